What follows belongs to an exercise in optimizing a design on an open flow for a short achievable clock period and few clock cycles; a production flow would make more cautious choices. Only simulation tests tie the RTL to the original design; equivalence was not proved. Order is by start time. A run may have started before the one above it ended, and the first run may already hold edits. The series may have gaps, and a smaller design here may also do less where the tests do not look. Power and IR drop assume default switching activity.

## design/flow/config.mk

```make
export PLATFORM = sky130hd
export DESIGN_NAME = riscv_pipeline
export DESIGN_NICKNAME = riscv_pipeline
export VERILOG_FILES = /design/flow/design.v
export SDC_FILE = /design/flow/constraint.sdc
export NUM_CORES = 4
export LEC_CHECK = 0
export CAP_MARGIN = 20
export CORE_MARGIN = 2
export CORE_UTILIZATION = 40
export SLEW_MARGIN = 20
```

## design/flow/constraint.sdc

```tcl
create_clock -name core_clock -period 10.0 [get_ports {clk}]
set_input_delay 2.0000 -clock core_clock [delete_from_list [all_inputs] [get_ports {clk}]]
set_output_delay 2.0000 -clock core_clock [all_outputs]
set_load 0.01 [all_outputs]
```

## design/flow/design.v

```verilog
module flopenrc 
#(parameter WIDTH = 8) (
	input logic clk,
  input logic rst_n,
  input logic en,
  input logic clear,
	input logic [WIDTH-1:0] d,
	output logic [WIDTH-1:0] q
);
always @(posedge clk) begin
  if(~rst_n) begin
    q <= 0;
  end else if(clear) begin
    q <= 0;
  end else if(en) begin
    q <= d;
  end
end
endmodule
module ram32x32 (
  input logic clk,
  input logic rst_n,
  input logic i_we,
  input logic [ 4:0] i_waddr,
  input logic [31:0] i_wdata,
  input logic [ 4:0] i_raddr1,
  input logic [ 4:0] i_raddr2,
  output logic [31:0] o_rdata1,
  output logic [31:0] o_rdata2
);
logic [31:0] data_ram_cell [0:31];
always_ff @(posedge clk) begin
  if (~rst_n) begin
    for (int i = 0; i < 32; i++) data_ram_cell[i] <= 32'b0;
  end else if (i_we) begin
    data_ram_cell[i_waddr] <= i_wdata;
  end
end
assign o_rdata1 = data_ram_cell[i_raddr1];
assign o_rdata2 = data_ram_cell[i_raddr2];
endmodule
module riscv_reg(
  input logic clk,
  input logic rst_n,
  input logic i_re1,
  input logic [4:0]  i_raddr1,
  input logic i_re2,
  input logic [4:0]  i_raddr2,
  input logic i_we,
  input logic [4:0] i_waddr,
  input logic [31:0] i_wdata,
  output logic [31:0] o_rdata1,
  output logic [31:0] o_rdata2
);
logic override1;
logic override2;
logic [31:0] or_rdata1;
logic [31:0] or_rdata2;
assign o_rdata1 = override1 ? 32'b0 : or_rdata1;
assign o_rdata2 = override2 ? 32'b0 : or_rdata2;
assign override1 = ~i_re1 || i_raddr1 == 5'b00000;
assign override2 = ~i_re2 || i_raddr2 == 5'b00000;
ram32x32 regfile(
  .clk(clk),
  .rst_n(rst_n),
  .i_we(i_we),
  .i_waddr(i_waddr),
  .i_wdata(i_wdata),
  .i_raddr1(i_raddr1),
  .i_raddr2(i_raddr2),
  .o_rdata1(or_rdata1),
  .o_rdata2(or_rdata2)
);
endmodule
module riscv_if(
  input logic clk,
  input logic rst_n,
  input logic i_ex_jmp,
  input logic i_id_jmp,
  input logic i_stall,
  input logic [31:0] i_boot_addr,
  input logic [31:0] i_ex_target,
  input logic [31:0] i_id_target, 
  output logic [31:0] o_pc,
  output logic [31:0] o_instr,
  output logic [31:0] o_imem_addr,
  input  logic [31:0] i_imem_data
);
logic [31:0] npc;
assign o_imem_addr = npc;
always_comb begin
  if (i_ex_jmp) begin
    npc = i_ex_target;
  end else if (i_id_jmp) begin
    npc = i_id_target;
  end else if (~i_stall) begin
    npc = o_pc;
  end else begin
    npc = o_pc + 4;
  end
end
always_ff @(posedge clk) begin
  if (~rst_n) begin
    o_instr <= 32'b0;
  end else if (~i_stall) begin
    o_instr <= o_instr;
  end else begin
    o_instr <= i_imem_data;
  end 
end
always_ff @(posedge clk) begin
  if (~rst_n) begin
    o_pc <= {i_boot_addr[31:2], 2'b00} - 4;
  end else begin
    o_pc <= npc;
  end
end
endmodule
module riscv_id(
  input logic [31:0] i_instr,
  output logic [6:0] o_opcode,
  output logic [6:0] o_funct7,
  output logic [2:0] o_funct3,
  output logic [31:0] o_imm_num,
  output logic o_src1_reg_en,
  output logic o_src2_reg_en,
  output logic [4:0] o_src1_reg_addr, 
  output logic [4:0] o_src2_reg_addr,
  output logic o_jal,
  output logic o_alures2reg,
  output logic o_memory2reg,
  output logic o_mem_write,
  output logic [4:0] o_dst_reg_addr
);
parameter OP_LUI    = 7'b0110111;
parameter OP_AUIPC  = 7'b0010111;
parameter OP_JAL    = 7'b1101111;
parameter OP_JALR   = 7'b1100111;
parameter OP_BRANCH = 7'b1100011;
parameter OP_LOAD   = 7'b0000011;
parameter OP_STORE  = 7'b0100011;
parameter OP_ALI    = 7'b0010011;  
parameter OP_ALR    = 7'b0110011;  
assign {o_funct7, o_src2_reg_addr, o_src1_reg_addr, o_funct3, o_dst_reg_addr, o_opcode} = i_instr;
localparam UKNOWN_TYPE = 3'd0, R_TYPE = 3'd1, I_TYPE = 3'd2, S_TYPE = 3'd3, B_TYPE = 3'd4, U_TYPE = 3'd5, J_TYPE = 3'd6;
logic [2:0] instr_type;
assign o_jal = (o_opcode == OP_JAL);
assign o_memory2reg = (o_opcode == OP_LOAD);
assign o_mem_write = (o_opcode == OP_STORE);
assign o_alures2reg = (o_opcode == OP_LUI || o_opcode == OP_AUIPC ||
                       o_opcode == OP_JAL || o_opcode == OP_JALR ||
                       o_opcode == OP_ALI || o_opcode == OP_ALR );
always_comb begin
  case(o_opcode)
    OP_LUI : instr_type = U_TYPE;
    OP_AUIPC : instr_type = U_TYPE;
    OP_JAL : instr_type = J_TYPE;
    OP_JALR : instr_type = I_TYPE;
    OP_BRANCH : instr_type = B_TYPE;
    OP_LOAD : instr_type = I_TYPE;
    OP_STORE : instr_type = S_TYPE;
    OP_ALI : instr_type = I_TYPE;
    OP_ALR : instr_type = R_TYPE;
    default : instr_type = UKNOWN_TYPE;
  endcase
end
always_comb begin
  case(instr_type)
    I_TYPE : o_imm_num = {{20{i_instr[31]}}, i_instr[31:20]};
    S_TYPE : o_imm_num = {{20{i_instr[31]}}, i_instr[31:25], i_instr[11:7]};
    B_TYPE : o_imm_num = {{20{i_instr[31]}}, i_instr[7], i_instr[30:25], i_instr[11:8], 1'b0};
    U_TYPE : o_imm_num = {i_instr[31:12], 12'h0};
    J_TYPE : o_imm_num = {{12{i_instr[31]}}, i_instr[19:12], i_instr[20], i_instr[30:21], 1'b0};
    default: o_imm_num = 0;
  endcase
end
always_comb begin
  case(instr_type)
    R_TYPE : {o_src2_reg_en, o_src1_reg_en} = 2'b11;
    I_TYPE : {o_src2_reg_en, o_src1_reg_en} = 2'b01;
    S_TYPE : {o_src2_reg_en, o_src1_reg_en} = 2'b11;
    B_TYPE : {o_src2_reg_en, o_src1_reg_en} = 2'b11;
    default: {o_src2_reg_en, o_src1_reg_en} = 2'b00;
  endcase
end
endmodule
module riscv_alu(
  input logic [6:0] i_opcode,
  input logic [6:0] i_funct7,
  input logic [2:0] i_funct3,
  input logic [31:0] i_num1,
  input logic [31:0] i_num2,
  input logic [31:0] i_imm_num,
  input logic [31:0] i_pc,
  output logic o_if_branch,
  output logic [31:0] o_num,
  output logic [31:0] o_pc
);
parameter OP_JALR   = 7'b1100111;
parameter OP_BRANCH = 7'b1100011;
parameter OP_BEQ    = 3'b000;
parameter OP_BNE    = 3'b001;
parameter OP_BLT    = 3'b100;
parameter OP_BGE    = 3'b101;
parameter OP_BLTU   = 3'b110;
parameter OP_BGEU   = 3'b111;
logic [ 4:0] shamt, shamt_rs;
logic [31:0] num1_plus_imm;
logic [31:0] pc_plus_imm;
logic signed [31:0] i_num1s, i_num2s, i_imm_nums;
assign shamt         = i_imm_num[4:0];
assign shamt_rs      = i_num2[4:0];
assign num1_plus_imm = i_num1 + i_imm_num;
assign pc_plus_imm   = i_pc + i_imm_num;
assign i_num1s       = i_num1;
assign i_num2s       = i_num2;
assign i_imm_nums    = i_imm_num;
always_comb begin : PC_handle
  case(i_opcode)
    OP_JALR: begin
      o_if_branch = 1'b1;
      o_pc        = {num1_plus_imm[31:1], 1'b0};
    end   
    OP_BRANCH: begin
      case(i_funct3)
        OP_BEQ:  o_if_branch = (i_num1  == i_num2 );
        OP_BNE:  o_if_branch = (i_num1  != i_num2 );
        OP_BLT:  o_if_branch = (i_num1s <  i_num2s);
        OP_BGE:  o_if_branch = (i_num1s >= i_num2s);
        OP_BLTU: o_if_branch = (i_num1  <  i_num2 );
        OP_BGEU: o_if_branch = (i_num1  >= i_num2 );
        default: o_if_branch = 1'b0;  
      endcase
      o_pc        = pc_plus_imm;
    end
    default: begin
      o_if_branch = 1'b0;  
      o_pc        = 32'b0;
    end
  endcase
end
always_comb begin : ONUM_handle
  casex({i_funct7,i_funct3,i_opcode})
    17'bxxxxxxx_xxx_0110111: o_num = i_imm_num;      
    17'bxxxxxxx_xxx_0010111: o_num = pc_plus_imm;    
    17'bxxxxxxx_xxx_110x111: o_num = i_pc + 4;       
    17'bxxxxxxx_000_0010011: o_num = num1_plus_imm;  
    17'bxxxxxxx_010_0010011: o_num = (i_num1s < i_imm_nums) ? 1 : 0;  
    17'bxxxxxxx_011_0010011: o_num = (i_num1 < i_imm_num) ? 1 : 0;  
    17'bxxxxxxx_100_0010011: o_num = i_num1 ^ i_imm_num;  
    17'bxxxxxxx_110_0010011: o_num = i_num1 | i_imm_num;  
    17'bxxxxxxx_111_0010011: o_num = i_num1 & i_imm_num;  
    17'b0000000_001_0010011: o_num = i_num1 << shamt;  
    17'b0000000_101_0010011: o_num = i_num1 >> shamt;  
    17'b0100000_101_0010011: o_num = i_num1s >>> shamt;  
    17'b0000000_000_0110011: o_num = i_num1 + i_num2;  
    17'b0100000_000_0110011: o_num = i_num1 - i_num2;  
    17'b0000000_001_0110011: o_num = i_num1 << shamt_rs;  
    17'b0000000_010_0110011: o_num = (i_num1s < i_num2s) ? 1 : 0;  
    17'b0000000_011_0110011: o_num = (i_num1 < i_num2) ? 1 : 0;  
    17'b0000000_100_0110011: o_num = i_num1 ^ i_num2;  
    17'b0000000_101_0110011: o_num = i_num1 >> shamt_rs;  
    17'b0100000_101_0110011: o_num = i_num1s >>> shamt_rs;  
    17'b0000000_110_0110011: o_num = i_num1 | i_num2;  
    17'b0000000_111_0110011: o_num = i_num1 & i_num2;  
    default:                 o_num = 0;  
  endcase
end
endmodule
module riscv_mem(
  input logic i_re,
  input logic i_we,
  input logic [2:0] i_funct3,
  input logic [31:0] i_addr,
  input logic [31:0] i_wdata,
  output logic [31:0] o_rdata,
  output logic [31:0] o_dmem_rd_addr,
  input  logic [31:0] i_dmem_rd_data,
  output logic o_dmem_wr_req,
  output logic [3:0] o_dmem_wr_be,
  output logic [31:0] o_dmem_wr_addr,
  output logic [31:0] o_dmem_wr_data
);
logic [31:0] addr_bus;
logic [1:0] addr_lsb;
logic [31:0] rdata;
logic [3:0] byte_enable;
logic [31:0] wdata;
assign addr_bus = {i_addr[31:2], 2'b00};
assign addr_lsb = i_addr[1:0];
assign o_dmem_rd_addr = i_re ? addr_bus : 32'b0;
assign rdata = i_dmem_rd_data;
assign o_dmem_wr_req = i_we;
assign o_dmem_wr_be = i_we ? byte_enable : 4'h0;
assign o_dmem_wr_addr = i_we ? addr_bus : 32'b0;
assign o_dmem_wr_data = i_we ? wdata : 32'b0;
always_comb begin
  casex(i_funct3)
    3'bx00: begin
      if (addr_lsb == 2'b00) begin 
        byte_enable = 4'b0001;
      end else if (addr_lsb == 2'b01) begin
        byte_enable = 4'b0010;
      end else if (addr_lsb == 2'b10) begin
        byte_enable = 4'b0100;
      end else begin
        byte_enable = 4'b1000;
      end
    end
    3'bx01: begin
      if (addr_lsb == 2'b00) begin 
        byte_enable = 4'b0011;
      end else if (addr_lsb == 2'b10) begin
        byte_enable = 4'b1100;
      end else begin
        byte_enable = 4'b0000;
      end
    end
    3'b010: begin
      if (addr_lsb == 2'b00) begin 
        byte_enable = 4'b1111;
      end else begin
        byte_enable = 4'b0000;
      end   
    end
    default: begin
      byte_enable = 4'b0000;
    end
  endcase
end
always_comb begin
  casex(i_funct3)
    3'bx00: begin
      if (addr_lsb == 2'b00) begin 
        wdata = {24'b0, i_wdata[7:0]};
      end else if (addr_lsb == 2'b01) begin
        wdata = {16'b0, i_wdata[7:0], 8'b0};
      end else if (addr_lsb == 2'b10) begin
        wdata = {8'b0, i_wdata[7:0], 16'b0};
      end else begin
        wdata = {i_wdata[7:0], 24'b0};
      end
    end
    3'bx01: begin
      if (addr_lsb == 2'b00) begin 
        wdata = {16'b0, i_wdata[15:0]};
      end else if (addr_lsb == 2'b10) begin
        wdata = {i_wdata[15:0], 16'b0};
      end else begin
        wdata = 32'b0;
      end
    end
    3'b010: begin
      if (addr_lsb == 2'b00) begin 
        wdata = i_wdata;
      end else begin
        wdata = 32'b0;
      end   
    end
    default: begin
      wdata = 32'b0;
    end
  endcase
end
always_comb begin
  if(i_re) begin
    case(i_funct3)
      3'b000: if (addr_lsb==2'b00) o_rdata = {{24{rdata[7]}}, rdata[7:0]};
              else if(addr_lsb==2'b01) o_rdata = {{24{rdata[15]}}, rdata[15:8]};
              else if(addr_lsb==2'b10) o_rdata = {{24{rdata[23]}}, rdata[23:16]};
              else o_rdata = {{24{rdata[31]}}, rdata[31:24]};
      3'b100: if (addr_lsb==2'b00) o_rdata = {24'b0, rdata[7:0]};
              else if(addr_lsb==2'b01) o_rdata = {24'b0, rdata[15: 8]};
              else if(addr_lsb==2'b10) o_rdata = {24'b0, rdata[23:16]};
              else o_rdata = {24'b0, rdata[31:24]};
      3'b001: if (addr_lsb==2'b00) o_rdata = {{16{rdata[15]}}, rdata[15:0]};
              else if(addr_lsb==2'b10) o_rdata = {{16{rdata[31]}}, rdata[31:16]};
              else o_rdata = 0;
      3'b101: if (addr_lsb==2'b00) o_rdata = {16'b0, rdata[15:0]};
              else if(addr_lsb==2'b10) o_rdata = {16'b0, rdata[31:16]};
              else o_rdata = 0;
      3'b010: if(addr_lsb==2'b00) o_rdata = rdata;
              else o_rdata = 0;
      default: o_rdata = 0;
    endcase
  end else begin
    o_rdata = 0;
  end
end
endmodule
module riscv_hazard(
  input logic clk,
  input logic rst_n,
  input logic i_src1_reg_en,
  input logic i_src2_reg_en,
  input logic [4:0] i_src1_reg_addr,
  input logic [4:0] i_src2_reg_addr,
  input logic i_dst_reg_enE,
  input logic i_dst_reg_enM,
  input logic i_dst_reg_enB,
  input logic [4:0] i_dst_reg_addrE,
  input logic [4:0] i_dst_reg_addrM,
  input logic [4:0] i_dst_reg_addrB,
  input logic i_jalD,  
  input logic i_ex_branchE,
  input logic i_bus_stallM,
  output logic o_stallFD,o_flushFD,
  output logic o_stallDE,o_flushDE,
  output logic o_stallEM,o_flushEM,
  output logic o_stallMB,o_flushMB,
  output logic o_stallF
);
logic [3:0] pipeline_stall;
logic [3:0] pipeline_flush;
logic stall_bus, stall_conflict;
assign {o_flushFD,o_flushDE,o_flushEM,o_flushMB} = pipeline_flush;
assign {o_stallFD,o_stallDE,o_stallEM,o_stallMB} = pipeline_stall;
assign o_stallF = stall_bus & stall_conflict;
always_comb begin
  if (~rst_n) begin
    pipeline_flush = 4'b0000;
    stall_conflict = 1'b1;
  end else if (i_ex_branchE) begin
    pipeline_flush = 4'b1100;
    stall_conflict = 1'b1;
  end else if (i_src1_reg_en && i_src1_reg_addr != 5'b00000) begin
    if (i_dst_reg_enE && i_dst_reg_addrE == i_src1_reg_addr) begin
      pipeline_flush = 4'b0100;
      stall_conflict = 1'b0;
    end else if (i_dst_reg_enM && i_dst_reg_addrM == i_src1_reg_addr) begin
      pipeline_flush = 4'b0100;
      stall_conflict = 1'b0;
    end else if (i_dst_reg_enB && i_dst_reg_addrB == i_src1_reg_addr) begin
      pipeline_flush = 4'b0100;
      stall_conflict = 1'b0;
    end else if (i_src2_reg_en && i_src2_reg_addr != 5'b00000) begin
      if (i_dst_reg_enE && i_dst_reg_addrE == i_src2_reg_addr) begin
        pipeline_flush = 4'b0100;
        stall_conflict = 1'b0;
      end else if (i_dst_reg_enM && i_dst_reg_addrM == i_src2_reg_addr) begin
        pipeline_flush = 4'b0100;
        stall_conflict = 1'b0;
      end else if (i_dst_reg_enB && i_dst_reg_addrB == i_src2_reg_addr) begin
        pipeline_flush = 4'b0100;
        stall_conflict = 1'b0;
      end else begin
        pipeline_flush = 4'b0000;
        stall_conflict = 1'b1;
      end
    end else begin
      pipeline_flush = 4'b0000;
      stall_conflict = 1'b1;
    end
  end else if (i_src2_reg_en && i_src2_reg_addr != 5'b00000) begin
    if (i_dst_reg_enE && i_dst_reg_addrE == i_src2_reg_addr) begin
      pipeline_flush = 4'b0100;
      stall_conflict = 1'b0;
    end else if (i_dst_reg_enM && i_dst_reg_addrM == i_src2_reg_addr) begin
      pipeline_flush = 4'b0100;
      stall_conflict = 1'b0;
    end else if (i_dst_reg_enB && i_dst_reg_addrB == i_src2_reg_addr) begin
      pipeline_flush = 4'b0100;
      stall_conflict = 1'b0;
    end else begin
      pipeline_flush = 4'b0000;
      stall_conflict = 1'b1;
    end
  end else if (i_jalD) begin
    pipeline_flush = 4'b1000;
    stall_conflict = 1'b1;
  end else begin
    pipeline_flush = 4'b0000;
    stall_conflict = 1'b1;
  end
end
always_comb begin
  stall_bus = 1;
  if (~rst_n) begin
    pipeline_stall = 4'b1111;
    stall_bus = 1;
  end else if (i_bus_stallM) begin
    pipeline_stall = 4'b0001;
    stall_bus = 0;
  end else if (i_src1_reg_en && i_src1_reg_addr != 5'b00000) begin
    if (i_dst_reg_enE && i_dst_reg_addrE == i_src1_reg_addr) begin
      pipeline_stall = 4'b0111;
    end else if (i_dst_reg_enM && i_dst_reg_addrM == i_src1_reg_addr) begin
      pipeline_stall = 4'b0111;
    end else if (i_dst_reg_enB && i_dst_reg_addrB == i_src1_reg_addr) begin
      pipeline_stall = 4'b0111;
    end else if (i_src2_reg_en && i_src2_reg_addr != 5'b00000) begin
      if (i_dst_reg_enE && i_dst_reg_addrE == i_src2_reg_addr) begin
        pipeline_stall = 4'b0111;
      end else if (i_dst_reg_enM && i_dst_reg_addrM == i_src2_reg_addr) begin
        pipeline_stall = 4'b0111;
      end else if (i_dst_reg_enB && i_dst_reg_addrB == i_src2_reg_addr) begin
        pipeline_stall = 4'b0111;
      end else begin
        pipeline_stall = 4'b1111;
      end
    end else begin
      pipeline_stall = 4'b1111;
    end
  end else if (i_src2_reg_en && i_src2_reg_addr != 5'b00000) begin
    if (i_dst_reg_enE && i_dst_reg_addrE == i_src2_reg_addr) begin
      pipeline_stall = 4'b0111;
    end else if (i_dst_reg_enM && i_dst_reg_addrM == i_src2_reg_addr) begin
      pipeline_stall = 4'b0111;
    end else if (i_dst_reg_enB && i_dst_reg_addrB == i_src2_reg_addr) begin
      pipeline_stall = 4'b0111;
    end else begin
      pipeline_stall = 4'b1111;
    end
  end else begin
    pipeline_stall = 4'b1111;
    stall_bus = 1;
  end
end
endmodule
module riscv_pipeline(
  input logic clk,
  input logic rst_n,
  input logic [31:0] i_boot_addr,
  output logic [31:0] imem_rd_addr,
  input  logic [31:0] imem_rd_data,
  output logic [31:0] dmem_rd_addr,
  input  logic [31:0] dmem_rd_data,
  output logic        dmem_wr_req,
  output logic [3:0]  dmem_wr_be,
  output logic [31:0] dmem_wr_addr,
  output logic [31:0] dmem_wr_data
);
logic stallFD,stallDE,stallEM,stallMB;
logic flushFD,flushDE,flushEM,flushMB;
logic stallF;
logic [31:0] instrF,instrD;
logic [31:0] pcF,pcD,pcE;
logic [6:0] opcodeD,opcodeE;
logic [6:0] funct7D,funct7E;
logic [2:0] funct3D,funct3E,funct3M;
logic [31:0] imm_numD,imm_numE;
logic src1_reg_enD;
logic src2_reg_enD;
logic [4:0] src1_reg_addrD;
logic [4:0] src2_reg_addrD;
logic jalD;
logic alures2regD,alures2regE,alures2regM,alures2regB;
logic memory2regD,memory2regE,memory2regM,memory2regB;
logic mem_writeD,mem_writeE,mem_writeM;
logic [4:0] dst_reg_addrD,dst_reg_addrE,dst_reg_addrM,dst_reg_addrB;
logic [31:0] rdata1D,num1E;
logic [31:0] rdata2D,num2E,num2M;
logic [31:0] jal_addrD;
logic [31:0] mem_addrE,mem_addrM;
logic if_branchE;
logic [31:0] numE,numM,numB;
logic [31:0] ex_targetE;
logic [31:0] rdataM,rdataB;
logic bus_stallM;
assign bus_stallM = 1'b0;
logic reg_weB;
logic [31:0] reg_wdataB;
riscv_if IF_if(
  .clk(clk), 
  .rst_n(rst_n), 
  .i_ex_jmp(if_branchE), 
  .i_id_jmp(jalD), 
  .i_stall(stallF),
  .i_boot_addr(i_boot_addr), 
  .i_ex_target(ex_targetE), 
  .i_id_target(jal_addrD), 
  .o_pc(pcF), 
  .o_instr(instrF), 
  .o_imem_addr(imem_rd_addr),
  .i_imem_data(imem_rd_data)
);
flopenrc #(32) instrFD(clk,rst_n,stallFD,flushFD,instrF,instrD);
flopenrc #(32) pcFD(clk,rst_n,stallFD,flushFD,pcF,pcD);
riscv_id ID_id(
  .i_instr(instrD),
  .o_opcode(opcodeD), 
  .o_funct7(funct7D), 
  .o_funct3(funct3D), 
  .o_imm_num(imm_numD), 
  .o_src1_reg_en(src1_reg_enD), 
  .o_src2_reg_en(src2_reg_enD), 
  .o_src1_reg_addr(src1_reg_addrD), 
  .o_src2_reg_addr(src2_reg_addrD), 
  .o_jal(jalD),
  .o_alures2reg(alures2regD), 
  .o_memory2reg(memory2regD), 
  .o_mem_write(mem_writeD), 
  .o_dst_reg_addr(dst_reg_addrD) 
);
riscv_reg ID_reg (
  .clk(clk), 
  .rst_n(rst_n), 
  .i_re1(src1_reg_enD), 
  .i_raddr1(src1_reg_addrD), 
  .i_re2(src2_reg_enD), 
  .i_raddr2(src2_reg_addrD), 
  .i_we(reg_weB), 
  .i_waddr(dst_reg_addrB), 
  .i_wdata(reg_wdataB), 
  .o_rdata1(rdata1D), 
  .o_rdata2(rdata2D) 
);
assign jal_addrD = imm_numD + pcD;
flopenrc #(7) opcodeDE(clk,rst_n,stallDE,flushDE,opcodeD,opcodeE);
flopenrc #(7) funct7DE(clk,rst_n,stallDE,flushDE,funct7D,funct7E);
flopenrc #(3) funct3DE(clk,rst_n,stallDE,flushDE,funct3D,funct3E);
flopenrc #(32) imm_numDE(clk,rst_n,stallDE,flushDE,imm_numD,imm_numE);
flopenrc #(32) num1DE(clk,rst_n,stallDE,flushDE,rdata1D,num1E);
flopenrc #(32) num2DE(clk,rst_n,stallDE,flushDE,rdata2D,num2E);
flopenrc #(32) pcDE(clk,rst_n,stallDE,flushDE,pcD,pcE);
flopenrc #(1) alures2regDE(clk,rst_n,stallDE,flushDE,alures2regD,alures2regE);
flopenrc #(1) memory2regDE(clk,rst_n,stallDE,flushDE,memory2regD,memory2regE);
flopenrc #(5) dst_reg_addrDE(clk,rst_n,stallDE,flushDE,dst_reg_addrD,dst_reg_addrE);
flopenrc #(1) mem_writeDE(clk,rst_n,stallDE,flushDE,mem_writeD,mem_writeE);
riscv_alu EX_alu(
  .i_opcode(opcodeE), 
  .i_funct7(funct7E), 
  .i_funct3(funct3E), 
  .i_num1(num1E), 
  .i_num2(num2E), 
  .i_imm_num(imm_numE), 
  .i_pc(pcE), 
  .o_if_branch(if_branchE), 
  .o_num(numE), 
  .o_pc(ex_targetE) 
);
assign mem_addrE = imm_numE + num1E;
flopenrc #(3) funct3EM(clk,rst_n,stallEM,flushEM,funct3E,funct3M);
flopenrc #(32) mem_addrEM(clk,rst_n,stallEM,flushEM,mem_addrE,mem_addrM);
flopenrc #(1) alures2regEM(clk,rst_n,stallEM,flushEM,alures2regE,alures2regM);
flopenrc #(1) memory2regEM(clk,rst_n,stallEM,flushEM,memory2regE,memory2regM);
flopenrc #(32) alu_numEM(clk,rst_n,stallEM,flushEM,numE,numM);
flopenrc #(5) dst_reg_addrEM(clk,rst_n,stallEM,flushEM,dst_reg_addrE,dst_reg_addrM);
flopenrc #(1) mem_writeEM(clk,rst_n,stallEM,flushEM,mem_writeE,mem_writeM);
flopenrc #(32) num2EM(clk,rst_n,stallEM,flushEM,num2E,num2M);
riscv_mem MEM_mem(
  .i_re(memory2regM), 
  .i_we(mem_writeM), 
  .i_funct3(funct3M), 
  .i_addr(mem_addrM), 
  .i_wdata(num2M), 
  .o_rdata(rdataM), 
  .o_dmem_rd_addr(dmem_rd_addr),
  .i_dmem_rd_data(dmem_rd_data),
  .o_dmem_wr_req(dmem_wr_req),
  .o_dmem_wr_be(dmem_wr_be),
  .o_dmem_wr_addr(dmem_wr_addr),
  .o_dmem_wr_data(dmem_wr_data)
);
flopenrc #(1) alures2regMB(clk,rst_n,stallMB,flushMB,alures2regM,alures2regB);
flopenrc #(1) memory2regMB(clk,rst_n,stallMB,flushMB,memory2regM,memory2regB);
flopenrc #(32) mem_rdataMB(clk,rst_n,stallMB,flushMB,rdataM,rdataB);
flopenrc #(32) alu_numMB(clk,rst_n,stallMB,flushMB,numM,numB);
flopenrc #(5) dst_reg_addrMB(clk,rst_n,stallMB,flushMB,dst_reg_addrM,dst_reg_addrB);
assign reg_weB = (alures2regB | memory2regB); 
assign reg_wdataB = memory2regB ? rdataB : numB; 
riscv_hazard pipeline_hazard(
  .clk(clk),
  .rst_n(rst_n),
  .i_src1_reg_en(src1_reg_enD),
  .i_src2_reg_en(src2_reg_enD),
  .i_src1_reg_addr(src1_reg_addrD),
  .i_src2_reg_addr(src2_reg_addrD),
  .i_dst_reg_enE(alures2regE | memory2regE),
  .i_dst_reg_enM(alures2regM | memory2regM),
  .i_dst_reg_enB(alures2regB | memory2regB),
  .i_dst_reg_addrE(dst_reg_addrE),
  .i_dst_reg_addrM(dst_reg_addrM),
  .i_dst_reg_addrB(dst_reg_addrB),
  .i_jalD(jalD),
  .i_ex_branchE(if_branchE),
  .i_bus_stallM(bus_stallM),
  .o_stallFD(stallFD),
  .o_flushFD(flushFD),
  .o_stallDE(stallDE),
  .o_flushDE(flushDE),
  .o_stallEM(stallEM),
  .o_flushEM(flushEM),
  .o_stallMB(stallMB),
  .o_flushMB(flushMB),
  .o_stallF(stallF)
);
endmodule
```

## design/flow/run.sh

```bash
#!/bin/bash
# synth_recipe.tcl (not shown) runs the flow's synth.tcl, then flattens the netlist and writes it again
# the make line also repeats each setting of config.mk as NAME=value (left out here)
make -C /OpenROAD-flow-scripts/flow DESIGN_CONFIG=/design/flow/config.mk WORK_HOME=/design/flow/orfs CLKGATE_MAP_FILE= SYNTH_SCRIPT=/design/flow/synth_recipe.tcl finish
```

==> out/summary.txt, run 1 <==
Avg Cell Area, Syn - 11.2 µm²
CTS sink count - 1,493
Yosys reg bits - 1,493
Pin count of the biggest net entering global routing - 107
Final Slew Violations - 0
DRC viols - 0
I/O pins - 231
Final core utilization - 45.5%
Synth top area cells - edfxtp_1 (35%), mux4_2 (17%), dfxtp_1 (11%)
Drt via density - 6.37
Total Wirelength - 362 mm
Critical Path End - imem_rd_addr[29]
Via Count - 68,628
Reg2Reg Setup Slack - 3060 ps
Clock power frac - 42.9%
Worst Skew - 72.8 ps
FFs w/ async S/R, synth - 0%
Placed cell areas - 93,100 µm²
Row count - 171
Dpl cells - 10,461
Number of global-route vias before repair - 66,267
Worst VDD drop - 0.000177 V
Post-synth EDFFs - 1,024
Worst-Skew Late Latency - 840 ps
Ys Warns - 11
CP Max Fanout - 46
Cell accounting for the most synthesized area - edfxtp_1
Cell Pwr Density - 140 nW/µm²
Post-synth cell types - 106
GRT Overall Usage - 31.8%
R2R Path End - num2DE.q[23]$_SDFF_PP0_
Combinational Power Share - 7.4%
Gr ovfl total - 0
Final hold violations - 0
R2R depth - 15
Arr. time, crit path - 6570 ps
Cell internal pwr - 10,500 µW
Layout net count - 8,082
Syn-to-layout area delta - 13.2%
Worst slew pin tran - 1330 ps
Hpwl dp - 251 mm
Register with the most flip-flops - ID_reg.regfile.data_ram_cell
Average wire per standard cell - 33.6 µm
Initial Util - 40.2%
Net switching power - 3350 µW
Sequential area share after synthesis - 46.0%
Total CTS buffers - 158
Core outline area - 217,000 µm²
Cell leakage power - 0.0348 µW
CTS tree - built
Outcome - no timing/DRC/antenna violations
RSZ-0062 raised after global routing - no
Die boundary height - 471 µm
FF-to-FF Start - num2DE.q[3]$_SDFF_PP0_
CTS resizes - 0
Max transition margin - 11.4%
Clock Tree Buf Depth - 3
Crit. End Element - primary output
Top FF cell, synth - edfxtp_1
Sw frac - 24.2%
Final setup fails - 0
Non-filler cells, final - 10,775
Setup tns final - 0 ps
Period utilization - 85.7%
DIE AREA - 222,000 µm²
CP Launch Point - instrFD.q[5]$_SDFFE_PP0N_
Post-Layout Inst Area - 98,800 µm²
First-pass DRT Iterations - 9
Post-CTS Hold Buffers - 0
Flop pwr share - 49.7%
Synth Instances - 7,801
Syn Std Cell Area - 87,200 µm²
Final Wtd Congestion - 1.04
Port bufs - 224
Register clock-pin slew on the reported worst setup and hold paths - 60 ps
Initial DRC Count - 9,134
MaxCap Viol Count - 0
Share of layout cells above drive strength 1 - 17.5%
Initial antenna violation count - 18
Total power - 13,900 µW
Element type at the critical path start - flop
Fmax - 117 MHz
H-tree depth - 4
Worst Path Required - 8000 ps
Antenna viol nets, final - 0
Kind of critical path - flop to primary output
Post-CTS Setup Inserts - 0
Hold Path Class - flop to flop
Area fraction of the dominant cell type after synthesis - 35.2%
Max reg flops - 1,024
First-pass GRT wire length - 503 mm
CTS Root Cell - clkbuf_16
Die width - 471 µm
Final min period - 8570 ps
## cell usage after synthesis (all sizes together) (35+ instances only)
library cell / n
a21oi: 335
a221oi: 45
and2: 228
inv: 151
nand4: 46
nor2: 1568
xor2: 75
a22oi: 44
o211ai: 49
and3: 56
xnor2: 165
nand2: 462
mux2i: 396
mux2: 50
dfxtp: 469
a211oi: 58
nand3: 96
buf: 140
edfxtp: 1024
nand2b: 47
mux4: 644
o21ai: 218
nor3: 109
clkbuf: 524
a21o: 68
nor4: 35
a31oi: 61
ha: 191
## how the worst min path moves through the flow
stage | start | end | slack [ps] | depth (start not counted)
global route | alu_numEM.q[29]$_SDFF_PN0_ | alu_numMB.q[29]$_SDFF_PN0_ | 410 | 1
detailed placement | alu_numEM.q[16]$_SDFF_PN0_ | alu_numMB.q[16]$_SDFF_PN0_ | 420 | 1
finish | alu_numEM.q[29]$_SDFF_PN0_ | alu_numMB.q[29]$_SDFF_PN0_ | 390 | 1
global placement | alu_numEM.q[0]$_SDFF_PN0_ | alu_numMB.q[0]$_SDFF_PN0_ | 420 | 1
CTS | alu_numEM.q[29]$_SDFF_PN0_ | alu_numMB.q[29]$_SDFF_PN0_ | 390 | 1
floorplan | IF_if.o_instr[3]$_SDFFE_PN0N_ | instrFD.q[3]$_SDFFE_PP0N_ | 410 | 2
## per-layer routing
metal | track usage (%) | vias to the layer above | part of all wire, %
li1 | - | 28915 | -
met1 | 39.5 | 34707 | 37
met2 | 50.7 | 4068 | 46
met3 | 6.20 | 924 | 9.4
met4 | 20.8 | 14 | 7.7
met5 | 0 | - | 0.022
## metrics by stage
| step | worst slack (ps) | hold WS (ps) |
|---|---|---|
| after floorplan | 3940 | 410 |
| after global routing | 1070 | 413 |
| final | 1430 | 392 |
| after detailed placement | 2320 | 421 |
| after CTS | 1410 | 395 |
| after global placement | 2190 | 417 |
## power by group through the flow
stage          Clock, µW  Sequential, µW  Combinational, µW
6_report            5940            6890               1030
5_1_grt             6240            6900               1070
4_1_cts             6000            6880               1020
3_5_place_dp           0            7020               1020
3_3_place_gp           0            7000               1020
2_1_floorplan          0            6930                647
## logic make-up (layout without fill, tap and decap cells)
kind of cell	count (synthesis)	count (layout)	share of synthesized area, %
muxes	1090	1090	21.9
buffers and inverters	817	928	3.71
xor gates and xnor gates	240	240	2.41
DFF	1493	1493	46.0
and+or+nand+nor	2761	2761	13.9
other	1	10	0.00430
adders and majority gates	196	196	2.85
AOI/OAI and AO/OA	1203	1203	9.17
## placed cells by master (no fill, tap or decap), types with 26 or more instances in the layout
master	Yosys	layout
dfxtp_1	469	456
clkbuf_16	0	161
clkinv_2	0	28
clkbuf_1	523	35
nand2_2	0	65
a22oi_1	44	44
mux2_2	48	48
nand3_1	92	92
a31oi_1	59	59
buf_4	10	236
clkdlybuf4s50_1	0	223
nor4_1	32	30
and2_1	226	226
xnor2_1	165	162
o211ai_1	49	49
xor2_1	75	75
a221oi_1	44	44
o31ai_1	28	28
a211oi_1	58	58
o21a_1	26	26
and3_1	56	55
nand2_1	461	396
mux4_2	644	644
nand2b_1	47	46
nand4_1	44	44
mux2i_4	6	39
o21bai_1	32	32
nor2_1	1565	1559
ha_1	191	191
a21oi_1	332	330
a21o_1	68	68
o21ai_0	201	200
edfxtp_1	1024	1024
mux2i_1	387	352
inv_1	150	150
nor3_1	108	106
## layout make-up
class                   count  area, µm²
fillers                 19862     118000
clock inverters            81        912
well taps                2854       3570
inverters                 153        574
clock buffers             206       4260
flip-flops and latches   1493      40200
repair buffers            488       4690
diodes                      6       15.0
multi-input cells        5494      44600
## critical path: stages, from the launching register on
cell             delay, ps
dfxtp_1                430
nor2b_1                270
nand3_1                220
nor2_4                 140
buf_4                  450
or2_2                  260
a22o_1                 340
ha_1                   340
o21a_1                 200
a2111oi_0              630
o41ai_1                230
o21ai_1                350
o31a_1                 280
nor2_1                 100
a221oi_1               340
xor2_1                 210
mux2i_1                 90
a21oi_1                260
a21oi_1                 80
clkdlybuf4s50_1        500
Testbench counts, summed over its fixed seeds: cycles 45,842.
==> run 2: changes to the inputs <==
--- a/design/flow/design.v
+++ b/design/flow/design.v
@@ -530,159 +530,212 @@
   output logic [31:0] dmem_wr_addr,
   output logic [31:0] dmem_wr_data
 );
-logic stallFD,stallDE,stallEM,stallMB;
-logic flushFD,flushDE,flushEM,flushMB;
-logic stallF;
-logic [31:0] instrF,instrD;
-logic [31:0] pcF,pcD,pcE;
-logic [6:0] opcodeD,opcodeE;
-logic [6:0] funct7D,funct7E;
-logic [2:0] funct3D,funct3E,funct3M;
-logic [31:0] imm_numD,imm_numE;
-logic src1_reg_enD;
-logic src2_reg_enD;
-logic [4:0] src1_reg_addrD;
-logic [4:0] src2_reg_addrD;
-logic jalD;
-logic alures2regD,alures2regE,alures2regM,alures2regB;
-logic memory2regD,memory2regE,memory2regM,memory2regB;
-logic mem_writeD,mem_writeE,mem_writeM;
-logic [4:0] dst_reg_addrD,dst_reg_addrE,dst_reg_addrM,dst_reg_addrB;
-logic [31:0] rdata1D,num1E;
-logic [31:0] rdata2D,num2E,num2M;
-logic [31:0] jal_addrD;
-logic [31:0] mem_addrE,mem_addrM;
-logic if_branchE;
-logic [31:0] numE,numM,numB;
-logic [31:0] ex_targetE;
-logic [31:0] rdataM,rdataB;
-logic bus_stallM;
-assign bus_stallM = 1'b0;
-logic reg_weB;
-logic [31:0] reg_wdataB;
-riscv_if IF_if(
-  .clk(clk), 
-  .rst_n(rst_n), 
-  .i_ex_jmp(if_branchE), 
-  .i_id_jmp(jalD), 
-  .i_stall(stallF),
-  .i_boot_addr(i_boot_addr), 
-  .i_ex_target(ex_targetE), 
-  .i_id_target(jal_addrD), 
-  .o_pc(pcF), 
-  .o_instr(instrF), 
-  .o_imem_addr(imem_rd_addr),
-  .i_imem_data(imem_rd_data)
-);
-flopenrc #(32) instrFD(clk,rst_n,stallFD,flushFD,instrF,instrD);
-flopenrc #(32) pcFD(clk,rst_n,stallFD,flushFD,pcF,pcD);
-riscv_id ID_id(
-  .i_instr(instrD),
-  .o_opcode(opcodeD), 
-  .o_funct7(funct7D), 
-  .o_funct3(funct3D), 
-  .o_imm_num(imm_numD), 
-  .o_src1_reg_en(src1_reg_enD), 
-  .o_src2_reg_en(src2_reg_enD), 
-  .o_src1_reg_addr(src1_reg_addrD), 
-  .o_src2_reg_addr(src2_reg_addrD), 
-  .o_jal(jalD),
-  .o_alures2reg(alures2regD), 
-  .o_memory2reg(memory2regD), 
-  .o_mem_write(mem_writeD), 
-  .o_dst_reg_addr(dst_reg_addrD) 
-);
-riscv_reg ID_reg (
-  .clk(clk), 
-  .rst_n(rst_n), 
-  .i_re1(src1_reg_enD), 
-  .i_raddr1(src1_reg_addrD), 
-  .i_re2(src2_reg_enD), 
-  .i_raddr2(src2_reg_addrD), 
-  .i_we(reg_weB), 
-  .i_waddr(dst_reg_addrB), 
-  .i_wdata(reg_wdataB), 
-  .o_rdata1(rdata1D), 
-  .o_rdata2(rdata2D) 
-);
-assign jal_addrD = imm_numD + pcD;
-flopenrc #(7) opcodeDE(clk,rst_n,stallDE,flushDE,opcodeD,opcodeE);
-flopenrc #(7) funct7DE(clk,rst_n,stallDE,flushDE,funct7D,funct7E);
-flopenrc #(3) funct3DE(clk,rst_n,stallDE,flushDE,funct3D,funct3E);
-flopenrc #(32) imm_numDE(clk,rst_n,stallDE,flushDE,imm_numD,imm_numE);
-flopenrc #(32) num1DE(clk,rst_n,stallDE,flushDE,rdata1D,num1E);
-flopenrc #(32) num2DE(clk,rst_n,stallDE,flushDE,rdata2D,num2E);
-flopenrc #(32) pcDE(clk,rst_n,stallDE,flushDE,pcD,pcE);
-flopenrc #(1) alures2regDE(clk,rst_n,stallDE,flushDE,alures2regD,alures2regE);
-flopenrc #(1) memory2regDE(clk,rst_n,stallDE,flushDE,memory2regD,memory2regE);
-flopenrc #(5) dst_reg_addrDE(clk,rst_n,stallDE,flushDE,dst_reg_addrD,dst_reg_addrE);
-flopenrc #(1) mem_writeDE(clk,rst_n,stallDE,flushDE,mem_writeD,mem_writeE);
-riscv_alu EX_alu(
-  .i_opcode(opcodeE), 
-  .i_funct7(funct7E), 
-  .i_funct3(funct3E), 
-  .i_num1(num1E), 
-  .i_num2(num2E), 
-  .i_imm_num(imm_numE), 
-  .i_pc(pcE), 
-  .o_if_branch(if_branchE), 
-  .o_num(numE), 
-  .o_pc(ex_targetE) 
-);
-assign mem_addrE = imm_numE + num1E;
-flopenrc #(3) funct3EM(clk,rst_n,stallEM,flushEM,funct3E,funct3M);
-flopenrc #(32) mem_addrEM(clk,rst_n,stallEM,flushEM,mem_addrE,mem_addrM);
-flopenrc #(1) alures2regEM(clk,rst_n,stallEM,flushEM,alures2regE,alures2regM);
-flopenrc #(1) memory2regEM(clk,rst_n,stallEM,flushEM,memory2regE,memory2regM);
-flopenrc #(32) alu_numEM(clk,rst_n,stallEM,flushEM,numE,numM);
-flopenrc #(5) dst_reg_addrEM(clk,rst_n,stallEM,flushEM,dst_reg_addrE,dst_reg_addrM);
-flopenrc #(1) mem_writeEM(clk,rst_n,stallEM,flushEM,mem_writeE,mem_writeM);
-flopenrc #(32) num2EM(clk,rst_n,stallEM,flushEM,num2E,num2M);
-riscv_mem MEM_mem(
-  .i_re(memory2regM), 
-  .i_we(mem_writeM), 
-  .i_funct3(funct3M), 
-  .i_addr(mem_addrM), 
-  .i_wdata(num2M), 
-  .o_rdata(rdataM), 
-  .o_dmem_rd_addr(dmem_rd_addr),
-  .i_dmem_rd_data(dmem_rd_data),
-  .o_dmem_wr_req(dmem_wr_req),
-  .o_dmem_wr_be(dmem_wr_be),
-  .o_dmem_wr_addr(dmem_wr_addr),
-  .o_dmem_wr_data(dmem_wr_data)
-);
-flopenrc #(1) alures2regMB(clk,rst_n,stallMB,flushMB,alures2regM,alures2regB);
-flopenrc #(1) memory2regMB(clk,rst_n,stallMB,flushMB,memory2regM,memory2regB);
-flopenrc #(32) mem_rdataMB(clk,rst_n,stallMB,flushMB,rdataM,rdataB);
-flopenrc #(32) alu_numMB(clk,rst_n,stallMB,flushMB,numM,numB);
-flopenrc #(5) dst_reg_addrMB(clk,rst_n,stallMB,flushMB,dst_reg_addrM,dst_reg_addrB);
-assign reg_weB = (alures2regB | memory2regB); 
-assign reg_wdataB = memory2regB ? rdataB : numB; 
-riscv_hazard pipeline_hazard(
-  .clk(clk),
-  .rst_n(rst_n),
-  .i_src1_reg_en(src1_reg_enD),
-  .i_src2_reg_en(src2_reg_enD),
-  .i_src1_reg_addr(src1_reg_addrD),
-  .i_src2_reg_addr(src2_reg_addrD),
-  .i_dst_reg_enE(alures2regE | memory2regE),
-  .i_dst_reg_enM(alures2regM | memory2regM),
-  .i_dst_reg_enB(alures2regB | memory2regB),
-  .i_dst_reg_addrE(dst_reg_addrE),
-  .i_dst_reg_addrM(dst_reg_addrM),
-  .i_dst_reg_addrB(dst_reg_addrB),
-  .i_jalD(jalD),
-  .i_ex_branchE(if_branchE),
-  .i_bus_stallM(bus_stallM),
-  .o_stallFD(stallFD),
-  .o_flushFD(flushFD),
-  .o_stallDE(stallDE),
-  .o_flushDE(flushDE),
-  .o_stallEM(stallEM),
-  .o_flushEM(flushEM),
-  .o_stallMB(stallMB),
-  .o_flushMB(flushMB),
-  .o_stallF(stallF)
-);
+logic [31:2] pcF;
+logic        vD;
+logic [31:0] instD;
+logic [31:2] pcD;
+logic [31:0] aE, bE, sdE;
+logic [31:0] linkE;
+logic [31:2] btgtE;
+logic [4:0]  rdE;
+logic [2:0]  f3E;
+logic        wenE, loadE, storeE, brE, jalrE, predE;
+logic        subE, arithE, cmpuE;
+logic        selSumE, selLtE, selXorE, selOrE, selAndE, selSllE, selSrE, selLinkE;
+logic [31:0] resM, sdM;
+logic [3:0]  beM;
+logic [4:0]  rdM;
+logic [2:0]  f3M;
+logic        wenM, loadM, wreqM;
+logic [31:0] resW;
+logic [4:0]  rdW;
+logic        wenW;
+logic [31:0] rf [1:31];
+logic [31:1] rfv;
+assign imem_rd_addr = {pcF, 2'b00};
+wire [4:0] opD  = instD[6:2];
+wire [2:0] f3D  = instD[14:12];
+wire [4:0] rdD  = instD[11:7];
+wire [4:0] rs1D = instD[19:15];
+wire [4:0] rs2D = instD[24:20];
+wire isLuiD   = opD == 5'b01101;
+wire isAuipcD = opD == 5'b00101;
+wire isJalD   = opD == 5'b11011;
+wire isJalrD  = opD == 5'b11001;
+wire isBrD    = opD == 5'b11000;
+wire isLoadD  = opD == 5'b00000;
+wire isStoreD = opD == 5'b01000;
+wire isAluiD  = opD == 5'b00100;
+wire isAlurD  = opD == 5'b01100;
+wire isAluD   = isAluiD | isAlurD;
+wire use1D = isJalrD | isBrD | isLoadD | isStoreD | isAluD;
+wire use2D = isBrD | isStoreD | isAlurD;
+wire wrD   = (isLuiD | isAuipcD | isJalD | isJalrD | isLoadD | isAluD) & (rdD != 5'd0);
+logic [31:0] immD;
+always_comb begin
+  if (isStoreD)             immD = {{20{instD[31]}}, instD[31:25], instD[11:7]};
+  else if (isBrD)           immD = {{20{instD[31]}}, instD[7], instD[30:25], instD[11:8], 1'b0};
+  else if (isLuiD|isAuipcD) immD = {instD[31:12], 12'h0};
+  else if (isJalD)          immD = {{12{instD[31]}}, instD[19:12], instD[20], instD[30:21], 1'b0};
+  else                      immD = {{20{instD[31]}}, instD[31:20]};
+end
+wire [31:0] pcD32 = {pcD, 2'b00};
+wire [31:0] tgtD  = pcD32 + immD;
+wire [31:0] link4D = pcD32 + 32'd4;
+logic [31:0] resE;        
+logic [31:0] mresM;       
+wire [31:0] rf1 = (rs1D != 5'd0 && rfv[rs1D]) ? rf[rs1D] : 32'd0;
+wire [31:0] rf2 = (rs2D != 5'd0 && rfv[rs2D]) ? rf[rs2D] : 32'd0;
+wire e1 = wenE & (rdE == rs1D);
+wire m1 = wenM & (rdM == rs1D);
+wire w1 = wenW & (rdW == rs1D);
+wire e2 = wenE & (rdE == rs2D);
+wire m2 = wenM & (rdM == rs2D);
+wire w2 = wenW & (rdW == rs2D);
+wire [31:0] rs1v = e1 ? resE : m1 ? mresM : w1 ? resW : rf1;
+wire [31:0] rs2v = e2 ? resE : m2 ? mresM : w2 ? resW : rf2;
+logic redirE;
+logic [31:0] npcE;
+wire stallD  = vD & loadE & ((use1D & (rdE == rs1D)) | (use2D & (rdE == rs2D)));
+wire predD   = isJalD | (isBrD & instD[31]);
+wire redirD  = vD & predD & ~stallD;
+wire goD     = vD & ~stallD & ~redirE;      
+always_ff @(posedge clk) begin
+  if (~rst_n) begin
+    pcF <= i_boot_addr[31:2];
+    vD  <= 1'b0;
+  end else begin
+    if (redirE)       pcF <= npcE[31:2];
+    else if (stallD)  pcF <= pcF;
+    else if (redirD)  pcF <= tgtD[31:2];
+    else              pcF <= pcF + 30'd1;
+    if (redirE)       vD <= 1'b0;
+    else if (~stallD) vD <= ~redirD;
+  end
+end
+always_ff @(posedge clk) begin
+  if (~stallD) begin
+    instD <= imem_rd_data;
+    pcD   <= pcF;
+  end
+end
+always_ff @(posedge clk) begin
+  if (~rst_n) begin
+    wenE <= 1'b0; loadE <= 1'b0; storeE <= 1'b0; brE <= 1'b0; jalrE <= 1'b0;
+  end else begin
+    wenE   <= goD & wrD;
+    loadE  <= goD & isLoadD;
+    storeE <= goD & isStoreD;
+    brE    <= goD & isBrD;
+    jalrE  <= goD & isJalrD;
+  end
+end
+always_ff @(posedge clk) begin
+  aE    <= isLuiD ? 32'd0 : (isAuipcD ? pcD32 : rs1v);
+  bE    <= use2D & ~isStoreD ? rs2v : immD;
+  sdE   <= rs2v;
+  linkE <= link4D;
+  btgtE <= tgtD[31:2];
+  rdE   <= rdD;
+  f3E   <= f3D;
+  predE <= instD[31];
+  subE  <= isAlurD & (f3D == 3'b000) & instD[30];
+  arithE <= instD[30];
+  cmpuE <= isBrD ? f3D[1] : f3D[0];
+  selSumE  <= isLuiD | isAuipcD | isLoadD | isStoreD | (isAluD & f3D == 3'b000);
+  selLtE   <= isAluD & (f3D == 3'b010 || f3D == 3'b011);
+  selXorE  <= isAluD & f3D == 3'b100;
+  selOrE   <= isAluD & f3D == 3'b110;
+  selAndE  <= isAluD & f3D == 3'b111;
+  selSllE  <= isAluD & f3D == 3'b001;
+  selSrE   <= isAluD & f3D == 3'b101;
+  selLinkE <= isJalD | isJalrD;
+end
+wire [31:0] sumE = subE ? (aE - bE) : (aE + bE);
+wire ltuE = aE < bE;
+wire ltE  = (aE[31] ^ bE[31]) ? (cmpuE ? bE[31] : aE[31]) : ltuE;
+wire eqE  = aE == bE;
+wire [31:0] sllE = aE << bE[4:0];
+wire signed [31:0] aEs = aE;
+wire [31:0] sraE = aEs >>> bE[4:0];
+wire [31:0] srE  = arithE ? sraE : (aE >> bE[4:0]);
+assign resE = ({32{selSumE}}  & sumE)
+            | ({32{selLtE}}   & {31'd0, ltE})
+            | ({32{selXorE}}  & (aE ^ bE))
+            | ({32{selOrE}}   & (aE | bE))
+            | ({32{selAndE}}  & (aE & bE))
+            | ({32{selSllE}}  & sllE)
+            | ({32{selSrE}}   & srE)
+            | ({32{selLinkE}} & linkE);
+wire condE  = f3E[2] ? ltE : eqE;
+wire takenE = condE ^ f3E[0];
+assign redirE = (brE & (takenE ^ predE)) | jalrE;
+always_comb begin
+  if (jalrE)       npcE = {sumE[31:1], 1'b0};
+  else if (takenE) npcE = {btgtE, 2'b00};
+  else             npcE = linkE;
+end
+logic [3:0]  beE;
+logic [31:0] sdalE;
+always_comb begin
+  case (f3E[1:0])
+    2'b00:   begin beE = 4'b0001 << sumE[1:0];         sdalE = {4{sdE[7:0]}};  end
+    2'b01:   begin beE = sumE[1] ? 4'b1100 : 4'b0011;  sdalE = {2{sdE[15:0]}}; end
+    default: begin beE = 4'b1111;                      sdalE = sdE;            end
+  endcase
+end
+always_ff @(posedge clk) begin
+  if (~rst_n) begin
+    wenM <= 1'b0; loadM <= 1'b0; wreqM <= 1'b0;
+  end else begin
+    wenM  <= wenE;
+    loadM <= loadE;
+    wreqM <= storeE;
+  end
+end
+always_ff @(posedge clk) begin
+  resM <= resE;
+  sdM  <= sdalE;
+  beM  <= beE;
+  rdM  <= rdE;
+  f3M  <= f3E;
+end
+assign dmem_rd_addr = resM;
+assign dmem_wr_req  = wreqM;
+assign dmem_wr_be   = beM;
+assign dmem_wr_addr = resM;
+assign dmem_wr_data = sdM;
+logic [31:0] ldM;
+always_comb begin
+  logic [7:0]  b;
+  logic [15:0] h;
+  case (resM[1:0])
+    2'b00: b = dmem_rd_data[7:0];
+    2'b01: b = dmem_rd_data[15:8];
+    2'b10: b = dmem_rd_data[23:16];
+    default: b = dmem_rd_data[31:24];
+  endcase
+  h = resM[1] ? dmem_rd_data[31:16] : dmem_rd_data[15:0];
+  case (f3M[1:0])
+    2'b00:   ldM = {{24{b[7] & ~f3M[2]}}, b};
+    2'b01:   ldM = {{16{h[15] & ~f3M[2]}}, h};
+    default: ldM = dmem_rd_data;
+  endcase
+end
+assign mresM = loadM ? ldM : resM;
+always_ff @(posedge clk) begin
+  if (~rst_n) wenW <= 1'b0;
+  else        wenW <= wenM;
+end
+always_ff @(posedge clk) begin
+  resW <= mresM;
+  rdW  <= rdM;
+end
+always_ff @(posedge clk) begin
+  if (~rst_n) rfv <= '0;
+  else if (wenW) rfv[rdW] <= 1'b1;
+end
+always_ff @(posedge clk) begin
+  if (wenW) rf[rdW] <= resW;
+end
 endmodule
==> out/summary.txt, run 2 <==
DRC viols - 0 (unchanged)
Register with the most flip-flops - rf
Synth Instances - 5,469 (-30%)
Commonest cells after routing, fill and taps aside - edfxtp_1 (1,082), mux4_2 (656), nor2_1 (409)
Crit. End Element - flop
Flop pwr share - 47.4% (-2.3 points)
Cell leakage power - 0.0286 µW (-18%)
Drt via density - 6.40 (+0.44%)
CTS tree - built
Avg Cell Area, Syn - 13.6 µm² (+22%)
Worst VDD drop - 0.000142 V (-20%)
CTS resizes - 0 (unchanged)
Kind of critical path - flop to flop
Total CTS buffers - 156 (-1.3%)
Max reg flops - 992 (-3.1%)
Hpwl dp - 180 mm (-28%)
Period utilization - 59.8% (-26 points)
Cell internal pwr - 10,700 µW (+1.4%)
CP Max Fanout - 52 (+13%)
Hold WS - 392 ps (-0.150 ps)
CP Cell Sequence - buf_4, inv_2, buf_4, ha_1, o21bai_1, o2111ai_2, a211oi_2, nor3b_2, o21ai_4, and3b_1, o311ai_0, and3_1, buf_4, a222oi_1, a21oi_1
Cell Pwr Density - 173 nW/µm² (+23%)
Final hold violations - 0 (unchanged)
Ys Warns - 1 (-10)
Worst slew pin tran - 1240 ps (-85.1 ps)
Synth top area cells - edfxtp_1 (44%), mux4_2 (20%), dfxtp_1 (9.1%)
Syn Std Cell Area - 74,600 µm² (-14%)
Most frequent cells after synthesis - edfxtp_1 (1,082), mux4_2 (656), nor2_1 (431)
First-pass DRT Iterations - 6 (-3)
Row count - 158 (-7.6%)
H-tree depth - 4 (unchanged)
FFs w/ async S/R, synth - 0% (unchanged)
Sw frac - 27.2% (+3.0 points)
RSZ-0062 raised after global routing - no
Cell accounting for the most synthesized area - edfxtp_1
Worst Skew - 48.7 ps (-24.1 ps)
Share of layout cells above drive strength 1 - 21.4% (+3.9 points)
Gr ovfl total - 0 (unchanged)
Final Slew Violations - 0 (unchanged)
Via Count - 52,206 (-24%)
Post-CTS Hold Buffers - 0 (unchanged)
Post-CTS Setup Inserts - 0 (unchanged)
Average wire per standard cell - 33.6 µm (+0.27%)
Final min period - 5980 ps (-2590 ps)
Layout net count - 5,794 (-28%)
Crit-path slowest cell - and3b_1
Clock power frac - 39.6% (-3.3 points)
Initial DRC Count - 6,564 (-28%)
Setup tns final - 0 ps (unchanged)
Pin count of the biggest net entering global routing - 122 (+14%)
Arr. time, crit path - 6530 ps (-40 ps)
CTS sink count - 1,422 (-4.8%)
Fill cells - 16,438 (-17%)
Worst Path Required - 10,540 ps (+2540 ps)
Combinational Power Share - 13.0% (+5.6 points)
Register Area - 39,400 µm² (-2.0%)
Most common cell in the netlist - edfxtp_1
Port bufs - 224 (unchanged)
Final Wtd Congestion - 1.01 (-3.0%)
Die width - 436 µm (-7.4%)
Worst hold stages - 0 (-1)
GRT Overall Usage - 28.4% (-3.4 points)
Fmax - 167 MHz (+43%)
Outcome - no timing/DRC/antenna violations
R2R depth - 15 (unchanged)
Final setup fails - 0 (unchanged)
Yosys reg bits - 1,422 (-4.8%)
MaxCap Viol Count - 0 (unchanged)
I/O pins - 231 (unchanged)
Number of global-route vias before repair - 50,402 (-24%)
Most common cell after layout, fill and taps aside - edfxtp_1
Syn-to-layout area delta - 13.4%
CP dominant cell by count - buf_4
Initial antenna violation count - 13 (-5)
Top FF cell, synth - edfxtp_1
Sequential area share after synthesis - 52.6% (+6.6 points)
Worst path max stage delay - 750 ps (+120 ps)
Clock Tree Buf Depth - 3 (unchanged)
CTS Root Cell - clkbuf_16
Area fraction of the dominant cell type after synthesis - 43.5% (+8.3 points)
Worst-Skew Late Latency - 820 ps (-20 ps)
DIE AREA - 190,000 µm² (-14%)
Total Wirelength - 275 mm (-24%)
Net switching power - 3980 µW (+19%)
Core outline area - 185,000 µm² (-15%)
Antenna viol nets, final - 0 (unchanged)
Die boundary height - 436 µm (-7.4%)
First-pass GRT wire length - 384 mm (-24%)
Post-synth cell types - 94 (-11%)
Max transition margin - 16.5% (+5.1 points)
Post-synth EDFFs - 1,082 (+5.7%)
Element type at the critical path start - flop
Area of the multi-input gates - 33,100 µm² (-26%)
Register clock-pin slew on the reported worst setup and hold paths - 60 ps (about the same)
Hold Path Class - flop to flop
Initial Util - 40.3% (+0.043 points)
## run 2: power by group through the flow
stage | clock [µW] | combinational, µW | sequential [µW]
finish | 5800 | 1900 | 6940
global route | 6130 | 1990 | 6950
CTS | 5880 | 1850 | 6930
detailed placement | 0 | 1840 | 7050
global placement | 0 | 1840 | 7040
floorplan | 0 | 1210 | 6830
## run 2: kinds of logic (layout without fill, tap and decap cells)
group | count (synthesis) | in the layout | share of synthesized area [%]
xor gates and xnor gates | 147 | 147 | 1.72
AOI/OAI and AO/OA | 1136 | 1136 | 9.77
adders and majority gates | 145 | 145 | 2.46
DFF | 1422 | 1422 | 52.6
muxes | 912 | 912 | 23.4
and+or+nand+nor | 1113 | 1113 | 6.71
buffers and inverters | 593 | 798 | 3.33
other | 1 | 8 | 0.00502
## run 2: worst paths after layout
kind	start	endpoint	slack, ps
setup reg to reg	bE[2]$_DFF_P_	pcF[3]$_DFFE_PP_	4020
hold / removal	rdM[3]$_DFF_P_	rdW[3]$_DFF_P_	390
setup / recovery	bE[2]$_DFF_P_	pcF[3]$_DFFE_PP_	4020
hold reg to reg	rdM[3]$_DFF_P_	rdW[3]$_DFF_P_	390
## run 2: area by class of cell
cell class / instances / area share (%)
antenna: 6 / 0.0177
clock buffer: 195 / 4.91
sequential: 1422 / 46.5
multi-input combinational: 3455 / 39.1
tap: 2480 / 3.67
clock inverter: 87 / 1.15
timing repair buffer: 365 / 3.98
inverter: 151 / 0.669
## run 2: critical path, delay by kind of cell (launching register included)
family,cells,cell delay [ps]
flip-flops,1,300
AND/OR/NAND/NOR,3,1320
adder cells (fa/ha/maj),1,470
buffers and inverters,4,1290
AO/OA/AOI/OAI,7,2250
## run 2: layer usage
layer | global-route usage, % | up-vias | wire length, µm
li1 | - | 21745 | -
met1 | 35.7 | 26857 | 102000
met2 | 44.1 | 2925 | 126000
met3 | 5.82 | 665 | 24300
met4 | 19.5 | 14 | 22400
met5 | 0 | - | 97
## run 2: stage by stage
step,cells,utilization [%],cell area (µm²),total power (µW),worst slack (ps)
floorplan,5470,-,74600,8040,5460
global placement,7873,42.9,79500,8890,4130
detailed placement,7873,42.9,79500,8890,4100
CTS,8155,45.6,84600,14700,4090
global route,8157,45.6,84600,15100,3770
finish,8161,45.7,84700,14600,4020
Testbench counts for the RTL of run 2, summed over its fixed seeds: cycles 28,789.
==> run 3: changes to the inputs <==
--- a/design/flow/config.mk
+++ b/design/flow/config.mk
@@ -8,4 +8,6 @@
 export CAP_MARGIN = 20
 export CORE_MARGIN = 2
 export CORE_UTILIZATION = 40
+export GPL_TIMING_DRIVEN = 1
+export SETUP_SLACK_MARGIN = 5
 export SLEW_MARGIN = 20
==> out/summary.txt, run 3 <==
Outcome - no timing/DRC/antenna violations
Gr ovfl total - 0 (unchanged)
CTS tree - built
Dpl cells - 7,873 (unchanged)
Element type at the critical path start - flop
Largest family of logic cells by synthesized area - multiplexers
Mux cell area share after synthesis - 23.4% (unchanged)
Total CTS buffers - 156 (unchanged)
First-pass DRT Iterations - 6 (unchanged)
Crit. End Element - flop
Ys Warns - 1 (unchanged)
Hpwl dp - 180 mm (unchanged)
Final setup fails - 0 (unchanged)
Number of global-route vias before repair - 50,460 (+0.12%)
Xor and xnor area share after synthesis - 1.72% (unchanged)
CTS Root Cell - clkbuf_16
Antenna viol nets, final - 0 (unchanged)
Most common cell in the netlist - edfxtp_1
Max reg flops - 992 (unchanged)
Via Count - 52,013 (-0.37%)
Worst hold stages - 0 (unchanged)
Layout net count - 5,804 (+0.17%)
FFs w/ async S/R, synth - 0% (unchanged)
Row count - 158 (unchanged)
Synth top area cells - edfxtp_1 (44%), mux4_2 (20%), dfxtp_1 (9.1%)
Initial Util - 40.3% (unchanged)
Final Slew Violations - 0 (unchanged)
Final hold violations - 0 (unchanged)
Area fraction of the dominant cell type after synthesis - 43.5% (unchanged)
Min-Delay Endpoint - rdW[3]$_DFF_P_
Commonest cells after routing, fill and taps aside - edfxtp_1 (1,082), mux4_2 (656), nor2_1 (409)
First-pass GRT wire length - 385 mm (+0.13%)
R2R depth - 14 (-1)
Worst-Skew Late Latency - 840 ps (+20 ps)
Die width - 436 µm (unchanged)
Post-synth cell types - 94 (unchanged)
Pin count of the biggest net entering global routing - 122 (unchanged)
Synth Instances - 5,469 (unchanged)
Hold WS - 392 ps (-0.00500 ps)
Hold wc startpoint - rdM[3]$_DFF_P_
CTS sink count - 1,422 (unchanged)
Total Wirelength - 276 mm (+0.39%)
Setup tns final - 0 ps (unchanged)
Register clock-pin slew on the reported worst setup and hold paths - 60 ps (about the same)
Initial antenna violation count - 15 (+2)
Most common cell after layout, fill and taps aside - edfxtp_1
Sequential area share after synthesis - 52.6% (unchanged)
Share of layout cells above drive strength 1 - 22.2% (+0.84 points)
Clock Tree Buf Depth - 3 (unchanged)
Synth Area in Compound Gates - 9.77% (unchanged)
Drt via density - 6.36 (-0.52%)
Adder-Cell Fraction of Synth Area - 2.46% (unchanged)
Die boundary height - 436 µm (unchanged)
Syn Std Cell Area - 74,600 µm² (unchanged)
Most frequent cells after synthesis - edfxtp_1 (1,082), mux4_2 (656), nor2_1 (431)
Cell accounting for the most synthesized area - edfxtp_1
Cell Pwr Density - 172 nW/µm² (-0.22%)
GRT Overall Usage - 28.4% (+0.049 points)
Cell leakage power - 0.0287 µW (+0.58%)
Worst slew pin tran - 1270 ps (+21.6 ps)
Final min period - 4910 ps (-1070 ps)
Period utilization - 49.1% (-11 points)
Worst Path Required - 10,560 ps (+20 ps)
RSZ-0062 raised after global routing - yes
Avg Cell Area, Syn - 13.6 µm² (unchanged)
Non-filler cells, final - 8,173 (+0.15%)
Fill cells - 16,407 (-0.19%)
Syn-to-layout area delta - 14.0%
Kind of critical path - flop to flop
Post-synthesis simple-gate area fraction - 6.71% (unchanged)
Max transition margin - 15.6% (-0.85 points)
H-tree depth - 4 (unchanged)
DIE AREA - 190,000 µm² (unchanged)
R2R Path End - bE[1]$_DFF_P_
Reg2Reg Setup Slack - 5090 ps (+1070 ps)
MaxCap Viol Count - 0 (unchanged)
CP Max Fanout - 22 (-58%)
Final Wtd Congestion - 1.01 (unchanged)
Port bufs - 224 (unchanged)
DRC viols - 0 (unchanged)
Worst Skew - 63.3 ps (+14.6 ps)
Top FF cell, synth - edfxtp_1
Core outline area - 185,000 µm² (unchanged)
FF-to-FF Start - instD[21]$_DFFE_PN_
Post-synth EDFFs - 1,082 (unchanged)
Worst VDD drop - 0.000145 V (+2.6%)
Register with the most flip-flops - rf
Post-CTS Hold Buffers - 0 (unchanged)
Fmax - 204 MHz (+22%)
Average wire per standard cell - 33.7 µm (+0.24%)
Hold Path Class - flop to flop
Arr. time, crit path - 5480 ps (-1050 ps)
I/O pins - 231 (unchanged)
Initial DRC Count - 6,647 (+1.3%)
Yosys reg bits - 1,422 (unchanged)
run 3: cells by family after synthesis:
kind of cell	count (synthesis)
AND/OR/NAND/NOR	1113
AO/OA/AOI/OAI	1136
multiplexers	912
adder cells (fa/ha/maj)	145
buffers and inverters	593
XOR/XNOR	147
other	1
flip-flops	1422
run 3: how the worst max path moves through the flow:
stage | start | to | slack, ps | cells past startpoint
6_report | instD[21]$_DFFE_PN_ | bE[1]$_DFF_P_ | 5090 | 14
5_1_grt | instD[5]$_DFFE_PN_ | pcF[30]$_DFFE_PP_ | 4890 | 19
4_1_cts | aE[26]$_SDFF_PN0_ | pcF[3]$_DFFE_PP_ | 5000 | 12
3_5_place_dp | bE[0]$_DFF_P_ | pcF[3]$_DFFE_PP_ | 4100 | 12
3_3_place_gp | bE[0]$_DFF_P_ | pcF[2]$_DFFE_PP_ | 4130 | 12
2_1_floorplan | bE[3]$_DFF_P_ | pcF[10]$_DFFE_PP_ | 5460 | 17
run 3: power breakdown:
group | switching [µW] | internal, µW | total, µW | leakage [µW]
clock network | 2490 | 3310 | 5800 | 0.00250
registers | 372 | 6560 | 6930 | 0.0129
logic | 1140 | 800 | 1940 | 0.0134
run 3: per-layer routing:
metal	global-route usage, %	wire (µm)	vias to the layer above
li1	-	-	21760
met1	35.7	103000	26801
met2	44.4	127000	2775
met3	5.90	23900	661
met4	19.3	22200	16
met5	0	101	-
run 3: area by class of cell:
type | count | area (µm²) | share of cell area, %
Antenna cell | 8 | 20.0 | 0.0235
Clock buffer | 195 | 4150 | 4.88
Clock inverter | 87 | 973 | 1.14
Sequential cell | 1422 | 39400 | 46.3
Timing Repair Buffer | 374 | 3530 | 4.15
Inverter | 151 | 568 | 0.668
Multi-Input combinational cell | 3456 | 33300 | 39.2
Tap cell | 2480 | 3100 | 3.65
run 3: through the flow:
stage / instance area (µm²) / util, % / setup slack (ps) / total power (µW)
after floorplan: 74600 / - / 5460 / 8040
after global placement: 79500 / 42.9 / 4130 / 8890
after detailed placement: 79500 / 42.9 / 4100 / 8890
after CTS: 84800 / 45.7 / 5000 / 14700
after global routing: 85100 / 45.9 / 4890 / 15100
final: 85100 / 45.9 / 5090 / 14700
run 3: critical path, stage by stage (launching register included):
cell,delay [ps]
edfxtp_1,620
inv_1,150
ha_1,250
xor2_1,550
mux2i_1,270
o21ai_0,200
a21oi_1,100
o32ai_2,190
buf_4,320
nand2_1,80
buf_4,230
o21ai_0,290
a22o_1,490
nor2_1,100
a31oi_1,760
run 3: repair_timing:
item                       CTS  global route
setup endpoints to repair  117            82
pin swaps                    1             6
resized for setup           30            36
setup buffers                3             5
hold endpoints to repair     0             0
gates cloned                 0             2
==> run 4: changes to the inputs <==
--- a/design/flow/design.v
+++ b/design/flow/design.v
@@ -534,9 +534,14 @@
 logic        vD;
 logic [31:0] instD;
 logic [31:2] pcD;
+logic        ptD;         
+logic [31:2] ptgtD;       
 logic [31:0] aE, bE, sdE;
 logic [31:0] linkE;
 logic [31:2] btgtE;
+logic [31:2] pcE;
+logic [31:2] ptgtE;
+logic        ptE, jalE;
 logic [4:0]  rdE;
 logic [2:0]  f3E;
 logic        wenE, loadE, storeE, brE, jalrE, predE;
@@ -553,6 +558,52 @@
 logic [31:0] rf [1:31];
 logic [31:1] rfv;
 assign imem_rd_addr = {pcF, 2'b00};
+localparam NB = 8;
+logic [NB-1:0] bV, bPt, bUn;
+logic [31:2]   bPc [NB];
+logic [31:2]   bTg [NB];
+logic [1:0]    bCt [NB];
+logic [2:0]    bPtr;
+logic [NB-1:0] hitF;
+logic [31:2]   btbTgtF;
+always_comb begin
+  btbTgtF = '0;
+  for (int i = 0; i < NB; i++) begin
+    hitF[i] = bPt[i] & (bPc[i] == pcF);
+    btbTgtF = btbTgtF | ({30{hitF[i]}} & bTg[i]);
+  end
+end
+wire btbTakeF = |hitF;
+logic        uV, uTaken, uUn;
+logic [31:2] uPc, uTgt;
+logic [NB-1:0] um;
+always_comb for (int i = 0; i < NB; i++) um[i] = bV[i] & (bPc[i] == uPc);
+wire uHit = |um;
+always_ff @(posedge clk) begin
+  if (~rst_n) begin
+    bV <= '0; bPt <= '0; bPtr <= '0;
+  end else if (uV) begin
+    if (uHit) begin
+      for (int i = 0; i < NB; i++) if (um[i]) begin
+        logic [1:0] c;
+        c = uTaken ? ((bCt[i] == 2'b11) ? 2'b11 : bCt[i] + 2'd1)
+                   : ((bCt[i] == 2'b00) ? 2'b00 : bCt[i] - 2'd1);
+        bCt[i] <= c;
+        bTg[i] <= uTgt;
+        bUn[i] <= uUn;
+        bPt[i] <= uUn | c[1];
+      end
+    end else if (uTaken) begin
+      bV[bPtr]  <= 1'b1;
+      bPt[bPtr] <= 1'b1;
+      bPc[bPtr] <= uPc;
+      bTg[bPtr] <= uTgt;
+      bCt[bPtr] <= 2'b10;
+      bUn[bPtr] <= uUn;
+      bPtr <= bPtr + 3'd1;
+    end
+  end
+end
 wire [4:0] opD  = instD[6:2];
 wire [2:0] f3D  = instD[14:12];
 wire [4:0] rdD  = instD[11:7];
@@ -597,7 +648,7 @@
 logic redirE;
 logic [31:0] npcE;
 wire stallD  = vD & loadE & ((use1D & (rdE == rs1D)) | (use2D & (rdE == rs2D)));
-wire predD   = isJalD | (isBrD & instD[31]);
+wire predD   = ~ptD & (isJalD | (isBrD & instD[31]));    
 wire redirD  = vD & predD & ~stallD;
 wire goD     = vD & ~stallD & ~redirE;      
 always_ff @(posedge clk) begin
@@ -608,6 +659,7 @@
     if (redirE)       pcF <= npcE[31:2];
     else if (stallD)  pcF <= pcF;
     else if (redirD)  pcF <= tgtD[31:2];
+    else if (btbTakeF) pcF <= btbTgtF;
     else              pcF <= pcF + 30'd1;
     if (redirE)       vD <= 1'b0;
     else if (~stallD) vD <= ~redirD;
@@ -617,12 +669,15 @@
   if (~stallD) begin
     instD <= imem_rd_data;
     pcD   <= pcF;
+    ptD   <= btbTakeF;
+    ptgtD <= btbTgtF;
   end
 end
 always_ff @(posedge clk) begin
   if (~rst_n) begin
-    wenE <= 1'b0; loadE <= 1'b0; storeE <= 1'b0; brE <= 1'b0; jalrE <= 1'b0;
+    wenE <= 1'b0; loadE <= 1'b0; storeE <= 1'b0; brE <= 1'b0; jalrE <= 1'b0; jalE <= 1'b0;
   end else begin
+    jalE   <= goD & isJalD;
     wenE   <= goD & wrD;
     loadE  <= goD & isLoadD;
     storeE <= goD & isStoreD;
@@ -638,7 +693,10 @@
   btgtE <= tgtD[31:2];
   rdE   <= rdD;
   f3E   <= f3D;
-  predE <= instD[31];
+  predE <= ptD | instD[31];
+  ptE   <= ptD;
+  ptgtE <= ptgtD;
+  pcE   <= pcD;
   subE  <= isAlurD & (f3D == 3'b000) & instD[30];
   arithE <= instD[30];
   cmpuE <= isBrD ? f3D[1] : f3D[0];
@@ -669,7 +727,17 @@
             | ({32{selLinkE}} & linkE);
 wire condE  = f3E[2] ? ltE : eqE;
 wire takenE = condE ^ f3E[0];
-assign redirE = (brE & (takenE ^ predE)) | jalrE;
+logic jeqE;
+always_comb begin
+  logic c;
+  jeqE = 1'b1;
+  c = (aE[1] & bE[1]) | ((aE[1] ^ bE[1]) & aE[0] & bE[0]);
+  for (int i = 2; i < 32; i++) begin
+    if ((aE[i] ^ bE[i] ^ c) != ptgtE[i]) jeqE = 1'b0;
+    c = (aE[i] & bE[i]) | ((aE[i] ^ bE[i]) & ~ptgtE[i]);
+  end
+end
+assign redirE = (brE & (takenE ^ predE)) | (jalrE & ~(ptE & jeqE));
 always_comb begin
   if (jalrE)       npcE = {sumE[31:1], 1'b0};
   else if (takenE) npcE = {btgtE, 2'b00};
@@ -686,8 +754,9 @@
 end
 always_ff @(posedge clk) begin
   if (~rst_n) begin
-    wenM <= 1'b0; loadM <= 1'b0; wreqM <= 1'b0;
+    wenM <= 1'b0; loadM <= 1'b0; wreqM <= 1'b0; uV <= 1'b0;
   end else begin
+    uV    <= brE | jalrE | jalE;
     wenM  <= wenE;
     loadM <= loadE;
     wreqM <= storeE;
@@ -695,6 +764,10 @@
 end
 always_ff @(posedge clk) begin
   resM <= resE;
+  uPc    <= pcE;
+  uTgt   <= jalrE ? sumE[31:2] : btgtE;
+  uTaken <= ~brE | takenE;
+  uUn    <= ~brE;
   sdM  <= sdalE;
   beM  <= beE;
   rdM  <= rdE;
==> out/summary.txt, run 4 <==
Outcome - no timing/DRC/antenna violations
Period utilization - 50.2% (+1.1 points)
Sequential area share after synthesis - 55.9% (+3.3 points)
Row count - 186 (+18%)
Share of layout cells above drive strength 1 - 19.1% (-3.2 points)
CTS sink count - 2,093 (+47%)
Crit-path slowest cell - dfxtp_1
Register clock-pin slew on the reported worst setup and hold paths - 60 ps (about the same)
Most common cell in the netlist - edfxtp_1
Element type at the critical path start - flop
GRT Overall Usage - 29.0% (+0.57 points)
Clock Tree Buf Depth - 3 (unchanged)
Register with the most flip-flops - rf
Kind of critical path - flop to flop
Worst VDD drop - 0.000206 V (+41%)
CTS tree - built
CTS Root Cell - clkbuf_16
Adder-Cell Fraction of Synth Area - 1.82% (-0.64 points)
Synth top area cells - edfxtp_1 (46%), mux4_2 (14%), dfxtp_1 (9.7%)
MaxCap Viol Count - 0 (unchanged)
Worst-Skew Late Latency - 910 ps (+70 ps)
First-pass GRT wire length - 539 mm (+40%)
Cell accounting for the most synthesized area - edfxtp_1
Synth Instances - 7,604 (+39%)
Final Wtd Congestion - 1.01 (+0.16%)
First-pass DRT Iterations - 6 (unchanged)
Drt via density - 6.33 (-0.55%)
Worst Path Required - 10,780 ps (+220 ps)
Avg Cell Area, Syn - 13.6 µm² (-0.37%)
Yosys reg bits - 2,093 (+47%)
Hold WS - 302 ps (-90.2 ps)
Area fraction of the dominant cell type after synthesis - 46.3% (+2.7 points)
Biggest regs - rf (992), bPc (240), bTg (240)
Cell Pwr Density - 183 nW/µm² (+6.4%)
Most common cell after layout, fill and taps aside - edfxtp_1
Max reg flops - 992 (unchanged)
Post-CTS Hold Buffers - 0 (unchanged)
Pin count of the biggest net entering global routing - 117 (-4.1%)
CP Depth - 12 (-2)
Final Slew Violations - 0 (unchanged)
FFs w/ async S/R, synth - 0% (unchanged)
Final setup fails - 0 (unchanged)
DRC viols - 0 (unchanged)
Top FF cell, synth - edfxtp_1
Hold Path Class - flop to flop
Worst slew pin tran - 1210 ps (-59.0 ps)
Fmax - 199 MHz (-2.2%)
Xor and xnor area share after synthesis - 5.69% (+4.0 points)
Initial Util - 40.2% (about the same)
Post-synth cell types - 90 (-4.3%)
Setup tns final - 0 ps (unchanged)
Cell leakage power - 0.0392 µW (+36%)
RSZ-0062 raised after global routing - yes
H-tree depth - 4 (unchanged)
Max transition margin - 19.6% (+3.9 points)
Crit. End Element - flop
Total CTS buffers - 215 (+38%)
Post-synthesis simple-gate area fraction - 7.63% (+0.93 points)
Layout net count - 7,986 (+38%)
Worst hold stages - 0 (unchanged)
Initial antenna violation count - 12 (-3)
Die width - 512 µm (+18%)
Most frequent cells after synthesis - edfxtp_1 (1,593), mux4_2 (655), xnor2_1 (570)
Ys Warns - 1 (unchanged)
Hpwl dp - 260 mm (+45%)
Syn-to-layout area delta - 13.7%
Largest family of logic cells by synthesized area - multiplexers
Average wire per standard cell - 34.5 µm (+2.2%)
DIE AREA - 263,000 µm² (+38%)
Syn Std Cell Area - 103,000 µm² (+39%)
CP Cell Sequence - inv_1, ha_1, nor3b_1, nor3_1, a211oi_1, nor4_2, o41ai_1, a211oi_1, xnor2_1, o2111ai_1, a22o_1, mux2_2
Gr ovfl total - 0 (unchanged)
Total Wirelength - 390 mm (+42%)
Final min period - 5020 ps (+112 ps)
Mux cell area share after synthesis - 16.9% (-6.4 points)
Antenna viol nets, final - 0 (unchanged)
Die boundary height - 512 µm (+18%)
Synth Area in Compound Gates - 8.90% (-0.87 points)
Worst path top cell family by delay - compound AO/OA/AOI/OAI gates
Final hold violations - 0 (unchanged)
CP Max Fanout - 13 (-41%)
I/O pins - 231 (unchanged)
Port bufs - 224 (unchanged)
Worst path max stage delay - 720 ps (-40 ps)
Commonest cells after routing, fill and taps aside - edfxtp_1 (1,593), mux4_2 (655), xnor2_1 (567)
Post-synth EDFFs - 1,593 (+47%)
Via Count - 71,604 (+38%)
Number of global-route vias before repair - 69,549 (+38%)
Worst Skew - 93.1 ps (+29.8 ps)
Buf/Inv on CP - 1 (-2)
CP dominant cell by count - a211oi_1
Arr. time, crit path - 5810 ps (+330 ps)
R2R depth - 12 (-2)
Initial DRC Count - 10,253 (+54%)
Core outline area - 257,000 µm² (+39%)
-- run 4: cell types whose count changed after synthesis, sizes merged, moves of 46 or more --
cell / before / now
nand3: 79 / 134
a22oi: 21 / 78
inv: 146 / 208
buf: 163 / 249
nand4: 28 / 193
nor2: 431 / 477
dfxtp: 340 / 500
edfxtp: 1082 / 1593
nand2: 316 / 399
xnor2: 89 / 570
-- run 4: cell families (layout without fill, tap and decap cells) --
family                     after synthesis  in the layout
AOI/OAI and AO/OA                     1370           1372
xor gates and xnor gates               672            672
adders and majority gates              149            149
buffers and inverters                  772           1088
DFF                                   2093           2093
muxes                                  915            915
other                                    1              7
and+or+nand+nor                       1632           1634
-- run 4: report_power, final --
part	switching (µW)	internal, µW
Clock	3600	4810
Combinational	1850	1070
Sequential	465	9760
Total	5920	15600
-- run 4: what timing repair did --
| action | CTS | global route |
|---|---|---|
| setup endpoints to repair | 101 | 43 |
| resized for setup | 22 | 20 |
| setup buffers | 3 | 8 |
| pin swaps | 4 | 3 |
| cloned | 4 | 0 |
-- run 4: path summary, 6_finish.rpt --
| check | from | to | slack (ps) |
|---|---|---|---|
| setup reg to reg | aE[4]$_SDFF_PN0_ | bE[29]$_DFF_P_ | 4980 |
| hold reg to reg | pcE[12]$_DFF_P_ | uPc[12]$_DFF_P_ | 300 |
| setup / recovery | aE[4]$_SDFF_PN0_ | bE[29]$_DFF_P_ | 4980 |
| hold / removal | pcE[12]$_DFF_P_ | uPc[12]$_DFF_P_ | 300 |
-- run 4: per-layer routing --
metal / global-route usage [%] / wire [µm] / vias up
met5: 0 / 19 / -
met3: 5.45 / 36500 / 911
met1: 36.8 / 145000 / 36651
met4: 18.4 / 29300 / 4
li1: - / - / 29781
met2: 45.7 / 179000 / 4257
-- run 4: worst reg2reg max path, stage by stage (launching register included) --
cell       delay (ps)
dfxtp_1           720
inv_1             120
ha_1              660
nor3b_1           110
nor3_1            470
a211oi_1          210
nor4_2            620
o41ai_1           160
a211oi_1          440
xnor2_1           290
o2111ai_1         420
a22o_1            410
mux2_2            260
-- run 4: through the flow --
step	std cells	util, %	power, µW	setup slack (ps)	cell area, µm²
global placement	10889	42.7	13200	3770	110000
finish	11314	45.7	21600	4980	118000
detailed placement	10891	42.7	13200	3830	110000
global route	11311	45.7	22100	4990	118000
CTS	11301	45.7	21500	5000	117000
floorplan	7605	-	11900	5070	103000
-- run 4: final cells by class --
| type | count | area [µm²] |
|---|---|---|
| antenna | 5 | 12.5 |
| clock buffer | 284 | 5850 |
| clock inverter | 119 | 1600 |
| fill | 22718 | 139000 |
| inverter | 212 | 801 |
| multi-input combinational | 4744 | 42900 |
| sequential | 2093 | 57900 |
| tap | 3384 | 4230 |
| timing repair buffer | 473 | 4240 |
Testbench counts for the RTL of run 4, summed over its fixed seeds: cycles 25,300.
==> run 5: changes to the inputs <==
==> design/flow/flow/run.sh (new file) <==
#!/bin/bash
set -euo pipefail
bash standard.sh SETUP_SLACK_MARGIN=7 GPL_TIMING_DRIVEN=1 finish > make_finish.log 2>&1
==> design/flow/standard.sh (new file) <==
#!/bin/bash
# synth_recipe.tcl (not shown) runs the flow's synth.tcl, then flattens the netlist and writes it again
# the make line also repeats each setting of config.mk as NAME=value (left out here)
make -C /OpenROAD-flow-scripts/flow DESIGN_CONFIG=/design/flow/config.mk WORK_HOME=/design/flow/orfs CLKGATE_MAP_FILE= SYNTH_SCRIPT=/design/flow/synth_recipe.tcl "${@:-finish}"
--- a/design/flow/config.mk
+++ b/design/flow/config.mk
@@ -8,6 +8,4 @@
 export CAP_MARGIN = 20
 export CORE_MARGIN = 2
 export CORE_UTILIZATION = 40
-export GPL_TIMING_DRIVEN = 1
-export SETUP_SLACK_MARGIN = 5
 export SLEW_MARGIN = 20
removed: design/flow/run.sh
==> out/summary.txt, run 5 <==
Outcome - no timing/DRC/antenna violations
CTS tree - built
Sw frac - 28.3% (+0.82 points)
Combinational Power Share - 18.4% (+4.8 points)
Crit. End Element - flop
Ys Warns - 1 (unchanged)
Total CTS buffers - 216 (+0.47%)
Initial antenna violation count - 27 (+15)
Cell internal pwr - 16,500 µW (+5.6%)
Worst VDD drop - 0.000178 V (-14%)
CP Launch Point - aE[28]$_SDFF_PN0_
Share of layout cells above drive strength 1 - 37.5% (+18 points)
I/O pins - 231 (unchanged)
Syn Std Cell Area - 103,000 µm² (unchanged)
CTS sink count - 2,093 (unchanged)
FFs w/ async S/R, synth - 0% (unchanged)
Worst Path Required - 10,780 ps (about the same)
Port bufs - 224 (unchanged)
Hpwl dp - 249 mm (-4.3%)
Hold wc startpoint - pcE[15]$_DFF_P_
Kind of critical path - flop to flop
Register with the most flip-flops - rf
Arr. time, crit path - 4840 ps (-970 ps)
Net switching power - 6510 µW (+10%)
Post-synth EDFFs - 1,593 (unchanged)
R2R depth - 16 (+4)
H-tree depth - 4 (unchanged)
Most frequent cells after synthesis - edfxtp_1 (1,593), mux4_2 (655), xnor2_1 (570)
Post-synth cell types - 90 (unchanged)
Antenna viol nets, final - 0 (unchanged)
Gr ovfl total - 0 (unchanged)
Final Wtd Congestion - 1.02 (+0.95%)
CP Max Fanout - 12 (-1)
CTS Root Cell - clkbuf_16
Max transition margin - 19.7% (+0.093 points)
Most common cell in the netlist - edfxtp_1
Pin count of the biggest net entering global routing - 66 (-44%)
Most common cell after layout, fill and taps aside - edfxtp_1
Cell leakage power - 0.0465 µW (+19%)
Cell accounting for the most synthesized area - edfxtp_1
Post-Layout Inst Area - 134,000 µm² (+14%)
DRC viols - 0 (unchanged)
Number of global-route vias before repair - 75,352 (+8.3%)
Row count - 186 (unchanged)
Register clock-pin slew on the reported worst setup and hold paths - 70 ps (about the same)
Initial Util - 40.2% (unchanged)
Die width - 512 µm (unchanged)
Sequential area share after synthesis - 55.9% (unchanged)
Final Slew Violations - 0 (unchanged)
Worst hold stages - 0 (unchanged)
Syn-to-layout area delta - 29.8%
Hold Path Class - flop to flop
Cell Pwr Density - 172 nW/µm² (-6.5%)
Worst-Skew Late Latency - 910 ps (about the same)
Setup tns final - 0 ps (unchanged)
Worst Skew - 101 ps (+8.23 ps)
Total power - 23,000 µW (+6.8%)
Top FF cell, synth - edfxtp_1
FF-to-FF Start - aE[28]$_SDFF_PN0_
DIE AREA - 263,000 µm² (unchanged)
Final min period - 4050 ps (-970 ps)
Clock power frac - 37.0% (-2.0 points)
Synth Instances - 7,604 (unchanged)
Final hold violations - 0 (unchanged)
Area fraction of the dominant cell type after synthesis - 46.3% (unchanged)
Element type at the critical path start - flop
Yosys reg bits - 2,093 (unchanged)
Flop pwr share - 44.5% (-2.9 points)
Placed cell areas - 110,000 µm² (+0.59%)
Total Wirelength - 433 mm (+11%)
Clock Tree Buf Depth - 3 (unchanged)
Avg Cell Area, Syn - 13.6 µm² (unchanged)
Die boundary height - 512 µm (unchanged)
Initial DRC Count - 11,674 (+14%)
Commonest cells after routing, fill and taps aside - edfxtp_1 (1,593), mux4_2 (655), buf_4 (577)
GRT Overall Usage - 31.8% (+2.8 points)
Worst slew pin tran - 1210 ps (-1.39 ps)
Biggest regs - rf (992), bPc (240), bTg (240)
First-pass DRT Iterations - 8 (+2)
Synth top area cells - edfxtp_1 (46%), mux4_2 (14%), dfxtp_1 (9.7%)
Average wire per standard cell - 35.7 µm (+3.5%)
Core outline area - 257,000 µm² (unchanged)
RSZ-0062 raised after global routing - yes
Period utilization - 40.5% (-9.7 points)
Drt via density - 6.48 (+2.4%)
MaxCap Viol Count - 0 (unchanged)
First-pass GRT wire length - 589 mm (+9.2%)
Final setup fails - 0 (unchanged)
Fmax - 247 MHz (+24%)
Max reg flops - 992 (unchanged)
Layout net count - 8,800 (+10%)
Via Count - 78,680 (+9.9%)
-- run 5: cell counts after synthesis --
No cell type changed its count.
-- run 5: worst max-delay path, cell delays in order, from the launching register on --
cell        delay [ps]
dfxtp_4            450
inv_1              120
ha_4               450
clkinvlp_4         220
a221oi_2           320
a21oi_1            120
o21a_2             310
mux2i_4            230
buf_4              160
o41ai_4            300
buf_4              190
o211a_4            290
buf_12             170
nand4_1            110
buf_6              180
buf_4              130
a221oi_2           160
-- run 5: stage by stage --
stage	setup slack [ps]	instances	util [%]	hold WS (ps)
2_1_floorplan	6180	7605	-	310
3_3_place_gp	4260	10835	43.0	314
3_5_place_dp	4190	10835	43.0	312
4_1_cts	6090	11900	50.6	288
5_1_grt	5900	12129	52.2	287
6_report	5950	12136	52.3	286
-- run 5: per-layer routing --
metal / global-route usage (%) / up-vias / wire length, µm
met3: 8.19 / 1552 / 47700
li1: - / 31586 / -
met2: 49.5 / 5426 / 196000
met1: 38.7 / 40104 / 151000
met5: 0 / - / 81
met4: 21.9 / 12 / 37800
-- run 5: final timing paths --
kind / end / slack (ps)
max: wenE$_SDFF_PN0_ / 5950
max reg2reg: wenE$_SDFF_PN0_ / 5950
min reg2reg: uPc[15]$_DFF_P_ / 290
min: uPc[15]$_DFF_P_ / 290
-- run 5: kinds of logic after synthesis --
kind of cell	synth area share [%]
simple gates	7.63
mux	16.9
xor+xnor	5.69
buf+inv	3.10
other cells	0.00363
compound gates	8.90
fa+ha+maj	1.82
flops	55.9
-- run 5: power by group through the flow --
stage               clock [µW]  sequential (µW)  combinational (µW)
floorplan                    0            10200                1770
global placement             0            10400                2800
detailed placement           0            10400                2810
CTS                       8580            10200                3760
global route              8930            10300                4340
finish                    8530            10300                4250
-- run 5: timing repair --
item                        CTS  global route
hold buffers                  0             0
setup endpoints to repair  1231           948
gates cloned                 82             9
buffers inserted            577           214
pin swaps                   251           248
gates resized for setup    1868           418
-- run 5: final cells by class --
type                    instances  area [µm²]
flip-flops and latches       2093       58300
repair inverters               13         106
clock buffers                 280        5910
repair buffers               1237       14100
fillers                     21011      123000
diodes                         11        27.5
well taps                    3384        4230
clock inverters               126        1590
inverters                     212         920
multi-input cells            4780       49100
==> run 6: changes to the inputs <==
--- a/design/flow/design.v
+++ b/design/flow/design.v
@@ -643,26 +643,34 @@
 wire e2 = wenE & (rdE == rs2D);
 wire m2 = wenM & (rdM == rs2D);
 wire w2 = wenW & (rdW == rs2D);
-wire [31:0] rs1v = e1 ? resE : m1 ? mresM : w1 ? resW : rf1;
-wire [31:0] rs2v = e2 ? resE : m2 ? mresM : w2 ? resW : rf2;
-logic redirE;
-logic [31:0] npcE;
-wire stallD  = vD & loadE & ((use1D & (rdE == rs1D)) | (use2D & (rdE == rs2D)));
+wire [31:0] rs1n = m1 ? mresM : w1 ? resW : rf1;
+wire [31:0] rs2n = m2 ? mresM : w2 ? resW : rf2;
+wire [31:0] aEarly = isLuiD ? 32'd0 : (isAuipcD ? pcD32 : rs1n);
+wire        aFromE = e1 & ~isLuiD & ~isAuipcD;
+wire        bReg   = use2D & ~isStoreD;
+wire [31:0] bEarly = bReg ? rs2n : immD;
+wire        bFromE = e2 & bReg;
+logic redirE, misE, jmisE;
+logic killQ;
+logic [31:2] altE;
+wire vDk     = vD & ~killQ;
+wire stallD  = vDk & loadE & ((use1D & (rdE == rs1D)) | (use2D & (rdE == rs2D)));
 wire predD   = ~ptD & (isJalD | (isBrD & instD[31]));    
-wire redirD  = vD & predD & ~stallD;
-wire goD     = vD & ~stallD & ~redirE;      
+wire redirD  = vDk & predD & ~stallD;
+wire goD     = vDk & ~stallD;               
+wire [31:2] seqF  = btbTakeF ? btbTgtF : pcF + 30'd1;
+wire [31:2] nextF = stallD ? pcF : (redirD ? tgtD[31:2] : seqF);
 always_ff @(posedge clk) begin
   if (~rst_n) begin
-    pcF <= i_boot_addr[31:2];
-    vD  <= 1'b0;
+    pcF   <= i_boot_addr[31:2];
+    vD    <= 1'b0;
+    killQ <= 1'b0;
   end else begin
-    if (redirE)       pcF <= npcE[31:2];
-    else if (stallD)  pcF <= pcF;
-    else if (redirD)  pcF <= tgtD[31:2];
-    else if (btbTakeF) pcF <= btbTgtF;
-    else              pcF <= pcF + 30'd1;
-    if (redirE)       vD <= 1'b0;
-    else if (~stallD) vD <= ~redirD;
+    if (misE)         pcF <= altE;
+    else if (jmisE)   pcF <= sumE[31:2];
+    else              pcF <= nextF;
+    if (~stallD) vD <= ~redirD;
+    killQ <= redirE;
   end
 end
 always_ff @(posedge clk) begin
@@ -686,10 +694,11 @@
   end
 end
 always_ff @(posedge clk) begin
-  aE    <= isLuiD ? 32'd0 : (isAuipcD ? pcD32 : rs1v);
-  bE    <= use2D & ~isStoreD ? rs2v : immD;
-  sdE   <= rs2v;
+  aE    <= aFromE ? resE : aEarly;
+  bE    <= bFromE ? resE : bEarly;
+  sdE   <= e2 ? resE : rs2n;
   linkE <= link4D;
+  altE  <= (ptD | instD[31]) ? link4D[31:2] : tgtD[31:2];    
   btgtE <= tgtD[31:2];
   rdE   <= rdD;
   f3E   <= f3D;
@@ -737,12 +746,9 @@
     c = (aE[i] & bE[i]) | ((aE[i] ^ bE[i]) & ~ptgtE[i]);
   end
 end
-assign redirE = (brE & (takenE ^ predE)) | (jalrE & ~(ptE & jeqE));
-always_comb begin
-  if (jalrE)       npcE = {sumE[31:1], 1'b0};
-  else if (takenE) npcE = {btgtE, 2'b00};
-  else             npcE = linkE;
-end
+assign misE   = brE & ~killQ & (takenE ^ predE);
+assign jmisE  = jalrE & ~killQ & ~(ptE & jeqE);
+assign redirE = misE | jmisE;
 logic [3:0]  beE;
 logic [31:0] sdalE;
 always_comb begin
@@ -756,10 +762,10 @@
   if (~rst_n) begin
     wenM <= 1'b0; loadM <= 1'b0; wreqM <= 1'b0; uV <= 1'b0;
   end else begin
-    uV    <= brE | jalrE | jalE;
-    wenM  <= wenE;
-    loadM <= loadE;
-    wreqM <= storeE;
+    uV    <= (brE | jalrE | jalE) & ~killQ;
+    wenM  <= wenE & ~killQ;
+    loadM <= loadE & ~killQ;
+    wreqM <= storeE & ~killQ;
   end
 end
 always_ff @(posedge clk) begin
==> out/summary.txt, run 6 <==
Element type at the critical path start - flop
CTS Root Cell - clkbuf_16
Period utilization - 40.9% (+0.40 points)
Register with the most flip-flops - rf
Antenna viol nets, final - 0 (unchanged)
Drt via density - 6.47 (-0.25%)
Hold Path Class - flop to flop
Cell accounting for the most synthesized area - edfxtp_1
Commonest cells after routing, fill and taps aside - edfxtp_1 (1,593), buf_4 (682), mux4_2 (652)
Final setup fails - 0 (unchanged)
Yosys reg bits - 2,124 (+1.5%)
Worst hold stages - 0 (unchanged)
Top FF cell, synth - edfxtp_1
Placed cell areas - 111,000 µm² (+0.35%)
Fill cells - 20,633 (-1.8%)
Avg Cell Area, Syn - 13.6 µm² (-0.20%)
First-pass DRT Iterations - 10 (+2)
Outcome - no timing/DRC/antenna violations
Initial antenna violation count - 39 (+44%)
Biggest regs - rf (992), bPc (240), bTg (240)
FFs w/ async S/R, synth - 0% (unchanged)
Synth top area cells - edfxtp_1 (46%), mux4_2 (14%), dfxtp_1 (10%)
Total Wirelength - 444 mm (+2.7%)
Ys Warns - 1 (unchanged)
Crit. End Element - flop
Final Wtd Congestion - 0.989 (-2.9%)
Adder-Cell Fraction of Synth Area - 1.82% (-0.0066 points)
FF-to-FF Start - instD[6]$_DFFE_PN_
Worst Skew - 86.0 ps (-15.3 ps)
Initial DRC Count - 12,000 (+2.8%)
Die boundary height - 513 µm (+0.18%)
Worst Path Required - 10,760 ps (-20 ps)
RSZ-0062 raised after global routing - yes
Synth Area in Compound Gates - 8.56% (-0.34 points)
Post-synth EDFFs - 1,593 (unchanged)
Xor and xnor area share after synthesis - 5.65% (-0.046 points)
Gr ovfl total - 0 (unchanged)
I/O pins - 231 (unchanged)
Max transition margin - 20.5% (+0.82 points)
R2R Path End - pcF[29]$_DFFE_PP_
Via Count - 80,324 (+2.1%)
DRC viols - 0 (unchanged)
Largest family of logic cells by synthesized area - multiplexers
Pin count of the biggest net entering global routing - 73 (+11%)
Post-synth cell types - 95 (+5.6%)
Total CTS buffers - 219 (+1.4%)
CP Max Fanout - 6 (-6)
Area fraction of the dominant cell type after synthesis - 46.1% (-0.17 points)
Port bufs - 224 (unchanged)
Mux cell area share after synthesis - 17.0% (+0.051 points)
Syn Std Cell Area - 104,000 µm² (+0.36%)
Kind of critical path - flop to flop
Sequential area share after synthesis - 56.3% (+0.40 points)
Most common cell after layout, fill and taps aside - edfxtp_1
H-tree depth - 4 (unchanged)
Reg2Reg Setup Slack - 5910 ps (-40 ps)
Share of layout cells above drive strength 1 - 39.6% (+2.1 points)
Final min period - 4090 ps (+40.2 ps)
Post-CTS Hold Buffers - 0 (unchanged)
Worst-Skew Late Latency - 940 ps (+30 ps)
Arr. time, crit path - 4850 ps (about the same)
Dpl cells - 10,892 (+0.53%)
Final Slew Violations - 0 (unchanged)
Cell Pwr Density - 172 nW/µm² (+0.31%)
Most common cell in the netlist - edfxtp_1
Number of global-route vias before repair - 76,894 (+2.0%)
Setup tns final - 0 ps (unchanged)
Register clock-pin slew on the reported worst setup and hold paths - 60 ps (about the same)
Non-filler cells, final - 12,421 (+2.3%)
Layout net count - 9,074 (+3.1%)
Average wire per standard cell - 35.8 µm (+0.33%)
Hold WS - 310 ps (+24.3 ps)
Synth Instances - 7,647 (+0.57%)
GRT Overall Usage - 32.4% (+0.68 points)
Worst slew pin tran - 1180 ps (-20.2 ps)
Row count - 186 (unchanged)
MaxCap Viol Count - 0 (unchanged)
Post-Layout Inst Area - 137,000 µm² (+2.4%)
Initial Util - 40.3% (+0.073 points)
First-pass GRT wire length - 602 mm (+2.3%)
Max reg flops - 992 (unchanged)
Final hold violations - 0 (unchanged)
Most frequent cells after synthesis - edfxtp_1 (1,593), mux4_2 (652), nor2_1 (569)
Hold wc startpoint - pcE[3]$_DFF_P_
CTS sink count - 2,124 (+1.5%)
Fmax - 244 MHz (-0.98%)
Post-synthesis simple-gate area fraction - 7.66% (+0.028 points)
CP Launch Point - instD[6]$_DFFE_PN_
R2R depth - 17 (+1)
Clock Tree Buf Depth - 3 (unchanged)
Worst VDD drop - 0.000194 V (+9.3%)
CTS tree - built
Core outline area - 257,000 µm² (+0.18%)
Syn-to-layout area delta - 32.4%
Hpwl dp - 251 mm (+0.69%)
Min-Delay Endpoint - uPc[3]$_DFF_P_
Cell leakage power - 0.0484 µW (+4.0%)
Die width - 513 µm (+0.18%)
DIE AREA - 264,000 µm² (+0.36%)
-- run 6: how the worst max path moves through the flow --
| stage | endpoint | slack [ps] |
|---|---|---|
| 6_report | pcF[29]$_DFFE_PP_ | 5910 |
| 2_1_floorplan | bE[31]$_DFF_P_ | 5980 |
| 5_1_grt | pcF[29]$_DFFE_PP_ | 5790 |
| 3_5_place_dp | bE[24]$_DFF_P_ | 4450 |
| 4_1_cts | pcF[28]$_DFFE_PP_ | 6010 |
| 3_3_place_gp | bE[24]$_DFF_P_ | 4380 |
-- run 6: final cells by class --
cell class / count / area, µm² / area share (%)
Sequential cell: 2124 / 58900 / 42.9
Multi-Input combinational cell: 4802 / 49500 / 36.0
Timing Repair Buffer: 1459 / 16400 / 11.9
Clock buffer: 284 / 5970 / 4.35
Tap cell: 3384 / 4230 / 3.08
Clock inverter: 124 / 1410 / 1.03
Inverter: 209 / 938 / 0.683
Timing Repair inverter: 12 / 95.1 / 0.0692
Antenna cell: 23 / 57.6 / 0.0419
-- run 6: per-layer routing --
metal  vias up  wire, µm  GRT usage (%)
li1      32137         -              -
met1     40602    153000           39.4
met4        16     40700           23.3
met2      5916    199000           50.0
met5         -       188              0
met3      1653     51400           8.65
-- run 6: timing repair --
| action | CTS | global route |
|---|---|---|
| buffers inserted | 797 | 202 |
| cloned | 91 | 5 |
| setup endpoints to repair | 1286 | 1025 |
| gates resized for setup | 2206 | 466 |
| pin swaps | 422 | 306 |
-- run 6: cell families (layout without fill, tap and decap cells) --
logic type / after synthesis / after routing
DFF: 2124 / 2124
and+or+nand+nor: 1660 / 1684
AOI/OAI and AO/OA: 1360 / 1364
muxes: 933 / 934
buffers and inverters: 751 / 2088
xor gates and xnor gates: 669 / 669
adders and majority gates: 149 / 149
other: 1 / 25
-- run 6: per-stage QoR --
stage,worst slack [ps],util (%),total power [µW]
finish,5910,53.4,23700
global route,5790,53.4,24100
CTS,6010,51.9,23100
detailed placement,4450,43.0,13600
global placement,4380,43.0,13600
floorplan,5980,-,12200
-- run 6: where the power goes --
part / switching (µW) / total (µW) / leakage [µW] / internal [µW]
clock network: 3670 / 8430 / 0.00355 / 4760
logic: 2700 / 4830 / 0.0255 / 2130
registers: 467 / 10400 / 0.0193 / 9920
-- run 6: critical path: stages (launching register included) --
cell	delay [ps]
edfxtp_1	410
buf_12	170
nor2_4	200
buf_12	140
nand3_4	140
nand3_4	200
nand2_4	140
ha_4	200
a221o_1	390
a31oi_2	210
o21ai_2	100
a21o_1	200
o311a_1	370
o31a_1	300
a31oi_2	230
mux2i_1	100
mux2_4	290
a21oi_2	130
Testbench counts for the RTL of run 6, summed over its fixed seeds: cycles 25,300.
==> run 7: changes to the inputs <==
==> design/flow/flow/run.sh (replaced) <==
#!/bin/bash
set -euo pipefail
bash standard.sh SETUP_SLACK_MARGIN=7 GPL_TIMING_DRIVEN=1 MATCH_CELL_FOOTPRINT=0 \
  'BUFFER_PORTS_ARGS=-buffer_cell sky130_fd_sc_hd__buf_4' finish > make_finish.log 2>&1
==> out/summary.txt, run 7 <==
Post-Place Setup Slack - 4190 ps (-263 ps)
H-tree depth - 4 (unchanged)
Post-synth cell types - 95 (unchanged)
Total CTS buffers - 219 (unchanged)
FFs w/ async S/R, synth - 0% (unchanged)
Synth top area cells - edfxtp_1 (46%), mux4_2 (14%), dfxtp_1 (10%)
Placed cell areas - 110,000 µm² (-0.46%)
Post-route setup slack - 5940 ps (+37.6 ps)
DIE AREA - 264,000 µm² (unchanged)
Row count - 186 (unchanged)
Max transition margin - 19.8% (-0.66 points)
Post-Layout Inst Area - 136,000 µm² (-0.89%)
Worst Skew - 137 ps (+50.6 ps)
First-pass DRT Iterations - 10 (unchanged)
Cell accounting for the most synthesized area - edfxtp_1
Die boundary height - 513 µm (unchanged)
Arr. time, crit path - 4770 ps (-80 ps)
Element type at the critical path start - flop
CTS sink count - 2,124 (unchanged)
Most common cell in the netlist - edfxtp_1
GRT Overall Usage - 31.9% (-0.51 points)
Initial antenna violation count - 35 (-10%)
Worst Path Required - 10,710 ps (-50 ps)
Antenna viol nets, final - 0 (unchanged)
CP dominant cell by count - buf_12
Max reg flops - 992 (unchanged)
Number of global-route vias before repair - 76,006 (-1.2%)
Sequential area share after synthesis - 56.3% (unchanged)
Gr ovfl total - 0 (unchanged)
Share of layout cells above drive strength 1 - 40.5% (+0.91 points)
DRC viols - 0 (unchanged)
Clock Tree Buf Depth - 3 (unchanged)
Hold WS - 259 ps (-51.3 ps)
Final hold violations - 0 (unchanged)
Period utilization - 40.6% (-0.38 points)
Avg Cell Area, Syn - 13.6 µm² (unchanged)
Register with the most flip-flops - rf
Most frequent cells after synthesis - edfxtp_1 (1,593), mux4_2 (652), nor2_1 (569)
Worst slew pin tran - 1190 ps (+9.89 ps)
CP Max Fanout - 5 (-1)
Worst path top cell family by delay - compound AO/OA/AOI/OAI gates
Final Wtd Congestion - 0.992 (+0.27%)
Crit-path slowest cell - edfxtp_1
First-pass GRT wire length - 594 mm (-1.4%)
Crit. End Element - flop
Initial Util - 40.3% (unchanged)
Final Slew Violations - 0 (unchanged)
Top FF cell, synth - edfxtp_1
Post-CTS Hold Buffers - 0 (unchanged)
Ys Warns - 1 (unchanged)
Hold Path Class - flop to flop
Cell Pwr Density - 175 nW/µm² (+1.7%)
Syn Std Cell Area - 104,000 µm² (unchanged)
Initial DRC Count - 12,292 (+2.4%)
Worst-Skew Late Latency - 960 ps (+20 ps)
Buf/Inv on CP - 4 (+2)
CTS tree - built
Biggest regs - rf (992), bPc (240), bTg (240)
Worst VDD drop - 0.000199 V (+2.5%)
Die width - 513 µm (unchanged)
Register clock-pin slew on the reported worst setup and hold paths - 60 ps (about the same)
Worst path max stage delay - 420 ps (about the same)
Outcome - no timing/DRC/antenna violations
Reg2Reg Setup Slack - 5940 ps (+40 ps)
Average wire per standard cell - 35.5 µm (-0.74%)
Yosys reg bits - 2,124 (unchanged)
MaxCap Viol Count - 0 (unchanged)
Post-synth EDFFs - 1,593 (unchanged)
Most common cell after layout, fill and taps aside - edfxtp_1
I/O pins - 231 (unchanged)
Register Area - 58,900 µm² (about the same)
Area fraction of the dominant cell type after synthesis - 46.1% (unchanged)
Commonest cells after routing, fill and taps aside - edfxtp_1 (1,593), buf_4 (719), mux4_2 (652)
Core outline area - 257,000 µm² (unchanged)
Kind of critical path - flop to flop
Fmax - 246 MHz (+0.93%)
Total Wirelength - 437 mm (-1.7%)
Pin count of the biggest net entering global routing - 73 (unchanged)
Layout net count - 8,956 (-1.3%)
Syn-to-layout area delta - 31.3%
Cell leakage power - 0.0478 µW (-1.1%)
Synth Instances - 7,647 (unchanged)
Fill cells - 20,733 (+0.48%)
RSZ-0062 raised after global routing - yes
Final min period - 4060 ps (-37.6 ps)
CTS Root Cell - clkbuf_16
Via Count - 79,607 (-0.89%)
Drt via density - 6.47 (about the same)
Total power - 23,800 µW (+0.82%)
Port bufs - 224 (unchanged)
Area of the multi-input gates - 49,600 µm² (+0.38%)
Final setup fails - 0 (unchanged)
Setup tns final - 0 ps (unchanged)
Hpwl dp - 246 mm (-1.8%)
CP Cell Sequence - buf_12, buf_12, nand3_4, buf_12, nand2_2, o21ai_4, ha_2, inv_2, fa_2, nor2b_4, o2111ai_4, a21boi_4, o31ai_4, o21ba_4, o21ai_4, xor2_4, o211ai_1, a31oi_4, a21o_1
==> run 7: final timing paths <==
| kind | start | to | cells past startpoint |
|---|---|---|---|
| min reg2reg | pcE[25]$_DFF_P_ | uPc[25]$_DFF_P_ | 0 |
| min | pcE[25]$_DFF_P_ | uPc[25]$_DFF_P_ | 0 |
| max | instD[4]$_DFFE_PN_ | pcF[20]$_DFFE_PP_ | 19 |
| max reg2reg | instD[4]$_DFFE_PN_ | pcF[20]$_DFFE_PP_ | 19 |
==> run 7: cells by family after synthesis <==
group / Yosys count / synth area share, %
buffers and inverters: 751 / 3.01
DFF: 2124 / 56.3
AOI/OAI and AO/OA: 1360 / 8.56
other: 1 / 0.00361
and+or+nand+nor: 1660 / 7.66
muxes: 933 / 17.0
adders and majority gates: 149 / 1.82
xor gates and xnor gates: 669 / 5.65
==> run 7: area by class of cell <==
type / instances / area share (%)
repair buffers: 1342 / 10.7
multi-input cells: 4800 / 36.4
repair inverters: 13 / 0.0790
clock buffers: 294 / 4.52
well taps: 3384 / 3.11
diodes: 21 / 0.0386
inverters: 209 / 0.694
clock inverters: 119 / 1.17
flip-flops and latches: 2124 / 43.3
==> run 7: what timing repair did <==
action                                  in CTS  in global routing
gates resized for setup                   1617                555
endpoints found under the setup margin    1124                961
pin swaps                                  339                326
buffers inserted                           704                185
cloned                                      78                  9
==> run 7: metal layers <==
layer	vias up	part of all wire, %	GRT usage [%]
li1	31861	-	-
met5	-	0.029	0
met2	5776	45	49.0
met4	18	8.7	22.1
met1	40412	35	39.6
met3	1540	12	8.12
==> run 7: through the flow <==
stage	utilization [%]	cells
finish	52.9	12306
global route	52.9	12293
CTS	51.3	12090
detailed placement	42.8	10895
global placement	42.8	10893
floorplan	-	7648
==> run 7: power by group <==
part | internal [µW] | switching [µW] | leakage [µW] | total, µW
sequential | 9920 | 490 | 0.0193 | 10400
combinational | 2040 | 2640 | 0.0248 | 4670
clock | 5060 | 3700 | 0.00376 | 8760
total | 17000 | 6820 | 0.0478 | 23800
==> run 8: changes to the inputs <==
--- a/design/flow/design.v
+++ b/design/flow/design.v
@@ -609,26 +609,28 @@
 wire [4:0] rdD  = instD[11:7];
 wire [4:0] rs1D = instD[19:15];
 wire [4:0] rs2D = instD[24:20];
-wire isLuiD   = opD == 5'b01101;
-wire isAuipcD = opD == 5'b00101;
-wire isJalD   = opD == 5'b11011;
-wire isJalrD  = opD == 5'b11001;
-wire isBrD    = opD == 5'b11000;
-wire isLoadD  = opD == 5'b00000;
-wire isStoreD = opD == 5'b01000;
-wire isAluiD  = opD == 5'b00100;
-wire isAlurD  = opD == 5'b01100;
-wire isAluD   = isAluiD | isAlurD;
-wire use1D = isJalrD | isBrD | isLoadD | isStoreD | isAluD;
-wire use2D = isBrD | isStoreD | isAlurD;
-wire wrD   = (isLuiD | isAuipcD | isJalD | isJalrD | isLoadD | isAluD) & (rdD != 5'd0);
+logic isLuiD, isAuipcD, isJalD, isJalrD, isBrD, isLoadD, isStoreD, isAluiD, isAlurD;
+logic use1D, use2D, wrD;
 logic [31:0] immD;
+wire isAluD = isAluiD | isAlurD;
+wire [31:0] iF = imem_rd_data;
+wire [4:0] opF = iF[6:2];
+wire fLui   = opF == 5'b01101;
+wire fAuipc = opF == 5'b00101;
+wire fJal   = opF == 5'b11011;
+wire fJalr  = opF == 5'b11001;
+wire fBr    = opF == 5'b11000;
+wire fLoad  = opF == 5'b00000;
+wire fStore = opF == 5'b01000;
+wire fAlui  = opF == 5'b00100;
+wire fAlur  = opF == 5'b01100;
+logic [31:0] immF;
 always_comb begin
-  if (isStoreD)             immD = {{20{instD[31]}}, instD[31:25], instD[11:7]};
-  else if (isBrD)           immD = {{20{instD[31]}}, instD[7], instD[30:25], instD[11:8], 1'b0};
-  else if (isLuiD|isAuipcD) immD = {instD[31:12], 12'h0};
-  else if (isJalD)          immD = {{12{instD[31]}}, instD[19:12], instD[20], instD[30:21], 1'b0};
-  else                      immD = {{20{instD[31]}}, instD[31:20]};
+  if (fStore)            immF = {{20{iF[31]}}, iF[31:25], iF[11:7]};
+  else if (fBr)          immF = {{20{iF[31]}}, iF[7], iF[30:25], iF[11:8], 1'b0};
+  else if (fLui|fAuipc)  immF = {iF[31:12], 12'h0};
+  else if (fJal)         immF = {{12{iF[31]}}, iF[19:12], iF[20], iF[30:21], 1'b0};
+  else                   immF = {{20{iF[31]}}, iF[31:20]};
 end
 wire [31:0] pcD32 = {pcD, 2'b00};
 wire [31:0] tgtD  = pcD32 + immD;
@@ -676,6 +678,12 @@
 always_ff @(posedge clk) begin
   if (~stallD) begin
     instD <= imem_rd_data;
+    isLuiD <= fLui; isAuipcD <= fAuipc; isJalD <= fJal; isJalrD <= fJalr; isBrD <= fBr;
+    isLoadD <= fLoad; isStoreD <= fStore; isAluiD <= fAlui; isAlurD <= fAlur;
+    use1D <= fJalr | fBr | fLoad | fStore | fAlui | fAlur;
+    use2D <= fBr | fStore | fAlur;
+    wrD   <= (fLui | fAuipc | fJal | fJalr | fLoad | fAlui | fAlur) & (iF[11:7] != 5'd0);
+    immD  <= immF;
     pcD   <= pcF;
     ptD   <= btbTakeF;
     ptgtD <= btbTgtF;
@@ -694,8 +702,8 @@
   end
 end
 always_ff @(posedge clk) begin
-  aE    <= aFromE ? resE : aEarly;
-  bE    <= bFromE ? resE : bEarly;
+  aE    <= (aFromE & selSumE) ? sumE : (aFromE ? resOE : aEarly);
+  bE    <= (bFromE & selSumE) ? sumE : (bFromE ? resOE : bEarly);
   sdE   <= e2 ? resE : rs2n;
   linkE <= link4D;
   altE  <= (ptD | instD[31]) ? link4D[31:2] : tgtD[31:2];    
@@ -726,14 +734,15 @@
 wire signed [31:0] aEs = aE;
 wire [31:0] sraE = aEs >>> bE[4:0];
 wire [31:0] srE  = arithE ? sraE : (aE >> bE[4:0]);
-assign resE = ({32{selSumE}}  & sumE)
-            | ({32{selLtE}}   & {31'd0, ltE})
+logic [31:0] resOE;      
+assign resOE = ({32{selLtE}}   & {31'd0, ltE})
             | ({32{selXorE}}  & (aE ^ bE))
             | ({32{selOrE}}   & (aE | bE))
             | ({32{selAndE}}  & (aE & bE))
             | ({32{selSllE}}  & sllE)
             | ({32{selSrE}}   & srE)
             | ({32{selLinkE}} & linkE);
+assign resE = ({32{selSumE}} & sumE) | resOE;
 wire condE  = f3E[2] ? ltE : eqE;
 wire takenE = condE ^ f3E[0];
 logic jeqE;
==> out/summary.txt, run 8 <==
Row count - 187 (+0.54%)
FFs w/ async S/R, synth - 0% (unchanged)
Core outline area - 260,000 µm² (+1.1%)
Initial antenna violation count - 41 (+17%)
Cell accounting for the most synthesized area - edfxtp_1
Non-filler cells, final - 12,385 (+0.64%)
Worst VDD drop - 0.000208 V (+4.7%)
Share of layout cells above drive strength 1 - 38.3% (-2.2 points)
Syn-to-layout area delta - 30.0%
Avg Cell Area, Syn - 13.6 µm² (+0.22%)
Mux cell area share after synthesis - 16.7% (-0.23 points)
Ys Warns - 1 (unchanged)
CP Max Fanout - 6 (+1)
Max transition margin - 22.3% (+2.5 points)
Total power - 23,600 µW (-0.94%)
Worst Path Required - 10,640 ps (-70 ps)
MaxCap Viol Count - 0 (unchanged)
Drt via density - 6.33 (-2.1%)
Post-synth EDFFs - 1,626 (+2.1%)
RSZ-0062 raised after global routing - yes
Dpl cells - 11,071 (+1.6%)
Cell internal pwr - 16,800 µW (-1.2%)
Worst slew pin tran - 1160 ps (-31.3 ps)
Layout net count - 8,924 (-0.36%)
Total Wirelength - 437 mm (-0.12%)
First-pass DRT Iterations - 8 (-2)
Final hold violations - 0 (unchanged)
Sequential area share after synthesis - 56.7% (+0.38 points)
Die width - 516 µm (+0.50%)
CTS tree - built
Clock power frac - 36.3% (-0.4 points)
Fmax - 267 MHz (+8.2%)
Initial DRC Count - 11,709 (-4.7%)
Synth Area in Compound Gates - 8.41% (-0.15 points)
GRT Overall Usage - 31.3% (-0.60 points)
Final Wtd Congestion - 0.980 (-1.2%)
H-tree depth - 4 (unchanged)
Hold WS - 298 ps (+39.4 ps)
Period utilization - 37.5% (-3.1 points)
Most common cell after layout, fill and taps aside - edfxtp_1
Antenna viol nets, final - 0 (unchanged)
Fill cells - 21,394 (+3.2%)
Hold Path Class - flop to flop
Yosys reg bits - 2,157 (+1.6%)
Pin count of the biggest net entering global routing - 66 (-9.6%)
CTS Root Cell - clkbuf_16
Max reg flops - 992 (unchanged)
Cell Pwr Density - 173 nW/µm² (-0.98%)
Adder-Cell Fraction of Synth Area - 1.90% (+0.082 points)
Area fraction of the dominant cell type after synthesis - 46.6% (+0.49 points)
Hpwl dp - 255 mm (+3.5%)
Crit. End Element - flop
Cell leakage power - 0.0478 µW (about the same)
Outcome - no timing/DRC/antenna violations
Post-synthesis simple-gate area fraction - 7.47% (-0.19 points)
Sw frac - 28.8% (+0.18 points)
Final setup fails - 0 (unchanged)
I/O pins - 231 (unchanged)
Combinational Power Share - 19.0% (-0.6 points)
Final Slew Violations - 0 (unchanged)
Port bufs - 224 (unchanged)
Average wire per standard cell - 35.2 µm (-0.76%)
Post-synth cell types - 94 (-1.1%)
Most frequent cells after synthesis - edfxtp_1 (1,626), mux4_2 (654), nor2_1 (569)
Arr. time, crit path - 4390 ps (-380 ps)
Worst Skew - 118 ps (-18.8 ps)
Register with the most flip-flops - rf
Biggest regs - rf (992), bPc (240), bTg (240)
Commonest cells after routing, fill and taps aside - edfxtp_1 (1,626), buf_4 (691), mux4_2 (654)
DRC viols - 0 (unchanged)
Most common cell in the netlist - edfxtp_1
DIE AREA - 266,000 µm² (+1.0%)
Post-CTS Hold Buffers - 0 (unchanged)
Register clock-pin slew on the reported worst setup and hold paths - 70 ps (about the same)
Element type at the critical path start - flop
Setup tns final - 0 ps (unchanged)
Net switching power - 6800 µW (-0.30%)
Initial Util - 40.3% (about the same)
Kind of critical path - flop to flop
Total CTS buffers - 226 (+3.2%)
Synth Instances - 7,707 (+0.78%)
Number of global-route vias before repair - 75,435 (-0.75%)
Top FF cell, synth - edfxtp_1
Gr ovfl total - 0 (unchanged)
First-pass GRT wire length - 585 mm (-1.4%)
Final min period - 3750 ps (-307 ps)
Xor and xnor area share after synthesis - 5.72% (+0.071 points)
Die boundary height - 516 µm (+0.50%)
Area of the multi-input gates - 49,100 µm² (-1.1%)
Worst-Skew Late Latency - 940 ps (-20 ps)
Flop pwr share - 44.7% (+1.0 points)
Largest family of logic cells by synthesized area - multiplexers
Synth top area cells - edfxtp_1 (47%), mux4_2 (14%), dfxtp_1 (10%)
Register Area - 59,900 µm² (+1.6%)
Syn Std Cell Area - 105,000 µm² (+1.0%)
CTS sink count - 2,157 (+1.6%)
Clock Tree Buf Depth - 3 (unchanged)
Via Count - 78,443 (-1.5%)
## run 8: cell type report
| class | instances | share of cell area [%] |
|---|---|---|
| flip-flops and latches | 2157 | 43.9 |
| multi-input cells | 4809 | 36.0 |
| repair buffers | 1251 | 10.4 |
| clock buffers | 287 | 4.45 |
| well taps | 3496 | 3.21 |
| clock inverters | 139 | 1.12 |
| inverters | 219 | 0.723 |
| repair inverters | 11 | 0.0689 |
| diodes | 16 | 0.0294 |
## run 8: power groups by stage
stage	combinational (µW)	clock, µW	sequential [µW]
after floorplan	1820	0	10500
after global placement	2940	0	10800
after detailed placement	2950	0	10800
after CTS	4070	8630	10500
after global routing	4590	8990	10600
final	4490	8570	10600
## run 8: stage by stage
step	setup WS, ps	util [%]	area [µm²]
6_report	6250	52.4	136000
5_1_grt	6080	52.4	136000
4_1_cts	6250	50.6	132000
3_5_place_dp	4690	42.9	112000
3_3_place_gp	4710	42.9	112000
2_1_floorplan	6180	-	106000
## run 8: cell families after synthesis
family,Yosys count
DFF,2157
and+or+nand+nor,1671
AOI/OAI and AO/OA,1340
muxes,926
buffers and inverters,772
xor gates and xnor gates,681
adders and majority gates,159
other,1
## run 8: timing repair
action,CTS,global route
cloned,70,28
endpoints found under the setup margin,1461,970
resized for setup,1423,449
pin swaps,244,262
buffers inserted,575,198
## run 8: critical path, cell delays in order, from the launching register on
cell and delay [ps]:
edfxtp_1 410, buf_12 170, buf_4 180, xnor2_1 180, nand4_1 110, or4_4 540
nor4_4 350, clkbuf_16 240, nor3_4 90, nand3b_4 180, mux2_2 360, mux2i_1 180
mux2i_1 100, a221o_1 330
## run 8: layer usage
metal	GRT usage [%]	vias up	routed length (µm)
li1	-	31734	-
met1	39.4	40118	155000
met2	48.7	5247	200000
met3	6.77	1330	46200
met4	21.1	14	36100
met5	0	-	80
## run 8: final timing paths
path                             to  cells past startpoint         startpoint  slack (ps)
setup reg to reg  pcF[25]$_DFFE_PP_                     13  pcF[10]$_DFFE_PP_        6250
hold / removal       sdM[3]$_DFF_P_                      0     sdE[3]$_DFF_P_         300
hold reg to reg      sdM[3]$_DFF_P_                      0     sdE[3]$_DFF_P_         300
setup / recovery  pcF[25]$_DFFE_PP_                     13  pcF[10]$_DFFE_PP_        6250
Testbench counts for the RTL of run 8, summed over its fixed seeds: cycles 25,300.
==> run 9: changes to the inputs <==
--- a/design/flow/design.v
+++ b/design/flow/design.v
@@ -530,7 +530,9 @@
   output logic [31:0] dmem_wr_addr,
   output logic [31:0] dmem_wr_data
 );
-logic [31:2] pcF;
+logic [31:2] pcF;         
+logic [31:2] pcHn;        
+wire  [31:2] pcH = ~pcHn;
 logic        vD;
 logic [31:0] instD;
 logic [31:2] pcD;
@@ -569,7 +571,7 @@
 always_comb begin
   btbTgtF = '0;
   for (int i = 0; i < NB; i++) begin
-    hitF[i] = bPt[i] & (bPc[i] == pcF);
+    hitF[i] = bPt[i] & (bPc[i] == pcH);
     btbTgtF = btbTgtF | ({30{hitF[i]}} & bTg[i]);
   end
 end
@@ -660,17 +662,18 @@
 wire predD   = ~ptD & (isJalD | (isBrD & instD[31]));    
 wire redirD  = vDk & predD & ~stallD;
 wire goD     = vDk & ~stallD;               
-wire [31:2] seqF  = btbTakeF ? btbTgtF : pcF + 30'd1;
-wire [31:2] nextF = stallD ? pcF : (redirD ? tgtD[31:2] : seqF);
+wire [31:2] seqF  = btbTakeF ? btbTgtF : pcH + 30'd1;
+wire [31:2] nextF = stallD ? pcH : (redirD ? tgtD[31:2] : seqF);
+wire [31:2] newF  = misE ? altE : (jmisE ? sumE[31:2] : nextF);
 always_ff @(posedge clk) begin
   if (~rst_n) begin
     pcF   <= i_boot_addr[31:2];
+    pcHn  <= ~i_boot_addr[31:2];
     vD    <= 1'b0;
     killQ <= 1'b0;
   end else begin
-    if (misE)         pcF <= altE;
-    else if (jmisE)   pcF <= sumE[31:2];
-    else              pcF <= nextF;
+    pcF <= newF;
+    pcHn <= ~newF;
     if (~stallD) vD <= ~redirD;
     killQ <= redirE;
   end
@@ -684,7 +687,7 @@
     use2D <= fBr | fStore | fAlur;
     wrD   <= (fLui | fAuipc | fJal | fJalr | fLoad | fAlui | fAlur) & (iF[11:7] != 5'd0);
     immD  <= immF;
-    pcD   <= pcF;
+    pcD   <= pcH;
     ptD   <= btbTakeF;
     ptgtD <= btbTgtF;
   end
==> out/summary.txt, run 9 <==
Die boundary height - 519 µm (+0.64%)
Final Slew Violations - 0 (unchanged)
Cell Pwr Density - 174 nW/µm² (+0.58%)
Final core utilization - 51.8% (-0.61 points)
Average wire per standard cell - 35.1 µm (-0.54%)
Post-Place Setup Slack - 4570 ps (-117 ps)
Port bufs - 224 (unchanged)
Final min period - 3810 ps (+61.6 ps)
Element type at the critical path start - flop
Flop pwr share - 44.7% (about the same)
Worst slew pin tran - 1240 ps (+79.6 ps)
Crit-path slowest cell - dfxtp_4
Sequential area share after synthesis - 56.3% (-0.44 points)
FF-to-FF Start - aE[24]$_DFF_P_
Combinational Power Share - 19.1% (about the same)
Initial antenna violation count - 37 (-9.8%)
H-tree depth - 4 (unchanged)
Min-Delay Endpoint - uPc[29]$_DFF_P_
Synth top area cells - edfxtp_1 (45%), mux4_2 (14%), dfxtp_1 (11%)
Row count - 189 (+1.1%)
Total power - 23,900 µW (+1.1%)
Worst Skew - 132 ps (+14.5 ps)
CP Max Fanout - 11 (+5)
Drt via density - 6.33 (-0.12%)
Worst VDD drop - 0.000160 V (-23%)
Final hold violations - 0 (unchanged)
Syn-to-layout area delta - 29.0%
Final Wtd Congestion - 1.02 (+4.6%)
RSZ-0062 raised after global routing - yes
I/O pins - 231 (unchanged)
Syn Std Cell Area - 106,000 µm² (+1.3%)
Gr ovfl total - 0 (unchanged)
Fill cells - 21,872 (+2.2%)
Clock power frac - 36.2% (about the same)
Placed cell areas - 113,000 µm² (+0.84%)
Layout net count - 9,138 (+2.4%)
Register clock-pin slew on the reported worst setup and hold paths - 60 ps (about the same)
CTS tree - built
Worst Path Required - 10,790 ps (+150 ps)
Final setup fails - 0 (unchanged)
Number of global-route vias before repair - 76,754 (+1.7%)
Cell accounting for the most synthesized area - edfxtp_1
Max reg flops - 992 (unchanged)
Via Count - 79,953 (+1.9%)
Fmax - 262 MHz (-1.6%)
Outcome - no timing/DRC/antenna violations
Synth Instances - 7,937 (+3.0%)
Share of layout cells above drive strength 1 - 37.5% (-0.82 points)
Area fraction of the dominant cell type after synthesis - 45.1% (-1.4 points)
MaxCap Viol Count - 0 (unchanged)
Worst hold stages - 0 (unchanged)
First-pass GRT wire length - 602 mm (+2.8%)
Top FF cell, synth - edfxtp_1
Yosys reg bits - 2,187 (+1.4%)
Hold wc startpoint - pcE[29]$_DFF_P_
Cell internal pwr - 17,000 µW (+0.94%)
GRT Overall Usage - 31.6% (+0.27 points)
Max transition margin - 16.8% (-5.5 points)
R2R Path End - pcF[24]$_DFF_P_
Crit. End Element - flop
Core outline area - 265,000 µm² (+1.7%)
Post-Layout Inst Area - 137,000 µm² (+0.53%)
Arr. time, crit path - 4600 ps (+210 ps)
Avg Cell Area, Syn - 13.4 µm² (-1.6%)
Reg2Reg Setup Slack - 6190 ps (-60 ps)
CP dominant cell by count - nand4_1
Register with the most flip-flops - rf
Most common cell after layout, fill and taps aside - edfxtp_1
Most frequent cells after synthesis - edfxtp_1 (1,596), mux4_2 (653), nor2_1 (608)
Most common cell in the netlist - edfxtp_1
Sw frac - 28.9% (+0.12 points)
Initial DRC Count - 11,065 (-5.5%)
Worst path max stage delay - 480 ps (-60 ps)
DIE AREA - 270,000 µm² (+1.3%)
Initial Util - 40.1% (-0.16 points)
Post-route setup slack - 6190 ps (-61.6 ps)
Setup tns final - 0 ps (unchanged)
Total Wirelength - 443 mm (+1.5%)
First-pass DRT Iterations - 7 (-1)
Hpwl dp - 263 mm (+3.4%)
Clock Tree Buf Depth - 4 (+1)
Kind of critical path - flop to flop
Worst-Skew Late Latency - 930 ps (about the same)
Cell leakage power - 0.0480 µW (+0.40%)
Net switching power - 6910 µW (+1.5%)
Ys Warns - 1 (unchanged)
R2R depth - 14 (+1)
Post-synth EDFFs - 1,596 (-1.8%)
Total CTS buffers - 236 (+4.4%)
CP Cell Sequence - inv_1, ha_4, nor2b_1, o21ai_0, nand4_1, nor4_2, nand4_1, o311ai_4, buf_6, nand2_8, or2_0, a2bb2oi_2, o221a_2, a221o_1
Period utilization - 38.1% (+0.62 points)
Pin count of the biggest net entering global routing - 61 (-7.6%)
DRC viols - 0 (unchanged)
Antenna viol nets, final - 0 (unchanged)
Post-synth cell types - 99 (+5.3%)
Biggest regs - rf (992), bPc (240), bTg (240)
Commonest cells after routing, fill and taps aside - edfxtp_1 (1,596), mux4_2 (653), buf_4 (644)
Die width - 519 µm (+0.64%)
CTS Root Cell - clkbuf_16
CTS sink count - 2,187 (+1.4%)
Hold Path Class - flop to flop
FFs w/ async S/R, synth - 0% (unchanged)
## run 9: critical path: cells and delay by family (launching register included)
family / cells / cell delay (ps)
fa+ha+maj: 1 / 320
compound gates: 5 / 1220
simple gates: 6 / 1280
flops: 1 / 480
buf+inv: 2 / 350
## run 9: through the flow
step,cells,hold WS (ps)
floorplan,7938,310
global placement,11356,313
detailed placement,11356,313
CTS,12450,326
global route,12632,330
finish,12639,325
## run 9: cells by family (layout without fill, tap and decap cells)
family / count (synthesis) / after routing / synth area share [%]
compound gates: 1493 / 1493 / 9.14
buf+inv: 781 / 1908 / 3.18
flops: 2187 / 2187 / 56.3
other cells: 1 / 28 / 0.00353
fa+ha+maj: 149 / 149 / 1.78
simple gates: 1762 / 1777 / 7.88
mux: 900 / 900 / 16.2
xor+xnor: 664 / 664 / 5.49
## run 9: how the worst max path moves through the flow
stage                     slack, ps             start               to
after detailed placement       4570    aE[19]$_DFF_P_   pcF[9]$_DFF_P_
after floorplan                6330  dmem_rd_data[31]   bE[15]$_DFF_P_
after CTS                      6260    aE[27]$_DFF_P_  pcF[24]$_DFF_P_
after global routing           6130    aE[23]$_DFF_P_  pcF[24]$_DFF_P_
final                          6190    aE[24]$_DFF_P_  pcF[24]$_DFF_P_
after global placement         4600    aE[19]$_DFF_P_   pcF[9]$_DFF_P_
## run 9: cell type report
class | count | area, µm² | area share (%)
Multi-Input combinational cell | 4985 | 49700 | 36.3
Inverter | 230 | 961 | 0.701
Antenna cell | 26 | 65.1 | 0.0475
Clock buffer | 304 | 6450 | 4.71
Timing Repair Buffer | 1243 | 14100 | 10.3
Sequential cell | 2187 | 60200 | 44.0
Timing Repair inverter | 8 | 67.6 | 0.0493
Tap cell | 3533 | 4420 | 3.23
Clock inverter | 123 | 1000 | 0.733
## run 9: layer usage
metal  routed length [µm]  global-route usage (%)  vias up
met5                   84                       0        -
li1                     -                       -    32526
met3                44500                    5.84     1288
met1               163000                    40.9    40817
met2               202000                    49.2     5310
met4                33400                    19.5       12
## run 9: timing repair
| action | CTS | global route |
|---|---|---|
| cloned | 86 | 12 |
| setup buffers | 581 | 151 |
| endpoints found under the setup margin | 1193 | 890 |
| pin swaps | 320 | 271 |
| endpoints found under the hold margin | 0 | 0 |
| gates resized for setup | 1578 | 481 |
| hold buffers | 0 | 0 |
## run 9: power groups by stage
stage          Sequential, µW  Combinational [µW]  Clock (µW)
2_1_floorplan           10600                1860           0
6_report                10700                4560        8630
5_1_grt                 10700                4650        9020
3_5_place_dp            10900                3040           0
3_3_place_gp            10900                3030           0
4_1_cts                 10700                4130        8680
Testbench counts for the RTL of run 9, summed over its fixed seeds: cycles 25,300.
==> run 10: changes to the inputs <==
--- a/design/flow/design.v
+++ b/design/flow/design.v
@@ -662,9 +662,19 @@
 wire predD   = ~ptD & (isJalD | (isBrD & instD[31]));    
 wire redirD  = vDk & predD & ~stallD;
 wire goD     = vDk & ~stallD;               
-wire [31:2] seqF  = btbTakeF ? btbTgtF : pcH + 30'd1;
-wire [31:2] nextF = stallD ? pcH : (redirD ? tgtD[31:2] : seqF);
-wire [31:2] newF  = misE ? altE : (jmisE ? sumE[31:2] : nextF);
+wire keepF   = ~misE & ~jmisE;
+wire selHold = keepF & stallD;
+wire selRedD = keepF & ~stallD & redirD;
+wire seqOk   = keepF & ~stallD & ~redirD;
+wire selBtb  = seqOk & btbTakeF;
+wire selSeq  = seqOk & ~btbTakeF;
+wire [31:2] pcInc = pcH + 30'd1;
+wire [31:2] newF  = ({30{misE}}    & altE)
+                  | ({30{jmisE}}   & sumE[31:2])
+                  | ({30{selHold}} & pcH)
+                  | ({30{selRedD}} & tgtD[31:2])
+                  | ({30{selBtb}}  & btbTgtF)
+                  | ({30{selSeq}}  & pcInc);
 always_ff @(posedge clk) begin
   if (~rst_n) begin
     pcF   <= i_boot_addr[31:2];
@@ -707,7 +717,7 @@
 always_ff @(posedge clk) begin
   aE    <= (aFromE & selSumE) ? sumE : (aFromE ? resOE : aEarly);
   bE    <= (bFromE & selSumE) ? sumE : (bFromE ? resOE : bEarly);
-  sdE   <= e2 ? resE : rs2n;
+  sdE   <= (e2 & selSumE) ? sumE : (e2 ? resOE : rs2n);
   linkE <= link4D;
   altE  <= (ptD | instD[31]) ? link4D[31:2] : tgtD[31:2];    
   btgtE <= tgtD[31:2];
==> out/summary.txt, run 10 <==
Die width - 517 µm (-0.41%)
I/O pins - 231 (unchanged)
Final Slew Violations - 0 (unchanged)
CP Cell Sequence - clkinvlp_4, buf_12, ha_4, buf_6, buf_6, o211ai_1, o211ai_1, buf_4, nand4_1, buf_6, a211oi_4, or4_4, a31o_4, o211ai_1, xnor2_2, buf_4, buf_6, a211oi_2, o21bai_4, mux2_4
Register with the most flip-flops - rf
First-pass GRT wire length - 580 mm (-3.6%)
Kind of critical path - flop to flop
Biggest regs - rf (992), bPc (240), bTg (240)
CTS tree - built
Share of layout cells above drive strength 1 - 39.1% (+1.6 points)
Synth top area cells - edfxtp_1 (46%), mux4_2 (14%), dfxtp_1 (11%)
Cell accounting for the most synthesized area - edfxtp_1
Via Count - 78,164 (-2.2%)
CP Max Fanout - 4 (-7)
Hold Path Class - flop to flop
Cell leakage power - 0.0478 µW (-0.30%)
Pin count of the biggest net entering global routing - 77 (+26%)
Antenna viol nets, final - 0 (unchanged)
Hpwl dp - 255 mm (-3.3%)
Total CTS buffers - 227 (-3.8%)
Sequential area share after synthesis - 56.7% (+0.46 points)
Most common cell after layout, fill and taps aside - edfxtp_1
Register clock-pin slew on the reported worst setup and hold paths - 70 ps (about the same)
Post-CTS Hold Buffers - 0 (unchanged)
Fmax - 258 MHz (-1.8%)
Max reg flops - 992 (unchanged)
Non-filler cells, final - 12,343 (-2.3%)
Post-route setup slack - 6120 ps (-70.2 ps)
Setup tns final - 0 ps (unchanged)
FFs w/ async S/R, synth - 0% (unchanged)
Initial DRC Count - 11,634 (+5.1%)
Period utilization - 38.8% (+0.70 points)
Final hold violations - 0 (unchanged)
Most common cell in the netlist - edfxtp_1
Crit-path slowest cell - or4_4
RSZ-0062 raised after global routing - yes
CP dominant cell by count - buf_6
Final setup fails - 0 (unchanged)
Post-synth EDFFs - 1,596 (unchanged)
Yosys reg bits - 2,187 (unchanged)
Top FF cell, synth - edfxtp_1
Worst path max stage delay - 560 ps (+80 ps)
Layout net count - 8,854 (-3.1%)
Port bufs - 224 (unchanged)
Max transition margin - 18.1% (+1.2 points)
Commonest cells after routing, fill and taps aside - edfxtp_1 (1,596), mux4_2 (648), buf_4 (615)
Row count - 188 (-0.53%)
Fill cells - 21,472 (-1.8%)
Avg Cell Area, Syn - 13.7 µm² (+2.2%)
Gr ovfl total - 0 (unchanged)
Drt via density - 6.33 (+0.11%)
Clock Tree Buf Depth - 3 (-1)
Area fraction of the dominant cell type after synthesis - 45.5% (+0.37 points)
Arr. time, crit path - 4670 ps (+70 ps)
CTS sink count - 2,187 (unchanged)
Syn Std Cell Area - 105,000 µm² (-0.82%)
CTS Root Cell - clkbuf_16
Initial Util - 40.2% (+0.064 points)
Worst Skew - 129 ps (-3.30 ps)
DIE AREA - 267,000 µm² (-0.81%)
H-tree depth - 4 (unchanged)
Number of global-route vias before repair - 74,104 (-3.5%)
Die boundary height - 517 µm (-0.41%)
Core outline area - 262,000 µm² (-0.97%)
Post-Place Setup Slack - 4700 ps (+134 ps)
Worst slew pin tran - 1220 ps (-20.5 ps)
Worst Path Required - 10,780 ps (about the same)
MaxCap Viol Count - 0 (unchanged)
Total Wirelength - 432 mm (-2.5%)
Ys Warns - 1 (unchanged)
Average wire per standard cell - 35.0 µm (-0.19%)
Synth Instances - 7,703 (-2.9%)
Outcome - no timing/DRC/antenna violations
DRC viols - 0 (unchanged)
Element type at the critical path start - flop
Post-synth cell types - 102 (+3.0%)
First-pass DRT Iterations - 7 (unchanged)
GRT Overall Usage - 30.9% (-0.68 points)
Worst VDD drop - 0.000201 V (+26%)
Crit. End Element - flop
Cell Pwr Density - 170 nW/µm² (-2.5%)
Worst-Skew Late Latency - 980 ps (+50 ps)
Final min period - 3880 ps (+70.2 ps)
Final Wtd Congestion - 0.992 (-3.2%)
Initial antenna violation count - 29 (-22%)
Most frequent cells after synthesis - edfxtp_1 (1,596), mux4_2 (648), dfxtp_1 (591)
Syn-to-layout area delta - 29.6%
Dpl cells - 11,089 (-2.4%)
## run 10: worst paths after layout
check,startpoint,to,slack [ps],depth (start not counted)
max,bE[4]$_DFF_P_,bE[29]$_DFF_P_,6120,20
min reg2reg,ptgtD[30]$_DFFE_PN_,ptgtE[30]$_DFF_P_,290,0
max reg2reg,bE[4]$_DFF_P_,bE[29]$_DFF_P_,6120,20
min,ptgtD[30]$_DFFE_PN_,ptgtE[30]$_DFF_P_,290,0
## run 10: critical path: cells and delay by family (launching register included)
kind                       cells  cell delay, ps
buffers and inverters          8            1060
muxes                          1             290
xor gates and xnor gates       1             170
adders and majority gates      1             260
AOI/OAI and AO/OA              7             920
and+or+nand+nor                2             660
DFF                            1             370
## run 10: power by group
group / internal, µW / switching (µW) / total (µW)
Clock: 5000 / 3810 / 8800
Sequential: 10200 / 490 / 10600
Combinational: 1600 / 2160 / 3750
## run 10: logic make-up (layout without fill, tap and decap cells)
group           after synthesis  count (layout)  synth area share (%)
xor+xnor                    659             659                  5.49
fa+ha+maj                   151             151                  1.82
buf+inv                     779            1859                  3.12
simple gates               1641            1664                  7.43
other cells                   1              22               0.00356
mux                         947             948                  16.9
compound gates             1338            1338                  8.55
flops                      2187            2187                  56.7
## run 10: timing repair
| item | CTS | global route |
|---|---|---|
| endpoints found under the setup margin | 1146 | 982 |
| cloned | 76 | 27 |
| setup buffers | 487 | 212 |
| pin swaps | 266 | 274 |
| resized for setup | 1464 | 530 |
## run 10: through the flow
stage          hold WS, ps  util (%)  power, µW  cell area [µm²]
5_1_grt                296      52.1      23700           136000
3_5_place_dp           313      42.8      13400           112000
2_1_floorplan          310         -      12200           107000
6_report               293      52.1      23200           137000
4_1_cts                290      50.2      22800           132000
3_3_place_gp           315      42.8      13400           112000
## run 10: per-layer routing
metal / global-route usage, % / vias to the layer above / routed length, µm / share of wire (%)
met5: 0 / - / 24 / 0.0056
met4: 18.7 / 4 / 33100 / 7.7
met3: 6.12 / 1361 / 43500 / 10
met2: 48.7 / 5269 / 198000 / 46
met1: 39.5 / 39936 / 157000 / 36
li1: - / 31594 / - / -
## run 10: layout make-up
cell class	instances	area [µm²]	share of cell area, %
multi-input cells	4762	49500	36.2
flip-flops and latches	2187	60300	44.2
well taps	3515	4400	3.22
repair buffers	1185	13500	9.85
repair inverters	5	45.0	0.0330
diodes	20	50.0	0.0367
clock buffers	300	6310	4.62
clock inverters	132	1500	1.10
inverters	237	990	0.725
Testbench counts for the RTL of run 10, summed over its fixed seeds: cycles 25,300.
==> run 11: changes to the inputs <==
--- a/design/flow/design.v
+++ b/design/flow/design.v
@@ -538,7 +538,9 @@
 logic [31:2] pcD;
 logic        ptD;         
 logic [31:2] ptgtD;       
-logic [31:0] aE, bE, sdE;
+logic [31:0] aE, bE, sdE;     
+logic [31:0] aXn, bXn;         
+wire  [31:0] aX = ~aXn, bX = ~bXn;
 logic [31:0] linkE;
 logic [31:2] btgtE;
 logic [31:2] pcE;
@@ -717,6 +719,8 @@
 always_ff @(posedge clk) begin
   aE    <= (aFromE & selSumE) ? sumE : (aFromE ? resOE : aEarly);
   bE    <= (bFromE & selSumE) ? sumE : (bFromE ? resOE : bEarly);
+  aXn   <= ~((aFromE & selSumE) ? sumE : (aFromE ? resOE : aEarly));
+  bXn   <= ~((bFromE & selSumE) ? sumE : (bFromE ? resOE : bEarly));
   sdE   <= (e2 & selSumE) ? sumE : (e2 ? resOE : rs2n);
   linkE <= link4D;
   altE  <= (ptD | instD[31]) ? link4D[31:2] : tgtD[31:2];    
@@ -740,18 +744,18 @@
   selLinkE <= isJalD | isJalrD;
 end
 wire [31:0] sumE = subE ? (aE - bE) : (aE + bE);
-wire ltuE = aE < bE;
-wire ltE  = (aE[31] ^ bE[31]) ? (cmpuE ? bE[31] : aE[31]) : ltuE;
-wire eqE  = aE == bE;
-wire [31:0] sllE = aE << bE[4:0];
-wire signed [31:0] aEs = aE;
-wire [31:0] sraE = aEs >>> bE[4:0];
-wire [31:0] srE  = arithE ? sraE : (aE >> bE[4:0]);
+wire ltuE = aX < bX;
+wire ltE  = (aX[31] ^ bX[31]) ? (cmpuE ? bX[31] : aX[31]) : ltuE;
+wire eqE  = aX == bX;
+wire [31:0] sllE = aX << bX[4:0];
+wire signed [31:0] aXs = aX;
+wire [31:0] sraE = aXs >>> bX[4:0];
+wire [31:0] srE  = arithE ? sraE : (aX >> bX[4:0]);
 logic [31:0] resOE;      
 assign resOE = ({32{selLtE}}   & {31'd0, ltE})
-            | ({32{selXorE}}  & (aE ^ bE))
-            | ({32{selOrE}}   & (aE | bE))
-            | ({32{selAndE}}  & (aE & bE))
+            | ({32{selXorE}}  & (aX ^ bX))
+            | ({32{selOrE}}   & (aX | bX))
+            | ({32{selAndE}}  & (aX & bX))
             | ({32{selSllE}}  & sllE)
             | ({32{selSrE}}   & srE)
             | ({32{selLinkE}} & linkE);
@@ -762,10 +766,10 @@
 always_comb begin
   logic c;
   jeqE = 1'b1;
-  c = (aE[1] & bE[1]) | ((aE[1] ^ bE[1]) & aE[0] & bE[0]);
+  c = (aX[1] & bX[1]) | ((aX[1] ^ bX[1]) & aX[0] & bX[0]);
   for (int i = 2; i < 32; i++) begin
-    if ((aE[i] ^ bE[i] ^ c) != ptgtE[i]) jeqE = 1'b0;
-    c = (aE[i] & bE[i]) | ((aE[i] ^ bE[i]) & ~ptgtE[i]);
+    if ((aX[i] ^ bX[i] ^ c) != ptgtE[i]) jeqE = 1'b0;
+    c = (aX[i] & bX[i]) | ((aX[i] ^ bX[i]) & ~ptgtE[i]);
   end
 end
 assign misE   = brE & ~killQ & (takenE ^ predE);
==> out/summary.txt, run 11 <==
Worst Skew - 89.0 ps (-40.0 ps)
Max transition margin - 21.5% (+3.4 points)
Hold wc startpoint - pcE[10]$_DFF_P_
Total Wirelength - 453 mm (+4.8%)
FF-to-FF Start - bE[6]$_DFF_P_
Die width - 525 µm (+1.6%)
Share of layout cells above drive strength 1 - 37.2% (-1.9 points)
Worst slew pin tran - 1170 ps (-47.9 ps)
Final core utilization - 51.4% (-0.74 points)
Post-route setup slack - 5400 ps (-714 ps)
Total power - 24,300 µW (+4.5%)
H-tree depth - 4 (unchanged)
Most common cell in the netlist - edfxtp_1
Setup tns final - 0 ps (unchanged)
GRT Overall Usage - 31.5% (+0.54 points)
Fmax - 218 MHz (-16%)
Hold Path Class - flop to flop
Register with the most flip-flops - rf
Synth Instances - 7,973 (+3.5%)
DRC viols - 0 (unchanged)
Syn Std Cell Area - 109,000 µm² (+3.2%)
Post-synth cell types - 109 (+6.9%)
R2R depth - 18 (-10%)
CP Max Fanout - 7 (+3)
Final min period - 4600 ps (+714 ps)
Period utilization - 46.0% (+7.1 points)
Pin count of the biggest net entering global routing - 70 (-9.1%)
Post-synthesis simple-gate area fraction - 8.25% (+0.82 points)
Crit. End Element - flop
Most common cell after layout, fill and taps aside - edfxtp_1
Drt via density - 6.34 (about the same)
First-pass GRT wire length - 612 mm (+5.4%)
Port bufs - 224 (unchanged)
Most frequent cells after synthesis - edfxtp_1 (1,596), dfxtp_1 (655), mux4_2 (653)
Fill cells - 22,390 (+4.3%)
Synth Area in Compound Gates - 8.24% (-0.31 points)
Final Slew Violations - 0 (unchanged)
Initial Util - 40.2% (about the same)
Average wire per standard cell - 35.6 µm (+1.9%)
Register clock-pin slew on the reported worst setup and hold paths - 70 ps (about the same)
Syn-to-layout area delta - 27.9%
Largest family of logic cells by synthesized area - multiplexers
Cell accounting for the most synthesized area - edfxtp_1
FFs w/ async S/R, synth - 0% (unchanged)
Row count - 191 (+1.6%)
Arr. time, crit path - 5360 ps (+690 ps)
Post-synth EDFFs - 1,596 (unchanged)
Top FF cell, synth - edfxtp_1
Avg Cell Area, Syn - 13.6 µm² (-0.31%)
Layout net count - 9,175 (+3.6%)
Yosys reg bits - 2,251 (+2.9%)
Worst VDD drop - 0.000176 V (-12%)
DIE AREA - 276,000 µm² (+3.2%)
Clock Tree Buf Depth - 4 (+1)
Initial antenna violation count - 48 (+66%)
Final Wtd Congestion - 0.983 (-0.89%)
Xor and xnor area share after synthesis - 5.63% (+0.14 points)
Hpwl dp - 269 mm (+5.5%)
Cell leakage power - 0.0495 µW (+3.4%)
Kind of critical path - flop to flop
Cell Pwr Density - 175 nW/µm² (+2.7%)
Area fraction of the dominant cell type after synthesis - 44.1% (-1.4 points)
Number of global-route vias before repair - 77,716 (+4.9%)
Worst hold stages - 0 (unchanged)
Initial DRC Count - 11,217 (-3.6%)
Biggest regs - rf (992), bPc (240), bTg (240)
CP Launch Point - bE[6]$_DFF_P_
Outcome - no timing/DRC/antenna violations
I/O pins - 231 (unchanged)
Final hold violations - 0 (unchanged)
Max reg flops - 992 (unchanged)
Adder-Cell Fraction of Synth Area - 2.11% (+0.30 points)
Sequential area share after synthesis - 56.2% (-0.57 points)
Antenna viol nets, final - 0 (unchanged)
MaxCap Viol Count - 0 (unchanged)
Gr ovfl total - 0 (unchanged)
Synth top area cells - edfxtp_1 (44%), mux4_2 (14%), dfxtp_1 (12%)
CTS Root Cell - clkbuf_16
RSZ-0062 raised after global routing - yes
Worst Path Required - 10,760 ps (-20 ps)
Die boundary height - 525 µm (+1.6%)
Ys Warns - 1 (unchanged)
CTS sink count - 2,251 (+2.9%)
Hold WS - 300 ps (+7.35 ps)
CTS tree - built
Mux cell area share after synthesis - 16.6% (-0.30 points)
Core outline area - 271,000 µm² (+3.2%)
Total CTS buffers - 239 (+5.3%)
Via Count - 80,452 (+2.9%)
Worst-Skew Late Latency - 960 ps (-20 ps)
Post-Place Setup Slack - 4510 ps (-197 ps)
Final setup fails - 0 (unchanged)
Commonest cells after routing, fill and taps aside - edfxtp_1 (1,596), mux4_2 (653), buf_4 (624)
First-pass DRT Iterations - 8 (+1)
Element type at the critical path start - flop
==> run 11: final cells by class <==
| type | instances | area (µm²) | area share, % |
|---|---|---|---|
| flip-flops and latches | 2251 | 61500 | 44.3 |
| multi-input cells | 4983 | 50900 | 36.6 |
| repair buffers | 1160 | 12800 | 9.19 |
| clock buffers | 316 | 6620 | 4.76 |
| well taps | 3570 | 4470 | 3.21 |
| clock inverters | 132 | 1340 | 0.965 |
| inverters | 252 | 1160 | 0.834 |
| repair inverters | 10 | 146 | 0.105 |
| diodes | 23 | 57.6 | 0.0414 |
==> run 11: kinds of logic (layout without fill, tap and decap cells) <==
logic type,count (synthesis),count (layout)
compound gates,1301,1303
mux,964,964
simple gates,1800,1833
flops,2251,2251
other cells,1,25
fa+ha+maj,183,183
xor+xnor,698,698
buf+inv,775,1870
==> run 11: routing by layer <==
| layer | part of all wire, % | GRT usage, % |
|---|---|---|
| met3 | 11 | 7.83 |
| met1 | 36 | 39.2 |
| met2 | 45 | 48.1 |
| met4 | 8.2 | 21.8 |
| met5 | 0.023 | 0 |
==> run 11: power by group <==
part,switching (µW),internal (µW),total [µW]
clock network,3920,5210,9130
registers,501,10500,11000
logic,2410,1730,4140
total,6830,17400,24300
==> run 11: per-stage QoR <==
step,cells,area [µm²]
after floorplan,7974,110000
after global placement,11449,116000
after detailed placement,11449,116000
after CTS,12469,135000
after global routing,12688,139000
final,12697,139000
==> run 11: final timing paths <==
path	end	slack (ps)
hold / removal	uPc[10]$_DFF_P_	300
setup reg to reg	aXn[30]$_DFF_P_	5400
setup / recovery	aXn[30]$_DFF_P_	5400
hold reg to reg	uPc[10]$_DFF_P_	300
==> run 11: critical path: stages, from the launching register on <==
cell and delay [ps]:
dfxtp_2 330, nor4_4 290, nand2b_1 180, buf_4 180, and4bb_4 370, nor2_1 60, xnor2_1 130, ha_2 490
and3_4 230, nand4_1 150, o21a_4 270, buf_12 130, o21ai_4 230, a21oi_4 110, o41ai_4 370, xor2_1 210
buf_6 140, a311oi_2 110, or3_4 410
==> run 11: what timing repair did <==
item / in CTS / in global routing
setup endpoints to repair: 1162 / 1224
buffers inserted: 493 / 193
gates cloned: 79 / 12
hold buffers: 0 / 0
pin swaps: 242 / 246
gates resized for setup: 1332 / 432
Testbench counts for the RTL of run 11, summed over its fixed seeds: cycles 25,300.
==> run 12: changes to the inputs <==
--- a/design/flow/design.v
+++ b/design/flow/design.v
@@ -656,23 +656,26 @@
 wire        bReg   = use2D & ~isStoreD;
 wire [31:0] bEarly = bReg ? rs2n : immD;
 wire        bFromE = e2 & bReg;
-logic redirE, misE, jmisE;
+logic misE, jmisE;
+logic misM, jmisM;
 logic killQ;
-logic [31:2] altE;
-wire vDk     = vD & ~killQ;
+logic [31:2] altE, altM, jtgtM;
+wire redirM = misM | jmisM;
+wire killE  = redirM;
+wire vDk     = vD & ~redirM & ~killQ;
 wire stallD  = vDk & loadE & ((use1D & (rdE == rs1D)) | (use2D & (rdE == rs2D)));
 wire predD   = ~ptD & (isJalD | (isBrD & instD[31]));    
 wire redirD  = vDk & predD & ~stallD;
 wire goD     = vDk & ~stallD;               
-wire keepF   = ~misE & ~jmisE;
+wire keepF   = ~redirM;
 wire selHold = keepF & stallD;
 wire selRedD = keepF & ~stallD & redirD;
 wire seqOk   = keepF & ~stallD & ~redirD;
 wire selBtb  = seqOk & btbTakeF;
 wire selSeq  = seqOk & ~btbTakeF;
 wire [31:2] pcInc = pcH + 30'd1;
-wire [31:2] newF  = ({30{misE}}    & altE)
-                  | ({30{jmisE}}   & sumE[31:2])
+wire [31:2] newF  = ({30{misM}}    & altM)
+                  | ({30{jmisM}}   & jtgtM)
                   | ({30{selHold}} & pcH)
                   | ({30{selRedD}} & tgtD[31:2])
                   | ({30{selBtb}}  & btbTgtF)
@@ -687,7 +690,7 @@
     pcF <= newF;
     pcHn <= ~newF;
     if (~stallD) vD <= ~redirD;
-    killQ <= redirE;
+    killQ <= redirM;
   end
 end
 always_ff @(posedge clk) begin
@@ -772,9 +775,8 @@
     c = (aX[i] & bX[i]) | ((aX[i] ^ bX[i]) & ~ptgtE[i]);
   end
 end
-assign misE   = brE & ~killQ & (takenE ^ predE);
-assign jmisE  = jalrE & ~killQ & ~(ptE & jeqE);
-assign redirE = misE | jmisE;
+assign misE   = brE & ~killE & (takenE ^ predE);
+assign jmisE  = jalrE & ~killE & ~(ptE & jeqE);
 logic [3:0]  beE;
 logic [31:0] sdalE;
 always_comb begin
@@ -786,16 +788,20 @@
 end
 always_ff @(posedge clk) begin
   if (~rst_n) begin
-    wenM <= 1'b0; loadM <= 1'b0; wreqM <= 1'b0; uV <= 1'b0;
+    wenM <= 1'b0; loadM <= 1'b0; wreqM <= 1'b0; uV <= 1'b0; misM <= 1'b0; jmisM <= 1'b0;
   end else begin
-    uV    <= (brE | jalrE | jalE) & ~killQ;
-    wenM  <= wenE & ~killQ;
-    loadM <= loadE & ~killQ;
-    wreqM <= storeE & ~killQ;
+    uV    <= (brE | jalrE | jalE) & ~killE;
+    wenM  <= wenE & ~killE;
+    loadM <= loadE & ~killE;
+    wreqM <= storeE & ~killE;
+    misM  <= misE;
+    jmisM <= jmisE;
   end
 end
 always_ff @(posedge clk) begin
   resM <= resE;
+  altM  <= altE;
+  jtgtM <= sumE[31:2];
   uPc    <= pcE;
   uTgt   <= jalrE ? sumE[31:2] : btgtE;
   uTaken <= ~brE | takenE;
==> out/summary.txt, run 12 <==
Area fraction of the dominant cell type after synthesis - 43.9% (-0.18 points)
Period utilization - 45.8% (-0.17 points)
Most common cell in the netlist - edfxtp_1
Sequential area share after synthesis - 57.1% (+0.91 points)
CP Cell Sequence - nor3_4, nand2_2, nor4_4, and3_4, a21oi_2, xnor2_2, ha_4, and3_4, and2_1, a221o_1, a2111o_1, a311oi_2, nor2_2, a221o_1, o21ai_2, mux2i_2
Commonest cells after routing, fill and taps aside - edfxtp_1 (1,596), mux4_2 (656), buf_4 (621)
Register Area - 62,800 µm² (+2.0%)
Initial Util - 40.3% (+0.089 points)
GRT Overall Usage - 30.8% (-0.67 points)
Setup tns final - 0 ps (unchanged)
H-tree depth - 4 (unchanged)
First-pass GRT wire length - 601 mm (-1.8%)
Hold Path Class - flop to flop
Outcome - no timing/DRC/antenna violations
Final hold violations - 0 (unchanged)
Biggest regs - rf (992), bPc (240), bTg (240)
Fmax - 218 MHz (+0.38%)
Arr. time, crit path - 5350 ps (about the same)
Synth top area cells - edfxtp_1 (44%), mux4_2 (14%), dfxtp_1 (13%)
Final setup fails - 0 (unchanged)
Top FF cell, synth - edfxtp_1
Max reg flops - 992 (unchanged)
RSZ-0062 raised after global routing - yes
Pin count of the biggest net entering global routing - 93 (+33%)
Final min period - 4580 ps (-17.2 ps)
Total Wirelength - 444 mm (-1.9%)
Worst path max stage delay - 480 ps (about the same)
Element type at the critical path start - flop
Final Slew Violations - 0 (unchanged)
Die boundary height - 526 µm (+0.20%)
Post-CTS Hold Buffers - 0 (unchanged)
Antenna viol nets, final - 0 (unchanged)
Hpwl dp - 270 mm (+0.54%)
Core outline area - 271,000 µm² (+0.18%)
Register with the most flip-flops - rf
Kind of critical path - flop to flop
Synth Instances - 7,843 (-1.6%)
Crit. End Element - flop
Crit-path slowest cell - a2111o_1
Worst Path Required - 10,770 ps (about the same)
Max transition margin - 16.0% (-5.6 points)
Final Wtd Congestion - 0.981 (-0.18%)
Drt via density - 6.35 (+0.18%)
Initial DRC Count - 11,672 (+4.1%)
Register clock-pin slew on the reported worst setup and hold paths - 70 ps (about the same)
Initial antenna violation count - 52 (+8.3%)
Ys Warns - 1 (unchanged)
Cell accounting for the most synthesized area - edfxtp_1
Number of global-route vias before repair - 76,519 (-1.5%)
I/O pins - 231 (unchanged)
Port bufs - 224 (unchanged)
Average wire per standard cell - 35.3 µm (-0.87%)
Syn Std Cell Area - 109,000 µm² (+0.40%)
Avg Cell Area, Syn - 13.9 µm² (+2.1%)
Buf/Inv on CP - 0 (-3)
Most frequent cells after synthesis - edfxtp_1 (1,596), dfxtp_1 (717), mux4_2 (656)
Total CTS buffers - 243 (+1.7%)
Worst-Skew Late Latency - 970 ps (about the same)
CP Max Fanout - 5 (-2)
MaxCap Viol Count - 0 (unchanged)
Via Count - 79,806 (-0.80%)
Die width - 526 µm (+0.20%)
Fill cells - 22,292 (-0.44%)
Area of the multi-input gates - 49,400 µm² (-2.8%)
Gr ovfl total - 0 (unchanged)
Post-synth cell types - 95 (-13%)
Hold WS - 300 ps (-0.284 ps)
Post-synth EDFFs - 1,596 (unchanged)
Syn-to-layout area delta - 27.7%
Yosys reg bits - 2,313 (+2.8%)
CTS sink count - 2,313 (+2.8%)
CTS Root Cell - clkbuf_16
CTS tree - built
Worst slew pin tran - 1250 ps (+78.0 ps)
Worst VDD drop - 0.000189 V (+7.6%)
DRC viols - 0 (unchanged)
Layout net count - 9,060 (-1.3%)
FFs w/ async S/R, synth - 0% (unchanged)
Cell leakage power - 0.0496 µW (+0.37%)
Worst path top cell family by delay - compound AO/OA/AOI/OAI gates
Share of layout cells above drive strength 1 - 36.9% (-0.31 points)
Worst Skew - 77.9 ps (-11.1 ps)
Most common cell after layout, fill and taps aside - edfxtp_1
DIE AREA - 277,000 µm² (+0.40%)
Clock Tree Buf Depth - 4 (unchanged)
Cell Pwr Density - 183 nW/µm² (+4.7%)
First-pass DRT Iterations - 6 (-2)
Row count - 191 (unchanged)
==> run 12: cell count changes after synthesis, sizes merged, moves of 22 or more <==
| cell | before | now |
|---|---|---|
| mux2 | 128 | 105 |
| nand3 | 98 | 123 |
| nor2 | 517 | 432 |
| o21ai | 220 | 245 |
| o22ai | 7 | 31 |
| buf | 225 | 203 |
| mux2i | 183 | 252 |
| nand4 | 210 | 167 |
| xor2 | 314 | 262 |
| xnor2 | 384 | 424 |
| a222oi | 31 | 59 |
| a221oi | 66 | 32 |
| dfxtp | 655 | 717 |
| nand2 | 438 | 345 |
==> run 12: path summary, 6_finish.rpt <==
kind | from | slack [ps] | to | cells after the start
max | bE[8]$_DFF_P_ | 5420 | bXn[26]$_DFF_P_ | 16
min reg2reg | altE[13]$_DFF_P_ | 300 | altM[13]$_DFF_P_ | 0
min | altE[13]$_DFF_P_ | 300 | altM[13]$_DFF_P_ | 0
max reg2reg | bE[8]$_DFF_P_ | 5420 | bXn[26]$_DFF_P_ | 16
==> run 12: final cells by class <==
class,instances,share of cell area (%)
sequential,2313,45.1
multi-input combinational,4779,35.5
timing repair buffer,1178,9.37
clock buffer,301,4.70
tap,3570,3.21
clock inverter,152,1.32
inverter,261,0.756
timing repair inverter,6,0.0404
antenna,12,0.0216
==> run 12: cells by family (layout without fill, tap and decap cells) <==
| group | count (synthesis) | after routing | synth area share, % |
|---|---|---|---|
| AO/OA/AOI/OAI | 1326 | 1326 | 8.35 |
| flip-flops | 2313 | 2313 | 57.1 |
| AND/OR/NAND/NOR | 1548 | 1572 | 7.05 |
| other | 1 | 14 | 0.00344 |
| adder cells (fa/ha/maj) | 180 | 180 | 2.08 |
| buffers and inverters | 776 | 1898 | 2.97 |
| multiplexers | 1013 | 1013 | 16.9 |
| XOR/XNOR | 686 | 686 | 5.51 |
==> run 12: where the power goes <==
part	internal, µW	switching, µW
Sequential	10800	622
Combinational	1930	2500
Clock	5510	4050
Total	18300	7170
==> run 12: routing by layer <==
| metal | GRT usage [%] | wire (µm) |
|---|---|---|
| met1 | 38.9 | 159000 |
| met2 | 48.0 | 202000 |
| met4 | 20.0 | 35200 |
| met5 | 0 | 157 |
| met3 | 6.45 | 47700 |
==> run 12: timing repair <==
action,4_1_cts,5_1_grt
setup buffers,522,171
cloned,71,15
endpoints found under the setup margin,1494,1055
pin swaps,261,209
resized for setup,1364,401
==> run 12: per-stage QoR <==
stage          cells  total power [µW]  cell area [µm²]  worst slack, ps  utilization (%)
2_1_floorplan   7844             13300           110000             6050                -
3_3_place_gp   11327             14700           116000             4890             42.7
3_5_place_dp   11328             14800           116000             4810             42.7
4_1_cts        12374             25000           136000             5530             50.0
5_1_grt        12565             26000           139000             5330             51.4
6_report       12572             25500           139000             5420             51.4
Testbench counts for the RTL of run 12, summed over its fixed seeds: cycles 25,579.
==> run 13: changes to the inputs <==
--- a/design/flow/design.v
+++ b/design/flow/design.v
@@ -538,9 +538,7 @@
 logic [31:2] pcD;
 logic        ptD;         
 logic [31:2] ptgtD;       
-logic [31:0] aE, bE, sdE;     
-logic [31:0] aXn, bXn;         
-wire  [31:0] aX = ~aXn, bX = ~bXn;
+logic [31:0] aE, bE, sdE;
 logic [31:0] linkE;
 logic [31:2] btgtE;
 logic [31:2] pcE;
@@ -722,8 +720,6 @@
 always_ff @(posedge clk) begin
   aE    <= (aFromE & selSumE) ? sumE : (aFromE ? resOE : aEarly);
   bE    <= (bFromE & selSumE) ? sumE : (bFromE ? resOE : bEarly);
-  aXn   <= ~((aFromE & selSumE) ? sumE : (aFromE ? resOE : aEarly));
-  bXn   <= ~((bFromE & selSumE) ? sumE : (bFromE ? resOE : bEarly));
   sdE   <= (e2 & selSumE) ? sumE : (e2 ? resOE : rs2n);
   linkE <= link4D;
   altE  <= (ptD | instD[31]) ? link4D[31:2] : tgtD[31:2];    
@@ -747,18 +743,18 @@
   selLinkE <= isJalD | isJalrD;
 end
 wire [31:0] sumE = subE ? (aE - bE) : (aE + bE);
-wire ltuE = aX < bX;
-wire ltE  = (aX[31] ^ bX[31]) ? (cmpuE ? bX[31] : aX[31]) : ltuE;
-wire eqE  = aX == bX;
-wire [31:0] sllE = aX << bX[4:0];
-wire signed [31:0] aXs = aX;
-wire [31:0] sraE = aXs >>> bX[4:0];
-wire [31:0] srE  = arithE ? sraE : (aX >> bX[4:0]);
+wire ltuE = aE < bE;
+wire ltE  = (aE[31] ^ bE[31]) ? (cmpuE ? bE[31] : aE[31]) : ltuE;
+wire eqE  = aE == bE;
+wire [31:0] sllE = aE << bE[4:0];
+wire signed [31:0] aEs = aE;
+wire [31:0] sraE = aEs >>> bE[4:0];
+wire [31:0] srE  = arithE ? sraE : (aE >> bE[4:0]);
 logic [31:0] resOE;      
 assign resOE = ({32{selLtE}}   & {31'd0, ltE})
-            | ({32{selXorE}}  & (aX ^ bX))
-            | ({32{selOrE}}   & (aX | bX))
-            | ({32{selAndE}}  & (aX & bX))
+            | ({32{selXorE}}  & (aE ^ bE))
+            | ({32{selOrE}}   & (aE | bE))
+            | ({32{selAndE}}  & (aE & bE))
             | ({32{selSllE}}  & sllE)
             | ({32{selSrE}}   & srE)
             | ({32{selLinkE}} & linkE);
@@ -769,10 +765,10 @@
 always_comb begin
   logic c;
   jeqE = 1'b1;
-  c = (aX[1] & bX[1]) | ((aX[1] ^ bX[1]) & aX[0] & bX[0]);
+  c = (aE[1] & bE[1]) | ((aE[1] ^ bE[1]) & aE[0] & bE[0]);
   for (int i = 2; i < 32; i++) begin
-    if ((aX[i] ^ bX[i] ^ c) != ptgtE[i]) jeqE = 1'b0;
-    c = (aX[i] & bX[i]) | ((aX[i] ^ bX[i]) & ~ptgtE[i]);
+    if ((aE[i] ^ bE[i] ^ c) != ptgtE[i]) jeqE = 1'b0;
+    c = (aE[i] & bE[i]) | ((aE[i] ^ bE[i]) & ~ptgtE[i]);
   end
 end
 assign misE   = brE & ~killE & (takenE ^ predE);
==> out/summary.txt, run 13 <==
DIE AREA - 272,000 µm² (-1.7%)
Die boundary height - 522 µm (-0.85%)
Core outline area - 267,000 µm² (-1.4%)
Hpwl dp - 263 mm (-2.7%)
Arr. time, crit path - 4340 ps (-1010 ps)
Post-synth cell types - 97 (+2.1%)
Final Slew Violations - 0 (unchanged)
Clock Tree Buf Depth - 4 (unchanged)
Worst VDD drop - 0.000177 V (-6.8%)
CP Max Fanout - 7 (+2)
RSZ-0062 raised after global routing - yes
Combinational Power Share - 17.2% (-0.2 points)
Outcome - no timing/DRC/antenna violations
Dpl cells - 11,314 (-0.12%)
Sequential area share after synthesis - 56.9% (-0.20 points)
Crit. End Element - flop
First-pass DRT Iterations - 6 (unchanged)
Pin count of the biggest net entering global routing - 80 (-14%)
Worst-Skew Late Latency - 930 ps (-40 ps)
Max transition margin - 24.5% (+8.5 points)
Area fraction of the dominant cell type after synthesis - 44.7% (+0.76 points)
GRT Overall Usage - 31.6% (+0.77 points)
Final setup fails - 0 (unchanged)
Average wire per standard cell - 35.1 µm (-0.62%)
Crit-path slowest cell - mux4_2
Cell leakage power - 0.0500 µW (+0.65%)
Register Area - 61,500 µm² (-2.0%)
Initial DRC Count - 10,684 (-8.5%)
Number of global-route vias before repair - 76,690 (+0.22%)
Final Wtd Congestion - 1.01 (+3.3%)
CP Cell Sequence - buf_4, buf_16, mux4_2, mux2_4, mux4_2, a221oi_4, and2_4, nor2_1, a31oi_1, nand2_2, o21ai_1, a21oi_1
Xor and xnor area share after synthesis - 5.37% (-0.15 points)
Hold Path Class - flop to flop
Commonest cells after routing, fill and taps aside - edfxtp_1 (1,596), buf_4 (657), mux4_2 (653)
Share of layout cells above drive strength 1 - 39.7% (+2.8 points)
Largest family of logic cells by synthesized area - multiplexers
Non-filler cells, final - 12,658 (+0.68%)
CTS Root Cell - clkbuf_16
Yosys reg bits - 2,249 (-2.8%)
Setup tns final - 0 ps (unchanged)
Final hold violations - 0 (unchanged)
Adder-Cell Fraction of Synth Area - 1.79% (-0.29 points)
Most common cell in the netlist - edfxtp_1
Synth Instances - 7,863 (+0.26%)
I/O pins - 231 (unchanged)
Worst Skew - 66.7 ps (-11.2 ps)
Final min period - 3570 ps (-1010 ps)
Via Count - 79,742 (-0.080%)
Layout net count - 9,131 (+0.78%)
Register with the most flip-flops - rf
Most common cell after layout, fill and taps aside - edfxtp_1
Initial Util - 40.1% (-0.13 points)
FFs w/ async S/R, synth - 0% (unchanged)
Syn-to-layout area delta - 30.7%
Net switching power - 6730 µW (-6.2%)
Gr ovfl total - 0 (unchanged)
CTS sink count - 2,249 (-2.8%)
MaxCap Viol Count - 0 (unchanged)
Post-CTS Hold Buffers - 0 (unchanged)
Initial antenna violation count - 35 (-33%)
Sw frac - 27.8% (-0.36 points)
Cell Pwr Density - 173 nW/µm² (-5.6%)
First-pass GRT wire length - 605 mm (+0.61%)
Element type at the critical path start - flop
Worst path max stage delay - 590 ps (+110 ps)
Drt via density - 6.30 (-0.76%)
Fmax - 280 MHz (+28%)
DRC viols - 0 (unchanged)
CP dominant cell by count - mux4_2
Max reg flops - 992 (unchanged)
Cell accounting for the most synthesized area - edfxtp_1
Flop pwr share - 45.5% (+0.5 points)
Post-synth EDFFs - 1,596 (unchanged)
Row count - 190 (-0.52%)
Period utilization - 35.7% (-10 points)
Ys Warns - 1 (unchanged)
Worst Path Required - 10,770 ps (about the same)
CTS tree - built
Antenna viol nets, final - 0 (unchanged)
Port bufs - 224 (unchanged)
Fill cells - 21,854 (-2.0%)
Register clock-pin slew on the reported worst setup and hold paths - 60 ps (about the same)
Syn Std Cell Area - 107,000 µm² (-1.7%)
H-tree depth - 4 (unchanged)
Most frequent cells after synthesis - edfxtp_1 (1,596), dfxtp_1 (653), mux4_2 (653)
Total Wirelength - 444 mm (about the same)
Area of the multi-input gates - 49,900 µm² (+1.0%)
Cell internal pwr - 17,500 µW (-4.5%)
Mux cell area share after synthesis - 16.5% (-0.47 points)
Total CTS buffers - 241 (-0.82%)
Top FF cell, synth - edfxtp_1
Avg Cell Area, Syn - 13.6 µm² (-2.0%)
Worst slew pin tran - 1130 ps (-122 ps)
Final core utilization - 52.5% (+1.1 points)
Synth top area cells - edfxtp_1 (45%), mux4_2 (14%), dfxtp_1 (12%)
Biggest regs - rf (992), bPc (240), bTg (240)
Die width - 522 µm (-0.85%)
Post-synthesis simple-gate area fraction - 7.31% (+0.26 points)
Kind of critical path - flop to flop
Clock power frac - 37.4% (about the same)
Synth Area in Compound Gates - 8.92% (+0.57 points)
==> run 13: logic make-up after synthesis <==
| group | Yosys count |
|---|---|
| buffers and inverters | 805 |
| XOR/XNOR | 656 |
| flip-flops | 2249 |
| adder cells (fa/ha/maj) | 152 |
| AO/OA/AOI/OAI | 1424 |
| AND/OR/NAND/NOR | 1640 |
| other | 1 |
| multiplexers | 936 |
==> run 13: path summary, 6_finish.rpt <==
| path | depth (start not counted) | end | slack (ps) | start |
|---|---|---|---|---|
| worst max-delay path | 12 | bE[26]$_DFF_P_ | 6430 | bE[0]$_DFF_P_ |
| worst min-delay path | 0 | uPc[19]$_DFF_P_ | 320 | pcE[19]$_DFF_P_ |
| worst max register to register | 12 | bE[26]$_DFF_P_ | 6430 | bE[0]$_DFF_P_ |
| worst min register to register | 0 | uPc[19]$_DFF_P_ | 320 | pcE[19]$_DFF_P_ |
==> run 13: metal layers <==
layer	up-vias	track usage, %	part of all wire [%]
li1	32391	-	-
met1	40810	39.6	36
met2	5222	49.7	46
met3	1307	7.13	10
met4	12	19.5	7.7
met5	-	0	0.014
==> run 13: power groups by stage <==
stage	Sequential (µW)	Combinational [µW]	Clock, µW
after global routing	11000	4240	9450
after CTS	11000	3740	9100
after global placement	11200	2750	0
after detailed placement	11200	2760	0
final	11000	4150	9040
after floorplan	10900	1690	0
==> run 13: repair_timing <==
action / CTS / global route
endpoints found under the setup margin: 1070 / 995
gates cloned: 98 / 14
endpoints found under the hold margin: 0 / 0
pin swaps: 320 / 252
setup buffers: 558 / 209
gates resized for setup: 1710 / 455
==> run 13: metrics by stage <==
stage	power (µW)	hold WS, ps	area [µm²]	setup slack, ps
floorplan	12600	310	108000	6070
global placement	13900	310	114000	4940
detailed placement	13900	312	114000	4930
CTS	23800	321	136000	6420
global route	24700	327	140000	6370
finish	24200	321	140000	6430
==> run 13: worst max-delay path, delay by kind of cell, from the launching register on <==
kind / cells / cell delay [ps]
simple gates: 3 / 410
flops: 1 / 430
mux: 3 / 1400
compound gates: 4 / 900
buf+inv: 2 / 290
==> run 13: final cells by class <==
type                       count  share of cell area, %
tap                         3552                   3.17
timing repair buffer        1292                   10.8
clock buffer                 327                   4.91
multi-input combinational   4828                   35.6
sequential                  2249                   43.9
inverter                     265                  0.786
antenna                       19                 0.0339
clock inverter               119                  0.761
timing repair inverter         7                 0.0384
Testbench counts for the RTL of run 13, summed over its fixed seeds: cycles 25,579.
==> run 14: changes to the inputs <==
--- a/design/flow/config.mk
+++ b/design/flow/config.mk
@@ -7,5 +7,5 @@
 export LEC_CHECK = 0
 export CAP_MARGIN = 20
 export CORE_MARGIN = 2
-export CORE_UTILIZATION = 40
+export CORE_UTILIZATION = 60
 export SLEW_MARGIN = 20
==> out/summary.txt, run 14 <==
Worst-Skew Late Latency - 930 ps (about the same)
Non-filler cells, final - 11,494 (-9.2%)
Fmax - 260 MHz (-7.0%)
Cell leakage power - 0.0499 µW (about the same)
Synth Instances - 7,863 (unchanged)
First-pass GRT wire length - 609 mm (+0.64%)
Port bufs - 224 (unchanged)
Buf/Inv on CP - 2 (unchanged)
Hold Path Class - flop to flop
Crit-path slowest cell - o211ai_1
Crit. End Element - flop
Hpwl dp - 253 mm (-3.6%)
Worst hold stages - 0 (unchanged)
Commonest cells after routing, fill and taps aside - edfxtp_1 (1,596), buf_4 (715), mux4_2 (653)
Max reg flops - 992 (unchanged)
Worst Path Required - 10,760 ps (about the same)
R2R Path End - pcHn[13]$_DFF_P_
Gr ovfl total - 0 (unchanged)
Register clock-pin slew on the reported worst setup and hold paths - 60 ps (about the same)
Final hold violations - 0 (unchanged)
MaxCap Viol Count - 0 (unchanged)
Clock Tree Buf Depth - 3 (-1)
CP Max Fanout - 4 (-3)
DRC viols - 0 (unchanged)
Core outline area - 178,000 µm² (-33%)
Outcome - no timing/DRC/antenna violations
Worst path top cell family by delay - compound AO/OA/AOI/OAI gates
Synth Area in Compound Gates - 8.92% (unchanged)
Final Wtd Congestion - 1.04 (+2.5%)
Dpl cells - 10,130 (-10%)
GRT Overall Usage - 48.6% (+17 points)
CTS Root Cell - clkbuf_16
Xor and xnor area share after synthesis - 5.37% (unchanged)
Min-Delay Endpoint - uPc[17]$_DFF_P_
Post-Layout Inst Area - 138,000 µm² (-1.3%)
Register Area - 61,500 µm² (-0.14%)
Largest family of logic cells by synthesized area - multiplexers
Initial DRC Count - 14,021 (+31%)
Final core utilization - 77.7% (+25 points)
Post-route setup slack - 6160 ps (-270 ps)
Fill cells - 10,066 (-54%)
Worst Skew - 68.5 ps (+1.74 ps)
Syn Std Cell Area - 107,000 µm² (unchanged)
I/O pins - 231 (unchanged)
Total CTS buffers - 220 (-8.7%)
Cell Pwr Density - 172 nW/µm² (about the same)
Via Count - 84,257 (+5.7%)
Biggest regs - rf (992), bPc (240), bTg (240)
Max transition margin - 21.1% (-3.4 points)
R2R depth - 13 (+1)
Post-synthesis simple-gate area fraction - 7.31% (unchanged)
FFs w/ async S/R, synth - 0% (unchanged)
Average wire per standard cell - 40.4 µm (+15%)
CP dominant cell by count - o211ai_1
Post-CTS Hold Buffers - 0 (unchanged)
Final min period - 3840 ps (+270 ps)
FF-to-FF Start - pcHn[17]$_DFF_P_
Worst slew pin tran - 1180 ps (+51.3 ps)
Total Wirelength - 464 mm (+4.5%)
DIE AREA - 182,000 µm² (-33%)
Share of layout cells above drive strength 1 - 39.4% (-0.26 points)
Period utilization - 38.4% (+2.7 points)
Hold wc startpoint - pcE[17]$_DFF_P_
Antenna viol nets, final - 0 (unchanged)
Drt via density - 7.33 (+16%)
Most frequent cells after synthesis - edfxtp_1 (1,596), dfxtp_1 (653), mux4_2 (653)
Placed cell areas - 112,000 µm² (-1.3%)
Worst path max stage delay - 800 ps (+210 ps)
Most common cell after layout, fill and taps aside - edfxtp_1
Worst VDD drop - 0.000198 V (+12%)
Synth top area cells - edfxtp_1 (45%), mux4_2 (14%), dfxtp_1 (12%)
Die width - 427 µm (-18%)
Area of the multi-input gates - 50,000 µm² (about the same)
CTS sink count - 2,249 (unchanged)
First-pass DRT Iterations - 15 (+9)
Row count - 155 (-18%)
Ys Warns - 1 (unchanged)
Reg2Reg Setup Slack - 6190 ps (-240 ps)
Syn-to-layout area delta - 29.0%
Number of global-route vias before repair - 78,576 (+2.5%)
Cell accounting for the most synthesized area - edfxtp_1
Final setup fails - 0 (unchanged)
Final Slew Violations - 0 (unchanged)
Most common cell in the netlist - edfxtp_1
CP Launch Point - dmem_rd_data[31]
Initial antenna violation count - 40 (+14%)
CTS tree - built
Post-synth EDFFs - 1,596 (unchanged)
H-tree depth - 4 (unchanged)
Top FF cell, synth - edfxtp_1
Element type at the critical path start - input pin
Post-Place Setup Slack - 4620 ps (-309 ps)
Layout net count - 9,166 (+0.38%)
Adder-Cell Fraction of Synth Area - 1.79% (unchanged)
Die boundary height - 427 µm (-18%)
Yosys reg bits - 2,249 (unchanged)
Register with the most flip-flops - rf
Mux cell area share after synthesis - 16.5% (unchanged)
CP Cell Sequence - buf_8, mux4_2, nand2_2, nor2_4, a21oi_2, o211ai_1, o21ai_4, inv_2, o211ai_1, o31ai_2, mux2_4
Kind of critical path - input pin to flop
Arr. time, crit path - 4600 ps (+260 ps)
RSZ-0062 raised after global routing - yes
Post-synth cell types - 97 (unchanged)
Initial Util - 60.2% (+20 points)
Setup tns final - 0 ps (unchanged)
Sequential area share after synthesis - 56.9% (unchanged)
Area fraction of the dominant cell type after synthesis - 44.7% (unchanged)
Avg Cell Area, Syn - 13.6 µm² (unchanged)
Pin count of the biggest net entering global routing - 84 (+5.0%)
-- run 14: power breakdown --
part           total [µW]  switching, µW  internal, µW
logic                4360           2550          1810
clock network        8530           3760          4770
registers           11000            491         10500
-- run 14: how the worst max path moves through the flow --
stage | to | slack (ps) | cells past startpoint
final | bE[13]$_DFF_P_ | 6160 | 11
after global routing | bE[13]$_DFF_P_ | 6160 | 11
after CTS | dmem_wr_req | 6500 | 1
after detailed placement | pcF[5]$_DFF_P_ | 4620 | 8
after global placement | pcF[5]$_DFF_P_ | 4640 | 8
after floorplan | bTg[1][0]$_DFFE_PP_ | 6070 | 4
-- run 14: per-layer routing --
metal	routed length [µm]	vias up	global-route usage, %
li1	-	32440	-
met1	147000	41801	57.0
met2	199000	7646	70.4
met3	66600	2338	18.2
met4	51900	32	41.8
met5	429	-	0.450
-- run 14: final cells by class --
cell class / instances / share of cell area (%)
flip-flops and latches: 2249 / 44.4
multi-input cells: 4828 / 36.1
clock buffers: 312 / 4.61
repair inverters: 7 / 0.0389
clock inverters: 105 / 0.702
repair buffers: 1348 / 11.1
inverters: 265 / 0.796
well taps: 2355 / 2.13
diodes: 25 / 0.0452
-- run 14: timing repair --
item                                    4_1_cts  5_1_grt
endpoints found under the setup margin     1218      960
gates resized for setup                    1606      536
cloned                                       78       21
pin swaps                                   341      290
setup buffers                               557      266
-- run 14: cells by family (layout without fill, tap and decap cells) --
| kind of cell | after synthesis | after routing |
|---|---|---|
| XOR/XNOR | 656 | 656 |
| adder cells (fa/ha/maj) | 152 | 152 |
| AND/OR/NAND/NOR | 1640 | 1657 |
| flip-flops | 2249 | 2249 |
| buffers and inverters | 805 | 2037 |
| multiplexers | 936 | 936 |
| other | 1 | 27 |
| AO/OA/AOI/OAI | 1424 | 1425 |
-- run 14: worst register-to-register path, stage by stage, from the launching register on --
cell       delay [ps]
dfxtp_2           330
buf_12            160
buf_4             150
xnor2_1           140
nor4_1            560
nand4_1           300
nor4_4            410
clkbuf_16         210
or4_4             130
or2_4             150
and2_4            250
buf_12            180
a221o_1           520
o32ai_2           200
-- run 14: through the flow --
| step | hold WS, ps | power [µW] |
|---|---|---|
| 5_1_grt | 322 | 24200 |
| 3_5_place_dp | 312 | 13900 |
| 2_1_floorplan | 310 | 12600 |
| 4_1_cts | 318 | 23100 |
| 3_3_place_gp | 310 | 13900 |
| 6_report | 309 | 23900 |
==> run 15: changes to the inputs <==
--- a/design/flow/design.v
+++ b/design/flow/design.v
@@ -539,6 +539,7 @@
 logic        ptD;         
 logic [31:2] ptgtD;       
 logic [31:0] aE, bE, sdE;
+logic        sdFwdE;       
 logic [31:0] linkE;
 logic [31:2] btgtE;
 logic [31:2] pcE;
@@ -576,11 +577,12 @@
   end
 end
 wire btbTakeF = |hitF;
-logic        uV, uTaken, uUn;
+logic        uV, uTaken, uUn, uJalr;
 logic [31:2] uPc, uTgt;
 logic [NB-1:0] um;
 always_comb for (int i = 0; i < NB; i++) um[i] = bV[i] & (bPc[i] == uPc);
 wire uHit = |um;
+wire [31:2] uTgtX = uJalr ? jtgtM : uTgt;
 always_ff @(posedge clk) begin
   if (~rst_n) begin
     bV <= '0; bPt <= '0; bPtr <= '0;
@@ -591,7 +593,7 @@
         c = uTaken ? ((bCt[i] == 2'b11) ? 2'b11 : bCt[i] + 2'd1)
                    : ((bCt[i] == 2'b00) ? 2'b00 : bCt[i] - 2'd1);
         bCt[i] <= c;
-        bTg[i] <= uTgt;
+        bTg[i] <= uTgtX;
         bUn[i] <= uUn;
         bPt[i] <= uUn | c[1];
       end
@@ -599,7 +601,7 @@
       bV[bPtr]  <= 1'b1;
       bPt[bPtr] <= 1'b1;
       bPc[bPtr] <= uPc;
-      bTg[bPtr] <= uTgt;
+      bTg[bPtr] <= uTgtX;
       bCt[bPtr] <= 2'b10;
       bUn[bPtr] <= uUn;
       bPtr <= bPtr + 3'd1;
@@ -661,7 +663,7 @@
 wire redirM = misM | jmisM;
 wire killE  = redirM;
 wire vDk     = vD & ~redirM & ~killQ;
-wire stallD  = vDk & loadE & ((use1D & (rdE == rs1D)) | (use2D & (rdE == rs2D)));
+wire stallD  = vDk & loadE & ((use1D & (rdE == rs1D)) | (use2D & ~isStoreD & (rdE == rs2D)));
 wire predD   = ~ptD & (isJalD | (isBrD & instD[31]));    
 wire redirD  = vDk & predD & ~stallD;
 wire goD     = vDk & ~stallD;               
@@ -720,7 +722,8 @@
 always_ff @(posedge clk) begin
   aE    <= (aFromE & selSumE) ? sumE : (aFromE ? resOE : aEarly);
   bE    <= (bFromE & selSumE) ? sumE : (bFromE ? resOE : bEarly);
-  sdE   <= (e2 & selSumE) ? sumE : (e2 ? resOE : rs2n);
+  sdE   <= rs2n;
+  sdFwdE <= e2;
   linkE <= link4D;
   altE  <= (ptD | instD[31]) ? link4D[31:2] : tgtD[31:2];    
   btgtE <= tgtD[31:2];
@@ -742,7 +745,7 @@
   selSrE   <= isAluD & f3D == 3'b101;
   selLinkE <= isJalD | isJalrD;
 end
-wire [31:0] sumE = subE ? (aE - bE) : (aE + bE);
+wire [31:0] sumE = aE + (bE ^ {32{subE}}) + {31'd0, subE};
 wire ltuE = aE < bE;
 wire ltE  = (aE[31] ^ bE[31]) ? (cmpuE ? bE[31] : aE[31]) : ltuE;
 wire eqE  = aE == bE;
@@ -775,11 +778,12 @@
 assign jmisE  = jalrE & ~killE & ~(ptE & jeqE);
 logic [3:0]  beE;
 logic [31:0] sdalE;
+wire  [31:0] sdv = sdFwdE ? mresM : sdE;
 always_comb begin
   case (f3E[1:0])
-    2'b00:   begin beE = 4'b0001 << sumE[1:0];         sdalE = {4{sdE[7:0]}};  end
-    2'b01:   begin beE = sumE[1] ? 4'b1100 : 4'b0011;  sdalE = {2{sdE[15:0]}}; end
-    default: begin beE = 4'b1111;                      sdalE = sdE;            end
+    2'b00:   begin beE = 4'b0001 << sumE[1:0];         sdalE = {4{sdv[7:0]}};  end
+    2'b01:   begin beE = sumE[1] ? 4'b1100 : 4'b0011;  sdalE = {2{sdv[15:0]}}; end
+    default: begin beE = 4'b1111;                      sdalE = sdv;            end
   endcase
 end
 always_ff @(posedge clk) begin
@@ -799,7 +803,8 @@
   altM  <= altE;
   jtgtM <= sumE[31:2];
   uPc    <= pcE;
-  uTgt   <= jalrE ? sumE[31:2] : btgtE;
+  uTgt   <= btgtE;
+  uJalr  <= jalrE;
   uTaken <= ~brE | takenE;
   uUn    <= ~brE;
   sdM  <= sdalE;
--- a/design/flow/config.mk
+++ b/design/flow/config.mk
@@ -7,5 +7,5 @@
 export LEC_CHECK = 0
 export CAP_MARGIN = 20
 export CORE_MARGIN = 2
-export CORE_UTILIZATION = 60
+export CORE_UTILIZATION = 40
 export SLEW_MARGIN = 20
==> out/summary.txt, run 15 <==
Outcome - no timing/DRC/antenna violations
Top FF cell, synth - edfxtp_1
Hold wc startpoint - pcE[6]$_DFF_P_
Hold WS - 297 ps (-11.4 ps)
Kind of critical path - input pin to flop
Element type at the critical path start - input pin
Crit. End Element - flop
Worst slew pin tran - 1220 ps (+36.0 ps)
Die width - 522 µm (+22%)
Initial antenna violation count - 30 (-25%)
Gr ovfl total - 0 (unchanged)
Yosys reg bits - 2,251 (+0.089%)
Fmax - 280 MHz (+7.7%)
CP Max Fanout - 5 (+1)
Final setup fails - 0 (unchanged)
Final Slew Violations - 0 (unchanged)
Cell accounting for the most synthesized area - edfxtp_1
Commonest cells after routing, fill and taps aside - edfxtp_1 (1,596), buf_4 (690), mux4_2 (582)
Syn Std Cell Area - 107,000 µm² (+0.21%)
Register with the most flip-flops - rf
CTS Root Cell - clkbuf_16
Max reg flops - 992 (unchanged)
Core outline area - 268,000 µm² (+50%)
CP Cell Sequence - buf_6, mux4_2, a21oi_4, buf_4, nand2_1, o211ai_1, o21ai_2, a22oi_1, o211ai_1, a22oi_2, nor2_1
H-tree depth - 4 (unchanged)
R2R Path End - bE[20]$_DFF_P_
RSZ-0062 raised after global routing - yes
Post-synth cell types - 91 (-6.2%)
FF-to-FF Start - instD[20]$_DFFE_PN_
Most frequent cells after synthesis - edfxtp_1 (1,596), dfxtp_1 (655), mux4_2 (582)
First-pass GRT wire length - 600 mm (-1.4%)
R2R depth - 15 (+2)
Via Count - 80,618 (-4.3%)
I/O pins - 231 (unchanged)
Hpwl dp - 265 mm (+4.4%)
GR Util met1 - 40.0% (-17 points)
Syn-to-layout area delta - 28.5%
Row count - 190 (+23%)
Max transition margin - 17.9% (-3.2 points)
Worst Path Required - 10,820 ps (+60 ps)
Setup tns final - 0 ps (unchanged)
Sequential area share after synthesis - 56.8% (-0.080 points)
Final hold violations - 0 (unchanged)
Die boundary height - 522 µm (+22%)
CP Launch Point - dmem_rd_data[15]
Pin count of the biggest net entering global routing - 66 (-21%)
M3 GR Usage - 7.18% (-11 points)
Hold Path Class - flop to flop
DIE AREA - 273,000 µm² (+50%)
Biggest regs - rf (992), bPc (240), bTg (240)
Final Wtd Congestion - 1.00 (-3.8%)
Initial DRC Count - 11,940 (-15%)
Average wire per standard cell - 35.3 µm (-13%)
Worst Skew - 116 ps (+47.4 ps)
Worst VDD drop - 0.000169 V (-15%)
FFs w/ async S/R, synth - 0% (unchanged)
Total CTS buffers - 235 (+6.8%)
Synth Instances - 7,916 (+0.67%)
Most common cell after layout, fill and taps aside - edfxtp_1
Worst path max stage delay - 510 ps (-290 ps)
Post-synth EDFFs - 1,596 (unchanged)
Area fraction of the dominant cell type after synthesis - 44.6% (-0.092 points)
Register Area - 61,500 µm² (about the same)
Number of global-route vias before repair - 76,698 (-2.4%)
Final min period - 3570 ps (-274 ps)
MaxCap Viol Count - 0 (unchanged)
Initial Util - 40.1% (-20 points)
Layout net count - 9,171 (+0.055%)
Period utilization - 35.7% (-2.7 points)
Cell Pwr Density - 168 nW/µm² (-2.3%)
CTS tree - built
Reg2Reg Setup Slack - 6460 ps (+270 ps)
Met2 GRT Util - 47.7% (-23 points)
Port bufs - 224 (unchanged)
Clock Tree Buf Depth - 4 (+1)
Ys Warns - 1 (unchanged)
Avg Cell Area, Syn - 13.6 µm² (-0.46%)
CP dominant cell by count - o211ai_1
Arr. time, crit path - 4390 ps (-210 ps)
GRT Overall Usage - 31.3% (-17 points)
Crit-path slowest cell - mux4_2
First-pass DRT Iterations - 9 (-6)
Worst-Skew Late Latency - 990 ps (+60 ps)
Drt via density - 6.35 (-13%)
Antenna viol nets, final - 0 (unchanged)
Min-Delay Endpoint - uPc[6]$_DFF_P_
DRC viols - 0 (unchanged)
Synth top area cells - edfxtp_1 (45%), dfxtp_1 (12%), mux4_2 (12%)
Worst hold stages - 0 (unchanged)
Share of layout cells above drive strength 1 - 36.6% (-2.9 points)
Register clock-pin slew on the reported worst setup and hold paths - 70 ps (about the same)
CTS sink count - 2,251 (+0.089%)
Most common cell in the netlist - edfxtp_1
Total Wirelength - 447 mm (-3.7%)
Fill cells - 22,040 (+120%)
Cell leakage power - 0.0498 µW (-0.36%)
Top Usage Layer GRT - met2
Area of the multi-input gates - 49,200 µm² (-1.5%)
run 15: cell count changes after synthesis, moves of 40 or more:
cell	before	now
mux2i_1	191	282
mux4_2	653	582
xor2_1	326	386
nor2_1	526	467
clkbuf_1	267	323
a22o_1	71	19
a211oi_1	47	94
buf_2	152	107
a21oi_1	391	351
run 15: cells by family (layout without fill, tap and decap cells):
group,count (synthesis),count (layout),synth area share [%]
flip-flops,2251,2251,56.8
AND/OR/NAND/NOR,1573,1591,7.02
AO/OA/AOI/OAI,1463,1463,9.44
multiplexers,973,973,16.0
buffers and inverters,788,1948,3.05
XOR/XNOR,689,689,5.62
adder cells (fa/ha/maj),178,178,2.09
other,1,41,0.00349
run 15: final cells by class:
| type | count | area share, % |
|---|---|---|
| repair inverters | 1 | 0.00544 |
| well taps | 3552 | 3.22 |
| clock buffers | 309 | 4.68 |
| clock inverters | 128 | 0.863 |
| diodes | 39 | 0.0707 |
| repair buffers | 1253 | 10.2 |
| multi-input cells | 4896 | 35.6 |
| flip-flops and latches | 2251 | 44.5 |
| inverters | 257 | 0.760 |
run 15: worst max path at each step:
stage / to / slack, ps / cells past startpoint
after floorplan: bTg[7][0]$_DFFE_PP_ / 6140 / 5
final: aE[9]$_DFF_P_ / 6430 / 11
after global routing: dmem_rd_addr[1] / 6430 / 2
after CTS: dmem_rd_addr[1] / 6420 / 2
after global placement: bTg[7][27]$_DFFE_PP_ / 4590 / 6
after detailed placement: bTg[7][24]$_DFFE_PP_ / 4540 / 6
run 15: per-layer routing:
metal / vias up / wire [µm]
met5: - / 128
met4: 18 / 36600
met3: 1401 / 49900
met2: 5435 / 198000
met1: 41132 / 163000
li1: 32632 / -
run 15: repair_timing:
item | CTS | global route
buffers inserted | 503 | 237
gates cloned | 58 | 19
gates resized for setup | 1462 | 433
setup endpoints to repair | 1135 | 860
pin swaps | 275 | 269
hold buffers | 0 | 0
run 15: worst max-delay path: cells and delay by family:
family                 cells  cell delay, ps
buffers and inverters      2             260
AND/OR/NAND/NOR            2             100
AO/OA/AOI/OAI              6            1510
multiplexers               1             510
run 15: per-stage QoR:
step / total power [µW] / cell area [µm²] / std cells / util [%] / setup slack [ps]
after CTS: 22900 / 133000 / 12390 / 49.9 / 6420
after global routing: 23800 / 138000 / 12680 / 51.6 / 6430
final: 23300 / 138000 / 12686 / 51.6 / 6430
after floorplan: 12400 / 108000 / 7917 / - / 6140
after global placement: 13600 / 114000 / 11391 / 42.6 / 4590
after detailed placement: 13600 / 114000 / 11392 / 42.6 / 4540
run 15: power by group:
group	internal (µW)	switching, µW
Sequential	10500	386
Clock	4900	3860
Combinational	1540	2110
Total	16900	6360
Testbench counts for the RTL of run 15, summed over its fixed seeds: cycles 25,510.
==> run 16: changes to the inputs <==
--- a/design/flow/design.v
+++ b/design/flow/design.v
@@ -544,7 +544,7 @@
 logic [31:2] btgtE;
 logic [31:2] pcE;
 logic [31:2] ptgtE;
-logic        ptE, jalE;
+logic        ptE, jalE, ncE;    
 logic [4:0]  rdE;
 logic [2:0]  f3E;
 logic        wenE, loadE, storeE, brE, jalrE, predE;
@@ -563,7 +563,8 @@
 assign imem_rd_addr = {pcF, 2'b00};
 localparam NB = 8;
 logic [NB-1:0] bV, bPt, bUn;
-logic [31:2]   bPc [NB];
+localparam TB = 11;              
+logic [TB:2]   bPc [NB];
 logic [31:2]   bTg [NB];
 logic [1:0]    bCt [NB];
 logic [2:0]    bPtr;
@@ -572,7 +573,7 @@
 always_comb begin
   btbTgtF = '0;
   for (int i = 0; i < NB; i++) begin
-    hitF[i] = bPt[i] & (bPc[i] == pcH);
+    hitF[i] = bPt[i] & (bPc[i] == pcH[TB:2]);
     btbTgtF = btbTgtF | ({30{hitF[i]}} & bTg[i]);
   end
 end
@@ -580,7 +581,7 @@
 logic        uV, uTaken, uUn, uJalr;
 logic [31:2] uPc, uTgt;
 logic [NB-1:0] um;
-always_comb for (int i = 0; i < NB; i++) um[i] = bV[i] & (bPc[i] == uPc);
+always_comb for (int i = 0; i < NB; i++) um[i] = bV[i] & (bPc[i] == uPc[TB:2]);
 wire uHit = |um;
 wire [31:2] uTgtX = uJalr ? jtgtM : uTgt;
 always_ff @(posedge clk) begin
@@ -600,7 +601,7 @@
     end else if (uTaken) begin
       bV[bPtr]  <= 1'b1;
       bPt[bPtr] <= 1'b1;
-      bPc[bPtr] <= uPc;
+      bPc[bPtr] <= uPc[TB:2];
       bTg[bPtr] <= uTgtX;
       bCt[bPtr] <= 2'b10;
       bUn[bPtr] <= uUn;
@@ -659,7 +660,7 @@
 logic misE, jmisE;
 logic misM, jmisM;
 logic killQ;
-logic [31:2] altE, altM, jtgtM;
+logic [31:2] altM, jtgtM;
 wire redirM = misM | jmisM;
 wire killE  = redirM;
 wire vDk     = vD & ~redirM & ~killQ;
@@ -709,9 +710,10 @@
 end
 always_ff @(posedge clk) begin
   if (~rst_n) begin
-    wenE <= 1'b0; loadE <= 1'b0; storeE <= 1'b0; brE <= 1'b0; jalrE <= 1'b0; jalE <= 1'b0;
+    wenE <= 1'b0; loadE <= 1'b0; storeE <= 1'b0; brE <= 1'b0; jalrE <= 1'b0; jalE <= 1'b0; ncE <= 1'b0;
   end else begin
     jalE   <= goD & isJalD;
+    ncE    <= goD & ~isJalD & ~isJalrD & ~isBrD;
     wenE   <= goD & wrD;
     loadE  <= goD & isLoadD;
     storeE <= goD & isStoreD;
@@ -725,7 +727,6 @@
   sdE   <= rs2n;
   sdFwdE <= e2;
   linkE <= link4D;
-  altE  <= (ptD | instD[31]) ? link4D[31:2] : tgtD[31:2];    
   btgtE <= tgtD[31:2];
   rdE   <= rdD;
   f3E   <= f3D;
@@ -774,7 +775,10 @@
     c = (aE[i] & bE[i]) | ((aE[i] ^ bE[i]) & ~ptgtE[i]);
   end
 end
-assign misE   = brE & ~killE & (takenE ^ predE);
+wire tgtOkE = ptgtE == btgtE;
+assign misE   = ~killE & ((brE & ((takenE ^ predE) | (takenE & ptE & ~tgtOkE)))
+                        | (jalE & ptE & ~tgtOkE)
+                        | (ncE & ptE));
 assign jmisE  = jalrE & ~killE & ~(ptE & jeqE);
 logic [3:0]  beE;
 logic [31:0] sdalE;
@@ -800,7 +804,7 @@
 end
 always_ff @(posedge clk) begin
   resM <= resE;
-  altM  <= altE;
+  altM  <= (jalE | (brE & takenE)) ? btgtE : linkE[31:2];    
   jtgtM <= sumE[31:2];
   uPc    <= pcE;
   uTgt   <= btgtE;
==> out/summary.txt, run 16 <==
Fmax - 281 MHz (+0.16%)
Clock Tree Buf Depth - 3 (-1)
Area of the multi-input gates - 44,100 µm² (-10%)
Cell Pwr Density - 173 nW/µm² (+2.5%)
Top Usage Layer GRT - met2
Area fraction of the dominant cell type after synthesis - 44.5% (-0.11 points)
Share of layout cells above drive strength 1 - 36.2% (-0.34 points)
Gr ovfl total - 0 (unchanged)
Die width - 496 µm (-5.0%)
Met2 GRT Util - 47.8% (+0.13 points)
DIE AREA - 246,000 µm² (-9.7%)
Most common cell in the netlist - edfxtp_1
GR Util met1 - 38.3% (-1.7 points)
Arr. time, crit path - 4280 ps (-110 ps)
Worst-Skew Late Latency - 900 ps (-90 ps)
FFs w/ async S/R, synth - 0% (unchanged)
Synth Instances - 7,052 (-11%)
Hpwl dp - 240 mm (-9.3%)
Max transition margin - 22.6% (+4.7 points)
Number of global-route vias before repair - 68,054 (-11%)
Final Slew Violations - 0 (unchanged)
Drt via density - 6.38 (+0.38%)
Initial antenna violation count - 30 (unchanged)
Syn Std Cell Area - 96,900 µm² (-9.8%)
Worst path max stage delay - 820 ps (+310 ps)
Via Count - 71,057 (-12%)
CTS Root Cell - clkbuf_16
First-pass GRT wire length - 528 mm (-12%)
Register Area - 55,300 µm² (-10%)
Initial DRC Count - 10,618 (-11%)
CTS tree - built
I/O pins - 231 (unchanged)
Total CTS buffers - 211 (-10%)
Avg Cell Area, Syn - 13.7 µm² (+1.3%)
CP Max Fanout - 3 (-2)
Reg2Reg Setup Slack - 6610 ps (+150 ps)
Row count - 180 (-5.3%)
Sequential area share after synthesis - 56.6% (-0.21 points)
Crit-path slowest cell - a222oi_1
Element type at the critical path start - input pin
Cell leakage power - 0.0432 µW (-13%)
Crit. End Element - flop
Ys Warns - 1 (unchanged)
Final min period - 3560 ps (-5.87 ps)
Register with the most flip-flops - rf
Worst path top cell family by delay - compound AO/OA/AOI/OAI gates
Antenna viol nets, final - 0 (unchanged)
Top FF cell, synth - edfxtp_1
GRT Overall Usage - 30.5% (-0.82 points)
Min-Delay Endpoint - uPc[7]$_DFF_P_
Post-synth EDFFs - 1,436 (-10%)
Worst Skew - 103 ps (-12.8 ps)
Biggest regs - rf (992), bTg (240), bPc (80)
Period utilization - 35.6% (-0.059 points)
CTS sink count - 2,022 (-10%)
Port bufs - 224 (unchanged)
Kind of critical path - input pin to flop
M3 GR Usage - 7.56% (+0.38 points)
Final hold violations - 0 (unchanged)
Final setup fails - 0 (unchanged)
Hold Path Class - flop to flop
Total Wirelength - 389 mm (-13%)
Register clock-pin slew on the reported worst setup and hold paths - 60 ps (about the same)
Most common cell after layout, fill and taps aside - edfxtp_1
Cell accounting for the most synthesized area - edfxtp_1
CP dominant cell by count - buf_6
Non-filler cells, final - 11,139 (-12%)
Post-synth cell types - 99 (+8.8%)
CP Cell Sequence - buf_6, mux2_2, a222oi_1, a21oi_2, buf_6, a22oi_2, o21ai_4, a221o_1
R2R Path End - altM[25]$_DFF_P_
Most frequent cells after synthesis - edfxtp_1 (1,436), mux4_2 (607), dfxtp_1 (586)
H-tree depth - 4 (unchanged)
Core outline area - 241,000 µm² (-10%)
Worst slew pin tran - 1160 ps (-58.5 ps)
R2R depth - 15 (unchanged)
Worst hold stages - 0 (unchanged)
Hold WS - 314 ps (+16.4 ps)
DRC viols - 0 (unchanged)
Final Wtd Congestion - 1.05 (+5.3%)
Max reg flops - 992 (unchanged)
MaxCap Viol Count - 0 (unchanged)
Fill cells - 20,139 (-8.6%)
Synth top area cells - edfxtp_1 (44%), mux4_2 (14%), dfxtp_1 (12%)
Initial Util - 40.3% (+0.12 points)
Dpl cells - 10,163 (-11%)
Pin count of the biggest net entering global routing - 102 (+55%)
Die boundary height - 496 µm (-5.0%)
Syn-to-layout area delta - 25.1%
First-pass DRT Iterations - 8 (-1)
RSZ-0062 raised after global routing - yes
Outcome - no timing/DRC/antenna violations
Average wire per standard cell - 34.9 µm (-1.0%)
Layout net count - 8,032 (-12%)
Buf/Inv on CP - 2 (unchanged)
Worst Path Required - 10,720 ps (-100 ps)
Yosys reg bits - 2,022 (-10%)
Total power - 20,900 µW (-10%)
Hold wc startpoint - pcE[7]$_DFF_P_
FF-to-FF Start - bE[2]$_DFF_P_
Setup tns final - 0 ps (unchanged)
Worst VDD drop - 0.000191 V (+13%)
Commonest cells after routing, fill and taps aside - edfxtp_1 (1,436), mux4_2 (607), buf_4 (564)
-- run 16: cell count changes after synthesis, moves of 41 or more --
cell	delta
dfxtp_1	-69
xor2_1	-210
xnor2_1	-72
nor2b_1	+41
nand4_1	-86
edfxtp_1	-160
nor2_1	-67
a22oi_1	+90
clkbuf_1	-77
mux2i_1	-42
o21ai_0	+52
-- run 16: cell families (layout without fill, tap and decap cells) --
logic type / after synthesis / in the layout / synth area share (%)
and+or+nand+nor: 1388 / 1399 / 6.75
buffers and inverters: 702 / 1576 / 3.18
adders and majority gates: 179 / 179 / 2.33
AOI/OAI and AO/OA: 1401 / 1402 / 9.64
other: 1 / 17 / 0.00387
DFF: 2022 / 2022 / 56.6
muxes: 952 / 952 / 17.8
xor gates and xnor gates: 407 / 407 / 3.70
-- run 16: worst max path at each step --
| stage | from | endpoint | slack, ps | cells past startpoint |
|---|---|---|---|---|
| after floorplan | dmem_rd_data[31] | aE[17]$_DFF_P_ | 6190 | 9 |
| after detailed placement | dmem_rd_data[31] | aE[9]$_DFF_P_ | 5140 | 9 |
| final | dmem_rd_data[29] | bE[5]$_DFF_P_ | 6440 | 8 |
| after global placement | dmem_rd_data[31] | aE[9]$_DFF_P_ | 5170 | 9 |
| after CTS | resM[0]$_DFF_P_ | dmem_rd_addr[0] | 6460 | 2 |
| after global routing | dmem_rd_data[31] | aE[17]$_DFF_P_ | 6460 | 11 |
-- run 16: repair_timing --
item                                    in CTS  in global routing
endpoints found under the setup margin    1146                565
gates resized for setup                   1152                374
gates cloned                                35                 11
setup buffers                              370                148
hold buffers                                 0                  0
pin swaps                                  216                220
-- run 16: final cells by class --
| type | instances | area share, % |
|---|---|---|
| tap | 3185 | 3.29 |
| antenna | 15 | 0.0310 |
| timing repair inverter | 1 | 0.00619 |
| timing repair buffer | 954 | 8.11 |
| inverter | 224 | 0.754 |
| clock buffer | 264 | 4.72 |
| sequential | 2022 | 45.6 |
| clock inverter | 133 | 1.10 |
| multi-input combinational | 4341 | 36.4 |
-- run 16: metal layers --
metal / vias to the layer above / share of wire, % / routed length [µm]
met4: 8 / 7.3 / 28600
met2: 4561 / 46 / 177000
met1: 36371 / 36 / 141000
met5: - / 0.016 / 61
li1: 28913 / - / -
met3: 1204 / 11 / 41400
-- run 16: power breakdown --
group / switching [µW] / total (µW) / internal, µW
Combinational: 1780 / 3080 / 1300
Sequential: 432 / 9850 / 9420
Clock: 3510 / 8020 / 4520
Total: 5720 / 20900 / 15200
-- run 16: metrics by stage --
stage                     worst slack, ps  utilization (%)  area [µm²]
after floorplan                      6190                -       97600
after global placement               5170             42.6      103000
after detailed placement             5140             42.6      103000
after CTS                            6460             49.0      118000
after global routing                 6460             50.3      121000
final                                6440             50.4      121000
Testbench counts for the RTL of run 16, summed over its fixed seeds: cycles 25,510.
==> run 17: changes to the inputs <==
--- a/design/flow/design.v
+++ b/design/flow/design.v
@@ -642,6 +642,7 @@
 wire [31:0] link4D = pcD32 + 32'd4;
 logic [31:0] resE;        
 logic [31:0] mresM;       
+logic [31:0] ldM;         
 wire [31:0] rf1 = (rs1D != 5'd0 && rfv[rs1D]) ? rf[rs1D] : 32'd0;
 wire [31:0] rf2 = (rs2D != 5'd0 && rfv[rs2D]) ? rf[rs2D] : 32'd0;
 wire e1 = wenE & (rdE == rs1D);
@@ -650,13 +651,22 @@
 wire e2 = wenE & (rdE == rs2D);
 wire m2 = wenM & (rdM == rs2D);
 wire w2 = wenW & (rdW == rs2D);
-wire [31:0] rs1n = m1 ? mresM : w1 ? resW : rf1;
-wire [31:0] rs2n = m2 ? mresM : w2 ? resW : rf2;
-wire [31:0] aEarly = isLuiD ? 32'd0 : (isAuipcD ? pcD32 : rs1n);
+wire [31:0] rs1q = (m1 & ~loadM) ? resM : w1 ? resW : rf1;
+wire [31:0] rs2q = (m2 & ~loadM) ? resM : w2 ? resW : rf2;
 wire        aFromE = e1 & ~isLuiD & ~isAuipcD;
-wire        bReg   = use2D & ~isStoreD;
-wire [31:0] bEarly = bReg ? rs2n : immD;
-wire        bFromE = e2 & bReg;
+wire        aSelSum = aFromE & selSumE;
+wire        aSelOth = aFromE & ~selSumE;
+wire        aSelLd  = ~e1 & m1 & loadM & ~isLuiD & ~isAuipcD;
+wire        aSelQ   = ~aFromE & ~aSelLd;
+wire [31:0] aQ      = isLuiD ? 32'd0 : (isAuipcD ? pcD32 : rs1q);
+wire        bReg    = use2D & ~isStoreD;
+wire        bFromE  = e2 & bReg;
+wire        bSelSum = bFromE & selSumE;
+wire        bSelOth = bFromE & ~selSumE;
+wire        bSelLd  = bReg & ~e2 & m2 & loadM;
+wire        bSelQ   = ~bFromE & ~bSelLd;
+wire [31:0] bQ      = bReg ? rs2q : immD;
+wire        sdSelLd = m2 & loadM;
 logic misE, jmisE;
 logic misM, jmisM;
 logic killQ;
@@ -722,9 +732,9 @@
   end
 end
 always_ff @(posedge clk) begin
-  aE    <= (aFromE & selSumE) ? sumE : (aFromE ? resOE : aEarly);
-  bE    <= (bFromE & selSumE) ? sumE : (bFromE ? resOE : bEarly);
-  sdE   <= rs2n;
+  aE    <= ({32{aSelSum}} & sumE) | ({32{aSelOth}} & resOE) | ({32{aSelLd}} & ldM) | ({32{aSelQ}} & aQ);
+  bE    <= ({32{bSelSum}} & sumE) | ({32{bSelOth}} & resOE) | ({32{bSelLd}} & ldM) | ({32{bSelQ}} & bQ);
+  sdE   <= sdSelLd ? ldM : rs2q;
   sdFwdE <= e2;
   linkE <= link4D;
   btgtE <= tgtD[31:2];
@@ -821,23 +831,31 @@
 assign dmem_wr_be   = beM;
 assign dmem_wr_addr = resM;
 assign dmem_wr_data = sdM;
-logic [31:0] ldM;
-always_comb begin
-  logic [7:0]  b;
-  logic [15:0] h;
-  case (resM[1:0])
-    2'b00: b = dmem_rd_data[7:0];
-    2'b01: b = dmem_rd_data[15:8];
-    2'b10: b = dmem_rd_data[23:16];
-    default: b = dmem_rd_data[31:24];
-  endcase
-  h = resM[1] ? dmem_rd_data[31:16] : dmem_rd_data[15:0];
-  case (f3M[1:0])
-    2'b00:   ldM = {{24{b[7] & ~f3M[2]}}, b};
-    2'b01:   ldM = {{16{h[15] & ~f3M[2]}}, h};
-    default: ldM = dmem_rd_data;
-  endcase
-end
+logic [3:0]  lbSelM;             
+logic        hi1M, hi3M;         
+logic        ldWM;               
+logic [3:0]  sxBM;               
+logic        sxH1M, sxH3M;       
+wire  [1:0]  aoE = sumE[1:0];
+always_ff @(posedge clk) begin
+  lbSelM[0] <= (f3E[1:0] == 2'b00 & aoE == 2'd0) | (f3E[1:0] == 2'b01 & ~aoE[1]) | f3E[1];
+  lbSelM[1] <= (f3E[1:0] == 2'b00 & aoE == 2'd1);
+  lbSelM[2] <= (f3E[1:0] == 2'b00 & aoE == 2'd2) | (f3E[1:0] == 2'b01 & aoE[1]);
+  lbSelM[3] <= (f3E[1:0] == 2'b00 & aoE == 2'd3);
+  hi1M      <= (f3E[1:0] == 2'b01 & ~aoE[1]) | f3E[1];
+  hi3M      <= (f3E[1:0] == 2'b01 & aoE[1]);
+  ldWM      <= f3E[1];
+  for (int k = 0; k < 4; k++) sxBM[k] <= (f3E == 3'b000) & (aoE == 2'(k));
+  sxH1M     <= (f3E == 3'b001) & ~aoE[1];
+  sxH3M     <= (f3E == 3'b001) & aoE[1];
+end
+wire [7:0] ln0 = dmem_rd_data[7:0],   ln1 = dmem_rd_data[15:8];
+wire [7:0] ln2 = dmem_rd_data[23:16], ln3 = dmem_rd_data[31:24];
+wire extB = (sxBM[0] & ln0[7]) | (sxBM[1] & ln1[7]) | (sxBM[2] & ln2[7]) | (sxBM[3] & ln3[7]);
+wire extH = (sxH1M & ln1[7]) | (sxH3M & ln3[7]);
+assign ldM[7:0]   = ({8{lbSelM[0]}} & ln0) | ({8{lbSelM[1]}} & ln1) | ({8{lbSelM[2]}} & ln2) | ({8{lbSelM[3]}} & ln3);
+assign ldM[15:8]  = ({8{hi1M}} & ln1) | ({8{hi3M}} & ln3) | {8{extB}};
+assign ldM[31:16] = ldWM ? {ln3, ln2} : {16{extB | extH}};
 assign mresM = loadM ? ldM : resM;
 always_ff @(posedge clk) begin
   if (~rst_n) wenW <= 1'b0;
==> out/summary.txt, run 17 <==
Post-route setup slack - 6430 ps (-6.76 ps)
Syn Std Cell Area - 97,700 µm² (+0.81%)
Drt via density - 6.33 (-0.73%)
Setup tns final - 0 ps (unchanged)
Final Wtd Congestion - 1.08 (+2.8%)
Worst-Skew Late Latency - 890 ps (about the same)
Biggest regs - rf (992), bTg (240), bPc (80)
Layout net count - 8,171 (+1.7%)
Share of layout cells above drive strength 1 - 38.9% (+2.7 points)
Reg2Reg Setup Slack - 6530 ps (-80 ps)
Sequential area share after synthesis - 56.3% (-0.25 points)
Most frequent cells after synthesis - edfxtp_1 (1,436), mux4_2 (644), dfxtp_1 (596)
Via Count - 71,582 (+0.74%)
CP Cell Sequence - buf_6
Hold wc startpoint - pcE[9]$_DFF_P_
Total power - 21,400 µW (+2.4%)
Die boundary height - 498 µm (+0.40%)
Post-CTS Hold Buffers - 0 (unchanged)
Final Slew Violations - 0 (unchanged)
Cell Pwr Density - 172 nW/µm² (-0.39%)
Row count - 181 (+0.56%)
Arr. time, crit path - 1570 ps (-2710 ps)
Avg Cell Area, Syn - 13.7 µm² (-0.15%)
Core outline area - 243,000 µm² (+0.93%)
Max transition margin - 21.8% (-0.80 points)
CP Max Fanout - 3 (unchanged)
Fmax - 280 MHz (-0.19%)
Worst hold stages - 0 (unchanged)
Outcome - no timing/DRC/antenna violations
Average wire per standard cell - 34.1 µm (-2.4%)
Number of global-route vias before repair - 68,754 (+1.0%)
Worst Skew - 59.3 ps (-43.8 ps)
Worst path top cell family by delay - flip-flops
Worst path max stage delay - 510 ps (-310 ps)
Worst Path Required - 8000 ps (-2720 ps)
Total Wirelength - 385 mm (-0.94%)
Final hold violations - 0 (unchanged)
Final min period - 3570 ps (+6.76 ps)
Register with the most flip-flops - rf
Initial antenna violation count - 50 (+67%)
Period utilization - 35.7% (+0.068 points)
Most common cell in the netlist - edfxtp_1
Crit-path slowest cell - dfxtp_4
Worst VDD drop - 0.000167 V (-13%)
Clock Tree Buf Depth - 3 (unchanged)
Worst slew pin tran - 1160 ps (+1.37 ps)
First-pass DRT Iterations - 6 (-2)
DIE AREA - 248,000 µm² (+0.80%)
Top FF cell, synth - edfxtp_1
Synth Instances - 7,120 (+0.96%)
Buf/Inv on CP - 1 (-1)
Total CTS buffers - 207 (-1.9%)
Post-Place Setup Slack - 4800 ps (-331 ps)
Die width - 498 µm (+0.40%)
Commonest cells after routing, fill and taps aside - edfxtp_1 (1,436), mux4_2 (644), buf_4 (613)
Syn-to-layout area delta - 27.6%
Crit. End Element - primary output
H-tree depth - 4 (unchanged)
DRC viols - 0 (unchanged)
CTS sink count - 2,032 (+0.49%)
FFs w/ async S/R, synth - 0% (unchanged)
Antenna viol nets, final - 0 (unchanged)
Kind of critical path - flop to primary output
Cell leakage power - 0.0442 µW (+2.4%)
Ys Warns - 1 (unchanged)
Final core utilization - 51.3% (+0.93 points)
Pin count of the biggest net entering global routing - 74 (-27%)
Initial DRC Count - 9,798 (-7.7%)
CTS tree - built
Hold Path Class - flop to flop
Area fraction of the dominant cell type after synthesis - 44.1% (-0.36 points)
Element type at the critical path start - flop
MaxCap Viol Count - 0 (unchanged)
Hpwl dp - 233 mm (-2.8%)
RSZ-0062 raised after global routing - yes
CTS Root Cell - clkbuf_16
Register clock-pin slew on the reported worst setup and hold paths - 60 ps (about the same)
Yosys reg bits - 2,032 (+0.49%)
First-pass GRT wire length - 529 mm (about the same)
GRT Overall Usage - 30.0% (-0.44 points)
I/O pins - 231 (unchanged)
Port bufs - 224 (unchanged)
R2R depth - 8 (-7)
Synth top area cells - edfxtp_1 (44%), mux4_2 (15%), dfxtp_1 (12%)
Initial Util - 40.2% (-0.049 points)
Most common cell after layout, fill and taps aside - edfxtp_1
Gr ovfl total - 0 (unchanged)
R2R Path End - aE[23]$_DFF_P_
Max reg flops - 992 (unchanged)
Min-Delay Endpoint - uPc[9]$_DFF_P_
Cell accounting for the most synthesized area - edfxtp_1
Final setup fails - 0 (unchanged)
Post-synth cell types - 105 (+6.1%)
Post-synth EDFFs - 1,436 (unchanged)
-- run 17: cell types whose count changed in the layout (fill, tap and decap cells not counted), moves of 32 or more --
cell	change
mux2i_1	-54
mux4_2	+37
nand2_1	-32
nor2_1	+52
a221o_1	+32
a22oi_1	-72
nor2b_1	-45
buf_4	+49
-- run 17: worst max path at each step --
stage,startpoint,end,slack (ps),cells after the start
floorplan,dmem_rd_data[23],aE[31]$_DFF_P_,6380,9
global placement,instD[15]$_DFFE_PN_,aE[23]$_DFF_P_,4900,11
detailed placement,instD[15]$_DFFE_PN_,aE[23]$_DFF_P_,4800,11
CTS,resM[10]$_DFF_P_,dmem_rd_addr[10],6490,1
global route,resM[7]$_DFF_P_,dmem_wr_addr[7],6410,1
finish,resM[7]$_DFF_P_,dmem_wr_addr[7],6430,1
-- run 17: repair_timing --
action                      CTS  global route
setup buffers               412           217
pin swaps                   236           272
setup endpoints to repair   983           727
gates resized for setup    1322           491
gates cloned                 51             8
-- run 17: logic make-up (layout without fill, tap and decap cells) --
group | Yosys count | in the layout | share of synthesized area [%]
multiplexers | 944 | 944 | 18.0
AO/OA/AOI/OAI | 1401 | 1403 | 9.55
buffers and inverters | 702 | 1648 | 3.08
adder cells (fa/ha/maj) | 186 | 186 | 2.38
AND/OR/NAND/NOR | 1449 | 1460 | 6.98
flip-flops | 2032 | 2032 | 56.3
XOR/XNOR | 405 | 405 | 3.63
other | 1 | 24 | 0.00384
-- run 17: metrics by stage --
step | hold slack [ps] | area [µm²] | cells
floorplan | 310 | 98500 | 7121
detailed placement | 312 | 103000 | 10200
finish | 309 | 125000 | 11304
CTS | 318 | 120000 | 11057
global placement | 311 | 103000 | 10200
global route | 328 | 125000 | 11296
-- run 17: per-layer routing --
| metal | up-vias | wire [µm] | track usage, % |
|---|---|---|---|
| met3 | 1014 | 39900 | 6.81 |
| met2 | 4453 | 176000 | 46.4 |
| met4 | 10 | 28500 | 18.9 |
| li1 | 29409 | - | - |
| met5 | - | 73 | 0 |
| met1 | 36696 | 141000 | 38.3 |
-- run 17: layout make-up --
class | count | area [µm²]
Tap cell | 3202 | 4010
Multi-Input combinational cell | 4400 | 45900
Fill cell | 20080 | 118000
Sequential cell | 2032 | 55600
Inverter | 217 | 921
Antenna cell | 22 | 55.1
Timing Repair inverter | 3 | 21.3
Clock buffer | 271 | 5680
Clock inverter | 123 | 1510
Timing Repair Buffer | 1034 | 10900
-- run 17: report_power, final --
part           internal [µW]  switching, µW
Sequential              9460            472
Combinational           1450           1840
Clock                   4690           3540
Testbench counts for the RTL of run 17, summed over its fixed seeds: cycles 25,510.
==> run 18: changes to the inputs <==
--- a/design/flow/design.v
+++ b/design/flow/design.v
@@ -548,9 +548,13 @@
 logic [4:0]  rdE;
 logic [2:0]  f3E;
 logic        wenE, loadE, storeE, brE, jalrE, predE;
+logic        eqBrE;         
+logic [31:2] altE;          
 logic        subE, arithE, cmpuE;
 logic        selSumE, selLtE, selXorE, selOrE, selAndE, selSllE, selSrE, selLinkE;
-logic [31:0] resM, sdM;
+logic [31:0] resM, sdM;        
+logic [31:0] resMn;            
+wire  [31:0] resMi = ~resMn;
 logic [3:0]  beM;
 logic [4:0]  rdM;
 logic [2:0]  f3M;
@@ -651,8 +655,8 @@
 wire e2 = wenE & (rdE == rs2D);
 wire m2 = wenM & (rdM == rs2D);
 wire w2 = wenW & (rdW == rs2D);
-wire [31:0] rs1q = (m1 & ~loadM) ? resM : w1 ? resW : rf1;
-wire [31:0] rs2q = (m2 & ~loadM) ? resM : w2 ? resW : rf2;
+wire [31:0] rs1q = (m1 & ~loadM) ? resMi : w1 ? resW : rf1;
+wire [31:0] rs2q = (m2 & ~loadM) ? resMi : w2 ? resW : rf2;
 wire        aFromE = e1 & ~isLuiD & ~isAuipcD;
 wire        aSelSum = aFromE & selSumE;
 wire        aSelOth = aFromE & ~selSumE;
@@ -672,8 +676,9 @@
 logic killQ;
 logic [31:2] altM, jtgtM;
 wire redirM = misM | jmisM;
-wire killE  = redirM;
-wire vDk     = vD & ~redirM & ~killQ;
+logic fmisE, zQ;
+wire killE  = redirM | zQ;
+wire vDk     = vD & ~redirM & ~killQ & ~zQ;
 wire stallD  = vDk & loadE & ((use1D & (rdE == rs1D)) | (use2D & ~isStoreD & (rdE == rs2D)));
 wire predD   = ~ptD & (isJalD | (isBrD & instD[31]));    
 wire redirD  = vDk & predD & ~stallD;
@@ -685,19 +690,22 @@
 wire selBtb  = seqOk & btbTakeF;
 wire selSeq  = seqOk & ~btbTakeF;
 wire [31:2] pcInc = pcH + 30'd1;
-wire [31:2] newF  = ({30{misM}}    & altM)
+wire [31:2] newR  = ({30{misM}}    & altM)
                   | ({30{jmisM}}   & jtgtM)
                   | ({30{selHold}} & pcH)
                   | ({30{selRedD}} & tgtD[31:2])
                   | ({30{selBtb}}  & btbTgtF)
                   | ({30{selSeq}}  & pcInc);
+wire [31:2] newF  = fmisE ? altE : newR;
 always_ff @(posedge clk) begin
   if (~rst_n) begin
     pcF   <= i_boot_addr[31:2];
     pcHn  <= ~i_boot_addr[31:2];
     vD    <= 1'b0;
     killQ <= 1'b0;
+    zQ    <= 1'b0;
   end else begin
+    zQ    <= fmisE;
     pcF <= newF;
     pcHn <= ~newF;
     if (~stallD) vD <= ~redirD;
@@ -721,6 +729,7 @@
 always_ff @(posedge clk) begin
   if (~rst_n) begin
     wenE <= 1'b0; loadE <= 1'b0; storeE <= 1'b0; brE <= 1'b0; jalrE <= 1'b0; jalE <= 1'b0; ncE <= 1'b0;
+    eqBrE <= 1'b0;
   end else begin
     jalE   <= goD & isJalD;
     ncE    <= goD & ~isJalD & ~isJalrD & ~isBrD;
@@ -728,6 +737,7 @@
     loadE  <= goD & isLoadD;
     storeE <= goD & isStoreD;
     brE    <= goD & isBrD;
+    eqBrE  <= goD & isBrD & ~f3D[2];
     jalrE  <= goD & isJalrD;
   end
 end
@@ -741,6 +751,7 @@
   rdE   <= rdD;
   f3E   <= f3D;
   predE <= ptD | instD[31];
+  altE  <= (ptD | instD[31]) ? link4D[31:2] : tgtD[31:2];
   ptE   <= ptD;
   ptgtE <= ptgtD;
   pcE   <= pcD;
@@ -786,7 +797,9 @@
   end
 end
 wire tgtOkE = ptgtE == btgtE;
-assign misE   = ~killE & ((brE & ((takenE ^ predE) | (takenE & ptE & ~tgtOkE)))
+assign fmisE  = eqBrE & ~killE & (eqE ^ f3E[0] ^ predE);
+assign misE   = ~killE & ((brE & ~eqBrE & (takenE ^ predE))
+                        | (brE & takenE & predE & ptE & ~tgtOkE)
                         | (jalE & ptE & ~tgtOkE)
                         | (ncE & ptE));
 assign jmisE  = jalrE & ~killE & ~(ptE & jeqE);
@@ -814,6 +827,7 @@
 end
 always_ff @(posedge clk) begin
   resM <= resE;
+  resMn <= ~resE;
   altM  <= (jalE | (brE & takenE)) ? btgtE : linkE[31:2];    
   jtgtM <= sumE[31:2];
   uPc    <= pcE;
@@ -856,7 +870,7 @@
 assign ldM[7:0]   = ({8{lbSelM[0]}} & ln0) | ({8{lbSelM[1]}} & ln1) | ({8{lbSelM[2]}} & ln2) | ({8{lbSelM[3]}} & ln3);
 assign ldM[15:8]  = ({8{hi1M}} & ln1) | ({8{hi3M}} & ln3) | {8{extB}};
 assign ldM[31:16] = ldWM ? {ln3, ln2} : {16{extB | extH}};
-assign mresM = loadM ? ldM : resM;
+assign mresM = loadM ? ldM : resMi;
 always_ff @(posedge clk) begin
   if (~rst_n) wenW <= 1'b0;
   else        wenW <= wenM;
==> out/summary.txt, run 18 <==
Hold wc startpoint - pcE[0]$_DFF_P_
Kind of critical path - flop to primary output
Initial DRC Count - 10,261 (+4.7%)
RSZ-0062 raised after global routing - yes
Final setup fails - 0 (unchanged)
Hold Path Class - flop to flop
Post-CTS Hold Buffers - 0 (unchanged)
CTS sink count - 2,096 (+3.1%)
Period utilization - 34.2% (-1.4 points)
Most frequent cells after synthesis - edfxtp_1 (1,436), dfxtp_1 (660), mux4_2 (635)
Gr ovfl total - 0 (unchanged)
Cell accounting for the most synthesized area - edfxtp_1
Yosys reg bits - 2,096 (+3.1%)
Die width - 505 µm (+1.3%)
Top FF cell, synth - edfxtp_1
Most common cell in the netlist - edfxtp_1
Hpwl dp - 252 mm (+7.9%)
Worst VDD drop - 0.000168 V (+0.78%)
R2R Path End - altM[19]$_DFF_P_
Worst Path Required - 8000 ps (about the same)
Sequential area share after synthesis - 56.2% (-0.13 points)
Fmax - 292 MHz (+4.2%)
Port bufs - 224 (unchanged)
Biggest regs - rf (992), bTg (240), bPc (80)
Via Count - 74,096 (+3.5%)
Initial Util - 40.3% (+0.057 points)
First-pass GRT wire length - 557 mm (+5.4%)
Layout net count - 8,479 (+3.8%)
Final Slew Violations - 0 (unchanged)
Antenna viol nets, final - 0 (unchanged)
Syn-to-layout area delta - 27.8%
Number of global-route vias before repair - 70,948 (+3.2%)
Pin count of the biggest net entering global routing - 66 (-11%)
Share of layout cells above drive strength 1 - 38.7% (-0.17 points)
Final Wtd Congestion - 1.02 (-6.1%)
Ys Warns - 1 (unchanged)
Worst Skew - 77.1 ps (+17.8 ps)
Buf/Inv on CP - 1 (unchanged)
Crit. End Element - primary output
Synth Instances - 7,419 (+4.2%)
Row count - 183 (+1.1%)
Worst hold stages - 0 (unchanged)
Crit-path slowest cell - dfxtp_4
R2R depth - 13 (+5)
Setup tns final - 0 ps (unchanged)
Register clock-pin slew on the reported worst setup and hold paths - 70 ps (about the same)
Reg2Reg Setup Slack - 6620 ps (+90 ps)
Drt via density - 6.32 (-0.15%)
Total Wirelength - 408 mm (+6.0%)
Syn Std Cell Area - 100,000 µm² (+2.6%)
Synth top area cells - edfxtp_1 (43%), mux4_2 (14%), dfxtp_1 (13%)
MaxCap Viol Count - 0 (unchanged)
FF-to-FF Start - aE[21]$_DFF_P_
Avg Cell Area, Syn - 13.5 µm² (-1.6%)
Most common cell after layout, fill and taps aside - edfxtp_1
Dpl cells - 10,657 (+4.5%)
Worst-Skew Late Latency - 900 ps (about the same)
Post-synth cell types - 99 (-5.7%)
Post-Place Setup Slack - 4750 ps (-53.3 ps)
GRT Overall Usage - 30.9% (+0.86 points)
CTS Root Cell - clkbuf_16
Outcome - no timing/DRC/antenna violations
First-pass DRT Iterations - 6 (unchanged)
Max transition margin - 18.7% (-3.1 points)
DRC viols - 0 (unchanged)
Worst path max stage delay - 420 ps (-90 ps)
Non-filler cells, final - 11,719 (+3.7%)
Max reg flops - 992 (unchanged)
Final hold violations - 0 (unchanged)
Area fraction of the dominant cell type after synthesis - 43.0% (-1.1 points)
Average wire per standard cell - 34.8 µm (+2.2%)
Total CTS buffers - 215 (+3.9%)
FFs w/ async S/R, synth - 0% (unchanged)
CP Launch Point - pcF[26]$_DFF_P_
CP Cell Sequence - buf_6
Cell leakage power - 0.0453 µW (+2.6%)
Core outline area - 249,000 µm² (+2.4%)
DIE AREA - 255,000 µm² (+2.6%)
Element type at the critical path start - flop
Min-Delay Endpoint - uPc[0]$_DFF_P_
Post-route setup slack - 6580 ps (+144 ps)
Die boundary height - 505 µm (+1.3%)
Worst path top cell family by delay - flip-flops
Cell Pwr Density - 171 nW/µm² (-0.69%)
Initial antenna violation count - 20 (-60%)
H-tree depth - 4 (unchanged)
Worst slew pin tran - 1210 ps (+45.5 ps)
Register with the most flip-flops - rf
I/O pins - 231 (unchanged)
Arr. time, crit path - 1420 ps (-150 ps)
Commonest cells after routing, fill and taps aside - edfxtp_1 (1,436), mux4_2 (635), buf_4 (580)
CTS tree - built
Final min period - 3420 ps (-144 ps)
Post-synth EDFFs - 1,436 (unchanged)
CP Max Fanout - 1 (-2)
Clock Tree Buf Depth - 3 (unchanged)
## run 18: cell count changes after synthesis, moves of 19 or more
cell	delta
nor2_1	+97
dfxtp_1	+64
a211oi_1	+29
inv_1	+31
mux2i_1	+36
xnor2_1	+22
a221o_1	-19
a22oi_1	+19
nand2_1	+36
## run 18: kinds of logic after synthesis
kind of cell    count (synthesis)  synth area share [%]
fa+ha+maj                     180                  2.26
mux                           987                  17.9
buf+inv                       741                  3.15
xor+xnor                      419                  3.66
flops                        2096                  56.2
compound gates               1441                  9.71
other cells                     1               0.00374
simple gates                 1554                  7.09
## run 18: stage by stage
stage          hold WS [ps]  total power [µW]  util, %  instance area, µm²
3_5_place_dp            312             12700     42.6              106000
6_report                327             21900     51.5              128000
3_3_place_gp            313             12700     42.6              106000
4_1_cts                 325             21600     49.8              124000
5_1_grt                 331             22400     51.5              128000
2_1_floorplan           310             11600        -              101000
## run 18: power by group
part | switching, µW | internal, µW | total (µW)
combinational | 1820 | 1390 | 3210
clock | 3620 | 4820 | 8450
sequential | 508 | 9730 | 10200
total | 5950 | 15900 | 21900
## run 18: how the worst max path moves through the flow
stage                       endpoint  slack, ps  cells past startpoint
finish              imem_rd_addr[26]       6580                      1
floorplan             bE[22]$_DFF_P_       6500                      9
global placement     pcHn[4]$_DFF_P_       4750                     12
global route          aE[18]$_DFF_P_       6540                     13
detailed placement   pcHn[4]$_DFF_P_       4750                     12
CTS                 imem_rd_addr[27]       6530                      1
## run 18: cell type report
class / instances / area [µm²]
sequential: 2096 / 56800
timing repair buffer: 1046 / 11500
clock buffer: 286 / 6100
inverter: 246 / 988
multi-input combinational: 4595 / 47300
tap: 3330 / 4170
fill: 20620 / 121000
antenna: 6 / 15.0
timing repair inverter: 2 / 22.5
clock inverter: 112 / 1330
## run 18: repair_timing
| action | CTS | global route |
|---|---|---|
| resized for setup | 1392 | 539 |
| pin swaps | 241 | 269 |
| setup buffers | 398 | 199 |
| cloned | 53 | 7 |
| endpoints found under the setup margin | 1053 | 627 |
| endpoints found under the hold margin | 0 | 0 |
## run 18: metal layers
layer | global-route usage, % | vias to the layer above | routed length [µm] | part of all wire [%]
met5 | 0 | - | 57 | 0.014
met2 | 47.8 | 4607 | 185000 | 45
met4 | 19.5 | 8 | 31800 | 7.8
met1 | 40.0 | 38123 | 151000 | 37
met3 | 5.95 | 1031 | 40500 | 9.9
li1 | - | 30327 | - | -
Testbench counts for the RTL of run 18, summed over its fixed seeds: cycles 25,327.
==> run 19: changes to the inputs <==
--- a/design/flow/design.v
+++ b/design/flow/design.v
@@ -552,9 +552,9 @@
 logic [31:2] altE;          
 logic        subE, arithE, cmpuE;
 logic        selSumE, selLtE, selXorE, selOrE, selAndE, selSllE, selSrE, selLinkE;
-logic [31:0] resM, sdM;        
-logic [31:0] resMn;            
-wire  [31:0] resMi = ~resMn;
+logic [31:0] resM, sdM;
+logic [31:0] rdAddrM;          
+logic [31:0] wrAddrM;          
 logic [3:0]  beM;
 logic [4:0]  rdM;
 logic [2:0]  f3M;
@@ -655,8 +655,8 @@
 wire e2 = wenE & (rdE == rs2D);
 wire m2 = wenM & (rdM == rs2D);
 wire w2 = wenW & (rdW == rs2D);
-wire [31:0] rs1q = (m1 & ~loadM) ? resMi : w1 ? resW : rf1;
-wire [31:0] rs2q = (m2 & ~loadM) ? resMi : w2 ? resW : rf2;
+wire [31:0] rs1q = (m1 & ~loadM) ? resM : w1 ? resW : rf1;
+wire [31:0] rs2q = (m2 & ~loadM) ? resM : w2 ? resW : rf2;
 wire        aFromE = e1 & ~isLuiD & ~isAuipcD;
 wire        aSelSum = aFromE & selSumE;
 wire        aSelOth = aFromE & ~selSumE;
@@ -827,7 +827,8 @@
 end
 always_ff @(posedge clk) begin
   resM <= resE;
-  resMn <= ~resE;
+  rdAddrM <= {32{loadE}} & sumE;
+  wrAddrM <= {32{storeE}} & sumE;
   altM  <= (jalE | (brE & takenE)) ? btgtE : linkE[31:2];    
   jtgtM <= sumE[31:2];
   uPc    <= pcE;
@@ -840,10 +841,10 @@
   rdM  <= rdE;
   f3M  <= f3E;
 end
-assign dmem_rd_addr = resM;
+assign dmem_rd_addr = rdAddrM;
 assign dmem_wr_req  = wreqM;
 assign dmem_wr_be   = beM;
-assign dmem_wr_addr = resM;
+assign dmem_wr_addr = wrAddrM;
 assign dmem_wr_data = sdM;
 logic [3:0]  lbSelM;             
 logic        hi1M, hi3M;         
@@ -870,7 +871,7 @@
 assign ldM[7:0]   = ({8{lbSelM[0]}} & ln0) | ({8{lbSelM[1]}} & ln1) | ({8{lbSelM[2]}} & ln2) | ({8{lbSelM[3]}} & ln3);
 assign ldM[15:8]  = ({8{hi1M}} & ln1) | ({8{hi3M}} & ln3) | {8{extB}};
 assign ldM[31:16] = ldWM ? {ln3, ln2} : {16{extB | extH}};
-assign mresM = loadM ? ldM : resMi;
+assign mresM = loadM ? ldM : resM;
 always_ff @(posedge clk) begin
   if (~rst_n) wenW <= 1'b0;
   else        wenW <= wenM;
==> out/summary.txt, run 19 <==
Period utilization - 36.0% (+1.7 points)
Synth Instances - 7,429 (+0.13%)
RSZ-0062 raised after global routing - yes
Area fraction of the dominant cell type after synthesis - 42.9% (-0.16 points)
Die width - 505 µm (+0.19%)
Worst Path Required - 10,790 ps (+2790 ps)
Yosys reg bits - 2,128 (+1.5%)
Gr ovfl total - 0 (unchanged)
Biggest regs - rf (992), bTg (240), bPc (80)
DIE AREA - 256,000 µm² (+0.37%)
Flop pwr share - 45.9% (-0.9 points)
Final min period - 3600 ps (+171 ps)
Most common cell after layout, fill and taps aside - edfxtp_1
Combinational Power Share - 16.0% (+1.3 points)
Post-route setup slack - 6400 ps (-171 ps)
Most frequent cells after synthesis - edfxtp_1 (1,436), dfxtp_1 (692), mux4_2 (648)
Mux cell area share after synthesis - 18.0% (+0.12 points)
Syn-to-layout area delta - 27.4%
Register clock-pin slew on the reported worst setup and hold paths - 60 ps (about the same)
Average wire per standard cell - 34.0 µm (-2.4%)
Register with the most flip-flops - rf
Layout net count - 8,457 (-0.26%)
Port bufs - 224 (unchanged)
Post-synthesis simple-gate area fraction - 7.61% (+0.53 points)
Initial Util - 40.1% (-0.14 points)
Arr. time, crit path - 4390 ps (+2970 ps)
Crit. End Element - flop
Net switching power - 6260 µW (+5.2%)
Kind of critical path - flop to flop
MaxCap Viol Count - 0 (unchanged)
R2R depth - 11 (-2)
Hold Path Class - flop to flop
Core outline area - 251,000 µm² (+0.73%)
R2R Path End - pcF[16]$_DFF_P_
Share of layout cells above drive strength 1 - 37.6% (-1.1 points)
Drt via density - 6.29 (-0.49%)
Synth Area in Compound Gates - 9.26% (-0.45 points)
Outcome - no timing/DRC/antenna violations
Cell leakage power - 0.0456 µW (+0.64%)
Clock Tree Buf Depth - 3 (unchanged)
First-pass DRT Iterations - 6 (unchanged)
Reg2Reg Setup Slack - 6400 ps (-220 ps)
Hold wc startpoint - ptgtD[10]$_DFFE_PN_
Hpwl dp - 243 mm (-3.6%)
Min-Delay Endpoint - ptgtE[10]$_DFF_P_
FF-to-FF Start - bE[1]$_DFF_P_
Syn Std Cell Area - 101,000 µm² (+0.37%)
FFs w/ async S/R, synth - 0% (unchanged)
Cell Pwr Density - 177 nW/µm² (+3.4%)
Post-synth cell types - 93 (-6.1%)
Largest family of logic cells by synthesized area - multiplexers
CTS sink count - 2,128 (+1.5%)
Worst VDD drop - 0.000205 V (+22%)
Commonest cells after routing, fill and taps aside - edfxtp_1 (1,436), mux4_2 (648), buf_4 (530)
Antenna viol nets, final - 0 (unchanged)
Max transition margin - 21.3% (+2.6 points)
Dpl cells - 10,725 (+0.64%)
Fill cells - 20,546 (-0.36%)
GRT Overall Usage - 30.1% (-0.76 points)
Worst Skew - 106 ps (+28.9 ps)
First-pass GRT wire length - 547 mm (-1.8%)
Initial antenna violation count - 31 (+55%)
Fmax - 278 MHz (-4.8%)
Final setup fails - 0 (unchanged)
Non-filler cells, final - 11,740 (+0.18%)
Element type at the critical path start - flop
Xor and xnor area share after synthesis - 3.46% (-0.21 points)
Avg Cell Area, Syn - 13.5 µm² (+0.24%)
Number of global-route vias before repair - 70,999 (+0.072%)
Total Wirelength - 399 mm (-2.2%)
Post-Place Setup Slack - 4870 ps (+117 ps)
Worst slew pin tran - 1170 ps (-39.3 ps)
Cell internal pwr - 16,400 µW (+2.8%)
CTS tree - built
Placed cell areas - 107,000 µm² (+1.3%)
Worst hold stages - 0 (unchanged)
Final Wtd Congestion - 1.04 (+2.3%)
Setup tns final - 0 ps (unchanged)
I/O pins - 231 (unchanged)
Total power - 22,600 µW (+3.4%)
Final Slew Violations - 0 (unchanged)
Most common cell in the netlist - edfxtp_1
CTS Root Cell - clkbuf_16
Sequential area share after synthesis - 56.6% (+0.43 points)
Sw frac - 27.6% (+0.46 points)
Ys Warns - 1 (unchanged)
Total CTS buffers - 222 (+3.3%)
Via Count - 73,866 (-0.31%)
Final hold violations - 0 (unchanged)
Top FF cell, synth - edfxtp_1
H-tree depth - 4 (unchanged)
Post-Layout Inst Area - 128,000 µm² (about the same)
DRC viols - 0 (unchanged)
Worst-Skew Late Latency - 920 ps (+20 ps)
Die boundary height - 505 µm (+0.19%)
Initial DRC Count - 10,120 (-1.4%)
Row count - 184 (+0.55%)
Pin count of the biggest net entering global routing - 71 (+7.6%)
Adder-Cell Fraction of Synth Area - 2.26% (about the same)
Synth top area cells - edfxtp_1 (43%), mux4_2 (15%), dfxtp_1 (14%)
Cell accounting for the most synthesized area - edfxtp_1
CP Max Fanout - 7 (+6)
Post-synth EDFFs - 1,436 (unchanged)
Clock power frac - 38.1% (-0.5 points)
Max reg flops - 992 (unchanged)
run 19: power by group through the flow:
stage	combinational [µW]	clock, µW	sequential, µW
after global placement	2530	0	10600
after detailed placement	2550	0	10600
after floorplan	1630	0	10300
after CTS	3280	8700	10400
final	3620	8630	10400
after global routing	3720	9040	10400
run 19: worst max-delay path: stages (launching register included):
cell and delay [ps]:
dfxtp_4 360, buf_12 120, clkinvlp_4 110, buf_12 150, ha_4 220, or4_4 450
or4_4 590, and3_4 230, a221o_1 280, a221o_1 280, o32a_1 390, mux2_4 280
run 19: worst max path at each step:
stage / startpoint / endpoint / slack (ps) / depth (start not counted)
floorplan: bE[0]$_DFF_P_ / pcF[16]$_DFF_P_ / 6380 / 15
global placement: aE[29]$_DFF_P_ / pcF[18]$_DFF_P_ / 4860 / 12
detailed placement: aE[29]$_DFF_P_ / pcF[18]$_DFF_P_ / 4870 / 12
CTS: bE[1]$_DFF_P_ / aE[28]$_DFF_P_ / 6460 / 14
global route: subE$_DFF_P_ / bE[21]$_DFF_P_ / 6360 / 15
finish: bE[1]$_DFF_P_ / pcF[16]$_DFF_P_ / 6400 / 11
run 19: per-stage QoR:
step | hold WS, ps | util, %
floorplan | 310 | -
global placement | 314 | 42.9
detailed placement | 312 | 42.9
CTS | 302 | 49.8
global route | 304 | 51.1
finish | 293 | 51.1
run 19: layout make-up:
type                    instances  area [µm²]  share of cell area, %
diodes                         14        35.0                 0.0273
clock inverters               121        1420                   1.11
flip-flops and latches       2128       57400                   44.8
multi-input cells            4626       47300                   36.9
inverters                     224         938                  0.733
clock buffers                 301        6290                   4.91
well taps                    3348        4190                   3.27
repair inverters                3        22.5                 0.0176
repair buffers                975       10500                   8.22
run 19: logic make-up (layout without fill, tap and decap cells):
family | after synthesis | after routing
AOI/OAI and AO/OA | 1389 | 1391
xor gates and xnor gates | 397 | 397
adders and majority gates | 181 | 181
buffers and inverters | 691 | 1624
DFF | 2128 | 2128
muxes | 989 | 989
other | 1 | 16
and+or+nand+nor | 1653 | 1666
run 19: timing repair:
action	CTS	global route
setup buffers	372	150
gates resized for setup	1279	439
cloned	52	5
pin swaps	206	215
setup endpoints to repair	988	564
hold endpoints to repair	0	0
hold buffers	0	0
run 19: metal layers:
metal,vias up,GRT usage [%],wire [µm]
li1,30338,-,-
met1,37913,38.0,146000
met2,4510,47.5,184000
met3,1089,6.45,39100
met4,16,18.4,30200
met5,-,0,109
Testbench counts for the RTL of run 19, summed over its fixed seeds: cycles 25,327.
==> run 20: changes to the inputs <==
--- a/design/flow/design.v
+++ b/design/flow/design.v
@@ -550,11 +550,11 @@
 logic        wenE, loadE, storeE, brE, jalrE, predE;
 logic        eqBrE;         
 logic [31:2] altE;          
-logic        subE, arithE, cmpuE;
+logic        selSubE, arithE, cmpuE;
 logic        selSumE, selLtE, selXorE, selOrE, selAndE, selSllE, selSrE, selLinkE;
-logic [31:0] resM, sdM;
-logic [31:0] rdAddrM;          
-logic [31:0] wrAddrM;          
+logic [31:0] resM, sdM;        
+logic [31:0] resMn;            
+wire  [31:0] resMi = ~resMn;
 logic [3:0]  beM;
 logic [4:0]  rdM;
 logic [2:0]  f3M;
@@ -655,8 +655,8 @@
 wire e2 = wenE & (rdE == rs2D);
 wire m2 = wenM & (rdM == rs2D);
 wire w2 = wenW & (rdW == rs2D);
-wire [31:0] rs1q = (m1 & ~loadM) ? resM : w1 ? resW : rf1;
-wire [31:0] rs2q = (m2 & ~loadM) ? resM : w2 ? resW : rf2;
+wire [31:0] rs1q = (m1 & ~loadM) ? resMi : w1 ? resW : rf1;
+wire [31:0] rs2q = (m2 & ~loadM) ? resMi : w2 ? resW : rf2;
 wire        aFromE = e1 & ~isLuiD & ~isAuipcD;
 wire        aSelSum = aFromE & selSumE;
 wire        aSelOth = aFromE & ~selSumE;
@@ -674,7 +674,8 @@
 logic misE, jmisE;
 logic misM, jmisM;
 logic killQ;
-logic [31:2] altM, jtgtM;
+logic [31:2] altM, jtgtM, btgtM;
+logic        fixM;       
 wire redirM = misM | jmisM;
 logic fmisE, zQ;
 wire killE  = redirM | zQ;
@@ -690,7 +691,8 @@
 wire selBtb  = seqOk & btbTakeF;
 wire selSeq  = seqOk & ~btbTakeF;
 wire [31:2] pcInc = pcH + 30'd1;
-wire [31:2] newR  = ({30{misM}}    & altM)
+wire [31:2] newR  = ({30{misM & ~fixM}} & altM)
+                  | ({30{misM & fixM}}  & btgtM)
                   | ({30{jmisM}}   & jtgtM)
                   | ({30{selHold}} & pcH)
                   | ({30{selRedD}} & tgtD[31:2])
@@ -755,10 +757,10 @@
   ptE   <= ptD;
   ptgtE <= ptgtD;
   pcE   <= pcD;
-  subE  <= isAlurD & (f3D == 3'b000) & instD[30];
+  selSubE <= isAlurD & (f3D == 3'b000) & instD[30];
   arithE <= instD[30];
   cmpuE <= isBrD ? f3D[1] : f3D[0];
-  selSumE  <= isLuiD | isAuipcD | isLoadD | isStoreD | (isAluD & f3D == 3'b000);
+  selSumE  <= isLuiD | isAuipcD | isLoadD | isStoreD | (isAluD & f3D == 3'b000 & ~(isAlurD & instD[30]));
   selLtE   <= isAluD & (f3D == 3'b010 || f3D == 3'b011);
   selXorE  <= isAluD & f3D == 3'b100;
   selOrE   <= isAluD & f3D == 3'b110;
@@ -767,7 +769,8 @@
   selSrE   <= isAluD & f3D == 3'b101;
   selLinkE <= isJalD | isJalrD;
 end
-wire [31:0] sumE = aE + (bE ^ {32{subE}}) + {31'd0, subE};
+wire [31:0] sumE  = aE + bE;
+wire [31:0] diffE = aE - bE;
 wire ltuE = aE < bE;
 wire ltE  = (aE[31] ^ bE[31]) ? (cmpuE ? bE[31] : aE[31]) : ltuE;
 wire eqE  = aE == bE;
@@ -777,6 +780,7 @@
 wire [31:0] srE  = arithE ? sraE : (aE >> bE[4:0]);
 logic [31:0] resOE;      
 assign resOE = ({32{selLtE}}   & {31'd0, ltE})
+            | ({32{selSubE}}  & diffE)
             | ({32{selXorE}}  & (aE ^ bE))
             | ({32{selOrE}}   & (aE | bE))
             | ({32{selAndE}}  & (aE & bE))
@@ -827,9 +831,10 @@
 end
 always_ff @(posedge clk) begin
   resM <= resE;
-  rdAddrM <= {32{loadE}} & sumE;
-  wrAddrM <= {32{storeE}} & sumE;
-  altM  <= (jalE | (brE & takenE)) ? btgtE : linkE[31:2];    
+  resMn <= ~resE;
+  altM  <= (jalE | (brE & ~predE)) ? btgtE : linkE[31:2];
+  btgtM <= btgtE;
+  fixM  <= brE & takenE & ptE & ~tgtOkE;
   jtgtM <= sumE[31:2];
   uPc    <= pcE;
   uTgt   <= btgtE;
@@ -841,10 +846,10 @@
   rdM  <= rdE;
   f3M  <= f3E;
 end
-assign dmem_rd_addr = rdAddrM;
+assign dmem_rd_addr = resM;
 assign dmem_wr_req  = wreqM;
 assign dmem_wr_be   = beM;
-assign dmem_wr_addr = wrAddrM;
+assign dmem_wr_addr = resM;
 assign dmem_wr_data = sdM;
 logic [3:0]  lbSelM;             
 logic        hi1M, hi3M;         
@@ -871,7 +876,7 @@
 assign ldM[7:0]   = ({8{lbSelM[0]}} & ln0) | ({8{lbSelM[1]}} & ln1) | ({8{lbSelM[2]}} & ln2) | ({8{lbSelM[3]}} & ln3);
 assign ldM[15:8]  = ({8{hi1M}} & ln1) | ({8{hi3M}} & ln3) | {8{extB}};
 assign ldM[31:16] = ldWM ? {ln3, ln2} : {16{extB | extH}};
-assign mresM = loadM ? ldM : resM;
+assign mresM = loadM ? ldM : resMi;
 always_ff @(posedge clk) begin
   if (~rst_n) wenW <= 1'b0;
   else        wenW <= wenM;
==> out/summary.txt, run 20 <==
Cell internal pwr - 16,100 µW (-1.5%)
First-pass GRT wire length - 554 mm (+1.2%)
Syn Std Cell Area - 101,000 µm² (+0.46%)
Initial DRC Count - 10,146 (+0.26%)
Max reg flops - 992 (unchanged)
Cell accounting for the most synthesized area - edfxtp_1
First-pass DRT Iterations - 9 (+3)
CTS Root Cell - clkbuf_16
Clock power frac - 38.6% (+0.5 points)
Port bufs - 224 (unchanged)
Worst slew pin tran - 1260 ps (+94.2 ps)
Post-synth EDFFs - 1,436 (unchanged)
CP Max Fanout - 2 (-5)
Register with the most flip-flops - rf
Final min period - 3470 ps (-122 ps)
Max transition margin - 15.3% (-6.1 points)
CP Cell Sequence - buf_6
Top FF cell, synth - edfxtp_1
RSZ-0062 raised after global routing - yes
Die width - 507 µm (+0.23%)
Via Count - 74,104 (+0.32%)
Syn-to-layout area delta - 26.1%
Most common cell after layout, fill and taps aside - edfxtp_1
Worst-Skew Late Latency - 910 ps (about the same)
Ys Warns - 1 (unchanged)
Share of layout cells above drive strength 1 - 37.2% (-0.40 points)
Yosys reg bits - 2,097 (-1.5%)
CTS tree - built
Outcome - no timing/DRC/antenna violations
Drt via density - 6.29 (about the same)
Total CTS buffers - 221 (-0.45%)
DR WL met3 - 38.7 mm (-0.93%)
Avg Cell Area, Syn - 13.3 µm² (-1.8%)
MaxCap Viol Count - 0 (unchanged)
Area fraction of the dominant cell type after synthesis - 42.7% (-0.20 points)
Hold Path Class - flop to flop
Cell Pwr Density - 175 nW/µm² (-0.97%)
Sequential area share after synthesis - 55.8% (-0.88 points)
Worst Path Required - 8000 ps (-2790 ps)
Row count - 184 (unchanged)
Highest Signal Layer - met5
Most frequent cells after synthesis - edfxtp_1 (1,436), dfxtp_1 (661), nor2_1 (606)
Worst path max stage delay - 470 ps (-120 ps)
Most common cell in the netlist - edfxtp_1
Hold WS - 295 ps (+2.11 ps)
Final setup fails - 0 (unchanged)
Synth Instances - 7,600 (+2.3%)
Pin count of the biggest net entering global routing - 90 (+27%)
Crit. End Element - primary output
Element type at the critical path start - flop
Post-CTS Hold Buffers - 0 (unchanged)
Cell leakage power - 0.0448 µW (-1.8%)
Final Wtd Congestion - 1.01 (-2.4%)
Worst path top cell family by delay - flip-flops
Antenna viol nets, final - 0 (unchanged)
FFs w/ async S/R, synth - 0% (unchanged)
Arr. time, crit path - 1470 ps (-2920 ps)
Met1 wire length - 147 mm (+0.76%)
Initial antenna violation count - 41 (+32%)
Final hold violations - 0 (unchanged)
Layout net count - 8,458 (+0.012%)
Net switching power - 6150 µW (-1.7%)
GRT Overall Usage - 30.4% (+0.24 points)
Number of global-route vias before repair - 72,262 (+1.8%)
H-tree depth - 4 (unchanged)
Kind of critical path - flop to primary output
Biggest regs - rf (992), bTg (240), bPc (80)
Core outline area - 251,000 µm² (+0.28%)
Commonest cells after routing, fill and taps aside - edfxtp_1 (1,436), mux4_2 (605), nor2_1 (525)
Buf/Inv on CP - 1 (-2)
Synth top area cells - edfxtp_1 (43%), mux4_2 (13%), dfxtp_1 (13%)
Post-Place Setup Slack - 4770 ps (-102 ps)
Worst Skew - 80.4 ps (-25.6 ps)
CTS sink count - 2,097 (-1.5%)
Fmax - 288 MHz (+3.5%)
Met2 Routed Length - 187 mm (+2.0%)
Post-route setup slack - 6530 ps (+122 ps)
Register clock-pin slew on the reported worst setup and hold paths - 70 ps (about the same)
Combinational Power Share - 15.5% (-0.5 points)
Clock Tree Buf Depth - 3 (unchanged)
Sw frac - 27.6% (-0.039 points)
Worst VDD drop - 0.000199 V (-2.9%)
Die boundary height - 507 µm (+0.23%)
Period utilization - 34.7% (-1.2 points)
Average wire per standard cell - 34.2 µm (+0.54%)
Setup tns final - 0 ps (unchanged)
DRC viols - 0 (unchanged)
Total Wirelength - 403 mm (+0.91%)
Gr ovfl total - 0 (unchanged)
DIE AREA - 257,000 µm² (+0.46%)
I/O pins - 231 (unchanged)
Hpwl dp - 249 mm (+2.8%)
Initial Util - 40.2% (+0.075 points)
Final Slew Violations - 0 (unchanged)
Post-synth cell types - 108 (+16%)
Flop pwr share - 46.0% (about the same)
Crit-path slowest cell - dfxtp_4
[run 20: cells by family (layout without fill, tap and decap cells)]
logic type	after synthesis	count (layout)	share of synthesized area [%]
compound gates	1501	1501	10.1
xor+xnor	392	392	3.42
fa+ha+maj	156	156	1.94
buf+inv	801	1592	3.53
flops	2097	2097	55.8
mux	1020	1020	17.8
other cells	1	32	0.00371
simple gates	1632	1646	7.47
[run 20: per-layer routing]
metal / track usage [%] / up-vias
li1: - / 30594
met1: 38.2 / 38073
met2: 48.1 / 4410
met3: 6.14 / 1021
met4: 19.2 / 6
met5: 0 / -
[run 20: worst register-to-register path: stages (launching register included)]
cell and delay (ps):
edfxtp_1 460, buf_4 170, buf_6 100, buf_6 110
buf_6 110, xor2_2 140, nor3_2 180, buf_4 160
nand3_4 70, a21o_1 210, and2_4 160, buf_12 150
a222oi_1 620, o211ai_1 220, a211oi_2 300, a211o_1 150
inv_1 50
[run 20: timing repair]
item,CTS,global route
gates resized for setup,1418,380
setup endpoints to repair,1199,534
buffers inserted,370,107
pin swaps,274,224
gates cloned,53,7
[run 20: per-stage QoR]
stage	instances	cell area [µm²]	utilization [%]	total power (µW)
finish	11784	127000	50.7	22300
global route	11770	127000	50.7	22800
CTS	11639	124000	49.5	22100
detailed placement	10798	107000	42.5	12900
global placement	10798	107000	42.5	12900
floorplan	7601	102000	-	11800
[run 20: final cells by class]
| type | count | area, µm² |
|---|---|---|
| Timing Repair inverter | 1 | 7.51 |
| Antenna cell | 30 | 75.1 |
| Timing Repair Buffer | 903 | 9680 |
| Clock inverter | 119 | 1380 |
| Sequential cell | 2097 | 56800 |
| Fill cell | 21176 | 124000 |
| Clock buffer | 299 | 6260 |
| Tap cell | 3348 | 4190 |
| Inverter | 270 | 1140 |
| Multi-Input combinational cell | 4717 | 47900 |
[run 20: path summary, 6_finish.rpt]
kind / start / endpoint / slack [ps] / cells past startpoint
hold reg to reg: instD[10]$_DFFE_PN_ / rdE[3]$_DFF_P_ / 300 / 0
setup / recovery: resM[10]$_DFF_P_ / dmem_wr_addr[10] / 6530 / 1
hold / removal: instD[10]$_DFFE_PN_ / rdE[3]$_DFF_P_ / 300 / 0
setup reg to reg: instD[20]$_DFFE_PN_ / pcF[9]$_DFF_P_ / 6530 / 16
[run 20: power groups by stage]
stage	Clock, µW	Sequential, µW	Combinational [µW]
after floorplan	0	10100	1630
after detailed placement	0	10400	2520
final	8600	10300	3450
after CTS	8670	10200	3190
after global routing	9000	10300	3550
after global placement	0	10400	2500
Testbench counts for the RTL of run 20, summed over its fixed seeds: cycles 25,327.
==> run 21: changes to the inputs <==
--- a/design/flow/design.v
+++ b/design/flow/design.v
@@ -649,12 +649,8 @@
 logic [31:0] ldM;         
 wire [31:0] rf1 = (rs1D != 5'd0 && rfv[rs1D]) ? rf[rs1D] : 32'd0;
 wire [31:0] rf2 = (rs2D != 5'd0 && rfv[rs2D]) ? rf[rs2D] : 32'd0;
-wire e1 = wenE & (rdE == rs1D);
-wire m1 = wenM & (rdM == rs1D);
-wire w1 = wenW & (rdW == rs1D);
-wire e2 = wenE & (rdE == rs2D);
-wire m2 = wenM & (rdM == rs2D);
-wire w2 = wenW & (rdW == rs2D);
+logic e1, m1, w1, e2, m2, w2;
+logic stallQ;             
 wire [31:0] rs1q = (m1 & ~loadM) ? resMi : w1 ? resW : rf1;
 wire [31:0] rs2q = (m2 & ~loadM) ? resMi : w2 ? resW : rf2;
 wire        aFromE = e1 & ~isLuiD & ~isAuipcD;
@@ -680,7 +676,7 @@
 logic fmisE, zQ;
 wire killE  = redirM | zQ;
 wire vDk     = vD & ~redirM & ~killQ & ~zQ;
-wire stallD  = vDk & loadE & ((use1D & (rdE == rs1D)) | (use2D & ~isStoreD & (rdE == rs2D)));
+wire stallD  = vDk & stallQ;
 wire predD   = ~ptD & (isJalD | (isBrD & instD[31]));    
 wire redirD  = vDk & predD & ~stallD;
 wire goD     = vDk & ~stallD;               
@@ -714,6 +710,26 @@
     killQ <= redirM;
   end
 end
+wire use1F   = fJalr | fBr | fLoad | fStore | fAlui | fAlur;
+wire use2nsF = fBr | fAlur;
+always_ff @(posedge clk) begin
+  if (~rst_n) begin
+    e1 <= 1'b0; m1 <= 1'b0; w1 <= 1'b0; e2 <= 1'b0; m2 <= 1'b0; w2 <= 1'b0; stallQ <= 1'b0;
+  end else if (stallD) begin
+    e1 <= 1'b0;          e2 <= 1'b0;
+    m1 <= e1 & ~killE;   m2 <= e2 & ~killE;
+    w1 <= m1;            w2 <= m2;
+    stallQ <= 1'b0;
+  end else begin
+    e1 <= goD & wrD & (rdD == iF[19:15]);
+    e2 <= goD & wrD & (rdD == iF[24:20]);
+    m1 <= wenE & ~killE & (rdE == iF[19:15]);
+    m2 <= wenE & ~killE & (rdE == iF[24:20]);
+    w1 <= wenM & (rdM == iF[19:15]);
+    w2 <= wenM & (rdM == iF[24:20]);
+    stallQ <= goD & isLoadD & ((use1F & (rdD == iF[19:15])) | (use2nsF & (rdD == iF[24:20])));
+  end
+end
 always_ff @(posedge clk) begin
   if (~stallD) begin
     instD <= imem_rd_data;
==> out/summary.txt, run 21 <==
Worst VDD drop - 0.000172 V (-13%)
Antenna viol nets, final - 0 (unchanged)
Port bufs - 224 (unchanged)
Share of layout cells above drive strength 1 - 37.9% (+0.73 points)
Initial Util - 40.2% (about the same)
CP Depth - 14 (+13)
Setup tns final - 0 ps (unchanged)
I/O pins - 231 (unchanged)
Area fraction of the dominant cell type after synthesis - 42.7% (+0.058 points)
Gr ovfl total - 0 (unchanged)
Synth Area in Compound Gates - 9.75% (-0.36 points)
Fill cells - 20,853 (-1.5%)
Die boundary height - 506 µm (-0.10%)
Crit-path slowest cell - or4_4
Commonest cells after routing, fill and taps aside - edfxtp_1 (1,435), mux4_2 (651), buf_4 (547)
DIE AREA - 256,000 µm² (-0.20%)
CTS Root Cell - clkbuf_16
CP Launch Point - bE[22]$_DFF_P_
Initial antenna violation count - 20 (-51%)
R2R Path End - pcF[24]$_DFF_P_
Syn-to-layout area delta - 26.5%
Max reg flops - 992 (unchanged)
Clock Tree Buf Depth - 3 (unchanged)
Synth top area cells - edfxtp_1 (43%), mux4_2 (15%), dfxtp_1 (13%)
Avg Cell Area, Syn - 13.4 µm² (+1.1%)
Register clock-pin slew on the reported worst setup and hold paths - 60 ps (about the same)
Yosys reg bits - 2,103 (+0.29%)
CP Max Fanout - 6 (+4)
Worst path top cell family by delay - simple AND/OR/NAND/NOR gates
Cell accounting for the most synthesized area - edfxtp_1
Period utilization - 37.4% (+2.7 points)
Cell leakage power - 0.0448 µW (-0.11%)
Mux cell area share after synthesis - 18.6% (+0.83 points)
Outcome - no timing/DRC/antenna violations
FFs w/ async S/R, synth - 0% (unchanged)
R2R depth - 14 (-2)
Element type at the critical path start - flop
Arr. time, crit path - 4470 ps (+3000 ps)
Most common cell in the netlist - edfxtp_1
FF-to-FF Start - bE[22]$_DFF_P_
Worst-Skew Late Latency - 900 ps (about the same)
First-pass DRT Iterations - 9 (unchanged)
Fmax - 267 MHz (-7.2%)
Total Wirelength - 402 mm (about the same)
Crit. End Element - flop
Total CTS buffers - 214 (-3.2%)
CP dominant cell by count - buf_6
Largest family of logic cells by synthesized area - multiplexers
Cell Pwr Density - 181 nW/µm² (+3.2%)
Pin count of the biggest net entering global routing - 82 (-8.9%)
MaxCap Viol Count - 0 (unchanged)
Biggest regs - rf (992), bTg (240), bPc (80)
Worst Skew - 85.2 ps (+4.76 ps)
Syn Std Cell Area - 101,000 µm² (-0.20%)
H-tree depth - 4 (unchanged)
Post-synth cell types - 104 (-3.7%)
Sequential area share after synthesis - 56.0% (+0.22 points)
CTS sink count - 2,103 (+0.29%)
Final Wtd Congestion - 0.996 (-1.8%)
Initial DRC Count - 9,630 (-5.1%)
Synth Instances - 7,502 (-1.3%)
Drt via density - 6.31 (+0.30%)
Hpwl dp - 252 mm (+0.98%)
Dpl cells - 10,701 (-0.90%)
Ys Warns - 1 (unchanged)
Adder-Cell Fraction of Synth Area - 1.94% (+0.0040 points)
Hold Path Class - flop to flop
Most common cell after layout, fill and taps aside - edfxtp_1
GRT Overall Usage - 30.2% (-0.19 points)
Final setup fails - 0 (unchanged)
Reg2Reg Setup Slack - 6260 ps (-270 ps)
Worst path max stage delay - 450 ps (-20 ps)
Final min period - 3740 ps (+270 ps)
Buf/Inv on CP - 5 (+4)
Top FF cell, synth - edfxtp_1
Max transition margin - 19.7% (+4.4 points)
DRC viols - 0 (unchanged)
Post-synthesis simple-gate area fraction - 7.18% (-0.29 points)
Average wire per standard cell - 34.4 µm (+0.61%)
Row count - 184 (unchanged)
CP Cell Sequence - inv_2, ha_4, or3_4, or3_4, or4_4, buf_6, buf_6, nand3_4, buf_12, nand2_8, buf_6, a221o_1, a21o_1, o31a_1
Core outline area - 251,000 µm² (-0.18%)
Worst slew pin tran - 1200 ps (-65.4 ps)
Critical Path End - pcF[24]$_DFF_P_
Via Count - 73,818 (-0.39%)
Most frequent cells after synthesis - edfxtp_1 (1,435), dfxtp_1 (668), mux4_2 (651)
Die width - 506 µm (-0.10%)
First-pass GRT wire length - 549 mm (-0.94%)
RSZ-0062 raised after global routing - yes
Xor and xnor area share after synthesis - 3.37% (-0.054 points)
CTS tree - built
Post-CTS Hold Buffers - 0 (unchanged)
Post-synth EDFFs - 1,435 (-0.070%)
Kind of critical path - flop to flop
Final hold violations - 0 (unchanged)
Non-filler cells, final - 11,703 (-0.69%)
Layout net count - 8,402 (-0.66%)
Register with the most flip-flops - rf
Final Slew Violations - 0 (unchanged)
Worst Path Required - 10,730 ps (+2730 ps)
Number of global-route vias before repair - 70,684 (-2.2%)
==> run 21: cell count changes after synthesis, sizes merged, moves of 14 or more <==
| cell | delta |
|---|---|
| and2 | -14 |
| a22oi | +36 |
| a211o | -14 |
| a211oi | -17 |
| nor2 | -31 |
| clkbuf | +86 |
| o31a | +16 |
| nor2b | +17 |
| mux4 | +46 |
| buf | -85 |
| nand2 | -16 |
| a21oi | -40 |
| a221oi | -24 |
==> run 21: layer usage <==
metal | routed length [µm] | vias up | GRT usage [%] | part of all wire, %
met5 | 13 | - | 0 | 0.0032
met4 | 30500 | 2 | 18.7 | 7.6
met3 | 36900 | 1007 | 5.53 | 9.2
met2 | 190000 | 4348 | 48.6 | 47
met1 | 145000 | 38053 | 37.8 | 36
li1 | - | 30408 | - | -
==> run 21: worst reg2reg max path, cell delays in order (launching register included) <==
cell	delay, ps
dfxtp_4	380
inv_2	60
ha_4	250
or3_4	420
or3_4	440
or4_4	450
buf_6	140
buf_6	110
nand3_4	80
buf_12	150
nand2_8	90
buf_6	160
a221o_1	290
a21o_1	220
o31a_1	320
==> run 21: kinds of logic (layout without fill, tap and decap cells) <==
kind of cell	Yosys count	after routing
buf+inv	792	1622
mux	1044	1044
compound gates	1450	1451
fa+ha+maj	156	156
flops	2103	2103
simple gates	1568	1579
xor+xnor	388	388
other cells	1	12
==> run 21: cell type report <==
type	instances	area, µm²	area share (%)
diodes	10	25.0	0.0196
clock buffers	295	6040	4.74
clock inverters	111	1280	1.00
inverters	259	1090	0.855
multi-input cells	4620	47900	37.6
flip-flops and latches	2103	56900	44.6
well taps	3348	4190	3.28
repair buffers	955	10000	7.87
repair inverters	2	13.8	0.0108
==> run 21: repair_timing <==
item / in CTS / in global routing
endpoints found under the setup margin: 927 / 639
setup buffers: 327 / 207
gates resized for setup: 1181 / 506
pin swaps: 247 / 243
gates cloned: 39 / 11
hold endpoints to repair: 0 / 0
==> run 21: metrics by stage <==
| step | util, % | worst slack (ps) | instance area, µm² | total power (µW) | hold WS (ps) |
|---|---|---|---|---|---|
| global placement | 42.7 | 4970 | 107000 | 13600 | 315 |
| detailed placement | 42.7 | 4970 | 107000 | 13600 | 315 |
| finish | 50.8 | 6260 | 128000 | 23000 | 306 |
| CTS | 49.1 | 6120 | 123000 | 22600 | 300 |
| global route | 50.8 | 6240 | 128000 | 23600 | 308 |
| floorplan | - | 6390 | 102000 | 12200 | 310 |
==> run 21: worst min path at each step <==
| stage | endpoint | cells past startpoint | start |
|---|---|---|---|
| 2_1_floorplan | uPc[0]$_DFF_P_ | 0 | pcE[0]$_DFF_P_ |
| 3_3_place_gp | uPc[3]$_DFF_P_ | 0 | pcE[3]$_DFF_P_ |
| 3_5_place_dp | uPc[4]$_DFF_P_ | 0 | pcE[4]$_DFF_P_ |
| 4_1_cts | ptgtE[9]$_DFF_P_ | 0 | ptgtD[9]$_DFFE_PN_ |
| 5_1_grt | ptgtE[9]$_DFF_P_ | 0 | ptgtD[9]$_DFFE_PN_ |
| 6_report | ptgtE[9]$_DFF_P_ | 0 | ptgtD[9]$_DFFE_PN_ |
==> run 21: power by group <==
group,leakage (µW),switching (µW),internal [µW],total [µW]
sequential,0.0190,611,9860,10500
combinational,0.0223,2450,1840,4290
clock,0.00355,3580,4700,8280
total,0.0448,6640,16400,23000
Testbench counts for the RTL of run 21, summed over its fixed seeds: cycles 25,327.
==> run 22: changes to the inputs <==
--- a/design/flow/design.v
+++ b/design/flow/design.v
@@ -550,7 +550,7 @@
 logic        wenE, loadE, storeE, brE, jalrE, predE;
 logic        eqBrE;         
 logic [31:2] altE;          
-logic        selSubE, arithE, cmpuE;
+logic        subE, arithE, cmpuE;
 logic        selSumE, selLtE, selXorE, selOrE, selAndE, selSllE, selSrE, selLinkE;
 logic [31:0] resM, sdM;        
 logic [31:0] resMn;            
@@ -670,8 +670,7 @@
 logic misE, jmisE;
 logic misM, jmisM;
 logic killQ;
-logic [31:2] altM, jtgtM, btgtM;
-logic        fixM;       
+logic [31:2] altM, jtgtM;
 wire redirM = misM | jmisM;
 logic fmisE, zQ;
 wire killE  = redirM | zQ;
@@ -687,8 +686,7 @@
 wire selBtb  = seqOk & btbTakeF;
 wire selSeq  = seqOk & ~btbTakeF;
 wire [31:2] pcInc = pcH + 30'd1;
-wire [31:2] newR  = ({30{misM & ~fixM}} & altM)
-                  | ({30{misM & fixM}}  & btgtM)
+wire [31:2] newR  = ({30{misM}}    & altM)
                   | ({30{jmisM}}   & jtgtM)
                   | ({30{selHold}} & pcH)
                   | ({30{selRedD}} & tgtD[31:2])
@@ -773,10 +771,10 @@
   ptE   <= ptD;
   ptgtE <= ptgtD;
   pcE   <= pcD;
-  selSubE <= isAlurD & (f3D == 3'b000) & instD[30];
+  subE  <= isAlurD & (f3D == 3'b000) & instD[30];
   arithE <= instD[30];
   cmpuE <= isBrD ? f3D[1] : f3D[0];
-  selSumE  <= isLuiD | isAuipcD | isLoadD | isStoreD | (isAluD & f3D == 3'b000 & ~(isAlurD & instD[30]));
+  selSumE  <= isLuiD | isAuipcD | isLoadD | isStoreD | (isAluD & f3D == 3'b000);
   selLtE   <= isAluD & (f3D == 3'b010 || f3D == 3'b011);
   selXorE  <= isAluD & f3D == 3'b100;
   selOrE   <= isAluD & f3D == 3'b110;
@@ -785,8 +783,7 @@
   selSrE   <= isAluD & f3D == 3'b101;
   selLinkE <= isJalD | isJalrD;
 end
-wire [31:0] sumE  = aE + bE;
-wire [31:0] diffE = aE - bE;
+wire [31:0] sumE = aE + (bE ^ {32{subE}}) + {31'd0, subE};
 wire ltuE = aE < bE;
 wire ltE  = (aE[31] ^ bE[31]) ? (cmpuE ? bE[31] : aE[31]) : ltuE;
 wire eqE  = aE == bE;
@@ -796,7 +793,6 @@
 wire [31:0] srE  = arithE ? sraE : (aE >> bE[4:0]);
 logic [31:0] resOE;      
 assign resOE = ({32{selLtE}}   & {31'd0, ltE})
-            | ({32{selSubE}}  & diffE)
             | ({32{selXorE}}  & (aE ^ bE))
             | ({32{selOrE}}   & (aE | bE))
             | ({32{selAndE}}  & (aE & bE))
@@ -848,9 +844,7 @@
 always_ff @(posedge clk) begin
   resM <= resE;
   resMn <= ~resE;
-  altM  <= (jalE | (brE & ~predE)) ? btgtE : linkE[31:2];
-  btgtM <= btgtE;
-  fixM  <= brE & takenE & ptE & ~tgtOkE;
+  altM  <= (jalE | (brE & takenE)) ? btgtE : linkE[31:2];    
   jtgtM <= sumE[31:2];
   uPc    <= pcE;
   uTgt   <= btgtE;
==> out/summary.txt, run 22 <==
Outcome - no timing/DRC/antenna violations
Post-CTS Hold Buffers - 0 (unchanged)
Yosys reg bits - 2,102 (-0.048%)
CTS Root Cell - clkbuf_16
Crit-path slowest cell - o311a_4
Syn Std Cell Area - 100,000 µm² (-0.78%)
Initial DRC Count - 10,028 (+4.1%)
Initial antenna violation count - 28 (+40%)
R2R depth - 16 (+2)
Average wire per standard cell - 34.9 µm (+1.4%)
Number of global-route vias before repair - 69,797 (-1.3%)
Initial Util - 40.2% (+0.052 points)
Kind of critical path - flop to flop
I/O pins - 231 (unchanged)
Final setup fails - 0 (unchanged)
Die width - 504 µm (-0.39%)
DRC viols - 0 (unchanged)
Worst slew pin tran - 1260 ps (+61.9 ps)
Hold Path Class - flop to flop
Worst hold stages - 0 (unchanged)
Drt via density - 6.34 (+0.47%)
Net switching power - 6450 µW (-2.8%)
Top FF cell, synth - edfxtp_1
Sw frac - 28.4% (-0.40 points)
CP Depth - 16 (+2)
Cell accounting for the most synthesized area - edfxtp_1
Crit. End Element - flop
Combinational Power Share - 17.3% (-1.3 points)
Biggest regs - rf (992), bTg (240), bPc (80)
CP Cell Sequence - buf_12, clkbuf_16, xor2_1, ha_1, buf_4, nand4_1, nor2_2, a31oi_4, buf_6, buf_6, o311a_4, buf_6, a21oi_4, o21ai_2, xnor2_2, a21bo_2
Syn-to-layout area delta - 26.3%
Flop pwr share - 46.0% (+0.6 points)
Hpwl dp - 245 mm (-2.9%)
Die boundary height - 504 µm (-0.39%)
Clock Tree Buf Depth - 3 (unchanged)
Total CTS buffers - 215 (+0.47%)
Max transition margin - 15.3% (-4.3 points)
Worst-Skew Late Latency - 910 ps (about the same)
Post-synth EDFFs - 1,435 (unchanged)
Arr. time, crit path - 4300 ps (-170 ps)
CP dominant cell by count - buf_6
Worst path max stage delay - 390 ps (-60 ps)
Element type at the critical path start - flop
Via Count - 72,890 (-1.3%)
Cell Pwr Density - 180 nW/µm² (-0.58%)
Worst Path Required - 10,710 ps (-20 ps)
Final Slew Violations - 0 (unchanged)
Core outline area - 249,000 µm² (-0.91%)
Most common cell in the netlist - edfxtp_1
Ys Warns - 1 (unchanged)
H-tree depth - 4 (unchanged)
Buf/Inv on CP - 6 (+1)
Worst path top cell family by delay - compound AO/OA/AOI/OAI gates
Port bufs - 224 (unchanged)
Post-synth cell types - 95 (-8.7%)
Synth Instances - 7,310 (-2.6%)
Most frequent cells after synthesis - edfxtp_1 (1,435), dfxtp_1 (667), mux4_2 (657)
Synth top area cells - edfxtp_1 (43%), mux4_2 (15%), dfxtp_1 (13%)
Cell leakage power - 0.0446 µW (-0.41%)
Worst Skew - 107 ps (+21.6 ps)
First-pass GRT wire length - 547 mm (-0.28%)
CP Max Fanout - 7 (+1)
Final Wtd Congestion - 1.00 (+0.58%)
Antenna viol nets, final - 0 (unchanged)
Pin count of the biggest net entering global routing - 77 (-6.1%)
CTS tree - built
Final core utilization - 50.8% (about the same)
MaxCap Viol Count - 0 (unchanged)
Max reg flops - 992 (unchanged)
Row count - 183 (-0.54%)
RSZ-0062 raised after global routing - yes
Clock power frac - 36.8% (+0.9 points)
GRT Overall Usage - 30.4% (+0.18 points)
Period utilization - 36.0% (-1.5 points)
Total Wirelength - 401 mm (-0.33%)
CTS sink count - 2,102 (-0.048%)
Setup tns final - 0 ps (unchanged)
Layout net count - 8,252 (-1.8%)
Avg Cell Area, Syn - 13.7 µm² (+1.8%)
Most common cell after layout, fill and taps aside - edfxtp_1
DIE AREA - 254,000 µm² (-0.77%)
FFs w/ async S/R, synth - 0% (unchanged)
Final hold violations - 0 (unchanged)
Cell internal pwr - 16,300 µW (-0.91%)
Gr ovfl total - 0 (unchanged)
Commonest cells after routing, fill and taps aside - edfxtp_1 (1,435), mux4_2 (657), buf_4 (472)
Register with the most flip-flops - rf
Share of layout cells above drive strength 1 - 37.1% (-0.82 points)
Worst VDD drop - 0.000183 V (+6.6%)
Fmax - 278 MHz (+4.1%)
First-pass DRT Iterations - 8 (-1)
Register clock-pin slew on the reported worst setup and hold paths - 60 ps (about the same)
Sequential area share after synthesis - 56.4% (+0.42 points)
Area fraction of the dominant cell type after synthesis - 43.1% (+0.34 points)
Final min period - 3600 ps (-148 ps)
-- run 22: changes by cell type after synthesis, sizes merged, moves of 16 or more --
cell,change
a222oi,+22
ha,+30
nor2b,-21
buf,+40
a22oi,-28
clkbuf,-72
nor2,-52
o31a,-16
xnor2,+20
mux2,-45
nor3,-21
inv,-17
-- run 22: cell families (layout without fill, tap and decap cells) --
group                    after synthesis  after routing  synth area share (%)
multiplexers                        1001           1001                  18.3
AO/OA/AOI/OAI                       1380           1383                  9.35
AND/OR/NAND/NOR                     1487           1503                  6.88
flip-flops                          2102           2102                  56.4
XOR/XNOR                             416            416                  3.64
adder cells (fa/ha/maj)              182            182                  2.28
buffers and inverters                741           1575                  3.10
other                                  1             10               0.00375
-- run 22: final cells by class --
class                           instances  area (µm²)
Sequential cell                      2102       56900
Antenna cell                            8        20.0
Inverter                              241        1000
Multi-Input combinational cell       4487       46600
Clock inverter                        131        1580
Timing Repair Buffer                  927       10300
Clock buffer                          274        5760
Fill cell                           20672      122000
Timing Repair inverter                  2        16.3
Tap cell                             3330        4170
-- run 22: path summary, 6_finish.rpt --
path	from	to	slack, ps
hold / removal	pcE[2]$_DFF_P_	uPc[2]$_DFF_P_	330
hold reg to reg	pcE[2]$_DFF_P_	uPc[2]$_DFF_P_	330
setup reg to reg	subE$_DFF_P_	resM[29]$_DFF_P_	6400
setup / recovery	subE$_DFF_P_	resM[29]$_DFF_P_	6400
-- run 22: power groups by stage --
stage	logic [µW]	registers, µW	clock network (µW)
6_report	3920	10400	8350
5_1_grt	4040	10400	8760
4_1_cts	3480	10400	8410
3_5_place_dp	2720	10600	0
3_3_place_gp	2700	10600	0
2_1_floorplan	1760	10200	0
-- run 22: layer usage --
metal	track usage, %	part of all wire, %
met4	20.4	8.5
met1	38.5	36
met5	0	0.0082
met2	46.9	45
met3	6.46	10
-- run 22: what timing repair did --
action                      CTS  global route
pin swaps                   182           244
hold endpoints to repair      0             0
gates resized for setup    1208           536
setup buffers               339           164
setup endpoints to repair   976           653
gates cloned                 53            15
-- run 22: metrics by stage --
stage	area, µm²	instances	power (µW)	hold slack [ps]	setup WS, ps
after floorplan	101000	7311	12000	310	6520
after global placement	106000	10516	13300	311	4260
after detailed placement	106000	10517	13300	312	4270
after CTS	122000	11314	22300	309	6450
after global routing	126000	11496	23200	332	6370
final	126000	11502	22700	325	6400
Testbench counts for the RTL of run 22, summed over its fixed seeds: cycles 25,327.
==> run 23: changes to the inputs <==
--- a/design/flow/design.v
+++ b/design/flow/design.v
@@ -549,6 +549,7 @@
 logic [2:0]  f3E;
 logic        wenE, loadE, storeE, brE, jalrE, predE;
 logic        eqBrE;         
+logic        invE;          
 logic [31:2] altE;          
 logic        subE, arithE, cmpuE;
 logic        selSumE, selLtE, selXorE, selOrE, selAndE, selSllE, selSrE, selLinkE;
@@ -649,8 +650,12 @@
 logic [31:0] ldM;         
 wire [31:0] rf1 = (rs1D != 5'd0 && rfv[rs1D]) ? rf[rs1D] : 32'd0;
 wire [31:0] rf2 = (rs2D != 5'd0 && rfv[rs2D]) ? rf[rs2D] : 32'd0;
-logic e1, m1, w1, e2, m2, w2;
-logic stallQ;             
+wire e1 = wenE & (rdE == rs1D);
+wire m1 = wenM & (rdM == rs1D);
+wire w1 = wenW & (rdW == rs1D);
+wire e2 = wenE & (rdE == rs2D);
+wire m2 = wenM & (rdM == rs2D);
+wire w2 = wenW & (rdW == rs2D);
 wire [31:0] rs1q = (m1 & ~loadM) ? resMi : w1 ? resW : rf1;
 wire [31:0] rs2q = (m2 & ~loadM) ? resMi : w2 ? resW : rf2;
 wire        aFromE = e1 & ~isLuiD & ~isAuipcD;
@@ -675,7 +680,7 @@
 logic fmisE, zQ;
 wire killE  = redirM | zQ;
 wire vDk     = vD & ~redirM & ~killQ & ~zQ;
-wire stallD  = vDk & stallQ;
+wire stallD  = vDk & loadE & ((use1D & (rdE == rs1D)) | (use2D & ~isStoreD & (rdE == rs2D)));
 wire predD   = ~ptD & (isJalD | (isBrD & instD[31]));    
 wire redirD  = vDk & predD & ~stallD;
 wire goD     = vDk & ~stallD;               
@@ -708,26 +713,6 @@
     killQ <= redirM;
   end
 end
-wire use1F   = fJalr | fBr | fLoad | fStore | fAlui | fAlur;
-wire use2nsF = fBr | fAlur;
-always_ff @(posedge clk) begin
-  if (~rst_n) begin
-    e1 <= 1'b0; m1 <= 1'b0; w1 <= 1'b0; e2 <= 1'b0; m2 <= 1'b0; w2 <= 1'b0; stallQ <= 1'b0;
-  end else if (stallD) begin
-    e1 <= 1'b0;          e2 <= 1'b0;
-    m1 <= e1 & ~killE;   m2 <= e2 & ~killE;
-    w1 <= m1;            w2 <= m2;
-    stallQ <= 1'b0;
-  end else begin
-    e1 <= goD & wrD & (rdD == iF[19:15]);
-    e2 <= goD & wrD & (rdD == iF[24:20]);
-    m1 <= wenE & ~killE & (rdE == iF[19:15]);
-    m2 <= wenE & ~killE & (rdE == iF[24:20]);
-    w1 <= wenM & (rdM == iF[19:15]);
-    w2 <= wenM & (rdM == iF[24:20]);
-    stallQ <= goD & isLoadD & ((use1F & (rdD == iF[19:15])) | (use2nsF & (rdD == iF[24:20])));
-  end
-end
 always_ff @(posedge clk) begin
   if (~stallD) begin
     instD <= imem_rd_data;
@@ -753,7 +738,7 @@
     loadE  <= goD & isLoadD;
     storeE <= goD & isStoreD;
     brE    <= goD & isBrD;
-    eqBrE  <= goD & isBrD & ~f3D[2];
+    eqBrE  <= goD & isBrD & ~f3D[2] & (rs2D == 5'd0);
     jalrE  <= goD & isJalrD;
   end
 end
@@ -767,6 +752,7 @@
   rdE   <= rdD;
   f3E   <= f3D;
   predE <= ptD | instD[31];
+  invE  <= f3D[0] ^ (ptD | instD[31]);
   altE  <= (ptD | instD[31]) ? link4D[31:2] : tgtD[31:2];
   ptE   <= ptD;
   ptgtE <= ptgtD;
@@ -813,7 +799,7 @@
   end
 end
 wire tgtOkE = ptgtE == btgtE;
-assign fmisE  = eqBrE & ~killE & (eqE ^ f3E[0] ^ predE);
+assign fmisE  = eqBrE & ~killE & ((aE == 32'd0) ^ invE);
 assign misE   = ~killE & ((brE & ~eqBrE & (takenE ^ predE))
                         | (brE & takenE & predE & ptE & ~tgtOkE)
                         | (jalE & ptE & ~tgtOkE)
==> out/summary.txt, run 23 <==
Syn-to-layout area delta - 28.3%
Initial DRC Count - 10,012 (-0.16%)
Core outline area - 251,000 µm² (+1.1%)
Die width - 507 µm (+0.51%)
Register clock-pin slew on the reported worst setup and hold paths - 70 ps (about the same)
Period utilization - 35.2% (-0.74 points)
Worst hold stages - 0 (unchanged)
H-tree depth - 4 (unchanged)
Commonest cells after routing, fill and taps aside - edfxtp_1 (1,436), buf_4 (620), mux4_2 (589)
Max transition margin - 16.6% (+1.3 points)
Arr. time, crit path - 4250 ps (-50 ps)
GRT Overall Usage - 31.9% (+1.5 points)
Initial antenna violation count - 50 (+79%)
Total Wirelength - 426 mm (+6.1%)
CTS Root Cell - clkbuf_16
Placed cell areas - 107,000 µm² (+1.4%)
R2R depth - 15 (-1)
Hold Path Class - flop to flop
Die boundary height - 507 µm (+0.51%)
Final setup fails - 0 (unchanged)
Final hold violations - 0 (unchanged)
Pin count of the biggest net entering global routing - 70 (-9.1%)
Gr ovfl total - 0 (unchanged)
Max reg flops - 992 (unchanged)
I/O pins - 231 (unchanged)
Post-synthesis simple-gate area fraction - 7.76% (+0.88 points)
Total power - 23,200 µW (+2.4%)
Post-synth cell types - 93 (-2.1%)
First-pass GRT wire length - 576 mm (+5.2%)
Most common cell after layout, fill and taps aside - edfxtp_1
CTS sink count - 2,097 (-0.24%)
Cell Pwr Density - 179 nW/µm² (-0.20%)
Synth top area cells - edfxtp_1 (43%), mux4_2 (13%), dfxtp_1 (13%)
Worst Skew - 120 ps (+13.3 ps)
Port bufs - 224 (unchanged)
Most common cell in the netlist - edfxtp_1
CP dominant cell by count - buf_6
Final Slew Violations - 0 (unchanged)
Element type at the critical path start - flop
Average wire per standard cell - 35.7 µm (+2.4%)
Worst VDD drop - 0.000177 V (-3.2%)
MaxCap Viol Count - 0 (unchanged)
First-pass DRT Iterations - 8 (unchanged)
Setup tns final - 0 ps (unchanged)
RSZ-0062 raised after global routing - yes
Post-synth EDFFs - 1,436 (+0.070%)
Reg2Reg Setup Slack - 6480 ps (+70 ps)
Final Wtd Congestion - 1.00 (+0.18%)
Clock Tree Buf Depth - 3 (unchanged)
Area fraction of the dominant cell type after synthesis - 42.7% (-0.41 points)
Crit. End Element - flop
Share of layout cells above drive strength 1 - 37.9% (+0.79 points)
Outcome - no timing/DRC/antenna violations
Cell leakage power - 0.0462 µW (+3.7%)
Post-Layout Inst Area - 130,000 µm² (+2.6%)
Row count - 184 (+0.55%)
Top FF cell, synth - edfxtp_1
Synth Area in Compound Gates - 10.1% (+0.72 points)
Total CTS buffers - 218 (+1.4%)
Most frequent cells after synthesis - edfxtp_1 (1,436), dfxtp_1 (661), mux4_2 (589)
Syn Std Cell Area - 101,000 µm² (+1.0%)
DIE AREA - 257,000 µm² (+1.0%)
Number of global-route vias before repair - 73,151 (+4.8%)
Ys Warns - 1 (unchanged)
Layout net count - 8,638 (+4.7%)
Largest family of logic cells by synthesized area - multiplexers
Cell accounting for the most synthesized area - edfxtp_1
Adder-Cell Fraction of Synth Area - 2.27% (-0.011 points)
Yosys reg bits - 2,097 (-0.24%)
Drt via density - 6.41 (+1.1%)
Worst Path Required - 10,720 ps (about the same)
Via Count - 76,354 (+4.8%)
CP Max Fanout - 8 (+1)
CTS tree - built
Antenna viol nets, final - 0 (unchanged)
Worst-Skew Late Latency - 930 ps (+20 ps)
Xor and xnor area share after synthesis - 3.56% (-0.083 points)
Worst path max stage delay - 420 ps (+30 ps)
CP Cell Sequence - buf_12, buf_16, xor2_1, ha_2, o21a_1, o31a_1, o41a_1, buf_4, buf_6, o21ai_4, buf_6, nor2b_4, xnor2_4, a221oi_2, a21bo_2
Hpwl dp - 266 mm (+8.6%)
Sequential area share after synthesis - 55.7% (-0.66 points)
Avg Cell Area, Syn - 13.4 µm² (-2.4%)
Biggest regs - rf (992), bTg (240), bPc (80)
DRC viols - 0 (unchanged)
Synth Instances - 7,569 (+3.5%)
Crit-path slowest cell - o41a_1
FFs w/ async S/R, synth - 0% (unchanged)
Final min period - 3520 ps (-73.9 ps)
Kind of critical path - flop to flop
Worst slew pin tran - 1250 ps (-12.2 ps)
Register with the most flip-flops - rf
Initial Util - 40.2% (about the same)
Mux cell area share after synthesis - 17.5% (-0.82 points)
Fmax - 284 MHz (+2.1%)
[run 23: cell types whose count changed after synthesis, moves of 22 or more]
cell,previous run,this run
mux4_2,657,589
xor2_1,186,125
a221oi_1,71,125
xnor2_1,230,282
clkbuf_1,283,333
a211oi_1,39,83
mux2i_1,257,301
buf_2,102,60
mux2_2,87,126
a222oi_1,33,3
and3_1,31,58
nand4_1,72,94
[run 23: worst paths after layout]
kind	from	end
worst max-delay path	subE$_DFF_P_	bE[14]$_DFF_P_
worst min-delay path	jalrE$_SDFF_PN0_	uJalr$_DFF_P_
worst max register to register	subE$_DFF_P_	bE[14]$_DFF_P_
worst min register to register	jalrE$_SDFF_PN0_	uJalr$_DFF_P_
[run 23: cell type report]
| cell class | instances | area (µm²) |
|---|---|---|
| Inverter | 234 | 988 |
| Multi-Input combinational cell | 4737 | 48900 |
| Tap cell | 3348 | 4190 |
| Fill cell | 20867 | 122000 |
| Timing Repair inverter | 5 | 48.8 |
| Antenna cell | 23 | 57.6 |
| Clock inverter | 120 | 1310 |
| Sequential cell | 2097 | 56700 |
| Clock buffer | 288 | 6010 |
| Timing Repair Buffer | 1068 | 11400 |
[run 23: metrics by stage]
step | utilization [%] | hold WS (ps) | instances | worst slack, ps
after floorplan | - | 310 | 7570 | 6580
final | 51.6 | 320 | 11920 | 6480
after global placement | 42.7 | 314 | 10838 | 4870
after global routing | 51.6 | 333 | 11906 | 6420
after CTS | 50.0 | 317 | 11729 | 6530
after detailed placement | 42.7 | 314 | 10839 | 4840
[run 23: per-layer routing]
metal	GRT usage, %	wire (µm)	up-vias
met5	0	161	-
met4	21.1	34800	26
met3	7.66	47400	1329
met2	49.2	192000	5124
met1	39.9	152000	38775
li1	-	-	31100
[run 23: what timing repair did]
item,4_1_cts,5_1_grt
setup buffers,434,161
cloned,48,7
pin swaps,218,253
resized for setup,1417,528
endpoints found under the setup margin,1010,634
hold buffers,0,0
[run 23: worst max-delay path: cells and delay by family, from the launching register on]
kind	cells	cell delay, ps
adders and majority gates	1	330
and+or+nand+nor	1	200
buffers and inverters	5	760
xor gates and xnor gates	2	300
DFF	1	410
AOI/OAI and AO/OA	6	1420
[run 23: cell families after synthesis]
group           count (synthesis)
simple gates                 1628
compound gates               1486
fa+ha+maj                     183
flops                        2097
xor+xnor                      409
mux                          1017
buf+inv                       748
other cells                     1
[run 23: power breakdown]
part / internal, µW / leakage (µW) / switching (µW)
registers: 9830 / 0.0189 / 516
logic: 1920 / 0.0238 / 2680
clock network: 4680 / 0.00355 / 3600
total: 16400 / 0.0462 / 6800
Testbench counts for the RTL of run 23, summed over its fixed seeds: cycles 25,350.
==> run 24: changes to the inputs <==
--- a/design/flow/design.v
+++ b/design/flow/design.v
@@ -551,7 +551,7 @@
 logic        eqBrE;         
 logic        invE;          
 logic [31:2] altE;          
-logic        subE, arithE, cmpuE;
+logic        selSubE, arithE, cmpuE;
 logic        selSumE, selLtE, selXorE, selOrE, selAndE, selSllE, selSrE, selLinkE;
 logic [31:0] resM, sdM;        
 logic [31:0] resMn;            
@@ -675,7 +675,8 @@
 logic misE, jmisE;
 logic misM, jmisM;
 logic killQ;
-logic [31:2] altM, jtgtM;
+logic [31:2] altM, jtgtM, btgtM;
+logic        fixM;       
 wire redirM = misM | jmisM;
 logic fmisE, zQ;
 wire killE  = redirM | zQ;
@@ -691,7 +692,8 @@
 wire selBtb  = seqOk & btbTakeF;
 wire selSeq  = seqOk & ~btbTakeF;
 wire [31:2] pcInc = pcH + 30'd1;
-wire [31:2] newR  = ({30{misM}}    & altM)
+wire [31:2] newR  = ({30{misM & ~fixM}} & altM)
+                  | ({30{misM & fixM}}  & btgtM)
                   | ({30{jmisM}}   & jtgtM)
                   | ({30{selHold}} & pcH)
                   | ({30{selRedD}} & tgtD[31:2])
@@ -757,10 +759,10 @@
   ptE   <= ptD;
   ptgtE <= ptgtD;
   pcE   <= pcD;
-  subE  <= isAlurD & (f3D == 3'b000) & instD[30];
+  selSubE <= isAlurD & (f3D == 3'b000) & instD[30];
   arithE <= instD[30];
   cmpuE <= isBrD ? f3D[1] : f3D[0];
-  selSumE  <= isLuiD | isAuipcD | isLoadD | isStoreD | (isAluD & f3D == 3'b000);
+  selSumE  <= isLuiD | isAuipcD | isLoadD | isStoreD | (isAluD & f3D == 3'b000 & ~(isAlurD & instD[30]));
   selLtE   <= isAluD & (f3D == 3'b010 || f3D == 3'b011);
   selXorE  <= isAluD & f3D == 3'b100;
   selOrE   <= isAluD & f3D == 3'b110;
@@ -769,7 +771,8 @@
   selSrE   <= isAluD & f3D == 3'b101;
   selLinkE <= isJalD | isJalrD;
 end
-wire [31:0] sumE = aE + (bE ^ {32{subE}}) + {31'd0, subE};
+wire [31:0] sumE  = aE + bE;
+wire [31:0] diffE = aE - bE;
 wire ltuE = aE < bE;
 wire ltE  = (aE[31] ^ bE[31]) ? (cmpuE ? bE[31] : aE[31]) : ltuE;
 wire eqE  = aE == bE;
@@ -779,6 +782,7 @@
 wire [31:0] srE  = arithE ? sraE : (aE >> bE[4:0]);
 logic [31:0] resOE;      
 assign resOE = ({32{selLtE}}   & {31'd0, ltE})
+            | ({32{selSubE}}  & diffE)
             | ({32{selXorE}}  & (aE ^ bE))
             | ({32{selOrE}}   & (aE | bE))
             | ({32{selAndE}}  & (aE & bE))
@@ -830,7 +834,9 @@
 always_ff @(posedge clk) begin
   resM <= resE;
   resMn <= ~resE;
-  altM  <= (jalE | (brE & takenE)) ? btgtE : linkE[31:2];    
+  altM  <= (jalE | (brE & ~predE)) ? btgtE : linkE[31:2];
+  btgtM <= btgtE;
+  fixM  <= brE & takenE & ptE & ~tgtOkE;
   jtgtM <= sumE[31:2];
   uPc    <= pcE;
   uTgt   <= btgtE;
==> out/summary.txt, run 24 <==
Synth top area cells - edfxtp_1 (43%), mux4_2 (14%), dfxtp_1 (13%)
Worst path top cell family by delay - compound AO/OA/AOI/OAI gates
Cell accounting for the most synthesized area - edfxtp_1
Row count - 184 (unchanged)
Number of global-route vias before repair - 70,637 (-3.4%)
Final Wtd Congestion - 1.01 (+0.41%)
Final hold violations - 0 (unchanged)
Gr ovfl total - 0 (unchanged)
Hold Path Class - flop to flop
Most frequent cells after synthesis - edfxtp_1 (1,436), dfxtp_1 (662), mux4_2 (638)
Max transition margin - 24.2% (+7.5 points)
Buf/Inv on CP - 4 (-1)
Worst Path Required - 10,670 ps (-50 ps)
Layout net count - 8,424 (-2.5%)
Kind of critical path - flop to flop
R2R Path End - bE[26]$_DFF_P_
Post-synth EDFFs - 1,436 (unchanged)
Average wire per standard cell - 33.6 µm (-5.8%)
CP Max Fanout - 6 (-2)
Worst VDD drop - 0.000219 V (+23%)
Fmax - 275 MHz (-3.1%)
Sequential area share after synthesis - 56.0% (+0.22 points)
Setup tns final - 0 ps (unchanged)
Final setup fails - 0 (unchanged)
Drt via density - 6.30 (-1.7%)
Cell internal pwr - 16,400 µW (-0.55%)
Worst hold stages - 0 (unchanged)
FF-to-FF Start - bE[4]$_DFF_P_
Total CTS buffers - 215 (-1.4%)
Post-CTS Hold Buffers - 0 (unchanged)
Synth Instances - 7,433 (-1.8%)
Non-filler cells, final - 11,736 (-1.5%)
Initial Util - 40.1% (-0.070 points)
Net switching power - 6110 µW (-10%)
Core outline area - 251,000 µm² (-0.18%)
FFs w/ async S/R, synth - 0% (unchanged)
Crit. End Element - flop
Crit-path slowest cell - o211ai_1
Worst Skew - 105 ps (-14.9 ps)
Avg Cell Area, Syn - 13.6 µm² (+1.5%)
DIE AREA - 256,000 µm² (-0.35%)
Dpl cells - 10,626 (-2.0%)
Port bufs - 224 (unchanged)
Worst-Skew Late Latency - 910 ps (-20 ps)
CP Depth - 15 (unchanged)
Final min period - 3630 ps (+111 ps)
Max reg flops - 992 (unchanged)
DRC viols - 0 (unchanged)
Die width - 506 µm (-0.18%)
R2R depth - 15 (unchanged)
H-tree depth - 4 (unchanged)
MaxCap Viol Count - 0 (unchanged)
CTS sink count - 2,098 (+0.048%)
Initial DRC Count - 10,676 (+6.6%)
Yosys reg bits - 2,098 (+0.048%)
Post-synth cell types - 112 (+20%)
RSZ-0062 raised after global routing - yes
Outcome - no timing/DRC/antenna violations
CTS tree - built
CP Cell Sequence - buf_12, clkinvlp_4, buf_8, ha_4, nor2b_4, o21a_1, o311a_4, o31ai_4, o2111a_2, o41ai_2, xnor2_1, o21ai_1, mux2i_2, buf_4, o211ai_1
Worst slew pin tran - 1140 ps (-110 ps)
Reg2Reg Setup Slack - 6370 ps (-110 ps)
Element type at the critical path start - flop
Register clock-pin slew on the reported worst setup and hold paths - 70 ps (about the same)
First-pass DRT Iterations - 7 (-1)
Placed cell areas - 106,000 µm² (-0.84%)
Syn-to-layout area delta - 27.6%
Hold wc startpoint - pcE[0]$_DFF_P_
GRT Overall Usage - 29.4% (-2.5 points)
Most common cell after layout, fill and taps aside - edfxtp_1
I/O pins - 231 (unchanged)
Pin count of the biggest net entering global routing - 81 (+16%)
Combinational Power Share - 15.7% (-4.1 points)
Hpwl dp - 234 mm (-12%)
Area fraction of the dominant cell type after synthesis - 42.8% (+0.15 points)
Flop pwr share - 45.6% (+1.1 points)
Final Slew Violations - 0 (unchanged)
Post-Layout Inst Area - 129,000 µm² (-0.86%)
Share of layout cells above drive strength 1 - 38.8% (+0.87 points)
First-pass GRT wire length - 536 mm (-6.8%)
CP Launch Point - bE[4]$_DFF_P_
Ys Warns - 1 (unchanged)
Arr. time, crit path - 4300 ps (+50 ps)
Die boundary height - 506 µm (-0.18%)
Worst path max stage delay - 520 ps (+100 ps)
Antenna viol nets, final - 0 (unchanged)
Min-Delay Endpoint - uPc[0]$_DFF_P_
Clock Tree Buf Depth - 3 (unchanged)
Clock power frac - 38.6% (+2.9 points)
Syn Std Cell Area - 101,000 µm² (-0.36%)
Total Wirelength - 395 mm (-7.3%)
Register with the most flip-flops - rf
CTS Root Cell - clkbuf_16
Cell Pwr Density - 175 nW/µm² (-2.5%)
Cell leakage power - 0.0453 µW (-2.0%)
Final core utilization - 51.2% (-0.35 points)
Top FF cell, synth - edfxtp_1
Most common cell in the netlist - edfxtp_1
Period utilization - 36.3% (+1.1 points)
Biggest regs - rf (992), bTg (240), bPc (80)
Sw frac - 27.2% (-2.1 points)
Commonest cells after routing, fill and taps aside - edfxtp_1 (1,436), mux4_2 (640), buf_4 (623)
Via Count - 73,900 (-3.2%)
Initial antenna violation count - 37 (-26%)
run 24: kinds of logic after synthesis:
kind of cell | count (synthesis) | share of synthesized area (%)
AO/OA/AOI/OAI | 1460 | 9.88
other | 1 | 0.00372
AND/OR/NAND/NOR | 1522 | 7.03
flip-flops | 2098 | 56.0
adder cells (fa/ha/maj) | 153 | 1.91
XOR/XNOR | 392 | 3.42
multiplexers | 1018 | 18.3
buffers and inverters | 789 | 3.47
run 24: how the worst max path moves through the flow:
stage / endpoint / slack, ps
global route: bE[26]$_DFF_P_ / 6430
floorplan: bTg[4][0]$_DFFE_PP_ / 6530
finish: bE[26]$_DFF_P_ / 6370
CTS: bE[26]$_DFF_P_ / 6530
detailed placement: aE[18]$_DFF_P_ / 5110
global placement: aE[0]$_DFF_P_ / 5090
run 24: area by class of cell:
type / instances / area, µm²
clock buffers: 261 / 5780
repair inverters: 5 / 56.3
diodes: 18 / 45.0
fillers: 20645 / 122000
well taps: 3348 / 4190
clock inverters: 149 / 1940
inverters: 253 / 1070
multi-input cells: 4562 / 47300
repair buffers: 1042 / 11400
flip-flops and latches: 2098 / 56800
run 24: worst reg2reg max path, delay by kind of cell (launching register included):
kind,cells,cell delay (ps)
AOI/OAI and AO/OA,7,1880
xor gates and xnor gates,1,140
adders and majority gates,1,320
buffers and inverters,4,570
DFF,1,370
muxes,1,90
and+or+nand+nor,1,60
run 24: power by group through the flow:
stage | combinational (µW) | sequential (µW) | clock [µW]
after detailed placement | 2420 | 10400 | 0
after floorplan | 1640 | 10100 | 0
after global placement | 2400 | 10400 | 0
after CTS | 3140 | 10200 | 8730
final | 3540 | 10200 | 8680
after global routing | 3650 | 10300 | 9090
run 24: repair_timing:
item	CTS	global route
gates cloned	70	25
setup endpoints to repair	1012	735
setup buffers	340	246
gates resized for setup	1189	492
pin swaps	216	281
run 24: stage by stage:
stage | total power, µW | hold slack [ps] | worst slack [ps]
detailed placement | 12900 | 312 | 5110
global route | 23000 | 333 | 6430
global placement | 12800 | 314 | 5090
finish | 22500 | 319 | 6370
CTS | 22100 | 319 | 6530
floorplan | 11800 | 310 | 6530
run 24: per-layer routing:
metal | GRT usage [%] | up-vias | wire [µm]
li1 | - | 30336 | -
met1 | 36.9 | 37748 | 144000
met2 | 46.1 | 4670 | 181000
met3 | 6.46 | 1136 | 39800
met4 | 18.7 | 10 | 29700
met5 | 0 | - | 70
Testbench counts for the RTL of run 24, summed over its fixed seeds: cycles 25,350.
==> run 25: changes to the inputs <==
==> design/flow/design.v: back to that of run 18 <==
--- a/design/flow/config.mk
+++ b/design/flow/config.mk
@@ -8,4 +8,5 @@
 export CAP_MARGIN = 20
 export CORE_MARGIN = 2
 export CORE_UTILIZATION = 40
+export PLACE_DENSITY = 0.7
 export SLEW_MARGIN = 20
==> out/summary.txt, run 25 <==
Initial DRC Count - 11,646 (+9.1%)
Most common cell in the netlist - edfxtp_1
Syn-to-layout area delta - 27.1%
R2R Path End - resM[30]$_DFF_P_
FF-to-FF Start - subE$_DFF_P_
Buf/Inv on CP - 1 (-3)
Outcome - no timing/DRC/antenna violations
Dpl cells - 10,657 (+0.29%)
Die width - 505 µm (-0.25%)
Most common cell after layout, fill and taps aside - edfxtp_1
Register with the most flip-flops - rf
Port bufs - 224 (unchanged)
CTS tree - built
CTS sink count - 2,096 (-0.095%)
R2R depth - 14 (-1)
MaxCap Viol Count - 0 (unchanged)
Worst VDD drop - 0.000180 V (-18%)
CP Depth - 1 (-14)
Worst hold stages - 0 (unchanged)
Non-filler cells, final - 11,685 (-0.43%)
Via Count - 75,695 (+2.4%)
Max reg flops - 992 (unchanged)
Post-CTS Hold Buffers - 0 (unchanged)
Row count - 183 (-0.54%)
First-pass GRT wire length - 548 mm (+2.1%)
Worst slew pin tran - 1210 ps (+71.6 ps)
H-tree depth - 4 (unchanged)
CP Cell Sequence - buf_6
Worst Path Required - 8000 ps (-2670 ps)
Arr. time, crit path - 1480 ps (-2820 ps)
First-pass DRT Iterations - 10 (+3)
Worst path top cell family by delay - flip-flops
Sequential area share after synthesis - 56.2% (+0.25 points)
Synth top area cells - edfxtp_1 (43%), mux4_2 (14%), dfxtp_1 (13%)
Antenna viol nets, final - 0 (unchanged)
Post-synth EDFFs - 1,436 (unchanged)
Number of global-route vias before repair - 72,825 (+3.1%)
Final min period - 3480 ps (-158 ps)
RSZ-0062 raised after global routing - yes
Worst Skew - 95.7 ps (-9.43 ps)
Syn Std Cell Area - 100,000 µm² (-0.51%)
Top FF cell, synth - edfxtp_1
Hold Path Class - flop to flop
DRC viols - 0 (unchanged)
Total CTS buffers - 209 (-2.8%)
Post-synth cell types - 99 (-12%)
Cell accounting for the most synthesized area - edfxtp_1
Most frequent cells after synthesis - edfxtp_1 (1,436), dfxtp_1 (660), mux4_2 (635)
Clock Tree Buf Depth - 3 (unchanged)
I/O pins - 231 (unchanged)
Commonest cells after routing, fill and taps aside - edfxtp_1 (1,436), mux4_2 (635), buf_4 (567)
Final core utilization - 51.2% (about the same)
Gr ovfl total - 0 (unchanged)
Biggest regs - rf (992), bTg (240), bPc (80)
Cell Pwr Density - 171 nW/µm² (-2.0%)
Share of layout cells above drive strength 1 - 38.1% (-0.70 points)
Reg2Reg Setup Slack - 6560 ps (+190 ps)
Final hold violations - 0 (unchanged)
Critical Path End - dmem_wr_addr[24]
CTS Root Cell - clkbuf_16
Ys Warns - 1 (unchanged)
Layout net count - 8,440 (+0.19%)
Final Wtd Congestion - 1.02 (+0.79%)
Die boundary height - 505 µm (-0.25%)
Crit-path slowest cell - dfxtp_4
Final Slew Violations - 0 (unchanged)
Setup tns final - 0 ps (unchanged)
Core outline area - 249,000 µm² (-0.82%)
DIE AREA - 255,000 µm² (-0.50%)
Cell leakage power - 0.0450 µW (-0.65%)
Initial Util - 40.3% (+0.13 points)
Initial antenna violation count - 21 (-43%)
Kind of critical path - flop to primary output
Max transition margin - 19.4% (-4.8 points)
Average wire per standard cell - 34.1 µm (+1.4%)
CP Launch Point - resM[24]$_DFF_P_
GRT Overall Usage - 30.0% (+0.55 points)
Element type at the critical path start - flop
CP Max Fanout - 2 (-4)
Crit. End Element - primary output
Period utilization - 34.8% (-1.6 points)
Pin count of the biggest net entering global routing - 72 (-11%)
FFs w/ async S/R, synth - 0% (unchanged)
Yosys reg bits - 2,096 (-0.095%)
Drt via density - 6.48 (+2.9%)
Worst-Skew Late Latency - 910 ps (about the same)
Fmax - 288 MHz (+4.5%)
Total Wirelength - 398 mm (+0.91%)
Synth Instances - 7,419 (-0.19%)
Register clock-pin slew on the reported worst setup and hold paths - 70 ps (about the same)
Worst path max stage delay - 450 ps (-70 ps)
Final setup fails - 0 (unchanged)
Avg Cell Area, Syn - 13.5 µm² (-0.32%)
Area fraction of the dominant cell type after synthesis - 43.0% (+0.22 points)
Hpwl dp - 239 mm (+1.9%)
## run 25: worst min-delay path by stage
stage          slack, ps           startpoint                 to
6_report             320  ptgtD[31]$_DFFE_PN_  ptgtE[31]$_DFF_P_
5_1_grt              330  ptgtD[31]$_DFFE_PN_  ptgtE[31]$_DFF_P_
4_1_cts              330       pcE[0]$_DFF_P_     uPc[0]$_DFF_P_
3_5_place_dp         310       pcE[0]$_DFF_P_     uPc[0]$_DFF_P_
3_3_place_gp         310       pcE[0]$_DFF_P_     uPc[0]$_DFF_P_
2_1_floorplan        310       pcE[0]$_DFF_P_     uPc[0]$_DFF_P_
## run 25: logic make-up (layout without fill, tap and decap cells)
logic type	Yosys count	in the layout	synth area share, %
and+or+nand+nor	1554	1560	7.09
DFF	2096	2096	56.2
xor gates and xnor gates	419	419	3.66
other	1	14	0.00374
AOI/OAI and AO/OA	1441	1443	9.71
muxes	987	987	17.9
adders and majority gates	180	180	2.26
buffers and inverters	741	1656	3.15
## run 25: cell type report
class / count / area (µm²)
multi-input cells: 4591 / 47100
clock buffers: 276 / 5860
flip-flops and latches: 2096 / 56800
fillers: 19978 / 121000
repair inverters: 1 / 5.00
diodes: 12 / 30.0
repair buffers: 1018 / 11100
well taps: 3330 / 4170
inverters: 246 / 998
clock inverters: 115 / 1390
## run 25: stage by stage
stage	cell area [µm²]	setup WS [ps]	hold slack, ps	total power, µW
floorplan	101000	6500	310	11600
global placement	106000	4790	314	12600
detailed placement	106000	4750	312	12700
CTS	123000	6530	326	21400
global route	127000	6510	332	22300
finish	127000	6520	316	21800
## run 25: repair_timing
action | in CTS | in global routing
resized for setup | 1320 | 568
pin swaps | 248 | 263
setup endpoints to repair | 1012 | 828
cloned | 55 | 6
buffers inserted | 363 | 199
## run 25: where the power goes
group / internal [µW] / switching, µW / total (µW) / leakage, µW
Sequential: 9730 / 495 / 10200 / 0.0190
Combinational: 1430 / 1850 / 3280 / 0.0225
Clock: 4720 / 3580 / 8310 / 0.00353
Total: 15900 / 5930 / 21800 / 0.0450
## run 25: metal layers
layer,global-route usage (%),share of wire [%],up-vias
li1,-,-,30278
met1,35.6,33,37815
met2,46.8,45,6021
met3,8.12,12,1577
met4,22.0,9.3,4
met5,0,0.0088,-
Testbench counts for the RTL of run 25, summed over its fixed seeds: cycles 25,327.
==> run 26: changes to the inputs <==
--- a/design/flow/config.mk
+++ b/design/flow/config.mk
@@ -8,5 +8,5 @@
 export CAP_MARGIN = 20
 export CORE_MARGIN = 2
 export CORE_UTILIZATION = 40
-export PLACE_DENSITY = 0.7
+export PLACE_DENSITY = 0.5
 export SLEW_MARGIN = 20
==> out/summary.txt, run 26 <==
Outcome - no timing/DRC/antenna violations
Antenna viol nets, final - 0 (unchanged)
Worst-Skew Late Latency - 910 ps (about the same)
Kind of critical path - flop to flop
Adder-Cell Fraction of Synth Area - 2.26% (unchanged)
RSZ-0062 raised after global routing - yes
First-pass GRT wire length - 576 mm (+5.1%)
Worst slew pin tran - 1140 ps (-69.1 ps)
DRC viols - 0 (unchanged)
Total CTS buffers - 224 (+7.2%)
Non-filler cells, final - 11,764 (+0.68%)
CP Launch Point - instD[21]$_DFFE_PN_
CP Cell Sequence - buf_4, nor3_4, xor2_2, mux4_2, o2bb2ai_4, o21bai_4, buf_12, buf_12, buf_6, buf_12, buf_4, buf_6, o21ai_4, o21ai_4, o221ai_2
Drt via density - 6.20 (-4.2%)
Synth Area in Compound Gates - 9.71% (unchanged)
Reg2Reg Setup Slack - 6580 ps (+20 ps)
Ys Warns - 1 (unchanged)
Core outline area - 249,000 µm² (unchanged)
Top FF cell, synth - edfxtp_1
Via Count - 72,974 (-3.6%)
Largest family of logic cells by synthesized area - multiplexers
Syn Std Cell Area - 100,000 µm² (unchanged)
Hold wc startpoint - pcE[1]$_DFF_P_
Final Slew Violations - 0 (unchanged)
Most common cell after layout, fill and taps aside - edfxtp_1
Average wire per standard cell - 36.0 µm (+5.7%)
Fmax - 292 MHz (+1.5%)
Max transition margin - 24.0% (+4.6 points)
Syn-to-layout area delta - 28.2%
Setup tns final - 0 ps (unchanged)
Mux cell area share after synthesis - 17.9% (unchanged)
Register with the most flip-flops - rf
Total power - 22,300 µW (+2.3%)
Synth top area cells - edfxtp_1 (43%), mux4_2 (14%), dfxtp_1 (13%)
Hpwl dp - 260 mm (+9.1%)
Final core utilization - 51.6% (+0.42 points)
Final hold violations - 0 (unchanged)
Arr. time, crit path - 4170 ps (+2690 ps)
Commonest cells after routing, fill and taps aside - edfxtp_1 (1,436), mux4_2 (635), buf_4 (581)
Register clock-pin slew on the reported worst setup and hold paths - 60 ps (about the same)
Number of global-route vias before repair - 70,719 (-2.9%)
Biggest regs - rf (992), bTg (240), bPc (80)
Xor and xnor area share after synthesis - 3.66% (unchanged)
CTS sink count - 2,096 (unchanged)
Port bufs - 224 (unchanged)
Worst VDD drop - 0.000169 V (-6.4%)
I/O pins - 231 (unchanged)
Post-synth cell types - 99 (unchanged)
MaxCap Viol Count - 0 (unchanged)
Element type at the critical path start - flop
Cell accounting for the most synthesized area - edfxtp_1
Die boundary height - 505 µm (unchanged)
Synth Instances - 7,419 (unchanged)
Post-synthesis simple-gate area fraction - 7.09% (unchanged)
Share of layout cells above drive strength 1 - 38.4% (+0.37 points)
Worst path max stage delay - 600 ps (+150 ps)
Top Usage Layer GRT - met2
DIE AREA - 255,000 µm² (unchanged)
Die width - 505 µm (unchanged)
Crit-path slowest cell - mux4_2
Initial Util - 40.3% (unchanged)
Max reg flops - 992 (unchanged)
Post-CTS Hold Buffers - 0 (unchanged)
Row count - 183 (unchanged)
GRT Overall Usage - 32.3% (+2.3 points)
Cell Pwr Density - 174 nW/µm² (+1.5%)
CP Max Fanout - 4 (+2)
Yosys reg bits - 2,096 (unchanged)
H-tree depth - 4 (unchanged)
Most frequent cells after synthesis - edfxtp_1 (1,436), dfxtp_1 (660), mux4_2 (635)
FFs w/ async S/R, synth - 0% (unchanged)
CTS tree - built
First-pass DRT Iterations - 6 (-4)
Pin count of the biggest net entering global routing - 82 (+14%)
M3 GR Usage - 5.06% (-3.1 points)
Gr ovfl total - 0 (unchanged)
Fill cells - 21,086 (+5.5%)
CTS Root Cell - clkbuf_16
CP dominant cell by count - buf_12
Clock Tree Buf Depth - 3 (unchanged)
Area fraction of the dominant cell type after synthesis - 43.0% (unchanged)
Total Wirelength - 424 mm (+6.5%)
Period utilization - 34.2% (-0.53 points)
Worst Path Required - 10,750 ps (+2750 ps)
GR Util met1 - 40.9% (+5.4 points)
Initial antenna violation count - 21 (unchanged)
Worst Skew - 83.8 ps (-11.9 ps)
Met2 GRT Util - 52.3% (+5.5 points)
Sequential area share after synthesis - 56.2% (unchanged)
Hold WS - 327 ps (+10.5 ps)
Post-synth EDFFs - 1,436 (unchanged)
Hold Path Class - flop to flop
Crit. End Element - flop
Final min period - 3420 ps (-53.0 ps)
Layout net count - 8,495 (+0.65%)
FF-to-FF Start - instD[21]$_DFFE_PN_
Initial DRC Count - 8,935 (-23%)
Most common cell in the netlist - edfxtp_1
Final Wtd Congestion - 0.954 (-6.1%)
Dpl cells - 10,680 (+0.22%)
Final setup fails - 0 (unchanged)
Cell leakage power - 0.0456 µW (+1.3%)
Avg Cell Area, Syn - 13.5 µm² (unchanged)
## run 26: cell types whose count changed in the layout (fill, tap and decap cells not counted), sizes merged, moves of 2 or more
| cell | change |
|---|---|
| clkbuf | +10 |
| or2 | +2 |
| diode | +4 |
| clkinvlp | +8 |
| inv | -7 |
| buf | +41 |
| clkinv | +13 |
| bufinv | +7 |
## run 26: final cells by class
class	count	area [µm²]	area share, %
Sequential cell	2096	56700	44.2
Multi-Input combinational cell	4594	47000	36.6
Timing Repair Buffer	1056	11600	9.05
Clock buffer	289	6190	4.82
Tap cell	3330	4170	3.24
Clock inverter	137	1750	1.36
Inverter	246	1010	0.784
Antenna cell	16	40.0	0.0312
## run 26: timing repair
item	4_1_cts	5_1_grt
endpoints found under the setup margin	1293	676
pin swaps	245	238
setup buffers	427	152
cloned	56	6
gates resized for setup	1379	526
## run 26: metal layers
layer | part of all wire [%] | wire, µm
met2 | 47 | 200000
met3 | 7.5 | 32000
met5 | 0.0031 | 13
met1 | 38 | 161000
met4 | 7.3 | 30800
## run 26: worst paths after layout
kind         depth (start not counted)              to
max                                 15  bE[22]$_DFF_P_
min                                  0  uPc[1]$_DFF_P_
max reg2reg                         15  bE[22]$_DFF_P_
min reg2reg                          0  uPc[1]$_DFF_P_
## run 26: metrics by stage
stage	area [µm²]	worst slack, ps
finish	128000	6580
global route	128000	6510
CTS	125000	6520
detailed placement	106000	4960
global placement	106000	5020
floorplan	101000	6500
## run 26: report_power, final
| part | switching [µW] | internal (µW) |
|---|---|---|
| Sequential | 417 | 9730 |
| Clock | 3740 | 5170 |
| Combinational | 1900 | 1360 |
| Total | 6060 | 16300 |
## run 26: kinds of logic (layout without fill, tap and decap cells)
logic type | after synthesis | in the layout
flops | 2096 | 2096
simple gates | 1554 | 1564
compound gates | 1441 | 1442
mux | 987 | 987
buf+inv | 741 | 1728
xor+xnor | 419 | 419
fa+ha+maj | 180 | 180
other cells | 1 | 18
## run 26: worst max-delay path: cells and delay by family, from the launching register on
| kind | cells | cell delay [ps] |
|---|---|---|
| xor+xnor | 1 | 250 |
| buf+inv | 7 | 870 |
| flops | 1 | 500 |
| mux | 1 | 600 |
| compound gates | 5 | 790 |
| simple gates | 1 | 250 |
==> run 27: changes to the inputs <==
--- a/design/flow/design.v
+++ b/design/flow/design.v
@@ -674,7 +674,8 @@
 logic misE, jmisE;
 logic misM, jmisM;
 logic killQ;
-logic [31:2] altM, jtgtM;
+logic [31:2] altM, jtgtM, btgtM;
+logic        fixM;       
 wire redirM = misM | jmisM;
 logic fmisE, zQ;
 wire killE  = redirM | zQ;
@@ -690,7 +691,8 @@
 wire selBtb  = seqOk & btbTakeF;
 wire selSeq  = seqOk & ~btbTakeF;
 wire [31:2] pcInc = pcH + 30'd1;
-wire [31:2] newR  = ({30{misM}}    & altM)
+wire [31:2] newR  = ({30{misM & ~fixM}} & altM)
+                  | ({30{misM & fixM}}  & btgtM)
                   | ({30{jmisM}}   & jtgtM)
                   | ({30{selHold}} & pcH)
                   | ({30{selRedD}} & tgtD[31:2])
@@ -828,7 +830,9 @@
 always_ff @(posedge clk) begin
   resM <= resE;
   resMn <= ~resE;
-  altM  <= (jalE | (brE & takenE)) ? btgtE : linkE[31:2];    
+  altM  <= (jalE | (brE & ~predE)) ? btgtE : linkE[31:2];
+  btgtM <= btgtE;
+  fixM  <= brE & takenE & ptE & ~tgtOkE;
   jtgtM <= sumE[31:2];
   uPc    <= pcE;
   uTgt   <= btgtE;
--- a/design/flow/config.mk
+++ b/design/flow/config.mk
@@ -8,5 +8,4 @@
 export CAP_MARGIN = 20
 export CORE_MARGIN = 2
 export CORE_UTILIZATION = 40
-export PLACE_DENSITY = 0.5
 export SLEW_MARGIN = 20
==> out/summary.txt, run 27 <==
Sw frac - 27.1% (-0.034 points)
Layout net count - 8,473 (-0.26%)
First-pass DRT Iterations - 6 (unchanged)
Kind of critical path - flop to primary output
R2R Path End - resM[31]$_DFF_P_
Synth Instances - 7,464 (+0.61%)
Net switching power - 5990 µW (-1.0%)
Worst slew pin tran - 1150 ps (+7.53 ps)
Critical Path End - dmem_wr_addr[15]
Post-synth EDFFs - 1,436 (unchanged)
Drt via density - 6.20 (about the same)
Syn-to-layout area delta - 27.4%
First-pass GRT wire length - 542 mm (-5.9%)
Final hold violations - 0 (unchanged)
Core outline area - 251,000 µm² (+0.73%)
Port bufs - 224 (unchanged)
Yosys reg bits - 2,097 (+0.048%)
Max reg flops - 992 (unchanged)
Final setup fails - 0 (unchanged)
CTS Root Cell - clkbuf_16
Hold wc startpoint - instD[7]$_DFFE_PN_
Worst-Skew Late Latency - 950 ps (+40 ps)
Initial Util - 40.1% (-0.16 points)
Gr ovfl total - 0 (unchanged)
Initial antenna violation count - 27 (+29%)
Element type at the critical path start - flop
GRT Overall Usage - 29.8% (-2.5 points)
Met2 GRT Util - 46.7% (-5.6 points)
Area fraction of the dominant cell type after synthesis - 42.9% (-0.14 points)
Register with the most flip-flops - rf
Cell leakage power - 0.0453 µW (-0.74%)
Register Area - 56,800 µm² (about the same)
CP Max Fanout - 2 (-2)
Die width - 505 µm (+0.17%)
Die boundary height - 505 µm (+0.17%)
Final min period - 3480 ps (+59.2 ps)
CP Depth - 1 (-14)
Buf/Inv on CP - 1 (-6)
Total Wirelength - 395 mm (-6.8%)
FFs w/ async S/R, synth - 0% (unchanged)
Row count - 184 (+0.55%)
Worst Path Required - 8000 ps (-2750 ps)
Register clock-pin slew on the reported worst setup and hold paths - 60 ps (about the same)
Most frequent cells after synthesis - edfxtp_1 (1,436), dfxtp_1 (661), mux4_2 (625)
Fmax - 287 MHz (-1.7%)
GR Util met1 - 38.4% (-2.5 points)
Pin count of the biggest net entering global routing - 66 (-20%)
Worst Skew - 102 ps (+17.9 ps)
Number of global-route vias before repair - 70,497 (-0.31%)
Reg2Reg Setup Slack - 6590 ps (about the same)
R2R depth - 14 (-1)
Worst VDD drop - 0.000188 V (+11%)
CTS tree - built
Initial DRC Count - 9,281 (+3.9%)
DIE AREA - 255,000 µm² (+0.33%)
MaxCap Viol Count - 0 (unchanged)
Hpwl dp - 248 mm (-4.9%)
Period utilization - 34.8% (+0.59 points)
Flop pwr share - 46.1% (+0.6 points)
M3 GR Usage - 4.81% (-0.24 points)
Total CTS buffers - 219 (-2.2%)
Ys Warns - 1 (unchanged)
I/O pins - 231 (unchanged)
Cell accounting for the most synthesized area - edfxtp_1
Worst path top cell family by delay - flip-flops
Post-synth cell types - 102 (+3.0%)
Area of the multi-input gates - 47,400 µm² (+0.91%)
Worst path max stage delay - 430 ps (-170 ps)
Setup tns final - 0 ps (unchanged)
Final Wtd Congestion - 0.976 (+2.3%)
Most common cell in the netlist - edfxtp_1
Clock Tree Buf Depth - 3 (unchanged)
Outcome - no timing/DRC/antenna violations
Sequential area share after synthesis - 56.0% (-0.17 points)
CP Launch Point - resM[15]$_DFF_P_
FF-to-FF Start - subE$_DFF_P_
Crit. End Element - primary output
Combinational Power Share - 14.8% (+0.2 points)
RSZ-0062 raised after global routing - yes
Clock power frac - 39.0% (-0.9 points)
Synth top area cells - edfxtp_1 (43%), mux4_2 (14%), dfxtp_1 (13%)
Biggest regs - rf (992), bTg (240), bPc (80)
Hold Path Class - flop to flop
Cell Pwr Density - 173 nW/µm² (-0.61%)
Avg Cell Area, Syn - 13.5 µm² (-0.27%)
Final Slew Violations - 0 (unchanged)
Hold WS - 292 ps (-34.1 ps)
Via Count - 72,882 (-0.13%)
Crit-path slowest cell - dfxtp_4
DRC viols - 0 (unchanged)
Arr. time, crit path - 1480 ps (-2690 ps)
Average wire per standard cell - 33.6 µm (-6.7%)
Top FF cell, synth - edfxtp_1
Fill cells - 20,779 (-1.5%)
Max transition margin - 23.0% (-0.95 points)
Commonest cells after routing, fill and taps aside - edfxtp_1 (1,436), mux4_2 (625), buf_4 (543)
Cell internal pwr - 16,100 µW (-0.87%)
CP Cell Sequence - buf_6
Most common cell after layout, fill and taps aside - edfxtp_1
Share of layout cells above drive strength 1 - 37.8% (-0.60 points)
H-tree depth - 4 (unchanged)
Syn Std Cell Area - 101,000 µm² (+0.33%)
CTS sink count - 2,097 (+0.048%)
Antenna viol nets, final - 0 (unchanged)
Top Usage Layer GRT - met2
-- run 27: changes by cell type after synthesis, moves of 19 or more --
cell	previous run	this run
xnor2_1	234	206
clkbuf_1	261	304
a21oi_1	384	355
a221oi_1	80	103
nor2_1	571	547
xor2_1	185	206
mux2_2	98	136
a31oi_1	34	54
o21ai_0	264	304
nand3_1	111	135
nand2_1	417	397
a22oi_1	111	92
o211ai_1	48	67
a21o_1	56	75
-- run 27: power by group through the flow --
stage	sequential [µW]	clock, µW	combinational (µW)
floorplan	10100	0	1520
global placement	10400	0	2300
detailed placement	10400	0	2320
CTS	10200	8710	2930
global route	10200	9050	3400
finish	10200	8630	3280
-- run 27: cell families after synthesis --
kind of cell,after synthesis,synth area share [%]
adder cells (fa/ha/maj),179,2.24
AO/OA/AOI/OAI,1471,9.81
XOR/XNOR,415,3.64
other,1,0.00373
buffers and inverters,755,3.12
flip-flops,2097,56.0
multiplexers,1016,18.1
AND/OR/NAND/NOR,1530,7.08
-- run 27: worst min-delay path by stage --
stage | to | slack, ps | cells past startpoint
2_1_floorplan | uPc[0]$_DFF_P_ | 310 | 0
3_3_place_gp | uPc[1]$_DFF_P_ | 310 | 0
3_5_place_dp | uPc[4]$_DFF_P_ | 310 | 0
4_1_cts | rdE[0]$_DFF_P_ | 300 | 0
5_1_grt | rdE[0]$_DFF_P_ | 310 | 0
6_report | rdE[0]$_DFF_P_ | 290 | 0
-- run 27: stage by stage --
stage               total power, µW  util (%)  instance area (µm²)  setup slack [ps]  instances
CTS                           21800      49.3               124000              6480      11526
detailed placement            12700      42.5               107000              4610      10700
finish                        22100      51.1               128000              6520      11756
global placement              12700      42.5               107000              4580      10699
floorplan                     11600         -               102000              6390       7465
global route                  22700      51.1               128000              6470      11752
-- run 27: layer usage --
layer  routed length (µm)  vias up
li1                     -    30419
met1               150000    37456
met2               182000     4028
met3                32800      977
met4                30500        2
met5                   13        -
-- run 27: layout make-up --
class | instances | share of cell area, %
multi-input cells | 4629 | 37.0
clock inverters | 139 | 1.29
inverters | 242 | 0.785
repair buffers | 1006 | 8.54
flip-flops and latches | 2097 | 44.3
clock buffers | 276 | 4.73
diodes | 18 | 0.0352
repair inverters | 1 | 0.0127
well taps | 3348 | 3.27
-- run 27: what timing repair did --
action / in CTS / in global routing
gates resized for setup: 1223 / 571
pin swaps: 192 / 256
gates cloned: 40 / 14
hold buffers: 0 / 0
endpoints found under the setup margin: 983 / 690
setup buffers: 371 / 196
Testbench counts for the RTL of run 27, summed over its fixed seeds: cycles 25,327.
==> run 28: changes to the inputs <==
--- a/design/flow/design.v
+++ b/design/flow/design.v
@@ -539,6 +539,7 @@
 logic        ptD;         
 logic [31:2] ptgtD;       
 logic [31:0] aE, bE, sdE;
+logic [31:0] bAddE;            
 logic        sdFwdE;       
 logic [31:0] linkE;
 logic [31:2] btgtE;
@@ -746,6 +747,8 @@
 always_ff @(posedge clk) begin
   aE    <= ({32{aSelSum}} & sumE) | ({32{aSelOth}} & resOE) | ({32{aSelLd}} & ldM) | ({32{aSelQ}} & aQ);
   bE    <= ({32{bSelSum}} & sumE) | ({32{bSelOth}} & resOE) | ({32{bSelLd}} & ldM) | ({32{bSelQ}} & bQ);
+  bAddE <= (({32{bSelSum}} & sumE) | ({32{bSelOth}} & resOE) | ({32{bSelLd}} & ldM) | ({32{bSelQ}} & bQ))
+           ^ {32{isAlurD & (f3D == 3'b000) & instD[30]}};
   sdE   <= sdSelLd ? ldM : rs2q;
   sdFwdE <= e2;
   linkE <= link4D;
@@ -769,7 +772,7 @@
   selSrE   <= isAluD & f3D == 3'b101;
   selLinkE <= isJalD | isJalrD;
 end
-wire [31:0] sumE = aE + (bE ^ {32{subE}}) + {31'd0, subE};
+wire [31:0] sumE = aE + bAddE + {31'd0, subE};
 wire ltuE = aE < bE;
 wire ltE  = (aE[31] ^ bE[31]) ? (cmpuE ? bE[31] : aE[31]) : ltuE;
 wire eqE  = aE == bE;
==> out/summary.txt, run 28 <==
Outcome - no timing/DRC/antenna violations
Register Area - 57,400 µm² (+1.1%)
RSZ-0062 raised after global routing - yes
Initial antenna violation count - 27 (unchanged)
R2R Path End - pcF[16]$_DFF_P_
Drt via density - 6.35 (+2.5%)
Ys Warns - 1 (unchanged)
Worst Skew - 92.9 ps (-8.70 ps)
Area of the multi-input gates - 48,300 µm² (+1.9%)
CP dominant cell by count - or4_4
Worst VDD drop - 0.000189 V (+0.57%)
Worst-Skew Late Latency - 910 ps (-40 ps)
Setup tns final - 0 ps (unchanged)
Final Wtd Congestion - 0.991 (+1.5%)
DIE AREA - 260,000 µm² (+1.9%)
Most common cell after layout, fill and taps aside - edfxtp_1
Final setup fails - 0 (unchanged)
CTS sink count - 2,129 (+1.5%)
Antenna viol nets, final - 0 (unchanged)
Top FF cell, synth - edfxtp_1
Max reg flops - 992 (unchanged)
Syn Std Cell Area - 102,000 µm² (+1.9%)
MaxCap Viol Count - 0 (unchanged)
First-pass GRT wire length - 561 mm (+3.6%)
Die boundary height - 510 µm (+0.92%)
Layout net count - 8,687 (+2.5%)
Number of global-route vias before repair - 72,815 (+3.3%)
Gr ovfl total - 0 (unchanged)
Synth Instances - 7,719 (+3.4%)
Period utilization - 35.9% (+1.1 points)
Kind of critical path - flop to flop
CP Cell Sequence - inv_4, ha_4, or4_4, or4_4, o21a_1, o31ai_4, clkbuf_16, a221oi_1, o21ai_1, o31a_1
Element type at the critical path start - flop
Min-Delay Endpoint - ptgtE[26]$_DFF_P_
Worst hold stages - 0 (unchanged)
Final min period - 3590 ps (+108 ps)
First-pass DRT Iterations - 6 (unchanged)
Hold Path Class - flop to flop
Cell Pwr Density - 179 nW/µm² (+3.8%)
Syn-to-layout area delta - 26.2%
Post-route setup slack - 6410 ps (-108 ps)
Core outline area - 254,000 µm² (+1.5%)
Fill cells - 21,123 (+1.7%)
Avg Cell Area, Syn - 13.3 µm² (-1.5%)
Post-synth EDFFs - 1,436 (unchanged)
Arr. time, crit path - 4300 ps (+2820 ps)
Crit. End Element - flop
Initial Util - 40.3% (+0.16 points)
DRC viols - 0 (unchanged)
Reg2Reg Setup Slack - 6410 ps (-180 ps)
FFs w/ async S/R, synth - 0% (unchanged)
Final hold violations - 0 (unchanged)
Hold wc startpoint - ptgtD[26]$_DFFE_PN_
Worst path max stage delay - 600 ps (+170 ps)
Commonest cells after routing, fill and taps aside - edfxtp_1 (1,436), mux4_2 (618), buf_4 (556)
H-tree depth - 4 (unchanged)
FF-to-FF Start - aE[31]$_DFF_P_
Post-synth cell types - 90 (-12%)
CTS tree - built
Final Slew Violations - 0 (unchanged)
Biggest regs - rf (992), bTg (240), bPc (80)
Register clock-pin slew on the reported worst setup and hold paths - 70 ps (about the same)
Sequential area share after synthesis - 55.6% (-0.40 points)
Share of layout cells above drive strength 1 - 36.7% (-1.1 points)
Register with the most flip-flops - rf
GRT Overall Usage - 30.5% (+0.70 points)
Synth top area cells - edfxtp_1 (42%), mux4_2 (14%), dfxtp_1 (14%)
Cell leakage power - 0.0458 µW (+1.2%)
Post-Place Setup Slack - 4840 ps (+231 ps)
Cell accounting for the most synthesized area - edfxtp_1
Initial DRC Count - 10,734 (+16%)
Area fraction of the dominant cell type after synthesis - 42.1% (-0.79 points)
Crit-path slowest cell - or4_4
Row count - 185 (+0.54%)
I/O pins - 231 (unchanged)
Via Count - 76,102 (+4.4%)
Average wire per standard cell - 34.1 µm (+1.6%)
Yosys reg bits - 2,129 (+1.5%)
Fmax - 279 MHz (-3.0%)
Worst Path Required - 10,710 ps (+2710 ps)
Most frequent cells after synthesis - edfxtp_1 (1,436), dfxtp_1 (693), mux4_2 (618)
Total CTS buffers - 222 (+1.4%)
R2R depth - 10 (-4)
Total Wirelength - 409 mm (+3.5%)
Clock Tree Buf Depth - 3 (unchanged)
Hpwl dp - 254 mm (+2.4%)
Die width - 510 µm (+0.92%)
Worst slew pin tran - 1180 ps (+37.4 ps)
Max transition margin - 21.0% (-2.1 points)
CP Max Fanout - 10 (+8)
CTS Root Cell - clkbuf_16
Pin count of the biggest net entering global routing - 86 (+30%)
Port bufs - 224 (unchanged)
Most common cell in the netlist - edfxtp_1
## run 28: changes by cell type in the layout (fill, tap and decap cells not counted), moves of 24 or more
cell | previous run | this run
dfxtp_1 | 461 | 511
o21ai_0 | 206 | 156
a21oi_1 | 262 | 305
nand2_1 | 353 | 391
xor2_1 | 187 | 150
nor2_1 | 472 | 437
a22oi_1 | 79 | 112
mux2_2 | 121 | 151
xnor2_1 | 181 | 211
o21a_1 | 28 | 52
## run 28: cell families (layout without fill, tap and decap cells)
family	count (synthesis)	in the layout	share of synthesized area (%)
adder cells (fa/ha/maj)	186	186	2.28
multiplexers	1046	1046	18.0
XOR/XNOR	392	392	3.35
AO/OA/AOI/OAI	1565	1566	10.4
flip-flops	2129	2129	55.6
buffers and inverters	801	1674	3.18
AND/OR/NAND/NOR	1599	1606	7.20
other	1	16	0.00366
## run 28: area by class of cell
cell class	count	area share (%)
Tap cell	3366	3.26
Antenna cell	14	0.0271
Timing Repair Buffer	992	8.27
Clock inverter	139	1.29
Sequential cell	2129	44.4
Multi-Input combinational cell	4798	37.3
Inverter	267	0.842
Clock buffer	276	4.58
## run 28: critical path, delay by kind of cell, from the launching register on
family	cells	cell delay, ps
AO/OA/AOI/OAI	5	1330
buffers and inverters	2	330
AND/OR/NAND/NOR	2	1160
flip-flops	1	370
adder cells (fa/ha/maj)	1	240
## run 28: through the flow
step / power, µW / hold WS, ps / std cells / util, % / cell area, µm²
6_report: 23200 / 291 / 11981 / 50.8 / 129000
5_1_grt: 23700 / 289 / 11975 / 50.8 / 129000
4_1_cts: 22800 / 282 / 11794 / 49.4 / 126000
3_5_place_dp: 13600 / 312 / 10972 / 42.8 / 109000
3_3_place_gp: 13600 / 315 / 10970 / 42.8 / 109000
2_1_floorplan: 12300 / 310 / 7720 / - / 104000
## run 28: report_power, final
part	total, µW	switching, µW	leakage, µW	internal (µW)
Sequential	10500	529	0.0192	9930
Combinational	4100	2360	0.0230	1740
Clock	8610	3720	0.00362	4880
Total	23200	6610	0.0458	16600
## run 28: what timing repair did
item | in CTS | in global routing
gates resized for setup | 1222 | 438
hold buffers | 0 | 0
endpoints found under the hold margin | 0 | 0
setup buffers | 364 | 167
pin swaps | 239 | 245
gates cloned | 43 | 5
setup endpoints to repair | 955 | 578
## run 28: how the worst max path moves through the flow
stage,start,to,slack (ps),depth (start not counted)
global placement,bE[0]$_DFF_P_,pcF[13]$_DFF_P_,4830,12
finish,aE[31]$_DFF_P_,pcF[16]$_DFF_P_,6410,10
floorplan,dmem_rd_data[23],bAddE[8]$_DFF_P_,6400,8
global route,aE[31]$_DFF_P_,pcHn[29]$_DFF_P_,6390,13
CTS,aE[30]$_DFF_P_,pcF[13]$_DFF_P_,6510,11
detailed placement,bE[0]$_DFF_P_,pcF[13]$_DFF_P_,4840,12
## run 28: layer usage
layer	GRT usage [%]	part of all wire, %	up-vias
met5	0	0.018	-
met2	47.2	45	4803
li1	-	-	31311
met1	39.2	37	38862
met4	19.2	7.6	12
met3	6.24	9.9	1114
Testbench counts for the RTL of run 28, summed over its fixed seeds: cycles 25,327.

-- separate check: timing with driven ports --
In the flow no input, the clock included, has a driving cell. The finished layouts below were timed again as built, in two steps.
Step 1 sets driving cells, clkbuf_16 on the clock port and buf_2 on the other inputs (assumed; they add their load-dependent delay and slew).
Step 2, shift: input delay + t, output delay - t, t = (earliest + latest rising clock arrival at the registers) / 2. This alone moves slack from input paths to output paths.
Slacks: ideal ports / drivers / drivers and shift; pairs: ideal ports / drivers.
| run | t, ns | slack for setup (ns) | latest minus earliest clock arrival (ns) | worst slew at a driven data input, ns |
|---|---|---|---|---|
| run 1 | 0.893 | 1.428 / 1.335 / 2.227 | 0.075 / 0.075 | 0.08 |
| run 2 | 0.877 | 4.015 / 4.015 / 4.015 | 0.052 / 0.052 | 0.06 |
| run 3 | 0.887 | 5.087 / 5.087 / 4.349 | 0.066 / 0.066 | 0.06 |
| run 4 | 0.956 | 4.975 / 4.975 / 4.647 | 0.100 / 0.101 | 0.08 |
| run 5 | 0.945 | 5.946 / 5.946 / 5.491 | 0.116 / 0.116 | 0.14 |
| run 6 | 0.977 | 5.906 / 5.906 / 5.530 | 0.087 / 0.088 | 0.21 |
| run 7 | 0.980 | 5.943 / 5.943 / 5.492 | 0.137 / 0.136 | 0.21 |
| run 8 | 0.999 | 6.250 / 6.160 / 5.758 | 0.124 / 0.123 | 0.25 |
| run 9 | 0.972 | 6.188 / 6.188 / 5.530 | 0.142 / 0.142 | 0.22 |
| run 10 | 0.994 | 6.118 / 6.118 / 5.561 | 0.144 / 0.144 | 0.22 |
| run 11 | 0.998 | 5.404 / 5.404 / 5.404 | 0.116 / 0.116 | 0.24 |
| run 12 | 1.010 | 5.421 / 5.421 / 5.183 | 0.078 / 0.078 | 0.21 |
| run 13 | 0.986 | 6.428 / 6.387 / 5.623 | 0.084 / 0.083 | 0.23 |
| run 14 | 0.993 | 6.158 / 6.189 / 5.202 | 0.072 / 0.072 | 0.45 |
| run 15 | 1.016 | 6.432 / 6.362 / 5.454 | 0.132 / 0.132 | 0.31 |
| run 16 | 0.962 | 6.438 / 6.369 / 5.550 | 0.121 / 0.121 | 0.22 |
| run 17 | 0.961 | 6.431 / 6.333 / 5.889 | 0.061 / 0.061 | 0.19 |
| run 18 | 0.956 | 6.575 / 6.485 / 5.817 | 0.079 / 0.079 | 0.13 |
| run 19 | 0.960 | 6.404 / 6.404 / 5.779 | 0.115 / 0.115 | 0.22 |
| run 20 | 0.967 | 6.526 / 6.431 / 5.715 | 0.081 / 0.080 | 0.22 |
| run 21 | 0.952 | 6.256 / 6.256 / 5.744 | 0.086 / 0.087 | 0.26 |
| run 22 | 0.967 | 6.404 / 6.404 / 5.894 | 0.115 / 0.116 | 0.15 |
| run 23 | 0.963 | 6.478 / 6.478 / 5.837 | 0.120 / 0.120 | 0.20 |
| run 24 | 0.950 | 6.367 / 6.367 / 5.808 | 0.108 / 0.109 | 0.28 |
| run 25 | 0.958 | 6.524 / 6.431 / 5.835 | 0.096 / 0.096 | 0.19 |
| run 26 | 0.970 | 6.577 / 6.492 / 5.798 | 0.098 / 0.098 | 0.26 |
| run 27 | 0.975 | 6.518 / 6.437 / 5.692 | 0.104 / 0.104 | 0.20 |
| run 28 | 0.966 | 6.410 / 6.410 / 5.698 | 0.094 / 0.094 | 0.22 |
After both steps every run listed still meets setup and hold. The setup slack of run 15, which loses most, moves by -0.070 ns with the drivers and by -0.978 ns with both steps.
